This is an optimization exercise on Yosys and OpenROAD, whose aim is small area, not a production implementation. Where RTL was checked, it was by simulation tests only, not by an equivalence proof against the original. Order is by start time. A run may have started before the one above it ended, and the first run may already hold edits. Not every run is shown, and edits may drop behaviour that the tests do not exercise. Only the layout flow was run in runs 2 to 4, 7 to 11, 13, 15, 21, 26 and 31; the RTL was not checked for function there. Power figures rest on the tool's default switching activity, not on a simulated workload.

## design/flow/config.mk

```make
export PLATFORM = sky130hd
export DESIGN_NAME = Snake
export DESIGN_NICKNAME = Snake
export VERILOG_FILES = /design/flow/design.v
export SDC_FILE = /design/flow/constraint.sdc
export NUM_CORES = 8
export LEC_CHECK = 0
export CAP_MARGIN = 20
export CORE_MARGIN = 2
export CORE_UTILIZATION = 40
export SLEW_MARGIN = 20
```

## design/flow/constraint.sdc

```tcl
create_clock -name core_clock -period 10.0 [get_ports {CLK_100MHz}]
set_input_delay 2.0000 -clock core_clock [delete_from_list [all_inputs] [get_ports {CLK_100MHz}]]
set_output_delay 2.0000 -clock core_clock [all_outputs]
set_load 0.01 [all_outputs]
```

## design/flow/design.v

```verilog
module Snake (CLK_100MHz,Tick,Reset,Go,dir,gameOver,randX,randY,VBlank,HBlank,
			  CurrentX,CurrentY,RED,GREEN,BLUE);
    input CLK_100MHz, Tick, Reset, VBlank, HBlank, Go;
    input [10:0] randX, randY, CurrentX, CurrentY;  
    input [1:0] dir; 
    output reg gameOver;
    output reg [3:0] RED, GREEN, BLUE;
    parameter MAXSIZE = 127;  
    reg displayArea, apple, border, snake, head, temp;
    wire R, G, B;
    reg [10:0] appleX, appleY;
    reg [10:0] snakeX[0:MAXSIZE];  
    reg [10:0] snakeY[0:MAXSIZE];  
    reg [10:0] snakeX2[0:MAXSIZE];  
    reg [10:0] snakeY2[0:MAXSIZE];  
    reg pause;
    reg [6:0] size;  
    integer i, j ,k, m; 
    always@(posedge CLK_100MHz) begin
        if (Go) pause <= 0;
        if(Reset || gameOver) begin  
            appleX <= 400;
            appleY <= 300;
            snakeX2[0] <= 100;
            snakeY2[0] <= 500;
            pause <= 1;
            size <= 3;
            for(i=1; i<=MAXSIZE; i=i+1) begin
                snakeX2[i] <= 0;
                snakeY2[i] <= 0;
            end
        end
        else if (~pause) begin 
            case(dir)  
                2'b00: begin snakeY2[0] <= snakeY[0] - 20;  
                             snakeX2[0] <= snakeX[0]; end
                2'b01: begin snakeX2[0] <= snakeX[0] + 20;  
                             snakeY2[0] <= snakeY[0]; end
                2'b10: begin snakeY2[0] <= snakeY[0] + 20;  
                             snakeX2[0] <= snakeX[0]; end
                2'b11: begin snakeX2[0] <= snakeX[0] - 20;  
                             snakeY2[0] <= snakeY[0]; end
                default: begin snakeY2[0] <= snakeY[0] - 20;  
                               snakeX2[0] <= snakeX[0]; end
            endcase
            for(j=1; j<=MAXSIZE; j=j+1) begin
                snakeX2[j] <= snakeX[j-1];
                snakeY2[j] <= snakeY[j-1];
            end
        end
        else begin  
            for (i=0; i<=MAXSIZE; i=i+1) begin
                snakeX2[i] <= snakeX2[i];
                snakeY2[i] <= snakeY2[i];
            end
        end
        if(apple && head) begin  
            appleX <= randX;
            appleY <= randY;
            size <= (size<MAXSIZE) ? size+4: size; 
	end  
        if(Reset)
            gameOver <= 0;
        else if((border && head) || (head && snake))
            gameOver <= 1;
        else 
            gameOver <= 0;
    end
    always@(posedge CLK_100MHz) begin 
        if (Reset) begin
          snakeX[0] <= 100;
          snakeY[0] <= 500;
          for(m=1; m<=MAXSIZE; m=m+1) begin
            snakeX[m] <= 0;
            snakeY[m] <= 0;
          end
        end
        else if (Tick) begin
          for(m=0; m<=MAXSIZE; m=m+1) begin
            snakeX[m] <= snakeX2[m];
            snakeY[m] <= snakeY2[m];
          end
        end
	end
    always@(*) begin
		border = (CurrentX <= 20) || (CurrentX >= 780) || (CurrentY <= 20) || (CurrentY >= 580);
		apple  = (CurrentX > appleX && CurrentX < (appleX+20)) && (CurrentY > appleY & CurrentY < (appleY+20));
        head   = (CurrentX > snakeX[0] && CurrentX < (snakeX[0]+20)) && (CurrentY > snakeY[0] && CurrentY < (snakeY[0]+20));
		temp   = 0;
		for (k=1; k<=MAXSIZE; k=k+1) 
			if (k<=size)
				temp = temp || ((CurrentX > snakeX[k] && CurrentX < snakeX[k]+20) && (CurrentY > snakeY[k] && CurrentY < snakeY[k]+20));
		snake = temp;
    end
    assign R = apple && ~snake;
    assign G = (head || snake) && ~border;
    assign B = border;
    always@(posedge CLK_100MHz) 
    begin
        if(VBlank || HBlank) 
			{RED,GREEN,BLUE} <= 0; 
         else
			{RED,GREEN,BLUE}  <= {{4{R}},{4{G}},{4{B}}}; 
    end             
endmodule 
```

## design/flow/run.sh

```bash
#!/bin/bash
# synth_recipe.tcl (not shown) runs the flow's synth.tcl, then flattens the netlist and writes it again
# the make line also repeats each setting of config.mk as NAME=value (left out here)
make -C /OpenROAD-flow-scripts/flow DESIGN_CONFIG=/design/flow/config.mk WORK_HOME=/design/flow/orfs CLKGATE_MAP_FILE= SYNTH_SCRIPT=/design/flow/synth_recipe.tcl finish
```

==> results of run 1 <==
[layout make-up]
| class | instances | area share |
|---|---|---|
| clock buffer | 747 | 0.0462 |
| antenna | 43 | 0.000319 |
| sequential | 4648 | 0.276 |
| tap | 10174 | 0.0377 |
| multi-input combinational | 25674 | 0.584 |
| inverter | 2717 | 0.0302 |
| timing repair buffer | 503 | 0.0160 |
| clock inverter | 229 | 0.00910 |
[worst paths after layout]
| check | cells after the start | from | end | slack, ns |
|---|---|---|---|---|
| min reg2reg | 2 | snakeX2[26][3] | snakeX[26][3] | 0.47 |
| max reg2reg | 15 | snakeX[0][1] | RED[0] | 3.57 |
| max | 15 | CurrentX[1] | RED[0] | 2.25 |
| min | 2 | snakeX2[26][3] | snakeX[26][3] | 0.47 |
[power groups by stage]
stage	combinational, uW	sequential (uW)	clock [uW]
after global placement	5210	19000	0
after floorplan	3260	19000	0
after global routing	5850	18600	22000
final	5390	18600	20900
after detailed placement	5330	19000	0
after CTS	5350	18600	21300
[critical path: stages]
cell             delay [ns]
clkdlybuf4s50_1        0.79
ha_4                   0.52
nand2b_4               0.37
nand2_4                0.79
buf_4                  0.67
a221oi_1               0.19
o211ai_1               0.26
a21oi_1                0.11
o2111a_1               0.27
nor4_2                 0.87
nand4_1                0.37
nor4_1                 0.79
buf_4                  0.26
and4_1                 0.23
and4_1                 0.20
[layer usage]
layer  vias to the layer above  share of wire  global-route usage
met5                         -        0.00023                   0
li1                     120610              -                   -
met2                      6692           0.44               0.404
met4                        28          0.045              0.0998
met3                      1731          0.058              0.0321
met1                    122153           0.46               0.341
[cell usage after synthesis, types with 219 or more instances]
cell type  number  area (um2)
a211oi_1      263        1970
a21o_1        475        3570
a21oi_1      1409        7050
clkbuf_1     1078        4050
dfxtp_1      4621       92500
ha_1         4916       61500
inv_1        2714       10200
mux2i_1      4595       46000
nand2_1       785        2950
nand3_1       482        2410
nand4_1       473        2960
nor2_1       5426       20400
nor3_1        725        3630
nor4_1        219        1370
o21a_1        220        1650
o21ai_0      1471        7360
xnor2_1      1562       13700
xor2_1        260        2280
[cells by family (layout without fill, tap and decap cells)]
logic type | after synthesis | count (layout) | synth area share
mux | 4595 | 4595 | 0.150
simple gates | 9060 | 9060 | 0.131
buf+inv | 4058 | 4196 | 0.0502
other cells | 0 | 43 | 0
xor+xnor | 1822 | 1822 | 0.0522
compound gates | 5281 | 5281 | 0.109
fa+ha+maj | 4916 | 4916 | 0.201
flops | 4648 | 4648 | 0.305
[stage by stage]
step,cell area (um2),std cells,total power (uW),hold slack (ns)
detailed placement,319000,43715,24300,0.462
global route,338000,44714,46400,0.494
CTS,338000,44691,45300,0.472
floorplan,306000,34380,22200,0.441
finish,338000,44735,44900,0.472
global placement,319000,43712,24200,0.454
[flip-flops by register name, summed over array words and instances (netlist names), 5 cells and up]
name / flops
size: 5
snakeY2: 1154
appleY: 11
appleX: 11
snakeY: 1154
snakeX: 1154
snakeX2: 1154
[cell usage in the layout (no fill, tap or decap), drive strengths merged, types with 206 or more instances in the layout]
| cell type | synthesis | layout |
|---|---|---|
| nor2 | 5428 | 5428 |
| ha | 4916 | 4916 |
| dfxtp | 4621 | 4621 |
| mux2i | 4595 | 4595 |
| inv | 2715 | 2747 |
| xnor2 | 1562 | 1562 |
| o21ai | 1472 | 1472 |
| a21oi | 1409 | 1409 |
| nand2 | 786 | 786 |
| clkbuf | 1078 | 747 |
| nor3 | 726 | 726 |
| nand3 | 482 | 482 |
| a21o | 475 | 475 |
| nand4 | 473 | 473 |
| buf | 263 | 459 |
| a211oi | 263 | 263 |
| xor2 | 260 | 260 |
| o21a | 220 | 220 |
| nor4 | 219 | 219 |
| o211ai | 206 | 206 |
==> summary.md, run 1 <==
| Metric | Value |
|---|---|
| Slew Viols, Final | `0` |
| Clock Path Buffers | `4` |
| CTS Root Cell | `clkbuf_16` |
| Die span in y | `878 um` |
| Hold Fails Final Rpt | `0` |
| Synth cell types | `88` |
| Final setup viols | `0` |
| Std-Cell Rows | `321` |
| Post-cts gate resize count | `0` |
| Multi-input logic area | `197000 um2` |
| Setup bufs post-CTS | `0` |
| DRC Markers | `0` |
| Final core occ | `0.443` |
| TritonCTS clock tree | `built` |
| Logic pwr share | `0.120` |
| Post-synthesis sequential area ratio | `0.305` |
| Worst vdd ir | `0.191 mV` |
| Clk_skew | `0.0682 ns` |
| Worst setup EP type | `register` |
| Fin worst setup slack | `2.25 ns` |
| Sequential share of power | `0.414` |
| Internal power | `32700 uW` |
| Worst slack, placed | `1.25 ns` |
| Num CTS Buffers | `548` |
| Later-pin clock latency in the skew report | `1.15 ns` |
| Tmin final | `7.75 ns` |
| Worst Tran Pin Value | `1.20 ns` |
| Crit path launch type | `input port` |
| Slew headroom | `0.196` |
| Fin nets | `39060` |
| Unrepaired setup endpoints after global routing | `false` |
| First-pass GRT wire length | `1530 mm` |
| Worst EP required | `11.07 ns` |
| Mean area per synthesized cell | `8.89 um2` |
| Synth warnings | `5` |
| Synth Flop Type | `dfxtp_1` |
| Fmax | `0.129 GHz` |
| Largest net degree at the start of global routing | `160` |
| GPL Wtd Cong | `0.918` |
| Routed Antenna Nets | `0` |
| Fraction of layout cells with a size suffix above 1 | `0.0414` |
| Sw Ratio | `0.272` |
| Critical path data arrival time | `8.82 ns` |
| Total track usage | `0.251` |
| Power density cells | `133 nW/um2` |
| Critical setup path kind | `input port to register` |
| TNS Setup | `0 ns` |
| CORE AREA | `763000 um2` |
| Worst hold path type | `register to register` |
| Initial antenna violation count | `84` |
| Die area | `771000 um2` |
| Initial DRC Count | `18579` |
| Drt pass-1 iters | `6` |
| Die W | `878 um` |
| P_sw | `12200 uW` |
| Storage cell area | `93300 um2` |
| DPL Wire Length | `711 mm` |
| Detailed-route via count | `251214` |
| Cell Area, Synth | `306000 um2` |
| Via/cell ratio | `5.62` |
| Static leakage | `0.143 uW` |
| Initial Util | `0.401` |
| Ys async rst share | `0` |
| Post-synth EDFFs | `27` |
| Yosys reg bits | `4648` |
| Max-cap viol count | `0` |
| IO Count | `65` |
| Hold buffer count at cts | `0` |
| WL final | `1010 mm` |
| Fin crit share | `0.775` |
| Fillers | `73589` |
| Status | `finished clean` |
| Max FO, Critical Path | `19` |
| H-tree levels | `6` |
| WL per Instance | `22.6 um` |
| Post-Syn Instances | `34380` |
| Clock transition at path regs | `0.06 ns` |
| PortBufs | `64` |
| Clk pwr share | `0.466` |
| CTS sink count | `4648` |
| Congestion Overflow GR | `0` |
| Vias in the first global route | `245315` |
| Area Overhead vs Synth | `10.5%` |
==> run 2: changes to the inputs <==
==> design/flow/design.v (replaced) <==
module Snake (CLK_100MHz,Tick,Reset,Go,dir,gameOver,randX,randY,VBlank,HBlank,
              CurrentX,CurrentY,RED,GREEN,BLUE);
    input CLK_100MHz, Tick, Reset, VBlank, HBlank, Go;
    input [10:0] randX, randY, CurrentX, CurrentY;
    input [1:0] dir;
    output reg gameOver;
    output [3:0] RED, GREEN, BLUE;
    localparam NBLK = 8;    
    localparam BS   = 16;   
    reg        r_q, g_q, b_q;
    assign RED   = {4{r_q}};
    assign GREEN = {4{g_q}};
    assign BLUE  = {4{b_q}};
    reg  [8:0]  hx, hy;             
    reg  [8:0]  ancx [1:NBLK-1];    
    reg  [8:0]  ancy [1:NBLK-1];
    reg  [127:1] sa, sb;            
    reg  [6:0]  nvalid;             
    reg  [4:0]  sz;                 
    reg  [10:0] appleX, appleY;
    reg         pause, zflag;
    reg  [1:0]  ldir;
    wire [10:0] cx = CurrentX, cy = CurrentY;
    wire border = (cx <= 20) || (cx >= 780) || (cy <= 20) || (cy >= 580);
    wire apple  = (cx > appleX) && ({1'b0,cx} < {1'b0,appleX} + 12'd20) &&
                  (cy > appleY) && ({1'b0,cy} < {1'b0,appleY} + 12'd20);
    wire box00  = (cx != 0) && (cx < 20) && (cy != 0) && (cy < 20);
    wire [8:0] cqx = cx[10:2], cqy = cy[10:2];
    wire [8:0] zcx = cqx * 9'd205;
    wire [8:0] zcy = cqy * 9'd205;
    wire lox = (cx[1:0] == 2'b00), loy = (cy[1:0] == 2'b00);
    wire [4:0] rokx, roky;
    genvar r;
    generate
        for (r = 0; r < 5; r = r + 1) begin : rk
            assign rokx[r] = (r >= 1 || !lox) && (cqx >= r);
            assign roky[r] = (r >= 1 || !loy) && (cqy >= r);
        end
    endgenerate
    wire [NBLK-1:0] blk_ok, blk_pi;
    wire [3:0] ta [0:NBLK-1];
    wire [3:0] tb [0:NBLK-1];
    wire [127:0] hit;               
    genvar m, i;
    generate
        for (m = 0; m < NBLK; m = m + 1) begin : blk
            wire [8:0] axm, aym;
            if (m == 0) begin : h
                assign axm = hx;
                assign aym = hy;
            end else begin : a
                assign axm = ancx[m];
                assign aym = ancy[m];
            end
            wire okx, oky;
            wire [4:0] nx5, ny5;
            Snake_axis ax_(.zc(zcx), .za(axm), .rok(rokx), .ok(okx), .n(nx5));
            Snake_axis ay_(.zc(zcy), .za(aym), .rok(roky), .ok(oky), .n(ny5));
            wire [5:0] nx = {nx5[4], nx5};
            wire [5:0] ny = {ny5[4], ny5};
            wire [5:0] ps = nx + ny;
            wire [5:0] qs = nx - ny;
            wire pin = ($signed(ps) >= -15) && ($signed(ps) <= 15);
            wire qin = ($signed(qs) >= -15) && ($signed(qs) <= 15);
            assign blk_ok[m] = okx && oky && pin && qin;
            assign blk_pi[m] = ps[0];
            wire [5:0] pr = ps + {5'd0, ps[0]};
            wire [5:0] qr = qs + {5'd0, ps[0]};
            assign ta[m] = pr[4:1];
            assign tb[m] = qr[4:1];
            wire [3:0] ca [0:BS-1];
            wire [3:0] cb [0:BS-1];
            assign ca[0] = 4'd0;
            assign cb[0] = 4'd0;
            assign hit[BS*m] = blk_ok[m] && !blk_pi[m] && (ta[m] == 4'd0) && (tb[m] == 4'd0);
            for (i = 1; i < BS; i = i + 1) begin : ent
                if (BS*m + i <= 127) begin : e
                    assign ca[i] = ca[i-1] + {3'd0, sa[BS*m+i]} - ((i % 2 == 0) ? 4'd1 : 4'd0);
                    assign cb[i] = cb[i-1] + {3'd0, sb[BS*m+i]} - ((i % 2 == 0) ? 4'd1 : 4'd0);
                    assign hit[BS*m+i] = blk_ok[m] && (blk_pi[m] == (i % 2)) &&
                                         (ca[i] == ta[m]) && (cb[i] == tb[m]);
                end
            end
        end
    endgenerate
    wire head = hit[0];
    wire [6:0] size = {sz, 2'b11};
    wire [6:0] lim = (size < nvalid) ? size : nvalid;
    reg  snake_body;
    integer k;
    always @(*) begin
        snake_body = 1'b0;
        for (k = 1; k <= 127; k = k + 1)
            if (k <= lim) snake_body = snake_body | hit[k];
    end
    wire snake = snake_body | ((size > nvalid) && box00);
    wire restart = Reset || gameOver;
    wire eat = apple && head;
    wire zload = Reset || (Tick && zflag);
    wire [8:0] nhx = hx + ((ldir == 2'd1) ? 9'd1 : (ldir == 2'd3) ? 9'd511 : 9'd0);
    wire [8:0] nhy = hy + ((ldir == 2'd2) ? 9'd1 : (ldir == 2'd0) ? 9'd511 : 9'd0);
    wire na = (ldir == 2'd1) || (ldir == 2'd2);
    wire nb = (ldir == 2'd1) || (ldir == 2'd0);
    always @(posedge CLK_100MHz) begin
        ldir <= dir;
        if (restart) begin
            pause <= 1'b1;
            zflag <= 1'b1;
        end else begin
            if (Go) pause <= 1'b0;
            if (!pause) zflag <= 1'b0;
        end
        if (eat) begin
            appleX <= randX;
            appleY <= randY;
            if (sz != 5'd31) sz <= sz + 5'd1;
        end else if (restart) begin
            appleX <= 11'd400;
            appleY <= 11'd300;
            sz <= 5'd0;
        end
        gameOver <= !Reset && head && (border || snake);
        if (zload) begin
            hx <= 9'd5;       
            hy <= 9'd25;      
            nvalid <= 7'd0;
        end else if (Tick) begin
            hx <= nhx;
            hy <= nhy;
            if (nvalid != 7'd127) nvalid <= nvalid + 7'd1;
        end
        if (Tick) begin
            sa <= {sa[126:1], na};
            sb <= {sb[126:1], nb};
        end
        if (VBlank || HBlank) begin
            r_q <= 1'b0; g_q <= 1'b0; b_q <= 1'b0;
        end else begin
            r_q <= apple && !snake;
            g_q <= (head || snake) && !border;
            b_q <= border;
        end
    end
    generate
        for (m = 1; m < NBLK; m = m + 1) begin : anc
            wire a_ = sa[BS*m], b_ = sb[BS*m];
            wire xs = (a_ == b_);
            wire [8:0] ux = ancx[m] + (xs ? (a_ ? 9'd1 : 9'd511) : 9'd0);
            wire [8:0] uy = ancy[m] + (!xs ? (a_ ? 9'd1 : 9'd511) : 9'd0);
            wire v = (nvalid >= BS*m);
            always @(posedge CLK_100MHz)
                if (Tick) begin
                    ancx[m] <= v ? ux : 9'd5;
                    ancy[m] <= v ? uy : 9'd25;
                end
        end
    endgenerate
endmodule
module Snake_axis(zc, za, rok, ok, n);
    input  [8:0] zc, za;
    input  [4:0] rok;
    output ok;
    output [4:0] n;
    wire [8:0] d = zc - za;
    wire [8:0] e0 = d + 9'd15;
    wire [8:0] e1 = d + 9'd322;
    wire [8:0] e2 = d + 9'd117;
    wire [8:0] e3 = d + 9'd424;
    wire [8:0] e4 = d + 9'd219;
    wire s0 = rok[0] && (e0 < 9'd31);
    wire s1 = rok[1] && (e1 < 9'd31);
    wire s2 = rok[2] && (e2 < 9'd31);
    wire s3 = rok[3] && (e3 < 9'd31);
    wire s4 = rok[4] && (e4 < 9'd31);
    assign ok = s0 | s1 | s2 | s3 | s4;
    wire [4:0] e = ({5{s0}} & e0[4:0]) | ({5{s1}} & e1[4:0]) | ({5{s2}} & e2[4:0]) |
                   ({5{s3}} & e3[4:0]) | ({5{s4}} & e4[4:0]);
    assign n = {e[4], ~e[3:0]};
endmodule
==> design/flow/flow/run.sh (new file) <==
#!/bin/bash
# Own flow: the standard layout, with a synthesis that skips Yosys's full/half
# adder extraction (extract_fa) and maps with ABC's default area-recovering
# script.  Registers, their names and cell types are those of the standard
# synthesis (same RTL passes, same flop mapping); only the combinational
# mapping differs.
set -euo pipefail
W=$PWD
sed "s#SYNTH_SCRIPT=[^ ]*#SYNTH_SCRIPT=$W/flow/synth.tcl#" standard.sh > own_synth.sh
bash own_synth.sh synth > synth_make.log 2>&1
bash standard.sh > layout_make.log 2>&1
==> design/flow/flow/synth.tcl (new file) <==
# The standard synthesis script (synth_recipe.tcl) with two changes made by
# overriding commands: extract_fa does nothing, and abc maps with Yosys's
# default ABC script (no ORFS speed script, no delay target or drive constraints).
proc synth {args} { yosys synth -nofsm -noshare {*}$args }
proc extract_fa {args} { puts "own flow: extract_fa skipped" }
proc abc {args} {
  foreach k {-script -constr -D} {
    set i [lsearch -exact $args $k]
    if {$i >= 0} { set args [lreplace $args $i [expr {$i + 1}]] }
  }
  puts "own flow: abc $args"
  yosys abc {*}$args
}
source $::env(SCRIPTS_DIR)/synth.tcl
# left out here: clear keep_hierarchy, flatten, clean up, hide names made inside functions, write 1_2_yosys.v
==> design/flow/standard.sh (new file) <==
#!/bin/bash
# synth_recipe.tcl (not shown) runs the flow's synth.tcl, then flattens the netlist and writes it again
# the make line also repeats each setting of config.mk as NAME=value (left out here)
make -C /OpenROAD-flow-scripts/flow DESIGN_CONFIG=/design/flow/config.mk WORK_HOME=/design/flow/orfs CLKGATE_MAP_FILE= SYNTH_SCRIPT=/design/flow/synth_recipe.tcl "${@:-finish}"
removed: design/flow/run.sh
==> run 2 against run 1 <==
Net effect: first-iteration DRC count down 74%; via count down 78%; clock-buffer cell count down 675; synthesized area down 82%; worst setup slack worse by 2.0 ns; fmax down 21%; hold slack worse by 0.023 ns; cell area down 79%; global-route usage up 2.8 points; cell count down 78%; critical path depth up 17; sequential share of layout area down 9.5 points; critical path type unchanged; largest cell class unchanged.
==> summary.md, run 2 <==
| Metric | Value |
|---|---|
| Worst hold path type | `register to register` |
| Synth Flop Type | `edfxtp_1` |
| Count leader, synth | `xnor2_1` |
| Initial DRC Count | `4853` |
| Initial antenna violation count | `10` |
| WL per Instance | `20.0 um` |
| Routed Antenna Nets | `0` |
| Die span in y | `372 um` |
| Mean area per synthesized cell | `8.16 um2` |
| H-tree levels | `2` |
| Most frequent cells in the layout | `buf_4, xnor2_1, nand2_1` |
| Fmax | `0.102 GHz` |
| Drt pass-1 iters | `6` |
| Std-Cell Rows | `135` |
| Slowest stage delay, CP | `0.52 ns` |
| WL final | `198 mm` |
| Top flop regs | `sa x127, sb x127` |
| Synth warnings | `3` |
| Vias in the first global route | `53887` |
| M2 GR Usage | `0.464` |
| Largest net degree at the start of global routing | `94` |
| Final setup viols | `0` |
| Cell Area, Synth | `54200 um2` |
| Clk_skew | `0.0397 ns` |
| Slew headroom | `0.195` |
| Status | `finished clean` |
| Commonest non-fill, non-tap cell in the layout | `buf_4` |
| CTS sink count | `440` |
| Post-synth EDFFs | `407` |
| Later-pin clock latency in the skew report | `0.71 ns` |
| Via/cell ratio | `5.62` |
| Leading area contributor after synthesis | `edfxtp_1` |
| Synth top cells by count | `xnor2_1, nand2_1, xor2_1` |
| Met3 usage | `0.0348` |
| Fin crit share | `0.977` |
| Congestion Overflow GR | `0` |
| Worst Tran Pin Value | `1.20 ns` |
| Total track usage | `0.279` |
| Critical setup path kind | `input port to register` |
| DRC Markers | `0` |
| Fin nets | `8117` |
| Max-cap viol count | `0` |
| Fraction of layout cells with a size suffix above 1 | `0.202` |
| CORE AREA | `135000 um2` |
| TNS Setup | `0 ns` |
| Post-Syn Instances | `6638` |
| First-pass GRT wire length | `305 mm` |
| Worst EP required | `10.61 ns` |
| Num CTS Buffers | `61` |
| Hold WS | `0.449 ns` |
| Yosys reg bits | `440` |
| Synth cell types | `78` |
| IO Count | `65` |
| Clock transition at path regs | `0.06 ns` |
| Die area | `138000 um2` |
| Tmin final | `9.77 ns` |
| DPL Wire Length | `156 mm` |
| Initial Util | `0.401` |
| TritonCTS clock tree | `built` |
| Final core occ | `0.527` |
| Crit path launch type | `input port` |
| Max FO, Critical Path | `11` |
| Detailed-route via count | `55626` |
| Met1 GRT Util | `0.372` |
| PortBufs | `64` |
| GR peak layer | `met2` |
| Ys async rst share | `0` |
| Critical path data arrival time | `10.38 ns` |
| GPL Wtd Cong | `0.969` |
| Area Overhead vs Synth | `31.3%` |
| Clock Path Buffers | `3` |
| Die W | `372 um` |
| Crit-path slowest cell | `or4_1` |
| Hold Fails Final Rpt | `0` |
| Yosys top cell area share | `0.226` |
| Hold buffer count at cts | `0` |
| CTS Root Cell | `clkbuf_16` |
| Slew Viols, Final | `0` |
| Post-synthesis sequential area ratio | `0.238` |
| Ranking of synthesized cells by area | `edfxtp_1, xnor2_1, xor2_1, nand2_1, nor2_1` |
| Worst setup EP type | `register` |
[run 2: changes by cell type in the layout (fill, tap and decap cells not counted), moves of 380 or more]
cell and change:
nor2_1 -4747, mux2i_1 -4573, o21ai_0 -1106, edfxtp_1 +380, xnor2_1 -618, buf_4 +926, a21o_1 -432, nor3_1 -572
xor2_1 +449, clkbuf_16 -498, inv_1 -2713, dfxtp_1 -4587, ha_1 -4914, a21oi_1 -1038
[run 2: layout make-up]
type                            count  area, um2
Clock buffer                       72       1580
Clock inverter                     41        448
Timing Repair Buffer             1376      11100
Tap cell                         1781       2230
Multi-Input combinational cell   6051      42300
Inverter                          135        508
Sequential cell                   440      12900
Fill cell                       12728      63900
Antenna cell                        3       7.51
[run 2: cell families after synthesis]
family,synth area share
AO/OA/AOI/OAI,0.183
XOR/XNOR,0.313
adder cells (fa/ha/maj),0.0283
buffers and inverters,0.0110
flip-flops,0.238
multiplexers,0.00834
AND/OR/NAND/NOR,0.219
[run 2: critical path, delay by kind of cell]
| kind | cells | cell delay (ns) |
|---|---|---|
| multiplexers | 1 | 0.38 |
| AO/OA/AOI/OAI | 8 | 1.83 |
| buffers and inverters | 6 | 1.34 |
| XOR/XNOR | 6 | 1.67 |
| AND/OR/NAND/NOR | 8 | 1.98 |
| adder cells (fa/ha/maj) | 3 | 1.16 |
[run 2: worst paths after layout]
check | start | end | slack [ns] | cells after the start
max reg2reg | ancx[7][0] | gameOver | 1.39 | 29
min reg2reg | pause | zflag | 0.45 | 2
min | pause | zflag | 0.45 | 2
max | CurrentX[4] | gameOver | 0.23 | 32
[run 2: timing repair]
action                                  in CTS  in global routing
pin swaps                                   22                 57
hold endpoints to repair                     0                  0
buffers inserted                            13                 18
resized for setup                           80                198
endpoints found under the setup margin       3                  8
[run 2: per-stage QoR]
step,setup slack [ns],cells,area [um2]
2_1_floorplan,0.0105,6638,54300
3_3_place_gp,-2.01,9752,67400
3_5_place_dp,-2.13,9752,67400
4_1_cts,0.000790,9877,70000
5_1_grt,-0.0376,9896,71100
6_report,0.231,9899,71100
[run 2: per-layer routing]
layer / up-vias / share of wire
met4: 4 / 0.041
met2: 1701 / 0.46
met5: - / 0.00016
met3: 361 / 0.064
met1: 26536 / 0.44
li1: 27024 / -
Power of run 2 is left out: the tool's default activity adds up to more than one toggle a clock period on the data nets, which glitch-free logic cannot reach.
==> run 3: changes to the inputs <==
==> design/flow/design.v (replaced) <==
module Snake (CLK_100MHz,Tick,Reset,Go,dir,gameOver,randX,randY,VBlank,HBlank,
              CurrentX,CurrentY,RED,GREEN,BLUE);
    input CLK_100MHz, Tick, Reset, VBlank, HBlank, Go;
    input [10:0] randX, randY, CurrentX, CurrentY;
    input [1:0] dir;
    output reg gameOver;
    output [3:0] RED, GREEN, BLUE;
    reg        r_q, g_q, b_q;
    assign RED   = {4{r_q}};
    assign GREEN = {4{g_q}};
    assign BLUE  = {4{b_q}};
    reg  [8:0]   hx, hy;            
    reg  [8:0]   ancx [1:2];        
    reg  [8:0]   ancy [1:2];
    reg  [127:1] sa, sb;            
    reg  [6:0]   nvalid;            
    reg  [4:0]   sz;                
    reg  [10:0]  appleX, appleY;
    reg          pause, zflag;
    reg  [1:0]   ldir;
    wire [10:0] cx = CurrentX, cy = CurrentY;
    wire border = (cx <= 20) || (cx >= 780) || (cy <= 20) || (cy >= 580);
    wire apple  = (cx > appleX) && ({1'b0,cx} < {1'b0,appleX} + 12'd20) &&
                  (cy > appleY) && ({1'b0,cy} < {1'b0,appleY} + 12'd20);
    wire box00  = (cx != 0) && (cx < 20) && (cy != 0) && (cy < 20);
    wire [8:0] cqx = cx[10:2], cqy = cy[10:2];
    wire lox = (cx[1:0] == 2'b00), loy = (cy[1:0] == 2'b00);
    wire [4:0] rokx, roky;
    genvar r;
    generate
        for (r = 0; r < 5; r = r + 1) begin : rk
            assign rokx[r] = (r >= 1 || !lox) && (cqx >= r);
            assign roky[r] = (r >= 1 || !loy) && (cqy >= r);
        end
    endgenerate
    wire [8:0] zsx, zcx_, zsy, zcy_;
    Snake_csa5 mx(.c(cqx), .s(zsx), .k(zcx_));
    Snake_csa5 my(.c(cqy), .s(zsy), .k(zcy_));
    wire [2:0] okx, oky;
    wire [6:0] ex [0:2];
    wire [6:0] ey [0:2];
    genvar m, i;
    generate
        for (m = 0; m < 3; m = m + 1) begin : big
            wire [8:0] axm, aym;
            if (m == 0) begin : h
                assign axm = hx;
                assign aym = hy;
            end else begin : a
                assign axm = ancx[m];
                assign aym = ancy[m];
            end
            Snake_axis ax_(.zs(zsx), .zk(zcx_), .za(axm), .rok(rokx), .ok(okx[m]), .e(ex[m]));
            Snake_axis ay_(.zs(zsy), .zk(zcy_), .za(aym), .rok(roky), .ok(oky[m]), .e(ey[m]));
        end
    endgenerate
    wire [6:0] size = {sz, 2'b11};
    wire [6:0] lim = (size < nvalid) ? size : nvalid;
    wire [4:0] ea [0:7];            
    wire [4:0] eb [0:7];
    wire [5:0] offa [0:7];          
    wire [5:0] offb [0:7];
    wire [7:0] sub_any;             
    wire head;
    generate
        for (m = 0; m < 8; m = m + 1) begin : sub
            localparam BIG = m / 3;
            if (m % 3 == 0) begin : o0
                assign offa[m] = 6'd0;
                assign offb[m] = 6'd0;
            end else begin : o1
                assign offa[m] = offa[m-1] + {ea[m-1][4], ea[m-1]};
                assign offb[m] = offb[m-1] + {eb[m-1][4], eb[m-1]};
            end
            wire [8:0] sA = {2'b00, ex[BIG]} + {2'b00, ey[BIG]} + {offa[m][5], offa[m][5], offa[m], 1'b0};
            wire [8:0] sB = {2'b00, ey[BIG]} - {2'b00, ex[BIG]} + 9'd1 - {offb[m][5], offb[m][5], offb[m], 1'b0};
            wire rin = ($signed(sA) >= 78) && ($signed(sA) <= 109) &&
                       ($signed(sB) >= -14) && ($signed(sB) <= 17);
            wire ok = okx[BIG] && oky[BIG] && rin;
            wire pi = sA[0];
            wire [3:0] ta = ~sA[4:1];
            wire [3:0] tb = sB[4:1];
            wire [4:0] ca [0:16];
            wire [4:0] cb [0:16];
            assign ca[0] = 5'd0;
            assign cb[0] = 5'd0;
            wire [15:0] mt;             
            assign mt[0] = (ta == 4'd0) && (tb == 4'd0) && ((m == 0) ? 1'b1 : (16*m <= lim));
            for (i = 1; i <= 16; i = i + 1) begin : ent
                if (16*m + i <= 127) begin : e
                    assign ca[i] = ca[i-1] + {4'd0, sa[16*m+i]} - ((i % 2 == 0) ? 5'd1 : 5'd0);
                    assign cb[i] = cb[i-1] + {4'd0, sb[16*m+i]} - ((i % 2 == 0) ? 5'd1 : 5'd0);
                    if (i < 16) begin : h
                        assign mt[i] = (ca[i][3:0] == ta) && (cb[i][3:0] == tb) && (16*m + i <= lim);
                    end
                end else begin : z
                    assign ca[i] = 5'd0;
                    assign cb[i] = 5'd0;
                end
            end
            assign ea[m] = ca[16];
            assign eb[m] = cb[16];
            wire even_any = (m == 0) ? (|{mt[14], mt[12], mt[10], mt[8], mt[6], mt[4], mt[2]})
                                     : (|{mt[14], mt[12], mt[10], mt[8], mt[6], mt[4], mt[2], mt[0]});
            wire odd_any  = |{mt[15], mt[13], mt[11], mt[9], mt[7], mt[5], mt[3], mt[1]};
            assign sub_any[m] = ok && (pi ? odd_any : even_any);
            if (m == 0) begin : hd
                assign head = ok && !pi && mt[0];
            end
        end
    endgenerate
    wire snake = (|sub_any) | ((size > nvalid) && box00);
    wire restart = Reset || gameOver;
    wire eat = apple && head;
    wire zload = Reset || (Tick && zflag);
    wire [8:0] nhx = hx + ((ldir == 2'd1) ? 9'd1 : (ldir == 2'd3) ? 9'd511 : 9'd0);
    wire [8:0] nhy = hy + ((ldir == 2'd2) ? 9'd1 : (ldir == 2'd0) ? 9'd511 : 9'd0);
    wire na = (ldir == 2'd1) || (ldir == 2'd2);
    wire nb = (ldir == 2'd1) || (ldir == 2'd0);
    always @(posedge CLK_100MHz) begin
        ldir <= dir;
        if (restart) begin
            pause <= 1'b1;
            zflag <= 1'b1;
        end else begin
            if (Go) pause <= 1'b0;
            if (!pause) zflag <= 1'b0;
        end
        if (eat) begin
            appleX <= randX;
            appleY <= randY;
            if (sz != 5'd31) sz <= sz + 5'd1;
        end else if (restart) begin
            appleX <= 11'd400;
            appleY <= 11'd300;
            sz <= 5'd0;
        end
        gameOver <= !Reset && head && (border || snake);
        if (zload) begin
            hx <= 9'd5;       
            hy <= 9'd25;      
            nvalid <= 7'd0;
        end else if (Tick) begin
            hx <= nhx;
            hy <= nhy;
            if (nvalid != 7'd127) nvalid <= nvalid + 7'd1;
        end
        if (Tick) begin
            sa <= {sa[126:1], na};
            sb <= {sb[126:1], nb};
        end
        if (VBlank || HBlank) begin
            r_q <= 1'b0; g_q <= 1'b0; b_q <= 1'b0;
        end else begin
            r_q <= apple && !snake;
            g_q <= (head || snake) && !border;
            b_q <= border;
        end
    end
    generate
        for (m = 1; m < 3; m = m + 1) begin : anc
            wire a_ = sa[48*m], b_ = sb[48*m];
            wire xs = (a_ == b_);
            wire [8:0] ux = ancx[m] + (xs ? (a_ ? 9'd1 : 9'd511) : 9'd0);
            wire [8:0] uy = ancy[m] + (!xs ? (a_ ? 9'd1 : 9'd511) : 9'd0);
            wire v = (nvalid >= 48*m);
            always @(posedge CLK_100MHz)
                if (Tick) begin
                    ancx[m] <= v ? ux : 9'd5;
                    ancy[m] <= v ? uy : 9'd25;
                end
        end
    endgenerate
endmodule
module Snake_csa5(c, s, k);
    input  [8:0] c;
    output [8:0] s, k;
    wire [8:0] p0 = c, p1 = {c[6:0], 2'b0}, p2 = {c[5:0], 3'b0},
               p3 = {c[2:0], 6'b0}, p4 = {c[1:0], 7'b0};
    wire [8:0] s1 = p0 ^ p1 ^ p2;
    wire [8:0] k1 = {((p0 & p1) | (p0 & p2) | (p1 & p2)), 1'b0};
    wire [8:0] s2 = s1 ^ p3 ^ p4;
    wire [8:0] k2 = {((s1 & p3) | (s1 & p4) | (p3 & p4)), 1'b0};
    assign s = s2 ^ k1 ^ k2;
    assign k = {((s2 & k1) | (s2 & k2) | (k1 & k2)), 1'b0};
endmodule
module Snake_axis(zs, zk, za, rok, ok, e);
    input  [8:0] zs, zk, za;
    input  [4:0] rok;
    output ok;
    output [6:0] e;
    wire [8:0] d = zs + zk - za;
    wire [8:0] e0 = d + 9'd47;
    wire [8:0] e1 = d + 9'd354;
    wire [8:0] e2 = d + 9'd149;
    wire [8:0] e3 = d + 9'd456;
    wire [8:0] e4 = d + 9'd251;
    wire s0 = rok[0] && (e0 <= 9'd94);
    wire s1 = rok[1] && (e1 <= 9'd94);
    wire s2 = rok[2] && (e2 <= 9'd94);
    wire s3 = rok[3] && (e3 <= 9'd94);
    wire s4 = rok[4] && (e4 <= 9'd94);
    assign ok = s0 | s1 | s2 | s3 | s4;
    assign e = ({7{s0}} & e0[6:0]) | ({7{s1}} & e1[6:0]) | ({7{s2}} & e2[6:0]) |
               ({7{s3}} & e3[6:0]) | ({7{s4}} & e4[6:0]);
endmodule
==> run 3 against run 2 <==
Net effect: non-clock buffer count decreased by 354; hold slack improved by 0.0075 ns; routed wire length decreased by 24%; synthesized cell count decreased by 20%; largest cell class unchanged; highest routed layer unchanged.
==> summary.md, run 3 <==
| Metric | Value |
|---|---|
| Status | `finished clean` |
| CTS sink count | `350` |
| Capture point of the worst reg-to-reg path | `gameOver` |
| Commonest non-fill, non-tap cell in the layout | `xnor2_1` |
| Slew headroom | `0.239` |
| Post-synthesis simple-gate area fraction | `0.193` |
| Critical setup path kind | `input port to register` |
| PortBufs | `64` |
| Yosys top cell area share | `0.212` |
| Total track usage | `0.252` |
| Synth Flop Type | `edfxtp_1` |
| Final setup viols | `0` |
| Hold EP | `zflag` |
| CTS Root Cell | `clkbuf_16` |
| DRC Markers | `0` |
| Synth cell types | `72` |
| Fin nets | `6449` |
| WP depth | `37` |
| DP Area | `54900 um2` |
| H-tree levels | `2` |
| Worst hold path type | `register to register` |
| Max-cap viol count | `0` |
| Ranking of synthesized cells by area | `edfxtp_1, xnor2_1, xor2_1, xnor3_1, nor2_1` |
| Slew Viols, Final | `0` |
| Initial antenna violation count | `5` |
| Worst EP required | `10.53 ns` |
| Detailed-route via count | `43412` |
| TritonCTS clock tree | `built` |
| Via/cell ratio | `5.48` |
| Most frequent cells in the layout | `xnor2_1, buf_4, nor2_1` |
| Die area | `115000 um2` |
| Top flop regs | `sa x127, sb x127` |
| Post-synth EDFFs | `317` |
| Crit path launch type | `input port` |
| Later-pin clock latency in the skew report | `0.67 ns` |
| Congestion Overflow GR | `0` |
| First-pass GRT wire length | `232 mm` |
| Worst path bufs/invs | `10` |
| Leading area contributor after synthesis | `edfxtp_1` |
| Die W | `339 um` |
| Die span in y | `339 um` |
| Area Overhead vs Synth | `28.7%` |
| Synth top cells by count | `xnor2_1, nor2_1, xor2_1` |
| XOR/XNOR Fraction of Synth Area | `0.371` |
| WL final | `151 mm` |
| Hold Fails Final Rpt | `0` |
| DPL Wire Length | `120 mm` |
| Mean area per synthesized cell | `8.42 um2` |
| Fraction of layout cells with a size suffix above 1 | `0.195` |
| Fmax | `0.102 GHz` |
| WL per Instance | `19.0 um` |
| Num CTS Buffers | `49` |
| Fin crit share | `0.979` |
| Tmin final | `9.79 ns` |
| Crit-path slowest cell | `or4_4` |
| Worst setup EP type | `register` |
| Vias in the first global route | `41292` |
| Initial DRC Count | `3198` |
| Post-synthesis sequential area ratio | `0.227` |
| Multiplexer area fraction after synthesis | `0.00680` |
| GPL Wtd Cong | `0.971` |
| Synth warnings | `5` |
| CORE AREA | `111000 um2` |
| GR peak layer | `met2` |
| R2r worst-path depth | `31` |
| IO Count | `65` |
| Largest family of logic cells by synthesized area | `XOR/XNOR gates` |
| Met1 GRT Util | `0.343` |
| Worst Tran Pin Value | `1.14 ns` |
| Cell Area, Synth | `44900 um2` |
| Met3 usage | `0.0325` |
| WHS Path Cells | `2` |
| Critical path's top delay family | `simple AND/OR/NAND/NOR gates` |
| Final instance area | `57800 um2` |
| Initial Util | `0.405` |
| M2 GR Usage | `0.420` |
| Critical path data arrival time | `10.32 ns` |
| Clock transition at path regs | `0.06 ns` |
| Routed Antenna Nets | `0` |
| Std-Cell Rows | `122` |
| Post-synthesis compound-gate area fraction | `0.166` |
| Slowest stage delay, CP | `0.53 ns` |
| Ys async rst share | `0` |
| Reg2Reg Setup Slack | `0.85 ns` |
| Drt pass-1 iters | `5` |
| Crit path from | `CurrentX[5]` |
| Post-synthesis adder-cell area fraction | `0.0258` |
| Count leader, synth | `xnor2_1` |
| Clock Path Buffers | `3` |
| Most frequent CP cell | `buf_4` |
| Clk_skew | `0.0277 ns` |
| Largest net degree at the start of global routing | `130` |
| Max FO, Critical Path | `7` |
| Hold path startpoint | `pause` |
| Worst reg2reg path startpoint | `sb[65]` |
| Yosys reg bits | `350` |
| Post-Syn Instances | `5335` |
[run 3: cell count changes in the layout (fill, tap and decap cells not counted), sizes merged, moves of 74 or more]
| cell | previous run | this run |
|---|---|---|
| xnor3 | 49 | 123 |
| xor2 | 738 | 559 |
| o21ai | 393 | 266 |
| edfxtp | 407 | 317 |
| buf | 1316 | 959 |
| nand2 | 778 | 545 |
[run 3: per-layer routing]
metal	wire length (um)	part of all wire	vias up
met4	4080	0.027	6
met1	69500	0.46	20777
met2	69700	0.46	1049
li1	-	-	21354
met3	7510	0.050	226
met5	39	0.00026	-
[run 3: stage by stage]
step                 util  TNS [ns]  cells  worst slack (ns)  hold WS (ns)
floorplan               -         0   5335            0.0215         0.425
global placement    0.495     -4.80   7803             -1.54         0.435
detailed placement  0.495     -6.27   7803             -1.62         0.447
CTS                 0.513         0   7904           0.00220         0.458
global route        0.521    -0.103   7924           -0.0582         0.486
finish              0.521         0   7925             0.210         0.456
[run 3: what timing repair did]
action                     4_1_cts  5_1_grt
buffers inserted                11       19
resized for setup               70      165
pin swaps                       20       53
gates cloned                     0        1
hold buffers                     0        0
hold endpoints to repair         0        0
setup endpoints to repair        3        3
[run 3: kinds of logic after synthesis]
kind of cell,count (synthesis)
flip-flops,350
XOR/XNOR,1686
AO/OA/AOI/OAI,1158
multiplexers,29
adder cells (fa/ha/maj),116
buffers and inverters,103
AND/OR/NAND/NOR,1893
[run 3: worst max path at each step]
| stage | end |
|---|---|
| after global routing | gameOver |
| after CTS | gameOver |
| after global placement | gameOver |
| after detailed placement | gameOver |
| after floorplan | gameOver |
| final | gameOver |
[run 3: final cells by class]
class / instances / area, um2
Multi-Input combinational cell: 4883 / 35600
Clock buffer: 61 / 1320
Sequential cell: 350 / 10200
Clock inverter: 29 / 335
Inverter: 91 / 343
Timing Repair Buffer: 1022 / 8120
Antenna cell: 1 / 2.50
Fill cell: 10576 / 53200
Tap cell: 1488 / 1860
[run 3: tightest hold or removal path, stage by stage, from the launching register on]
cell,delay [ns]
dfxtp_1,0.31
nand2_1,0.06
nand2_1,0.05
Power of run 3 is left out for the same reason.
==> run 4: changes to the inputs <==
--- a/design/flow/config.mk
+++ b/design/flow/config.mk
@@ -9,3 +9,5 @@
 export CORE_MARGIN = 2
 export CORE_UTILIZATION = 40
+export GPL_TIMING_DRIVEN = 0
+export SETUP_SLACK_MARGIN = 0.3
 export SLEW_MARGIN = 20
==> run 4 against run 3 <==
Net effect: hold slack got worse by 0.0053 ns; non-clock buffer count decreased by 725; still clean; sequential cell count unchanged; register-to-register slack got worse by 0.08 ns; largest cell class unchanged; synthesized area unchanged; sequential share of layout area increased by 1.1 points; first-iteration DRC count increased by 13%; clock-buffer cell count decreased by 2; die area unchanged; via count decreased by 5.0%; cell area decreased by 5.8%; cell count decreased by 9.0%.
==> summary.md, run 4 <==
| Metric | Value |
|---|---|
| Area Overhead vs Synth | `21.2%` |
| Mean area per synthesized cell | `8.42 um2` |
| Yosys reg bits | `350` |
| Hold Fails Final Rpt | `0` |
| Worst Tran Pin Value | `1.26 ns` |
| Routed Antenna Nets | `0` |
| Critical path data arrival time | `10.13 ns` |
| Final setup viols | `0` |
| Max FO, Critical Path | `12` |
| TritonCTS clock tree | `built` |
| Yosys top cell area share | `0.212` |
| H-tree levels | `2` |
| Post-synth EDFFs | `317` |
| CORE AREA | `111000 um2` |
| Clock Path Buffers | `3` |
| Worst reg2reg path startpoint | `sb[49]` |
| Leading area contributor after synthesis | `edfxtp_1` |
| Clk_skew | `0.0187 ns` |
| Diode count | `0` |
| Via/cell ratio | `5.72` |
| Crit path launch type | `input port` |
| IO Count | `65` |
| Fin crit share | `0.955` |
| DPL Wire Length | `106 mm` |
| Worst path bufs/invs | `4` |
| Post-Syn Instances | `5335` |
| Max layer used | `met5` |
| Synth warnings | `5` |
| Synth Flop Type | `edfxtp_1` |
| PortBufs | `64` |
| Crit-path slowest cell | `xor3_2` |
| Ys async rst share | `0` |
| Cell Area, Synth | `44900 um2` |
| Fmax | `0.105 GHz` |
| Tmin final | `9.55 ns` |
| Vias in the first global route | `38982` |
| Initial DRC Count | `3598` |
| GPL Wtd Cong | `0.936` |
| Top flop regs | `sa x127, sb x127` |
| Initial antenna violation count | `4` |
| Fin nets | `5735` |
| Synth top cells by count | `xnor2_1, nor2_1, xor2_1` |
| First-pass GRT wire length | `222 mm` |
| Capture point of the worst reg-to-reg path | `gameOver` |
| Fin worst setup slack | `0.447 ns` |
| Clock transition at path regs | `0.05 ns` |
| R2r worst-path depth | `27` |
| Die area | `115000 um2` |
| WHS Path Cells | `2` |
| Commonest non-fill, non-tap cell in the layout | `xnor2_1` |
| Largest net degree at the start of global routing | `86` |
| WL met2 | `67.1 mm` |
| Later-pin clock latency in the skew report | `0.64 ns` |
| Slew Viols, Final | `0` |
| Die W | `339 um` |
| Slew headroom | `0.158` |
| Post-synthesis sequential area ratio | `0.227` |
| Worst EP required | `10.57 ns` |
| Drt pass-1 iters | `6` |
| Worst hold path type | `register to register` |
| Worst slack, placed | `-3.68 ns` |
| Most frequent cells in the layout | `xnor2_1, nor2_1, nand2_1` |
| Status | `finished clean` |
| Met1 Wirelength | `64.3 mm` |
| WL per Instance | `20.1 um` |
| DRC Markers | `0` |
| Critical setup path kind | `input port to register` |
| Ranking of synthesized cells by area | `edfxtp_1, xnor2_1, xor2_1, xnor3_1, nor2_1` |
| Detailed-route via count | `41260` |
| Initial Util | `0.405` |
| Std-Cell Rows | `122` |
| Count leader, synth | `xnor2_1` |
| Slowest stage delay, CP | `0.53 ns` |
| Hold buffer count at cts | `0` |
| Fraction of layout cells with a size suffix above 1 | `0.126` |
| Hold path startpoint | `pause` |
| Hold EP | `zflag` |
| Synth cell types | `72` |
| CTS Root Cell | `clkbuf_16` |
| WL final | `145 mm` |
| Total track usage | `0.240` |
| Max-cap viol count | `0` |
| Unrepaired setup endpoints after global routing | `false` |
| Critical path's top delay family | `simple AND/OR/NAND/NOR gates` |
| Die span in y | `339 um` |
| CTS sink count | `350` |
| Congestion Overflow GR | `0` |
| Num CTS Buffers | `49` |
| Reg2Reg Setup Slack | `0.77 ns` |
| Routed met3 length | `9.60 mm` |
| Worst setup EP type | `register` |
## run 4: cell counts after synthesis
No cell type changed its count.
## run 4: cell type report
| type | count | area, um2 |
|---|---|---|
| Clock buffer | 59 | 1280 |
| Tap cell | 1488 | 1860 |
| Sequential cell | 350 | 10200 |
| Buffer | 12 | 90.1 |
| Multi-Input combinational cell | 4894 | 37500 |
| Fill cell | 10584 | 56500 |
| Inverter | 91 | 348 |
| Timing Repair Buffer | 285 | 2750 |
| Clock inverter | 30 | 417 |
## run 4: how the worst max path moves through the flow
stage / from / to / slack, ns / cells past startpoint
after floorplan: CurrentY[2] / sz[0] / 0.33 / 24
after global placement: Tick / nvalid[0] / -11.48 / 4
after detailed placement: CurrentX[4] / r_q / -3.68 / 27
after CTS: CurrentX[4] / r_q / 0.30 / 29
after global routing: CurrentY[7] / gameOver / 0.26 / 33
final: CurrentY[7] / r_q / 0.45 / 31
## run 4: repair_timing
item	CTS	global route
pin swaps	77	85
resized for setup	330	194
cloned	7	7
setup buffers	92	96
endpoints found under the setup margin	57	45
## run 4: kinds of logic (layout without fill, tap and decap cells)
kind of cell               count (synthesis)  after routing  share of synthesized area
xor gates and xnor gates                1686           1697                      0.371
muxes                                     29             29                    0.00680
adders and majority gates                116            116                     0.0258
DFF                                      350            350                      0.227
buffers and inverters                    103            477                    0.00961
and+or+nand+nor                         1893           1893                      0.193
AOI/OAI and AO/OA                       1158           1159                      0.166
## run 4: per-layer routing
metal / global-route usage / vias up
li1: - / 19922
met5: 0 / -
met3: 0.0290 / 217
met2: 0.398 / 1335
met1: 0.328 / 19782
met4: 0.0651 / 4
## run 4: worst reg2reg max path, stage by stage, from the launching register on
cell and delay, ns:
edfxtp_1 0.55, xnor3_1 0.56, xnor3_1 0.38, xnor3_1 0.33, nor2_1 0.24, xnor3_1 0.43, xnor2_1 0.37, xor2_1 0.33
xnor2_1 0.25, xor2_1 0.34, xnor2_1 0.26, xor2_1 0.31, xnor2_1 0.26, xor2_1 0.57, xor2_1 0.17, xnor2_1 0.27
maj3_2 0.37, maj3_2 0.35, maj3_2 0.36, maj3_1 0.40, xnor3_1 0.23, a2111o_1 0.40, mux2i_1 0.22, nand4_1 0.32
a211oi_4 0.41, nor4_4 0.10, buf_12 0.15, a211oi_1 0.22
## run 4: metrics by stage
stage / hold WS (ns) / TNS, ns / cell area (um2) / util / cells
after floorplan: 0.425 / 0 / 45400 / - / 5335
after global placement: 0.437 / -1661.44 / 47900 / 0.431 / 6887
after detailed placement: 0.443 / -107.90 / 48700 / 0.439 / 6918
after CTS: 0.453 / 0 / 52700 / 0.475 / 7106
after global routing: 0.484 / 0 / 54400 / 0.491 / 7209
final: 0.451 / 0 / 54400 / 0.491 / 7209
Power of run 4 is left out for the same reason.
==> run 5: changes to the inputs <==
--- a/design/flow/design.v
+++ b/design/flow/design.v
@@ -73,32 +73,34 @@
                 assign offb[m] = offb[m-1] + {eb[m-1][4], eb[m-1]};
             end
-            wire [8:0] sA = {2'b00, ex[BIG]} + {2'b00, ey[BIG]} + {offa[m][5], offa[m][5], offa[m], 1'b0};
-            wire [8:0] sB = {2'b00, ey[BIG]} - {2'b00, ex[BIG]} + 9'd1 - {offb[m][5], offb[m][5], offb[m], 1'b0};
-            wire rin = ($signed(sA) >= 78) && ($signed(sA) <= 109) &&
-                       ($signed(sB) >= -14) && ($signed(sB) <= 17);
+            wire [8:0] sA = {2'b00, ex[BIG]} + {2'b00, ey[BIG]} + {offa[m][5], offa[m][5], offa[m], 1'b0} - 9'd78;
+            wire [8:0] sB = {2'b00, ey[BIG]} - {2'b00, ex[BIG]} + 9'd15 - {offb[m][5], offb[m][5], offb[m], 1'b0};
+            wire rin = (sA[8:5] == 4'd0) && (sB[8:5] == 4'd0);
             wire ok = okx[BIG] && oky[BIG] && rin;
             wire pi = sA[0];
-            wire [3:0] ta = ~sA[4:1];
+            wire [3:0] ta = sA[4:1];
             wire [3:0] tb = sB[4:1];
-            wire [4:0] ca [0:16];
-            wire [4:0] cb [0:16];
-            assign ca[0] = 5'd0;
-            assign cb[0] = 5'd0;
+            wire [3:0] ca [0:15];
+            wire [3:0] cb [0:15];
+            assign ca[0] = 4'd8;
+            assign cb[0] = 4'd7;
             wire [15:0] mt;             
-            assign mt[0] = (ta == 4'd0) && (tb == 4'd0) && ((m == 0) ? 1'b1 : (16*m <= lim));
-            for (i = 1; i <= 16; i = i + 1) begin : ent
+            assign mt[0] = (ta == 4'd8) && (tb == 4'd7) && ((m == 0) ? 1'b1 : (16*m <= lim));
+            for (i = 1; i <= 15; i = i + 1) begin : ent
                 if (16*m + i <= 127) begin : e
-                    assign ca[i] = ca[i-1] + {4'd0, sa[16*m+i]} - ((i % 2 == 0) ? 5'd1 : 5'd0);
-                    assign cb[i] = cb[i-1] + {4'd0, sb[16*m+i]} - ((i % 2 == 0) ? 5'd1 : 5'd0);
-                    if (i < 16) begin : h
-                        assign mt[i] = (ca[i][3:0] == ta) && (cb[i][3:0] == tb) && (16*m + i <= lim);
-                    end
+                    assign ca[i] = ca[i-1] - {3'd0, sa[16*m+i]} + ((i % 2 == 0) ? 4'd1 : 4'd0);
+                    assign cb[i] = cb[i-1] + {3'd0, sb[16*m+i]} - ((i % 2 == 0) ? 4'd1 : 4'd0);
+                    assign mt[i] = (ca[i] == ta) && (cb[i] == tb) && (16*m + i <= lim);
                 end else begin : z
-                    assign ca[i] = 5'd0;
-                    assign cb[i] = 5'd0;
+                    assign ca[i] = 4'd0;
+                    assign cb[i] = 4'd0;
                 end
             end
-            assign ea[m] = ca[16];
-            assign eb[m] = cb[16];
+            if (16*m + 16 <= 127) begin : nx
+                assign ea[m] = 5'd7 - {1'b0, ca[15]} + {4'd0, sa[16*m+16]};
+                assign eb[m] = {1'b0, cb[15]} - 5'd8 + {4'd0, sb[16*m+16]};
+            end else begin : nn
+                assign ea[m] = 5'd0;
+                assign eb[m] = 5'd0;
+            end
             wire even_any = (m == 0) ? (|{mt[14], mt[12], mt[10], mt[8], mt[6], mt[4], mt[2]})
                                      : (|{mt[14], mt[12], mt[10], mt[8], mt[6], mt[4], mt[2], mt[0]});
@@ -196,9 +198,9 @@
     wire [8:0] e3 = d + 9'd456;
     wire [8:0] e4 = d + 9'd251;
-    wire s0 = rok[0] && (e0 <= 9'd94);
-    wire s1 = rok[1] && (e1 <= 9'd94);
-    wire s2 = rok[2] && (e2 <= 9'd94);
-    wire s3 = rok[3] && (e3 <= 9'd94);
-    wire s4 = rok[4] && (e4 <= 9'd94);
+    wire s0 = rok[0] && (e0 < 9'd96);
+    wire s1 = rok[1] && (e1 < 9'd96);
+    wire s2 = rok[2] && (e2 < 9'd96);
+    wire s3 = rok[3] && (e3 < 9'd96);
+    wire s4 = rok[4] && (e4 < 9'd96);
     assign ok = s0 | s1 | s2 | s3 | s4;
     assign e = ({7{s0}} & e0[6:0]) | ({7{s1}} & e1[6:0]) | ({7{s2}} & e2[6:0]) |
==> run 5 against run 4 <==
Net effect: global-route usage grew 0.38 points; cell count down 0.65%; die area shrank 0.44%; cell area barely moved; clock-buffer cell count is 5 lower; clock skew rose by 0.037 ns; synthesized cell count is 1.4% lower; still clean on timing, DRC and antenna; routed wire length increased by 1.8%; critical path depth is 4 lower; critical path type unchanged; first-iteration DRC count about the same.
==> summary.md, run 5 <==
| Metric | Value |
|---|---|
| Fin nets | `5687` |
| Vias in the first global route | `38526` |
| Slew headroom | `0.182` |
| DPL Wire Length | `108 mm` |
| Most frequent CP cell | `maj3_2` |
| Synth top cells by count | `xnor2_1, nand2_1, nor2_1` |
| WL final | `148 mm` |
| Hold buffer count at cts | `0` |
| Reg2Reg Setup Slack | `0.96 ns` |
| CTS sink count | `350` |
| Num CTS Buffers | `48` |
| Fraction of layout cells with a size suffix above 1 | `0.130` |
| Max-cap viol count | `0` |
| Crit path launch type | `input port` |
| Post-Layout Cell Count | `7162` |
| Leading area contributor after synthesis | `edfxtp_1` |
| Worst EP required | `10.58 ns` |
| Initial antenna violation count | `4` |
| Clk_skew | `0.0562 ns` |
| Largest net degree at the start of global routing | `101` |
| First-pass GRT wire length | `224 mm` |
| WL per Instance | `20.6 um` |
| Clock transition at path regs | `0.06 ns` |
| Drt pass-1 iters | `6` |
| Ys async rst share | `0` |
| Clock Path Buffers | `3` |
| Final setup viols | `0` |
| Commonest non-fill, non-tap cell in the layout | `xnor2_1` |
| Worst setup EP type | `register` |
| CTS Root Cell | `clkbuf_16` |
| Fmax | `0.104 GHz` |
| Synth cell types | `73` |
| Worst hold path type | `register to register` |
| CORE AREA | `111000 um2` |
| Ranking of synthesized cells by area | `edfxtp_1, xnor2_1, xor2_1, xnor3_1, nand2_1` |
| Count leader, synth | `xnor2_1` |
| PortBufs | `64` |
| Synth warnings | `5` |
| Die W | `338 um` |
| DRC Markers | `0` |
| Max FO, Critical Path | `12` |
| Crit-path slowest cell | `xnor3_2` |
| Slowest stage delay, CP | `0.56 ns` |
| Placed Cells | `6845` |
| Tmin final | `9.63 ns` |
| Via/cell ratio | `5.81` |
| Yosys reg bits | `350` |
| Die area | `114000 um2` |
| Initial DRC Count | `3597` |
| Yosys top cell area share | `0.213` |
| Fin crit share | `0.963` |
| H-tree levels | `2` |
| Cell Area, Synth | `44700 um2` |
| Hold Fails Final Rpt | `0` |
| Most frequent cells in the layout | `xnor2_1, nand2_1, nor2_1` |
| Worst Tran Pin Value | `1.21 ns` |
| Mean area per synthesized cell | `8.50 um2` |
| Area Overhead vs Synth | `21.6%` |
| TritonCTS clock tree | `built` |
| Die span in y | `338 um` |
| GPL Wtd Cong | `0.939` |
| Slew Viols, Final | `0` |
| Initial Util | `0.404` |
| Post-Syn Instances | `5261` |
| Synth Flop Type | `edfxtp_1` |
| Routed Antenna Nets | `0` |
| Congestion Overflow GR | `0` |
| Fillers | `10462` |
| Critical path data arrival time | `10.21 ns` |
| IO Count | `65` |
| Unrepaired setup endpoints after global routing | `false` |
| Detailed-route via count | `41603` |
| Total track usage | `0.243` |
| Post-synthesis sequential area ratio | `0.228` |
| Top flop regs | `sa x127, sb x127` |
| Post-synth EDFFs | `317` |
| Std-Cell Rows | `122` |
| Status | `finished clean` |
| Later-pin clock latency in the skew report | `0.68 ns` |
| Critical setup path kind | `input port to register` |
run 5: cell count changes in the layout (fill, tap and decap cells not counted), moves of 28 or more:
cell,delta
o21ai_0,+36
and3_1,+28
xnor2_1,-116
buf_4,+29
nand2_1,+61
nor2_1,-110
xor2_1,-59
run 5: logic make-up (layout without fill, tap and decap cells):
logic type	count (synthesis)	count (layout)	synth area share
adders and majority gates	98	98	0.0219
buffers and inverters	104	506	0.00974
xor gates and xnor gates	1525	1534	0.353
DFF	350	350	0.228
other	0	1	0
and+or+nand+nor	1912	1913	0.200
AOI/OAI and AO/OA	1239	1239	0.180
muxes	33	33	0.00758
run 5: worst paths after layout:
| path | endpoint | cells after the start | from |
|---|---|---|---|
| min | zflag | 2 | pause |
| min reg2reg | zflag | 2 | pause |
| max reg2reg | gameOver | 25 | sa[49] |
| max | gameOver | 27 | CurrentX[5] |
run 5: through the flow:
step | utilization | setup slack, ns | TNS (ns) | area (um2) | hold slack, ns
2_1_floorplan | - | 0.302 | 0 | 45100 | 0.427
3_3_place_gp | 0.429 | -10.10 | -1599.00 | 47600 | 0.435
3_5_place_dp | 0.437 | -3.61 | -81.16 | 48400 | 0.438
4_1_cts | 0.472 | 0.302 | 0 | 52300 | 0.446
5_1_grt | 0.491 | 0.213 | 0 | 54400 | 0.469
6_report | 0.491 | 0.373 | 0 | 54400 | 0.440
run 5: what timing repair did:
action,CTS,global route
gates resized for setup,333,204
pin swaps,74,101
setup buffers,85,131
hold endpoints to repair,0,0
endpoints found under the setup margin,57,30
cloned,6,6
run 5: critical path: cells and delay by family:
| family | cells | cell delay (ns) |
|---|---|---|
| adder cells (fa/ha/maj) | 10 | 3.70 |
| AO/OA/AOI/OAI | 7 | 1.87 |
| XOR/XNOR | 5 | 1.49 |
| AND/OR/NAND/NOR | 2 | 0.61 |
| buffers and inverters | 3 | 0.47 |
run 5: layout make-up:
class                   instances  area [um2]  share of cell area
multi-input cells            4817       37300               0.686
flip-flops and latches        350       10200               0.187
repair buffers                314        2960              0.0545
well taps                    1488        1860              0.0342
clock buffers                  54        1250              0.0231
clock inverters                34         392             0.00720
inverters                      92         358             0.00658
plain buffers                  12        90.1             0.00166
diodes                          1        2.50           0.0000460
run 5: per-layer routing:
metal  GRT usage  share of wire  vias to the layer above
met5           0        0.00018                        -
li1            -              -                    19962
met4      0.0730          0.033                        4
met1       0.335           0.44                    20041
met3      0.0332          0.068                      269
met2       0.396           0.46                     1327
Power of run 5 is left out for the same reason.
==> run 6: changes to the inputs <==
--- a/design/flow/config.mk
+++ b/design/flow/config.mk
@@ -9,4 +9,6 @@
 export CORE_MARGIN = 2
 export CORE_UTILIZATION = 40
+export CTS_BUF_LIST = sky130_fd_sc_hd__clkbuf_4 sky130_fd_sc_hd__clkbuf_8
+export CTS_CLUSTER_SIZE = 20
 export GPL_TIMING_DRIVEN = 0
 export SETUP_SLACK_MARGIN = 0.3
==> run 6 against run 5 <==
Net effect: hold slack better by 0.00059 ns; largest cell class unchanged; synthesized cell count unchanged; still clean; critical endpoint unchanged; cell count unchanged; sequential cell count stayed put.
==> summary.md, run 6 <==
| Metric | Value |
|---|---|
| Die W | `338 um` |
| Cell Area, Synth | `44700 um2` |
| Most frequent cells in the layout | `xnor2_1, nand2_1, nor2_1` |
| CORE AREA | `111000 um2` |
| Ranking of synthesized cells by area | `edfxtp_1, xnor2_1, xor2_1, xnor3_1, nand2_1` |
| Post-Syn Instances | `5261` |
| Worst Tran Pin Value | `1.23 ns` |
| Max-cap viol count | `0` |
| Vias in the first global route | `38611` |
| Clk_skew | `0.0391 ns` |
| Critical path data arrival time | `10.24 ns` |
| Die area | `114000 um2` |
| Worst EP required | `10.65 ns` |
| Post-synthesis sequential area ratio | `0.228` |
| Yosys reg bits | `350` |
| Post-synth EDFFs | `317` |
| DRC Markers | `0` |
| Total track usage | `0.244` |
| Slew headroom | `0.174` |
| Initial Util | `0.404` |
| IO Count | `65` |
| Commonest non-fill, non-tap cell in the layout | `xnor2_1` |
| Crit path launch type | `input port` |
| Leading area contributor after synthesis | `edfxtp_1` |
| Clock Path Buffers | `3` |
| Status | `finished clean` |
| Synth cell types | `73` |
| CTS Root Cell | `clkbuf_8` |
| Final setup viols | `0` |
| Die span in y | `338 um` |
| Fraction of layout cells with a size suffix above 1 | `0.126` |
| Fmax | `0.104 GHz` |
| Area Overhead vs Synth | `19.9%` |
| Mean area per synthesized cell | `8.50 um2` |
| Fin worst setup slack | `0.416 ns` |
| Slew Viols, Final | `0` |
| Count leader, synth | `xnor2_1` |
| H-tree levels | `3` |
| Congestion Overflow GR | `0` |
| TritonCTS clock tree | `built` |
| Hold WS | `0.441 ns` |
| Top flop regs | `sa x127, sb x127` |
| Yosys top cell area share | `0.213` |
| Std-Cell Rows | `122` |
| Ys async rst share | `0` |
| Num CTS Buffers | `74` |
| Fin crit share | `0.958` |
| DPL Wire Length | `108 mm` |
| Critical setup path kind | `input port to register` |
| Worst setup EP type | `register` |
| Max FO, Critical Path | `12` |
| Clock transition at path regs | `0.05 ns` |
| Tmin final | `9.58 ns` |
| Synth Flop Type | `edfxtp_1` |
| Drt pass-1 iters | `7` |
| PortBufs | `64` |
| Worst slack, placed | `-3.61 ns` |
| Initial DRC Count | `3649` |
| Later-pin clock latency in the skew report | `0.79 ns` |
| Largest net degree at the start of global routing | `101` |
| Routed Antenna Nets | `0` |
| CTS sink count | `350` |
| Slowest stage delay, CP | `0.63 ns` |
| Fin nets | `5665` |
| Synth top cells by count | `xnor2_1, nand2_1, nor2_1` |
| Unrepaired setup endpoints after global routing | `false` |
| Via/cell ratio | `5.78` |
| Crit-path slowest cell | `or4_4` |
| Worst hold path type | `register to register` |
| Hold Fails Final Rpt | `0` |
| Detailed-route via count | `41389` |
| WL per Instance | `20.4 um` |
| Synth warnings | `5` |
| First-pass GRT wire length | `223 mm` |
| Initial antenna violation count | `3` |
| GPL Wtd Cong | `0.939` |
| WL final | `146 mm` |
[run 6: cell counts after synthesis]
No cell type changed its count.
[run 6: layout make-up]
cell class                 count  area (um2)
timing repair buffer         269        2540
tap                         1488        1860
sequential                   350       10200
clock buffer                  96        1210
antenna                        2        5.00
fill                       10578       57200
clock inverter                39         330
multi-input combinational   4814       37100
buffer                        12        90.1
inverter                      92         353
[run 6: path summary, 6_finish.rpt]
path	endpoint	slack, ns	from	cells past startpoint
hold reg to reg	zflag	0.44	pause	2
setup reg to reg	gameOver	0.88	sa[49]	27
hold / removal	zflag	0.44	pause	2
setup / recovery	gameOver	0.42	CurrentX[5]	29
[run 6: what timing repair did]
action / CTS / global route
hold endpoints to repair: 0 / 0
endpoints found under the setup margin: 55 / 30
gates cloned: 5 / 3
gates resized for setup: 299 / 195
hold buffers: 0 / 0
buffers inserted: 76 / 96
pin swaps: 62 / 88
[run 6: metal layers]
| metal | GRT usage | vias to the layer above | wire length [um] |
|---|---|---|---|
| li1 | - | 19920 | - |
| met1 | 0.333 | 19858 | 65400 |
| met2 | 0.395 | 1345 | 66900 |
| met3 | 0.0355 | 266 | 9260 |
| met4 | 0.0784 | 0 | 4710 |
| met5 | 0 | - | 0 |
[run 6: cell families after synthesis]
family / Yosys count / share of synthesized area
buffers and inverters: 104 / 0.00974
flip-flops: 350 / 0.228
multiplexers: 33 / 0.00758
AND/OR/NAND/NOR: 1912 / 0.200
AO/OA/AOI/OAI: 1239 / 0.180
adder cells (fa/ha/maj): 98 / 0.0219
XOR/XNOR: 1525 / 0.353
[run 6: through the flow]
stage | std cells | TNS (ns) | area [um2] | utilization
2_1_floorplan | 5261 | 0 | 45100 | -
3_3_place_gp | 6813 | -1599.00 | 47600 | 0.429
3_5_place_dp | 6845 | -81.16 | 48400 | 0.437
4_1_cts | 7061 | 0 | 52000 | 0.469
5_1_grt | 7162 | 0 | 53600 | 0.484
6_report | 7162 | 0 | 53600 | 0.484
[run 6: worst max-delay path, delay by kind of cell]
kind	cells	cell delay [ns]
buffers and inverters	3	0.56
AO/OA/AOI/OAI	9	1.90
XOR/XNOR	4	1.74
adder cells (fa/ha/maj)	2	0.75
AND/OR/NAND/NOR	11	3.29
Power of run 6 is left out for the same reason.
==> run 7: changes to the inputs <==
--- a/design/flow/design.v
+++ b/design/flow/design.v
@@ -193,16 +193,11 @@
     output [6:0] e;
     wire [8:0] d = zs + zk - za;
-    wire [8:0] e0 = d + 9'd47;
-    wire [8:0] e1 = d + 9'd354;
-    wire [8:0] e2 = d + 9'd149;
-    wire [8:0] e3 = d + 9'd456;
-    wire [8:0] e4 = d + 9'd251;
-    wire s0 = rok[0] && (e0 < 9'd96);
-    wire s1 = rok[1] && (e1 < 9'd96);
-    wire s2 = rok[2] && (e2 < 9'd96);
-    wire s3 = rok[3] && (e3 < 9'd96);
-    wire s4 = rok[4] && (e4 < 9'd96);
+    wire s0 = rok[0] && ((d + 9'd47) < 9'd96);
+    wire s1 = rok[1] && ((d + 9'd354) < 9'd96);
+    wire s2 = rok[2] && ((d + 9'd149) < 9'd96);
+    wire s3 = rok[3] && ((d + 9'd456) < 9'd96);
+    wire s4 = rok[4] && ((d + 9'd251) < 9'd96);
     assign ok = s0 | s1 | s2 | s3 | s4;
-    assign e = ({7{s0}} & e0[6:0]) | ({7{s1}} & e1[6:0]) | ({7{s2}} & e2[6:0]) |
-               ({7{s3}} & e3[6:0]) | ({7{s4}} & e4[6:0]);
+    wire [6:0] k = ({7{s0}} & 7'd47) | ({7{s1}} & 7'd98) | ({7{s2}} & 7'd21) | ({7{s3}} & 7'd72) | ({7{s4}} & 7'd123);
+    assign e = d[6:0] + k;
 endmodule
==> run 7 against run 6 <==
Net effect: die area fell by 4.5%; worst setup slack worse by 0.12 ns; clock skew is 0.016 ns higher; critical path depth decreased by 2; first-iteration DRC count is 3.7% lower; still clean; utilization up 2.2 points; global-route usage rose by 0.12 points; cell area shrank 0.34%; critical path type unchanged; sequential share of layout area is 0.065 points higher; cell count shrank 3.5%; largest cell class unchanged; sequential cell count unchanged.
==> summary.md, run 7 <==
| Metric | Value |
|---|---|
| Status | `finished clean` |
| Final core occ | `0.506` |
| Largest net degree at the start of global routing | `96` |
| Vias in the first global route | `36948` |
| Cell Area, Synth | `42700 um2` |
| Detailed-route via count | `39560` |
| Hold EP | `zflag` |
| Die span in y | `331 um` |
| Synth Flop Type | `edfxtp_1` |
| Fin nets | `5511` |
| Leading area contributor after synthesis | `edfxtp_1` |
| Hold WS | `0.440 ns` |
| H-tree levels | `3` |
| Count leader, synth | `xnor2_1` |
| Worst hold path type | `register to register` |
| Later-pin clock latency in the skew report | `0.74 ns` |
| Placed Cells | `6494` |
| WHS Path Cells | `2` |
| Top flop regs | `sa x127, sb x127` |
| WL per Instance | `20.3 um` |
| IO Count | `65` |
| Clk_skew | `0.0551 ns` |
| Initial Util | `0.405` |
| TritonCTS clock tree | `built` |
| Max FO, Critical Path | `6` |
| Post-Layout Cell Count | `6911` |
| Synth cell types | `73` |
| Via/cell ratio | `5.72` |
| Worst setup EP type | `register` |
| CTS sink count | `350` |
| Synth top cells by count | `xnor2_1, nand2_1, xor2_1` |
| DRC Markers | `0` |
| Clock Path Buffers | `3` |
| Final setup viols | `0` |
| Most frequent cells in the layout | `xnor2_1, nand2_1, nor2_1` |
| Crit path from | `CurrentX[3]` |
| Area Overhead vs Synth | `25.2%` |
| Mean area per synthesized cell | `8.50 um2` |
| Ranking of synthesized cells by area | `edfxtp_1, xnor2_1, xor2_1, xnor3_1, nand2_1` |
| Post-Syn Instances | `5023` |
| Drt pass-1 iters | `6` |
| CTS Root Cell | `clkbuf_8` |
| Worst EP required | `10.64 ns` |
| Unrepaired setup endpoints after global routing | `true` |
| PortBufs | `64` |
| Post-synthesis sequential area ratio | `0.238` |
| Capture point of the worst reg-to-reg path | `r_q` |
| Synth warnings | `5` |
| DPL Wire Length | `101 mm` |
| Num CTS Buffers | `75` |
| Congestion Overflow GR | `0` |
| Yosys reg bits | `350` |
| Die area | `109000 um2` |
| Total track usage | `0.245` |
| Crit path launch type | `input port` |
| Slowest stage delay, CP | `0.57 ns` |
| Initial antenna violation count | `2` |
| Die W | `331 um` |
| Critical setup path kind | `input port to register` |
| CORE AREA | `106000 um2` |
| First-pass GRT wire length | `212 mm` |
| Worst reg2reg path startpoint | `sa[2]` |
| Crit-path slowest cell | `a2111oi_4` |
| Post-synth EDFFs | `317` |
| Fin crit share | `0.970` |
| Max-cap viol count | `0` |
| Multi-input logic area | `36100 um2` |
| Ys async rst share | `0` |
| Yosys top cell area share | `0.223` |
| Std-Cell Rows | `119` |
| Slew Viols, Final | `0` |
| Hold path startpoint | `pause` |
| Fmax | `0.103 GHz` |
| Fillers | `9790` |
| Tmin final | `9.70 ns` |
| WL final | `140 mm` |
| Hold Fails Final Rpt | `0` |
| R2r worst-path depth | `28` |
| Clock transition at path regs | `0.06 ns` |
| Slew headroom | `0.127` |
| TNS Setup | `0 ns` |
| Commonest non-fill, non-tap cell in the layout | `xnor2_1` |
| Routed Antenna Nets | `0` |
| Fraction of layout cells with a size suffix above 1 | `0.166` |
| Initial DRC Count | `3515` |
| Critical path data arrival time | `10.34 ns` |
| GPL Wtd Cong | `0.920` |
| Worst Tran Pin Value | `1.30 ns` |
| Storage cell area | `10200 um2` |
| Reg2Reg Setup Slack | `0.89 ns` |
-- run 7: cell types whose count changed in the layout (fill, tap and decap cells not counted), moves of 30 or more --
cell | previous run | this run
xnor2_1 | 780 | 730
nand2b_1 | 88 | 56
nand2_1 | 603 | 573
xnor2_4 | 38 | 69
xnor3_1 | 103 | 68
a21oi_1 | 302 | 263
maj3_2 | 22 | 56
buf_4 | 182 | 250
-- run 7: what timing repair did --
action | 4_1_cts | 5_1_grt
pin swaps | 112 | 148
gates resized for setup | 361 | 219
hold endpoints to repair | 0 | 0
setup buffers | 134 | 132
setup endpoints to repair | 57 | 45
cloned | 6 | 5
hold buffers | 0 | 0
-- run 7: logic make-up after synthesis --
logic type	after synthesis	share of synthesized area
adders and majority gates	137	0.0321
AOI/OAI and AO/OA	1118	0.169
and+or+nand+nor	1752	0.188
muxes	30	0.00727
xor gates and xnor gates	1517	0.353
buffers and inverters	119	0.0115
DFF	350	0.238
-- run 7: worst max-delay path by stage --
stage	endpoint	slack, ns	cells past startpoint
6_report	r_q	0.30	27
5_1_grt	r_q	0.21	35
4_1_cts	r_q	0.30	32
3_5_place_dp	r_q	-4.08	29
3_3_place_gp	hy[7]	-11.19	4
2_1_floorplan	sz[0]	0.30	25
-- run 7: layout make-up --
type | instances | share of cell area
Multi-Input combinational cell | 4562 | 0.675
Clock inverter | 30 | 0.00613
Antenna cell | 3 | 0.000140
Timing Repair Buffer | 351 | 0.0623
Inverter | 107 | 0.00791
Sequential cell | 350 | 0.190
Clock buffer | 105 | 0.0240
Tap cell | 1391 | 0.0326
Buffer | 12 | 0.00169
-- run 7: per-layer routing --
metal,GRT usage,share of wire,vias to the layer above,wire length (um)
met5,0,0,-,0
met4,0.0967,0.043,0,6000
met3,0.0343,0.063,296,8840
met2,0.397,0.46,1323,64400
met1,0.329,0.44,18910,61100
li1,-,-,19031,-
-- run 7: worst max-delay path: cells and delay by family --
family / cells / cell delay (ns)
AND/OR/NAND/NOR: 8 / 2.23
buffers and inverters: 1 / 0.11
AO/OA/AOI/OAI: 9 / 2.21
XOR/XNOR: 6 / 2.41
adder cells (fa/ha/maj): 3 / 1.33
-- run 7: through the flow --
step	instance area [um2]	setup WS [ns]
after CTS	51200	0.305
after global placement	46000	-11.19
after global routing	53400	0.208
final	53500	0.297
after floorplan	43700	0.300
after detailed placement	46600	-4.08
Power of run 7 is left out for the same reason.
==> run 8: changes to the inputs <==
==> design/flow/flow/synth.tcl (replaced) <==
# The standard synthesis script (synth_recipe.tcl) with three changes made
# by overriding commands: synth keeps the hierarchy (the design is flattened
# at the end, as in synth_recipe.tcl; only combinational modules are kept, so
# every register keeps its name), extract_fa does nothing, and abc maps each
# module with Yosys's default ABC script (no ORFS speed script, no delay
# target or drive constraints).
proc synth {args} {
  set i [lsearch -exact $args -flatten]
  if {$i >= 0} { set args [lreplace $args $i $i] }
  yosys synth -nofsm -noshare {*}$args
}
proc extract_fa {args} { puts "own flow: extract_fa skipped" }
proc abc {args} {
  foreach k {-script -constr -D} {
    set i [lsearch -exact $args $k]
    if {$i >= 0} { set args [lreplace $args $i [expr {$i + 1}]] }
  }
  puts "own flow: abc $args"
  yosys abc {*}$args
}
source $::env(SCRIPTS_DIR)/synth.tcl
# left out here: clear keep_hierarchy, flatten, clean up, hide names made inside functions, write 1_2_yosys.v
==> run 8 against run 7 <==
Net effect: still clean; clock skew increased by 0.0012 ns; synthesized cell count increased by 3.5%; sequential share of layout area decreased by 0.76 points; fmax decreased by 0.60%; routed wire length decreased by 0.11%; global-route usage decreased by 1.3 points; sequential cell count unchanged; synthesized area increased by 5.6%; utilization decreased by 1.0 points.
==> summary.md, run 8 <==
| Metric | Value |
|---|---|
| Total track usage | `0.232` |
| Fin crit share | `0.976` |
| Detailed-route via count | `40224` |
| DPL Wire Length | `104 mm` |
| PortBufs | `64` |
| Yosys top cell area share | `0.211` |
| WL per Instance | `19.4 um` |
| Worst path bufs/invs | `7` |
| Initial Util | `0.402` |
| Critical path data arrival time | `10.46 ns` |
| Worst hold path type | `register to register` |
| IO Count | `65` |
| Critical path endpoint | `r_q` |
| Clk_skew | `0.0563 ns` |
| Top flop regs | `sa x127, sb x127` |
| Worst setup EP type | `register` |
| First-pass GRT wire length | `214 mm` |
| Crit-path slowest cell | `xnor3_2` |
| Worst Tran Pin Value | `1.21 ns` |
| TritonCTS clock tree | `built` |
| Count leader, synth | `xnor2_1` |
| Ranking of synthesized cells by area | `edfxtp_1, xnor2_1, xor2_1, xnor3_1, nand2_1` |
| Synth cell types | `73` |
| Post-Layout Cell Count | `7210` |
| Std-Cell Rows | `123` |
| Cell Area, Synth | `45100 um2` |
| GPL Wtd Cong | `0.936` |
| Slowest stage delay, CP | `0.57 ns` |
| Initial antenna violation count | `5` |
| Worst EP required | `10.70 ns` |
| Die area | `115000 um2` |
| Drt pass-1 iters | `8` |
| Via/cell ratio | `5.58` |
| Clock Path Buffers | `3` |
| Critical setup path kind | `input port to register` |
| Reg2Reg Setup Slack | `1.02 ns` |
| Mean area per synthesized cell | `8.67 um2` |
| Synth top cells by count | `xnor2_1, nand2_1, xor2_1` |
| WP depth | `36` |
| Vias in the first global route | `37512` |
| Synth Flop Type | `edfxtp_1` |
| R2r worst-path depth | `34` |
| Fraction of layout cells with a size suffix above 1 | `0.167` |
| Die W | `340 um` |
| Most frequent cells in the layout | `xnor2_1, nand2_1, nor2_1` |
| Die span in y | `340 um` |
| Post-Syn Instances | `5198` |
| Slew Viols, Final | `0` |
| CTS sink count | `350` |
| Placed Cells | `6790` |
| Post-synth EDFFs | `317` |
| Commonest non-fill, non-tap cell in the layout | `xnor2_1` |
| Area Overhead vs Synth | `23.5%` |
| Worst reg2reg path startpoint | `hy[1]` |
| Unrepaired setup endpoints after global routing | `true` |
| Status | `finished clean` |
| Later-pin clock latency in the skew report | `0.77 ns` |
| CTS Root Cell | `clkbuf_8` |
| Largest net degree at the start of global routing | `97` |
| Yosys reg bits | `350` |
| Slew headroom | `0.187` |
| Hold buffer count at cts | `0` |
| Crit path from | `CurrentY[3]` |
| Fillers | `10555` |
| Final setup viols | `0` |
| WL final | `140 mm` |
| Initial DRC Count | `2998` |
| CORE AREA | `112000 um2` |
| Congestion Overflow GR | `0` |
| DRC Markers | `0` |
| Max-cap viol count | `0` |
| Most frequent CP cell | `maj3_2` |
| H-tree levels | `3` |
| Fin nets | `5699` |
| Leading area contributor after synthesis | `edfxtp_1` |
| Synth warnings | `5` |
| Clock transition at path regs | `0.06 ns` |
| Crit path launch type | `input port` |
| Critical path's top delay family | `adder cells` |
| Ys async rst share | `0` |
| Post-synthesis sequential area ratio | `0.226` |
| Routed Antenna Nets | `0` |
| Capture point of the worst reg-to-reg path | `r_q` |
| Hold Fails Final Rpt | `0` |
| Fmax | `0.102 GHz` |
| Tmin final | `9.76 ns` |
| Num CTS Buffers | `75` |
| Max FO, Critical Path | `6` |
==> run 8: changes by cell type in the layout (fill, tap and decap cells not counted), sizes merged, moves of 37 or more <==
cell	change
clkinv	+57
nor2	-41
xor2	-49
xnor3	+60
xnor2	+46
maj3	+37
==> run 8: worst min-delay path by stage <==
stage / to / cells past startpoint / slack, ns / start
floorplan: zflag / 2 / 0.43 / pause
global placement: zflag / 2 / 0.44 / pause
detailed placement: zflag / 2 / 0.44 / pause
CTS: zflag / 2 / 0.43 / pause
global route: zflag / 2 / 0.45 / pause
finish: zflag / 2 / 0.44 / pause
==> run 8: cell type report <==
cell class              count  area (um2)  share of cell area
inverters                 159         609              0.0109
clock buffers             105        1290              0.0231
multi-input cells        4674       37900               0.680
diodes                      4        10.0            0.000180
flip-flops and latches    350       10200               0.183
plain buffers              24         195             0.00351
clock inverters            31         322             0.00577
repair buffers            363        3330              0.0599
well taps                1500        1880              0.0337
==> run 8: cell families after synthesis <==
group	count (synthesis)	share of synthesized area
and+or+nand+nor	1790	0.187
xor gates and xnor gates	1584	0.368
AOI/OAI and AO/OA	1085	0.156
DFF	350	0.226
buffers and inverters	183	0.0172
adders and majority gates	174	0.0386
muxes	30	0.00694
other	2	0.000167
==> run 8: worst register-to-register path, delay by kind of cell (launching register included) <==
family                     cells  cell delay (ns)
AOI/OAI and AO/OA              8             1.86
xor gates and xnor gates       7             1.91
adders and majority gates      6             2.04
buffers and inverters          5             0.78
DFF                            1             0.45
and+or+nand+nor                8             1.88
==> run 8: timing repair <==
action | CTS | global route
buffers inserted | 137 | 136
setup endpoints to repair | 57 | 49
pin swaps | 115 | 151
gates resized for setup | 308 | 230
hold endpoints to repair | 0 | 0
cloned | 2 | 4
==> run 8: through the flow <==
stage	hold WS, ns	cell area [um2]	TNS [ns]	setup WS [ns]	utilization
final	0.435	55700	0	0.238	0.496
after global routing	0.453	55700	0	0.00785	0.496
after CTS	0.431	53600	0	0.310	0.477
after detailed placement	0.438	49500	-106.63	-3.53	0.441
after global placement	0.439	48900	-1525.64	-9.98	0.436
after floorplan	0.427	46400	0	0.261	-
==> run 8: per-module statistics from Yosys (local to each module, per instance) <==
module	flip-flops and latches	cells	cell area, um2
Snake_csa5	0	54	390
Snake_axis	0	139	948
Snake	350	4256	38600
==> run 8: metal layers <==
metal,up-vias,part of all wire,track usage
met4,6,0.034,0.0866
met2,1187,0.46,0.372
met3,248,0.061,0.0379
met1,19231,0.45,0.313
met5,-,0.00031,0
li1,19552,-,-
Power of run 8 is left out for the same reason.
==> run 9: changes to the inputs <==
--- a/design/flow/design.v
+++ b/design/flow/design.v
@@ -37,8 +37,10 @@
     Snake_csa5 mx(.c(cqx), .s(zsx), .k(zcx_));
     Snake_csa5 my(.c(cqy), .s(zsy), .k(zcy_));
-    wire [2:0] okx, oky;
-    wire [6:0] ex [0:2];
-    wire [6:0] ey [0:2];
-    genvar m, i;
+    wire [2:0] bok;
+    wire [8:0] dsum [0:2];
+    wire [8:0] ddif [0:2];
+    wire [8:0] ksum [0:2];
+    wire [8:0] kdif [0:2];
+    genvar m, i, rx, ry;
     generate
         for (m = 0; m < 3; m = m + 1) begin : big
@@ -51,6 +53,32 @@
                 assign aym = ancy[m];
             end
-            Snake_axis ax_(.zs(zsx), .zk(zcx_), .za(axm), .rok(rokx), .ok(okx[m]), .e(ex[m]));
-            Snake_axis ay_(.zs(zsy), .zk(zcy_), .za(aym), .rok(roky), .ok(oky[m]), .e(ey[m]));
+            wire okx, oky;
+            wire [4:0] selx, sely;
+            wire [8:0] dx, dy;
+            Snake_axis ax_(.zs(zsx), .zk(zcx_), .za(axm), .rok(rokx), .ok(okx), .sel(selx), .d(dx));
+            Snake_axis ay_(.zs(zsy), .zk(zcy_), .za(aym), .rok(roky), .ok(oky), .sel(sely), .d(dy));
+            assign bok[m] = okx && oky;
+            assign dsum[m] = dx + dy;
+            assign ddif[m] = dy - dx;
+            wire [8:0] ks [0:24];
+            wire [8:0] kd [0:24];
+            for (rx = 0; rx < 5; rx = rx + 1) begin : tx
+                for (ry = 0; ry < 5; ry = ry + 1) begin : ty
+                    localparam [8:0] KX = 47 - 205*rx;
+                    localparam [8:0] KY = 47 - 205*ry;
+                    localparam [8:0] KS = KX + KY;
+                    localparam [8:0] KD = KY - KX;
+                    wire hit = selx[rx] && sely[ry];
+                    if (rx == 0 && ry == 0) begin : f
+                        assign ks[0] = {9{hit}} & KS;
+                        assign kd[0] = {9{hit}} & KD;
+                    end else begin : n
+                        assign ks[5*rx+ry] = ks[5*rx+ry-1] | ({9{hit}} & KS);
+                        assign kd[5*rx+ry] = kd[5*rx+ry-1] | ({9{hit}} & KD);
+                    end
+                end
+            end
+            assign ksum[m] = ks[24];
+            assign kdif[m] = kd[24];
         end
     endgenerate
@@ -73,8 +101,8 @@
                 assign offb[m] = offb[m-1] + {eb[m-1][4], eb[m-1]};
             end
-            wire [8:0] sA = {2'b00, ex[BIG]} + {2'b00, ey[BIG]} + {offa[m][5], offa[m][5], offa[m], 1'b0} - 9'd78;
-            wire [8:0] sB = {2'b00, ey[BIG]} - {2'b00, ex[BIG]} + 9'd15 - {offb[m][5], offb[m][5], offb[m], 1'b0};
+            wire [8:0] sA = dsum[BIG] + ksum[BIG] + ({offa[m][5], offa[m][5], offa[m], 1'b0} - 9'd78);
+            wire [8:0] sB = ddif[BIG] + kdif[BIG] + (9'd15 - {offb[m][5], offb[m][5], offb[m], 1'b0});
             wire rin = (sA[8:5] == 4'd0) && (sB[8:5] == 4'd0);
-            wire ok = okx[BIG] && oky[BIG] && rin;
+            wire ok = bok[BIG] && rin;
             wire pi = sA[0];
             wire [3:0] ta = sA[4:1];
@@ -187,17 +215,16 @@
     assign k = {((s2 & k1) | (s2 & k2) | (k1 & k2)), 1'b0};
 endmodule
-module Snake_axis(zs, zk, za, rok, ok, e);
+module Snake_axis(zs, zk, za, rok, ok, sel, d);
     input  [8:0] zs, zk, za;
     input  [4:0] rok;
     output ok;
-    output [6:0] e;
-    wire [8:0] d = zs + zk - za;
-    wire s0 = rok[0] && ((d + 9'd47) < 9'd96);
-    wire s1 = rok[1] && ((d + 9'd354) < 9'd96);
-    wire s2 = rok[2] && ((d + 9'd149) < 9'd96);
-    wire s3 = rok[3] && ((d + 9'd456) < 9'd96);
-    wire s4 = rok[4] && ((d + 9'd251) < 9'd96);
-    assign ok = s0 | s1 | s2 | s3 | s4;
-    wire [6:0] k = ({7{s0}} & 7'd47) | ({7{s1}} & 7'd98) | ({7{s2}} & 7'd21) | ({7{s3}} & 7'd72) | ({7{s4}} & 7'd123);
-    assign e = d[6:0] + k;
+    output [4:0] sel;
+    output [8:0] d;
+    assign d = zs + zk - za;
+    assign sel[0] = rok[0] && ((d + 9'd47) < 9'd96);
+    assign sel[1] = rok[1] && ((d + 9'd354) < 9'd96);
+    assign sel[2] = rok[2] && ((d + 9'd149) < 9'd96);
+    assign sel[3] = rok[3] && ((d + 9'd456) < 9'd96);
+    assign sel[4] = rok[4] && ((d + 9'd251) < 9'd96);
+    assign ok = |sel;
 endmodule
==> design/flow/flow/synth.tcl (replaced) <==
# The standard synthesis script (synth_recipe.tcl) with two changes made by
# overriding commands: extract_fa does nothing, and abc maps with Yosys's
# default ABC script (no ORFS speed script, no delay target or drive constraints).
proc synth {args} { yosys synth -nofsm -noshare {*}$args }
proc extract_fa {args} { puts "own flow: extract_fa skipped" }
proc abc {args} {
  foreach k {-script -constr -D} {
    set i [lsearch -exact $args $k]
    if {$i >= 0} { set args [lreplace $args $i [expr {$i + 1}]] }
  }
  puts "own flow: abc $args"
  yosys abc {*}$args
}
source $::env(SCRIPTS_DIR)/synth.tcl
# left out here: clear keep_hierarchy, flatten, clean up, hide names made inside functions, write 1_2_yosys.v
==> run 9 against run 8 <==
Net effect: the layout now fails its checks (setup timing); via count rose by 2.4%; sequential share of layout area rose by 0.56 points; global-route usage rose by 1.7 points; non-clock buffer count fell by 44; synthesized area fell by 1.9%; utilization fell by 0.21 points; clock-buffer cell count fell by 10; critical path depth fell by 5; die area fell by 1.9%; critical path type unchanged.
==> summary.md, run 9 <==
| Metric | Value |
|---|---|
| Status | `finished with violations` |
| Layout Check Fails | `setup timing` |
| Max FO, Critical Path | `7` |
| CTS sink count | `350` |
| Critical path data arrival time | `10.79 ns` |
| Post-Layout Cell Count | `7146` |
| Largest net degree at the start of global routing | `95` |
| R2r worst-path depth | `29` |
| Max layer used | `met5` |
| Via/cell ratio | `5.76` |
| Routed met3 length | `10.3 mm` |
| Die span in y | `337 um` |
| Synth cell types | `74` |
| Initial Util | `0.405` |
| Max-cap viol count | `0` |
| Storage cell area | `10200 um2` |
| Later-pin clock latency in the skew report | `0.72 ns` |
| Initial antenna violation count | `5` |
| Fillers | `10362` |
| Area Overhead vs Synth | `22.2%` |
| Placed Cells | `6777` |
| Capture point of the worst reg-to-reg path | `gameOver` |
| Die W | `337 um` |
| Slew headroom | `0.244` |
| Synth Flop Type | `edfxtp_1` |
| Crit-path slowest cell | `or4b_4` |
| Crit path launch type | `input port` |
| IO Count | `65` |
| WL final | `146 mm` |
| Crit path from | `CurrentX[2]` |
| Fin worst setup slack | `-0.145 ns` |
| CORE AREA | `109000 um2` |
| Worst reg2reg path startpoint | `sa[1]` |
| Post-Syn Instances | `5198` |
| Critical setup path kind | `input port to register` |
| Yosys top cell area share | `0.215` |
| Commonest non-fill, non-tap cell in the layout | `xnor2_1` |
| Fin nets | `5664` |
| Leading area contributor after synthesis | `edfxtp_1` |
| Worst hold path type | `register to register` |
| Detailed-route via count | `41181` |
| Routed Antenna Nets | `0` |
| Synth warnings | `3` |
| Vias in the first global route | `38578` |
| PortBufs | `64` |
| Cell Area, Synth | `44200 um2` |
| Most frequent CP cell | `maj3_2` |
| Met1 Wirelength | `64.9 mm` |
| Hold Fails Final Rpt | `0` |
| Clk_skew | `0.0418 ns` |
| Std-Cell Rows | `121` |
| Clock Path Buffers | `3` |
| Synth top cells by count | `xnor2_1, xor2_1, nand2_1` |
| Tmin final | `10.15 ns` |
| Post-synthesis compound-gate area fraction | `0.162` |
| Count leader, synth | `xnor2_1` |
| Reg2Reg Setup Slack | `0.53 ns` |
| WL per Instance | `20.5 um` |
| Worst EP required | `10.64 ns` |
| Most frequent cells in the layout | `xnor2_1, nand2_1, xor2_1` |
| Drt pass-1 iters | `6` |
| Slowest stage delay, CP | `0.56 ns` |
| Total track usage | `0.249` |
| Fraction of layout cells with a size suffix above 1 | `0.151` |
| Hold buffer count at cts | `0` |
| WL met2 | `65.3 mm` |
| DRC Markers | `0` |
| Final setup viols | `3` |
| GPL Wtd Cong | `0.953` |
| CTS Root Cell | `clkbuf_8` |
| Mean area per synthesized cell | `8.51 um2` |
| Multiplexer area fraction after synthesis | `0.00710` |
| Post-synth EDFFs | `317` |
| Clock transition at path regs | `0.07 ns` |
| H-tree levels | `3` |
| Post-synthesis simple-gate area fraction | `0.186` |
| Unrepaired setup endpoints after global routing | `true` |
| Critical path endpoint | `gameOver` |
| Num CTS Buffers | `76` |
| Slew Viols, Final | `0` |
| Fin crit share | `1.01` |
| Congestion Overflow GR | `0` |
| First-pass GRT wire length | `223 mm` |
| XOR/XNOR Fraction of Synth Area | `0.358` |
| Initial DRC Count | `3391` |
| Fmax | `0.0986 GHz` |
| DPL Wire Length | `108 mm` |
| Multi-input logic area | `36600 um2` |
| Post-synthesis sequential area ratio | `0.230` |
| Worst setup EP type | `register` |
| Ys async rst share | `0` |
| Yosys reg bits | `350` |
| TritonCTS clock tree | `built` |
| Post-synthesis adder-cell area fraction | `0.0444` |
| Largest family of logic cells by synthesized area | `XOR/XNOR gates` |
| Ranking of synthesized cells by area | `edfxtp_1, xnor2_1, xor2_1, nand2_1, maj3_1` |
| Die area | `113000 um2` |
| Top flop regs | `sa x127, sb x127` |
| Worst Tran Pin Value | `1.13 ns` |
run 9: cells by family (layout without fill, tap and decap cells):
| logic type | Yosys count | in the layout |
|---|---|---|
| and+or+nand+nor | 1752 | 1755 |
| xor gates and xnor gates | 1627 | 1629 |
| adders and majority gates | 196 | 196 |
| buffers and inverters | 134 | 599 |
| other | 0 | 2 |
| AOI/OAI and AO/OA | 1109 | 1109 |
| muxes | 30 | 30 |
| DFF | 350 | 350 |
run 9: worst min-delay path by stage:
stage | startpoint | to | slack, ns | cells after the start
global route | sa[116] | sa[117] | 0.48 | 0
global placement | pause | zflag | 0.44 | 2
finish | pause | zflag | 0.45 | 2
floorplan | pause | zflag | 0.43 | 2
detailed placement | pause | zflag | 0.44 | 2
CTS | pause | zflag | 0.46 | 2
run 9: per-stage QoR:
step            util  area, um2    TNS (ns)  setup slack (ns)  hold WS (ns)
6_report       0.494      54000      -0.284            -0.145         0.454
5_1_grt        0.494      54000       -1.73            -0.317         0.479
4_1_cts        0.484      52900  -0.0000790        -0.0000790         0.460
3_5_place_dp   0.442      48300     -153.81             -4.43         0.442
3_3_place_gp   0.435      47500    -1666.87             -9.70         0.443
2_1_floorplan      -      45000           0             0.117         0.427
run 9: routing by layer:
| metal | vias to the layer above | global-route usage |
|---|---|---|
| li1 | 19631 | - |
| met1 | 19717 | 0.344 |
| met2 | 1531 | 0.394 |
| met3 | 296 | 0.0333 |
| met4 | 6 | 0.0988 |
| met5 | - | 0 |
run 9: worst max-delay path, delay by kind of cell:
| family | cells | cell delay (ns) |
|---|---|---|
| compound gates | 5 | 1.29 |
| fa+ha+maj | 10 | 3.45 |
| xor+xnor | 6 | 1.50 |
| mux | 1 | 0.27 |
| buf+inv | 3 | 0.38 |
| simple gates | 6 | 1.87 |
run 9: final cells by class:
| type | instances | share of cell area |
|---|---|---|
| multi-input combinational | 4719 | 0.678 |
| sequential | 350 | 0.188 |
| timing repair buffer | 331 | 0.0602 |
| tap | 1476 | 0.0342 |
| clock buffer | 95 | 0.0221 |
| inverter | 122 | 0.00908 |
| clock inverter | 39 | 0.00595 |
| buffer | 12 | 0.00167 |
| antenna | 2 | 0.0000926 |
run 9: repair_timing:
action / 4_1_cts / 5_1_grt
setup buffers: 157 / 69
resized for setup: 323 / 99
pin swaps: 119 / 75
gates cloned: 5 / 2
setup endpoints to repair: 57 / 57
Power of run 9 is left out for the same reason.
==> run 10: changes to the inputs <==
==> design/flow/design.v: back to that of run 7 <==
--- a/design/flow/config.mk
+++ b/design/flow/config.mk
@@ -12,4 +12,4 @@
 export CTS_CLUSTER_SIZE = 20
 export GPL_TIMING_DRIVEN = 0
-export SETUP_SLACK_MARGIN = 0.3
+export SETUP_SLACK_MARGIN = 0.15
 export SLEW_MARGIN = 20
==> run 10 against run 9 <==
Net effect: now clean on timing, DRC and antenna; routed wire length down 5.5%; non-clock buffer count down 19; worst setup slack better by 0.37 ns; via count down 4.7%; clock-buffer cell count up 2; critical path depth unchanged; fmax up 3.8%; die area down 3.4%; global-route usage down 0.37 points; hold slack better by 0.0091 ns; critical path type unchanged; critical endpoint unchanged; highest routed layer is now met4.
==> summary.md, run 10 <==
| Metric | Value |
|---|---|
| DPL Wire Length | `101 mm` |
| Vias in the first global route | `37238` |
| Die span in y | `331 um` |
| Slowest stage delay, CP | `0.50 ns` |
| Placed Cells | `6496` |
| Leading area contributor after synthesis | `edfxtp_1` |
| H-tree levels | `3` |
| Slew headroom | `0.146` |
| Commonest non-fill, non-tap cell in the layout | `xnor2_1` |
| WL final | `138 mm` |
| WL met2 | `62.5 mm` |
| Yosys reg bits | `350` |
| Worst EP required | `10.63 ns` |
| Capture point of the worst reg-to-reg path | `gameOver` |
| Mean area per synthesized cell | `8.50 um2` |
| Worst setup EP type | `register` |
| Slew Viols, Final | `0` |
| R2r worst-path depth | `29` |
| WL per Instance | `20.1 um` |
| Synth cell types | `73` |
| Fraction of layout cells with a size suffix above 1 | `0.153` |
| Tmin final | `9.78 ns` |
| Die W | `331 um` |
| Most frequent cells in the layout | `xnor2_1, nand2_1, nor2_1` |
| Post-Syn Instances | `5023` |
| Worst slack, placed | `-4.07 ns` |
| Status | `finished clean` |
| CORE AREA | `106000 um2` |
| Post-synth EDFFs | `317` |
| Std-Cell Rows | `119` |
| Fmax | `0.102 GHz` |
| Unrepaired setup endpoints after global routing | `true` |
| Area Overhead vs Synth | `23.4%` |
| Crit path launch type | `input port` |
| CTS sink count | `350` |
| Max layer used | `met4` |
| Total track usage | `0.246` |
| Synth warnings | `5` |
| PortBufs | `64` |
| Crit-path slowest cell | `xnor3_4` |
| Synth top cells by count | `xnor2_1, nand2_1, xor2_1` |
| Most frequent CP cell | `buf_4` |
| Met1 Wirelength | `60.3 mm` |
| TritonCTS clock tree | `built` |
| Yosys top cell area share | `0.223` |
| Clk_skew | `0.0434 ns` |
| Initial antenna violation count | `2` |
| DRC Markers | `0` |
| Fin crit share | `0.978` |
| Fin nets | `5469` |
| Die area | `109000 um2` |
| Final instance area | `52700 um2` |
| CTS Root Cell | `clkbuf_8` |
| Ranking of synthesized cells by area | `edfxtp_1, xnor2_1, xor2_1, xnor3_1, nand2_1` |
| First-pass GRT wire length | `212 mm` |
| Congestion Overflow GR | `0` |
| Num CTS Buffers | `74` |
| Detailed-route via count | `39261` |
| Critical path data arrival time | `10.40 ns` |
| Cell Area, Synth | `42700 um2` |
| GPL Wtd Cong | `0.931` |
| Hold path startpoint | `pause` |
| Critical setup path kind | `input port to register` |
| Count leader, synth | `xnor2_1` |
| Post-synthesis sequential area ratio | `0.238` |
| Clock Path Buffers | `3` |
| Reg2Reg Setup Slack | `0.57 ns` |
| Max-cap viol count | `0` |
| DP Area | `46400 um2` |
| Worst reg2reg path startpoint | `sa[1]` |
| WHS Path Cells | `2` |
| Ys async rst share | `0` |
| Largest net degree at the start of global routing | `95` |
| Worst Tran Pin Value | `1.28 ns` |
| Synth Flop Type | `edfxtp_1` |
| Top flop regs | `sa x127, sb x127` |
| Initial Util | `0.405` |
| Initial DRC Count | `3387` |
| Hold EP | `zflag` |
| Final setup viols | `0` |
| Hold buffer count at cts | `0` |
| IO Count | `65` |
| Drt pass-1 iters | `6` |
| Clock transition at path regs | `0.06 ns` |
| Routed met3 length | `9.41 mm` |
| Hold Fails Final Rpt | `0` |
| Post-Layout Cell Count | `6868` |
| Fin worst setup slack | `0.224 ns` |
| Max FO, Critical Path | `19` |
| Later-pin clock latency in the skew report | `0.76 ns` |
| Worst hold path type | `register to register` |
| Routed Antenna Nets | `0` |
| Via/cell ratio | `5.72` |
[run 10: metal layers]
metal  track usage  vias to the layer above
met5             0                        -
met4         0.105                        0
met3        0.0333                      295
met2         0.395                     1328
met1         0.330                    18698
li1              -                    18940
[run 10: timing repair]
item                       CTS  global route
pin swaps                   97           121
gates resized for setup    357           184
cloned                       5             1
setup endpoints to repair   57            52
setup buffers              137            91
[run 10: worst max path at each step]
stage	start	to	slack [ns]	cells after the start
5_1_grt	CurrentY[7]	r_q	0.05	31
2_1_floorplan	CurrentX[3]	r_q	0.15	28
3_5_place_dp	CurrentX[3]	r_q	-4.07	29
4_1_cts	CurrentX[6]	g_q	0.15	32
6_report	CurrentX[3]	gameOver	0.22	31
3_3_place_gp	Tick	hx[4]	-10.71	4
[run 10: layout make-up]
class / count / area (um2)
Inverter: 107 / 412
Multi-Input combinational cell: 4560 / 35700
Clock buffer: 97 / 1250
Tap cell: 1391 / 1740
Clock inverter: 36 / 417
Antenna cell: 3 / 7.51
Timing Repair Buffer: 312 / 2840
Fill cell: 9890 / 52900
Buffer: 12 / 90.1
Sequential cell: 350 / 10200
[run 10: logic make-up (layout without fill, tap and decap cells)]
family	Yosys count	in the layout	share of synthesized area
other	0	3	0
AOI/OAI and AO/OA	1118	1119	0.169
DFF	350	350	0.238
muxes	30	30	0.00727
buffers and inverters	119	564	0.0115
adders and majority gates	137	137	0.0321
xor gates and xnor gates	1517	1522	0.353
and+or+nand+nor	1752	1752	0.188
[run 10: worst max-delay path, delay by kind of cell]
family,cells,cell delay (ns)
and+or+nand+nor,8,1.87
adders and majority gates,3,1.20
AOI/OAI and AO/OA,9,2.11
buffers and inverters,4,0.73
xor gates and xnor gates,7,2.46
[run 10: stage by stage]
stage,setup TNS (ns),hold WS [ns],util
floorplan,0,0.427,-
global placement,-1632.83,0.440,0.434
global route,0,0.481,0.499
CTS,0,0.458,0.484
detailed placement,-156.52,0.448,0.439
finish,0,0.463,0.499
Power of run 10 is left out for the same reason.
==> run 11: changes to the inputs <==
--- a/design/flow/config.mk
+++ b/design/flow/config.mk
@@ -12,4 +12,4 @@
 export CTS_CLUSTER_SIZE = 20
 export GPL_TIMING_DRIVEN = 0
-export SETUP_SLACK_MARGIN = 0.15
+export SETUP_SLACK_MARGIN = 0.08
 export SLEW_MARGIN = 20
==> run 11 against run 10 <==
Net effect: still clean; global-route usage is 0.051 points higher; synthesized cell count stayed put; fmax fell by 0.18%; clock skew is 0.019 ns lower; critical path depth down 3; sequential cell count unchanged; hold slack worse by 0.016 ns; utilization fell by 0.35 points; sequential share of layout area up 0.14 points; routed wire length rose by 1.2%; largest cell class unchanged.
==> summary.md, run 11 <==
| Metric | Value |
|---|---|
| Commonest non-fill, non-tap cell in the layout | `xnor2_1` |
| Hold Fails Final Rpt | `0` |
| Vias in the first global route | `36739` |
| Clk_skew | `0.0245 ns` |
| PortBufs | `64` |
| Post-synthesis sequential area ratio | `0.238` |
| Multi-input logic area | `35700 um2` |
| Most frequent cells in the layout | `xnor2_1, nand2_1, nor2_1` |
| Capture point of the worst reg-to-reg path | `r_q` |
| Worst path bufs/invs | `1` |
| Max FO, Critical Path | `22` |
| Fmax | `0.102 GHz` |
| Crit path launch type | `input port` |
| Synth top cells by count | `xnor2_1, nand2_1, xor2_1` |
| WL final | `140 mm` |
| Max-cap viol count | `0` |
| Worst reg2reg path startpoint | `sa[2]` |
| Slew Viols, Final | `0` |
| Via/cell ratio | `5.73` |
| H-tree levels | `3` |
| Critical path's top delay family | `adder cells` |
| CORE AREA | `106000 um2` |
| Tmin final | `9.79 ns` |
| Area Overhead vs Synth | `22.5%` |
| DRC Markers | `0` |
| Critical path data arrival time | `10.46 ns` |
| Fin nets | `5451` |
| Routed Antenna Nets | `0` |
| Slowest stage delay, CP | `0.58 ns` |
| GPL Wtd Cong | `0.949` |
| Leading area contributor after synthesis | `edfxtp_1` |
| R2r worst-path depth | `29` |
| Post-Syn Instances | `5023` |
| Reg2Reg Setup Slack | `0.68 ns` |
| Die W | `331 um` |
| Congestion Overflow GR | `0` |
| Initial DRC Count | `3670` |
| Synth Flop Type | `edfxtp_1` |
| Hold path startpoint | `pause` |
| CTS Root Cell | `clkbuf_8` |
| Std-Cell Rows | `119` |
| Die area | `109000 um2` |
| Post-synth EDFFs | `317` |
| Fillers | `9877` |
| Mean area per synthesized cell | `8.50 um2` |
| Total track usage | `0.246` |
| Cell Area, Synth | `42700 um2` |
| Fraction of layout cells with a size suffix above 1 | `0.147` |
| Worst hold path type | `register to register` |
| Initial antenna violation count | `3` |
| Worst Tran Pin Value | `1.03 ns` |
| Count leader, synth | `xnor2_1` |
| Drt pass-1 iters | `6` |
| WL per Instance | `20.4 um` |
| Yosys top cell area share | `0.223` |
| Slew headroom | `0.306` |
| Final core occ | `0.496` |
| Largest net degree at the start of global routing | `100` |
| Storage cell area | `10200 um2` |
| CTS sink count | `350` |
| Ys async rst share | `0` |
| IO Count | `65` |
| DPL Wire Length | `102 mm` |
| Detailed-route via count | `39231` |
| Initial Util | `0.405` |
| Later-pin clock latency in the skew report | `0.72 ns` |
| Synth cell types | `73` |
| Num CTS Buffers | `74` |
| Worst EP required | `10.67 ns` |
| Placed Cells | `6500` |
| Synth warnings | `5` |
| Clock Path Buffers | `3` |
| Final setup viols | `0` |
| WHS Path Cells | `2` |
| Yosys reg bits | `350` |
| Fin crit share | `0.979` |
| Worst setup EP type | `register` |
| Crit-path slowest cell | `or4_4` |
| Most frequent CP cell | `maj3_2` |
| Clock transition at path regs | `0.06 ns` |
| Ranking of synthesized cells by area | `edfxtp_1, xnor2_1, xor2_1, xnor3_1, nand2_1` |
| Hold EP | `zflag` |
| Post-Layout Cell Count | `6851` |
| Top flop regs | `sa x127, sb x127` |
| First-pass GRT wire length | `212 mm` |
| Hold WS | `0.447 ns` |
| Status | `finished clean` |
| TritonCTS clock tree | `built` |
| Die span in y | `331 um` |
| Critical setup path kind | `input port to register` |
run 11: cell counts after synthesis:
Identical to the previous run, type by type.
run 11: cell type report:
type	instances	share of cell area
antenna	3	0.000143
buffer	12	0.00172
clock buffer	104	0.0248
clock inverter	30	0.00399
inverter	107	0.00801
multi-input combinational	4560	0.681
sequential	350	0.195
tap	1391	0.0333
timing repair buffer	294	0.0520
run 11: worst max path at each step:
| stage | cells after the start | to | start | slack [ns] |
|---|---|---|---|---|
| after global routing | 35 | gameOver | CurrentX[3] | -0.02 |
| after CTS | 33 | gameOver | CurrentX[6] | 0.08 |
| final | 28 | r_q | CurrentX[2] | 0.21 |
| after global placement | 4 | hx[6] | Tick | -10.62 |
| after floorplan | 25 | sz[0] | CurrentX[3] | 0.1 |
| after detailed placement | 29 | gameOver | CurrentX[3] | -4.14 |
run 11: layer usage:
metal / vias up / wire [um] / global-route usage
met5: - / 12 / 0
met4: 2 / 4750 / 0.0893
li1: 18897 / - / -
met1: 18876 / 63300 / 0.340
met3: 237 / 9100 / 0.0380
met2: 1219 / 62600 / 0.389
run 11: cells by family (layout without fill, tap and decap cells):
logic type,count (synthesis),after routing,synth area share
AOI/OAI and AO/OA,1118,1119,0.169
xor gates and xnor gates,1517,1522,0.353
adders and majority gates,137,137,0.0321
buffers and inverters,119,547,0.0115
DFF,350,350,0.238
muxes,30,30,0.00727
other,0,3,0
and+or+nand+nor,1752,1752,0.188
run 11: what timing repair did:
action	in CTS	in global routing
gates resized for setup	350	172
setup endpoints to repair	57	39
pin swaps	98	111
gates cloned	4	3
buffers inserted	137	69
hold buffers	0	0
run 11: stage by stage:
stage | cell area [um2] | setup TNS [ns] | setup WS [ns]
floorplan | 43400 | 0 | 0.0971
global placement | 45800 | -1677.29 | -10.62
detailed placement | 46400 | -169.00 | -4.14
CTS | 50900 | 0 | 0.0781
global route | 52300 | -0.0155 | -0.0155
finish | 52300 | 0 | 0.207
run 11: worst reg2reg max path: cells and delay by family, from the launching register on:
kind                     cells  cell delay, ns
adder cells (fa/ha/maj)      3            1.10
AO/OA/AOI/OAI                3            0.86
XOR/XNOR                    17            5.71
AND/OR/NAND/NOR              5            0.82
buffers and inverters        1            0.18
flip-flops                   1            0.51
Power of run 11 is left out for the same reason.
==> run 12: changes to the inputs <==
--- a/design/flow/design.v
+++ b/design/flow/design.v
@@ -193,11 +193,14 @@
     output [6:0] e;
     wire [8:0] d = zs + zk - za;
-    wire s0 = rok[0] && ((d + 9'd47) < 9'd96);
-    wire s1 = rok[1] && ((d + 9'd354) < 9'd96);
-    wire s2 = rok[2] && ((d + 9'd149) < 9'd96);
-    wire s3 = rok[3] && ((d + 9'd456) < 9'd96);
-    wire s4 = rok[4] && ((d + 9'd251) < 9'd96);
+    wire ge56 = (d >= 9'd56), ge158 = (d >= 9'd158), ge261 = (d >= 9'd261),
+         ge363 = (d >= 9'd363), ge465 = (d >= 9'd465);
+    wire s3 = rok[3] &&  ge56  && !ge158;
+    wire s1 = rok[1] &&  ge158 && !ge261;
+    wire s4 = rok[4] &&  ge261 && !ge363;
+    wire s2 = rok[2] &&  ge363 && !ge465;
+    wire s0 = rok[0] && (ge465 || !ge56);
     assign ok = s0 | s1 | s2 | s3 | s4;
-    wire [6:0] k = ({7{s0}} & 7'd47) | ({7{s1}} & 7'd98) | ({7{s2}} & 7'd21) | ({7{s3}} & 7'd72) | ({7{s4}} & 7'd123);
+    wire [6:0] k = ({7{s0}} & 7'd47) | ({7{s1}} & 7'd98) | ({7{s2}} & 7'd21) |
+                   ({7{s3}} & 7'd72) | ({7{s4}} & 7'd123);
     assign e = d[6:0] + k;
 endmodule
--- a/design/flow/config.mk
+++ b/design/flow/config.mk
@@ -12,4 +12,4 @@
 export CTS_CLUSTER_SIZE = 20
 export GPL_TIMING_DRIVEN = 0
-export SETUP_SLACK_MARGIN = 0.08
+export SETUP_SLACK_MARGIN = 0.15
 export SLEW_MARGIN = 20
==> run 12 against run 11 <==
Net effect: utilization shrank 0.58 points; cell area is essentially flat; routed wire length shrank 0.81%; worst setup slack gained 0.0091 ns; global-route usage shrank 0.49 points; clock-buffer cell count shrank 4; first-iteration DRC count shrank 15%; synthesized cell count shrank 1.5%; critical endpoint is now gameOver; cell count shrank 1.2%; non-clock buffer count shrank 24.
==> summary.md, run 12 <==
| Metric | Value |
|---|---|
| Slew headroom | `0.190` |
| Mean area per synthesized cell | `8.70 um2` |
| Tmin final | `9.78 ns` |
| Worst path bufs/invs | `5` |
| Placed Cells | `6443` |
| Crit path launch type | `input port` |
| Most frequent cells in the layout | `xnor2_1, nand2_1, nor2_1` |
| Vias in the first global route | `36692` |
| Via/cell ratio | `5.75` |
| Fmax | `0.102 GHz` |
| Count leader, synth | `xnor2_1` |
| Drt pass-1 iters | `6` |
| CORE AREA | `107000 um2` |
| H-tree levels | `3` |
| Num CTS Buffers | `73` |
| Ys async rst share | `0` |
| Post-synth EDFFs | `317` |
| CTS Root Cell | `clkbuf_8` |
| Fraction of layout cells with a size suffix above 1 | `0.139` |
| Hold buffer count at cts | `0` |
| IO Count | `65` |
| Post-Syn Instances | `4949` |
| WL per Instance | `20.5 um` |
| Commonest non-fill, non-tap cell in the layout | `xnor2_1` |
| Fin nets | `5354` |
| Initial antenna violation count | `2` |
| Fillers | `10044` |
| Area Overhead vs Synth | `21.6%` |
| Cell Area, Synth | `43100 um2` |
| Status | `finished clean` |
| Post-synthesis sequential area ratio | `0.236` |
| Initial DRC Count | `3113` |
| Max-cap viol count | `0` |
| First-pass GRT wire length | `212 mm` |
| Crit-path slowest cell | `xor3_2` |
| Detailed-route via count | `38919` |
| Top flop regs | `sa x127, sb x127` |
| Post-Layout Cell Count | `6769` |
| Critical path's top delay family | `adder cells` |
| Routed Antenna Nets | `0` |
| DRC Markers | `0` |
| Clk_skew | `0.0612 ns` |
| Max FO, Critical Path | `23` |
| Storage cell area | `10200 um2` |
| Die span in y | `332 um` |
| Worst hold path type | `register to register` |
| Congestion Overflow GR | `0` |
| Die area | `110000 um2` |
| Synth cell types | `74` |
| Critical setup path kind | `input port to register` |
| Initial Util | `0.403` |
| Synth Flop Type | `edfxtp_1` |
| Clock Path Buffers | `3` |
| Ranking of synthesized cells by area | `edfxtp_1, xnor2_1, xor2_1, xnor3_1, nor2_1` |
| Synth warnings | `5` |
| Later-pin clock latency in the skew report | `0.78 ns` |
| Leading area contributor after synthesis | `edfxtp_1` |
| DPL Wire Length | `101 mm` |
| Slew Viols, Final | `0` |
| Clock transition at path regs | `0.06 ns` |
| Fin crit share | `0.978` |
| TritonCTS clock tree | `built` |
| Worst Tran Pin Value | `1.18 ns` |
| Final setup viols | `0` |
| Most frequent CP cell | `maj3_2` |
| PortBufs | `64` |
| Worst setup EP type | `register` |
| Slowest stage delay, CP | `0.51 ns` |
| Die W | `332 um` |
| Multi-input logic area | `35700 um2` |
| CTS sink count | `350` |
| Std-Cell Rows | `120` |
| Largest net degree at the start of global routing | `96` |
| GPL Wtd Cong | `0.944` |
| Yosys reg bits | `350` |
| Critical path data arrival time | `10.40 ns` |
| Total track usage | `0.241` |
| Hold Fails Final Rpt | `0` |
| WL final | `139 mm` |
| Worst EP required | `10.62 ns` |
| Synth top cells by count | `xnor2_1, xor2_1, nor2_1` |
| Yosys top cell area share | `0.221` |
-- run 12: layer usage --
metal / vias up / GRT usage / share of wire
met2: 1286 / 0.390 / 0.45
met3: 298 / 0.0458 / 0.071
met5: - / 0 / 0
met4: 0 / 0.0924 / 0.042
li1: 18717 / - / -
met1: 18618 / 0.319 / 0.43
-- run 12: worst min-delay path, cell delays in order (launching register included) --
cell and delay (ns):
dfxtp_1 0.31, nand2_1 0.05, nand2_1 0.04
-- run 12: repair_timing --
action,in CTS,in global routing
endpoints found under the setup margin,57,45
setup buffers,74,104
gates resized for setup,318,183
cloned,5,3
pin swaps,65,95
-- run 12: cell type report --
| class | count | area share |
|---|---|---|
| Inverter | 106 | 0.00770 |
| Tap cell | 1403 | 0.0335 |
| Timing Repair Buffer | 270 | 0.0490 |
| Clock inverter | 36 | 0.00683 |
| Sequential cell | 350 | 0.194 |
| Multi-Input combinational cell | 4489 | 0.683 |
| Buffer | 12 | 0.00172 |
| Antenna cell | 3 | 0.000143 |
| Clock buffer | 100 | 0.0240 |
-- run 12: final timing paths --
check / slack, ns / depth (start not counted) / startpoint / to
min: 0.44 / 2 / pause / zflag
max reg2reg: 0.65 / 28 / sa[1] / gameOver
max: 0.22 / 32 / CurrentY[2] / gameOver
min reg2reg: 0.44 / 2 / pause / zflag
-- run 12: through the flow --
stage	setup TNS (ns)	instance area, um2	utilization	hold WS (ns)	setup WS, ns
finish	0	52400	0.490	0.445	0.216
detailed placement	-132.00	46700	0.437	0.439	-3.77
floorplan	0	43500	-	0.425	0.143
CTS	0	50600	0.473	0.448	0.151
global route	-0.00553	52400	0.490	0.497	-0.00553
global placement	-1615.13	45900	0.430	0.438	-9.65
-- run 12: cell families (layout without fill, tap and decap cells) --
family / Yosys count / count (layout) / share of synthesized area
AO/OA/AOI/OAI: 1120 / 1121 / 0.171
XOR/XNOR: 1527 / 1534 / 0.364
adder cells (fa/ha/maj): 143 / 143 / 0.0332
buffers and inverters: 118 / 524 / 0.0113
flip-flops: 350 / 350 / 0.236
multiplexers: 18 / 18 / 0.00424
other: 0 / 3 / 0
AND/OR/NAND/NOR: 1673 / 1673 / 0.180
Power of run 12 is left out for the same reason.
==> run 13: changes to the inputs <==
--- a/design/flow/design.v
+++ b/design/flow/design.v
@@ -193,14 +193,11 @@
     output [6:0] e;
     wire [8:0] d = zs + zk - za;
-    wire ge56 = (d >= 9'd56), ge158 = (d >= 9'd158), ge261 = (d >= 9'd261),
-         ge363 = (d >= 9'd363), ge465 = (d >= 9'd465);
-    wire s3 = rok[3] &&  ge56  && !ge158;
-    wire s1 = rok[1] &&  ge158 && !ge261;
-    wire s4 = rok[4] &&  ge261 && !ge363;
-    wire s2 = rok[2] &&  ge363 && !ge465;
-    wire s0 = rok[0] && (ge465 || !ge56);
+    wire s0 = rok[0] && ((d + 9'd47) < 9'd96);
+    wire s1 = rok[1] && ((d + 9'd354) < 9'd96);
+    wire s2 = rok[2] && ((d + 9'd149) < 9'd96);
+    wire s3 = rok[3] && ((d + 9'd456) < 9'd96);
+    wire s4 = rok[4] && ((d + 9'd251) < 9'd96);
     assign ok = s0 | s1 | s2 | s3 | s4;
-    wire [6:0] k = ({7{s0}} & 7'd47) | ({7{s1}} & 7'd98) | ({7{s2}} & 7'd21) |
-                   ({7{s3}} & 7'd72) | ({7{s4}} & 7'd123);
+    wire [6:0] k = ({7{s0}} & 7'd47) | ({7{s1}} & 7'd98) | ({7{s2}} & 7'd21) | ({7{s3}} & 7'd72) | ({7{s4}} & 7'd123);
     assign e = d[6:0] + k;
 endmodule
==> design/flow/flow/synth.tcl (replaced) <==
# The standard synthesis script (synth_recipe.tcl) with two changes made by
# overriding commands: extract_fa does nothing, and abc maps with Yosys's
# default ABC script (no ORFS speed script, no delay target).
proc synth {args} { yosys synth -nofsm -noshare {*}$args }
proc extract_fa {args} { puts "own flow: extract_fa skipped" }
proc abc {args} {
  foreach k {-script -D} {
    set i [lsearch -exact $args $k]
    if {$i >= 0} { set args [lreplace $args $i [expr {$i + 1}]] }
  }
  puts "own flow: abc $args"
  yosys abc {*}$args
}
source $::env(SCRIPTS_DIR)/synth.tcl
# left out here: clear keep_hierarchy, flatten, clean up, hide names made inside functions, write 1_2_yosys.v
==> run 13 against run 12 <==
Net effect: global-route usage up 0.14 points; routed wire length up 2.2%; clock skew down 0.023 ns; sequential cell count unchanged; fmax about the same; via count up 1.9%; die area up 1.7%; critical path type unchanged; worst setup slack worse by 0.0074 ns; hold slack better by 0.0086 ns.
==> summary.md, run 13 <==
| Metric | Value |
|---|---|
| Status | `finished clean` |
| Later-pin clock latency in the skew report | `0.74 ns` |
| CTS sink count | `350` |
| Worst hold path type | `register to register` |
| Critical setup path kind | `input port to register` |
| Slowest stage delay, CP | `0.57 ns` |
| Vias in the first global route | `37467` |
| Mean area per synthesized cell | `8.48 um2` |
| Hold buffer count at cts | `0` |
| Routed Antenna Nets | `0` |
| Largest net degree at the start of global routing | `84` |
| IO Count | `65` |
| Most frequent CP cell | `maj3_2` |
| Worst reg2reg path startpoint | `sb[17]` |
| Drt pass-1 iters | `8` |
| Yosys top cell area share | `0.217` |
| Yosys reg bits | `350` |
| Via/cell ratio | `5.70` |
| Critical path data arrival time | `10.41 ns` |
| Area Overhead vs Synth | `19.4%` |
| Fin worst setup slack | `0.208 ns` |
| Critical path endpoint | `gameOver` |
| CTS Root Cell | `clkbuf_8` |
| Hold Fails Final Rpt | `0` |
| Fin nets | `5529` |
| Max FO, Critical Path | `4` |
| Reg2Reg Setup Slack | `0.68 ns` |
| Synth warnings | `5` |
| Placed Cells | `6638` |
| Slew Viols, Final | `0` |
| Clock Path Buffers | `3` |
| Congestion Overflow GR | `0` |
| WL final | `142 mm` |
| DRC Markers | `0` |
| TritonCTS clock tree | `built` |
| Clk_skew | `0.0384 ns` |
| Initial antenna violation count | `4` |
| TNS Setup | `0 ns` |
| Synth Flop Type | `edfxtp_1` |
| Leading area contributor after synthesis | `edfxtp_1` |
| Commonest non-fill, non-tap cell in the layout | `xnor2_1` |
| Fmax | `0.102 GHz` |
| Die span in y | `335 um` |
| Top flop regs | `sa x127, sb x127` |
| Post-synthesis sequential area ratio | `0.232` |
| Num CTS Buffers | `74` |
| First-pass GRT wire length | `215 mm` |
| Synth cell types | `105` |
| PortBufs | `55` |
| Synth top cells by count | `xnor2_1, nand2_1, nor2_1` |
| Max-cap viol count | `0` |
| GPL Wtd Cong | `0.947` |
| Final core occ | `0.481` |
| Post-synth EDFFs | `317` |
| Hold path startpoint | `sa[49]` |
| Ranking of synthesized cells by area | `edfxtp_1, xnor2_1, xor2_1, nand2_1, xnor3_1` |
| Crit-path slowest cell | `xor3_2` |
| Post-Syn Instances | `5165` |
| Detailed-route via count | `39655` |
| CORE AREA | `109000 um2` |
| R2r worst-path depth | `30` |
| Fraction of layout cells with a size suffix above 1 | `0.158` |
| Worst EP required | `10.62 ns` |
| Worst Tran Pin Value | `1.26 ns` |
| Total track usage | `0.243` |
| Crit path from | `CurrentY[2]` |
| Cell Area, Synth | `43800 um2` |
| Worst setup EP type | `register` |
| Initial Util | `0.403` |
| Count leader, synth | `xnor2_1` |
| Ys async rst share | `0` |
| Tmin final | `9.79 ns` |
| Post-Layout Cell Count | `6952` |
| Final setup viols | `0` |
| Fin crit share | `0.979` |
| Capture point of the worst reg-to-reg path | `gameOver` |
| DPL Wire Length | `108 mm` |
| Most frequent cells in the layout | `xnor2_1, nand2_1, nor2_1` |
| H-tree levels | `3` |
| Unrepaired setup endpoints after global routing | `true` |
| Die area | `112000 um2` |
| Worst slack, placed | `-2.94 ns` |
| Die W | `335 um` |
| Initial DRC Count | `3821` |
| Clock transition at path regs | `0.05 ns` |
| Crit path launch type | `input port` |
| Slew headroom | `0.162` |
| Std-Cell Rows | `121` |
| WL per Instance | `20.4 um` |
## run 13: cell types whose count changed after synthesis, moves of 22 or more
| cell | change |
|---|---|
| and2_0 | -63 |
| and2_1 | +77 |
| clkbuf_1 | +94 |
| clkinv_1 | -106 |
| inv_1 | +104 |
| maj3_1 | -43 |
| maj3_2 | +37 |
| nand2_1 | +78 |
| nor3_1 | +22 |
| or2_0 | -43 |
| or2_2 | +39 |
| xnor2_2 | +26 |
| xnor3_1 | -32 |
## run 13: final cells by class
class                           instances  area [um2]
Antenna cell                            2        5.00
Fill cell                           10365       56400
Timing Repair Buffer                  236        2130
Inverter                              107         404
Multi-Input combinational cell       4555       35400
Clock buffer                          103        1270
Sequential cell                       350       10200
Buffer                                153         840
Clock inverter                         32         313
Tap cell                             1414        1770
## run 13: logic make-up (layout without fill, tap and decap cells)
family / Yosys count / after routing / synth area share
and+or+nand+nor: 1752 / 1752 / 0.184
xor gates and xnor gates: 1517 / 1517 / 0.353
AOI/OAI and AO/OA: 1118 / 1119 / 0.166
DFF: 350 / 350 / 0.232
buffers and inverters: 261 / 631 / 0.0249
adders and majority gates: 137 / 137 / 0.0324
muxes: 30 / 30 / 0.00708
other: 0 / 2 / 0
## run 13: worst min path at each step
stage | end | slack, ns | cells past startpoint
detailed placement | sa[66] | 0.44 | 0
global placement | sa[2] | 0.43 | 0
finish | sa[50] | 0.45 | 0
floorplan | sa[18] | 0.42 | 0
global route | sa[50] | 0.46 | 0
CTS | sa[50] | 0.45 | 0
## run 13: metal layers
layer	GRT usage	wire length, um
met5	0	40
met4	0.0890	5490
met3	0.0369	9160
met2	0.400	65600
met1	0.321	61400
## run 13: metrics by stage
stage                     hold slack, ns  cell area (um2)
after floorplan                    0.421            43900
after global placement             0.428            46200
after detailed placement           0.437            46300
after CTS                          0.452            50600
after global routing               0.459            52300
final                              0.453            52300
## run 13: worst max-delay path, delay by kind of cell
family                   cells  cell delay (ns)
multiplexers                 1             0.29
adder cells (fa/ha/maj)      6             2.18
XOR/XNOR                    10             3.35
AO/OA/AOI/OAI                7             1.51
AND/OR/NAND/NOR              2             0.54
buffers and inverters        3             0.50
## run 13: what timing repair did
action,in CTS,in global routing
setup endpoints to repair,57,44
buffers inserted,83,93
gates cloned,1,0
resized for setup,349,213
pin swaps,91,116
Power of run 13 is left out for the same reason.
==> run 14: changes to the inputs <==
--- a/design/flow/design.v
+++ b/design/flow/design.v
@@ -193,11 +193,14 @@
     output [6:0] e;
     wire [8:0] d = zs + zk - za;
-    wire s0 = rok[0] && ((d + 9'd47) < 9'd96);
-    wire s1 = rok[1] && ((d + 9'd354) < 9'd96);
-    wire s2 = rok[2] && ((d + 9'd149) < 9'd96);
-    wire s3 = rok[3] && ((d + 9'd456) < 9'd96);
-    wire s4 = rok[4] && ((d + 9'd251) < 9'd96);
+    wire ge56 = (d >= 9'd56), ge158 = (d >= 9'd158), ge261 = (d >= 9'd261),
+         ge363 = (d >= 9'd363), ge465 = (d >= 9'd465);
+    wire s3 = rok[3] &&  ge56  && !ge158;
+    wire s1 = rok[1] &&  ge158 && !ge261;
+    wire s4 = rok[4] &&  ge261 && !ge363;
+    wire s2 = rok[2] &&  ge363 && !ge465;
+    wire s0 = rok[0] && (ge465 || !ge56);
     assign ok = s0 | s1 | s2 | s3 | s4;
-    wire [6:0] k = ({7{s0}} & 7'd47) | ({7{s1}} & 7'd98) | ({7{s2}} & 7'd21) | ({7{s3}} & 7'd72) | ({7{s4}} & 7'd123);
+    wire [6:0] k = ({7{s0}} & 7'd47) | ({7{s1}} & 7'd98) | ({7{s2}} & 7'd21) |
+                   ({7{s3}} & 7'd72) | ({7{s4}} & 7'd123);
     assign e = d[6:0] + k;
 endmodule
==> run 14 against run 13 <==
Net effect: synthesized cell count shrank 1.2%; sequential share of layout area hardly changed; clock-buffer cell count down 2; hold slack got worse by 0.0050 ns; first-iteration DRC count fell by 21%; clock skew up 0.013 ns; critical path type unchanged.
==> summary.md, run 14 <==
| Metric | Value |
|---|---|
| Status | `finished clean` |
| Most frequent cells in the layout | `xnor2_1, nor2_1, nand2_1` |
| Slowest stage delay, CP | `0.51 ns` |
| Detailed-route via count | `39771` |
| Slew Viols, Final | `0` |
| Synth warnings | `5` |
| Clock Path Buffers | `3` |
| CTS Root Cell | `clkbuf_8` |
| Largest family of logic cells by synthesized area | `XOR/XNOR gates` |
| Fraction of layout cells with a size suffix above 1 | `0.144` |
| Later-pin clock latency in the skew report | `0.76 ns` |
| IO Count | `65` |
| WL per Instance | `21.1 um` |
| DRC Markers | `0` |
| H-tree levels | `3` |
| Worst hold path type | `register to register` |
| Initial antenna violation count | `4` |
| Congestion Overflow GR | `0` |
| Largest net degree at the start of global routing | `93` |
| Cell Area, Synth | `44100 um2` |
| Max-cap viol count | `0` |
| CORE AREA | `109000 um2` |
| Mean area per synthesized cell | `8.65 um2` |
| Leading area contributor after synthesis | `edfxtp_1` |
| Die span in y | `336 um` |
| R2r worst-path depth | `29` |
| Fin worst setup slack | `0.277 ns` |
| Reg2Reg Setup Slack | `0.73 ns` |
| Slew headroom | `0.116` |
| Commonest non-fill, non-tap cell in the layout | `xnor2_1` |
| Worst reg2reg path startpoint | `sa[49]` |
| Synth cell types | `106` |
| Clk_skew | `0.0518 ns` |
| Tmin final | `9.72 ns` |
| First-pass GRT wire length | `221 mm` |
| Ranking of synthesized cells by area | `edfxtp_1, xnor2_1, xor2_1, xnor3_1, nor2_1` |
| Most frequent CP cell | `maj3_2` |
| Hold path startpoint | `sb[65]` |
| Synth top cells by count | `xnor2_1, nor2_1, xor2_1` |
| Worst Tran Pin Value | `1.32 ns` |
| Area Overhead vs Synth | `18.4%` |
| Num CTS Buffers | `75` |
| WL final | `146 mm` |
| Vias in the first global route | `37639` |
| Fin nets | `5442` |
| TritonCTS clock tree | `built` |
| GPL Wtd Cong | `0.970` |
| Critical path data arrival time | `10.41 ns` |
| Routed Antenna Nets | `0` |
| Clock transition at path regs | `0.06 ns` |
| Worst EP required | `10.68 ns` |
| Crit path launch type | `input port` |
| Capture point of the worst reg-to-reg path | `gameOver` |
| Worst slack, placed | `-3.05 ns` |
| Critical setup path kind | `input port to register` |
| Yosys reg bits | `350` |
| Ys async rst share | `0` |
| Unrepaired setup endpoints after global routing | `false` |
| Fin crit share | `0.972` |
| Multiplexer area fraction after synthesis | `0.00414` |
| TNS Setup | `0 ns` |
| Via/cell ratio | `5.74` |
| Hold EP | `sb[66]` |
| Post-synthesis adder-cell area fraction | `0.0330` |
| Drt pass-1 iters | `6` |
| Crit-path slowest cell | `xnor3_2` |
| PortBufs | `58` |
| Post-synthesis compound-gate area fraction | `0.168` |
| Top flop regs | `sa x127, sb x127` |
| Hold buffer count at cts | `0` |
| Synth Flop Type | `edfxtp_1` |
| Final setup viols | `0` |
| WHS Path Cells | `0` |
| Initial Util | `0.404` |
| Yosys top cell area share | `0.216` |
| Die area | `113000 um2` |
| Worst setup EP type | `register` |
| Fmax | `0.103 GHz` |
| Hold Fails Final Rpt | `0` |
| Initial DRC Count | `3012` |
| CTS sink count | `350` |
| Post-synthesis simple-gate area fraction | `0.177` |
| Count leader, synth | `xnor2_1` |
| Final core occ | `0.478` |
| Die W | `336 um` |
| Total track usage | `0.249` |
| Post-Syn Instances | `5101` |
| Post-synth EDFFs | `317` |
| Max FO, Critical Path | `6` |
| Std-Cell Rows | `121` |
| DPL Wire Length | `110 mm` |
| XOR/XNOR Fraction of Synth Area | `0.361` |
| Post-synthesis sequential area ratio | `0.231` |
==> run 14: how the worst max path moves through the flow <==
stage / cells past startpoint / endpoint / from
6_report: 34 / gameOver / CurrentY[5]
5_1_grt: 32 / gameOver / CurrentY[5]
4_1_cts: 34 / gameOver / CurrentX[6]
3_5_place_dp: 33 / r_q / CurrentY[2]
3_3_place_gp: 5 / hx[6] / Tick
2_1_floorplan: 31 / r_q / CurrentX[5]
==> run 14: worst max-delay path, delay by kind of cell <==
family / cells / cell delay [ns]
adder cells (fa/ha/maj): 7 / 2.45
XOR/XNOR: 8 / 2.59
AO/OA/AOI/OAI: 3 / 0.35
buffers and inverters: 8 / 1.29
AND/OR/NAND/NOR: 8 / 1.72
==> run 14: layout make-up <==
type,count,area [um2]
Multi-Input combinational cell,4482,35400
Buffer,162,885
Timing Repair Buffer,213,1970
Fill cell,10426,56900
Antenna cell,3,7.51
Inverter,106,398
Clock inverter,34,310
Clock buffer,101,1250
Sequential cell,350,10200
Tap cell,1476,1850
==> run 14: repair_timing <==
action	4_1_cts	5_1_grt
gates cloned	1	1
gates resized for setup	319	214
setup buffers	59	88
pin swaps	81	103
endpoints found under the setup margin	57	51
==> run 14: cell families after synthesis <==
logic type	Yosys count
and+or+nand+nor	1673
adders and majority gates	143
xor gates and xnor gates	1527
buffers and inverters	270
muxes	18
AOI/OAI and AO/OA	1120
DFF	350
==> run 14: layer usage <==
layer,global-route usage,part of all wire,up-vias
li1,-,-,18834
met1,0.331,0.44,19301
met2,0.406,0.46,1358
met3,0.0429,0.066,272
met4,0.0925,0.034,6
met5,0.00851,0.0014,-
==> run 14: through the flow <==
| stage | hold WS (ns) | std cells | cell area, um2 |
|---|---|---|---|
| 2_1_floorplan | 0.421 | 5101 | 44200 |
| 3_3_place_gp | 0.427 | 6635 | 46600 |
| 3_5_place_dp | 0.435 | 6642 | 46800 |
| 4_1_cts | 0.449 | 6836 | 50600 |
| 5_1_grt | 0.460 | 6925 | 52200 |
| 6_report | 0.448 | 6927 | 52200 |
Power of run 14 is left out for the same reason.
==> run 15: changes to the inputs <==
--- a/design/flow/design.v
+++ b/design/flow/design.v
@@ -73,8 +73,11 @@
                 assign offb[m] = offb[m-1] + {eb[m-1][4], eb[m-1]};
             end
-            wire [8:0] sA = {2'b00, ex[BIG]} + {2'b00, ey[BIG]} + {offa[m][5], offa[m][5], offa[m], 1'b0} - 9'd78;
-            wire [8:0] sB = {2'b00, ey[BIG]} - {2'b00, ex[BIG]} + 9'd15 - {offb[m][5], offb[m][5], offb[m], 1'b0};
-            wire rin = (sA[8:5] == 4'd0) && (sB[8:5] == 4'd0);
-            wire ok = okx[BIG] && oky[BIG] && rin;
+            wire [4:0] sA, sB;
+            wire zA, zB;
+            Snake_sum3z ua(.a({2'b00, ex[BIG]}), .b({2'b00, ey[BIG]}),
+                           .c({offa[m][5], offa[m][5], offa[m], 1'b0} - 9'd78), .lo(sA), .zhi(zA));
+            Snake_sum3z ub(.a({2'b00, ey[BIG]}), .b({2'b11, ~ex[BIG]}),
+                           .c(9'd16 - {offb[m][5], offb[m][5], offb[m], 1'b0}), .lo(sB), .zhi(zB));
+            wire ok = okx[BIG] && oky[BIG] && zA && zB;
             wire pi = sA[0];
             wire [3:0] ta = sA[4:1];
@@ -201,6 +204,20 @@
     wire s0 = rok[0] && (ge465 || !ge56);
     assign ok = s0 | s1 | s2 | s3 | s4;
-    wire [6:0] k = ({7{s0}} & 7'd47) | ({7{s1}} & 7'd98) | ({7{s2}} & 7'd21) |
-                   ({7{s3}} & 7'd72) | ({7{s4}} & 7'd123);
-    assign e = d[6:0] + k;
-endmodule
+    wire [6:0] e0 = d[6:0] + 7'd47, e1 = d[6:0] + 7'd98, e2 = d[6:0] + 7'd21,
+               e3 = d[6:0] + 7'd72, e4 = d[6:0] + 7'd123;
+    assign e = ({7{s0}} & e0) | ({7{s1}} & e1) | ({7{s2}} & e2) |
+               ({7{s3}} & e3) | ({7{s4}} & e4);
+endmodule
+module Snake_sum3z(a, b, c, lo, zhi);
+    input  [8:0] a, b, c;
+    output [4:0] lo;
+    output zhi;
+    wire [8:0] s = a ^ b ^ c;
+    wire [8:0] k = {((a & b) | (a & c) | (b & c)), 1'b0};
+    wire [5:0] l = {1'b0, s[4:0]} + {1'b0, k[4:0]};
+    assign lo = l[4:0];
+    wire [3:0] x = s[8:5], y = k[8:5];
+    wire [3:0] t = x ^ y;
+    assign zhi = (t[0] == l[5]) && (t[1] == (x[0] | y[0])) &&
+                 (t[2] == (x[1] | y[1])) && (t[3] == (x[2] | y[2]));
+endmodule
==> run 15 against run 14 <==
Net effect: clock-buffer cell count decreased by 12; worst setup slack better by 0.040 ns; largest cell class unchanged; register-to-register slack improved by 0.51 ns; die area up 7.4%; highest routed layer unchanged; critical endpoint is now g_q; cell area increased by 2.6%.
==> summary.md, run 15 <==
| Metric | Value |
|---|---|
| Yosys top cell area share | `0.201` |
| Initial Util | `0.403` |
| Die W | `348 um` |
| Num CTS Buffers | `75` |
| Fin crit share | `0.968` |
| WL per Instance | `20.7 um` |
| Via/cell ratio | `5.68` |
| Clock transition at path regs | `0.05 ns` |
| CTS sink count | `350` |
| Commonest non-fill, non-tap cell in the layout | `xnor2_1` |
| Critical setup path kind | `input port to register` |
| Die span in y | `348 um` |
| Critical path's top delay family | `simple AND/OR/NAND/NOR gates` |
| Post-Layout Cell Count | `7313` |
| Most frequent cells in the layout | `xnor2_1, nand2_1, nor2_1` |
| Ys async rst share | `0` |
| Mean area per synthesized cell | `8.61 um2` |
| WL final | `151 mm` |
| Post-synthesis sequential area ratio | `0.215` |
| Slowest stage delay, CP | `0.62 ns` |
| Clk_skew | `0.0452 ns` |
| Clock Path Buffers | `3` |
| Congestion Overflow GR | `0` |
| DPL Wire Length | `117 mm` |
| Worst path bufs/invs | `8` |
| Detailed-route via count | `41521` |
| Hold Fails Final Rpt | `0` |
| H-tree levels | `3` |
| Routed Antenna Nets | `0` |
| Crit-path slowest cell | `a2111oi_0` |
| Post-synth EDFFs | `317` |
| Leading area contributor after synthesis | `edfxtp_1` |
| Count leader, synth | `xnor2_1` |
| Synth Flop Type | `edfxtp_1` |
| Worst EP required | `10.63 ns` |
| Fin nets | `5765` |
| Fmax | `0.103 GHz` |
| Area Overhead vs Synth | `13.0%` |
| Slew headroom | `0.232` |
| Critical path data arrival time | `10.32 ns` |
| Initial DRC Count | `3480` |
| Unrepaired setup endpoints after global routing | `true` |
| Drt pass-1 iters | `5` |
| Final setup viols | `0` |
| GPL Wtd Cong | `0.939` |
| Largest net degree at the start of global routing | `98` |
| Worst setup EP type | `register` |
| Worst hold path type | `register to register` |
| Later-pin clock latency in the skew report | `0.77 ns` |
| Reg2Reg Setup Slack | `1.24 ns` |
| Fillers | `11410` |
| Synth warnings | `5` |
| PortBufs | `56` |
| CTS Root Cell | `clkbuf_8` |
| Multi-input logic area | `37200 um2` |
| Std-Cell Rows | `126` |
| Crit path launch type | `input port` |
| Storage cell area | `10200 um2` |
| Post-Syn Instances | `5504` |
| Hold WS | `0.448 ns` |
| Max FO, Critical Path | `10` |
| Top flop regs | `sa x127, sb x127` |
| Synth top cells by count | `xnor2_1, nand2_1, nor2_1` |
| Max-cap viol count | `0` |
| Placed Cells | `7101` |
| Cell Area, Synth | `47400 um2` |
| Most frequent CP cell | `buf_4` |
| Synth cell types | `131` |
| Initial antenna violation count | `5` |
| Status | `finished clean` |
| Ranking of synthesized cells by area | `edfxtp_1, xnor2_1, xor2_1, xnor3_1, nand2_1` |
| Slew Viols, Final | `0` |
| Die area | `121000 um2` |
| IO Count | `65` |
| Yosys reg bits | `350` |
| Fraction of layout cells with a size suffix above 1 | `0.118` |
| Tmin final | `9.68 ns` |
| Worst Tran Pin Value | `1.14 ns` |
| CORE AREA | `118000 um2` |
| Vias in the first global route | `39615` |
| First-pass GRT wire length | `231 mm` |
| DRC Markers | `0` |
| TritonCTS clock tree | `built` |
| Total track usage | `0.242` |
run 15: cell families (layout without fill, tap and decap cells):
| kind of cell | after synthesis | in the layout | synth area share |
|---|---|---|---|
| buffers and inverters | 280 | 548 | 0.0267 |
| xor gates and xnor gates | 1628 | 1628 | 0.371 |
| adders and majority gates | 106 | 106 | 0.0234 |
| DFF | 350 | 350 | 0.215 |
| and+or+nand+nor | 1947 | 1948 | 0.196 |
| other | 0 | 4 | 0 |
| AOI/OAI and AO/OA | 1152 | 1152 | 0.160 |
| muxes | 41 | 41 | 0.00892 |
run 15: layout make-up:
type | instances | share of cell area
well taps | 1536 | 0.0359
inverters | 109 | 0.00764
plain buffers | 171 | 0.0177
multi-input cells | 4875 | 0.695
flip-flops and latches | 350 | 0.190
clock buffers | 89 | 0.0213
clock inverters | 48 | 0.00806
repair buffers | 131 | 0.0244
diodes | 4 | 0.000187
run 15: path summary, 6_finish.rpt:
kind,from,to,depth (start not counted)
max,CurrentY[7],g_q,34
min,sa[97],sa[98],0
max reg2reg,sa[98],gameOver,26
min reg2reg,sa[97],sa[98],0
run 15: worst register-to-register path: cells and delay by family, from the launching register on:
family	cells	cell delay [ns]
AO/OA/AOI/OAI	4	1.22
XOR/XNOR	16	5.44
AND/OR/NAND/NOR	4	1.11
multiplexers	1	0.24
flip-flops	1	0.49
buffers and inverters	1	0.17
run 15: through the flow:
| step | setup TNS (ns) | instance area (um2) | setup slack [ns] | utilization |
|---|---|---|---|---|
| 4_1_cts | 0 | 52900 | 0.132 | 0.449 |
| 5_1_grt | 0 | 53600 | 0.121 | 0.455 |
| 3_3_place_gp | -1222.27 | 49900 | -4.52 | 0.424 |
| 2_1_floorplan | 0 | 47400 | 0.228 | - |
| 6_report | 0 | 53600 | 0.316 | 0.455 |
| 3_5_place_dp | -96.37 | 50100 | -2.59 | 0.425 |
run 15: routing by layer:
metal  global-route usage  vias to the layer above  part of all wire  wire length, um
met2                0.395                     1255              0.46            69500
met5                    0                        -           0.00046               69
met4               0.0775                        2             0.030             4520
met3               0.0281                      222             0.055             8300
met1                0.333                    19977              0.45            68800
li1                     -                    20065                 -                -
run 15: repair_timing:
item,4_1_cts,5_1_grt
hold buffers,0,0
pin swaps,26,27
cloned,0,1
gates resized for setup,158,103
setup endpoints to repair,57,48
buffers inserted,38,31
Power of run 15 is left out for the same reason.
==> run 16: changes to the inputs <==
--- a/design/flow/design.v
+++ b/design/flow/design.v
@@ -73,11 +73,8 @@
                 assign offb[m] = offb[m-1] + {eb[m-1][4], eb[m-1]};
             end
-            wire [4:0] sA, sB;
-            wire zA, zB;
-            Snake_sum3z ua(.a({2'b00, ex[BIG]}), .b({2'b00, ey[BIG]}),
-                           .c({offa[m][5], offa[m][5], offa[m], 1'b0} - 9'd78), .lo(sA), .zhi(zA));
-            Snake_sum3z ub(.a({2'b00, ey[BIG]}), .b({2'b11, ~ex[BIG]}),
-                           .c(9'd16 - {offb[m][5], offb[m][5], offb[m], 1'b0}), .lo(sB), .zhi(zB));
-            wire ok = okx[BIG] && oky[BIG] && zA && zB;
+            wire [8:0] sA = {2'b00, ex[BIG]} + {2'b00, ey[BIG]} + {offa[m][5], offa[m][5], offa[m], 1'b0} - 9'd78;
+            wire [8:0] sB = {2'b00, ey[BIG]} - {2'b00, ex[BIG]} + 9'd15 - {offb[m][5], offb[m][5], offb[m], 1'b0};
+            wire rin = (sA[8:5] == 4'd0) && (sB[8:5] == 4'd0);
+            wire ok = okx[BIG] && oky[BIG] && rin;
             wire pi = sA[0];
             wire [3:0] ta = sA[4:1];
@@ -204,20 +201,6 @@
     wire s0 = rok[0] && (ge465 || !ge56);
     assign ok = s0 | s1 | s2 | s3 | s4;
-    wire [6:0] e0 = d[6:0] + 7'd47, e1 = d[6:0] + 7'd98, e2 = d[6:0] + 7'd21,
-               e3 = d[6:0] + 7'd72, e4 = d[6:0] + 7'd123;
-    assign e = ({7{s0}} & e0) | ({7{s1}} & e1) | ({7{s2}} & e2) |
-               ({7{s3}} & e3) | ({7{s4}} & e4);
+    wire [6:0] k = ({7{s0}} & 7'd47) | ({7{s1}} & 7'd98) | ({7{s2}} & 7'd21) |
+                   ({7{s3}} & 7'd72) | ({7{s4}} & 7'd123);
+    assign e = d[6:0] + k;
 endmodule
-module Snake_sum3z(a, b, c, lo, zhi);
-    input  [8:0] a, b, c;
-    output [4:0] lo;
-    output zhi;
-    wire [8:0] s = a ^ b ^ c;
-    wire [8:0] k = {((a & b) | (a & c) | (b & c)), 1'b0};
-    wire [5:0] l = {1'b0, s[4:0]} + {1'b0, k[4:0]};
-    assign lo = l[4:0];
-    wire [3:0] x = s[8:5], y = k[8:5];
-    wire [3:0] t = x ^ y;
-    assign zhi = (t[0] == l[5]) && (t[1] == (x[0] | y[0])) &&
-                 (t[2] == (x[1] | y[1])) && (t[3] == (x[2] | y[2]));
-endmodule
--- a/design/flow/config.mk
+++ b/design/flow/config.mk
@@ -9,6 +9,7 @@
 export CORE_MARGIN = 2
 export CORE_UTILIZATION = 40
-export CTS_BUF_LIST = sky130_fd_sc_hd__clkbuf_4 sky130_fd_sc_hd__clkbuf_8
-export CTS_CLUSTER_SIZE = 20
+export CTS_BUF_LIST = sky130_fd_sc_hd__clkbuf_8 sky130_fd_sc_hd__clkbuf_16
+export CTS_CLUSTER_DIAMETER = 80
+export CTS_CLUSTER_SIZE = 40
 export GPL_TIMING_DRIVEN = 0
 export SETUP_SLACK_MARGIN = 0.15
==> run 16 against run 15 <==
Net effect: first-iteration DRC count down 15%; routed wire length down 4.9%; cell area down 3.0%; global-route usage up 0.34 points; clock skew down 0.0018 ns; still clean; fmax down 0.50%; non-clock buffer count up 81.
==> summary.md, run 16 <==
| Metric | Value |
|---|---|
| Max FO, Critical Path | `10` |
| TritonCTS clock tree | `built` |
| Congestion Overflow GR | `0` |
| Fraction of layout cells with a size suffix above 1 | `0.137` |
| Max-cap viol count | `0` |
| Ranking of synthesized cells by area | `edfxtp_1, xnor2_1, xor2_1, xnor3_1, nor2_1` |
| Crit-path slowest cell | `or4b_4` |
| Largest net degree at the start of global routing | `93` |
| Worst hold path type | `register to register` |
| IO Count | `65` |
| Fin nets | `5406` |
| CORE AREA | `109000 um2` |
| Most frequent cells in the layout | `xnor2_1, nor2_1, nand2_1` |
| Critical setup path kind | `input port to register` |
| Worst setup EP type | `register` |
| Total track usage | `0.245` |
| Yosys top cell area share | `0.216` |
| Top flop regs | `sa x127, sb x127` |
| Cell Area, Synth | `44100 um2` |
| Synth cell types | `106` |
| Slowest stage delay, CP | `0.53 ns` |
| Count leader, synth | `xnor2_1` |
| Slew Viols, Final | `0` |
| Hold EP | `zflag` |
| Capture point of the worst reg-to-reg path | `gameOver` |
| Worst Tran Pin Value | `1.28 ns` |
| WL final | `144 mm` |
| Drt pass-1 iters | `6` |
| Final setup viols | `0` |
| GPL Wtd Cong | `0.970` |
| Die area | `113000 um2` |
| Area Overhead vs Synth | `17.8%` |
| Status | `finished clean` |
| Clk_skew | `0.0434 ns` |
| Critical path data arrival time | `10.35 ns` |
| WHS Path Cells | `2` |
| Yosys reg bits | `350` |
| Reg2Reg Setup Slack | `0.75 ns` |
| Via/cell ratio | `5.73` |
| Most frequent CP cell | `buf_4` |
| Hold path startpoint | `pause` |
| TNS Setup | `0 ns` |
| R2r worst-path depth | `29` |
| CTS Root Cell | `clkbuf_16` |
| Tmin final | `9.73 ns` |
| PortBufs | `58` |
| Initial DRC Count | `2944` |
| Clock transition at path regs | `0.09 ns` |
| Crit path launch type | `input port` |
| Commonest non-fill, non-tap cell in the layout | `xnor2_1` |
| Detailed-route via count | `39274` |
| Clock Path Buffers | `3` |
| Post-synth EDFFs | `317` |
| Ys async rst share | `0` |
| Num CTS Buffers | `31` |
| Std-Cell Rows | `121` |
| Fmax | `0.103 GHz` |
| Leading area contributor after synthesis | `edfxtp_1` |
| WL per Instance | `21.0 um` |
| Slew headroom | `0.142` |
| First-pass GRT wire length | `218 mm` |
| Vias in the first global route | `37238` |
| Die span in y | `336 um` |
| H-tree levels | `1` |
| Mean area per synthesized cell | `8.65 um2` |
| Routed Antenna Nets | `0` |
| Unrepaired setup endpoints after global routing | `false` |
| Synth Flop Type | `edfxtp_1` |
| Post-synthesis sequential area ratio | `0.231` |
| Synth top cells by count | `xnor2_1, nor2_1, xor2_1` |
| Worst reg2reg path startpoint | `sa[49]` |
| Hold Fails Final Rpt | `0` |
| Diode count | `0` |
| Die W | `336 um` |
| Post-Syn Instances | `5101` |
| CTS sink count | `350` |
| DPL Wire Length | `110 mm` |
| Later-pin clock latency in the skew report | `0.69 ns` |
| Fin crit share | `0.973` |
| Initial Util | `0.404` |
| Initial antenna violation count | `3` |
| Worst EP required | `10.62 ns` |
| DRC Markers | `0` |
| Synth warnings | `5` |
## run 16: worst max path at each step
stage	start	cells past startpoint	endpoint	slack (ns)
6_report	CurrentY[7]	31	gameOver	0.27
5_1_grt	CurrentY[7]	31	gameOver	0.10
2_1_floorplan	CurrentX[5]	31	r_q	0.17
3_5_place_dp	CurrentY[2]	33	r_q	-3.05
3_3_place_gp	Tick	5	hx[6]	-7.24
4_1_cts	CurrentY[3]	31	gameOver	0.15
## run 16: cell type report
class | count | area, um2
Fill cell | 10421 | 57200
Multi-Input combinational cell | 4482 | 35500
Sequential cell | 350 | 10200
Timing Repair Buffer | 222 | 2040
Tap cell | 1476 | 1850
Buffer | 161 | 881
Clock buffer | 31 | 776
Inverter | 106 | 398
Clock inverter | 27 | 394
## run 16: cells by family after synthesis
family                     after synthesis  share of synthesized area
xor gates and xnor gates              1527                      0.361
DFF                                    350                      0.231
and+or+nand+nor                       1673                      0.177
buffers and inverters                  270                     0.0253
AOI/OAI and AO/OA                     1120                      0.168
adders and majority gates              143                     0.0330
muxes                                   18                    0.00414
## run 16: routing by layer
layer	part of all wire	track usage	wire [um]	vias up
li1	-	-	-	18732
met3	0.067	0.0415	9600	256
met5	0.00088	0.00851	127	-
met4	0.038	0.0824	5490	2
met2	0.46	0.400	65500	1327
met1	0.44	0.327	63100	18957
## run 16: worst max-delay path: cells and delay by family
family | cells | cell delay, ns
buffers and inverters | 8 | 1.82
AOI/OAI and AO/OA | 8 | 1.63
xor gates and xnor gates | 6 | 1.75
adders and majority gates | 4 | 1.54
and+or+nand+nor | 5 | 1.58
## run 16: through the flow
step / cell area, um2 / std cells / hold slack, ns / utilization / worst slack [ns]
floorplan: 44200 / 5101 / 0.421 / - / 0.171
global placement: 46600 / 6635 / 0.427 / 0.427 / -7.24
finish: 52000 / 6855 / 0.450 / 0.476 / 0.267
global route: 52000 / 6855 / 0.457 / 0.476 / 0.105
CTS: 50400 / 6768 / 0.456 / 0.462 / 0.153
detailed placement: 46800 / 6642 / 0.435 / 0.429 / -3.05
## run 16: timing repair
action                                  CTS  global route
gates cloned                              1             1
resized for setup                       343           205
hold buffers                              0             0
pin swaps                                87           113
buffers inserted                         68            88
endpoints found under the setup margin   57            54
Power of run 16 is left out for the same reason.
==> run 17: changes to the inputs <==
--- a/design/flow/config.mk
+++ b/design/flow/config.mk
@@ -9,7 +9,7 @@
 export CORE_MARGIN = 2
 export CORE_UTILIZATION = 40
-export CTS_BUF_LIST = sky130_fd_sc_hd__clkbuf_8 sky130_fd_sc_hd__clkbuf_16
-export CTS_CLUSTER_DIAMETER = 80
-export CTS_CLUSTER_SIZE = 40
+export CTS_BUF_LIST = sky130_fd_sc_hd__clkbuf_4 sky130_fd_sc_hd__clkbuf_8
+export CTS_CLUSTER_DIAMETER = 60
+export CTS_CLUSTER_SIZE = 30
 export GPL_TIMING_DRIVEN = 0
 export SETUP_SLACK_MARGIN = 0.15
==> run 17 against run 16 <==
Net effect: synthesized cell count is the same; first-iteration DRC count is 7.2% higher; routed wire length up 0.77%; clock-buffer cell count up 29; die area did not move; cell count up 0.34%; critical path depth up 2; via count up 0.11%; clock skew is 0.023 ns higher.
==> summary.md, run 17 <==
| Metric | Value |
|---|---|
| Routed Antenna Nets | `0` |
| Post-synthesis sequential area ratio | `0.231` |
| Critical path endpoint | `gameOver` |
| H-tree levels | `2` |
| Synth warnings | `5` |
| Die span in y | `336 um` |
| Critical setup path kind | `input port to register` |
| Clock transition at path regs | `0.09 ns` |
| Crit path from | `CurrentY[5]` |
| Max FO, Critical Path | `10` |
| Ranking of synthesized cells by area | `edfxtp_1, xnor2_1, xor2_1, xnor3_1, nor2_1` |
| Reg2Reg Setup Slack | `0.76 ns` |
| Worst Tran Pin Value | `1.25 ns` |
| GPL Wtd Cong | `0.970` |
| Detailed-route via count | `39319` |
| CORE AREA | `109000 um2` |
| Fmax | `0.103 GHz` |
| Post-synth EDFFs | `317` |
| Tmin final | `9.73 ns` |
| Congestion Overflow GR | `0` |
| Crit-path slowest cell | `xnor3_2` |
| Fin crit share | `0.973` |
| Cell Area, Synth | `44100 um2` |
| CTS sink count | `350` |
| TNS Setup | `0 ns` |
| Initial DRC Count | `3155` |
| PortBufs | `58` |
| Leading area contributor after synthesis | `edfxtp_1` |
| Placed Cells | `6642` |
| Final instance area | `51700 um2` |
| DRC Markers | `0` |
| Worst slack, placed | `-3.05 ns` |
| Initial Util | `0.404` |
| Die W | `336 um` |
| DP Area | `46800 um2` |
| WL per Instance | `21.1 um` |
| Hold buffer count at cts | `0` |
| Fraction of layout cells with a size suffix above 1 | `0.135` |
| Met3 usage | `0.0454` |
| Worst hold path type | `register to register` |
| Std-Cell Rows | `121` |
| Top flop regs | `sa x127, sb x127` |
| Largest net degree at the start of global routing | `93` |
| Synth Flop Type | `edfxtp_1` |
| Num CTS Buffers | `53` |
| Vias in the first global route | `37549` |
| Hold Fails Final Rpt | `0` |
| Synth top cells by count | `xnor2_1, nor2_1, xor2_1` |
| Fin nets | `5406` |
| Mean area per synthesized cell | `8.65 um2` |
| Ys async rst share | `0` |
| Slew Viols, Final | `0` |
| DPL Wire Length | `110 mm` |
| Capture point of the worst reg-to-reg path | `gameOver` |
| Synth cell types | `106` |
| Yosys reg bits | `350` |
| Total track usage | `0.248` |
| Clk_skew | `0.0661 ns` |
| M2 GR Usage | `0.401` |
| IO Count | `65` |
| Die area | `113000 um2` |
| Unrepaired setup endpoints after global routing | `false` |
| Count leader, synth | `xnor2_1` |
| Worst EP required | `10.73 ns` |
| Slew headroom | `0.165` |
| Crit path launch type | `input port` |
| Post-Syn Instances | `5101` |
| Commonest non-fill, non-tap cell in the layout | `xnor2_1` |
| TritonCTS clock tree | `built` |
| Worst reg2reg path startpoint | `sb[2]` |
| Initial antenna violation count | `5` |
| Slowest stage delay, CP | `0.51 ns` |
| Most frequent cells in the layout | `xnor2_1, nor2_1, nand2_1` |
| Final setup viols | `0` |
| Clock Path Buffers | `3` |
| GR peak layer | `met2` |
| Met1 GRT Util | `0.327` |
| Later-pin clock latency in the skew report | `0.79 ns` |
| R2r worst-path depth | `29` |
| Post-Layout Cell Count | `6878` |
| Worst setup EP type | `register` |
| WL final | `145 mm` |
| Area Overhead vs Synth | `17.2%` |
| Max-cap viol count | `0` |
| CTS Root Cell | `clkbuf_8` |
| Status | `finished clean` |
| Yosys top cell area share | `0.216` |
| Drt pass-1 iters | `7` |
| Critical path data arrival time | `10.46 ns` |
| Fin worst setup slack | `0.268 ns` |
| Via/cell ratio | `5.72` |
| Most frequent CP cell | `maj3_2` |
| First-pass GRT wire length | `220 mm` |
## run 17: cell types whose count changed in the layout (fill, tap and decap cells not counted), sizes merged
cell	change
buf	-21
clkinvlp	+2
clkinv	+3
clkdlybuf4s15	-1
diode	+4
dlymetal6s2s	+1
inv	+2
bufinv	+5
clkbuf	+28
## run 17: cell type report
type                    instances  area, um2
fillers                     10446      57400
inverters                     106        398
diodes                          4       10.0
flip-flops and latches        350      10200
well taps                    1476       1850
clock inverters                39        509
repair buffers                199       1870
plain buffers                 162        858
multi-input cells            4482      35200
clock buffers                  60        795
## run 17: cells by family after synthesis
family                   count (synthesis)  synth area share
AO/OA/AOI/OAI                         1120             0.168
adder cells (fa/ha/maj)                143            0.0330
buffers and inverters                  270            0.0253
XOR/XNOR                              1527             0.361
multiplexers                            18           0.00414
flip-flops                             350             0.231
AND/OR/NAND/NOR                       1673             0.177
## run 17: worst min path at each step
stage                     startpoint     end  slack [ns]  cells past startpoint
after floorplan               sb[49]  sb[50]        0.42                      0
after global placement        sb[49]  sb[50]        0.43                      0
after detailed placement       pause   zflag        0.43                      2
after CTS                      pause   zflag        0.45                      2
after global routing          sb[65]  sb[66]        0.47                      0
final                         sb[65]  sb[66]        0.45                      0
## run 17: stage by stage
step | utilization | hold WS (ns)
2_1_floorplan | - | 0.421
3_3_place_gp | 0.427 | 0.427
3_5_place_dp | 0.429 | 0.435
4_1_cts | 0.462 | 0.452
5_1_grt | 0.474 | 0.465
6_report | 0.474 | 0.453
## run 17: timing repair
| item | 4_1_cts | 5_1_grt |
|---|---|---|
| gates cloned | 1 | 0 |
| gates resized for setup | 322 | 169 |
| endpoints found under the setup margin | 57 | 51 |
| pin swaps | 80 | 87 |
| setup buffers | 61 | 72 |
## run 17: layer usage
| layer | vias up | share of wire |
|---|---|---|
| li1 | 18738 | - |
| met2 | 1338 | 0.46 |
| met4 | 4 | 0.038 |
| met1 | 18961 | 0.44 |
| met5 | - | 0.00097 |
| met3 | 278 | 0.070 |
## run 17: critical path: cells and delay by family
kind            cells  cell delay, ns
mux                 1            0.19
fa+ha+maj           8            2.80
compound gates      7            1.34
simple gates        3            0.71
buf+inv             7            1.15
xor+xnor            7            2.21
Power of run 17 is left out for the same reason.
==> run 18: changes to the inputs <==
--- a/design/flow/config.mk
+++ b/design/flow/config.mk
@@ -11,5 +11,5 @@
 export CTS_BUF_LIST = sky130_fd_sc_hd__clkbuf_4 sky130_fd_sc_hd__clkbuf_8
 export CTS_CLUSTER_DIAMETER = 60
-export CTS_CLUSTER_SIZE = 30
+export CTS_CLUSTER_SIZE = 40
 export GPL_TIMING_DRIVEN = 0
 export SETUP_SLACK_MARGIN = 0.15
==> run 18 against run 17 <==
Net effect: first-iteration DRC count did not move; cell area is the same; worst setup slack is the same; non-clock buffer count is the same; hold slack is the same; clock skew unchanged; register-to-register slack about the same; utilization did not move; cell count unchanged; synthesized area stayed put; highest routed layer unchanged; critical endpoint unchanged; synthesized cell count unchanged.
==> summary.md, run 18 <==
| Metric | Value |
|---|---|
| Multi-input logic area | `35200 um2` |
| DPL Wire Length | `110 mm` |
| Most frequent CP cell | `maj3_2` |
| DRC Markers | `0` |
| Synth cell types | `106` |
| Area Overhead vs Synth | `17.2%` |
| Yosys reg bits | `350` |
| Detailed-route via count | `39319` |
| Total track usage | `0.248` |
| WL final | `145 mm` |
| Hold WS | `0.453 ns` |
| Post-synthesis sequential area ratio | `0.231` |
| Mean area per synthesized cell | `8.65 um2` |
| WL per Instance | `21.1 um` |
| Hold buffer count at cts | `0` |
| Largest net degree at the start of global routing | `93` |
| Ys async rst share | `0` |
| Max-cap viol count | `0` |
| Worst EP required | `10.73 ns` |
| Fin crit share | `0.973` |
| Slowest stage delay, CP | `0.51 ns` |
| Crit-path slowest cell | `xnor3_2` |
| Slew Viols, Final | `0` |
| Hold EP | `sb[66]` |
| First-pass GRT wire length | `220 mm` |
| CTS sink count | `350` |
| Worst Tran Pin Value | `1.25 ns` |
| CTS Root Cell | `clkbuf_8` |
| Drt pass-1 iters | `7` |
| Clock Path Buffers | `3` |
| Synth warnings | `5` |
| Unrepaired setup endpoints after global routing | `false` |
| Status | `finished clean` |
| Count leader, synth | `xnor2_1` |
| Clk_skew | `0.0661 ns` |
| Reg2Reg Setup Slack | `0.76 ns` |
| Fin nets | `5406` |
| Worst reg2reg path startpoint | `sb[2]` |
| Critical path data arrival time | `10.46 ns` |
| H-tree levels | `2` |
| Most frequent cells in the layout | `xnor2_1, nor2_1, nand2_1` |
| IO Count | `65` |
| Tmin final | `9.73 ns` |
| Ranking of synthesized cells by area | `edfxtp_1, xnor2_1, xor2_1, xnor3_1, nor2_1` |
| Initial Util | `0.404` |
| Std-Cell Rows | `121` |
| Synth Flop Type | `edfxtp_1` |
| Die span in y | `336 um` |
| Critical setup path kind | `input port to register` |
| Synth top cells by count | `xnor2_1, nor2_1, xor2_1` |
| Critical path's top delay family | `adder cells` |
| Routed Antenna Nets | `0` |
| Yosys top cell area share | `0.216` |
| Capture point of the worst reg-to-reg path | `gameOver` |
| R2r worst-path depth | `29` |
| Fillers | `10446` |
| Post-Syn Instances | `5101` |
| Vias in the first global route | `37549` |
| Later-pin clock latency in the skew report | `0.79 ns` |
| Commonest non-fill, non-tap cell in the layout | `xnor2_1` |
| Die area | `113000 um2` |
| Max FO, Critical Path | `10` |
| Die W | `336 um` |
| Via/cell ratio | `5.72` |
| TritonCTS clock tree | `built` |
| Leading area contributor after synthesis | `edfxtp_1` |
| Initial DRC Count | `3155` |
| Fraction of layout cells with a size suffix above 1 | `0.135` |
| Hold path startpoint | `sb[65]` |
| PortBufs | `58` |
| Fmax | `0.103 GHz` |
| Hold Fails Final Rpt | `0` |
| Num CTS Buffers | `53` |
| Clock transition at path regs | `0.09 ns` |
| Cell Area, Synth | `44100 um2` |
| WHS Path Cells | `0` |
| Crit path launch type | `input port` |
| Final setup viols | `0` |
| Storage cell area | `10200 um2` |
| GPL Wtd Cong | `0.970` |
| Worst hold path type | `register to register` |
| Worst setup EP type | `register` |
| Slew headroom | `0.165` |
| Top flop regs | `sa x127, sb x127` |
| Initial antenna violation count | `5` |
| CORE AREA | `109000 um2` |
| Congestion Overflow GR | `0` |
| Worst path bufs/invs | `7` |
| Post-synth EDFFs | `317` |
## run 18: cell counts in the layout (fill, tap and decap cells not counted)
Identical to the previous run, type by type.
## run 18: cell families after synthesis
family | synth area share
and+or+nand+nor | 0.177
xor gates and xnor gates | 0.361
AOI/OAI and AO/OA | 0.168
DFF | 0.231
buffers and inverters | 0.0253
adders and majority gates | 0.0330
muxes | 0.00414
## run 18: area by class of cell
type | count | share of cell area
antenna | 4 | 0.000194
buffer | 162 | 0.0166
clock buffer | 60 | 0.0154
clock inverter | 39 | 0.00985
inverter | 106 | 0.00769
multi-input combinational | 4482 | 0.681
sequential | 350 | 0.197
tap | 1476 | 0.0357
timing repair buffer | 199 | 0.0362
## run 18: worst max path at each step
stage,startpoint,endpoint,depth (start not counted)
final,CurrentY[5],gameOver,33
after global routing,CurrentY[3],gameOver,34
after CTS,CurrentY[6],gameOver,26
after detailed placement,CurrentY[2],r_q,33
after global placement,Tick,hx[6],5
after floorplan,CurrentX[5],r_q,31
## run 18: timing repair
action | in CTS | in global routing
buffers inserted | 61 | 72
pin swaps | 80 | 87
hold endpoints to repair | 0 | 0
setup endpoints to repair | 57 | 51
gates cloned | 1 | 0
resized for setup | 322 | 169
## run 18: through the flow
stage,cells,cell area (um2),utilization,setup WS [ns],setup TNS [ns]
final,6878,51700,0.474,0.268,0
after global routing,6875,51700,0.474,0.102,0
after CTS,6802,50400,0.462,0.161,0
after detailed placement,6642,46800,0.429,-3.05,-113.82
after global placement,6635,46600,0.427,-7.24,-1265.07
after floorplan,5101,44200,-,0.171,0
## run 18: layer usage
layer / up-vias / wire length [um] / GRT usage / share of wire
li1: 18738 / - / - / -
met1: 18961 / 63100 / 0.327 / 0.44
met2: 1338 / 66000 / 0.401 / 0.46
met3: 278 / 10100 / 0.0454 / 0.070
met4: 4 / 5540 / 0.0961 / 0.038
met5: - / 141 / 0.00851 / 0.00097
Power of run 18 is left out for the same reason.
==> run 19: changes to the inputs <==
--- a/design/flow/config.mk
+++ b/design/flow/config.mk
@@ -9,7 +9,7 @@
 export CORE_MARGIN = 2
 export CORE_UTILIZATION = 40
-export CTS_BUF_LIST = sky130_fd_sc_hd__clkbuf_4 sky130_fd_sc_hd__clkbuf_8
-export CTS_CLUSTER_DIAMETER = 60
-export CTS_CLUSTER_SIZE = 40
+export CTS_BUF_LIST = sky130_fd_sc_hd__clkbuf_2 sky130_fd_sc_hd__clkbuf_4 sky130_fd_sc_hd__clkbuf_8
+export CTS_CLUSTER_DIAMETER = 50
+export CTS_CLUSTER_SIZE = 20
 export GPL_TIMING_DRIVEN = 0
 export SETUP_SLACK_MARGIN = 0.15
==> run 19 against run 18 <==
Net effect: still clean on timing, DRC and antenna; die area unchanged; sequential cell count unchanged; utilization up 0.35 points; non-clock buffer count up 7; synthesized area unchanged; via count up 0.33%; clock skew down 0.011 ns; cell area up 0.75%; clock-buffer cell count up 21; highest routed layer unchanged.
==> summary.md, run 19 <==
| Metric | Value |
|---|---|
| Final setup viols | `0` |
| Fin worst setup slack | `0.231 ns` |
| Fin crit share | `0.977` |
| Worst Tran Pin Value | `1.24 ns` |
| Post-Syn Instances | `5101` |
| Clock transition at path regs | `0.08 ns` |
| Initial Util | `0.404` |
| Total track usage | `0.249` |
| CTS sink count | `350` |
| Storage cell area | `10200 um2` |
| Synth cell types | `106` |
| Synth top cells by count | `xnor2_1, nor2_1, xor2_1` |
| Top flop regs | `sa x127, sb x127` |
| Crit path launch type | `input port` |
| Max-cap viol count | `0` |
| Max FO, Critical Path | `10` |
| DPL Wire Length | `110 mm` |
| Fraction of layout cells with a size suffix above 1 | `0.142` |
| Worst setup EP type | `register` |
| GPL Wtd Cong | `0.970` |
| Yosys reg bits | `350` |
| Std-Cell Rows | `121` |
| Die W | `336 um` |
| Routed Antenna Nets | `0` |
| Hold WS | `0.440 ns` |
| H-tree levels | `3` |
| Die area | `113000 um2` |
| Fin nets | `5430` |
| Post-synth EDFFs | `317` |
| Via/cell ratio | `5.71` |
| Hold Fails Final Rpt | `0` |
| Count leader, synth | `xnor2_1` |
| Initial DRC Count | `3093` |
| Critical setup path kind | `input port to register` |
| Later-pin clock latency in the skew report | `0.74 ns` |
| CTS Root Cell | `clkbuf_8` |
| Fmax | `0.102 GHz` |
| Critical path's top delay family | `XOR/XNOR gates` |
| TritonCTS clock tree | `built` |
| Leading area contributor after synthesis | `edfxtp_1` |
| Critical path data arrival time | `10.44 ns` |
| Post-synthesis sequential area ratio | `0.231` |
| Clock Path Buffers | `3` |
| Synth warnings | `5` |
| Yosys top cell area share | `0.216` |
| DP Area | `46800 um2` |
| Status | `finished clean` |
| Ranking of synthesized cells by area | `edfxtp_1, xnor2_1, xor2_1, xnor3_1, nor2_1` |
| Slew Viols, Final | `0` |
| Slowest stage delay, CP | `0.61 ns` |
| Detailed-route via count | `39448` |
| Largest net degree at the start of global routing | `93` |
| Final instance area | `52100 um2` |
| Drt pass-1 iters | `7` |
| PortBufs | `58` |
| IO Count | `65` |
| Commonest non-fill, non-tap cell in the layout | `xnor2_1` |
| Worst path bufs/invs | `8` |
| Mean area per synthesized cell | `8.65 um2` |
| CORE AREA | `109000 um2` |
| Worst EP required | `10.67 ns` |
| Area Overhead vs Synth | `18.1%` |
| Clk_skew | `0.0552 ns` |
| Most frequent CP cell | `clkbuf_2` |
| WL per Instance | `21.0 um` |
| Die span in y | `336 um` |
| Most frequent cells in the layout | `xnor2_1, nor2_1, nand2_1` |
| Worst hold path type | `register to register` |
| Synth Flop Type | `edfxtp_1` |
| Vias in the first global route | `37646` |
| Initial antenna violation count | `5` |
| Multi-input logic area | `35300 um2` |
| Worst slack, placed | `-3.05 ns` |
| Tmin final | `9.77 ns` |
| Unrepaired setup endpoints after global routing | `false` |
| WL final | `145 mm` |
| Congestion Overflow GR | `0` |
| Ys async rst share | `0` |
| Slew headroom | `0.168` |
| Fillers | `10412` |
| DRC Markers | `0` |
| Cell Area, Synth | `44100 um2` |
| Num CTS Buffers | `70` |
| Crit-path slowest cell | `xnor2_2` |
| First-pass GRT wire length | `220 mm` |
run 19: cell types whose count changed in the layout (fill, tap and decap cells not counted), moves of 5 or more:
cell,delta
clkbuf_8,+17
clkinvlp_4,+8
clkbuf_4,+7
clkinv_2,+7
buf_4,+5
inv_6,-5
run 19: final cells by class:
class / instances / area share
Antenna cell: 2 / 0.0000961
Buffer: 162 / 0.0170
Clock buffer: 81 / 0.0202
Clock inverter: 46 / 0.00961
Inverter: 106 / 0.00764
Multi-Input combinational cell: 4482 / 0.678
Sequential cell: 350 / 0.195
Tap cell: 1476 / 0.0354
Timing Repair Buffer: 206 / 0.0367
run 19: final timing paths:
path	startpoint	end	slack, ns	cells after the start
worst max-delay path	CurrentX[3]	gameOver	0.23	31
worst min-delay path	sb[49]	sb[50]	0.44	0
worst max register to register	sb[2]	gameOver	0.75	29
worst min register to register	sb[49]	sb[50]	0.44	0
run 19: cell families (layout without fill, tap and decap cells):
| group | count (synthesis) | count (layout) | synth area share |
|---|---|---|---|
| and+or+nand+nor | 1673 | 1673 | 0.177 |
| xor gates and xnor gates | 1527 | 1527 | 0.361 |
| AOI/OAI and AO/OA | 1120 | 1121 | 0.168 |
| DFF | 350 | 350 | 0.231 |
| buffers and inverters | 270 | 601 | 0.0253 |
| adders and majority gates | 143 | 143 | 0.0330 |
| muxes | 18 | 18 | 0.00414 |
| other | 0 | 2 | 0 |
run 19: per-layer routing:
layer,routed length [um],GRT usage,share of wire
met1,63500,0.329,0.44
met4,5800,0.0912,0.040
met2,65700,0.403,0.45
met5,143,0.00851,0.00099
met3,9790,0.0453,0.068
run 19: through the flow:
stage / TNS, ns / std cells / util
5_1_grt: 0 / 6910 / 0.477
4_1_cts: 0 / 6833 / 0.464
2_1_floorplan: 0 / 5101 / -
3_3_place_gp: -1265.07 / 6635 / 0.427
6_report: 0 / 6911 / 0.477
3_5_place_dp: -113.82 / 6642 / 0.429
run 19: what timing repair did:
item	4_1_cts	5_1_grt
endpoints found under the setup margin	57	55
gates cloned	1	1
gates resized for setup	321	195
pin swaps	82	98
buffers inserted	64	75
hold buffers	0	0
Power of run 19 is left out for the same reason.
==> run 20: changes to the inputs <==
==> design/flow/config.mk (replaced) <==
export PLATFORM = sky130hd
export DESIGN_NAME = Snake
export DESIGN_NICKNAME = Snake
export VERILOG_FILES = /design/flow/design.v
export SDC_FILE = /design/flow/constraint.sdc
export NUM_CORES = 8
export LEC_CHECK = 0
export CAP_MARGIN = 20
export CORE_MARGIN = 2
export CORE_UTILIZATION = 40
export CTS_BUF_LIST = sky130_fd_sc_hd__clkbuf_4 sky130_fd_sc_hd__clkbuf_8
export CTS_CLUSTER_DIAMETER = 60
export CTS_CLUSTER_SIZE = 30
export GPL_TIMING_DRIVEN = 0
export PLACE_DENSITY = 0.72
export SETUP_SLACK_MARGIN = 0.15
export SLEW_MARGIN = 20
==> run 20 against run 19 <==
Net effect: still clean; global-route usage is 1.3 points lower; cell count is 0.95% lower; sequential cell count stayed put; largest cell class unchanged; highest routed layer unchanged.
==> summary.md, run 20 <==
| Metric | Value |
|---|---|
| Final setup viols | `0` |
| Slew headroom | `0.171` |
| Clock Path Buffers | `3` |
| Worst EP required | `10.73 ns` |
| Later-pin clock latency in the skew report | `0.80 ns` |
| Ys async rst share | `0` |
| Worst path bufs/invs | `3` |
| Crit-path slowest cell | `xnor3_2` |
| Hold Fails Final Rpt | `0` |
| Post-Syn Instances | `5101` |
| Commonest non-fill, non-tap cell in the layout | `xnor2_1` |
| Detailed-route via count | `40113` |
| Met1 GRT Util | `0.306` |
| Unrepaired setup endpoints after global routing | `false` |
| Critical setup path kind | `input port to register` |
| H-tree levels | `2` |
| GPL Wtd Cong | `1.00` |
| Largest net degree at the start of global routing | `88` |
| Most frequent CP cell | `maj3_2` |
| GR peak layer | `met2` |
| Worst hold path type | `register to register` |
| PortBufs | `58` |
| Fraction of layout cells with a size suffix above 1 | `0.131` |
| Synth warnings | `5` |
| Fmax | `0.102 GHz` |
| CTS sink count | `350` |
| Initial Util | `0.404` |
| Initial antenna violation count | `10` |
| First-pass GRT wire length | `212 mm` |
| Total track usage | `0.235` |
| Synth Flop Type | `edfxtp_1` |
| Worst Tran Pin Value | `1.23 ns` |
| CTS Root Cell | `clkbuf_8` |
| Status | `finished clean` |
| Die W | `336 um` |
| Fin crit share | `0.977` |
| Mean area per synthesized cell | `8.65 um2` |
| Post-synth EDFFs | `317` |
| TNS Setup | `0 ns` |
| Max FO, Critical Path | `9` |
| Slew Viols, Final | `0` |
| Post-synthesis sequential area ratio | `0.231` |
| Count leader, synth | `xnor2_1` |
| Critical path's top delay family | `XOR/XNOR gates` |
| IO Count | `65` |
| Std-Cell Rows | `121` |
| Yosys top cell area share | `0.216` |
| Worst setup EP type | `register` |
| Slowest stage delay, CP | `0.64 ns` |
| Die span in y | `336 um` |
| Ranking of synthesized cells by area | `edfxtp_1, xnor2_1, xor2_1, xnor3_1, nor2_1` |
| Clock transition at path regs | `0.11 ns` |
| Crit path launch type | `input port` |
| DRC Markers | `0` |
| Most frequent cells in the layout | `xnor2_1, nor2_1, nand2_1` |
| CORE AREA | `109000 um2` |
| Cell Area, Synth | `44100 um2` |
| Fin nets | `5381` |
| Critical path data arrival time | `10.50 ns` |
| Hold buffer count at cts | `0` |
| WL per Instance | `20.3 um` |
| Post-Layout Cell Count | `6845` |
| Via/cell ratio | `5.86` |
| Met3 usage | `0.0474` |
| Tmin final | `9.77 ns` |
| Drt pass-1 iters | `6` |
| Yosys reg bits | `350` |
| TritonCTS clock tree | `built` |
| Max-cap viol count | `0` |
| Leading area contributor after synthesis | `edfxtp_1` |
| Congestion Overflow GR | `0` |
| Num CTS Buffers | `47` |
| Placed Cells | `6639` |
| Synth cell types | `106` |
| Die area | `113000 um2` |
| Vias in the first global route | `37759` |
| Fillers | `10207` |
| Synth top cells by count | `xnor2_1, nor2_1, xor2_1` |
| Area Overhead vs Synth | `16.8%` |
| Routed Antenna Nets | `0` |
| Initial DRC Count | `3867` |
| DPL Wire Length | `104 mm` |
| M2 GR Usage | `0.376` |
| Clk_skew | `0.117 ns` |
| WL final | `139 mm` |
| Top flop regs | `sa x127, sb x127` |
## run 20: layout make-up
cell class / count / area, um2 / share of cell area
Inverter: 106 / 398 / 0.00772
Antenna cell: 1 / 2.50 / 0.0000486
Clock inverter: 41 / 566 / 0.0110
Tap cell: 1476 / 1850 / 0.0358
Buffer: 162 / 850 / 0.0165
Timing Repair Buffer: 180 / 1670 / 0.0324
Multi-Input combinational cell: 4482 / 35400 / 0.686
Clock buffer: 47 / 647 / 0.0126
Sequential cell: 350 / 10200 / 0.198
## run 20: final timing paths
check	from	endpoint	slack [ns]	cells after the start
setup reg to reg	sa[49]	g_q	0.53	29
hold / removal	sa[30]	sa[31]	0.44	0
hold reg to reg	sa[30]	sa[31]	0.44	0
setup / recovery	CurrentY[2]	gameOver	0.23	28
## run 20: kinds of logic (layout without fill, tap and decap cells)
logic type	Yosys count	count (layout)	synth area share
xor gates and xnor gates	1527	1527	0.361
muxes	18	18	0.00414
other	0	1	0
AOI/OAI and AO/OA	1120	1121	0.168
buffers and inverters	270	536	0.0253
adders and majority gates	143	143	0.0330
DFF	350	350	0.231
and+or+nand+nor	1673	1673	0.177
## run 20: metal layers
metal	share of wire	wire, um	up-vias
met3	0.090	12500	431
met5	0.0013	183	-
li1	-	-	18700
met1	0.41	56900	19138
met4	0.051	7030	16
met2	0.45	62300	1828
## run 20: stage by stage
stage                     setup WS, ns  instance area (um2)  hold slack (ns)   util
after global placement           -6.88                46600            0.427  0.427
after detailed placement         -2.71                46800            0.433  0.428
after CTS                        0.157                50100            0.452  0.459
after global routing            0.0888                51500            0.461  0.472
after floorplan                  0.171                44200            0.421      -
final                            0.232                51500            0.443  0.472
## run 20: repair_timing
| item | 4_1_cts | 5_1_grt |
|---|---|---|
| gates resized for setup | 292 | 213 |
| buffers inserted | 55 | 63 |
| cloned | 1 | 0 |
| pin swaps | 63 | 69 |
| endpoints found under the setup margin | 57 | 51 |
## run 20: worst register-to-register path, delay by kind of cell (launching register included)
| family | cells | cell delay, ns |
|---|---|---|
| AOI/OAI and AO/OA | 7 | 1.56 |
| buffers and inverters | 3 | 0.80 |
| and+or+nand+nor | 4 | 0.94 |
| DFF | 1 | 0.34 |
| xor gates and xnor gates | 15 | 5.74 |
Power of run 20 is left out for the same reason.
==> run 21: changes to the inputs <==
--- a/design/flow/design.v
+++ b/design/flow/design.v
@@ -21,6 +21,7 @@
     wire [10:0] cx = CurrentX, cy = CurrentY;
     wire border = (cx <= 20) || (cx >= 780) || (cy <= 20) || (cy >= 580);
-    wire apple  = (cx > appleX) && ({1'b0,cx} < {1'b0,appleX} + 12'd20) &&
-                  (cy > appleY) && ({1'b0,cy} < {1'b0,appleY} + 12'd20);
+    wire [11:0] adx = {1'b0, cx} + {1'b1, ~appleX};
+    wire [11:0] ady = {1'b0, cy} + {1'b1, ~appleY};
+    wire apple  = (adx < 12'd19) && (ady < 12'd19);
     wire box00  = (cx != 0) && (cx < 20) && (cy != 0) && (cy < 20);
     wire [8:0] cqx = cx[10:2], cqy = cy[10:2];
@@ -40,5 +41,8 @@
     wire [6:0] ex [0:2];
     wire [6:0] ey [0:2];
-    genvar m, i;
+    genvar m, i, q;
+    localparam LW = 2;           
+    localparam LL = 1 << LW;
+    localparam NL = 16 / LL;
     generate
         for (m = 0; m < 3; m = m + 1) begin : big
@@ -80,33 +84,45 @@
             wire [3:0] ta = sA[4:1];
             wire [3:0] tb = sB[4:1];
-            wire [3:0] ca [0:15];
-            wire [3:0] cb [0:15];
-            assign ca[0] = 4'd8;
-            assign cb[0] = 4'd7;
             wire [15:0] mt;             
-            assign mt[0] = (ta == 4'd8) && (tb == 4'd7) && ((m == 0) ? 1'b1 : (16*m <= lim));
-            for (i = 1; i <= 15; i = i + 1) begin : ent
-                if (16*m + i <= 127) begin : e
-                    assign ca[i] = ca[i-1] - {3'd0, sa[16*m+i]} + ((i % 2 == 0) ? 4'd1 : 4'd0);
-                    assign cb[i] = cb[i-1] + {3'd0, sb[16*m+i]} - ((i % 2 == 0) ? 4'd1 : 4'd0);
-                    assign mt[i] = (ca[i] == ta) && (cb[i] == tb) && (16*m + i <= lim);
-                end else begin : z
-                    assign ca[i] = 4'd0;
-                    assign cb[i] = 4'd0;
-                end
-            end
-            if (16*m + 16 <= 127) begin : nx
-                assign ea[m] = 5'd7 - {1'b0, ca[15]} + {4'd0, sa[16*m+16]};
-                assign eb[m] = {1'b0, cb[15]} - 5'd8 + {4'd0, sb[16*m+16]};
-            end else begin : nn
-                assign ea[m] = 5'd0;
-                assign eb[m] = 5'd0;
-            end
-            wire even_any = (m == 0) ? (|{mt[14], mt[12], mt[10], mt[8], mt[6], mt[4], mt[2]})
-                                     : (|{mt[14], mt[12], mt[10], mt[8], mt[6], mt[4], mt[2], mt[0]});
+            wire [4:0] la [0:NL];       
+            wire [4:0] lb [0:NL];       
+            assign la[0] = 5'd0;
+            assign lb[0] = 5'd0;
+            for (q = 0; q < NL; q = q + 1) begin : lf
+                localparam S = LL*q;
+                wire [LW-1:0] ga [0:LL-1];
+                wire [LW-1:0] gb [0:LL-1];
+                assign ga[0] = LL/2;
+                assign gb[0] = LL/2 - 1;
+                for (i = 1; i < LL; i = i + 1) begin : e
+                    assign ga[i] = ga[i-1] - {{(LW-1){1'b0}}, sa[16*m+S+i]} + ((i % 2 == 0) ? 1 : 0);
+                    assign gb[i] = gb[i-1] + {{(LW-1){1'b0}}, sb[16*m+S+i]} - ((i % 2 == 0) ? 1 : 0);
+                end
+                wire [4:0] tA = {1'b0, ta} + la[q] + (LL/2 - 8);
+                wire [4:0] tB = {1'b0, tb} - lb[q] + (LL/2 - 8);
+                wire lok = (tA < LL) && (tB < LL);
+                for (i = 0; i < LL; i = i + 1) begin : c
+                    if (m == 0 && S + i == 0) begin : hd
+                        assign mt[0] = 1'b0;
+                    end else begin : b
+                        assign mt[S+i] = lok && (ga[i] == tA[LW-1:0]) && (gb[i] == tB[LW-1:0]) &&
+                                         (16*m + S + i <= lim);
+                    end
+                end
+                if (16*m + S + LL <= 127) begin : nx
+                    assign la[q+1] = la[q] + (LL/2 - 1) - ga[LL-1] + sa[16*m+S+LL];
+                    assign lb[q+1] = lb[q] + gb[LL-1] - (LL/2 - 1) - 1 + sb[16*m+S+LL];
+                end else begin : nn
+                    assign la[q+1] = 5'd0;
+                    assign lb[q+1] = 5'd0;
+                end
+            end
+            assign ea[m] = la[NL];
+            assign eb[m] = lb[NL];
+            wire even_any = |{mt[14], mt[12], mt[10], mt[8], mt[6], mt[4], mt[2], mt[0]};
             wire odd_any  = |{mt[15], mt[13], mt[11], mt[9], mt[7], mt[5], mt[3], mt[1]};
             assign sub_any[m] = ok && (pi ? odd_any : even_any);
             if (m == 0) begin : hd
-                assign head = ok && !pi && mt[0];
+                assign head = ok && !pi && (ta == 4'd8) && (tb == 4'd7);
             end
         end
==> run 21 against run 20 <==
Net effect: worst setup slack got worse by 0.044 ns; routed wire length shrank 8.0%; die area fell by 4.6%; synthesized area fell by 4.6%; via count decreased by 7.9%; global-route usage decreased by 1.3 points; clock skew is 0.029 ns lower; critical path type unchanged; critical endpoint is now r_q.
==> summary.md, run 21 <==
| Metric | Value |
|---|---|
| Final setup viols | `0` |
| Post-synthesis sequential area ratio | `0.242` |
| Max-cap viol count | `0` |
| Critical path endpoint | `r_q` |
| Area Overhead vs Synth | `18.0%` |
| WL per Instance | `19.8 um` |
| Reg2Reg Setup Slack | `1.26 ns` |
| Worst EP required | `10.61 ns` |
| Hold buffer count at cts | `0` |
| Post-synthesis simple-gate area fraction | `0.180` |
| Clock Path Buffers | `3` |
| Mean area per synthesized cell | `8.83 um2` |
| R2r worst-path depth | `29` |
| Multi-input logic area | `33400 um2` |
| Vias in the first global route | `34248` |
| PortBufs | `57` |
| Synth Flop Type | `edfxtp_1` |
| Worst setup EP type | `register` |
| Post-synthesis adder-cell area fraction | `0.0521` |
| Yosys reg bits | `350` |
| Largest family of logic cells by synthesized area | `XOR/XNOR gates` |
| Drt pass-1 iters | `9` |
| Post-synth EDFFs | `317` |
| CTS sink count | `350` |
| Crit path from | `CurrentX[4]` |
| Status | `finished clean` |
| Clock transition at path regs | `0.11 ns` |
| Critical setup path kind | `input port to register` |
| Later-pin clock latency in the skew report | `0.74 ns` |
| Clk_skew | `0.0879 ns` |
| Fin crit share | `0.981` |
| Largest net degree at the start of global routing | `98` |
| Post-synthesis compound-gate area fraction | `0.142` |
| Initial DRC Count | `3495` |
| Top flop regs | `sa x127, sb x127` |
| Worst hold path type | `register to register` |
| Leading area contributor after synthesis | `edfxtp_1` |
| Cell Area, Synth | `42100 um2` |
| Slew Viols, Final | `0` |
| Count leader, synth | `xnor2_1` |
| Tmin final | `9.81 ns` |
| Worst slack, placed | `-2.68 ns` |
| Capture point of the worst reg-to-reg path | `r_q` |
| Ys async rst share | `0` |
| Most frequent CP cell | `xnor2_4` |
| Crit-path slowest cell | `xnor3_2` |
| Storage cell area | `10200 um2` |
| DP Area | `44500 um2` |
| Critical path data arrival time | `10.42 ns` |
| Synth cell types | `114` |
| Std-Cell Rows | `118` |
| TritonCTS clock tree | `built` |
| Routed Antenna Nets | `0` |
| CTS Root Cell | `clkbuf_8` |
| Die span in y | `328 um` |
| Slew headroom | `0.218` |
| WL final | `128 mm` |
| Synth top cells by count | `xnor2_1, nand2_1, xor2_1` |
| CORE AREA | `104000 um2` |
| Ranking of synthesized cells by area | `edfxtp_1, xnor2_1, xor2_1, xnor3_1, nand2_1` |
| Most frequent cells in the layout | `xnor2_1, nand2_1, nor2_1` |
| Final instance area | `49600 um2` |
| Slowest stage delay, CP | `0.58 ns` |
| DPL Wire Length | `95.2 mm` |
| Fin nets | `5103` |
| Via/cell ratio | `5.71` |
| Total track usage | `0.223` |
| Fraction of layout cells with a size suffix above 1 | `0.154` |
| IO Count | `65` |
| Fmax | `0.102 GHz` |
| Num CTS Buffers | `45` |
| DRC Markers | `0` |
| Worst Tran Pin Value | `1.17 ns` |
| First-pass GRT wire length | `191 mm` |
| GPL Wtd Cong | `0.967` |
| Fillers | `9495` |
| Detailed-route via count | `36960` |
| XOR/XNOR Fraction of Synth Area | `0.352` |
| Initial Util | `0.405` |
| Commonest non-fill, non-tap cell in the layout | `xnor2_1` |
| Unrepaired setup endpoints after global routing | `false` |
| Worst reg2reg path startpoint | `ancx[2][0]` |
| Crit path launch type | `input port` |
| Hold Fails Final Rpt | `0` |
| Max FO, Critical Path | `9` |
| H-tree levels | `2` |
| Yosys top cell area share | `0.226` |
| Initial antenna violation count | `3` |
| Die area | `108000 um2` |
| Post-Syn Instances | `4763` |
| Fin worst setup slack | `0.188 ns` |
| Congestion Overflow GR | `0` |
| Die W | `328 um` |
| Multiplexer area fraction after synthesis | `0.00860` |
| Synth warnings | `5` |
-- run 21: changes by cell type after synthesis, moves of 49 or more --
cell,before,now
xor2_1,507,426
maj3_1,124,173
xnor2_1,826,776
inv_1,105,166
nor2_1,515,407
clkbuf_1,117,41
-- run 21: how the worst min path moves through the flow --
stage,startpoint,to,cells after the start
floorplan,pause,zflag,2
global placement,pause,zflag,2
detailed placement,pause,zflag,2
CTS,pause,zflag,2
global route,pause,zflag,2
finish,pause,zflag,2
-- run 21: worst max-delay path, delay by kind of cell --
family                     cells  cell delay (ns)
xor gates and xnor gates      11             3.28
and+or+nand+nor                7             1.73
buffers and inverters          6             1.23
muxes                          1             0.16
adders and majority gates      3             1.13
AOI/OAI and AO/OA              5             0.88
-- run 21: cells by family (layout without fill, tap and decap cells) --
kind of cell	Yosys count	after routing
xor+xnor	1397	1398
mux	34	34
other cells	0	1
flops	350	350
compound gates	935	936
fa+ha+maj	214	214
simple gates	1591	1591
buf+inv	242	564
-- run 21: area by class of cell --
cell class | count | area share
well taps | 1380 | 0.0348
repair buffers | 239 | 0.0435
diodes | 1 | 0.0000504
inverters | 166 | 0.0126
multi-input cells | 4173 | 0.674
clock buffers | 47 | 0.0129
plain buffers | 76 | 0.00862
clock inverters | 36 | 0.00882
flip-flops and latches | 350 | 0.205
-- run 21: repair_timing --
item                                   in CTS  in global routing
resized for setup                         269                192
buffers inserted                           68                111
pin swaps                                  69                120
cloned                                      1                  1
endpoints found under the hold margin       0                  0
setup endpoints to repair                  57                 57
-- run 21: per-stage QoR --
| stage | util | instances | hold slack [ns] | setup TNS [ns] |
|---|---|---|---|---|
| after detailed placement | 0.428 | 6203 | 0.431 | -98.81 |
| final | 0.478 | 6468 | 0.445 | 0 |
| after floorplan | - | 4763 | 0.422 | 0 |
| after CTS | 0.458 | 6355 | 0.448 | 0 |
| after global routing | 0.478 | 6468 | 0.485 | 0 |
| after global placement | 0.427 | 6200 | 0.433 | -1207.88 |
-- run 21: routing by layer --
metal,track usage,part of all wire,vias up
li1,-,-,17400
met1,0.290,0.41,17780
met2,0.365,0.46,1435
met3,0.0377,0.080,343
met4,0.0915,0.049,2
met5,0,0.000063,-
Power of run 21 is left out for the same reason.
==> run 22: changes to the inputs <==
--- a/design/flow/design.v
+++ b/design/flow/design.v
@@ -42,5 +42,5 @@
     wire [6:0] ey [0:2];
     genvar m, i, q;
-    localparam LW = 2;           
+    localparam LW = 3;           
     localparam LL = 1 << LW;
     localparam NL = 16 / LL;
==> run 22 against run 21 <==
Net effect: die area shrank 1.4%; fmax is 1.5% higher; largest cell class unchanged; critical path type unchanged; critical path depth decreased by 3; highest routed layer unchanged.
==> summary.md, run 22 <==
| Metric | Value |
|---|---|
| Status | `finished clean` |
| Worst hold path type | `register to register` |
| Critical setup path kind | `input port to register` |
| Final setup viols | `0` |
| Reg2Reg Setup Slack | `1.68 ns` |
| Die area | `106000 um2` |
| Fmax | `0.103 GHz` |
| Via/cell ratio | `5.73` |
| Slew Viols, Final | `0` |
| Fraction of layout cells with a size suffix above 1 | `0.141` |
| Max-cap viol count | `0` |
| Unrepaired setup endpoints after global routing | `false` |
| Post-synthesis compound-gate area fraction | `0.169` |
| Critical path data arrival time | `10.39 ns` |
| WL final | `126 mm` |
| DPL Wire Length | `94.6 mm` |
| PortBufs | `58` |
| Critical path endpoint | `g_q` |
| Clock Path Buffers | `3` |
| Post-synthesis sequential area ratio | `0.246` |
| Largest net degree at the start of global routing | `95` |
| Most frequent cells in the layout | `xnor2_1, nand2_1, xor2_1` |
| Die W | `326 um` |
| Ranking of synthesized cells by area | `edfxtp_1, xnor2_1, xor2_1, xnor3_1, nand2_1` |
| Count leader, synth | `xnor2_1` |
| Num CTS Buffers | `51` |
| Total track usage | `0.226` |
| R2r worst-path depth | `28` |
| GPL Wtd Cong | `0.962` |
| Leading area contributor after synthesis | `edfxtp_1` |
| CORE AREA | `103000 um2` |
| Vias in the first global route | `34379` |
| Synth Flop Type | `edfxtp_1` |
| Slew headroom | `0.142` |
| Initial Util | `0.402` |
| Yosys reg bits | `350` |
| Hold buffer count at cts | `0` |
| Drt pass-1 iters | `8` |
| Worst EP required | `10.71 ns` |
| Std-Cell Rows | `118` |
| DRC Markers | `0` |
| Detailed-route via count | `37177` |
| Slowest stage delay, CP | `0.57 ns` |
| Later-pin clock latency in the skew report | `0.77 ns` |
| Top flop regs | `sa x127, sb x127` |
| Synth warnings | `5` |
| Initial antenna violation count | `4` |
| Crit path launch type | `input port` |
| Crit-path slowest cell | `or4_4` |
| Synth cell types | `117` |
| Cell Area, Synth | `41500 um2` |
| Yosys top cell area share | `0.230` |
| Most frequent CP cell | `xnor2_4` |
| Post-Layout Cell Count | `6486` |
| Max FO, Critical Path | `7` |
| Post-synth EDFFs | `317` |
| CTS Root Cell | `clkbuf_8` |
| Hold Fails Final Rpt | `0` |
| Post-synthesis simple-gate area fraction | `0.187` |
| Worst setup EP type | `register` |
| Post-synthesis adder-cell area fraction | `0.0325` |
| Capture point of the worst reg-to-reg path | `g_q` |
| First-pass GRT wire length | `193 mm` |
| Largest family of logic cells by synthesized area | `XOR/XNOR gates` |
| Fin crit share | `0.967` |
| Congestion Overflow GR | `0` |
| Commonest non-fill, non-tap cell in the layout | `xnor2_1` |
| TritonCTS clock tree | `built` |
| TNS Setup | `0 ns` |
| Area Overhead vs Synth | `17.3%` |
| WL per Instance | `19.5 um` |
| Ys async rst share | `0` |
| Mean area per synthesized cell | `8.62 um2` |
| Synth top cells by count | `xnor2_1, nand2_1, xor2_1` |
| Routed Antenna Nets | `0` |
| Worst Tran Pin Value | `1.29 ns` |
| Initial DRC Count | `3440` |
| H-tree levels | `2` |
| Tmin final | `9.67 ns` |
| Die span in y | `326 um` |
| Clk_skew | `0.0446 ns` |
| Worst reg2reg path startpoint | `ancy[1][1]` |
| Fin nets | `5114` |
| XOR/XNOR Fraction of Synth Area | `0.336` |
| Placed Cells | `6253` |
| Post-Syn Instances | `4812` |
| Crit path from | `CurrentY[9]` |
| CTS sink count | `350` |
| Clock transition at path regs | `0.11 ns` |
| IO Count | `65` |
| Multiplexer area fraction after synthesis | `0.00441` |
[run 22: changes by cell type after synthesis, sizes merged, moves of 15 or more]
cell	change
a31oi	+24
maj3	-81
a211oi	+15
o211ai	+15
xnor2	-15
o21a	+22
buf	+15
xnor3	-26
o21ai	+29
a21oi	-26
clkbuf	+22
nand3	+15
[run 22: logic make-up (layout without fill, tap and decap cells)]
family / after synthesis / count (layout)
AOI/OAI and AO/OA: 1065 / 1065
xor gates and xnor gates: 1357 / 1359
adders and majority gates: 133 / 133
buffers and inverters: 266 / 556
DFF: 350 / 350
muxes: 17 / 17
other: 0 / 1
and+or+nand+nor: 1624 / 1625
[run 22: worst max-delay path: cells and delay by family]
kind | cells | cell delay (ns)
compound gates | 8 | 1.77
xor+xnor | 9 | 2.40
fa+ha+maj | 4 | 1.70
buf+inv | 3 | 0.90
simple gates | 6 | 1.59
[run 22: final cells by class]
class                   instances  area (um2)
fillers                      9603       54600
multi-input cells            4199       32500
flip-flops and latches        350       10200
repair buffers                195        1750
well taps                    1380        1730
clock buffers                  53         729
clock inverters                43         586
plain buffers                 112         583
inverters                     153         574
diodes                          1        2.50
[run 22: worst min-delay path by stage]
stage / startpoint / to / slack, ns / cells past startpoint
2_1_floorplan: pause / zflag / 0.42 / 2
3_3_place_gp: sb[28] / sb[29] / 0.43 / 0
3_5_place_dp: sa[44] / sa[45] / 0.44 / 0
4_1_cts: sa[44] / sa[45] / 0.46 / 0
5_1_grt: sa[44] / sa[45] / 0.47 / 0
6_report: pause / zflag / 0.45 / 2
[run 22: metrics by stage]
stage,setup WS (ns),cell area [um2],utilization,hold slack [ns]
floorplan,0.261,41500,-,0.422
global placement,-6.36,43800,0.424,0.431
detailed placement,-2.12,43900,0.425,0.436
CTS,0.151,46700,0.453,0.459
global route,0.0692,48600,0.471,0.474
finish,0.329,48600,0.471,0.453
[run 22: timing repair]
action / in CTS / in global routing
setup buffers: 43 / 91
endpoints found under the setup margin: 57 / 57
pin swaps: 49 / 88
resized for setup: 212 / 221
cloned: 1 / 2
[run 22: metal layers]
layer	routed length (um)	part of all wire	GRT usage
met1	54400	0.43	0.302
met2	57300	0.45	0.364
met3	9000	0.071	0.0354
met4	5710	0.045	0.0901
met5	22	0.00017	0
Power of run 22 is left out for the same reason.
==> run 23: changes to the inputs <==
--- a/design/flow/design.v
+++ b/design/flow/design.v
@@ -38,5 +38,5 @@
     Snake_csa5 mx(.c(cqx), .s(zsx), .k(zcx_));
     Snake_csa5 my(.c(cqy), .s(zsy), .k(zcy_));
-    wire [2:0] okx, oky;
+    wire [2:0] okx, oky, hitx, hity;
     wire [6:0] ex [0:2];
     wire [6:0] ey [0:2];
@@ -55,6 +55,6 @@
                 assign aym = ancy[m];
             end
-            Snake_axis ax_(.zs(zsx), .zk(zcx_), .za(axm), .rok(rokx), .ok(okx[m]), .e(ex[m]));
-            Snake_axis ay_(.zs(zsy), .zk(zcy_), .za(aym), .rok(roky), .ok(oky[m]), .e(ey[m]));
+            Snake_axis ax_(.zs(zsx), .zk(zcx_), .za(axm), .rok(rokx), .ok(okx[m]), .e(ex[m]), .h(hitx[m]));
+            Snake_axis ay_(.zs(zsy), .zk(zcy_), .za(aym), .rok(roky), .ok(oky[m]), .e(ey[m]), .h(hity[m]));
         end
     endgenerate
@@ -124,5 +124,5 @@
             assign sub_any[m] = ok && (pi ? odd_any : even_any);
             if (m == 0) begin : hd
-                assign head = ok && !pi && (ta == 4'd8) && (tb == 4'd7);
+                assign head = hitx[0] && hity[0];
             end
         end
@@ -203,9 +203,10 @@
     assign k = {((s2 & k1) | (s2 & k2) | (k1 & k2)), 1'b0};
 endmodule
-module Snake_axis(zs, zk, za, rok, ok, e);
+module Snake_axis(zs, zk, za, rok, ok, e, h);
     input  [8:0] zs, zk, za;
     input  [4:0] rok;
     output ok;
     output [6:0] e;
+    output h;                       
     wire [8:0] d = zs + zk - za;
     wire ge56 = (d >= 9'd56), ge158 = (d >= 9'd158), ge261 = (d >= 9'd261),
@@ -220,3 +221,5 @@
                    ({7{s3}} & 7'd72) | ({7{s4}} & 7'd123);
     assign e = d[6:0] + k;
+    assign h = (rok[0] && d == 9'd0) || (rok[1] && d == 9'd205) || (rok[2] && d == 9'd410) ||
+               (rok[3] && d == 9'd103) || (rok[4] && d == 9'd308);
 endmodule
==> run 23 against run 22 <==
Net effect: critical path depth rose by 2; clock-buffer cell count fell by 7; non-clock buffer count rose by 102.
==> summary.md, run 23 <==
| Metric | Value |
|---|---|
| Crit path from | `CurrentX[6]` |
| Initial Util | `0.404` |
| Clock Path Buffers | `3` |
| Hold buffer count at cts | `0` |
| Worst slack, placed | `-2.73 ns` |
| Post-synthesis adder-cell area fraction | `0.0384` |
| CTS Root Cell | `clkbuf_8` |
| Largest net degree at the start of global routing | `100` |
| Fraction of layout cells with a size suffix above 1 | `0.169` |
| First-pass GRT wire length | `190 mm` |
| H-tree levels | `2` |
| Ranking of synthesized cells by area | `edfxtp_1, xnor2_1, xor2_1, nand2_1, nor2_1` |
| Crit path launch type | `input port` |
| Post-synthesis simple-gate area fraction | `0.185` |
| Synth Flop Type | `edfxtp_1` |
| WL final | `125 mm` |
| Final setup viols | `0` |
| DPL Wire Length | `90.8 mm` |
| Std-Cell Rows | `116` |
| Worst reg2reg path startpoint | `hx[0]` |
| Largest family of logic cells by synthesized area | `XOR/XNOR gates` |
| Fmax | `0.102 GHz` |
| Synth top cells by count | `xnor2_1, nand2_1, xor2_1` |
| Clk_skew | `0.0861 ns` |
| DRC Markers | `0` |
| Most frequent CP cell | `xnor2_4` |
| Drt pass-1 iters | `9` |
| Post-Syn Instances | `4718` |
| TritonCTS clock tree | `built` |
| Worst Tran Pin Value | `1.27 ns` |
| Routed Antenna Nets | `0` |
| Hold Fails Final Rpt | `0` |
| WL per Instance | `19.3 um` |
| Multiplexer area fraction after synthesis | `0.00451` |
| Max FO, Critical Path | `8` |
| Crit-path slowest cell | `or4b_4` |
| Synth cell types | `102` |
| Initial DRC Count | `3549` |
| Unrepaired setup endpoints after global routing | `true` |
| Reg2Reg Setup Slack | `1.16 ns` |
| Met3 usage | `0.0404` |
| Leading area contributor after synthesis | `edfxtp_1` |
| Critical setup path kind | `input port to register` |
| Fin crit share | `0.976` |
| Die W | `322 um` |
| Critical path endpoint | `r_q` |
| Top flop regs | `sa x127, sb x127` |
| Fin worst setup slack | `0.240 ns` |
| GR peak layer | `met2` |
| Tmin final | `9.76 ns` |
| Yosys reg bits | `350` |
| Worst hold path type | `register to register` |
| CTS sink count | `350` |
| Cell Area, Synth | `40500 um2` |
| Slowest stage delay, CP | `0.53 ns` |
| IO Count | `65` |
| Initial antenna violation count | `5` |
| Via/cell ratio | `5.72` |
| Worst EP required | `10.68 ns` |
| Later-pin clock latency in the skew report | `0.76 ns` |
| Max-cap viol count | `0` |
| Met1 GRT Util | `0.305` |
| M2 GR Usage | `0.367` |
| Count leader, synth | `xnor2_1` |
| Vias in the first global route | `34778` |
| CORE AREA | `100000 um2` |
| GPL Wtd Cong | `0.969` |
| XOR/XNOR Fraction of Synth Area | `0.335` |
| Mean area per synthesized cell | `8.59 um2` |
| Post-synthesis compound-gate area fraction | `0.161` |
| Slew Viols, Final | `0` |
| Post-synth EDFFs | `317` |
| Capture point of the worst reg-to-reg path | `gameOver` |
| Detailed-route via count | `36959` |
| Hold path startpoint | `pause` |
| R2r worst-path depth | `30` |
| Total track usage | `0.229` |
| Worst setup EP type | `register` |
| Clock transition at path regs | `0.10 ns` |
| Area Overhead vs Synth | `21.0%` |
| Status | `finished clean` |
| Synth warnings | `5` |
| Fin nets | `5121` |
| Post-synthesis sequential area ratio | `0.251` |
| Congestion Overflow GR | `0` |
| Die area | `104000 um2` |
| Yosys top cell area share | `0.235` |
| Most frequent cells in the layout | `xnor2_1, nand2_1, xor2_1` |
| Num CTS Buffers | `44` |
| Critical path data arrival time | `10.44 ns` |
| PortBufs | `58` |
| Commonest non-fill, non-tap cell in the layout | `xnor2_1` |
| Die span in y | `322 um` |
| Ys async rst share | `0` |
| Slew headroom | `0.151` |
==> run 23: what timing repair did <==
| action | CTS | global route |
|---|---|---|
| setup endpoints to repair | 3 | 3 |
| gates resized for setup | 322 | 257 |
| setup buffers | 120 | 121 |
| pin swaps | 100 | 152 |
| cloned | 1 | 0 |
==> run 23: layout make-up <==
type                            instances  area (um2)
Timing Repair Buffer                  304        2620
Tap cell                             1357        1700
Buffer                                105         633
Sequential cell                       350       10200
Multi-Input combinational cell       4121       32400
Clock inverter                         36         405
Antenna cell                            3        7.51
Clock buffer                           46         621
Fill cell                            9115       51200
Inverter                              143         548
==> run 23: worst min-delay path by stage <==
stage               to  slack, ns  cells after the start
6_report         zflag       0.45                      2
5_1_grt         sa[76]       0.46                      0
3_3_place_gp     zflag       0.43                      2
3_5_place_dp   sa[125]       0.44                      0
2_1_floorplan    zflag       0.42                      2
4_1_cts         sa[76]       0.44                      0
==> run 23: logic make-up after synthesis <==
family,Yosys count
AO/OA/AOI/OAI,1006
XOR/XNOR,1370
adder cells (fa/ha/maj),152
buffers and inverters,248
flip-flops,350
multiplexers,16
AND/OR/NAND/NOR,1576
==> run 23: stage by stage <==
stage	std cells	setup TNS [ns]	hold slack [ns]	utilization	instance area, um2
CTS	6341	0	0.441	0.467	46800
floorplan	4718	0	0.422	-	40600
detailed placement	6138	-8.15	0.443	0.428	43000
global placement	6133	-1100.85	0.433	0.427	42800
global route	6463	0	0.461	0.489	49100
finish	6465	0	0.454	0.489	49100
==> run 23: metal layers <==
metal  vias to the layer above  routed length (um)
li1                      17429                   -
met1                     17618               52100
met2                      1554               56200
met3                       356               10600
met4                         2                5680
met5                         -                  11
==> run 23: critical path: cells and delay by family <==
family | cells | cell delay [ns]
adder cells (fa/ha/maj) | 3 | 1.11
XOR/XNOR | 11 | 3.35
buffers and inverters | 5 | 0.89
AND/OR/NAND/NOR | 5 | 1.16
AO/OA/AOI/OAI | 8 | 1.93
Power of run 23 is left out for the same reason.
==> run 24: changes to the inputs <==
--- a/design/flow/design.v
+++ b/design/flow/design.v
@@ -38,5 +38,5 @@
     Snake_csa5 mx(.c(cqx), .s(zsx), .k(zcx_));
     Snake_csa5 my(.c(cqy), .s(zsy), .k(zcy_));
-    wire [2:0] okx, oky, hitx, hity;
+    wire [2:0] okx, oky;
     wire [6:0] ex [0:2];
     wire [6:0] ey [0:2];
@@ -55,6 +55,6 @@
                 assign aym = ancy[m];
             end
-            Snake_axis ax_(.zs(zsx), .zk(zcx_), .za(axm), .rok(rokx), .ok(okx[m]), .e(ex[m]), .h(hitx[m]));
-            Snake_axis ay_(.zs(zsy), .zk(zcy_), .za(aym), .rok(roky), .ok(oky[m]), .e(ey[m]), .h(hity[m]));
+            Snake_axis ax_(.zs(zsx), .zk(zcx_), .za(axm), .rok(rokx), .ok(okx[m]), .e(ex[m]));
+            Snake_axis ay_(.zs(zsy), .zk(zcy_), .za(aym), .rok(roky), .ok(oky[m]), .e(ey[m]));
         end
     endgenerate
@@ -124,5 +124,5 @@
             assign sub_any[m] = ok && (pi ? odd_any : even_any);
             if (m == 0) begin : hd
-                assign head = hitx[0] && hity[0];
+                assign head = ok && !pi && (ta == 4'd8) && (tb == 4'd7);
             end
         end
@@ -203,10 +203,9 @@
     assign k = {((s2 & k1) | (s2 & k2) | (k1 & k2)), 1'b0};
 endmodule
-module Snake_axis(zs, zk, za, rok, ok, e, h);
+module Snake_axis(zs, zk, za, rok, ok, e);
     input  [8:0] zs, zk, za;
     input  [4:0] rok;
     output ok;
     output [6:0] e;
-    output h;                       
     wire [8:0] d = zs + zk - za;
     wire ge56 = (d >= 9'd56), ge158 = (d >= 9'd158), ge261 = (d >= 9'd261),
@@ -221,5 +220,3 @@
                    ({7{s3}} & 7'd72) | ({7{s4}} & 7'd123);
     assign e = d[6:0] + k;
-    assign h = (rok[0] && d == 9'd0) || (rok[1] && d == 9'd205) || (rok[2] && d == 9'd410) ||
-               (rok[3] && d == 9'd103) || (rok[4] && d == 9'd308);
 endmodule
--- a/design/flow/config.mk
+++ b/design/flow/config.mk
@@ -8,5 +8,5 @@
 export CAP_MARGIN = 20
 export CORE_MARGIN = 2
-export CORE_UTILIZATION = 40
+export CORE_UTILIZATION = 50
 export CTS_BUF_LIST = sky130_fd_sc_hd__clkbuf_4 sky130_fd_sc_hd__clkbuf_8
 export CTS_CLUSTER_DIAMETER = 60
==> run 24 against run 23 <==
Net effect: critical path type unchanged; cell count shrank 4.0%; worst setup slack improved by 0.075 ns; first-iteration DRC count rose by 2.2%; critical path depth is 2 lower; highest routed layer unchanged; die area fell by 18%; sequential cell count unchanged; clock skew is 0.021 ns lower; sequential share of layout area up 0.079 points; largest cell class unchanged; global-route usage is 4.8 points higher; register-to-register slack improved by 0.53 ns; still clean; cell area is 0.38% lower; via count increased by 0.67%.
==> summary.md, run 24 <==
| Metric | Value |
|---|---|
| DP Area | `43500 um2` |
| TritonCTS clock tree | `built` |
| Area Overhead vs Synth | `17.9%` |
| H-tree levels | `2` |
| Total track usage | `0.277` |
| Yosys reg bits | `350` |
| Most frequent cells in the layout | `xnor2_1, nand2_1, xor2_1` |
| Worst hold path type | `register to register` |
| Clk_skew | `0.0650 ns` |
| Post-Syn Instances | `4812` |
| Tmin final | `9.68 ns` |
| TNS Setup | `0 ns` |
| Most frequent CP cell | `xnor2_4` |
| Crit-path slowest cell | `buf_1` |
| Crit path launch type | `input port` |
| Worst Tran Pin Value | `1.16 ns` |
| Clock transition at path regs | `0.09 ns` |
| Initial Util | `0.505` |
| Post-synthesis compound-gate area fraction | `0.169` |
| R2r worst-path depth | `29` |
| Leading area contributor after synthesis | `edfxtp_1` |
| Synth cell types | `117` |
| Detailed-route via count | `37206` |
| Multiplexer area fraction after synthesis | `0.00441` |
| Count leader, synth | `xnor2_1` |
| Initial DRC Count | `3628` |
| Vias in the first global route | `34074` |
| Capture point of the worst reg-to-reg path | `gameOver` |
| Die span in y | `292 um` |
| GPL Wtd Cong | `0.962` |
| Later-pin clock latency in the skew report | `0.72 ns` |
| Cell Area, Synth | `41500 um2` |
| Final setup viols | `0` |
| CORE AREA | `82100 um2` |
| Max-cap viol count | `0` |
| Multi-input logic area | `33000 um2` |
| DPL Wire Length | `92.6 mm` |
| Via/cell ratio | `6.00` |
| Unrepaired setup endpoints after global routing | `false` |
| Post-synthesis adder-cell area fraction | `0.0325` |
| Critical setup path kind | `input port to register` |
| Slowest stage delay, CP | `0.59 ns` |
| Fin crit share | `0.968` |
| PortBufs | `58` |
| Slew headroom | `0.229` |
| Fin nets | `5147` |
| Slew Viols, Final | `0` |
| Drt pass-1 iters | `6` |
| Fillers | `7029` |
| WHS Path Cells | `2` |
| IO Count | `65` |
| WL final | `126 mm` |
| Mean area per synthesized cell | `8.62 um2` |
| DRC Markers | `0` |
| Num CTS Buffers | `46` |
| Synth warnings | `5` |
| Hold Fails Final Rpt | `0` |
| XOR/XNOR Fraction of Synth Area | `0.336` |
| Hold path startpoint | `pause` |
| First-pass GRT wire length | `189 mm` |
| Fmax | `0.103 GHz` |
| CTS Root Cell | `clkbuf_8` |
| Status | `finished clean` |
| Ys async rst share | `0` |
| Worst EP required | `10.59 ns` |
| Yosys top cell area share | `0.230` |
| Die W | `292 um` |
| Top flop regs | `sa x127, sb x127` |
| Reg2Reg Setup Slack | `1.69 ns` |
| Die area | `85200 um2` |
| Post-synthesis simple-gate area fraction | `0.187` |
| Largest net degree at the start of global routing | `105` |
| Critical path data arrival time | `10.27 ns` |
| Post-synthesis sequential area ratio | `0.246` |
| Fraction of layout cells with a size suffix above 1 | `0.157` |
| Hold EP | `zflag` |
| Worst setup EP type | `register` |
| CTS sink count | `350` |
| Largest family of logic cells by synthesized area | `XOR/XNOR gates` |
| Commonest non-fill, non-tap cell in the layout | `xnor2_1` |
| Synth top cells by count | `xnor2_1, nand2_1, xor2_1` |
| Worst reg2reg path startpoint | `ancy[1][1]` |
| Post-synth EDFFs | `317` |
| WL per Instance | `20.3 um` |
| Final instance area | `48900 um2` |
| Max FO, Critical Path | `10` |
| Initial antenna violation count | `6` |
| Synth Flop Type | `edfxtp_1` |
| Congestion Overflow GR | `0` |
| Clock Path Buffers | `3` |
| Storage cell area | `10200 um2` |
| Routed Antenna Nets | `0` |
| Ranking of synthesized cells by area | `edfxtp_1, xnor2_1, xor2_1, xnor3_1, nand2_1` |
| Std-Cell Rows | `105` |
## run 24: how the worst max path moves through the flow
stage / startpoint / end
after floorplan: CurrentX[7] / sz[0]
after global placement: Tick / hx[8]
after detailed placement: CurrentY[5] / sz[2]
after CTS: CurrentY[5] / g_q
after global routing: CurrentY[2] / g_q
final: CurrentY[2] / gameOver
## run 24: routing by layer
metal,part of all wire,vias to the layer above,track usage
li1,-,17705,-
met1,0.42,17707,0.367
met2,0.45,1462,0.439
met3,0.084,324,0.0614
met4,0.044,8,0.111
met5,0.00044,-,0
## run 24: area by class of cell
type,count,share of cell area
Multi-Input combinational cell,4199,0.675
Sequential cell,350,0.208
Timing Repair Buffer,232,0.0418
Tap cell,1070,0.0274
Clock buffer,52,0.0140
Buffer,113,0.0123
Inverter,153,0.0118
Clock inverter,34,0.00888
Antenna cell,2,0.000102
## run 24: kinds of logic after synthesis
| logic type | after synthesis |
|---|---|
| flops | 350 |
| buf+inv | 266 |
| mux | 17 |
| xor+xnor | 1357 |
| fa+ha+maj | 133 |
| compound gates | 1065 |
| simple gates | 1624 |
## run 24: per-stage QoR
stage / hold WS (ns) / cells / setup WS, ns / util
6_report: 0.462 / 6205 / 0.315 / 0.595
5_1_grt: 0.475 / 6204 / 0.0912 / 0.595
4_1_cts: 0.456 / 6075 / 0.155 / 0.564
3_5_place_dp: 0.435 / 5943 / -1.85 / 0.530
3_3_place_gp: 0.430 / 5940 / -5.98 / 0.528
2_1_floorplan: 0.422 / 4812 / 0.261 / -
## run 24: repair_timing
action,in CTS,in global routing
hold buffers,0,0
gates resized for setup,230,304
pin swaps,51,125
setup buffers,44,127
endpoints found under the setup margin,57,49
gates cloned,2,1
## run 24: critical path: cells and delay by family
kind	cells	cell delay, ns
xor+xnor	9	2.81
compound gates	11	2.35
buf+inv	6	1.61
simple gates	4	1.48
Power of run 24 is left out for the same reason.
==> run 25: changes to the inputs <==
--- a/design/flow/config.mk
+++ b/design/flow/config.mk
@@ -8,8 +8,9 @@
 export CAP_MARGIN = 20
 export CORE_MARGIN = 2
-export CORE_UTILIZATION = 50
+export CORE_UTILIZATION = 40
 export CTS_BUF_LIST = sky130_fd_sc_hd__clkbuf_4 sky130_fd_sc_hd__clkbuf_8
 export CTS_CLUSTER_DIAMETER = 60
 export CTS_CLUSTER_SIZE = 30
+export GPL_ROUTABILITY_DRIVEN = 0
 export GPL_TIMING_DRIVEN = 0
 export PLACE_DENSITY = 0.72
==> run 25 against run 24 <==
Net effect: fmax down 1.1%; sequential cell count unchanged; via count grew 0.62%; clock skew rose by 0.032 ns; cell area decreased by 1.0%; critical path type unchanged.
==> summary.md, run 25 <==
| Metric | Value |
|---|---|
| Status | `finished clean` |
| DPL Wire Length | `93.3 mm` |
| Synth Flop Type | `edfxtp_1` |
| Later-pin clock latency in the skew report | `0.79 ns` |
| First-pass GRT wire length | `190 mm` |
| Initial antenna violation count | `4` |
| Initial Util | `0.402` |
| Crit-path slowest cell | `a2111oi_0` |
| Synth cell types | `117` |
| Ys async rst share | `0` |
| Die area | `106000 um2` |
| DRC Markers | `0` |
| Post-synth EDFFs | `317` |
| Post-synthesis sequential area ratio | `0.246` |
| Hold Fails Final Rpt | `0` |
| Mean area per synthesized cell | `8.62 um2` |
| Met1 GRT Util | `0.290` |
| Vias in the first global route | `34999` |
| WL final | `124 mm` |
| XOR/XNOR Fraction of Synth Area | `0.336` |
| Largest family of logic cells by synthesized area | `XOR/XNOR gates` |
| Post-Syn Instances | `4812` |
| Area Overhead vs Synth | `16.6%` |
| Most frequent cells in the layout | `xnor2_1, nand2_1, xor2_1` |
| Drt pass-1 iters | `5` |
| Slew headroom | `0.111` |
| Yosys reg bits | `350` |
| Leading area contributor after synthesis | `edfxtp_1` |
| Met3 usage | `0.0350` |
| Die span in y | `326 um` |
| IO Count | `65` |
| Std-Cell Rows | `118` |
| TritonCTS clock tree | `built` |
| CTS Root Cell | `clkbuf_8` |
| CORE AREA | `103000 um2` |
| Largest net degree at the start of global routing | `94` |
| PortBufs | `58` |
| Cell Area, Synth | `41500 um2` |
| Slew Viols, Final | `0` |
| Tmin final | `9.79 ns` |
| Top flop regs | `sa x127, sb x127` |
| Fraction of layout cells with a size suffix above 1 | `0.138` |
| Slowest stage delay, CP | `0.61 ns` |
| Fillers | `9494` |
| Critical setup path kind | `input port to register` |
| Detailed-route via count | `37436` |
| Post-synthesis compound-gate area fraction | `0.169` |
| Count leader, synth | `xnor2_1` |
| Die W | `326 um` |
| Num CTS Buffers | `49` |
| Fin nets | `5089` |
| Multiplexer area fraction after synthesis | `0.00441` |
| Storage cell area | `10200 um2` |
| Fin crit share | `0.979` |
| Max FO, Critical Path | `10` |
| Crit path launch type | `input port` |
| Final setup viols | `0` |
| Post-synthesis adder-cell area fraction | `0.0325` |
| Post-synthesis simple-gate area fraction | `0.187` |
| Worst setup EP type | `register` |
| TNS Setup | `0 ns` |
| Via/cell ratio | `5.80` |
| GR peak layer | `met2` |
| Hold WS | `0.418 ns` |
| Total track usage | `0.221` |
| Clock Path Buffers | `3` |
| WL per Instance | `19.3 um` |
| CTS sink count | `350` |
| Synth warnings | `5` |
| Worst Tran Pin Value | `1.33 ns` |
| Commonest non-fill, non-tap cell in the layout | `xnor2_1` |
| Fin worst setup slack | `0.209 ns` |
| Congestion Overflow GR | `0` |
| Synth top cells by count | `xnor2_1, nand2_1, xor2_1` |
| Routed Antenna Nets | `0` |
| Fmax | `0.102 GHz` |
| M2 GR Usage | `0.357` |
| Max-cap viol count | `0` |
| Worst EP required | `10.68 ns` |
| Initial DRC Count | `3432` |
| Multi-input logic area | `32400 um2` |
| Yosys top cell area share | `0.230` |
| Clk_skew | `0.0971 ns` |
| Most frequent CP cell | `xnor3_2` |
| Ranking of synthesized cells by area | `edfxtp_1, xnor2_1, xor2_1, xnor3_1, nand2_1` |
| H-tree levels | `2` |
| Critical path data arrival time | `10.47 ns` |
| Worst slack, placed | `-1.96 ns` |
| Clock transition at path regs | `0.10 ns` |
| Worst hold path type | `register to register` |
| Unrepaired setup endpoints after global routing | `true` |
run 25: cell counts after synthesis:
No cell type changed its count.
run 25: area by class of cell:
class / count / share of cell area
tap: 1380 / 0.0357
multi-input combinational: 4198 / 0.671
clock inverter: 42 / 0.0125
clock buffer: 50 / 0.0141
buffer: 113 / 0.0121
sequential: 350 / 0.210
antenna: 2 / 0.000103
timing repair buffer: 172 / 0.0326
inverter: 153 / 0.0119
run 25: kinds of logic (layout without fill, tap and decap cells):
family                   count (synthesis)  in the layout
AO/OA/AOI/OAI                         1065           1065
multiplexers                            17             17
AND/OR/NAND/NOR                       1624           1625
flip-flops                             350            350
other                                    0              2
buffers and inverters                  266            530
adder cells (fa/ha/maj)                133            133
XOR/XNOR                              1357           1358
run 25: routing by layer:
layer | up-vias | wire length (um)
li1 | 17561 | -
met4 | 4 | 5970
met2 | 1587 | 56700
met5 | - | 27
met3 | 330 | 9640
met1 | 17954 | 52000
run 25: worst paths after layout:
| path | cells past startpoint | startpoint | slack (ns) | endpoint |
|---|---|---|---|---|
| worst max-delay path | 32 | CurrentY[5] | 0.21 | r_q |
| worst max register to register | 26 | ancy[1][1] | 1.75 | gameOver |
| worst min register to register | 0 | sb[126] | 0.42 | sb[127] |
| worst min-delay path | 0 | sb[126] | 0.42 | sb[127] |
run 25: critical path, delay by kind of cell:
family	cells	cell delay, ns
muxes	1	0.38
AOI/OAI and AO/OA	8	2.01
and+or+nand+nor	8	1.63
adders and majority gates	1	0.39
xor gates and xnor gates	9	3.05
buffers and inverters	5	0.97
run 25: through the flow:
stage                     area [um2]   util  std cells
after floorplan                41500      -       4812
after global placement         43800  0.424       6250
after detailed placement       43900  0.425       6253
after CTS                      46600  0.452       6388
after global routing           48400  0.469       6459
final                          48400  0.469       6460
run 25: what timing repair did:
action                                  4_1_cts  5_1_grt
endpoints found under the setup margin       57       56
hold buffers                                  0        0
buffers inserted                             42       69
pin swaps                                    47       77
gates resized for setup                     191      237
cloned                                        1        1
Power of run 25 is left out for the same reason.
==> run 26: changes to the inputs <==
--- a/design/flow/design.v
+++ b/design/flow/design.v
@@ -38,5 +38,5 @@
     Snake_csa5 mx(.c(cqx), .s(zsx), .k(zcx_));
     Snake_csa5 my(.c(cqy), .s(zsy), .k(zcy_));
-    wire [2:0] okx, oky;
+    wire [2:0] okx, oky, hitx, hity;
     wire [6:0] ex [0:2];
     wire [6:0] ey [0:2];
@@ -55,6 +55,6 @@
                 assign aym = ancy[m];
             end
-            Snake_axis ax_(.zs(zsx), .zk(zcx_), .za(axm), .rok(rokx), .ok(okx[m]), .e(ex[m]));
-            Snake_axis ay_(.zs(zsy), .zk(zcy_), .za(aym), .rok(roky), .ok(oky[m]), .e(ey[m]));
+            Snake_axis ax_(.zs(zsx), .zk(zcx_), .za(axm), .rok(rokx), .ok(okx[m]), .e(ex[m]), .h(hitx[m]));
+            Snake_axis ay_(.zs(zsy), .zk(zcy_), .za(aym), .rok(roky), .ok(oky[m]), .e(ey[m]), .h(hity[m]));
         end
     endgenerate
@@ -124,5 +124,5 @@
             assign sub_any[m] = ok && (pi ? odd_any : even_any);
             if (m == 0) begin : hd
-                assign head = ok && !pi && (ta == 4'd8) && (tb == 4'd7);
+                assign head = hitx[0] && hity[0];
             end
         end
@@ -203,9 +203,10 @@
     assign k = {((s2 & k1) | (s2 & k2) | (k1 & k2)), 1'b0};
 endmodule
-module Snake_axis(zs, zk, za, rok, ok, e);
+module Snake_axis(zs, zk, za, rok, ok, e, h);
     input  [8:0] zs, zk, za;
     input  [4:0] rok;
     output ok;
     output [6:0] e;
+    output h;                       
     wire [8:0] d = zs + zk - za;
     wire ge56 = (d >= 9'd56), ge158 = (d >= 9'd158), ge261 = (d >= 9'd261),
@@ -217,6 +218,9 @@
     wire s0 = rok[0] && (ge465 || !ge56);
     assign ok = s0 | s1 | s2 | s3 | s4;
-    wire [6:0] k = ({7{s0}} & 7'd47) | ({7{s1}} & 7'd98) | ({7{s2}} & 7'd21) |
-                   ({7{s3}} & 7'd72) | ({7{s4}} & 7'd123);
-    assign e = d[6:0] + k;
+    wire [6:0] e0 = d[6:0] + 7'd47, e1 = d[6:0] + 7'd98, e2 = d[6:0] + 7'd21,
+               e3 = d[6:0] + 7'd72, e4 = d[6:0] + 7'd123;
+    assign e = ({7{s0}} & e0) | ({7{s1}} & e1) | ({7{s2}} & e2) |
+               ({7{s3}} & e3) | ({7{s4}} & e4);
+    assign h = (rok[0] && d == 9'd0) || (rok[1] && d == 9'd205) || (rok[2] && d == 9'd410) ||
+               (rok[3] && d == 9'd103) || (rok[4] && d == 9'd308);
 endmodule
--- a/design/flow/config.mk
+++ b/design/flow/config.mk
@@ -12,5 +12,4 @@
 export CTS_CLUSTER_DIAMETER = 60
 export CTS_CLUSTER_SIZE = 30
-export GPL_ROUTABILITY_DRIVEN = 0
 export GPL_TIMING_DRIVEN = 0
 export PLACE_DENSITY = 0.72
==> run 26 against run 25 <==
Net effect: utilization is 1.1 points higher; sequential share of layout area is 0.14 points lower; die area is 1.3% lower; clock-buffer cell count stayed put; global-route usage is 0.98 points higher; still clean on timing, DRC and antenna; fmax is 0.24% lower; hold slack better by 0.041 ns; routed wire length is 2.1% higher; critical path depth is 5 higher; synthesized area is 1.4% lower.
==> summary.md, run 26 <==
| Metric | Value |
|---|---|
| Fraction of layout cells with a size suffix above 1 | `0.145` |
| Worst path bufs/invs | `9` |
| Detailed-route via count | `38008` |
| Crit path launch type | `input port` |
| Max-cap viol count | `0` |
| Slew Viols, Final | `0` |
| Count leader, synth | `xnor2_1` |
| Area Overhead vs Synth | `19.1%` |
| Yosys top cell area share | `0.233` |
| R2r worst-path depth | `32` |
| Synth cell types | `114` |
| Post-Syn Instances | `4923` |
| Fmax | `0.102 GHz` |
| Clock transition at path regs | `0.10 ns` |
| Hold EP | `zflag` |
| Die span in y | `324 um` |
| Worst hold path type | `register to register` |
| TNS Setup | `0 ns` |
| Via/cell ratio | `5.72` |
| Crit-path slowest cell | `a211oi_4` |
| Cell Area, Synth | `40900 um2` |
| CTS Root Cell | `clkbuf_8` |
| Synth Flop Type | `edfxtp_1` |
| First-pass GRT wire length | `193 mm` |
| Synth warnings | `5` |
| WL final | `127 mm` |
| Leading area contributor after synthesis | `edfxtp_1` |
| Num CTS Buffers | `47` |
| Drt pass-1 iters | `9` |
| DRC Markers | `0` |
| WHS Path Cells | `2` |
| Vias in the first global route | `35470` |
| IO Count | `65` |
| Slowest stage delay, CP | `0.43 ns` |
| Ranking of synthesized cells by area | `edfxtp_1, xnor2_1, xor2_1, nand2_1, nor2_1` |
| WL per Instance | `19.1 um` |
| Post-synthesis sequential area ratio | `0.249` |
| Yosys reg bits | `350` |
| Tmin final | `9.81 ns` |
| Status | `finished clean` |
| Worst reg2reg path startpoint | `ancy[1][0]` |
| Slew headroom | `0.186` |
| H-tree levels | `2` |
| Fillers | `9480` |
| Top flop regs | `sa x127, sb x127` |
| Initial DRC Count | `3287` |
| Unrepaired setup endpoints after global routing | `true` |
| Hold Fails Final Rpt | `0` |
| Critical setup path kind | `input port to register` |
| Post-synth EDFFs | `317` |
| CORE AREA | `102000 um2` |
| Largest net degree at the start of global routing | `102` |
| Fin crit share | `0.981` |
| CTS sink count | `350` |
| Initial Util | `0.403` |
| Total track usage | `0.231` |
| Congestion Overflow GR | `0` |
| Most frequent cells in the layout | `xnor2_1, nand2_1, xor2_1` |
| Initial antenna violation count | `5` |
| Hold buffer count at cts | `0` |
| Reg2Reg Setup Slack | `1.13 ns` |
| Max FO, Critical Path | `8` |
| Die area | `105000 um2` |
| Commonest non-fill, non-tap cell in the layout | `xnor2_1` |
| TritonCTS clock tree | `built` |
| Synth top cells by count | `xnor2_1, nand2_1, xor2_1` |
| Critical path's top delay family | `adder cells` |
| Worst setup EP type | `register` |
| Later-pin clock latency in the skew report | `0.75 ns` |
| Most frequent CP cell | `maj3_2` |
| Fin nets | `5285` |
| DPL Wire Length | `94.3 mm` |
| PortBufs | `58` |
| Critical path data arrival time | `10.49 ns` |
| Capture point of the worst reg-to-reg path | `g_q` |
| Ys async rst share | `0` |
| Std-Cell Rows | `117` |
| GPL Wtd Cong | `0.982` |
| Mean area per synthesized cell | `8.31 um2` |
| Final setup viols | `0` |
| Worst Tran Pin Value | `1.22 ns` |
| Clock Path Buffers | `3` |
| Routed Antenna Nets | `0` |
| Worst EP required | `10.67 ns` |
| Die W | `324 um` |
| Hold path startpoint | `pause` |
| Clk_skew | `0.0629 ns` |
==> run 26: cell count changes in the layout (fill, tap and decap cells not counted), moves of 16 or more <==
cell and change:
nand2_1 +57, xor2_4 +16, xnor2_1 -20, xnor2_2 -27, o22ai_1 +25, o21ai_0 +49
xnor3_2 -26, maj3_1 -16, buf_4 +81, a21oi_1 +34, xor2_1 +67, maj3_2 +25
xnor3_1 -43
==> run 26: worst max-delay path by stage <==
stage	start	end	slack [ns]	cells after the start
floorplan	CurrentX[3]	gameOver	0.16	29
global placement	Tick	hy[1]	-6.54	5
detailed placement	CurrentX[2]	gameOver	-3.11	28
CTS	CurrentX[3]	gameOver	0.15	32
global route	CurrentY[6]	gameOver	0.008	39
finish	CurrentY[3]	gameOver	0.19	37
==> run 26: cells by family after synthesis <==
family / count (synthesis) / synth area share
and+or+nand+nor: 1681 / 0.194
xor gates and xnor gates: 1344 / 0.314
AOI/OAI and AO/OA: 1124 / 0.177
DFF: 350 / 0.249
buffers and inverters: 261 / 0.0258
adders and majority gates: 138 / 0.0347
muxes: 25 / 0.00648
==> run 26: stage by stage <==
step                utilization  instances  setup WS (ns)  instance area (um2)  hold slack, ns
floorplan                     -       4923          0.155                41000           0.422
global placement          0.426       6349          -6.54                43300           0.439
detailed placement        0.427       6353          -3.11                43400           0.436
CTS                       0.460       6535          0.152                46800           0.452
global route              0.479       6641        0.00750                48700           0.484
finish                    0.479       6642          0.186                48700           0.459
==> run 26: routing by layer <==
layer  up-vias  routed length, um  global-route usage
li1      18118                  -                   -
met2      1492              58100               0.377
met4         4               6090              0.0999
met5         -                 23                   0
met1     18069              53300               0.302
met3       325               9470              0.0348
==> run 26: final cells by class <==
type / count / area [um2] / share of cell area
plain buffers: 112 / 608 / 0.0125
well taps: 1368 / 1710 / 0.0351
multi-input cells: 4312 / 32200 / 0.661
repair buffers: 261 / 2310 / 0.0474
inverters: 149 / 573 / 0.0118
clock buffers: 50 / 676 / 0.0139
flip-flops and latches: 350 / 10200 / 0.209
clock inverters: 38 / 424 / 0.00871
diodes: 2 / 5.00 / 0.000103
==> run 26: worst min-delay path, cell delays in order, from the launching register on <==
cell and delay, ns:
dfxtp_1 0.33, nand2_1 0.05, nand2_1 0.04
==> run 26: timing repair <==
| item | 4_1_cts | 5_1_grt |
|---|---|---|
| setup endpoints to repair | 3 | 3 |
| gates resized for setup | 260 | 213 |
| pin swaps | 79 | 103 |
| buffers inserted | 94 | 105 |
Power of run 26 is left out for the same reason.
==> run 27: changes to the inputs <==
--- a/design/flow/design.v
+++ b/design/flow/design.v
@@ -38,5 +38,5 @@
     Snake_csa5 mx(.c(cqx), .s(zsx), .k(zcx_));
     Snake_csa5 my(.c(cqy), .s(zsy), .k(zcy_));
-    wire [2:0] okx, oky, hitx, hity;
+    wire [2:0] okx, oky;
     wire [6:0] ex [0:2];
     wire [6:0] ey [0:2];
@@ -55,6 +55,6 @@
                 assign aym = ancy[m];
             end
-            Snake_axis ax_(.zs(zsx), .zk(zcx_), .za(axm), .rok(rokx), .ok(okx[m]), .e(ex[m]), .h(hitx[m]));
-            Snake_axis ay_(.zs(zsy), .zk(zcy_), .za(aym), .rok(roky), .ok(oky[m]), .e(ey[m]), .h(hity[m]));
+            Snake_axis ax_(.zs(zsx), .zk(zcx_), .za(axm), .rok(rokx), .ok(okx[m]), .e(ex[m]));
+            Snake_axis ay_(.zs(zsy), .zk(zcy_), .za(aym), .rok(roky), .ok(oky[m]), .e(ey[m]));
         end
     endgenerate
@@ -124,5 +124,5 @@
             assign sub_any[m] = ok && (pi ? odd_any : even_any);
             if (m == 0) begin : hd
-                assign head = hitx[0] && hity[0];
+                assign head = ok && !pi && (ta == 4'd8) && (tb == 4'd7);
             end
         end
@@ -203,10 +203,9 @@
     assign k = {((s2 & k1) | (s2 & k2) | (k1 & k2)), 1'b0};
 endmodule
-module Snake_axis(zs, zk, za, rok, ok, e, h);
+module Snake_axis(zs, zk, za, rok, ok, e);
     input  [8:0] zs, zk, za;
     input  [4:0] rok;
     output ok;
     output [6:0] e;
-    output h;                       
     wire [8:0] d = zs + zk - za;
     wire ge56 = (d >= 9'd56), ge158 = (d >= 9'd158), ge261 = (d >= 9'd261),
@@ -218,9 +217,6 @@
     wire s0 = rok[0] && (ge465 || !ge56);
     assign ok = s0 | s1 | s2 | s3 | s4;
-    wire [6:0] e0 = d[6:0] + 7'd47, e1 = d[6:0] + 7'd98, e2 = d[6:0] + 7'd21,
-               e3 = d[6:0] + 7'd72, e4 = d[6:0] + 7'd123;
-    assign e = ({7{s0}} & e0) | ({7{s1}} & e1) | ({7{s2}} & e2) |
-               ({7{s3}} & e3) | ({7{s4}} & e4);
-    assign h = (rok[0] && d == 9'd0) || (rok[1] && d == 9'd205) || (rok[2] && d == 9'd410) ||
-               (rok[3] && d == 9'd103) || (rok[4] && d == 9'd308);
+    wire [6:0] k = ({7{s0}} & 7'd47) | ({7{s1}} & 7'd98) | ({7{s2}} & 7'd21) |
+                   ({7{s3}} & 7'd72) | ({7{s4}} & 7'd123);
+    assign e = d[6:0] + k;
 endmodule
--- a/design/flow/config.mk
+++ b/design/flow/config.mk
@@ -8,8 +8,9 @@
 export CAP_MARGIN = 20
 export CORE_MARGIN = 2
-export CORE_UTILIZATION = 40
+export CORE_UTILIZATION = 32
 export CTS_BUF_LIST = sky130_fd_sc_hd__clkbuf_4 sky130_fd_sc_hd__clkbuf_8
 export CTS_CLUSTER_DIAMETER = 60
 export CTS_CLUSTER_SIZE = 30
+export GPL_ROUTABILITY_DRIVEN = 0
 export GPL_TIMING_DRIVEN = 0
 export PLACE_DENSITY = 0.72
==> run 27 against run 26 <==
Net effect: clock skew fell by 0.0066 ns; first-iteration DRC count is 16% higher; die area grew 26%; register-to-register slack improved by 0.53 ns; routed wire length down 1.5%.
==> summary.md, run 27 <==
| Metric | Value |
|---|---|
| Fraction of layout cells with a size suffix above 1 | `0.141` |
| Worst hold path type | `register to register` |
| Critical path data arrival time | `10.41 ns` |
| Via/cell ratio | `5.47` |
| Fillers | `12590` |
| Worst Tran Pin Value | `1.21 ns` |
| WHS Path Cells | `0` |
| R2r worst-path depth | `31` |
| Slew Viols, Final | `0` |
| Tmin final | `9.78 ns` |
| PortBufs | `58` |
| Worst slack, placed | `-2.15 ns` |
| Hold Fails Final Rpt | `0` |
| Ranking of synthesized cells by area | `edfxtp_1, xnor2_1, xor2_1, xnor3_1, nand2_1` |
| Fmax | `0.102 GHz` |
| H-tree levels | `2` |
| CORE AREA | `129000 um2` |
| Hold EP | `sa[45]` |
| Post-synth EDFFs | `317` |
| Most frequent CP cell | `buf_4` |
| Max FO, Critical Path | `8` |
| Commonest non-fill, non-tap cell in the layout | `xnor2_1` |
| Synth cell types | `117` |
| Critical setup path kind | `input port to register` |
| Slowest stage delay, CP | `0.56 ns` |
| Ys async rst share | `0` |
| Leading area contributor after synthesis | `edfxtp_1` |
| CTS Root Cell | `clkbuf_8` |
| CTS sink count | `350` |
| Count leader, synth | `xnor2_1` |
| Synth Flop Type | `edfxtp_1` |
| Later-pin clock latency in the skew report | `0.73 ns` |
| Vias in the first global route | `34890` |
| Largest net degree at the start of global routing | `94` |
| WL per Instance | `18.3 um` |
| Clock Path Buffers | `3` |
| Hold WS | `0.456 ns` |
| Unrepaired setup endpoints after global routing | `false` |
| Fin worst setup slack | `0.218 ns` |
| Final setup viols | `0` |
| Max-cap viol count | `0` |
| Worst EP required | `10.63 ns` |
| Yosys top cell area share | `0.230` |
| Synth top cells by count | `xnor2_1, nand2_1, xor2_1` |
| Capture point of the worst reg-to-reg path | `g_q` |
| Congestion Overflow GR | `0` |
| IO Count | `65` |
| Hold buffer count at cts | `0` |
| Hold path startpoint | `sa[44]` |
| Fin crit share | `0.978` |
| Crit path launch type | `input port` |
| Die W | `364 um` |
| DRC Markers | `0` |
| TritonCTS clock tree | `built` |
| Most frequent cells in the layout | `xnor2_1, nand2_1, xor2_1` |
| Die span in y | `364 um` |
| Routed Antenna Nets | `0` |
| Reg2Reg Setup Slack | `1.66 ns` |
| Status | `finished clean` |
| Initial antenna violation count | `7` |
| Synth warnings | `5` |
| Top flop regs | `sa x127, sb x127` |
| Yosys reg bits | `350` |
| Die area | `132000 um2` |
| Clock transition at path regs | `0.09 ns` |
| Worst reg2reg path startpoint | `ancy[1][1]` |
| Num CTS Buffers | `51` |
| Crit-path slowest cell | `xnor3_2` |
| Std-Cell Rows | `132` |
| Cell Area, Synth | `41500 um2` |
| DPL Wire Length | `92.9 mm` |
| Total track usage | `0.177` |
| Storage cell area | `10200 um2` |
| Post-synthesis sequential area ratio | `0.246` |
| Post-Syn Instances | `4812` |
| Clk_skew | `0.0563 ns` |
| Mean area per synthesized cell | `8.62 um2` |
| Fin nets | `5113` |
| Slew headroom | `0.188` |
| DP Area | `44300 um2` |
| Area Overhead vs Synth | `18.0%` |
| Drt pass-1 iters | `9` |
| Initial DRC Count | `3797` |
| Detailed-route via count | `37444` |
| Multi-input logic area | `32500 um2` |
| WL final | `125 mm` |
| Initial Util | `0.321` |
| Final instance area | `48900 um2` |
| Worst setup EP type | `register` |
| First-pass GRT wire length | `189 mm` |
[run 27: changes by cell type after synthesis, sizes merged, moves of 14 or more]
cell / previous run / this run
a21oi: 288 / 261
or2: 33 / 51
buf: 36 / 50
xor2: 550 / 454
xnor3: 30 / 100
o21ai: 305 / 262
o22ai: 46 / 21
o21bai: 4 / 18
xnor2: 748 / 783
nand2: 580 / 522
[run 27: timing repair]
action / 4_1_cts / 5_1_grt
setup buffers: 43 / 88
pin swaps: 39 / 90
endpoints found under the hold margin: 0 / 0
setup endpoints to repair: 57 / 56
gates resized for setup: 198 / 232
cloned: 1 / 2
[run 27: logic make-up after synthesis]
kind of cell / after synthesis / synth area share
compound gates: 1065 / 0.169
xor+xnor: 1357 / 0.336
fa+ha+maj: 133 / 0.0325
buf+inv: 266 / 0.0264
flops: 350 / 0.246
mux: 17 / 0.00441
simple gates: 1624 / 0.187
[run 27: layer usage]
layer,share of wire,vias to the layer above,global-route usage,routed length [um]
li1,-,17641,-,-
met1,0.41,17804,0.223,51100
met2,0.45,1572,0.289,56900
met3,0.082,419,0.0340,10200
met4,0.055,8,0.0887,6850
met5,0.00039,-,0,49
[run 27: how the worst max path moves through the flow]
stage                startpoint    end  slack (ns)  cells after the start
floorplan           CurrentX[7]  sz[0]        0.26                     28
global placement           Tick  hy[7]       -6.19                      5
detailed placement  CurrentX[4]  sz[3]       -2.15                     28
CTS                 CurrentY[5]    g_q        0.15                     30
global route        CurrentY[8]    g_q        0.07                     32
finish              CurrentY[8]    g_q        0.22                     33
[run 27: area by class of cell]
class / instances / share of cell area
multi-input cells: 4198 / 0.664
flip-flops and latches: 350 / 0.208
well taps: 1742 / 0.0445
repair buffers: 194 / 0.0351
clock buffers: 56 / 0.0154
plain buffers: 113 / 0.0118
inverters: 153 / 0.0117
clock inverters: 38 / 0.00962
diodes: 3 / 0.000153
[run 27: worst max-delay path, delay by kind of cell]
kind                       cells  cell delay [ns]
adders and majority gates      2             0.74
AOI/OAI and AO/OA             12             2.60
and+or+nand+nor                4             0.84
buffers and inverters          6             1.09
xor gates and xnor gates       9             3.14
[run 27: stage by stage]
stage	TNS [ns]	cells	utilization
after global routing	0	6845	0.379
final	0	6847	0.379
after global placement	-1195.46	6612	0.343
after floorplan	0	4812	-
after detailed placement	-93.71	6616	0.344
after CTS	0	6754	0.365
Power of run 27 is left out for the same reason.
==> run 28: changes to the inputs <==
--- a/design/flow/design.v
+++ b/design/flow/design.v
@@ -38,5 +38,5 @@
     Snake_csa5 mx(.c(cqx), .s(zsx), .k(zcx_));
     Snake_csa5 my(.c(cqy), .s(zsy), .k(zcy_));
-    wire [2:0] okx, oky;
+    wire [2:0] okx, oky, hitx, hity;
     wire [6:0] ex [0:2];
     wire [6:0] ey [0:2];
@@ -55,6 +55,6 @@
                 assign aym = ancy[m];
             end
-            Snake_axis ax_(.zs(zsx), .zk(zcx_), .za(axm), .rok(rokx), .ok(okx[m]), .e(ex[m]));
-            Snake_axis ay_(.zs(zsy), .zk(zcy_), .za(aym), .rok(roky), .ok(oky[m]), .e(ey[m]));
+            Snake_axis ax_(.zs(zsx), .zk(zcx_), .za(axm), .rok(rokx), .ok(okx[m]), .e(ex[m]), .h(hitx[m]));
+            Snake_axis ay_(.zs(zsy), .zk(zcy_), .za(aym), .rok(roky), .ok(oky[m]), .e(ey[m]), .h(hity[m]));
         end
     endgenerate
@@ -124,5 +124,5 @@
             assign sub_any[m] = ok && (pi ? odd_any : even_any);
             if (m == 0) begin : hd
-                assign head = ok && !pi && (ta == 4'd8) && (tb == 4'd7);
+                assign head = hitx[0] && hity[0];
             end
         end
@@ -203,9 +203,10 @@
     assign k = {((s2 & k1) | (s2 & k2) | (k1 & k2)), 1'b0};
 endmodule
-module Snake_axis(zs, zk, za, rok, ok, e);
+module Snake_axis(zs, zk, za, rok, ok, e, h);
     input  [8:0] zs, zk, za;
     input  [4:0] rok;
     output ok;
     output [6:0] e;
+    output h;                       
     wire [8:0] d = zs + zk - za;
     wire ge56 = (d >= 9'd56), ge158 = (d >= 9'd158), ge261 = (d >= 9'd261),
@@ -220,3 +221,5 @@
                    ({7{s3}} & 7'd72) | ({7{s4}} & 7'd123);
     assign e = d[6:0] + k;
+    assign h = (rok[0] && d == 9'd0) || (rok[1] && d == 9'd205) || (rok[2] && d == 9'd410) ||
+               (rok[3] && d == 9'd103) || (rok[4] && d == 9'd308);
 endmodule
--- a/design/flow/config.mk
+++ b/design/flow/config.mk
@@ -8,5 +8,5 @@
 export CAP_MARGIN = 20
 export CORE_MARGIN = 2
-export CORE_UTILIZATION = 32
+export CORE_UTILIZATION = 40
 export CTS_BUF_LIST = sky130_fd_sc_hd__clkbuf_4 sky130_fd_sc_hd__clkbuf_8
 export CTS_CLUSTER_DIAMETER = 60
==> run 28 against run 27 <==
Net effect: still clean on timing, DRC and antenna; clock-buffer cell count decreased by 7; via count shrank 2.0%; critical path depth is 2 lower; hold slack better by 0.0059 ns; worst setup slack got worse by 0.0087 ns; highest routed layer unchanged.
==> summary.md, run 28 <==
| Metric | Value |
|---|---|
| Routed met3 length | `11.3 mm` |
| Post-Syn Instances | `4718` |
| Post-synthesis compound-gate area fraction | `0.161` |
| Initial DRC Count | `3854` |
| Std-Cell Rows | `116` |
| Tmin final | `9.79 ns` |
| Hold WS | `0.462 ns` |
| Later-pin clock latency in the skew report | `0.75 ns` |
| Initial Util | `0.404` |
| Fin nets | `5048` |
| Post-synthesis adder-cell area fraction | `0.0384` |
| Worst path bufs/invs | `6` |
| Largest family of logic cells by synthesized area | `XOR/XNOR gates` |
| Most frequent cells in the layout | `xnor2_1, nand2_1, xor2_1` |
| Max FO, Critical Path | `6` |
| Critical path data arrival time | `10.44 ns` |
| Commonest non-fill, non-tap cell in the layout | `xnor2_1` |
| Fin worst setup slack | `0.209 ns` |
| IO Count | `65` |
| Hold Fails Final Rpt | `0` |
| Final setup viols | `0` |
| PortBufs | `58` |
| Via/cell ratio | `5.74` |
| Clock transition at path regs | `0.09 ns` |
| Multiplexer area fraction after synthesis | `0.00451` |
| Reg2Reg Setup Slack | `1.19 ns` |
| Crit path launch type | `input port` |
| Yosys top cell area share | `0.235` |
| Met1 Wirelength | `50.3 mm` |
| WL per Instance | `19.2 um` |
| WP depth | `31` |
| Die W | `322 um` |
| Synth Flop Type | `edfxtp_1` |
| CTS Root Cell | `clkbuf_8` |
| WL met2 | `54.9 mm` |
| Ys async rst share | `0` |
| Post-synth EDFFs | `317` |
| Crit-path slowest cell | `or4_4` |
| Unrepaired setup endpoints after global routing | `true` |
| Crit path from | `CurrentX[5]` |
| Vias in the first global route | `34083` |
| Post-synthesis sequential area ratio | `0.251` |
| Initial antenna violation count | `8` |
| Synth cell types | `102` |
| DRC Markers | `0` |
| Largest net degree at the start of global routing | `98` |
| Leading area contributor after synthesis | `edfxtp_1` |
| Die area | `104000 um2` |
| Capture point of the worst reg-to-reg path | `gameOver` |
| Synth top cells by count | `xnor2_1, nand2_1, xor2_1` |
| Worst EP required | `10.65 ns` |
| Clock Path Buffers | `3` |
| Worst reg2reg path startpoint | `hx[0]` |
| Worst setup EP type | `register` |
| Critical path endpoint | `gameOver` |
| Slowest stage delay, CP | `0.58 ns` |
| H-tree levels | `2` |
| Detailed-route via count | `36699` |
| CORE AREA | `100000 um2` |
| Count leader, synth | `xnor2_1` |
| Ranking of synthesized cells by area | `edfxtp_1, xnor2_1, xor2_1, nand2_1, nor2_1` |
| Slew Viols, Final | `0` |
| Die span in y | `322 um` |
| Fillers | `9078` |
| Hold buffer count at cts | `0` |
| Area Overhead vs Synth | `18.9%` |
| Fin crit share | `0.979` |
| Congestion Overflow GR | `0` |
| Top flop regs | `sa x127, sb x127` |
| DPL Wire Length | `89.8 mm` |
| Worst slack, placed | `-2.46 ns` |
| Synth warnings | `5` |
| Worst Tran Pin Value | `1.22 ns` |
| Most frequent CP cell | `xnor3_2` |
| Critical setup path kind | `input port to register` |
| First-pass GRT wire length | `187 mm` |
| Clk_skew | `0.0646 ns` |
| WL final | `123 mm` |
| Status | `finished clean` |
| Fmax | `0.102 GHz` |
| Multi-input logic area | `32000 um2` |
| Worst hold path type | `register to register` |
| Post-synthesis simple-gate area fraction | `0.185` |
| Yosys reg bits | `350` |
| Total track usage | `0.224` |
| Max layer used | `met5` |
| CTS sink count | `350` |
| XOR/XNOR Fraction of Synth Area | `0.335` |
| Max-cap viol count | `0` |
| Drt pass-1 iters | `6` |
| Slew headroom | `0.183` |
| Cell Area, Synth | `40500 um2` |
| Num CTS Buffers | `46` |
| Mean area per synthesized cell | `8.59 um2` |
| Routed Antenna Nets | `0` |
| R2r worst-path depth | `28` |
| Critical path's top delay family | `XOR/XNOR gates` |
| TritonCTS clock tree | `built` |
| Storage cell area | `10200 um2` |
| Fraction of layout cells with a size suffix above 1 | `0.148` |
run 28: cell types whose count changed after synthesis, moves of 12 or more:
cell | previous run | this run
a211oi_1 | 42 | 25
a21o_1 | 47 | 26
a31oi_1 | 66 | 54
and2_1 | 63 | 80
and3_1 | 42 | 22
nor2_1 | 397 | 369
nor3_1 | 112 | 100
xnor3_1 | 96 | 60
xor2_1 | 446 | 485
run 28: cells by family (layout without fill, tap and decap cells):
logic type,after synthesis,count (layout)
other,0,2
buffers and inverters,248,563
DFF,350,350
muxes,16,16
adders and majority gates,152,152
AOI/OAI and AO/OA,1006,1006
and+or+nand+nor,1576,1576
xor gates and xnor gates,1370,1371
run 28: what timing repair did:
item                                    in CTS  in global routing
cloned                                       1                  0
pin swaps                                  100                 97
setup buffers                              108                 60
endpoints found under the setup margin       3                  3
resized for setup                          310                176
run 28: metrics by stage:
| step | area (um2) | cells | setup TNS, ns | utilization |
|---|---|---|---|---|
| detailed placement | 42900 | 6136 | -7.33 | 0.428 |
| floorplan | 40600 | 4718 | 0 | - |
| global route | 48200 | 6392 | -0.0721 | 0.481 |
| global placement | 42800 | 6133 | -1117.55 | 0.427 |
| CTS | 46800 | 6331 | 0 | 0.467 |
| finish | 48200 | 6393 | 0 | 0.481 |
run 28: cell type report:
| class | instances | share of cell area |
|---|---|---|
| multi-input combinational | 4121 | 0.665 |
| sequential | 350 | 0.211 |
| timing repair buffer | 229 | 0.0435 |
| tap | 1357 | 0.0352 |
| clock buffer | 49 | 0.0137 |
| buffer | 105 | 0.0121 |
| inverter | 143 | 0.0111 |
| clock inverter | 37 | 0.00833 |
| antenna | 2 | 0.000104 |
run 28: worst min path at each step:
stage	from	endpoint	slack, ns	depth (start not counted)
2_1_floorplan	pause	zflag	0.42	2
4_1_cts	pause	zflag	0.46	2
3_5_place_dp	pause	zflag	0.44	2
6_report	pause	zflag	0.46	2
3_3_place_gp	pause	zflag	0.43	2
5_1_grt	sb[83]	sb[84]	0.49	0
run 28: worst register-to-register path: cells and delay by family (launching register included):
family	cells	cell delay [ns]
AND/OR/NAND/NOR	5	1.37
adder cells (fa/ha/maj)	7	2.36
AO/OA/AOI/OAI	5	1.41
flip-flops	1	0.38
XOR/XNOR	9	2.88
buffers and inverters	2	0.33
run 28: per-layer routing:
| layer | track usage | vias to the layer above |
|---|---|---|
| met2 | 0.358 | 1680 |
| met4 | 0.0937 | 8 |
| met1 | 0.297 | 17337 |
| met5 | 0 | - |
| li1 | - | 17309 |
| met3 | 0.0401 | 365 |
Power of run 28 is left out for the same reason.
==> run 29: changes to the inputs <==
--- a/design/flow/config.mk
+++ b/design/flow/config.mk
@@ -13,5 +13,5 @@
 export CTS_CLUSTER_SIZE = 30
 export GPL_ROUTABILITY_DRIVEN = 0
-export GPL_TIMING_DRIVEN = 0
+export GPL_TIMING_DRIVEN = 1
 export PLACE_DENSITY = 0.72
 export SETUP_SLACK_MARGIN = 0.15
==> run 29 against run 28 <==
Net effect: utilization increased by 2.6 points; sequential cell count unchanged; cell count increased by 7.6%; synthesized cell count did not move.
==> summary.md, run 29 <==
| Metric | Value |
|---|---|
| Count leader, synth | `xnor2_1` |
| Ys async rst share | `0` |
| Fmax | `0.103 GHz` |
| Hold WS | `0.456 ns` |
| Worst slack, placed | `-0.927 ns` |
| Post-synthesis adder-cell area fraction | `0.0384` |
| Mean area per synthesized cell | `8.59 um2` |
| Hold Fails Final Rpt | `0` |
| Cell Area, Synth | `40500 um2` |
| Yosys top cell area share | `0.235` |
| Initial DRC Count | `3280` |
| Leading area contributor after synthesis | `edfxtp_1` |
| Largest net degree at the start of global routing | `120` |
| Post-synthesis sequential area ratio | `0.251` |
| XOR/XNOR Fraction of Synth Area | `0.335` |
| Post-synthesis simple-gate area fraction | `0.185` |
| Area Overhead vs Synth | `25.5%` |
| DRC Markers | `0` |
| H-tree levels | `2` |
| DPL Wire Length | `98.0 mm` |
| Synth cell types | `102` |
| First-pass GRT wire length | `195 mm` |
| Ranking of synthesized cells by area | `edfxtp_1, xnor2_1, xor2_1, nand2_1, nor2_1` |
| Slew Viols, Final | `0` |
| Via/cell ratio | `5.59` |
| PortBufs | `64` |
| Later-pin clock latency in the skew report | `0.72 ns` |
| Critical setup path kind | `input port to register` |
| Slew headroom | `0.234` |
| Post-synthesis compound-gate area fraction | `0.161` |
| Std-Cell Rows | `116` |
| Largest family of logic cells by synthesized area | `XOR/XNOR gates` |
| Detailed-route via count | `38449` |
| Critical path data arrival time | `10.35 ns` |
| Die area | `104000 um2` |
| Post-Syn Instances | `4718` |
| Synth top cells by count | `xnor2_1, nand2_1, xor2_1` |
| Die W | `322 um` |
| Drt pass-1 iters | `8` |
| Commonest non-fill, non-tap cell in the layout | `buf_4` |
| Initial antenna violation count | `3` |
| Hold buffer count at cts | `0` |
| Initial Util | `0.404` |
| Congestion Overflow GR | `0` |
| TritonCTS clock tree | `built` |
| Most frequent cells in the layout | `buf_4, xnor2_1, nand2_1` |
| Worst hold path type | `register to register` |
| Vias in the first global route | `36364` |
| Fraction of layout cells with a size suffix above 1 | `0.219` |
| Num CTS Buffers | `46` |
| Multiplexer area fraction after synthesis | `0.00451` |
| Fillers | `9116` |
| Clock transition at path regs | `0.09 ns` |
| Status | `finished clean` |
| Most frequent CP cell | `buf_4` |
| Crit path launch type | `input port` |
| WL final | `127 mm` |
| Clk_skew | `0.0399 ns` |
| Post-synth EDFFs | `317` |
| CTS sink count | `350` |
| Total track usage | `0.234` |
| Synth warnings | `5` |
| Max FO, Critical Path | `6` |
| IO Count | `65` |
| Worst setup EP type | `register` |
| Tmin final | `9.72 ns` |
| Worst Tran Pin Value | `1.15 ns` |
| Crit-path slowest cell | `clkdlybuf4s50_1` |
| Synth Flop Type | `edfxtp_1` |
| Clock Path Buffers | `3` |
| Fin nets | `5536` |
| WL per Instance | `18.4 um` |
| Fin crit share | `0.972` |
| CTS Root Cell | `clkbuf_8` |
| CORE AREA | `100000 um2` |
| Fin worst setup slack | `0.278 ns` |
| Slowest stage delay, CP | `0.55 ns` |
| Yosys reg bits | `350` |
| Max-cap viol count | `0` |
| Worst EP required | `10.62 ns` |
| Routed Antenna Nets | `0` |
| Top flop regs | `sa x127, sb x127` |
| Die span in y | `322 um` |
| Final setup viols | `0` |
==> run 29: kinds of logic after synthesis <==
family,Yosys count
compound gates,1006
xor+xnor,1370
fa+ha+maj,152
buf+inv,248
flops,350
mux,16
simple gates,1576
==> run 29: what timing repair did <==
action | CTS | global route
buffers inserted | 5 | 47
gates resized for setup | 65 | 226
pin swaps | 20 | 109
setup endpoints to repair | 3 | 3
==> run 29: final timing paths <==
| kind | from | endpoint | slack, ns | depth (start not counted) |
|---|---|---|---|---|
| setup reg to reg | hx[0] | gameOver | 1.25 | 34 |
| setup / recovery | CurrentY[7] | gameOver | 0.28 | 38 |
| hold reg to reg | pause | zflag | 0.46 | 2 |
| hold / removal | pause | zflag | 0.46 | 2 |
==> run 29: metal layers <==
metal	up-vias	share of wire	wire length [um]	global-route usage
li1	18266	-	-	-
met1	18202	0.41	51800	0.302
met2	1620	0.45	57600	0.381
met3	359	0.082	10400	0.0378
met4	2	0.055	6970	0.116
met5	-	0.000079	10	0
==> run 29: cell type report <==
cell class	count	area [um2]	area share
flip-flops and latches	350	10200	0.200
clock inverters	36	528	0.0104
diodes	2	5.00	0.0000984
well taps	1357	1700	0.0334
clock buffers	50	682	0.0134
repair buffers	823	6480	0.127
inverters	143	537	0.0106
multi-input cells	4120	30700	0.605
==> run 29: critical path, delay by kind of cell <==
family / cells / cell delay (ns)
AO/OA/AOI/OAI: 6 / 1.36
AND/OR/NAND/NOR: 6 / 1.14
buffers and inverters: 15 / 2.57
adder cells (fa/ha/maj): 2 / 0.69
XOR/XNOR: 8 / 2.23
multiplexers: 1 / 0.32
==> run 29: through the flow <==
stage	utilization	setup TNS (ns)	std cells	area [um2]
3_3_place_gp	0.477	-2.14	6740	47800
2_1_floorplan	-	0	4718	40600
3_5_place_dp	0.477	-2.69	6741	47800
6_report	0.507	0	6881	50900
4_1_cts	0.492	0	6832	49400
5_1_grt	0.507	-0.00803	6880	50900
Power of run 29 is left out for the same reason.
==> run 30: changes to the inputs <==
--- a/design/flow/config.mk
+++ b/design/flow/config.mk
@@ -6,5 +6,5 @@
 export NUM_CORES = 8
 export LEC_CHECK = 0
-export CAP_MARGIN = 20
+export CAP_MARGIN = 0
 export CORE_MARGIN = 2
 export CORE_UTILIZATION = 40
@@ -13,6 +13,6 @@
 export CTS_CLUSTER_SIZE = 30
 export GPL_ROUTABILITY_DRIVEN = 0
-export GPL_TIMING_DRIVEN = 1
+export GPL_TIMING_DRIVEN = 0
 export PLACE_DENSITY = 0.72
 export SETUP_SLACK_MARGIN = 0.15
-export SLEW_MARGIN = 20
+export SLEW_MARGIN = 0
==> run 30 against run 29 <==
Net effect: utilization is 2.5 points lower; worst setup slack worse by 0.095 ns; clock-buffer cell count is 2 lower; first-iteration DRC count is 22% higher.
==> summary.md, run 30 <==
| Metric | Value |
|---|---|
| Status | `finished clean` |
| Hold Fails Final Rpt | `0` |
| Synth Flop Type | `edfxtp_1` |
| Placed Cells | `6135` |
| WL final | `123 mm` |
| Hold WS | `0.453 ns` |
| Initial Util | `0.404` |
| Worst Tran Pin Value | `1.37 ns` |
| First-pass GRT wire length | `187 mm` |
| Worst slack, placed | `-2.54 ns` |
| Ys async rst share | `0` |
| Fin crit share | `0.982` |
| Total track usage | `0.224` |
| Crit path launch type | `input port` |
| Hold buffer count at cts | `0` |
| Worst EP required | `10.60 ns` |
| CORE AREA | `100000 um2` |
| Die span in y | `322 um` |
| Worst setup EP type | `register` |
| TNS Setup | `0 ns` |
| GR peak layer | `met2` |
| Unrepaired setup endpoints after global routing | `false` |
| CTS Root Cell | `clkbuf_8` |
| Synth warnings | `5` |
| Clock transition at path regs | `0.10 ns` |
| Via/cell ratio | `5.79` |
| Crit-path slowest cell | `or4_4` |
| Detailed-route via count | `37139` |
| Count leader, synth | `xnor2_1` |
| Fraction of layout cells with a size suffix above 1 | `0.155` |
| Slew headroom | `0.0883` |
| Clk_skew | `0.106 ns` |
| Leading area contributor after synthesis | `edfxtp_1` |
| Cell Area, Synth | `40500 um2` |
| Final setup viols | `0` |
| Worst hold path type | `register to register` |
| Routed Antenna Nets | `0` |
| Post-Syn Instances | `4718` |
| Die area | `104000 um2` |
| Synth top cells by count | `xnor2_1, nand2_1, xor2_1` |
| Yosys top cell area share | `0.235` |
| Max FO, Critical Path | `7` |
| Die W | `322 um` |
| Fillers | `9069` |
| Ranking of synthesized cells by area | `edfxtp_1, xnor2_1, xor2_1, nand2_1, nor2_1` |
| Drt pass-1 iters | `8` |
| Clock Path Buffers | `3` |
| Congestion Overflow GR | `0` |
| Max-cap viol count | `0` |
| Yosys reg bits | `350` |
| Post-synth EDFFs | `317` |
| Critical setup path kind | `input port to register` |
| Fin worst setup slack | `0.183 ns` |
| Later-pin clock latency in the skew report | `0.77 ns` |
| Post-synthesis sequential area ratio | `0.251` |
| Slew Viols, Final | `0` |
| Num CTS Buffers | `46` |
| Most frequent CP cell | `maj3_2` |
| Top flop regs | `sa x127, sb x127` |
| Area Overhead vs Synth | `19.3%` |
| Tmin final | `9.82 ns` |
| Vias in the first global route | `34228` |
| TritonCTS clock tree | `built` |
| CTS sink count | `350` |
| WL per Instance | `19.2 um` |
| IO Count | `65` |
| Post-Layout Cell Count | `6413` |
| Fin nets | `5068` |
| PortBufs | `58` |
| M2 GR Usage | `0.357` |
| DPL Wire Length | `89.6 mm` |
| Initial DRC Count | `3990` |
| Most frequent cells in the layout | `xnor2_1, nand2_1, xor2_1` |
| Met1 GRT Util | `0.296` |
| Met3 usage | `0.0418` |
| Synth cell types | `102` |
| Std-Cell Rows | `116` |
| Critical path data arrival time | `10.41 ns` |
| DRC Markers | `0` |
| Slowest stage delay, CP | `0.57 ns` |
| Initial antenna violation count | `10` |
| Commonest non-fill, non-tap cell in the layout | `xnor2_1` |
| Mean area per synthesized cell | `8.59 um2` |
| Largest net degree at the start of global routing | `113` |
| Fmax | `0.102 GHz` |
| H-tree levels | `2` |
[run 30: cell count changes in the layout (fill, tap and decap cells not counted), moves of 17 or more]
cell and change:
xnor2_1 -50, xor2_4 +20, clkbuf_1 +50, xnor2_4 +33, xnor2_2 +17, xor2_1 -28, buf_4 -551
[run 30: per-stage QoR]
step | cell area (um2) | util
after floorplan | 40600 | -
after global placement | 42800 | 0.427
after detailed placement | 42900 | 0.428
after CTS | 46800 | 0.466
after global routing | 48400 | 0.482
final | 48400 | 0.482
[run 30: logic make-up (layout without fill, tap and decap cells)]
group                    Yosys count  after routing  share of synthesized area
buffers and inverters            248            582                     0.0252
other                              0              2                          0
AO/OA/AOI/OAI                   1006           1006                      0.161
flip-flops                       350            350                      0.251
adder cells (fa/ha/maj)          152            152                     0.0384
XOR/XNOR                        1370           1372                      0.335
AND/OR/NAND/NOR                 1576           1576                      0.185
multiplexers                      16             16                    0.00451
[run 30: final cells by class]
cell class                 instances  area [um2]  area share
antenna                            2        5.00    0.000103
sequential                       350       10200       0.210
timing repair buffer             248        2170      0.0449
buffer                           105         601      0.0124
clock inverter                    38         429     0.00887
multi-input combinational       4122       32100       0.663
inverter                         143         541      0.0112
clock buffer                      48         654      0.0135
tap                             1357        1700      0.0351
[run 30: worst max-delay path, delay by kind of cell]
kind / cells / cell delay (ns)
AOI/OAI and AO/OA: 6 / 1.19
adders and majority gates: 7 / 2.33
buffers and inverters: 6 / 0.89
and+or+nand+nor: 4 / 1.14
xor gates and xnor gates: 9 / 2.85
[run 30: final timing paths]
| path | from | to | slack, ns | cells after the start |
|---|---|---|---|---|
| worst min register to register | pause | zflag | 0.45 | 2 |
| worst min-delay path | pause | zflag | 0.45 | 2 |
| worst max register to register | hx[0] | gameOver | 1.18 | 31 |
| worst max-delay path | CurrentX[3] | gameOver | 0.18 | 32 |
[run 30: routing by layer]
layer  vias up  routed length, um
li1      17341                  -
met1     17615              50300
met2      1757              55000
met3       414              11400
met5         -                 74
met4        12               6260
[run 30: timing repair]
action	4_1_cts	5_1_grt
resized for setup	312	201
pin swaps	96	102
cloned	2	0
buffers inserted	112	76
setup endpoints to repair	3	3
Power of run 30 is left out for the same reason.
==> run 31: changes to the inputs <==
--- a/design/flow/design.v
+++ b/design/flow/design.v
@@ -42,7 +42,4 @@
     wire [6:0] ey [0:2];
     genvar m, i, q;
-    localparam LW = 3;           
-    localparam LL = 1 << LW;
-    localparam NL = 16 / LL;
     generate
         for (m = 0; m < 3; m = m + 1) begin : big
@@ -61,13 +58,53 @@
     wire [6:0] size = {sz, 2'b11};
     wire [6:0] lim = (size < nvalid) ? size : nvalid;
+    wire [2:0] gA [0:127];          
+    wire [2:0] gB [0:127];
+    wire [4:0] ein_a [0:15];
+    wire [4:0] ein_b [0:15];
+    wire [4:0] eout_a [0:15];
+    wire [4:0] eout_b [0:15];
+    generate
+        for (m = 0; m < 16; m = m + 1) begin : lf
+            assign gA[8*m+4] = 3'd2;
+            assign gB[8*m+4] = 3'd2;
+            for (i = 5; i < 8; i = i + 1) begin : f
+                assign gA[8*m+i] = gA[8*m+i-1] - {2'd0, sa[8*m+i]} + ((i % 2 == 0) ? 3'd1 : 3'd0);
+                assign gB[8*m+i] = gB[8*m+i-1] + {2'd0, sb[8*m+i]} - ((i % 2 == 0) ? 3'd1 : 3'd0);
+            end
+            for (i = 3; i >= 0; i = i - 1) begin : b
+                assign gA[8*m+i] = gA[8*m+i+1] + {2'd0, sa[8*m+i+1]} - (((i+1) % 2 == 0) ? 3'd1 : 3'd0);
+                assign gB[8*m+i] = gB[8*m+i+1] - {2'd0, sb[8*m+i+1]} + (((i+1) % 2 == 0) ? 3'd1 : 3'd0);
+            end
+            assign ein_a[m] = {2'b00, gA[8*m]} - 5'd2;
+            assign ein_b[m] = 5'd2 - {2'b00, gB[8*m]};
+            assign eout_a[m] = 5'd2 - {2'b00, gA[8*m+7]};
+            assign eout_b[m] = {2'b00, gB[8*m+7]} - 5'd2;
+        end
+    endgenerate
+    wire [7:0] sub_any;             
+    wire [5:0] offa [0:7];          
+    wire [5:0] offb [0:7];
     wire [4:0] ea [0:7];            
     wire [4:0] eb [0:7];
-    wire [5:0] offa [0:7];          
-    wire [5:0] offb [0:7];
-    wire [7:0] sub_any;             
-    wire head;
     generate
         for (m = 0; m < 8; m = m + 1) begin : sub
             localparam BIG = m / 3;
+            wire [2:0] pa4 = sa[16*m+1] + sa[16*m+2] + sa[16*m+3] + sa[16*m+4];
+            wire [2:0] pb4 = sb[16*m+1] + sb[16*m+2] + sb[16*m+3] + sb[16*m+4];
+            wire [3:0] pa8 = sa[16*m+5] + sa[16*m+6] + sa[16*m+7] + sa[16*m+8]
+                             + sa[16*m+9] + sa[16*m+10] + sa[16*m+11] + sa[16*m+12];
+            wire [3:0] pb8 = sb[16*m+5] + sb[16*m+6] + sb[16*m+7] + sb[16*m+8]
+                             + sb[16*m+9] + sb[16*m+10] + sb[16*m+11] + sb[16*m+12];
+            wire [4:0] da = {1'b0, pa8} - 5'd4;         
+            wire [4:0] db = {1'b0, pb8} - 5'd4;
+            if (16*m + 16 <= 127) begin : nx
+                wire [2:0] pa4b = sa[16*m+13] + sa[16*m+14] + sa[16*m+15] + sa[16*m+16];
+                wire [2:0] pb4b = sb[16*m+13] + sb[16*m+14] + sb[16*m+15] + sb[16*m+16];
+                assign ea[m] = pa4 + pa8 + pa4b - 5'd8;
+                assign eb[m] = pb4 + pb8 + pb4b - 5'd8;
+            end else begin : nn
+                assign ea[m] = 5'd0;
+                assign eb[m] = 5'd0;
+            end
             if (m % 3 == 0) begin : o0
                 assign offa[m] = 6'd0;
@@ -77,6 +114,8 @@
                 assign offb[m] = offb[m-1] + {eb[m-1][4], eb[m-1]};
             end
-            wire [8:0] sA = {2'b00, ex[BIG]} + {2'b00, ey[BIG]} + {offa[m][5], offa[m][5], offa[m], 1'b0} - 9'd78;
-            wire [8:0] sB = {2'b00, ey[BIG]} - {2'b00, ex[BIG]} + 9'd15 - {offb[m][5], offb[m][5], offb[m], 1'b0};
+            wire [6:0] ra0 = {offa[m][5], offa[m]} + {4'd0, pa4} - 7'd2;
+            wire [6:0] rb0 = {offb[m][5], offb[m]} + {4'd0, pb4} - 7'd2;
+            wire [8:0] sA = {2'b00, ex[BIG]} + {2'b00, ey[BIG]} + {ra0[6], ra0[6], ra0, 1'b0} - 9'd82;
+            wire [8:0] sB = {2'b00, ey[BIG]} - {2'b00, ex[BIG]} + 9'd13 - {rb0[6], rb0[6], rb0, 1'b0};
             wire rin = (sA[8:5] == 4'd0) && (sB[8:5] == 4'd0);
             wire ok = okx[BIG] && oky[BIG] && rin;
@@ -84,48 +123,24 @@
             wire [3:0] ta = sA[4:1];
             wire [3:0] tb = sB[4:1];
-            wire [15:0] mt;             
-            wire [4:0] la [0:NL];       
-            wire [4:0] lb [0:NL];       
-            assign la[0] = 5'd0;
-            assign lb[0] = 5'd0;
-            for (q = 0; q < NL; q = q + 1) begin : lf
-                localparam S = LL*q;
-                wire [LW-1:0] ga [0:LL-1];
-                wire [LW-1:0] gb [0:LL-1];
-                assign ga[0] = LL/2;
-                assign gb[0] = LL/2 - 1;
-                for (i = 1; i < LL; i = i + 1) begin : e
-                    assign ga[i] = ga[i-1] - {{(LW-1){1'b0}}, sa[16*m+S+i]} + ((i % 2 == 0) ? 1 : 0);
-                    assign gb[i] = gb[i-1] + {{(LW-1){1'b0}}, sb[16*m+S+i]} - ((i % 2 == 0) ? 1 : 0);
-                end
-                wire [4:0] tA = {1'b0, ta} + la[q] + (LL/2 - 8);
-                wire [4:0] tB = {1'b0, tb} - lb[q] + (LL/2 - 8);
-                wire lok = (tA < LL) && (tB < LL);
-                for (i = 0; i < LL; i = i + 1) begin : c
-                    if (m == 0 && S + i == 0) begin : hd
+            wire [1:0] lany;
+            for (q = 0; q < 2; q = q + 1) begin : lv
+                localparam L = 2*m + q;
+                wire [4:0] tA = (q == 0) ? {1'b0, ta} - 5'd4 : {1'b0, ta} + da - 5'd4;
+                wire [4:0] tB = (q == 0) ? {1'b0, tb} - 5'd4 : {1'b0, tb} - db - 5'd4;
+                wire lok = (tA < 5'd8) && (tB < 5'd8);
+                wire [7:0] mt;
+                for (i = 0; i < 8; i = i + 1) begin : c
+                    if (L == 0 && i == 0) begin : hd
                         assign mt[0] = 1'b0;
-                    end else begin : b
-                        assign mt[S+i] = lok && (ga[i] == tA[LW-1:0]) && (gb[i] == tB[LW-1:0]) &&
-                                         (16*m + S + i <= lim);
+                    end else begin : e
+                        assign mt[i] = (gA[8*L+i] == tA[2:0]) && (gB[8*L+i] == tB[2:0]) && (8*L + i <= lim);
                     end
                 end
-                if (16*m + S + LL <= 127) begin : nx
-                    assign la[q+1] = la[q] + (LL/2 - 1) - ga[LL-1] + sa[16*m+S+LL];
-                    assign lb[q+1] = lb[q] + gb[LL-1] - (LL/2 - 1) - 1 + sb[16*m+S+LL];
-                end else begin : nn
-                    assign la[q+1] = 5'd0;
-                    assign lb[q+1] = 5'd0;
-                end
-            end
-            assign ea[m] = la[NL];
-            assign eb[m] = lb[NL];
-            wire even_any = |{mt[14], mt[12], mt[10], mt[8], mt[6], mt[4], mt[2], mt[0]};
-            wire odd_any  = |{mt[15], mt[13], mt[11], mt[9], mt[7], mt[5], mt[3], mt[1]};
-            assign sub_any[m] = ok && (pi ? odd_any : even_any);
-            if (m == 0) begin : hd
-                assign head = hitx[0] && hity[0];
-            end
-        end
-    endgenerate
+                assign lany[q] = lok && (pi ? |{mt[7], mt[5], mt[3], mt[1]} : |{mt[6], mt[4], mt[2], mt[0]});
+            end
+            assign sub_any[m] = ok && (|lany);
+        end
+    endgenerate
+    wire head = hitx[0] && hity[0];     
     wire snake = (|sub_any) | ((size > nvalid) && box00);
     wire restart = Reset || gameOver;
--- a/design/flow/config.mk
+++ b/design/flow/config.mk
@@ -6,5 +6,5 @@
 export NUM_CORES = 8
 export LEC_CHECK = 0
-export CAP_MARGIN = 0
+export CAP_MARGIN = 20
 export CORE_MARGIN = 2
 export CORE_UTILIZATION = 40
@@ -16,3 +16,3 @@
 export PLACE_DENSITY = 0.72
 export SETUP_SLACK_MARGIN = 0.15
-export SLEW_MARGIN = 0
+export SLEW_MARGIN = 20
==> run 31 against run 30 <==
Net effect: the layout now fails its checks (setup timing); critical path depth is 5 higher; sequential cell count stayed put; largest cell class unchanged; clock-buffer cell count is 5 higher; register-to-register slack worse by 0.42 ns; sequential share of layout area hardly changed; via count is 1.3% lower; first-iteration DRC count is 16% lower; utilization is 0.62 points lower; hold slack worse by 0.0053 ns.
==> summary.md, run 31 <==
| Metric | Value |
|---|---|
| Status | `finished with violations` |
| Layout Check Fails | `setup timing` |
| Synth warnings | `5` |
| Fillers | `9293` |
| IO Count | `65` |
| Via/cell ratio | `5.64` |
| Critical setup path kind | `input port to register` |
| Later-pin clock latency in the skew report | `0.77 ns` |
| H-tree levels | `2` |
| Synth top cells by count | `xnor2_1, xor2_1, nand2_1` |
| Final setup viols | `3` |
| Hold Fails Final Rpt | `0` |
| Critical path data arrival time | `10.78 ns` |
| Std-Cell Rows | `117` |
| Post-synthesis sequential area ratio | `0.249` |
| Tmin final | `10.16 ns` |
| Post-Syn Instances | `4803` |
| Slew headroom | `0.233` |
| Die area | `105000 um2` |
| Synth cell types | `92` |
| CTS sink count | `350` |
| Fraction of layout cells with a size suffix above 1 | `0.141` |
| Area Overhead vs Synth | `18.3%` |
| DPL Wire Length | `90.0 mm` |
| Die W | `323 um` |
| Max FO, Critical Path | `5` |
| Max-cap viol count | `0` |
| DRC Markers | `0` |
| Synth Flop Type | `edfxtp_1` |
| CTS Root Cell | `clkbuf_8` |
| Worst setup EP type | `register` |
| Worst EP required | `10.62 ns` |
| Mean area per synthesized cell | `8.50 um2` |
| Hold buffer count at cts | `0` |
| Cell Area, Synth | `40800 um2` |
| Yosys top cell area share | `0.233` |
| Initial Util | `0.402` |
| Initial DRC Count | `3346` |
| Crit path launch type | `input port` |
| WL per Instance | `18.7 um` |
| Count leader, synth | `xnor2_1` |
| Routed Antenna Nets | `0` |
| Yosys reg bits | `350` |
| Multi-input logic area | `32000 um2` |
| Fin crit share | `1.02` |
| Top flop regs | `sa x127, sb x127` |
| Num CTS Buffers | `46` |
| Fin nets | `5142` |
| Vias in the first global route | `35114` |
| Clock Path Buffers | `3` |
| Unrepaired setup endpoints after global routing | `true` |
| Crit-path slowest cell | `xnor3_2` |
| Ranking of synthesized cells by area | `edfxtp_1, xnor2_1, xor2_1, maj3_1, nand2_1` |
| Slowest stage delay, CP | `0.57 ns` |
| Commonest non-fill, non-tap cell in the layout | `xnor2_1` |
| Worst slack, placed | `-3.19 ns` |
| Clk_skew | `0.0751 ns` |
| First-pass GRT wire length | `189 mm` |
| Drt pass-1 iters | `6` |
| Largest net degree at the start of global routing | `82` |
| CORE AREA | `101000 um2` |
| Slew Viols, Final | `0` |
| TritonCTS clock tree | `built` |
| Clock transition at path regs | `0.09 ns` |
| Fin worst setup slack | `-0.156 ns` |
| Storage cell area | `10200 um2` |
| Die span in y | `323 um` |
| Total track usage | `0.225` |
| Initial antenna violation count | `1` |
| Post-synth EDFFs | `317` |
| Detailed-route via count | `36651` |
| PortBufs | `57` |
| Most frequent cells in the layout | `xnor2_1, xor2_1, nand2_1` |
| Fmax | `0.0985 GHz` |
| WL final | `121 mm` |
| Most frequent CP cell | `maj3_2` |
| Worst Tran Pin Value | `1.15 ns` |
| Worst hold path type | `register to register` |
| Leading area contributor after synthesis | `edfxtp_1` |
| Ys async rst share | `0` |
| Congestion Overflow GR | `0` |
[run 31: changes by cell type after synthesis, sizes merged, moves of 18 or more]
cell / delta
inv: +18
xnor2: +29
a21oi: -20
nand2: -50
nand2b: -30
maj3: +80
or2: +26
nand3: +29
nor2: +82
[run 31: final cells by class]
| class | count | area share |
|---|---|---|
| Clock buffer | 53 | 0.0145 |
| Inverter | 161 | 0.0126 |
| Timing Repair Buffer | 239 | 0.0451 |
| Antenna cell | 1 | 0.0000518 |
| Sequential cell | 350 | 0.211 |
| Clock inverter | 32 | 0.00689 |
| Buffer | 106 | 0.0121 |
| Multi-Input combinational cell | 4186 | 0.663 |
| Tap cell | 1368 | 0.0354 |
[run 31: per-stage QoR]
step           utilization  area, um2  hold WS (ns)  TNS [ns]  std cells
2_1_floorplan            -      41200         0.422    -0.729       4803
5_1_grt              0.476      48300         0.459     -1.15       6496
6_report             0.476      48300         0.447    -0.426       6496
3_5_place_dp         0.430      43600         0.429     -9.49       6233
4_1_cts              0.469      47600         0.446         0       6454
3_3_place_gp         0.428      43500         0.429  -1062.64       6228
[run 31: critical path: cells and delay by family]
family | cells | cell delay (ns)
AOI/OAI and AO/OA | 10 | 1.79
adders and majority gates | 6 | 2.11
and+or+nand+nor | 3 | 0.64
buffers and inverters | 9 | 1.18
xor gates and xnor gates | 9 | 3.03
[run 31: final timing paths]
kind | slack [ns] | startpoint | depth (start not counted) | end
max | -0.16 | CurrentX[2] | 37 | g_q
min | 0.45 | sb[85] | 0 | sb[86]
max reg2reg | 0.76 | hy[0] | 33 | r_q
min reg2reg | 0.45 | sb[85] | 0 | sb[86]
[run 31: logic make-up (layout without fill, tap and decap cells)]
family / after synthesis / in the layout / synth area share
other: 0 / 1 / 0
muxes: 10 / 10 / 0.00248
xor gates and xnor gates: 1415 / 1415 / 0.337
adders and majority gates: 232 / 232 / 0.0574
AOI/OAI and AO/OA: 879 / 879 / 0.136
and+or+nand+nor: 1650 / 1650 / 0.192
buffers and inverters: 267 / 591 / 0.0261
DFF: 350 / 350 / 0.249
[run 31: repair_timing]
action	4_1_cts	5_1_grt
buffers inserted	136	41
gates cloned	0	0
endpoints found under the hold margin	0	0
setup endpoints to repair	3	3
pin swaps	135	78
gates resized for setup	342	84
[run 31: layer usage]
layer,GRT usage,routed length [um],up-vias
met5,0,0,-
met4,0.105,6300,0
met3,0.0388,9620,328
met2,0.369,55700,1455
met1,0.287,49600,17437
li1,-,-,17431
Power of run 31 is left out for the same reason.
==> run 32: changes to the inputs <==
==> design/flow/design.v: back to that of run 23 <==
--- a/design/flow/config.mk
+++ b/design/flow/config.mk
@@ -15,4 +15,4 @@
 export GPL_TIMING_DRIVEN = 0
 export PLACE_DENSITY = 0.72
-export SETUP_SLACK_MARGIN = 0.15
+export SETUP_SLACK_MARGIN = 0.1
 export SLEW_MARGIN = 20
==> run 32 against run 31 <==
Net effect: now clean on timing, DRC and antenna; non-clock buffer count rose by 9; sequential share of layout area fell by 0.12 points; cell area rose by 0.58%; utilization rose by 0.83 points; clock-buffer cell count fell by 7; via count rose by 0.85%; routed wire length rose by 1.7%; fmax rose by 3.3%; die area fell by 0.69%; synthesized area fell by 0.70%; critical path type unchanged; largest cell class unchanged.
==> summary.md, run 32 <==
| Metric | Value |
|---|---|
| Status | `finished clean` |
| Most frequent cells in the layout | `xnor2_1, nand2_1, xor2_1` |
| Crit-path slowest cell | `xor3_2` |
| Worst EP required | `10.52 ns` |
| Worst slack, placed | `-2.23 ns` |
| WHS Path Cells | `2` |
| Worst Tran Pin Value | `1.32 ns` |
| Later-pin clock latency in the skew report | `0.68 ns` |
| Hold Fails Final Rpt | `0` |
| Worst setup EP type | `register` |
| Synth warnings | `5` |
| Fmax | `0.102 GHz` |
| Routed Antenna Nets | `0` |
| WL final | `123 mm` |
| Synth Flop Type | `edfxtp_1` |
| Mean area per synthesized cell | `8.59 um2` |
| Ranking of synthesized cells by area | `edfxtp_1, xnor2_1, xor2_1, nand2_1, nor2_1` |
| Worst reg2reg path startpoint | `hx[0]` |
| Cell Area, Synth | `40500 um2` |
| Capture point of the worst reg-to-reg path | `gameOver` |
| Hold EP | `zflag` |
| Num CTS Buffers | `43` |
| Count leader, synth | `xnor2_1` |
| IO Count | `65` |
| Crit path from | `CurrentX[2]` |
| Die W | `322 um` |
| Max-cap viol count | `0` |
| R2r worst-path depth | `27` |
| Crit path launch type | `input port` |
| Most frequent CP cell | `xnor3_2` |
| Fin nets | `5066` |
| Std-Cell Rows | `116` |
| Critical setup path kind | `input port to register` |
| Reg2Reg Setup Slack | `1.23 ns` |
| Leading area contributor after synthesis | `edfxtp_1` |
| CORE AREA | `100000 um2` |
| PortBufs | `58` |
| Clk_skew | `0.0467 ns` |
| DPL Wire Length | `90.6 mm` |
| Final core occ | `0.484` |
| Congestion Overflow GR | `0` |
| Ys async rst share | `0` |
| Clock Path Buffers | `3` |
| Top flop regs | `sa x127, sb x127` |
| Final setup viols | `0` |
| Initial DRC Count | `3675` |
| Worst hold path type | `register to register` |
| Clock transition at path regs | `0.09 ns` |
| CTS Root Cell | `clkbuf_8` |
| Hold path startpoint | `pause` |
| DRC Markers | `0` |
| Die area | `104000 um2` |
| Vias in the first global route | `34012` |
| Fraction of layout cells with a size suffix above 1 | `0.163` |
| Post-Syn Instances | `4718` |
| First-pass GRT wire length | `185 mm` |
| Fin crit share | `0.983` |
| Drt pass-1 iters | `8` |
| Yosys top cell area share | `0.235` |
| Fin worst setup slack | `0.172 ns` |
| Via/cell ratio | `5.77` |
| Area Overhead vs Synth | `19.8%` |
| Synth top cells by count | `xnor2_1, nand2_1, xor2_1` |
| WL per Instance | `19.2 um` |
| Slew headroom | `0.117` |
| Synth cell types | `102` |
| Die span in y | `322 um` |
| Max FO, Critical Path | `9` |
| Yosys reg bits | `350` |
| Initial antenna violation count | `3` |
| Slew Viols, Final | `0` |
| H-tree levels | `2` |
| Initial Util | `0.404` |
| Tmin final | `9.83 ns` |
| TritonCTS clock tree | `built` |
| Detailed-route via count | `36963` |
| Post-synthesis sequential area ratio | `0.251` |
| Slowest stage delay, CP | `0.55 ns` |
| Commonest non-fill, non-tap cell in the layout | `xnor2_1` |
| Post-synth EDFFs | `317` |
| Total track usage | `0.223` |
| Critical path data arrival time | `10.35 ns` |
| Largest net degree at the start of global routing | `91` |
| CTS sink count | `350` |
| Fillers | `9065` |
run 32: changes by cell type after synthesis, moves of 19 or more:
| cell | previous run | this run |
|---|---|---|
| xnor2_2 | 8 | 30 |
| nand3_1 | 123 | 94 |
| nand2_1 | 464 | 514 |
| or2_2 | 63 | 36 |
| nand2b_1 | 67 | 97 |
| nor2_1 | 451 | 369 |
| inv_1 | 161 | 142 |
| maj3_1 | 214 | 127 |
| xnor2_1 | 811 | 757 |
run 32: area by class of cell:
class,count,area (um2),area share
multi-input combinational,4122,32300,0.665
antenna,3,7.51,0.000155
inverter,143,541,0.0111
clock buffer,46,627,0.0129
clock inverter,31,435,0.00896
timing repair buffer,249,2160,0.0445
tap,1357,1700,0.0350
buffer,105,606,0.0125
sequential,350,10200,0.210
run 32: repair_timing:
action	in CTS	in global routing
resized for setup	340	212
pin swaps	103	122
setup endpoints to repair	3	3
gates cloned	2	1
hold buffers	0	0
buffers inserted	102	85
run 32: critical path: cells and delay by family:
kind                     cells  cell delay, ns
XOR/XNOR                    10            3.12
AO/OA/AOI/OAI               12            2.68
AND/OR/NAND/NOR              5            1.30
buffers and inverters        5            0.89
adder cells (fa/ha/maj)      1            0.31
run 32: metal layers:
| metal | global-route usage | share of wire | vias to the layer above |
|---|---|---|---|
| met4 | 0.0960 | 0.049 | 2 |
| met5 | 0 | 0.00019 | - |
| met2 | 0.359 | 0.45 | 1702 |
| met3 | 0.0402 | 0.092 | 339 |
| li1 | - | - | 17347 |
| met1 | 0.293 | 0.41 | 17573 |
run 32: worst max-delay path by stage:
stage / end / slack [ns] / depth (start not counted)
after floorplan: r_q / 0.13 / 30
after global placement: hy[6] / -6.33 / 5
after detailed placement: gameOver / -2.23 / 30
after CTS: gameOver / 0.10 / 32
after global routing: gameOver / -0.04 / 33
final: gameOver / 0.17 / 33
run 32: kinds of logic after synthesis:
logic type / count (synthesis) / synth area share
DFF: 350 / 0.251
buffers and inverters: 248 / 0.0252
xor gates and xnor gates: 1370 / 0.335
AOI/OAI and AO/OA: 1006 / 0.161
adders and majority gates: 152 / 0.0384
muxes: 16 / 0.00451
and+or+nand+nor: 1576 / 0.185
run 32: metrics by stage:
stage | area [um2] | cells | hold slack [ns] | setup TNS (ns)
after floorplan | 40500 | 4718 | 0.422 | 0
after global placement | 42800 | 6133 | 0.432 | -1070.47
after detailed placement | 42900 | 6136 | 0.448 | -6.61
after CTS | 46800 | 6317 | 0.461 | 0
after global routing | 48600 | 6404 | 0.474 | -0.0624
final | 48600 | 6406 | 0.465 | 0
Power of run 32 is left out for the same reason.

-- separate check: timing with driven ports --
The results above use ideal ports. As a check the final layouts listed here were re-extracted and re-timed, cells and wires unchanged.
Step 1, drivers: a clkbuf_16 drives CLK_100MHz and a buf_2 each remaining input, both assumed.
Step 2, shift: input delay + t, output delay - t, t = (earliest + latest rising clock arrival at the registers) / 2. This alone moves slack from input paths to output paths.
Slacks: no drivers / after step 1 / after step 2; pairs: no drivers / after step 1.
| run | t, ns | setup WS [ns] | clock arrival spread, ns |
|---|---|---|---|
| run 1 | 1.256 | 2.247 / 2.356 / 1.099 | 0.073 / 0.073 |
| run 2 | 0.768 | 0.231 / 0.225 / -0.542 | 0.043 / 0.043 |
| run 3 | 0.730 | 0.210 / 0.257 / -0.472 | 0.033 / 0.033 |
| run 4 | 0.708 | 0.447 / 0.358 / -0.350 | 0.021 / 0.021 |
| run 5 | 0.729 | 0.373 / 0.304 / -0.425 | 0.063 / 0.064 |
| run 6 | 0.833 | 0.416 / 0.350 / -0.483 | 0.045 / 0.046 |
| run 7 | 0.802 | 0.297 / 0.200 / -0.603 | 0.079 / 0.079 |
| run 8 | 0.818 | 0.238 / 0.161 / -0.657 | 0.066 / 0.066 |
| run 9 | 0.776 | -0.145 / -0.253 / -1.029 | 0.053 / 0.054 |
| run 10 | 0.800 | 0.224 / 0.228 / -0.573 | 0.049 / 0.049 |
| run 11 | 0.788 | 0.207 / 0.121 / -0.667 | 0.035 / 0.035 |
| run 12 | 0.810 | 0.216 / 0.215 / -0.596 | 0.067 / 0.067 |
| run 13 | 0.784 | 0.208 / 0.243 / -0.541 | 0.058 / 0.059 |
| run 14 | 0.810 | 0.277 / 0.316 / -0.494 | 0.082 / 0.082 |
| run 15 | 0.824 | 0.316 / 0.364 / -0.459 | 0.051 / 0.051 |
| run 16 | 0.741 | 0.267 / 0.320 / -0.421 | 0.048 / 0.048 |
| run 17 | 0.829 | 0.268 / 0.307 / -0.521 | 0.068 / 0.069 |
| run 18 | 0.829 | 0.268 / 0.307 / -0.521 | 0.068 / 0.069 |
| run 19 | 0.789 | 0.231 / 0.271 / -0.518 | 0.064 / 0.064 |
| run 20 | 0.806 | 0.232 / 0.257 / -0.549 | 0.124 / 0.124 |
| run 21 | 0.761 | 0.188 / 0.230 / -0.531 | 0.098 / 0.098 |
| run 22 | 0.814 | 0.329 / 0.361 / -0.453 | 0.047 / 0.047 |
| run 23 | 0.785 | 0.240 / 0.249 / -0.536 | 0.095 / 0.095 |
| run 24 | 0.748 | 0.315 / 0.355 / -0.394 | 0.076 / 0.075 |
| run 25 | 0.813 | 0.209 / 0.259 / -0.554 | 0.120 / 0.120 |
| run 26 | 0.780 | 0.186 / 0.195 / -0.585 | 0.063 / 0.063 |
| run 27 | 0.779 | 0.218 / 0.186 / -0.593 | 0.063 / 0.062 |
| run 28 | 0.784 | 0.209 / 0.222 / -0.562 | 0.079 / 0.078 |
| run 29 | 0.765 | 0.278 / 0.322 / -0.443 | 0.041 / 0.040 |
| run 30 | 0.779 | 0.183 / 0.207 / -0.572 | 0.112 / 0.112 |
| run 31 | 0.796 | -0.156 / -0.146 / -0.942 | 0.079 / 0.079 |
| run 32 | 0.732 | 0.172 / 0.207 / -0.524 | 0.059 / 0.059 |
With both steps, setup timing fails in 29 of these runs, where it was met with ideal ports. The setup slack of run 1, which loses most, moves by +0.109 ns with the drivers and by -1.148 ns with both steps.
